Background: an optimization exercise with open tools, aiming at small area and a short achievable clock period. Do not read the settings as production practice. At most, simulation tests tie the RTL to the original design; equivalence was not proved. The runs stand in the order in which they began. Some may have run side by side, so a run need not build on the results above it, and the first need not be the original design. The series may have gaps, and a smaller design here may also do less where the tests do not look. The RTL of runs 1, 14, 16, 18 to 24, 32, 34 to 42, 47, 48 and 50 was laid out without a check of its function. The clock cells of runs 8 to 38 and 41 to 50 come from the design's own scripts or RTL, not from TritonCTS. No driver is modelled on the clock port, so clock power and skew are understated where the tree is cut down; a real chip needs a root buffer or a tree.

--- run.sh ---
#!/bin/bash
# synth_recipe.tcl (not shown) runs the flow's synth.tcl, then flattens the netlist and writes it again
# the make line also repeats each setting of config.mk as NAME=value (left out here)
make -C /OpenROAD-flow-scripts/flow DESIGN_CONFIG=/design/flow/config.mk WORK_HOME=/design/flow/orfs CLKGATE_MAP_FILE= SYNTH_SCRIPT=/design/flow/synth_recipe.tcl finish
--- config.mk ---
export PLATFORM = sky130hd
export DESIGN_NAME = hb_task_queue_top
export DESIGN_NICKNAME = hb_task_queue_top
export VERILOG_FILES = /design/flow/design.v
export SDC_FILE = /design/flow/constraint.sdc
export NUM_CORES = 4
export LEC_CHECK = 0
export CAP_MARGIN = 20
export CORE_MARGIN = 2
export CORE_UTILIZATION = 40
export SLEW_MARGIN = 20
--- constraint.sdc ---
create_clock -name core_clock -period 3.6 [get_ports {clk}]
set_input_delay 0.7200 -clock core_clock [delete_from_list [all_inputs] [get_ports {clk}]]
set_output_delay 0.7200 -clock core_clock [all_outputs]
set_load 0.01 [all_outputs]
--- design.v ---
module hb_task_queue_core #(
    parameter DEPTH = 16,
    parameter WIDTH = 32
)(
    input  logic clk,
    input  logic reset,                  
    input  logic push_req,
    input  logic [WIDTH-1:0] data_in,
    output logic full,
    output logic valid_out,
    output logic [WIDTH-1:0] data_out,
    input  logic pop_req
);
    localparam PTR_W = $clog2(DEPTH);
    logic [WIDTH-1:0] mem [0:DEPTH-1];
    logic [PTR_W-1:0] head, tail;
    logic [$clog2(DEPTH+1)-1:0] count;
    assign full = (count == DEPTH);
    assign valid_out = (count != 0);
    assign data_out = mem[head];
    always_ff @(posedge clk) begin
        if (reset) begin
            head <= '0;
            tail <= '0;
            count <= '0;
        end else begin
            if (push_req && !full) begin
                mem[tail] <= data_in;
                tail <= tail + 1;
            end
            if (pop_req && (count != 0)) begin
                head <= head + 1;
            end
            if ((push_req && !full) && !(pop_req && (count != 0)))
                count <= count + 1;
            else if (!(push_req && !full) && (pop_req && (count != 0)))
                count <= count - 1;
        end
    end
endmodule
module hb_task_distributor (
    input  logic clk,
    input  logic reset,                  
    input  logic in_valid,
    input  logic [31:0] in_data,
    output logic out_valid,
    output logic [31:0] out_data,
    input  logic consumer_ready
);
    logic buffered_valid;
    logic [31:0] buffered_data;
    assign out_valid = buffered_valid;
    assign out_data  = buffered_data;
    always_ff @(posedge clk) begin
        if (reset) begin
            buffered_valid <= 0;
            buffered_data <= 32'h0;
        end else begin
            if (buffered_valid && consumer_ready) begin
                buffered_valid <= 0;
            end
            if (in_valid && !buffered_valid) begin
                buffered_data <= in_data;
                buffered_valid <= 1;
            end
        end
    end
endmodule
module hb_arbiter_banked (
    input  logic clk,
    input  logic reset,                  
    input  logic in_valid,
    input  logic [31:0] in_data,
    output logic [1:0] grant_out,
    output logic [1:0] served_bank
);
    logic rr;
    always_ff @(posedge clk) begin
        if (reset) begin
            grant_out   <= 2'b00;
            served_bank <= 2'b00;
            rr          <= 0;
        end else begin
            grant_out   <= 2'b00;
            served_bank <= 2'b00;
            if (in_valid) begin
                if (rr == 0) begin
                    grant_out   <= 2'b01;
                    served_bank <= 2'b01;
                    rr          <= 1;
                end else begin
                    grant_out   <= 2'b10;
                    served_bank <= 2'b10;
                    rr          <= 0;
                end
            end
        end
    end
endmodule
module hb_task_queue_top (
    input  logic        clk,
    input  logic        reset,             
    input  logic        push_req,
    input  logic [31:0] data_in,
    input  logic        pop_req,
    output logic        full,
    output logic        valid_out,
    output logic [31:0] data_out,
    input  logic        consumer_ready,
    output logic        dist_out_valid,
    output logic [31:0] dist_out_data,
    output logic [1:0]  grant_out,
    output logic [1:0]  served_bank
);
    hb_task_queue_core #(.DEPTH(16), .WIDTH(32)) dut_queue (
        .clk(clk),
        .reset(reset),
        .push_req(push_req),
        .data_in(data_in),
        .full(full),
        .valid_out(valid_out),
        .data_out(data_out),
        .pop_req(pop_req)
    );
    hb_task_distributor distributor (
        .clk(clk),
        .reset(reset),
        .in_valid(valid_out),
        .in_data(data_out),
        .out_valid(dist_out_valid),
        .out_data(dist_out_data),
        .consumer_ready(consumer_ready)
    );
    hb_arbiter_banked arbiter (
        .clk(clk),
        .reset(reset),
        .in_valid(valid_out),
        .in_data(data_out),
        .grant_out(grant_out),
        .served_bank(served_bank)
    );
endmodule
==> results.py, run 1 <==
metrics = {
    "worst_setup_path": {
        "worstPathMaxFanout": 6,
        "reg2reg_setup_slack_ns": 0.56,
        "timing.rr.end": "dut_queue.count[4]",
        "crit_required_ns": 2.88,
        "cp-start-kind": "flip-flop",
        "critPathKind": "reg2out",
        "cp-end-kind": "output pin",
        "arrival_ns": 2.79,
        "worst_r2r_path_depth": 9,
        "regToRegStartpoint": "dut_queue.count[0]",
    },
    "sta": {
        "total_count_of_max_transition_violations_in_the_final_report": 0,
        "timing.setup.tns_ns": 0,
        "final.setup.worst_slack_ns": 0.08874,
        "max_slew.worst_pin.slew_ns": 0.7217,
        "worst_clock_skew_ns": 0.01531,
        "layout_worst_path_cycle_share_pct": 97.53,
        "final.min_clock_period_ns": 3.511,
        "setup_viol": 0,
        "finalHoldViolCount": 0,
        "clock.fmax_mhz": 284.8,
        "relSlewSlack_pct": 51.59,
    },
    "flow_run": {
        "cap_viol_max_count": 0,
    },
    "synth": {
        "synthCells": 1114,
        "yosys_warnings": 3,
        "synth-seq-area-share_pct": 75.15,
        "synth-seq-cells": 565,
        "synth.top_cells.by_area": "sky130_fd_sc_hd__edfxtp_1 70%, sky130_fd_sc_hd__mux4_2 13%, sky130_fd_sc_hd__dfxtp_1 4.9%",
        "ys_async_sr_fraction_pct": 0,
        "synth.cell_area_um2": 21870,
        "yosys.area.top_type": "sky130_fd_sc_hd__edfxtp_1",
        "synth_enable_flop_cells": 512,
        "synth.top_cell.area_share_pct": 70.30,
        "synth.avg_cell_area_um2": 19.63,
        "ys_dominant_reg_cell": "sky130_fd_sc_hd__edfxtp_1",
        "synthMostInstantiatedCell": "sky130_fd_sc_hd__edfxtp_1",
        "synth.lib_cells_used.distinct": 36,
        "yosys-top-cells-count": "512 x sky130_fd_sc_hd__edfxtp_1, 128 x sky130_fd_sc_hd__mux4_2, 96 x sky130_fd_sc_hd__nor2_1, 70 x sky130_fd_sc_hd__nand2_1, 53 x sky130_fd_sc_hd__dfxtp_1",
    },
    "cts": {
        "htree_num_levels": 2,
        "tritoncts_num_sinks": 565,
        "tritoncts": "yes",
        "clock_path_buffers": 3,
        "clk_pin_slew_ns": 0.06,
        "worstSkewPairLatency_ns": 0.61,
        "clock-root-buffer": "sky130_fd_sc_hd__clkbuf_16",
        "tritoncts.num_buffers": 57,
        "post_cts_hold_buffer_count": 0,
    },
    "routing": {
        "detail_route.wl_per_cell_um": 24.59,
        "detail_route.first_pass.iterations": 5,
        "drt_wl_total_um": 50020,
        "routed-via-count": 10910,
        "post_route_drc": 0,
        "antenna_violating_nets_post_route": 0,
        "drtIter0Drc": 737,
        "via_per_inst": 5.366,
    },
    "min_path": {
        "worst_hold_startpoint": "arbiter.rr",
        "min-delay-path-class": "reg2reg",
        "timing.hold.worst_path_depth": 1,
        "hold-path-endpoint": "arbiter.grant_out[0]",
    },
    "floorplan": {
        "die_h_um": 237.8,
        "die-area_um2": 56560,
        "floorplan.initialDensity_pct": 40.56,
        "ioPinCount": 108,
        "die_x_um": 237.8,
        "placeableCoreArea_um2": 53920,
        "std_cell_rows": 85,
    },
    "status": {
        "outcome": "finished clean",
    },
    "global_routing": {
        "grt_start_max_net_pins": 65,
        "antenna_found_initial": 3,
        "grt_first_pass_wirelength_um": 74080,
        "first_global_vias": 11180,
        "globalRouteTotalUtil_pct": 17.90,
        "grt-ovfl-total": 0,
    },
    "layout": {
        "final_layout_size_suffix_gt1_share_pct": 25.07,
        "postLayoutCoreUtil_pct": 49.71,
        "nFillCells": 4280,
        "syn2layout_area_growth_pct": 22.55,
        "nNetsFinal": 1334,
        "fin_cells": 2034,
    },
    "placed_design": {
        "hpwlAfterDp_um": 28600,
        "gp_congestion": 0.7323,
        "pre_cts_slack_ns": 0.04101,
        "dp_cell_count": 1906,
        "number_of_i_o_port_buffers": 107,
    },
}
layout by cell type, fill, tap and decap left out, types with 4 or more instances in the layout:
master and count:
sky130_fd_sc_hd__buf_4 34, sky130_fd_sc_hd__buf_12 24, sky130_fd_sc_hd__dlymetal6s2s_1 17, sky130_fd_sc_hd__mux2i_1 9, sky130_fd_sc_hd__nand2_1 69, sky130_fd_sc_hd__nor3_4 4, sky130_fd_sc_hd__mux2i_2 13, sky130_fd_sc_hd__edfxtp_1 512
sky130_fd_sc_hd__clkbuf_1 20, sky130_fd_sc_hd__clkinv_2 10, sky130_fd_sc_hd__mux4_2 128, sky130_fd_sc_hd__dfxtp_1 49, sky130_fd_sc_hd__buf_16 6, sky130_fd_sc_hd__mux2i_4 13, sky130_fd_sc_hd__xnor2_1 4, sky130_fd_sc_hd__a21o_1 34
sky130_fd_sc_hd__nor2_1 83, sky130_fd_sc_hd__xor2_1 6, sky130_fd_sc_hd__a221o_1 32, sky130_fd_sc_hd__inv_1 4, sky130_fd_sc_hd__a21oi_1 6, sky130_fd_sc_hd__clkbuf_16 60, sky130_fd_sc_hd__nand2b_1 34, sky130_fd_sc_hd__bufinv_16 6
sky130_fd_sc_hd__clkinv_1 6, sky130_fd_sc_hd__nor2_4 13, sky130_fd_sc_hd__ha_1 9, sky130_fd_sc_hd__clkdlybuf4s50_1 84
cells by family (layout without fill, tap and decap cells):
family,count (synthesis),count (layout),share of synthesized area (%)
buffers and inverters,70,292,1.596
DFF,565,565,75.15
adders and majority gates,10,10,0.6064
muxes,164,164,14.83
and+or+nand+nor,214,214,4.331
AOI/OAI and AO/OA,81,81,3.083
xor gates and xnor gates,10,10,0.4004
other,0,2,0
cell type report:
cell class	instances	area, um2	share of cell area [%]
antenna	2	5.005	0.01867
clock buffer	81	1579	5.891
clock inverter	27	294.0	1.097
inverter	6	22.52	0.08403
multi-input combinational	479	5451	20.34
sequential	565	16450	61.37
tap	696	870.8	3.249
timing repair buffer	178	2132	7.954
what timing repair did:
item,CTS,global route
hold endpoints to repair,0,0
setup buffers,5,9
resized for setup,38,44
cloned,3,1
endpoints found under the setup margin,32,26
metrics by stage:
stage / hold slack (ns) / area [um2]
4_1_cts: 0.4750 / 26510
3_3_place_gp: 0.4541 / 24350
2_1_floorplan: 0.4365 / 21890
6_report: 0.4726 / 26800
3_5_place_dp: 0.4636 / 24350
5_1_grt: 0.5003 / 26800
critical path: stages, from the launching register on:
cell,delay (ns)
sky130_fd_sc_hd__dfxtp_4,0.38
sky130_fd_sc_hd__buf_12,0.15
sky130_fd_sc_hd__clkbuf_16,0.18
sky130_fd_sc_hd__mux4_2,0.54
sky130_fd_sc_hd__mux2i_4,0.24
sky130_fd_sc_hd__nor2_1,0.07
sky130_fd_sc_hd__a21o_1,0.16
sky130_fd_sc_hd__clkdlybuf4s50_1,0.47
worst max-delay path by stage:
stage	from	end	slack, ns
global placement	push_req	dut_queue.mem[6][9]	0.08
finish	flip-flop	data_out[22]	0.09
CTS	flip-flop	data_out[26]	-0.09
detailed placement	push_req	dut_queue.mem[6][10]	0.04
floorplan	push_req	dut_queue.mem[12][0]	0.49
global route	flip-flop	data_out[9]	-0.003
layer usage:
metal,vias to the layer above,GRT usage [%],wire length (um)
li1,4827,-,-
met1,5755,25.10,22240
met2,273,29.36,24360
met3,59,2.892,2609
met4,0,4.669,804
met5,-,0,0
state kept, by name (all words and copies together) (netlist names), named ones only:
register / count
dut_queue.head: 4
distributor.buffered_data: 32
dut_queue.count: 5
arbiter.grant_out: 2
arbiter.rr: 1
dut_queue.mem: 512
distributor.buffered_valid: 1
dut_queue.tail: 4
Power of run 1 is not shown: the default activity estimate is doubtful for this run.
==> inputs of run 2 (changes only) <==
--- a/design.v
+++ b/design.v
@@ -13,26 +13,58 @@
 );
-    localparam PTR_W = $clog2(DEPTH);
-    logic [WIDTH-1:0] mem [0:DEPTH-1];
-    logic [PTR_W-1:0] head, tail;
-    logic [$clog2(DEPTH+1)-1:0] count;
-    assign full = (count == DEPTH);
-    assign valid_out = (count != 0);
-    assign data_out = mem[head];
+    localparam RDEPTH = DEPTH - 1;               
+    localparam PTR_W  = $clog2(RDEPTH);
+    localparam CNT_W  = $clog2(DEPTH + 1);
+    logic [WIDTH-1:0] head_q;
+    logic [WIDTH-1:0] ring [0:RDEPTH-1];
+    logic [PTR_W-1:0] rd, wr;
+    logic [CNT_W-1:0] count;
+    logic             valid_q, full_q, one_q;   
+    logic             le1_q;                    
+    assign data_out  = head_q;
+    assign valid_out = valid_q;
+    assign full      = full_q;
+    wire push_ok = push_req && !full_q;
+    wire pop_ok  = pop_req && valid_q;
+    wire inc     = push_ok && !pop_ok;
+    wire dec     = pop_ok && !push_ok;
+    wire head_en = valid_q ? pop_req : push_req;
+    always_ff @(posedge clk) begin
+        if (head_en)
+            head_q <= le1_q ? data_in : ring[rd];
+    end
+    wire ring_wr  = valid_q && !full_q;
+    wire ring_adv = push_ok && valid_q && !(pop_ok && one_q);
+    wire ring_rd  = pop_ok && !le1_q;
+    always_ff @(posedge clk) begin
+        if (push_req && ring_wr)
+            ring[wr] <= data_in;
+    end
+    function automatic [PTR_W-1:0] ptr_inc(input [PTR_W-1:0] p);
+        ptr_inc = (p == RDEPTH - 1) ? '0 : p + 1'b1;
+    endfunction
     always_ff @(posedge clk) begin
         if (reset) begin
-            head <= '0;
-            tail <= '0;
-            count <= '0;
+            rd      <= '0;
+            wr      <= '0;
+            count   <= '0;
+            valid_q <= 1'b0;
+            full_q  <= 1'b0;
+            one_q   <= 1'b0;
+            le1_q   <= 1'b1;
         end else begin
-            if (push_req && !full) begin
-                mem[tail] <= data_in;
-                tail <= tail + 1;
+            if (ring_adv) wr <= ptr_inc(wr);
+            if (ring_rd)  rd <= ptr_inc(rd);
+            if (inc) begin
+                count   <= count + 1'b1;
+                valid_q <= 1'b1;
+                full_q  <= (count == DEPTH - 1);
+                one_q   <= (count == 0);
+                le1_q   <= (count == 0);
+            end else if (dec) begin
+                count   <= count - 1'b1;
+                valid_q <= (count != 1);
+                full_q  <= 1'b0;
+                one_q   <= (count == 2);
+                le1_q   <= (count <= 2);
             end
-            if (pop_req && (count != 0)) begin
-                head <= head + 1;
-            end
-            if ((push_req && !full) && !(pop_req && (count != 0)))
-                count <= count + 1;
-            else if (!(push_req && !full) && (pop_req && (count != 0)))
-                count <= count - 1;
         end
@@ -54,14 +86,12 @@
     always_ff @(posedge clk) begin
-        if (reset) begin
-            buffered_valid <= 0;
-            buffered_data <= 32'h0;
-        end else begin
-            if (buffered_valid && consumer_ready) begin
-                buffered_valid <= 0;
-            end
-            if (in_valid && !buffered_valid) begin
-                buffered_data <= in_data;
-                buffered_valid <= 1;
-            end
-        end
+        if (in_valid && !buffered_valid)
+            buffered_data <= in_data;
+    end
+    always_ff @(posedge clk) begin
+        if (reset)
+            buffered_valid <= 1'b0;
+        else if (!buffered_valid)
+            buffered_valid <= in_valid;
+        else if (consumer_ready)
+            buffered_valid <= 1'b0;
     end
@@ -77,21 +107,12 @@
     logic rr;
+    logic [1:0] grant;
+    assign grant_out   = grant;
+    assign served_bank = grant;
     always_ff @(posedge clk) begin
         if (reset) begin
-            grant_out   <= 2'b00;
-            served_bank <= 2'b00;
-            rr          <= 0;
+            grant <= 2'b00;
+            rr    <= 1'b0;
         end else begin
-            grant_out   <= 2'b00;
-            served_bank <= 2'b00;
-            if (in_valid) begin
-                if (rr == 0) begin
-                    grant_out   <= 2'b01;
-                    served_bank <= 2'b01;
-                    rr          <= 1;
-                end else begin
-                    grant_out   <= 2'b10;
-                    served_bank <= 2'b10;
-                    rr          <= 0;
-                end
-            end
+            grant <= in_valid ? (rr ? 2'b10 : 2'b01) : 2'b00;
+            if (in_valid) rr <= ~rr;
         end
==> run 2 against run 1 <==
Worst setup slack better by 0.88 ns; register-to-register slack improved by 0.60 ns; core utilization is 2.1 points lower; largest cell class unchanged.
==> results.py, run 2 <==
metrics = {
    "cts": {
        "clock_path_buffers": 3,
        "ctsResizeCount": 0,
        "tritoncts.num_buffers": 58,
        "worstSkewPairLatency_ns": 0.63,
        "htree_num_levels": 2,
        "tritoncts": "yes",
        "clock-root-buffer": "sky130_fd_sc_hd__clkbuf_16",
        "post_cts_hold_buffer_count": 0,
        "clk_pin_slew_ns": 0.06,
        "tritoncts_num_sinks": 569,
        "cts_setup_buffers": 0,
    },
    "synth": {
        "yosys-top-cells-count": "544 x sky130_fd_sc_hd__edfxtp_1, 110 x sky130_fd_sc_hd__mux2i_1, 52 x sky130_fd_sc_hd__mux4_2, 32 x sky130_fd_sc_hd__o221ai_1, 31 x sky130_fd_sc_hd__nand2_1",
        "synth_enable_flop_cells": 544,
        "synth.cell_area_um2": 22190,
        "synth.top_cell.area_share_pct": 73.63,
        "synth.top_cells.by_area": "sky130_fd_sc_hd__edfxtp_1 74%, sky130_fd_sc_hd__mux4_2 5.3%, sky130_fd_sc_hd__mux2i_1 5.0%",
        "yosys.area.top_type": "sky130_fd_sc_hd__edfxtp_1",
        "synth-seq-area-share_pct": 75.89,
        "ys_dominant_reg_cell": "sky130_fd_sc_hd__edfxtp_1",
        "synth-seq-cells": 569,
        "synth.avg_cell_area_um2": 18.80,
        "synthCells": 1180,
        "synth.lib_cells_used.distinct": 52,
        "ys_async_sr_fraction_pct": 0,
        "synthMostInstantiatedCell": "sky130_fd_sc_hd__edfxtp_1",
        "yosys_warnings": 3,
    },
    "routing": {
        "drt_wl_total_um": 47000,
        "drtIter0Drc": 950,
        "via_per_inst": 5.256,
        "antenna_violating_nets_post_route": 0,
        "routed-via-count": 11140,
        "detail_route.first_pass.iterations": 5,
        "detail_route.wl_per_cell_um": 22.17,
        "post_route_drc": 0,
    },
    "floorplan": {
        "ioPinCount": 108,
        "std_cell_rows": 86,
        "die_x_um": 239.5,
        "floorplan.initialDensity_pct": 40.35,
        "placeableCoreArea_um2": 54990,
        "die-area_um2": 57370,
        "die_h_um": 239.5,
    },
    "sta": {
        "layout_worst_path_cycle_share_pct": 73.06,
        "max_slew.worst_pin.slew_ns": 0.8008,
        "worst_clock_skew_ns": 0.02788,
        "total_count_of_max_transition_violations_in_the_final_report": 0,
        "final.setup.worst_slack_ns": 0.9697,
        "finalHoldWorstSlack_ns": 0.4488,
        "clock.fmax_mhz": 380.2,
        "final.min_clock_period_ns": 2.630,
        "relSlewSlack_pct": 46.45,
        "setup_viol": 0,
        "finalHoldViolCount": 0,
        "rsz0062_at_grt": "false",
    },
    "flow_run": {
        "cap_viol_max_count": 0,
    },
    "global_routing": {
        "grt_first_pass_wirelength_um": 71260,
        "grt-ovfl-total": 0,
        "grt_start_max_net_pins": 53,
        "globalRouteTotalUtil_pct": 16.67,
        "antenna_found_initial": 1,
        "first_global_vias": 11500,
    },
    "layout": {
        "fin_cells": 2120,
        "nFillCells": 4562,
        "largest-register": "dut_queue.ring",
        "leading_cell_types_in_the_layout_fill_and_taps_excluded": "544 x sky130_fd_sc_hd__edfxtp_1, 110 x sky130_fd_sc_hd__mux2i_1, 107 x sky130_fd_sc_hd__clkdlybuf4s50_1",
        "n_antenna_cell": 0,
        "syn2layout_area_growth_pct": 17.91,
        "final_layout_size_suffix_gt1_share_pct": 18.66,
        "layout_top_registers": "dut_queue.ring x480, distributor.buffered_data x32, dut_queue.head_q x32",
        "most_common_cell_after_layout_fill_and_taps_aside": "sky130_fd_sc_hd__edfxtp_1",
        "nNetsFinal": 1366,
        "largest_register_ff_count": 480,
    },
    "worst_setup_path": {
        "arrival_ns": 1.91,
        "cp-end-kind": "output pin",
        "crit_path_top_delay_cell": "sky130_fd_sc_hd__dfxtp_1",
        "critical_path.top_delay_family": "flip-flops",
        "crit_required_ns": 2.88,
        "worstPathMaxFanout": 12,
        "cp_slowest_stage_delay_ns": 0.66,
        "cp-start-kind": "flip-flop",
        "critical_path.cell_chain": "clkdlybuf4s50_1",
        "critPathKind": "reg2out",
        "buf_inv_stages_crit_path": 1,
    },
    "placed_design": {
        "pre_cts_slack_ns": 0.6456,
        "number_of_i_o_port_buffers": 107,
        "hpwlAfterDp_um": 27970,
        "dp_cell_count": 2011,
        "gp_congestion": 0.7463,
    },
    "min_path": {
        "min-delay-path-class": "reg2reg",
    },
    "status": {
        "outcome": "finished clean",
    },
}
run 2: cell types whose count changed in the layout (fill, tap and decap cells not counted), sizes merged, moves of 39 or more:
cell   change
mux2i     +75
mux4      -76
nand2     -39
nor2      -71
run 2: worst reg2reg max path: stages (launching register included):
cell and delay, ns:
sky130_fd_sc_hd__dfxtp_4 0.68, sky130_fd_sc_hd__nor2_2 0.28, sky130_fd_sc_hd__nand2_1 0.46, sky130_fd_sc_hd__o221ai_1 0.24
sky130_fd_sc_hd__a211oi_1 0.44, sky130_fd_sc_hd__a21oi_1 0.07
run 2: cell families (layout without fill, tap and decap cells):
logic type               after synthesis  count (layout)  synth area share [%]
buffers and inverters                 91             283                 2.380
multiplexers                         175             175                 11.09
AND/OR/NAND/NOR                      162             162                 4.292
AO/OA/AOI/OAI                        173             173                 5.859
XOR/XNOR                               4               4                0.1579
adder cells (fa/ha/maj)                6               6                0.3384
flip-flops                           569             569                 75.89
run 2: layer usage:
layer / routed length [um] / GRT usage (%) / part of all wire [%]
met2: 22490 / 26.85 / 48
met5: 11 / 0 / 0.023
met3: 2340 / 3.054 / 5.0
met4: 1209 / 5.341 / 2.6
met1: 20950 / 23.00 / 45
run 2: worst paths after layout:
check / startpoint / end / slack (ns) / cells past startpoint
setup / recovery: dut_queue.valid_q / valid_out / 0.97 / 1
hold / removal: dut_queue.head_q[24] / distributor.buffered_data[24] / 0.45 / 0
setup reg to reg: flip-flop / dut_queue.head_q[30] / 1.16 / 5
hold reg to reg: dut_queue.head_q[24] / distributor.buffered_data[24] / 0.45 / 0
run 2: cell type report:
type                            instances  area, um2  share of cell area (%)
Sequential cell                       569      16850                   64.41
Timing Repair Buffer                  154       1511                   5.778
Inverter                               20      75.07                  0.2870
Clock buffer                           72       1504                   5.749
Multi-Input combinational cell        520       4956                   18.95
Tap cell                              748      935.9                   3.578
Clock inverter                         37      327.8                   1.253
run 2: through the flow:
stage | utilization (%) | setup TNS, ns | instance area (um2)
floorplan | - | -23.96 | 22200
global placement | 44.24 | 0 | 24330
detailed placement | 44.24 | 0 | 24330
CTS | 47.57 | 0 | 26160
global route | 47.57 | 0 | 26160
finish | 47.57 | 0 | 26160
Power of run 2 is not shown: the default activity estimate is doubtful for this run.
==> inputs of run 3 (changes only) <==
--- a/config.mk
+++ b/config.mk
@@ -10,2 +10,3 @@
 export CORE_UTILIZATION = 40
+export SETUP_SLACK_MARGIN = 1.8
 export SLEW_MARGIN = 20
==> run 3 against run 2 <==
Sequential share of layout area down 6.6 points; core utilization up 5.5 points; maximum frequency up 33%; via count up 11%; area after synthesis unchanged; clock skew down 0.00095 ns; clock-buffer cell count unchanged; still clean on timing, DRC and antenna; die area unchanged; hold slack worse by 0.0063 ns.
==> results.py, run 3 <==
metrics = {
    "floorplan": {
        "die-area_um2": 57370,
        "placeableCoreArea_um2": 54990,
        "die_h_um": 239.5,
        "floorplan.initialDensity_pct": 40.35,
        "die_x_um": 239.5,
        "ioPinCount": 108,
        "std_cell_rows": 86,
    },
    "sta": {
        "total_count_of_max_transition_violations_in_the_final_report": 0,
        "max_slew.worst_pin.slew_ns": 0.8085,
        "worst_clock_skew_ns": 0.02693,
        "layout_worst_path_cycle_share_pct": 54.80,
        "timing.setup.tns_ns": 0,
        "finalHoldViolCount": 0,
        "rsz0062_at_grt": "true",
        "final.min_clock_period_ns": 1.973,
        "final.setup.worst_slack_ns": 1.627,
        "relSlewSlack_pct": 45.93,
        "clock.fmax_mhz": 506.9,
        "setup_viol": 0,
    },
    "global_routing": {
        "grt_first_pass_wirelength_um": 79270,
        "globalRouteTotalUtil_pct": 18.95,
        "antenna_found_initial": 0,
        "grt-ovfl-total": 0,
        "grt_start_max_net_pins": 66,
        "first_global_vias": 12190,
    },
    "synth": {
        "synth.avg_cell_area_um2": 18.80,
        "ys_dominant_reg_cell": "sky130_fd_sc_hd__edfxtp_1",
        "yosys-top-cells-count": "544 x sky130_fd_sc_hd__edfxtp_1, 110 x sky130_fd_sc_hd__mux2i_1, 52 x sky130_fd_sc_hd__mux4_2, 32 x sky130_fd_sc_hd__o221ai_1, 31 x sky130_fd_sc_hd__nand2_1",
        "synth-seq-cells": 569,
        "synth.lib_cells_used.distinct": 52,
        "synth.cell_area_um2": 22190,
        "synth-seq-area-share_pct": 75.89,
        "synth_enable_flop_cells": 544,
        "synthCells": 1180,
        "synth.top_cells.by_area": "sky130_fd_sc_hd__edfxtp_1 74%, sky130_fd_sc_hd__mux4_2 5.3%, sky130_fd_sc_hd__mux2i_1 5.0%",
        "yosys_warnings": 3,
        "synth.top_cell.area_share_pct": 73.63,
        "synthMostInstantiatedCell": "sky130_fd_sc_hd__edfxtp_1",
        "ys_async_sr_fraction_pct": 0,
        "yosys.area.top_type": "sky130_fd_sc_hd__edfxtp_1",
    },
    "routing": {
        "routed-via-count": 12390,
        "via_per_inst": 5.506,
        "detail_route.first_pass.iterations": 5,
        "drt_wl_total_um": 59090,
        "antenna_violating_nets_post_route": 0,
        "drtIter0Drc": 1407,
        "detail_route.wl_per_cell_um": 26.25,
        "post_route_drc": 0,
    },
    "placed_design": {
        "pre_cts_slack_ns": 0.7383,
        "number_of_i_o_port_buffers": 107,
        "hpwlAfterDp_um": 25860,
        "gp_congestion": 0.7248,
        "dp_cell_count": 2001,
    },
    "layout": {
        "most_common_cell_after_layout_fill_and_taps_aside": "sky130_fd_sc_hd__edfxtp_1",
        "largest_register_ff_count": 480,
        "nNetsFinal": 1504,
        "seqCellArea_um2": 16870,
        "nFillCells": 4217,
        "fin_cells": 2251,
        "final_layout_size_suffix_gt1_share_pct": 37.59,
        "largest-register": "dut_queue.ring",
        "layout_top_registers": "dut_queue.ring x480, distributor.buffered_data x32, dut_queue.head_q x32",
        "syn2layout_area_growth_pct": 31.60,
        "leading_cell_types_in_the_layout_fill_and_taps_excluded": "544 x sky130_fd_sc_hd__edfxtp_1, 106 x sky130_fd_sc_hd__mux2i_1, 78 x sky130_fd_sc_hd__clkbuf_16",
        "multi_input_gate_area_in_the_final_layout_um2": 5605,
        "n_antenna_cell": 0,
    },
    "cts": {
        "clock_path_buffers": 3,
        "htree_num_levels": 2,
        "tritoncts.num_buffers": 59,
        "post_cts_hold_buffer_count": 0,
        "clock-root-buffer": "sky130_fd_sc_hd__clkbuf_16",
        "worstSkewPairLatency_ns": 0.62,
        "tritoncts_num_sinks": 569,
        "tritoncts": "yes",
        "clk_pin_slew_ns": 0.06,
    },
    "min_path": {
        "timing.hold.worst_path_depth": 0,
        "min-delay-path-class": "reg2reg",
    },
    "worst_setup_path": {
        "critPathKind": "reg2reg",
        "cp-start-kind": "flip-flop",
        "arrival_ns": 2.31,
        "worst_r2r_path_depth": 6,
        "crit_required_ns": 3.94,
        "worstPathMaxFanout": 6,
        "cp-end-kind": "flip-flop",
    },
    "status": {
        "outcome": "finished clean",
    },
    "flow_run": {
        "cap_viol_max_count": 0,
    },
}
-- run 3: critical path, stage by stage, from the launching register on --
cell and delay [ns]:
sky130_fd_sc_hd__dfxtp_4 0.44, sky130_fd_sc_hd__buf_8 0.17, sky130_fd_sc_hd__buf_6 0.11, sky130_fd_sc_hd__mux4_2 0.50
sky130_fd_sc_hd__nand2b_4 0.16, sky130_fd_sc_hd__a211oi_2 0.25, sky130_fd_sc_hd__a21oi_1 0.06
-- run 3: final cells by class --
class	instances	share of cell area [%]
Sequential cell	569	57.77
Multi-Input combinational cell	521	19.20
Clock inverter	31	1.106
Tap cell	748	3.205
Timing Repair Buffer	290	13.06
Clock buffer	72	5.370
Inverter	20	0.2957
-- run 3: worst paths after layout --
check / start / to / slack [ns]
worst max-delay path: flip-flop / dut_queue.head_q[2] / 1.63
worst min-delay path: dut_queue.head_q[13] / distributor.buffered_data[13] / 0.44
worst max register to register: flip-flop / dut_queue.head_q[2] / 1.63
worst min register to register: dut_queue.head_q[13] / distributor.buffered_data[13] / 0.44
-- run 3: cells by family after synthesis --
kind of cell / after synthesis / share of synthesized area, %
buf+inv: 91 / 2.380
mux: 175 / 11.09
simple gates: 162 / 4.292
fa+ha+maj: 6 / 0.3384
xor+xnor: 4 / 0.1579
compound gates: 173 / 5.859
flops: 569 / 75.89
-- run 3: timing repair --
action | CTS | global route
setup buffers | 68 | 33
pin swaps | 23 | 42
gates resized for setup | 446 | 115
cloned | 24 | 22
setup endpoints to repair | 664 | 552
-- run 3: per-layer routing --
| metal | share of wire [%] | GRT usage (%) | vias to the layer above |
|---|---|---|---|
| met1 | 41 | 25.93 | 6427 |
| met2 | 49 | 30.97 | 485 |
| met5 | 0 | 0 | - |
| met3 | 6.9 | 3.296 | 129 |
| li1 | - | - | 5352 |
| met4 | 3.4 | 5.947 | 0 |
-- run 3: per-stage QoR --
step	hold slack, ns	area (um2)	utilization (%)
2_1_floorplan	0.4345	22350	-
3_3_place_gp	0.4310	24310	44.21
5_1_grt	0.4566	29200	53.10
6_report	0.4425	29200	53.10
3_5_place_dp	0.4337	24310	44.21
4_1_cts	0.4433	27870	50.68
Power of run 3 is not shown: the default activity estimate is doubtful for this run.
==> inputs of run 4 (changes only) <==
--- a/config.mk
+++ b/config.mk
@@ -10,3 +10,3 @@
 export CORE_UTILIZATION = 40
-export SETUP_SLACK_MARGIN = 1.8
+export SETUP_SLACK_MARGIN = 2.2
 export SLEW_MARGIN = 20
==> run 4 against run 3 <==
Non-clock buffer count is 85 higher; maximum frequency is 3.8% lower; die area did not move; critical path type unchanged.
==> results.py, run 4 <==
metrics = {
    "placed_design": {
        "detailed_place.area_um2": 24330,
        "gp_congestion": 0.7366,
        "hpwlAfterDp_um": 27210,
        "number_of_i_o_port_buffers": 107,
    },
    "worst_setup_path": {
        "reg2reg_setup_slack_ns": 1.55,
        "critPathKind": "reg2reg",
        "worstPathMaxFanout": 8,
        "cp-startpoint": "dut_queue.valid_q",
        "regToRegStartpoint": "dut_queue.valid_q",
        "worst_setup_path_endpoint": "dut_queue.ring[10][21]",
        "cp-end-kind": "flip-flop",
        "cp-start-kind": "flip-flop",
        "arrival_ns": 2.37,
        "timing.rr.end": "dut_queue.ring[10][21]",
        "worst_r2r_path_depth": 10,
        "crit_required_ns": 3.92,
    },
    "floorplan": {
        "die-area_um2": 57370,
        "placeableCoreArea_um2": 54990,
        "std_cell_rows": 86,
        "ioPinCount": 108,
        "floorplan.initialDensity_pct": 40.35,
        "die_x_um": 239.5,
        "die_h_um": 239.5,
    },
    "sta": {
        "relSlewSlack_pct": 31.23,
        "setup_viol": 0,
        "total_count_of_max_transition_violations_in_the_final_report": 0,
        "max_slew.worst_pin.slew_ns": 1.032,
        "worst_clock_skew_ns": 0.01753,
        "timing.setup.tns_ns": 0,
        "rsz0062_at_grt": "true",
        "layout_worst_path_cycle_share_pct": 56.95,
        "clock.fmax_mhz": 487.8,
        "finalHoldViolCount": 0,
        "final.min_clock_period_ns": 2.050,
    },
    "routing": {
        "detail_route.wl_per_cell_um": 27.15,
        "drtIter0Drc": 1203,
        "detail_route.first_pass.iterations": 4,
        "antenna_violating_nets_post_route": 0,
        "drt_wl_total_um": 63380,
        "routed-via-count": 12870,
        "post_route_drc": 0,
        "via_per_inst": 5.513,
    },
    "global_routing": {
        "grt_first_pass_wirelength_um": 85380,
        "globalRouteTotalUtil_pct": 20.64,
        "first_global_vias": 12580,
        "grt_start_max_net_pins": 39,
        "grt-ovfl-total": 0,
        "antenna_found_initial": 0,
    },
    "cts": {
        "clk_pin_slew_ns": 0.06,
        "tritoncts": "yes",
        "tritoncts_num_sinks": 569,
        "worstSkewPairLatency_ns": 0.62,
        "clock_path_buffers": 3,
        "clock-root-buffer": "sky130_fd_sc_hd__clkbuf_16",
        "htree_num_levels": 2,
        "post_cts_hold_buffer_count": 0,
        "tritoncts.num_buffers": 56,
    },
    "min_path": {
        "min-delay-path-class": "reg2reg",
    },
    "layout": {
        "n_antenna_cell": 0,
        "largest-register": "dut_queue.ring",
        "syn2layout_area_growth_pct": 37.72,
        "largest_register_ff_count": 480,
        "finish.instance_area_um2": 30550,
        "final_layout_size_suffix_gt1_share_pct": 42.37,
        "nNetsFinal": 1585,
        "most_common_cell_after_layout_fill_and_taps_aside": "sky130_fd_sc_hd__edfxtp_1",
        "layout_top_registers": "dut_queue.ring x480, distributor.buffered_data x32, dut_queue.head_q x32",
        "leading_cell_types_in_the_layout_fill_and_taps_excluded": "544 x sky130_fd_sc_hd__edfxtp_1, 98 x sky130_fd_sc_hd__mux2i_1, 76 x sky130_fd_sc_hd__clkbuf_16, 76 x sky130_fd_sc_hd__buf_6, 64 x sky130_fd_sc_hd__buf_2",
    },
    "flow_run": {
        "cap_viol_max_count": 0,
    },
    "synth": {
        "yosys_warnings": 3,
        "ys_async_sr_fraction_pct": 0,
        "synth.top_cells.by_area": "sky130_fd_sc_hd__edfxtp_1 74%, sky130_fd_sc_hd__mux4_2 5.3%, sky130_fd_sc_hd__mux2i_1 5.0%",
        "synth-seq-area-share_pct": 75.89,
        "synthMostInstantiatedCell": "sky130_fd_sc_hd__edfxtp_1",
        "ys_dominant_reg_cell": "sky130_fd_sc_hd__edfxtp_1",
        "yosys.area.top_type": "sky130_fd_sc_hd__edfxtp_1",
        "synth.lib_cells_used.distinct": 52,
        "synthCells": 1180,
        "synth.top_cell.area_share_pct": 73.63,
        "yosys-top-cells-count": "544 x sky130_fd_sc_hd__edfxtp_1, 110 x sky130_fd_sc_hd__mux2i_1, 52 x sky130_fd_sc_hd__mux4_2, 32 x sky130_fd_sc_hd__o221ai_1, 31 x sky130_fd_sc_hd__nand2_1",
        "synth.avg_cell_area_um2": 18.80,
        "synth-seq-cells": 569,
        "synth.cell_area_um2": 22190,
        "synth_enable_flop_cells": 544,
    },
    "status": {
        "outcome": "finished clean",
    },
}
[run 4: cell counts after synthesis]
Identical to the previous run, type by type.
[run 4: kinds of logic (layout without fill, tap and decap cells)]
kind of cell | after synthesis | after routing | share of synthesized area (%)
fa+ha+maj | 6 | 6 | 0.3384
buf+inv | 91 | 497 | 2.380
mux | 175 | 175 | 11.09
xor+xnor | 4 | 4 | 0.1579
compound gates | 173 | 173 | 5.859
simple gates | 162 | 162 | 4.292
flops | 569 | 569 | 75.89
[run 4: timing repair]
action	in CTS	in global routing
gates resized for setup	558	126
pin swaps	39	46
setup endpoints to repair	669	670
cloned	46	21
setup buffers	118	42
hold endpoints to repair	0	0
[run 4: worst min-delay path by stage]
stage                                    end            startpoint  slack (ns)  cells past startpoint
6_report       distributor.buffered_data[16]  dut_queue.head_q[16]        0.44                      0
5_1_grt        distributor.buffered_data[31]  dut_queue.head_q[31]        0.46                      0
4_1_cts        distributor.buffered_data[16]  dut_queue.head_q[16]        0.44                      0
3_5_place_dp   distributor.buffered_data[16]  dut_queue.head_q[16]        0.44                      0
3_3_place_gp   distributor.buffered_data[24]  dut_queue.head_q[24]        0.44                      0
2_1_floorplan               arbiter.grant[0]            arbiter.rr        0.43                      1
[run 4: worst max-delay path: stages, from the launching register on]
cell and delay, ns:
sky130_fd_sc_hd__dfxtp_4 0.36, sky130_fd_sc_hd__buf_6 0.12, sky130_fd_sc_hd__buf_12 0.12, sky130_fd_sc_hd__buf_8 0.10, sky130_fd_sc_hd__buf_6 0.10, sky130_fd_sc_hd__nand4_1 0.14, sky130_fd_sc_hd__buf_6 0.18, sky130_fd_sc_hd__buf_6 0.12
sky130_fd_sc_hd__nor2_4 0.21, sky130_fd_sc_hd__buf_6 0.15, sky130_fd_sc_hd__buf_12 0.13
[run 4: layer usage]
metal | share of wire (%) | GRT usage [%]
met1 | 40 | 27.62
met2 | 49 | 33.86
met3 | 5.9 | 3.043
met4 | 4.6 | 8.580
met5 | 0 | 0
[run 4: cell type report]
cell class	count	area, um2
clock buffers	69	1471
clock inverters	33	158.9
fillers	4040	24430
inverters	20	93.84
multi-input cells	520	5762
flip-flops and latches	569	16870
well taps	748	935.9
repair buffers	375	5264
[run 4: per-stage QoR]
step / cells / setup WS [ns] / utilization, % / hold WS (ns)
floorplan: 1180 / 1.048 / - / 0.4345
global placement: 2005 / 0.6401 / 44.26 / 0.4383
detailed placement: 2005 / 0.5728 / 44.26 / 0.4353
CTS: 2271 / 1.615 / 52.97 / 0.4450
global route: 2334 / 1.540 / 55.57 / 0.4575
finish: 2334 / 1.550 / 55.57 / 0.4429
Power of run 4 is not shown: the default activity estimate is doubtful for this run.
==> inputs of run 5 (changes only) <==
==> design.v (replaced) <==
module hb_task_queue_core #(
    parameter DEPTH = 16,
    parameter WIDTH = 32
)(
    input  logic clk,
    input  logic reset,                  
    input  logic push_req,
    input  logic [WIDTH-1:0] data_in,
    output logic full,
    output logic valid_out,
    output logic [WIDTH-1:0] data_out,
    input  logic pop_req,
    output logic empty                   
);
    localparam RDEPTH = DEPTH - 1;       
    logic [WIDTH-1:0] head_q;
    logic [WIDTH-1:0] slot [0:RDEPTH-1];
    logic [DEPTH:0]   occ;               
    logic             valid_q, full_q;   
    logic             le1_q;             
    assign data_out  = head_q;
    assign valid_out = valid_q;
    assign full      = full_q;
    assign empty     = occ[0];
    wire push_ok = push_req && !occ[DEPTH];
    wire pop_ok  = pop_req && !occ[0];
    wire inc     = push_ok && !pop_ok;
    wire dec     = pop_ok && !push_ok;
    wire head_en = occ[0] ? push_req : pop_req;
    logic [WIDTH-1:0] head_d;
    always_comb begin
        head_d = le1_q ? data_in : '0;
        for (int j = 0; j < RDEPTH; j++)
            head_d = head_d | (occ[j+2] ? slot[j] : '0);
    end
    always_ff @(posedge clk) begin
        if (head_en)
            head_q <= head_d;
    end
    wire shift = push_req && !occ[0] && !occ[DEPTH];
    always_ff @(posedge clk) begin
        if (shift) begin
            slot[0] <= data_in;
            for (int j = 1; j < RDEPTH; j++)
                slot[j] <= slot[j-1];
        end
    end
    logic [DEPTH:0] occ_n;
    always_comb begin
        occ_n = occ;
        if (inc)      occ_n = {occ[DEPTH-1:0], 1'b0};
        else if (dec) occ_n = {1'b0, occ[DEPTH:1]};
    end
    always_ff @(posedge clk) begin
        if (reset) begin
            occ     <= {{DEPTH{1'b0}}, 1'b1};
            valid_q <= 1'b0;
            full_q  <= 1'b0;
            le1_q   <= 1'b1;
        end else begin
            occ     <= occ_n;
            valid_q <= !occ_n[0];
            full_q  <= occ_n[DEPTH];
            le1_q   <= occ_n[0] | occ_n[1];
        end
    end
endmodule
module hb_task_distributor (
    input  logic clk,
    input  logic reset,                  
    input  logic in_valid,
    input  logic [31:0] in_data,
    output logic out_valid,
    output logic [31:0] out_data,
    input  logic consumer_ready
);
    logic buffered_valid;                
    logic buffered_empty;                
    logic [31:0] buffered_data;
    assign out_valid = buffered_valid;
    assign out_data  = buffered_data;
    always_ff @(posedge clk) begin
        if (in_valid && buffered_empty)
            buffered_data <= in_data;
    end
    logic valid_n;
    always_comb begin
        if (buffered_empty)
            valid_n = in_valid;
        else
            valid_n = !consumer_ready;
    end
    always_ff @(posedge clk) begin
        if (reset) begin
            buffered_valid <= 1'b0;
            buffered_empty <= 1'b1;
        end else begin
            buffered_valid <= valid_n;
            buffered_empty <= !valid_n;
        end
    end
endmodule
module hb_arbiter_banked (
    input  logic clk,
    input  logic reset,                  
    input  logic in_valid,
    input  logic [31:0] in_data,
    output logic [1:0] grant_out,
    output logic [1:0] served_bank
);
    logic rr;
    logic [1:0] grant;
    assign grant_out   = grant;
    assign served_bank = grant;
    always_ff @(posedge clk) begin
        if (reset) begin
            grant <= 2'b00;
            rr    <= 1'b0;
        end else begin
            grant <= in_valid ? (rr ? 2'b10 : 2'b01) : 2'b00;
            if (in_valid) rr <= ~rr;
        end
    end
endmodule
module hb_task_queue_top (
    input  logic        clk,
    input  logic        reset,             
    input  logic        push_req,
    input  logic [31:0] data_in,
    input  logic        pop_req,
    output logic        full,
    output logic        valid_out,
    output logic [31:0] data_out,
    input  logic        consumer_ready,
    output logic        dist_out_valid,
    output logic [31:0] dist_out_data,
    output logic [1:0]  grant_out,
    output logic [1:0]  served_bank
);
    logic q_empty;
    hb_task_queue_core #(.DEPTH(16), .WIDTH(32)) dut_queue (
        .clk(clk),
        .reset(reset),
        .push_req(push_req),
        .data_in(data_in),
        .full(full),
        .valid_out(valid_out),
        .data_out(data_out),
        .pop_req(pop_req),
        .empty(q_empty)
    );
    hb_task_distributor distributor (
        .clk(clk),
        .reset(reset),
        .in_valid(!q_empty),
        .in_data(data_out),
        .out_valid(dist_out_valid),
        .out_data(dist_out_data),
        .consumer_ready(consumer_ready)
    );
    hb_arbiter_banked arbiter (
        .clk(clk),
        .reset(reset),
        .in_valid(!q_empty),
        .in_data(data_out),
        .grant_out(grant_out),
        .served_bank(served_bank)
    );
endmodule
--- a/config.mk
+++ b/config.mk
@@ -10,3 +10,3 @@
 export CORE_UTILIZATION = 40
-export SETUP_SLACK_MARGIN = 2.2
+export SETUP_SLACK_MARGIN = 1.8
 export SLEW_MARGIN = 20
==> run 5 against run 4 <==
Still clean on timing, DRC and antenna; global-route usage shrank 2.3 points; first-iteration DRC count decreased by 1.5%; worst setup slack gained 0.083 ns; register-to-register slack gained 0.27 ns; clock skew decreased by 0.0016 ns; cell count fell by 20%; critical path type is now reg2out.
==> results.py, run 5 <==
metrics = {
    "cts": {
        "tritoncts_num_sinks": 568,
        "clk_pin_slew_ns": 0.06,
        "tritoncts": "yes",
        "post_cts_hold_buffer_count": 0,
        "worstSkewPairLatency_ns": 0.62,
        "tritoncts.num_buffers": 57,
        "clock-root-buffer": "sky130_fd_sc_hd__clkbuf_16",
        "htree_num_levels": 2,
        "clock_path_buffers": 3,
    },
    "layout": {
        "postLayoutCoreUtil_pct": 48.18,
        "largest-register": "dut_queue.slot",
        "syn2layout_area_growth_pct": 19.11,
        "nNetsFinal": 1186,
        "largest_register_ff_count": 480,
        "n_antenna_cell": 0,
        "nFillCells": 4113,
        "most_common_cell_after_layout_fill_and_taps_aside": "sky130_fd_sc_hd__edfxtp_1",
        "final_layout_size_suffix_gt1_share_pct": 21.14,
        "leading_cell_types_in_the_layout_fill_and_taps_excluded": "544 x sky130_fd_sc_hd__edfxtp_1, 128 x sky130_fd_sc_hd__a22o_1, 127 x sky130_fd_sc_hd__a221oi_1",
        "layout_top_registers": "dut_queue.slot x480, distributor.buffered_data x32, dut_queue.head_q x32",
    },
    "floorplan": {
        "placeableCoreArea_um2": 50170,
        "die_h_um": 229.2,
        "floorplan.initialDensity_pct": 40.45,
        "die-area_um2": 52550,
        "std_cell_rows": 82,
        "ioPinCount": 108,
        "die_x_um": 229.2,
    },
    "worst_setup_path": {
        "buf_inv_stages_crit_path": 1,
        "crit_required_ns": 2.88,
        "crit_path_top_delay_cell": "sky130_fd_sc_hd__edfxtp_1",
        "arrival_ns": 1.25,
        "critical_path.cell_chain": "buf_2",
        "critical_path.top_delay_family": "flip-flops",
        "cp-end-kind": "output pin",
        "worstPathMaxFanout": 2,
        "cp-start-kind": "flip-flop",
        "cp_slowest_stage_delay_ns": 0.45,
        "critPathKind": "reg2out",
    },
    "synth": {
        "post_synth_and_or_nand_nor_area_fraction_pct": 2.343,
        "synth.mux.area_fraction_pct": 0.1541,
        "synth.lib_cells_used.distinct": 27,
        "synth-compound-area-share_pct": 11.84,
        "synth.top_cell.area_share_pct": 80.50,
        "synth-seq-area-share_pct": 82.87,
        "synth.avg_cell_area_um2": 20.17,
        "synth_enable_flop_cells": 544,
        "yosys-top-cells-count": "544 x sky130_fd_sc_hd__edfxtp_1, 139 x sky130_fd_sc_hd__a221oi_1, 128 x sky130_fd_sc_hd__a22o_1, 32 x sky130_fd_sc_hd__nand4_1, 28 x sky130_fd_sc_hd__buf_6",
        "ys_async_sr_fraction_pct": 0,
        "combinational_family_with_the_most_area_after_synthesis": "compound AO/OA/AOI/OAI gates",
        "synthMostInstantiatedCell": "sky130_fd_sc_hd__edfxtp_1",
        "synth.top_cells.by_area": "sky130_fd_sc_hd__edfxtp_1 80%, sky130_fd_sc_hd__a221oi_1 6.0%, sky130_fd_sc_hd__a22o_1 5.5%",
        "ys_dominant_reg_cell": "sky130_fd_sc_hd__edfxtp_1",
        "synthCells": 1006,
        "synth_xor_xnor_area_share_pct": 0.04316,
        "synth.cell_area_um2": 20290,
        "synth-seq-cells": 568,
        "yosys_warnings": 4,
        "synthAdderAreaFrac_pct": 0.1233,
        "yosys.area.top_type": "sky130_fd_sc_hd__edfxtp_1",
    },
    "routing": {
        "drt_wl_total_um": 49910,
        "detail_route.wl_per_cell_um": 26.77,
        "antenna_violating_nets_post_route": 0,
        "post_route_drc": 0,
        "via_per_inst": 5.891,
        "routed-via-count": 10980,
        "drtIter0Drc": 1185,
        "detail_route.first_pass.iterations": 5,
    },
    "global_routing": {
        "first_global_vias": 10880,
        "globalRouteTotalUtil_pct": 18.35,
        "grt-ovfl-total": 0,
        "grt_start_max_net_pins": 84,
        "grt_first_pass_wirelength_um": 71530,
        "antenna_found_initial": 0,
    },
    "placed_design": {
        "gp_congestion": 0.7541,
        "number_of_i_o_port_buffers": 107,
        "hpwlAfterDp_um": 25760,
    },
    "sta": {
        "setup_viol": 0,
        "clock.fmax_mhz": 508.3,
        "worst_clock_skew_ns": 0.01592,
        "layout_worst_path_cycle_share_pct": 54.64,
        "final.min_clock_period_ns": 1.967,
        "rsz0062_at_grt": "true",
        "relSlewSlack_pct": 37.54,
        "max_slew.worst_pin.slew_ns": 0.9340,
        "total_count_of_max_transition_violations_in_the_final_report": 0,
        "finalHoldViolCount": 0,
    },
    "min_path": {
        "min-delay-path-class": "reg2reg",
    },
    "flow_run": {
        "cap_viol_max_count": 0,
    },
    "status": {
        "outcome": "finished clean",
    },
}
## run 5: final timing paths
path                             start                             to  slack, ns  depth (start not counted)
setup / recovery  dut_queue.head_q[22]                   data_out[22]       1.63                          1
hold / removal    dut_queue.head_q[13]  distributor.buffered_data[13]       0.44                          0
hold reg to reg   dut_queue.head_q[13]  distributor.buffered_data[13]       0.44                          0
setup reg to reg      dut_queue.full_q               dut_queue.occ[3]       1.82                          8
## run 5: cells by family (layout without fill, tap and decap cells)
family,after synthesis,count (layout)
muxes,3,3
DFF,568,568
and+or+nand+nor,83,83
buffers and inverters,76,262
AOI/OAI and AO/OA,273,273
xor gates and xnor gates,1,1
adders and majority gates,2,2
## run 5: per-stage QoR
step                setup TNS (ns)  setup WS [ns]  instance area, um2  hold WS, ns  std cells
floorplan                 -2245.62         -4.678               20320       0.4267       1006
detailed placement               0         0.9411               22010       0.4329       1741
CTS                              0          1.577               23960       0.4428       1858
finish                           0          1.633               24170       0.4423       1864
global route                     0          1.565               24170       0.4570       1864
global placement                 0         0.9683               22010       0.4285       1741
## run 5: per-layer routing
| layer | track usage (%) | vias to the layer above | routed length, um |
|---|---|---|---|
| met5 | 0 | - | 0 |
| met4 | 5.682 | 0 | 1180 |
| met3 | 3.909 | 79 | 3963 |
| met2 | 29.15 | 549 | 23820 |
| met1 | 25.45 | 5716 | 20950 |
| li1 | - | 4637 | - |
## run 5: layout make-up
| type | count | area (um2) | area share [%] |
|---|---|---|---|
| Clock inverter | 43 | 480.5 | 1.988 |
| Tap cell | 672 | 840.8 | 3.478 |
| Clock buffer | 61 | 1441 | 5.963 |
| Multi-Input combinational cell | 362 | 3082 | 12.75 |
| Inverter | 2 | 7.507 | 0.03106 |
| Sequential cell | 568 | 16880 | 69.84 |
| Timing Repair Buffer | 156 | 1439 | 5.953 |
## run 5: what timing repair did
action                                  in CTS  in global routing
pin swaps                                    2                  2
endpoints found under the setup margin     585                321
resized for setup                          322                 29
setup buffers                                8                  3
gates cloned                                 5                  3
Power of run 5 is not shown: the default activity estimate is doubtful for this run.
==> inputs of run 6 (changes only) <==
--- a/config.mk
+++ b/config.mk
@@ -10,2 +10,4 @@
 export CORE_UTILIZATION = 40
+export CTS_CLUSTER_DIAMETER = 40
+export CTS_CLUSTER_SIZE = 30
 export SETUP_SLACK_MARGIN = 1.8
==> run 6 against run 5 <==
Worst setup slack better by 0.0051 ns; hold slack worse by 0.0039 ns; register-to-register slack hardly changed; core utilization is 1.4 points higher; critical path depth stayed put; clock skew is 0.0041 ns higher; non-clock buffer count is 4 higher; routed wire length is 0.82% higher; synthesized cell count stayed put; cell count is 2.0% higher.
==> results.py, run 6 <==
metrics = {
    "layout": {
        "nFillCells": 4035,
        "final_layout_size_suffix_gt1_share_pct": 23.52,
        "n_antenna_cell": 0,
        "syn2layout_area_growth_pct": 22.49,
        "nNetsFinal": 1209,
        "finish.instance_area_um2": 24860,
        "layout_top_registers": "dut_queue.slot x480, distributor.buffered_data x32, dut_queue.head_q x32",
        "leading_cell_types_in_the_layout_fill_and_taps_excluded": "544 x sky130_fd_sc_hd__edfxtp_1, 134 x sky130_fd_sc_hd__a221oi_1, 128 x sky130_fd_sc_hd__a22o_1",
        "most_common_cell_after_layout_fill_and_taps_aside": "sky130_fd_sc_hd__edfxtp_1",
        "largest_register_ff_count": 480,
        "largest-register": "dut_queue.slot",
    },
    "sta": {
        "finalHoldViolCount": 0,
        "relSlewSlack_pct": 35.84,
        "rsz0062_at_grt": "true",
        "finalHoldWorstSlack_ns": 0.4384,
        "max_slew.worst_pin.slew_ns": 0.9593,
        "final.min_clock_period_ns": 1.962,
        "worst_clock_skew_ns": 0.02003,
        "final.setup.worst_slack_ns": 1.638,
        "layout_worst_path_cycle_share_pct": 54.50,
        "total_count_of_max_transition_violations_in_the_final_report": 0,
        "setup_viol": 0,
        "clock.fmax_mhz": 509.6,
    },
    "worst_setup_path": {
        "critPathKind": "reg2out",
        "buf_inv_stages_crit_path": 1,
        "critical_path.cell_chain": "buf_6",
        "cp_slowest_stage_delay_ns": 0.47,
        "cp-start-kind": "flip-flop",
        "cp-end-kind": "output pin",
        "crit_path_top_delay_cell": "sky130_fd_sc_hd__edfxtp_1",
        "cp-startpoint": "dut_queue.head_q[1]",
        "regToRegStartpoint": "dut_queue.full_q",
        "critical_path.top_delay_family": "flip-flops",
        "worstPathMaxFanout": 2,
        "arrival_ns": 1.24,
        "crit_required_ns": 2.88,
    },
    "synth": {
        "yosys_warnings": 4,
        "synth-seq-cells": 568,
        "yosys.area.top_type": "sky130_fd_sc_hd__edfxtp_1",
        "synthMostInstantiatedCell": "sky130_fd_sc_hd__edfxtp_1",
        "synth.cell_area_um2": 20290,
        "yosys-top-cells-count": "544 x sky130_fd_sc_hd__edfxtp_1, 139 x sky130_fd_sc_hd__a221oi_1, 128 x sky130_fd_sc_hd__a22o_1, 32 x sky130_fd_sc_hd__nand4_1, 28 x sky130_fd_sc_hd__buf_6",
        "synth.avg_cell_area_um2": 20.17,
        "synth-seq-area-share_pct": 82.87,
        "synth.lib_cells_used.distinct": 27,
        "synth.top_cell.area_share_pct": 80.50,
        "synth.top_cells.by_area": "sky130_fd_sc_hd__edfxtp_1 80%, sky130_fd_sc_hd__a221oi_1 6.0%, sky130_fd_sc_hd__a22o_1 5.5%",
        "synth_enable_flop_cells": 544,
        "ys_dominant_reg_cell": "sky130_fd_sc_hd__edfxtp_1",
        "synthCells": 1006,
        "ys_async_sr_fraction_pct": 0,
    },
    "routing": {
        "drt_wl_total_um": 50320,
        "antenna_violating_nets_post_route": 0,
        "via_per_inst": 5.823,
        "detail_route.wl_per_cell_um": 26.47,
        "drtIter0Drc": 1137,
        "detail_route.first_pass.iterations": 5,
        "post_route_drc": 0,
        "routed-via-count": 11070,
    },
    "cts": {
        "tritoncts_num_sinks": 568,
        "clock_path_buffers": 3,
        "post_cts_hold_buffer_count": 0,
        "htree_num_levels": 3,
        "tritoncts": "yes",
        "worstSkewPairLatency_ns": 0.60,
        "clock-root-buffer": "sky130_fd_sc_hd__clkbuf_16",
        "tritoncts.num_buffers": 75,
        "clk_pin_slew_ns": 0.06,
    },
    "min_path": {
        "min-delay-path-class": "reg2reg",
        "worst_hold_startpoint": "dut_queue.slot[10][4]",
    },
    "global_routing": {
        "grt_first_pass_wirelength_um": 72060,
        "grt_start_max_net_pins": 84,
        "first_global_vias": 11020,
        "grt-ovfl-total": 0,
        "globalRouteTotalUtil_pct": 18.56,
        "antenna_found_initial": 0,
    },
    "floorplan": {
        "floorplan.initialDensity_pct": 40.45,
        "die_h_um": 229.2,
        "placeableCoreArea_um2": 50170,
        "std_cell_rows": 82,
        "die_x_um": 229.2,
        "ioPinCount": 108,
        "die-area_um2": 52550,
    },
    "placed_design": {
        "number_of_i_o_port_buffers": 107,
        "pre_cts_slack_ns": 0.9411,
        "detailed_place.area_um2": 22010,
        "gp_congestion": 0.7541,
        "hpwlAfterDp_um": 25760,
    },
    "status": {
        "outcome": "finished clean",
    },
    "flow_run": {
        "cap_viol_max_count": 0,
    },
}
[run 6: stage by stage]
stage                     setup TNS [ns]  instances  utilization (%)
after floorplan                 -2245.62       1006                -
after global placement                 0       1741            43.88
after detailed placement               0       1741            43.88
after CTS                              0       1892            49.08
after global routing                   0       1901            49.54
final                                  0       1901            49.54
[run 6: kinds of logic after synthesis]
logic type	synth area share, %
xor+xnor	0.04317
buf+inv	2.627
compound gates	11.84
fa+ha+maj	0.1233
simple gates	2.343
mux	0.1541
flops	82.87
[run 6: what timing repair did]
item                                    CTS  global route
setup buffers                             9             6
gates resized for setup                 314            22
pin swaps                                 3             5
gates cloned                              6             3
endpoints found under the setup margin  583           272
[run 6: worst paths after layout]
check	slack, ns	end	cells after the start
max	1.64	data_out[1]	1
min	0.44	dut_queue.slot[11][4]	0
max reg2reg	1.82	dut_queue.slot[0][11]	5
min reg2reg	0.44	dut_queue.slot[11][4]	0
[run 6: layout make-up]
cell class / instances / area (um2) / share of cell area, %
Sequential cell: 568 / 16880 / 67.90
Multi-Input combinational cell: 363 / 3052 / 12.28
Clock buffer: 84 / 1996 / 8.029
Timing Repair Buffer: 160 / 1459 / 5.869
Tap cell: 672 / 840.8 / 3.383
Clock inverter: 52 / 625.6 / 2.517
Inverter: 2 / 7.507 / 0.03020
[run 6: metal layers]
metal	vias to the layer above	global-route usage, %	part of all wire (%)
met5	-	0	0
met4	0	6.838	2.2
met3	62	3.810	7.5
met2	553	29.02	48
met1	5763	25.78	42
li1	4691	-	-
Power of run 6 is not shown: the default activity estimate is doubtful for this run.
==> inputs of run 7 (changes only) <==
--- a/config.mk
+++ b/config.mk
@@ -10,4 +10,4 @@
 export CORE_UTILIZATION = 40
-export CTS_CLUSTER_DIAMETER = 40
-export CTS_CLUSTER_SIZE = 30
+export CTS_CLUSTER_DIAMETER = 60
+export CTS_CLUSTER_SIZE = 25
 export SETUP_SLACK_MARGIN = 1.8
==> run 7 against run 6 <==
Still clean on timing, DRC and antenna; critical path depth is the same; flip-flop and latch count is the same; global-route usage shrank 0.41 points; first-iteration DRC count grew 6.7%; critical path type unchanged; critical endpoint is now data_out[22].
==> results.py, run 7 <==
metrics = {
    "synth": {
        "synth.top_cells.by_area": "sky130_fd_sc_hd__edfxtp_1 80%, sky130_fd_sc_hd__a221oi_1 6.0%, sky130_fd_sc_hd__a22o_1 5.5%",
        "yosys_warnings": 4,
        "synth.avg_cell_area_um2": 20.17,
        "yosys.area.top_type": "sky130_fd_sc_hd__edfxtp_1",
        "synth.lib_cells_used.distinct": 27,
        "synthCells": 1006,
        "synth_enable_flop_cells": 544,
        "yosys-top-cells-count": "544 x sky130_fd_sc_hd__edfxtp_1, 139 x sky130_fd_sc_hd__a221oi_1, 128 x sky130_fd_sc_hd__a22o_1, 32 x sky130_fd_sc_hd__nand4_1, 28 x sky130_fd_sc_hd__buf_6",
        "synth-seq-area-share_pct": 82.87,
        "synth.top_cell.area_share_pct": 80.50,
        "synth.cell_area_um2": 20290,
        "synthMostInstantiatedCell": "sky130_fd_sc_hd__edfxtp_1",
        "ys_async_sr_fraction_pct": 0,
        "ys_dominant_reg_cell": "sky130_fd_sc_hd__edfxtp_1",
        "synth-seq-cells": 568,
    },
    "floorplan": {
        "die_h_um": 229.2,
        "floorplan.initialDensity_pct": 40.45,
        "std_cell_rows": 82,
        "die-area_um2": 52550,
        "die_x_um": 229.2,
        "ioPinCount": 108,
        "placeableCoreArea_um2": 50170,
    },
    "sta": {
        "rsz0062_at_grt": "true",
        "layout_worst_path_cycle_share_pct": 55.04,
        "clock.fmax_mhz": 504.7,
        "setup_viol": 0,
        "finalHoldViolCount": 0,
        "max_slew.worst_pin.slew_ns": 0.9220,
        "final.min_clock_period_ns": 1.981,
        "relSlewSlack_pct": 38.34,
        "total_count_of_max_transition_violations_in_the_final_report": 0,
        "worst_clock_skew_ns": 0.02643,
    },
    "placed_design": {
        "gp_congestion": 0.7541,
        "detailed_place.area_um2": 22010,
        "hpwlAfterDp_um": 25760,
        "number_of_i_o_port_buffers": 107,
    },
    "cts": {
        "clock-root-buffer": "sky130_fd_sc_hd__clkbuf_16",
        "tritoncts_num_sinks": 568,
        "htree_num_levels": 2,
        "worstSkewPairLatency_ns": 0.59,
        "clk_pin_slew_ns": 0.09,
        "tritoncts": "yes",
        "clock_path_buffers": 3,
        "tritoncts.num_buffers": 40,
    },
    "global_routing": {
        "antenna_found_initial": 0,
        "grt_start_max_net_pins": 84,
        "first_global_vias": 10650,
        "globalRouteTotalUtil_pct": 18.15,
        "grt-ovfl-total": 0,
        "grt_first_pass_wirelength_um": 70340,
    },
    "worst_setup_path": {
        "buf_inv_stages_crit_path": 1,
        "cp-end-kind": "output pin",
        "crit_required_ns": 2.88,
        "critical_path.cell_chain": "buf_2",
        "crit_path_top_delay_cell": "sky130_fd_sc_hd__edfxtp_1",
        "worstPathMaxFanout": 2,
        "critPathKind": "reg2out",
        "arrival_ns": 1.26,
        "cp_slowest_stage_delay_ns": 0.49,
        "cp-start-kind": "flip-flop",
        "critical_path.top_delay_family": "flip-flops",
    },
    "routing": {
        "m1WireLength_um": 20880,
        "routed-via-count": 10780,
        "detail_route.wl_per_cell_um": 26.89,
        "via_per_inst": 5.883,
        "wl_met3_um": 3553,
        "route.top_layer_used": "met4",
        "drt_wl_total_um": 49300,
        "post_route_drc": 0,
        "detail_route.first_pass.iterations": 5,
        "antenna_violating_nets_post_route": 0,
        "drtIter0Drc": 1213,
        "route.met2.wl_um": 23640,
    },
    "layout": {
        "layout_top_registers": "dut_queue.slot x480, distributor.buffered_data x32, dut_queue.head_q x32",
        "final_layout_size_suffix_gt1_share_pct": 20.16,
        "finish.instance_area_um2": 23610,
        "n_antenna_cell": 0,
        "largest-register": "dut_queue.slot",
        "largest_register_ff_count": 480,
        "multi_input_gate_area_in_the_final_layout_um2": 3070,
        "leading_cell_types_in_the_layout_fill_and_taps_excluded": "544 x sky130_fd_sc_hd__edfxtp_1, 128 x sky130_fd_sc_hd__a22o_1, 128 x sky130_fd_sc_hd__a221oi_1",
        "most_common_cell_after_layout_fill_and_taps_aside": "sky130_fd_sc_hd__edfxtp_1",
        "nNetsFinal": 1170,
        "syn2layout_area_growth_pct": 16.34,
        "nFillCells": 4143,
        "seqCellArea_um2": 16880,
    },
    "min_path": {
        "min-delay-path-class": "reg2reg",
    },
    "flow_run": {
        "cap_viol_max_count": 0,
    },
    "status": {
        "outcome": "finished clean",
    },
}
run 7: logic make-up after synthesis:
kind of cell	count (synthesis)	synth area share [%]
DFF	568	82.87
buffers and inverters	76	2.627
AOI/OAI and AO/OA	273	11.84
and+or+nand+nor	83	2.343
xor gates and xnor gates	1	0.04317
adders and majority gates	2	0.1233
muxes	3	0.1541
run 7: worst paths after layout:
path	startpoint	endpoint	slack, ns	depth (start not counted)
setup / recovery	dut_queue.head_q[22]	data_out[22]	1.62	1
hold / removal	dut_queue.slot[11][17]	dut_queue.slot[12][17]	0.44	0
setup reg to reg	dut_queue.full_q	dut_queue.slot[10][19]	1.83	5
hold reg to reg	dut_queue.slot[11][17]	dut_queue.slot[12][17]	0.44	0
run 7: layer usage:
layer | up-vias | track usage (%)
met5 | - | 0
li1 | 4586 | -
met1 | 5653 | 25.45
met3 | 65 | 3.088
met2 | 479 | 28.57
met4 | 0 | 6.757
run 7: area by class of cell:
type                    instances  share of cell area (%)
clock inverters                31                   1.558
clock buffers                  41                   4.346
well taps                     672                   3.561
multi-input cells             362                   13.01
inverters                       2                 0.03180
repair buffers                157                   6.015
flip-flops and latches        568                   71.48
run 7: worst register-to-register path: cells and delay by family, from the launching register on:
| family | cells | cell delay, ns |
|---|---|---|
| buffers and inverters | 3 | 0.60 |
| flip-flops | 1 | 0.37 |
| AND/OR/NAND/NOR | 2 | 0.35 |
run 7: what timing repair did:
action	4_1_cts	5_1_grt
pin swaps	2	2
endpoints found under the setup margin	569	257
cloned	6	1
hold buffers	0	0
resized for setup	319	22
setup buffers	8	5
run 7: per-stage QoR:
stage | setup TNS, ns | std cells | setup WS (ns) | util, % | hold slack [ns]
global route | 0 | 1833 | 1.594 | 47.06 | 0.4535
detailed placement | 0 | 1741 | 0.9411 | 43.88 | 0.4329
floorplan | -2245.62 | 1006 | -4.678 | - | 0.4267
finish | 0 | 1833 | 1.619 | 47.06 | 0.4395
CTS | 0 | 1827 | 1.599 | 46.70 | 0.4337
global placement | 0 | 1741 | 0.9683 | 43.88 | 0.4285
Power of run 7 is not shown: the default activity estimate is doubtful for this run.
==> inputs of run 8 (changes only) <==
==> flow/run.sh (new file) <==
#!/bin/bash
# Own layout flow: the standard ORFS flow, with two changes:
#  - the clock tree is built by flow/pre_cts.tcl (a two-level tree) in
#    place of TritonCTS;
#  - every port gets a buf_2 as its port buffer.
# Each ORFS step writes its full log under orfs/logs/; make's own output goes
# to flow_make.log in the work folder.
set -euo pipefail
W=$(pwd)
bash standard.sh \
  PRE_CTS_TCL="$W/flow/pre_cts.tcl" \
  BUFFER_PORTS_ARGS="-buffer_cell sky130_fd_sc_hd__buf_2" \
  finish > "$W/flow_make.log" 2>&1
==> flow/mtree.tcl (new file) <==
# Manual two-level clock tree: NROOT root buffers fed by the clock port, each
# driving a group of leaf buffers; each leaf buffer drives a cluster of sinks.
proc manual_cts {nroot nleaf rootcell leafcell} {
  set block [ord::get_db_block]
  set db [ord::get_db]
  set clknet [$block findNet clk]
  set sinks {}
  foreach it [$clknet getITerms] {
    lassign [$it getAvgXY] ok x y
    lappend sinks [list $it $x $y]
  }
  set n [llength $sinks]
  puts "manual_cts: $n sinks"
  # balanced recursive bisection into nleaf clusters
  proc bisect {pts k} {
    if {$k <= 1} { return [list $pts] }
    set xs [lmap p $pts {lindex $p 1}]; set ys [lmap p $pts {lindex $p 2}]
    set dx [expr {[tcl::mathfunc::max {*}$xs] - [tcl::mathfunc::min {*}$xs]}]
    set dy [expr {[tcl::mathfunc::max {*}$ys] - [tcl::mathfunc::min {*}$ys]}]
    set idx [expr {$dx >= $dy ? 1 : 2}]
    set s [lsort -real -index $idx $pts]
    set k1 [expr {$k / 2}]; set k2 [expr {$k - $k1}]
    set cut [expr {round([llength $s] * double($k1) / $k)}]
    return [concat [bisect [lrange $s 0 [expr {$cut-1}]] $k1] [bisect [lrange $s $cut end] $k2]]
  }
  set clusters [bisect $sinks $nleaf]
  set lmaster [$db findMaster $leafcell]
  set rmaster [$db findMaster $rootcell]
  set leaves {}
  set i 0
  foreach c $clusters {
    set sx 0; set sy 0
    foreach p $c { set sx [expr {$sx + [lindex $p 1]}]; set sy [expr {$sy + [lindex $p 2]}] }
    set cx [expr {round($sx / [llength $c])}]; set cy [expr {round($sy / [llength $c])}]
    set inst [odb::dbInst_create $block $lmaster "clkbuf_leaf_m$i"]
    set net [odb::dbNet_create $block "clknet_leaf_m$i"]
    $net setSigType CLOCK
    foreach p $c { set it [lindex $p 0]; $it disconnect; $it connect $net }
    [$inst findITerm X] connect $net
    $inst setLocation $cx $cy
    $inst setPlacementStatus PLACED
    lappend leaves [list $inst $cx $cy]
    incr i
  }
  set groups [bisect $leaves $nroot]
  set i 0
  foreach g $groups {
    set sx 0; set sy 0
    foreach p $g { set sx [expr {$sx + [lindex $p 1]}]; set sy [expr {$sy + [lindex $p 2]}] }
    set cx [expr {round($sx / [llength $g])}]; set cy [expr {round($sy / [llength $g])}]
    set inst [odb::dbInst_create $block $rmaster "clkbuf_root_m$i"]
    set net [odb::dbNet_create $block "clknet_root_m$i"]
    $net setSigType CLOCK
    foreach p $g { [[lindex $p 0] findITerm A] connect $net }
    [$inst findITerm X] connect $net
    [$inst findITerm A] connect $clknet
    $inst setLocation $cx $cy
    $inst setPlacementStatus PLACED
    incr i
  }
  $clknet setSigType CLOCK
  puts "manual_cts: [llength $clusters] leaves, [llength $groups] roots"
}
==> flow/pre_cts.tcl (new file) <==
# Sourced by ORFS's cts.tcl before clock tree synthesis (PRE_CTS_TCL).
# Replaces TritonCTS with a two-level tree built by manual_cts: four root
# buffers on the clock port, each driving a group of leaf buffers, each leaf
# buffer driving a compact cluster of about 24 flip-flops. It has one buffer
# level less than TritonCTS builds for this design, so the clock arrives at
# every register earlier, with the same small skew.
source [file join [file dirname [info script]] mtree.tcl]

rename clock_tree_synthesis tritoncts_clock_tree_synthesis
proc clock_tree_synthesis {args} {
  set n [llength [[[ord::get_db_block] findNet clk] getITerms]]
  set nleaf [expr {max(4, ($n + 23) / 24)}]
  manual_cts 4 $nleaf sky130_fd_sc_hd__clkbuf_16 sky130_fd_sc_hd__clkbuf_16
  set_propagated_clock [all_clocks]
}
==> standard.sh (new file) <==
#!/bin/bash
# synth_recipe.tcl (not shown) runs the flow's synth.tcl, then flattens the netlist and writes it again
# the make line also repeats each setting of config.mk as NAME=value (left out here)
make -C /OpenROAD-flow-scripts/flow DESIGN_CONFIG=/design/flow/config.mk WORK_HOME=/design/flow/orfs CLKGATE_MAP_FILE= SYNTH_SCRIPT=/design/flow/synth_recipe.tcl "${@:-finish}"
--- a/config.mk
+++ b/config.mk
@@ -10,5 +10,3 @@
 export CORE_UTILIZATION = 40
-export CTS_CLUSTER_DIAMETER = 60
-export CTS_CLUSTER_SIZE = 25
-export SETUP_SLACK_MARGIN = 1.8
+export SETUP_SLACK_MARGIN = 1.9
 export SLEW_MARGIN = 20
removed: run.sh
==> run 8 against run 7 <==
Critical path depth up 5; critical endpoint is now dut_queue.slot[3][20]; sequential share of layout area up 1.8 points; die area unchanged; area after synthesis unchanged; maximum frequency up 13%; clock skew down 0.0080 ns; highest routed layer unchanged; final area down 2.6%; synthesized cell count unchanged; routed wire length down 2.9%; first-iteration DRC count up 7.6%; cell count down 1.0%; global-route usage down 1.0 points.
==> results.py, run 8 <==
metrics = {
    "layout": {
        "final_layout_size_suffix_gt1_share_pct": 20.93,
        "syn2layout_area_growth_pct": 13.32,
        "fin_cells": 1814,
        "largest_register_ff_count": 480,
        "layout_top_registers": "dut_queue.slot x480, distributor.buffered_data x32, dut_queue.head_q x32",
        "most_common_cell_after_layout_fill_and_taps_aside": "sky130_fd_sc_hd__edfxtp_1",
        "leading_cell_types_in_the_layout_fill_and_taps_excluded": "544 x sky130_fd_sc_hd__edfxtp_1, 134 x sky130_fd_sc_hd__a221oi_1, 128 x sky130_fd_sc_hd__a22o_1",
        "largest-register": "dut_queue.slot",
        "n_antenna_cell": 0,
        "nNetsFinal": 1183,
    },
    "global_routing": {
        "grt_start_max_net_pins": 201,
        "globalRouteTotalUtil_pct": 17.12,
        "grt_first_pass_wirelength_um": 68270,
        "grt-ovfl-total": 0,
        "antenna_found_initial": 1,
        "first_global_vias": 10300,
    },
    "worst_setup_path": {
        "critical_path.cell_chain": "buf_2 > nand2b_4 > nor2_4 > buf_6 > buf_4 > bufbuf_16",
        "crit_path_top_delay_cell": "sky130_fd_sc_hd__bufbuf_16",
        "worstPathMaxFanout": 17,
        "cp-start-kind": "input pin",
        "reg2reg_setup_slack_ns": 1.91,
        "cp-end-kind": "flip-flop",
        "critPathKind": "in2reg",
        "cp_slowest_stage_delay_ns": 0.31,
        "crit_required_ns": 3.66,
        "arrival_ns": 1.82,
        "worst_r2r_path_depth": 5,
    },
    "synth": {
        "synthMostInstantiatedCell": "sky130_fd_sc_hd__edfxtp_1",
        "synth-seq-area-share_pct": 82.87,
        "ys_async_sr_fraction_pct": 0,
        "synthCells": 1006,
        "synth.avg_cell_area_um2": 20.17,
        "synth.top_cell.area_share_pct": 80.50,
        "yosys_warnings": 4,
        "synth.cell_area_um2": 20290,
        "synth.top_cells.by_area": "sky130_fd_sc_hd__edfxtp_1 80%, sky130_fd_sc_hd__a221oi_1 6.0%, sky130_fd_sc_hd__a22o_1 5.5%",
        "synth.lib_cells_used.distinct": 27,
        "synth_enable_flop_cells": 544,
        "ys_dominant_reg_cell": "sky130_fd_sc_hd__edfxtp_1",
        "yosys.area.top_type": "sky130_fd_sc_hd__edfxtp_1",
        "synth-seq-cells": 568,
        "yosys-top-cells-count": "544 x sky130_fd_sc_hd__edfxtp_1, 139 x sky130_fd_sc_hd__a221oi_1, 128 x sky130_fd_sc_hd__a22o_1, 32 x sky130_fd_sc_hd__nand4_1, 28 x sky130_fd_sc_hd__buf_6",
    },
    "routing": {
        "drtIter0Drc": 1305,
        "post_route_drc": 0,
        "detail_route.wl_per_cell_um": 26.39,
        "detail_route.first_pass.iterations": 6,
        "routed-via-count": 10720,
        "antenna_violating_nets_post_route": 0,
        "drt_wl_total_um": 47880,
        "via_per_inst": 5.907,
    },
    "floorplan": {
        "die-area_um2": 52550,
        "die_h_um": 229.2,
        "std_cell_rows": 82,
        "die_x_um": 229.2,
        "ioPinCount": 108,
        "floorplan.initialDensity_pct": 40.45,
        "placeableCoreArea_um2": 50170,
    },
    "min_path": {
        "timing.hold.worst_path_depth": 0,
        "min-delay-path-class": "reg2reg",
    },
    "sta": {
        "max_slew.worst_pin.slew_ns": 0.6537,
        "total_count_of_max_transition_violations_in_the_final_report": 0,
        "relSlewSlack_pct": 56.42,
        "rsz0062_at_grt": "true",
        "final.min_clock_period_ns": 1.754,
        "layout_worst_path_cycle_share_pct": 48.72,
        "setup_viol": 0,
        "finalHoldViolCount": 0,
        "clock.fmax_mhz": 570.2,
        "worst_clock_skew_ns": 0.01839,
    },
    "placed_design": {
        "gp_congestion": 0.7624,
        "number_of_i_o_port_buffers": 107,
        "hpwlAfterDp_um": 25160,
        "dp_cell_count": 1744,
    },
    "cts": {
        "clk_pin_slew_ns": 0.09,
        "worstSkewPairLatency_ns": 0.36,
    },
    "status": {
        "outcome": "finished clean",
    },
    "flow_run": {
        "cap_viol_max_count": 0,
    },
}
## run 8: path summary, 6_finish.rpt
path	startpoint	to
min	dut_queue.slot[6][16]	dut_queue.slot[7][16]
min reg2reg	dut_queue.slot[6][16]	dut_queue.slot[7][16]
max	push_req	dut_queue.slot[3][20]
max reg2reg	dut_queue.full_q	dut_queue.head_q[16]
## run 8: kinds of logic after synthesis
| kind of cell | share of synthesized area [%] |
|---|---|
| compound gates | 11.84 |
| simple gates | 2.343 |
| buf+inv | 2.627 |
| xor+xnor | 0.04317 |
| mux | 0.1541 |
| fa+ha+maj | 0.1233 |
| flops | 82.87 |
## run 8: stage by stage
stage	instance area, um2	utilization (%)	worst slack, ns	TNS (ns)	hold WS (ns)
2_1_floorplan	20330	-	-4.678	-2245.62	0.4267
3_3_place_gp	21500	42.85	1.255	0	0.4278
3_5_place_dp	21500	42.85	1.220	0	0.4338
4_1_cts	22540	44.92	1.664	0	0.4493
5_1_grt	23000	45.84	1.850	0	0.4597
6_report	23000	45.84	1.846	0	0.4506
## run 8: final cells by class
cell class,count,area (um2)
flip-flops and latches,568,16850
repair buffers,182,1563
fillers,4195,27170
plain buffers,28,700.7
multi-input cells,362,3033
well taps,672,840.8
inverters,2,7.507
## run 8: critical path, delay by kind of cell
| kind | cells | cell delay (ns) |
|---|---|---|
| buf+inv | 4 | 0.83 |
| simple gates | 2 | 0.24 |
## run 8: metal layers
metal	vias to the layer above	global-route usage, %	part of all wire [%]	wire [um]
met5	-	0	0	0
met2	515	27.41	47	22510
met4	0	2.739	1.8	858
met3	55	2.577	7.7	3703
met1	5581	25.33	43	20810
li1	4564	-	-	-
## run 8: repair_timing
item,4_1_cts,5_1_grt
hold buffers,0,0
gates cloned,6,9
resized for setup,33,18
pin swaps,1,5
setup endpoints to repair,524,491
endpoints found under the hold margin,0,0
buffers inserted,5,22
Power of run 8 is not shown: the default activity estimate is doubtful for this run.
==> inputs of run 9 (changes only) <==
--- a/config.mk
+++ b/config.mk
@@ -10,3 +10,3 @@
 export CORE_UTILIZATION = 40
-export SETUP_SLACK_MARGIN = 1.9
+export SETUP_SLACK_MARGIN = 2.1
 export SLEW_MARGIN = 20
==> run 9 against run 8 <==
Sequential share of layout area shrank 8.6 points; worst setup slack worse by 0.020 ns; global-route usage is 1.6 points higher; routed wire length grew 19%; first-iteration DRC count up 6.1%; critical path depth shrank 5; cell count up 6.6%; synthesized cell count stayed put; clock skew fell by 0.0031 ns; die area unchanged; flip-flop and latch count unchanged; critical endpoint is now dist_out_data[1]; highest routed layer unchanged.
==> results.py, run 9 <==
metrics = {
    "status": {
        "outcome": "finished clean",
    },
    "synth": {
        "synth.avg_cell_area_um2": 20.17,
        "synth.cell_area_um2": 20290,
        "yosys_warnings": 4,
        "synth.top_cell.area_share_pct": 80.50,
        "ys_async_sr_fraction_pct": 0,
        "synth_enable_flop_cells": 544,
        "yosys-top-cells-count": "544 x sky130_fd_sc_hd__edfxtp_1, 139 x sky130_fd_sc_hd__a221oi_1, 128 x sky130_fd_sc_hd__a22o_1, 32 x sky130_fd_sc_hd__nand4_1, 28 x sky130_fd_sc_hd__buf_6",
        "yosys.area.top_type": "sky130_fd_sc_hd__edfxtp_1",
        "synthMostInstantiatedCell": "sky130_fd_sc_hd__edfxtp_1",
        "synth.lib_cells_used.distinct": 27,
        "synth-seq-cells": 568,
        "synth.top_cells.by_area": "sky130_fd_sc_hd__edfxtp_1 80%, sky130_fd_sc_hd__a221oi_1 6.0%, sky130_fd_sc_hd__a22o_1 5.5%",
        "synthCells": 1006,
        "synth-seq-area-share_pct": 82.87,
        "ys_dominant_reg_cell": "sky130_fd_sc_hd__edfxtp_1",
    },
    "global_routing": {
        "grt_first_pass_wirelength_um": 73590,
        "antenna_found_initial": 0,
        "first_global_vias": 10850,
        "grt-ovfl-total": 0,
        "grt_start_max_net_pins": 83,
        "globalRouteTotalUtil_pct": 18.76,
    },
    "worst_setup_path": {
        "cp_slowest_stage_delay_ns": 0.52,
        "critical_path_cell_count": 1,
        "worst_r2r_path_depth": 7,
        "buf_inv_stages_crit_path": 1,
        "crit_path_top_delay_cell": "sky130_fd_sc_hd__edfxtp_1",
        "crit_required_ns": 2.88,
        "arrival_ns": 1.05,
        "cp-start-kind": "flip-flop",
        "critPathKind": "reg2out",
        "cp-end-kind": "output pin",
        "worstPathMaxFanout": 1,
        "critical_path.cell_chain": "buf_6",
        "critical_path.top_delay_family": "flip-flops",
    },
    "sta": {
        "clock.fmax_mhz": 563.7,
        "layout_worst_path_cycle_share_pct": 49.28,
        "setup_viol": 0,
        "worst_clock_skew_ns": 0.01527,
        "timing.setup.tns_ns": 0,
        "total_count_of_max_transition_violations_in_the_final_report": 0,
        "relSlewSlack_pct": 66.10,
        "final.min_clock_period_ns": 1.774,
        "max_slew.worst_pin.slew_ns": 0.5084,
        "finalHoldViolCount": 0,
        "rsz0062_at_grt": "true",
    },
    "routing": {
        "route.top_layer_used": "met4",
        "via_per_inst": 6.104,
        "drtIter0Drc": 1384,
        "drt_wl_total_um": 56770,
        "detail_route.first_pass.iterations": 7,
        "detail_route.wl_per_cell_um": 29.35,
        "antenna_violating_nets_post_route": 0,
        "routed-via-count": 11810,
        "route.met2.wl_um": 26870,
        "wl_met3_um": 4356,
        "m1WireLength_um": 23790,
        "post_route_drc": 0,
    },
    "placed_design": {
        "number_of_i_o_port_buffers": 107,
        "gp_congestion": 0.7602,
        "dp_cell_count": 1736,
        "hpwlAfterDp_um": 25310,
    },
    "floorplan": {
        "die-area_um2": 52550,
        "ioPinCount": 108,
        "placeableCoreArea_um2": 50170,
        "die_x_um": 229.2,
        "die_h_um": 229.2,
        "floorplan.initialDensity_pct": 40.45,
        "std_cell_rows": 82,
    },
    "cts": {
        "post_cts_hold_buffer_count": 0,
        "clk_pin_slew_ns": 0.10,
        "worstSkewPairLatency_ns": 0.36,
    },
    "layout": {
        "syn2layout_area_growth_pct": 28.59,
        "final_layout_size_suffix_gt1_share_pct": 37.32,
        "fin_cells": 1934,
        "largest_register_ff_count": 480,
        "nNetsFinal": 1303,
        "leading_cell_types_in_the_layout_fill_and_taps_excluded": "544 x sky130_fd_sc_hd__edfxtp_1, 128 x sky130_fd_sc_hd__a22o_1, 98 x sky130_fd_sc_hd__buf_2",
        "layout_top_registers": "dut_queue.slot x480, distributor.buffered_data x32, dut_queue.head_q x32",
        "n_antenna_cell": 0,
        "most_common_cell_after_layout_fill_and_taps_aside": "sky130_fd_sc_hd__edfxtp_1",
        "largest-register": "dut_queue.slot",
        "nFillCells": 3846,
    },
    "min_path": {
        "min-delay-path-class": "reg2reg",
        "timing.hold.worst_path_depth": 0,
    },
    "flow_run": {
        "cap_viol_max_count": 0,
    },
}
-- run 9: cell types whose count changed in the layout (fill, tap and decap cells not counted), sizes merged --
cell    change
buf        +89
clkbuf     +31
bufbuf      -1
nor2b       +1
-- run 9: layout make-up --
cell class / count / area, um2 / area share, %
tap: 672 / 840.8 / 3.222
sequential: 568 / 16880 / 64.70
multi-input combinational: 363 / 3736 / 14.32
timing repair buffer: 301 / 3921 / 15.03
inverter: 2 / 12.51 / 0.04795
buffer: 28 / 700.7 / 2.685
-- run 9: cells by family after synthesis --
group	count (synthesis)	synth area share, %
flip-flops	568	82.87
AO/OA/AOI/OAI	273	11.84
AND/OR/NAND/NOR	83	2.343
buffers and inverters	76	2.627
multiplexers	3	0.1541
adder cells (fa/ha/maj)	2	0.1233
XOR/XNOR	1	0.04317
-- run 9: stage by stage --
| step | instance area, um2 | util (%) | setup WS (ns) | hold slack [ns] |
|---|---|---|---|---|
| CTS | 23900 | 47.63 | 1.659 | 0.4493 |
| global placement | 21490 | 42.83 | 1.220 | 0.4285 |
| finish | 26100 | 52.01 | 1.826 | 0.4481 |
| global route | 26100 | 52.01 | 1.810 | 0.4645 |
| detailed placement | 21490 | 42.83 | 1.190 | 0.4346 |
| floorplan | 20410 | - | -4.677 | 0.4267 |
-- run 9: path summary, 6_finish.rpt --
path                                 from               endpoint  slack, ns
max          distributor.buffered_data[1]       dist_out_data[1]       1.83
min                 dut_queue.slot[3][17]  dut_queue.slot[4][17]       0.45
max reg2reg              dut_queue.full_q  dut_queue.slot[10][6]       1.88
min reg2reg         dut_queue.slot[3][17]  dut_queue.slot[4][17]       0.45
-- run 9: what timing repair did --
item	4_1_cts	5_1_grt
setup endpoints to repair	514	556
cloned	14	59
gates resized for setup	117	149
pin swaps	26	34
buffers inserted	74	23
-- run 9: layer usage --
layer  global-route usage, %  vias to the layer above
li1                        -                     4838
met1                   26.88                     6249
met2                   29.75                      628
met3                   2.926                       91
met4                   5.601                        0
met5                       0                        -
Power of run 9 is not shown: the default activity estimate is doubtful for this run.
==> inputs of run 10 (changes only) <==
--- a/design.v
+++ b/design.v
@@ -20,2 +20,3 @@
     logic             le1_q;             
+    logic             mid_q;             
     assign data_out  = head_q;
@@ -38,4 +39,6 @@
             head_q <= head_d;
+        else
+            head_q <= head_q & {WIDTH{!occ[0]}};
     end
-    wire shift = push_req && !occ[0] && !occ[DEPTH];
+    wire shift = push_req && mid_q;
     always_ff @(posedge clk) begin
@@ -59,2 +62,3 @@
             le1_q   <= 1'b1;
+            mid_q   <= 1'b0;
         end else begin
@@ -64,2 +68,3 @@
             le1_q   <= occ_n[0] | occ_n[1];
+            mid_q   <= !occ_n[0] && !occ_n[DEPTH];
         end
@@ -84,2 +89,4 @@
             buffered_data <= in_data;
+        else
+            buffered_data <= buffered_data & {32{!buffered_empty}};
     end
--- a/config.mk
+++ b/config.mk
@@ -10,3 +10,3 @@
 export CORE_UTILIZATION = 40
-export SETUP_SLACK_MARGIN = 2.1
+export SETUP_SLACK_MARGIN = 1.9
 export SLEW_MARGIN = 20
==> run 10 against run 9 <==
Maximum frequency increased by 4.7%; sequential share of layout area grew 4.4 points; worst setup slack better by 0.080 ns; critical endpoint is now full; clock skew rose by 0.0069 ns; highest routed layer is now met5; die area rose by 0.92%; register-to-register slack gained 0.07 ns.
==> results.py, run 10 <==
metrics = {
    "routing": {
        "antenna_violating_nets_post_route": 0,
        "post_route_drc": 0,
        "routed-via-count": 11780,
        "drt_wl_total_um": 51730,
        "detail_route.first_pass.iterations": 5,
        "detail_route.wl_per_cell_um": 25.73,
        "drtIter0Drc": 1276,
        "via_per_inst": 5.862,
    },
    "layout": {
        "syn2layout_area_growth_pct": 14.78,
        "most_common_cell_after_layout_fill_and_taps_aside": "sky130_fd_sc_hd__edfxtp_1",
        "leading_cell_types_in_the_layout_fill_and_taps_excluded": "480 x sky130_fd_sc_hd__edfxtp_1, 152 x sky130_fd_sc_hd__a22o_1, 106 x sky130_fd_sc_hd__buf_2",
        "nFillCells": 4221,
        "final_layout_size_suffix_gt1_share_pct": 22.42,
        "n_antenna_cell": 0,
        "finish.instance_area_um2": 23510,
        "largest-register": "dut_queue.slot",
        "nNetsFinal": 1379,
        "fin_cells": 2010,
        "layout_top_registers": "dut_queue.slot x480, distributor.buffered_data x32, dut_queue.head_q x32",
        "postLayoutCoreUtil_pct": 46.67,
        "largest_register_ff_count": 480,
    },
    "placed_design": {
        "gp_congestion": 0.7665,
        "pre_cts_slack_ns": 1.224,
        "hpwlAfterDp_um": 29420,
        "dp_cell_count": 1934,
        "detailed_place.area_um2": 21840,
        "number_of_i_o_port_buffers": 107,
    },
    "synth": {
        "ys_dominant_reg_cell": "sky130_fd_sc_hd__edfxtp_1",
        "synth.cell_area_um2": 20480,
        "synth.avg_cell_area_um2": 17.11,
        "synth_enable_flop_cells": 480,
        "ys_async_sr_fraction_pct": 0,
        "yosys.area.top_type": "sky130_fd_sc_hd__edfxtp_1",
        "synthCells": 1197,
        "synth.top_cell.area_share_pct": 70.37,
        "synth.lib_cells_used.distinct": 30,
        "synth-seq-area-share_pct": 79.07,
        "synth-seq-cells": 569,
        "synth.top_cells.by_area": "sky130_fd_sc_hd__edfxtp_1 70%, sky130_fd_sc_hd__dfxtp_1 8.7%, sky130_fd_sc_hd__a22o_1 6.5%",
        "yosys_warnings": 4,
        "synthMostInstantiatedCell": "sky130_fd_sc_hd__edfxtp_1",
        "yosys-top-cells-count": "480 x sky130_fd_sc_hd__edfxtp_1, 152 x sky130_fd_sc_hd__a22o_1, 127 x sky130_fd_sc_hd__a221oi_1, 89 x sky130_fd_sc_hd__dfxtp_1, 47 x sky130_fd_sc_hd__nand2_1",
    },
    "sta": {
        "final.min_clock_period_ns": 1.694,
        "relSlewSlack_pct": 66.72,
        "layout_worst_path_cycle_share_pct": 47.07,
        "setup_viol": 0,
        "max_slew.worst_pin.slew_ns": 0.4992,
        "worst_clock_skew_ns": 0.02215,
        "clock.fmax_mhz": 590.2,
        "total_count_of_max_transition_violations_in_the_final_report": 0,
        "finalHoldViolCount": 0,
        "timing.setup.tns_ns": 0,
        "final.setup.worst_slack_ns": 1.906,
        "rsz0062_at_grt": "true",
        "finalHoldWorstSlack_ns": 0.4426,
    },
    "floorplan": {
        "die_x_um": 230.3,
        "placeableCoreArea_um2": 50380,
        "die_h_um": 230.3,
        "std_cell_rows": 82,
        "die-area_um2": 53030,
        "ioPinCount": 108,
        "floorplan.initialDensity_pct": 40.66,
    },
    "cts": {
        "worstSkewPairLatency_ns": 0.37,
        "clk_pin_slew_ns": 0.10,
        "post_cts_hold_buffer_count": 0,
    },
    "global_routing": {
        "grt-ovfl-total": 0,
        "first_global_vias": 11490,
        "globalRouteTotalUtil_pct": 18.49,
        "antenna_found_initial": 1,
        "grt_start_max_net_pins": 78,
        "grt_first_pass_wirelength_um": 74780,
    },
    "worst_setup_path": {
        "crit_required_ns": 2.88,
        "arrival_ns": 0.97,
        "cp-start-kind": "flip-flop",
        "crit_path_top_delay_cell": "sky130_fd_sc_hd__dfxtp_4",
        "critical_path_cell_count": 1,
        "cp-end-kind": "output pin",
        "worstPathMaxFanout": 5,
        "critPathKind": "reg2out",
        "cp_slowest_stage_delay_ns": 0.45,
        "critical_path.cell_chain": "buf_2",
        "buf_inv_stages_crit_path": 1,
        "critical_path.top_delay_family": "flip-flops",
        "worst_r2r_path_depth": 6,
    },
    "min_path": {
        "min-delay-path-class": "reg2reg",
        "timing.hold.worst_path_depth": 0,
    },
    "status": {
        "outcome": "finished clean",
    },
    "flow_run": {
        "cap_viol_max_count": 0,
    },
}
==> run 10: changes by cell type in the layout (fill, tap and decap cells not counted), moves of 29 or more <==
| cell | delta |
|---|---|
| sky130_fd_sc_hd__nand2_1 | +44 |
| sky130_fd_sc_hd__dfxtp_1 | +67 |
| sky130_fd_sc_hd__buf_6 | -31 |
| sky130_fd_sc_hd__a21oi_1 | +29 |
| sky130_fd_sc_hd__a221oi_2 | -59 |
| sky130_fd_sc_hd__inv_1 | +34 |
| sky130_fd_sc_hd__edfxtp_1 | -64 |
| sky130_fd_sc_hd__clkbuf_16 | -37 |
| sky130_fd_sc_hd__a221oi_1 | +49 |
| sky130_fd_sc_hd__o21ai_0 | +34 |
==> run 10: layout make-up <==
cell class | count | area [um2] | share of cell area (%)
Tap cell | 672 | 840.8 | 3.576
Timing Repair Buffer | 202 | 1615 | 6.870
Sequential cell | 569 | 16250 | 69.13
Inverter | 36 | 135.1 | 0.5747
Buffer | 28 | 700.7 | 2.980
Multi-Input combinational cell | 503 | 3966 | 16.87
==> run 10: path summary, 6_finish.rpt <==
check	start	endpoint	slack, ns
max reg2reg	dut_queue.occ[6]	dut_queue.head_q[18]	1.95
max	dut_queue.full_q	full	1.91
min	dut_queue.slot[5][21]	dut_queue.slot[6][21]	0.44
min reg2reg	dut_queue.slot[5][21]	dut_queue.slot[6][21]	0.44
==> run 10: worst reg2reg max path, cell delays in order, from the launching register on <==
cell	delay [ns]
sky130_fd_sc_hd__dfxtp_4	0.37
sky130_fd_sc_hd__buf_12	0.16
sky130_fd_sc_hd__buf_4	0.17
sky130_fd_sc_hd__a22o_1	0.20
sky130_fd_sc_hd__a221oi_1	0.24
sky130_fd_sc_hd__nand4_1	0.19
sky130_fd_sc_hd__a22o_1	0.23
==> run 10: layer usage <==
layer | up-vias | track usage, % | wire [um]
li1 | 5132 | - | -
met1 | 6065 | 26.80 | 22090
met2 | 505 | 29.87 | 24360
met3 | 79 | 2.170 | 3935
met4 | 2 | 4.496 | 1329
met5 | - | 0 | 7
==> run 10: cells by family (layout without fill, tap and decap cells) <==
group | after synthesis | count (layout) | synth area share (%)
xor+xnor | 1 | 1 | 0.04277
compound gates | 352 | 352 | 13.79
buf+inv | 127 | 266 | 3.158
simple gates | 136 | 138 | 3.335
mux | 10 | 10 | 0.4887
fa+ha+maj | 2 | 2 | 0.1221
flops | 569 | 569 | 79.07
==> run 10: what timing repair did <==
| action | CTS | global route |
|---|---|---|
| pin swaps | 8 | 16 |
| gates resized for setup | 58 | 45 |
| endpoints found under the setup margin | 548 | 45 |
| buffers inserted | 25 | 18 |
| gates cloned | 3 | 2 |
Power of run 10 is not shown: the default activity estimate is doubtful for this run.
==> inputs of run 11 (changes only) <==
--- a/config.mk
+++ b/config.mk
@@ -10,3 +10,3 @@
 export CORE_UTILIZATION = 40
-export SETUP_SLACK_MARGIN = 1.9
+export SETUP_SLACK_MARGIN = 2.0
 export SLEW_MARGIN = 20
==> run 11 against run 10 <==
Still clean on timing, DRC and antenna; die area is the same; clock skew shrank 0.0038 ns; register-to-register slack is essentially flat; core utilization grew 1.7 points; critical endpoint unchanged; highest routed layer is now met4.
==> results.py, run 11 <==
metrics = {
    "worst_setup_path": {
        "buf_inv_stages_crit_path": 1,
        "arrival_ns": 1.00,
        "critical_path_cell_count": 1,
        "regToRegStartpoint": "dut_queue.full_q",
        "cp-startpoint": "dut_queue.full_q",
        "critPathKind": "reg2out",
        "critical_path.top_delay_family": "flip-flops",
        "worstPathMaxFanout": 7,
        "cp-start-kind": "flip-flop",
        "cp_slowest_stage_delay_ns": 0.50,
        "worst_r2r_path_depth": 5,
        "critical_path.cell_chain": "buf_6",
        "cp-end-kind": "output pin",
        "reg2reg_setup_slack_ns": 1.95,
        "timing.rr.end": "dut_queue.head_q[9]",
        "worst_setup_path_endpoint": "full",
        "crit_path_top_delay_cell": "sky130_fd_sc_hd__dfxtp_4",
        "crit_required_ns": 2.88,
    },
    "sta": {
        "rsz0062_at_grt": "true",
        "layout_worst_path_cycle_share_pct": 47.78,
        "max_slew.worst_pin.slew_ns": 0.5390,
        "worst_clock_skew_ns": 0.01833,
        "finalHoldViolCount": 0,
        "timing.setup.tns_ns": 0,
        "clock.fmax_mhz": 581.3,
        "final.min_clock_period_ns": 1.720,
        "relSlewSlack_pct": 64.07,
        "setup_viol": 0,
        "total_count_of_max_transition_violations_in_the_final_report": 0,
    },
    "min_path": {
        "min-delay-path-class": "reg2reg",
    },
    "flow_run": {
        "cap_viol_max_count": 0,
    },
    "floorplan": {
        "die-area_um2": 53030,
        "std_cell_rows": 82,
        "placeableCoreArea_um2": 50380,
        "die_x_um": 230.3,
        "ioPinCount": 108,
        "floorplan.initialDensity_pct": 40.66,
        "die_h_um": 230.3,
    },
    "layout": {
        "n_antenna_cell": 0,
        "finish.instance_area_um2": 24370,
        "final_layout_size_suffix_gt1_share_pct": 28.55,
        "syn2layout_area_growth_pct": 18.99,
        "most_common_cell_after_layout_fill_and_taps_aside": "sky130_fd_sc_hd__edfxtp_1",
        "largest_register_ff_count": 480,
        "largest-register": "dut_queue.slot",
        "leading_cell_types_in_the_layout_fill_and_taps_excluded": "480 x sky130_fd_sc_hd__edfxtp_1, 152 x sky130_fd_sc_hd__a22o_1, 92 x sky130_fd_sc_hd__buf_2",
        "layout_top_registers": "dut_queue.slot x480, distributor.buffered_data x32, dut_queue.head_q x32",
        "nNetsFinal": 1400,
        "nFillCells": 4197,
    },
    "cts": {
        "clk_pin_slew_ns": 0.10,
        "worstSkewPairLatency_ns": 0.36,
    },
    "placed_design": {
        "hpwlAfterDp_um": 28800,
        "gp_congestion": 0.7450,
        "detailed_place.area_um2": 21810,
        "number_of_i_o_port_buffers": 107,
    },
    "routing": {
        "detail_route.first_pass.iterations": 5,
        "via_per_inst": 5.886,
        "drtIter0Drc": 1418,
        "routed-via-count": 11950,
        "detail_route.wl_per_cell_um": 26.02,
        "antenna_violating_nets_post_route": 0,
        "post_route_drc": 0,
        "drt_wl_total_um": 52850,
    },
    "global_routing": {
        "grt-ovfl-total": 0,
        "globalRouteTotalUtil_pct": 18.96,
        "antenna_found_initial": 0,
        "grt_first_pass_wirelength_um": 76120,
        "grt_start_max_net_pins": 52,
        "first_global_vias": 11540,
    },
    "synth": {
        "synth-seq-cells": 569,
        "yosys.area.top_type": "sky130_fd_sc_hd__edfxtp_1",
        "synth_enable_flop_cells": 480,
        "synth.top_cells.by_area": "sky130_fd_sc_hd__edfxtp_1 70%, sky130_fd_sc_hd__dfxtp_1 8.7%, sky130_fd_sc_hd__a22o_1 6.5%",
        "synthMostInstantiatedCell": "sky130_fd_sc_hd__edfxtp_1",
        "synthCells": 1197,
        "synth.lib_cells_used.distinct": 30,
        "yosys_warnings": 4,
        "ys_async_sr_fraction_pct": 0,
        "synth.avg_cell_area_um2": 17.11,
        "synth-seq-area-share_pct": 79.07,
        "yosys-top-cells-count": "480 x sky130_fd_sc_hd__edfxtp_1, 152 x sky130_fd_sc_hd__a22o_1, 127 x sky130_fd_sc_hd__a221oi_1, 89 x sky130_fd_sc_hd__dfxtp_1, 47 x sky130_fd_sc_hd__nand2_1",
        "synth.cell_area_um2": 20480,
        "synth.top_cell.area_share_pct": 70.37,
        "ys_dominant_reg_cell": "sky130_fd_sc_hd__edfxtp_1",
    },
    "status": {
        "outcome": "finished clean",
    },
}
## run 11: worst register-to-register path: stages (launching register included)
cell	delay, ns
sky130_fd_sc_hd__dfxtp_4	0.44
sky130_fd_sc_hd__bufbuf_16	0.33
sky130_fd_sc_hd__a22o_1	0.21
sky130_fd_sc_hd__a221oi_1	0.22
sky130_fd_sc_hd__nand4_1	0.14
sky130_fd_sc_hd__a22o_1	0.21
## run 11: layout make-up
type	count	area, um2	share of cell area [%]
Buffer	28	700.7	2.875
Timing Repair Buffer	224	2217	9.097
Sequential cell	569	16310	66.91
Inverter	36	135.1	0.5544
Multi-Input combinational cell	502	4170	17.11
Tap cell	672	840.8	3.450
## run 11: how the worst min path moves through the flow
| stage | to | cells past startpoint | startpoint |
|---|---|---|---|
| CTS | dut_queue.slot[2][15] | 0 | dut_queue.slot[1][15] |
| global route | dut_queue.slot[1][28] | 0 | dut_queue.slot[0][28] |
| global placement | dut_queue.slot[3][29] | 0 | dut_queue.slot[2][29] |
| finish | dut_queue.slot[2][15] | 0 | dut_queue.slot[1][15] |
| detailed placement | dut_queue.slot[14][0] | 0 | dut_queue.slot[13][0] |
| floorplan | dut_queue.slot[2][0] | 0 | dut_queue.slot[1][0] |
## run 11: routing by layer
layer,wire [um],global-route usage [%],vias to the layer above
met4,1200,4.234,0
met5,0,0,-
met1,22850,27.18,6220
li1,-,-,5201
met3,3469,2.133,63
met2,25330,31.19,470
## run 11: metrics by stage
stage	hold slack [ns]	setup slack, ns	util (%)	instances
3_5_place_dp	0.4343	1.070	43.30	1927
2_1_floorplan	0.4267	-1.020	-	1197
5_1_grt	0.4644	1.846	48.38	2031
6_report	0.4394	1.880	48.38	2031
4_1_cts	0.4519	1.877	46.62	1996
3_3_place_gp	0.4280	1.110	43.30	1927
## run 11: timing repair
action / 4_1_cts / 5_1_grt
cloned: 9 / 4
setup buffers: 32 / 31
endpoints found under the setup margin: 566 / 370
hold buffers: 0 / 0
pin swaps: 16 / 39
resized for setup: 121 / 100
## run 11: cells by family after synthesis
family	count (synthesis)	share of synthesized area [%]
buffers and inverters	127	3.158
and+or+nand+nor	136	3.335
adders and majority gates	2	0.1221
AOI/OAI and AO/OA	352	13.79
xor gates and xnor gates	1	0.04277
DFF	569	79.07
muxes	10	0.4887
Power of run 11 is not shown: the default activity estimate is doubtful for this run.
==> inputs of run 12 (changes only) <==
--- a/config.mk
+++ b/config.mk
@@ -12 +12,2 @@
 export SLEW_MARGIN = 20
+export TNS_END_PERCENT = 10
==> run 12 against run 11 <==
Still clean; clock skew decreased by 0.0067 ns; register-to-register slack got worse by 0.06 ns; synthesized cell count unchanged; die area unchanged.
==> results.py, run 12 <==
metrics = {
    "synth": {
        "synth-seq-area-share_pct": 79.07,
        "synthAdderAreaFrac_pct": 0.1222,
        "combinational_family_with_the_most_area_after_synthesis": "compound AO/OA/AOI/OAI gates",
        "synth-compound-area-share_pct": 13.79,
        "yosys-top-cells-count": "480 x sky130_fd_sc_hd__edfxtp_1, 152 x sky130_fd_sc_hd__a22o_1, 127 x sky130_fd_sc_hd__a221oi_1, 89 x sky130_fd_sc_hd__dfxtp_1, 47 x sky130_fd_sc_hd__nand2_1",
        "synth-seq-cells": 569,
        "synth.top_cells.by_area": "sky130_fd_sc_hd__edfxtp_1 70%, sky130_fd_sc_hd__dfxtp_1 8.7%, sky130_fd_sc_hd__a22o_1 6.5%",
        "synth.mux.area_fraction_pct": 0.4887,
        "synth_xor_xnor_area_share_pct": 0.04276,
        "synth.cell_area_um2": 20480,
        "synth.lib_cells_used.distinct": 30,
        "ys_dominant_reg_cell": "sky130_fd_sc_hd__edfxtp_1",
        "ys_async_sr_fraction_pct": 0,
        "synthMostInstantiatedCell": "sky130_fd_sc_hd__edfxtp_1",
        "synthCells": 1197,
        "synth.top_cell.area_share_pct": 70.37,
        "synth_enable_flop_cells": 480,
        "yosys_warnings": 4,
        "synth.avg_cell_area_um2": 17.11,
        "post_synth_and_or_nand_nor_area_fraction_pct": 3.335,
        "yosys.area.top_type": "sky130_fd_sc_hd__edfxtp_1",
    },
    "sta": {
        "max_slew.worst_pin.slew_ns": 0.5376,
        "final.min_clock_period_ns": 1.711,
        "finalHoldViolCount": 0,
        "total_count_of_max_transition_violations_in_the_final_report": 0,
        "rsz0062_at_grt": "true",
        "setup_viol": 0,
        "layout_worst_path_cycle_share_pct": 47.54,
        "worst_clock_skew_ns": 0.01158,
        "relSlewSlack_pct": 64.16,
        "clock.fmax_mhz": 584.3,
    },
    "layout": {
        "multi_input_gate_area_in_the_final_layout_um2": 4064,
        "syn2layout_area_growth_pct": 16.20,
        "largest-register": "dut_queue.slot",
        "n_antenna_cell": 0,
        "layout_top_registers": "dut_queue.slot x480, distributor.buffered_data x32, dut_queue.head_q x32",
        "leading_cell_types_in_the_layout_fill_and_taps_excluded": "480 x sky130_fd_sc_hd__edfxtp_1, 152 x sky130_fd_sc_hd__a22o_1, 103 x sky130_fd_sc_hd__buf_2",
        "nNetsFinal": 1385,
        "nFillCells": 4203,
        "seqCellArea_um2": 16250,
        "postLayoutCoreUtil_pct": 47.25,
        "largest_register_ff_count": 480,
        "most_common_cell_after_layout_fill_and_taps_aside": "sky130_fd_sc_hd__edfxtp_1",
        "final_layout_size_suffix_gt1_share_pct": 24.18,
    },
    "worst_setup_path": {
        "critical_path.cell_chain": "buf_12 > a22o_1 > a221oi_2 > nand4_1 > mux2i_1 > o21ai_1",
        "crit_required_ns": 3.84,
        "timing.rr.end": "dut_queue.head_q[21]",
        "cp_slowest_stage_delay_ns": 0.39,
        "reg2reg_setup_slack_ns": 1.89,
        "crit_path_top_delay_cell": "sky130_fd_sc_hd__dfxtp_4",
        "regToRegStartpoint": "dut_queue.occ[6]",
        "critical_path.top_delay_family": "compound AO/OA/AOI/OAI gates",
        "arrival_ns": 1.95,
        "worst_r2r_path_depth": 6,
        "worstPathMaxFanout": 7,
        "critPathKind": "reg2reg",
        "buf_inv_stages_crit_path": 1,
        "cp-end-kind": "flip-flop",
        "cp-start-kind": "flip-flop",
    },
    "routing": {
        "post_route_drc": 0,
        "routed-via-count": 11830,
        "via_per_inst": 5.869,
        "drtIter0Drc": 1444,
        "antenna_violating_nets_post_route": 0,
        "drt_wl_total_um": 51960,
        "detail_route.wl_per_cell_um": 25.77,
        "detail_route.first_pass.iterations": 5,
    },
    "global_routing": {
        "globalRouteTotalUtil_pct": 18.62,
        "first_global_vias": 11470,
        "antenna_found_initial": 0,
        "grt_start_max_net_pins": 92,
        "grt-ovfl-total": 0,
        "grt_first_pass_wirelength_um": 75390,
    },
    "cts": {
        "worstSkewPairLatency_ns": 0.36,
        "clk_pin_slew_ns": 0.10,
    },
    "placed_design": {
        "hpwlAfterDp_um": 28500,
        "gp_congestion": 0.7606,
        "number_of_i_o_port_buffers": 107,
    },
    "min_path": {
        "worst_hold_startpoint": "dut_queue.slot[13][21]",
        "timing.hold.worst_path_depth": 0,
        "min-delay-path-class": "reg2reg",
        "hold-path-endpoint": "dut_queue.slot[14][21]",
    },
    "flow_run": {
        "cap_viol_max_count": 0,
    },
    "floorplan": {
        "ioPinCount": 108,
        "placeableCoreArea_um2": 50380,
        "std_cell_rows": 82,
        "die-area_um2": 53030,
        "die_x_um": 230.3,
        "floorplan.initialDensity_pct": 40.66,
        "die_h_um": 230.3,
    },
    "status": {
        "outcome": "finished clean",
    },
}
-- run 12: cell type report --
cell class | count | share of cell area (%)
inverter | 36 | 0.5677
timing repair buffer | 209 | 7.596
buffer | 28 | 2.944
sequential | 569 | 68.29
multi-input combinational | 502 | 17.07
tap | 672 | 3.533
-- run 12: logic make-up after synthesis --
family | after synthesis
AO/OA/AOI/OAI | 352
XOR/XNOR | 1
adder cells (fa/ha/maj) | 2
buffers and inverters | 127
flip-flops | 569
multiplexers | 10
AND/OR/NAND/NOR | 136
-- run 12: worst max path at each step --
stage | from | to | slack (ns) | cells past startpoint
finish | dut_queue.occ[6] | dut_queue.head_q[21] | 1.89 | 6
detailed placement | dut_queue.occ[0] | dut_queue.occ[6] | 1.03 | 6
global route | dut_queue.occ[3] | dut_queue.head_q[21] | 1.87 | 5
global placement | dut_queue.occ[0] | dut_queue.occ[12] | 1.12 | 6
CTS | dut_queue.full_q | full | 1.88 | 1
floorplan | push_req | dut_queue.slot[0][0] | -1.02 | 2
-- run 12: stage by stage --
stage	area (um2)	instances	hold WS, ns	TNS (ns)	setup WS, ns
finish	23800	2016	0.4527	0	1.889
CTS	23320	1999	0.4476	0	1.878
global placement	21760	1928	0.4283	0	1.124
global route	23800	2016	0.4645	0	1.865
detailed placement	21760	1928	0.4346	0	1.026
floorplan	20510	1197	0.4267	-489.75	-1.020
-- run 12: worst reg2reg max path, delay by kind of cell, from the launching register on --
family / cells / cell delay, ns
compound gates: 3 / 0.53
flops: 1 / 0.39
simple gates: 1 / 0.28
mux: 1 / 0.23
buf+inv: 1 / 0.15
-- run 12: what timing repair did --
item	in CTS	in global routing
setup buffers	39	15
setup endpoints to repair	564	281
gates cloned	4	2
pin swaps	19	30
hold buffers	0	0
resized for setup	88	51
-- run 12: per-layer routing --
metal | track usage (%) | vias up | routed length (um)
li1 | - | 5149 | -
met2 | 30.65 | 481 | 25010
met4 | 3.609 | 0 | 1083
met1 | 26.86 | 6141 | 22440
met5 | 0 | - | 0
met3 | 2.170 | 61 | 3425
Power of run 12 is not shown: the default activity estimate is doubtful for this run.
==> inputs of run 13 (changes only) <==
--- a/config.mk
+++ b/config.mk
@@ -9,5 +9,4 @@
 export CORE_MARGIN = 2
-export CORE_UTILIZATION = 40
-export SETUP_SLACK_MARGIN = 2.0
+export CORE_UTILIZATION = 50
+export SETUP_SLACK_MARGIN = 1.9
 export SLEW_MARGIN = 20
-export TNS_END_PERCENT = 10
==> run 13 against run 12 <==
Cell count is 8.8% lower; worst setup slack better by 0.036 ns; critical path depth is 1 lower; routed wire length is 4.4% lower; maximum frequency is 2.2% higher; sequential share of layout area is 2.7 points higher; hold slack worse by 0.0057 ns; critical endpoint is now dut_queue.head_q[14]; global-route usage is 4.0 points higher; still clean on timing, DRC and antenna; die area is 20% lower.
==> results.py, run 13 <==
metrics = {
    "routing": {
        "drt_wl_total_um": 49690,
        "post_route_drc": 0,
        "drtIter0Drc": 1192,
        "via_per_inst": 6.373,
        "routed-via-count": 11710,
        "antenna_violating_nets_post_route": 0,
        "detail_route.wl_per_cell_um": 27.03,
        "detail_route.first_pass.iterations": 5,
    },
    "worst_setup_path": {
        "cp-start-kind": "flip-flop",
        "cp-end-kind": "flip-flop",
        "worstPathMaxFanout": 16,
        "crit_required_ns": 3.84,
        "arrival_ns": 1.92,
        "critPathKind": "reg2reg",
    },
    "flow_run": {
        "cap_viol_max_count": 0,
    },
    "layout": {
        "syn2layout_area_growth_pct": 11.72,
        "final_layout_size_suffix_gt1_share_pct": 18.38,
        "largest-register": "dut_queue.slot",
        "nNetsFinal": 1347,
        "most_common_cell_after_layout_fill_and_taps_aside": "sky130_fd_sc_hd__edfxtp_1",
        "layout_top_registers": "dut_queue.slot x480, distributor.buffered_data x32, dut_queue.head_q x32",
        "finish.instance_area_um2": 22880,
        "leading_cell_types_in_the_layout_fill_and_taps_excluded": "480 x sky130_fd_sc_hd__edfxtp_1, 152 x sky130_fd_sc_hd__a22o_1, 115 x sky130_fd_sc_hd__a221oi_1",
        "n_antenna_cell": 0,
        "largest_register_ff_count": 480,
    },
    "global_routing": {
        "grt-ovfl-total": 0,
        "first_global_vias": 10980,
        "antenna_found_initial": 1,
        "globalRouteTotalUtil_pct": 22.65,
        "grt_start_max_net_pins": 91,
        "grt_first_pass_wirelength_um": 71640,
    },
    "floorplan": {
        "ioPinCount": 108,
        "std_cell_rows": 74,
        "die_h_um": 206.4,
        "placeableCoreArea_um2": 40650,
        "floorplan.initialDensity_pct": 50.39,
        "die-area_um2": 42600,
        "die_x_um": 206.4,
    },
    "synth": {
        "ys_dominant_reg_cell": "sky130_fd_sc_hd__edfxtp_1",
        "synth.avg_cell_area_um2": 17.11,
        "synth-seq-cells": 569,
        "synth.top_cell.area_share_pct": 70.37,
        "yosys_warnings": 4,
        "synth.lib_cells_used.distinct": 30,
        "synth.top_cells.by_area": "sky130_fd_sc_hd__edfxtp_1 70%, sky130_fd_sc_hd__dfxtp_1 8.7%, sky130_fd_sc_hd__a22o_1 6.5%",
        "synthCells": 1197,
        "synth_enable_flop_cells": 480,
        "synthMostInstantiatedCell": "sky130_fd_sc_hd__edfxtp_1",
        "synth-seq-area-share_pct": 79.07,
        "yosys.area.top_type": "sky130_fd_sc_hd__edfxtp_1",
        "yosys-top-cells-count": "480 x sky130_fd_sc_hd__edfxtp_1, 152 x sky130_fd_sc_hd__a22o_1, 127 x sky130_fd_sc_hd__a221oi_1, 89 x sky130_fd_sc_hd__dfxtp_1, 47 x sky130_fd_sc_hd__nand2_1",
        "ys_async_sr_fraction_pct": 0,
        "synth.cell_area_um2": 20480,
    },
    "sta": {
        "final.setup.worst_slack_ns": 1.925,
        "rsz0062_at_grt": "true",
        "worst_clock_skew_ns": 0.02025,
        "finalHoldViolCount": 0,
        "total_count_of_max_transition_violations_in_the_final_report": 0,
        "setup_viol": 0,
        "final.min_clock_period_ns": 1.675,
        "relSlewSlack_pct": 65.64,
        "layout_worst_path_cycle_share_pct": 46.53,
        "clock.fmax_mhz": 597.0,
        "max_slew.worst_pin.slew_ns": 0.5143,
    },
    "cts": {
        "clk_pin_slew_ns": 0.09,
        "worstSkewPairLatency_ns": 0.36,
        "post_cts_hold_buffer_count": 0,
    },
    "placed_design": {
        "number_of_i_o_port_buffers": 107,
        "detailed_place.area_um2": 21590,
        "hpwlAfterDp_um": 27770,
        "gp_congestion": 0.7867,
        "pre_cts_slack_ns": 1.233,
    },
    "status": {
        "outcome": "finished clean",
    },
    "min_path": {
        "min-delay-path-class": "reg2reg",
    },
}
-- run 13: kinds of logic (layout without fill, tap and decap cells) --
family	Yosys count	in the layout	share of synthesized area, %
multiplexers	10	10	0.4887
AO/OA/AOI/OAI	352	352	13.79
XOR/XNOR	1	1	0.04277
adder cells (fa/ha/maj)	2	2	0.1221
buffers and inverters	127	234	3.158
flip-flops	569	569	79.07
AND/OR/NAND/NOR	136	138	3.335
-- run 13: routing by layer --
| layer | routed length [um] | GRT usage [%] | share of wire [%] |
|---|---|---|---|
| met1 | 21670 | 34.58 | 44 |
| met2 | 23250 | 35.62 | 47 |
| met3 | 3752 | 2.491 | 7.6 |
| met4 | 1014 | 4.337 | 2.0 |
| met5 | 0 | 0 | 0 |
-- run 13: final cells by class --
type / instances / area [um2]
inverters: 36 / 135.1
well taps: 532 / 665.6
multi-input cells: 503 / 3801
repair buffers: 170 / 1338
fillers: 3155 / 17760
flip-flops and latches: 569 / 16240
plain buffers: 28 / 700.7
-- run 13: path summary, 6_finish.rpt --
kind / startpoint / to / slack (ns) / cells past startpoint
max: dut_queue.occ[13] / dut_queue.head_q[14] / 1.93 / 5
min: dut_queue.slot[4][12] / dut_queue.slot[5][12] / 0.45 / 0
max reg2reg: dut_queue.occ[13] / dut_queue.head_q[14] / 1.93 / 5
min reg2reg: dut_queue.slot[4][12] / dut_queue.slot[5][12] / 0.45 / 0
-- run 13: critical path, cell delays in order, from the launching register on --
cell and delay (ns):
sky130_fd_sc_hd__dfxtp_4 0.46, sky130_fd_sc_hd__buf_6 0.23, sky130_fd_sc_hd__buf_4 0.20, sky130_fd_sc_hd__a221oi_1 0.32, sky130_fd_sc_hd__nand4_1 0.14, sky130_fd_sc_hd__a22o_1 0.22
-- run 13: per-stage QoR --
step           std cells  util [%]  hold slack [ns]  TNS, ns
2_1_floorplan       1197         -           0.4267  -489.75
3_3_place_gp        1782     53.12           0.4299        0
3_5_place_dp        1782     53.12           0.4346        0
4_1_cts             1833     55.89           0.4507        0
5_1_grt             1838     56.30           0.4638        0
6_report            1838     56.30           0.4471        0
-- run 13: repair_timing --
action                     in CTS  in global routing
pin swaps                       4                  5
buffers inserted               21                  5
cloned                          2                  0
gates resized for setup        40                 21
setup endpoints to repair     546                 52
Power of run 13 is not shown: the default activity estimate is doubtful for this run.
==> inputs of run 14 (changes only) <==
--- a/design.v
+++ b/design.v
@@ -17,2 +17,4 @@
     logic [WIDTH-1:0] slot [0:RDEPTH-1];
+    logic [DEPTH-1:0] occ_lo;            
+    logic             nfull_q;           
     logic [DEPTH:0]   occ;               
@@ -25,2 +27,3 @@
     assign empty     = occ[0];
+    assign occ       = {!nfull_q, occ_lo};
     wire push_ok = push_req && !occ[DEPTH];
@@ -58,3 +61,4 @@
         if (reset) begin
-            occ     <= {{DEPTH{1'b0}}, 1'b1};
+            occ_lo  <= {{(DEPTH-1){1'b0}}, 1'b1};
+            nfull_q <= 1'b1;
             valid_q <= 1'b0;
@@ -64,3 +68,4 @@
         end else begin
-            occ     <= occ_n;
+            occ_lo  <= occ_n[DEPTH-1:0];
+            nfull_q <= !occ_n[DEPTH];
             valid_q <= !occ_n[0];
--- a/config.mk
+++ b/config.mk
@@ -9,3 +9,4 @@
 export CORE_MARGIN = 2
-export CORE_UTILIZATION = 50
+export CORE_UTILIZATION = 60
+export PLACE_DENSITY = 0.72
 export SETUP_SLACK_MARGIN = 1.9
==> run 14 against run 13 <==
Still clean; sequential share of layout area shrank 0.17 points; register-to-register slack lost 0.07 ns; flip-flop and latch count grew 1; critical path depth grew 1.
==> results.py, run 14 <==
metrics = {
    "worst_setup_path": {
        "worstPathMaxFanout": 6,
        "critical_path.cell_chain": "clkinvlp_4 > buf_12 > a221oi_2 > nand4_1 > mux2i_1 > o21ai_0",
        "cp-end-kind": "flip-flop",
        "crit_required_ns": 3.85,
        "buf_inv_stages_crit_path": 2,
        "arrival_ns": 1.99,
        "crit_path_top_delay_cell": "sky130_fd_sc_hd__dfxtp_4",
        "critical_path.top_delay_family": "buffers and inverters",
        "cp-start-kind": "flip-flop",
        "critPathKind": "reg2reg",
        "cp_slowest_stage_delay_ns": 0.37,
    },
    "synth": {
        "synth.top_cells.by_area": "sky130_fd_sc_hd__edfxtp_1 70%, sky130_fd_sc_hd__dfxtp_1 8.7%, sky130_fd_sc_hd__a22o_1 6.1%",
        "ys_async_sr_fraction_pct": 0,
        "yosys-top-cells-count": "480 x sky130_fd_sc_hd__edfxtp_1, 144 x sky130_fd_sc_hd__a22o_1, 126 x sky130_fd_sc_hd__a221oi_1, 90 x sky130_fd_sc_hd__dfxtp_1, 47 x sky130_fd_sc_hd__nand2_1",
        "synth-seq-area-share_pct": 78.45,
        "synthMostInstantiatedCell": "sky130_fd_sc_hd__edfxtp_1",
        "ys_dominant_reg_cell": "sky130_fd_sc_hd__edfxtp_1",
        "yosys_warnings": 4,
        "synth_enable_flop_cells": 480,
        "synth.lib_cells_used.distinct": 34,
        "synth.avg_cell_area_um2": 17.23,
        "synthCells": 1200,
        "synth-seq-cells": 570,
        "synth.top_cell.area_share_pct": 69.73,
        "synth.cell_area_um2": 20670,
        "yosys.area.top_type": "sky130_fd_sc_hd__edfxtp_1",
    },
    "layout": {
        "multi_input_gate_area_in_the_final_layout_um2": 3839,
        "largest-register": "dut_queue.slot",
        "most_common_cell_after_layout_fill_and_taps_aside": "sky130_fd_sc_hd__edfxtp_1",
        "seqCellArea_um2": 16270,
        "syn2layout_area_growth_pct": 11.11,
        "fin_cells": 1774,
        "largest_register_ff_count": 480,
        "layout_top_registers": "dut_queue.slot x480, distributor.buffered_data x32, dut_queue.head_q x32",
        "nNetsFinal": 1366,
        "leading_cell_types_in_the_layout_fill_and_taps_excluded": "480 x sky130_fd_sc_hd__edfxtp_1, 144 x sky130_fd_sc_hd__a22o_1, 110 x sky130_fd_sc_hd__a221oi_1",
        "finish.instance_area_um2": 22970,
        "nFillCells": 2257,
        "final_layout_size_suffix_gt1_share_pct": 20.53,
    },
    "global_routing": {
        "grt-ovfl-total": 0,
        "globalRouteTotalUtil_pct": 26.04,
        "grt_first_pass_wirelength_um": 70310,
        "first_global_vias": 11430,
        "grt_start_max_net_pins": 63,
        "antenna_found_initial": 2,
    },
    "flow_run": {
        "cap_viol_max_count": 0,
    },
    "placed_design": {
        "pre_cts_slack_ns": 1.186,
        "dp_cell_count": 1710,
        "hpwlAfterDp_um": 27810,
        "detailed_place.area_um2": 21560,
        "number_of_i_o_port_buffers": 107,
        "gp_congestion": 0.7981,
    },
    "cts": {
        "post_cts_hold_buffer_count": 0,
        "worstSkewPairLatency_ns": 0.36,
        "clk_pin_slew_ns": 0.10,
    },
    "floorplan": {
        "die_x_um": 189.6,
        "placeableCoreArea_um2": 33700,
        "std_cell_rows": 67,
        "die-area_um2": 35950,
        "ioPinCount": 108,
        "die_h_um": 189.6,
        "floorplan.initialDensity_pct": 61.34,
    },
    "sta": {
        "layout_worst_path_cycle_share_pct": 48.50,
        "max_slew.worst_pin.slew_ns": 0.6484,
        "total_count_of_max_transition_violations_in_the_final_report": 0,
        "rsz0062_at_grt": "true",
        "clock.fmax_mhz": 572.7,
        "final.setup.worst_slack_ns": 1.854,
        "timing.setup.tns_ns": 0,
        "finalHoldViolCount": 0,
        "setup_viol": 0,
        "final.min_clock_period_ns": 1.746,
        "worst_clock_skew_ns": 0.01963,
        "relSlewSlack_pct": 56.77,
    },
    "min_path": {
        "min-delay-path-class": "reg2reg",
    },
    "routing": {
        "detail_route.wl_per_cell_um": 26.90,
        "post_route_drc": 0,
        "antenna_violating_nets_post_route": 0,
        "via_per_inst": 6.652,
        "drtIter0Drc": 1302,
        "routed-via-count": 11800,
        "detail_route.first_pass.iterations": 5,
        "drt_wl_total_um": 47710,
    },
    "status": {
        "outcome": "finished clean",
    },
}
[run 14: timing repair]
action	4_1_cts	5_1_grt
endpoints found under the setup margin	484	68
buffers inserted	22	7
pin swaps	4	8
cloned	4	2
gates resized for setup	47	23
hold endpoints to repair	0	0
[run 14: logic make-up after synthesis]
kind of cell	count (synthesis)	synth area share [%]
DFF	570	78.45
AOI/OAI and AO/OA	352	13.74
and+or+nand+nor	136	3.293
buffers and inverters	129	3.874
muxes	10	0.4843
adders and majority gates	2	0.1210
xor gates and xnor gates	1	0.04238
[run 14: metal layers]
| metal | track usage, % | vias to the layer above | wire length (um) |
|---|---|---|---|
| met5 | 0 | - | 11 |
| met4 | 6.649 | 2 | 1181 |
| met3 | 3.357 | 71 | 4532 |
| met2 | 41.81 | 642 | 22870 |
| met1 | 38.54 | 5968 | 19120 |
| li1 | - | 5118 | - |
[run 14: final timing paths]
path	start	to	slack (ns)	cells past startpoint
max reg2reg	dut_queue.nfull_q	dut_queue.head_q[20]	1.85	6
min reg2reg	dut_queue.slot[3][30]	dut_queue.slot[4][30]	0.45	0
max	dut_queue.nfull_q	dut_queue.head_q[20]	1.85	6
min	dut_queue.slot[3][30]	dut_queue.slot[4][30]	0.45	0
[run 14: worst reg2reg max path, delay by kind of cell (launching register included)]
kind,cells,cell delay [ns]
muxes,1,0.21
DFF,1,0.37
AOI/OAI and AO/OA,2,0.31
buffers and inverters,2,0.50
and+or+nand+nor,1,0.25
[run 14: metrics by stage]
stage,hold slack (ns),utilization (%)
6_report,0.4453,68.16
4_1_cts,0.4469,67.42
5_1_grt,0.4614,68.16
2_1_floorplan,0.4267,-
3_5_place_dp,0.4341,63.97
3_3_place_gp,0.4286,63.97
[run 14: layout make-up]
class,count,area share (%)
flip-flops and latches,570,70.82
diodes,1,0.01090
inverters,38,0.6374
multi-input cells,502,16.71
repair buffers,187,6.330
plain buffers,28,3.051
well taps,448,2.440
Power of run 14 is not shown: the default activity estimate is doubtful for this run.
==> inputs of run 15 (changes only) <==
--- a/design.v
+++ b/design.v
@@ -17,4 +17,2 @@
     logic [WIDTH-1:0] slot [0:RDEPTH-1];
-    logic [DEPTH-1:0] occ_lo;            
-    logic             nfull_q;           
     logic [DEPTH:0]   occ;               
@@ -27,3 +25,2 @@
     assign empty     = occ[0];
-    assign occ       = {!nfull_q, occ_lo};
     wire push_ok = push_req && !occ[DEPTH];
@@ -61,4 +58,3 @@
         if (reset) begin
-            occ_lo  <= {{(DEPTH-1){1'b0}}, 1'b1};
-            nfull_q <= 1'b1;
+            occ     <= {{DEPTH{1'b0}}, 1'b1};
             valid_q <= 1'b0;
@@ -68,4 +64,3 @@
         end else begin
-            occ_lo  <= occ_n[DEPTH-1:0];
-            nfull_q <= !occ_n[DEPTH];
+            occ     <= occ_n;
             valid_q <= !occ_n[0];
--- a/config.mk
+++ b/config.mk
@@ -9,4 +9,4 @@
 export CORE_MARGIN = 2
-export CORE_UTILIZATION = 60
-export PLACE_DENSITY = 0.72
+export CORE_UTILIZATION = 70
+export PLACE_DENSITY = 0.82
 export SETUP_SLACK_MARGIN = 1.9
==> run 15 against run 14 <==
Largest cell class unchanged; worst setup slack lost 0.020 ns; core utilization grew 11 points; routed wire length grew 1.1%; sequential share of layout area grew 0.35 points; critical endpoint is now dut_queue.occ[6]; die area shrank 15%; maximum frequency shrank 1.2%; cell count shrank 3.8%.
==> results.py, run 15 <==
metrics = {
    "routing": {
        "detail_route.first_pass.iterations": 5,
        "antenna_violating_nets_post_route": 0,
        "drt_wl_total_um": 48240,
        "routed-via-count": 12190,
        "post_route_drc": 0,
        "via_per_inst": 7.142,
        "detail_route.wl_per_cell_um": 28.26,
        "drtIter0Drc": 1865,
    },
    "layout": {
        "n_antenna_cell": 0,
        "layout_top_registers": "dut_queue.slot x480, distributor.buffered_data x32, dut_queue.head_q x32",
        "largest-register": "dut_queue.slot",
        "largest_register_ff_count": 480,
        "nNetsFinal": 1364,
        "syn2layout_area_growth_pct": 11.40,
        "postLayoutCoreUtil_pct": 79.28,
        "most_common_cell_after_layout_fill_and_taps_aside": "sky130_fd_sc_hd__edfxtp_1",
        "final_layout_size_suffix_gt1_share_pct": 19.50,
        "nFillCells": 1415,
        "leading_cell_types_in_the_layout_fill_and_taps_excluded": "480 x sky130_fd_sc_hd__edfxtp_1, 151 x sky130_fd_sc_hd__a22o_1, 112 x sky130_fd_sc_hd__a221oi_1",
    },
    "synth": {
        "synthAdderAreaFrac_pct": 0.1222,
        "synth.top_cell.area_share_pct": 70.37,
        "synth-compound-area-share_pct": 13.79,
        "synthMostInstantiatedCell": "sky130_fd_sc_hd__edfxtp_1",
        "post_synth_and_or_nand_nor_area_fraction_pct": 3.335,
        "yosys_warnings": 4,
        "synth_enable_flop_cells": 480,
        "synth.cell_area_um2": 20480,
        "synth.lib_cells_used.distinct": 30,
        "yosys.area.top_type": "sky130_fd_sc_hd__edfxtp_1",
        "synth.mux.area_fraction_pct": 0.4887,
        "synth_xor_xnor_area_share_pct": 0.04276,
        "synth.avg_cell_area_um2": 17.11,
        "synth.top_cells.by_area": "sky130_fd_sc_hd__edfxtp_1 70%, sky130_fd_sc_hd__dfxtp_1 8.7%, sky130_fd_sc_hd__a22o_1 6.5%",
        "synth-seq-cells": 569,
        "combinational_family_with_the_most_area_after_synthesis": "compound AO/OA/AOI/OAI gates",
        "yosys-top-cells-count": "480 x sky130_fd_sc_hd__edfxtp_1, 152 x sky130_fd_sc_hd__a22o_1, 127 x sky130_fd_sc_hd__a221oi_1, 89 x sky130_fd_sc_hd__dfxtp_1, 47 x sky130_fd_sc_hd__nand2_1",
        "ys_async_sr_fraction_pct": 0,
        "synth-seq-area-share_pct": 79.07,
        "ys_dominant_reg_cell": "sky130_fd_sc_hd__edfxtp_1",
        "synthCells": 1197,
    },
    "flow_run": {
        "cap_viol_max_count": 0,
    },
    "sta": {
        "timing.setup.tns_ns": 0,
        "finalHoldViolCount": 0,
        "total_count_of_max_transition_violations_in_the_final_report": 0,
        "setup_viol": 0,
        "clock.fmax_mhz": 566.1,
        "relSlewSlack_pct": 49.81,
        "rsz0062_at_grt": "true",
        "layout_worst_path_cycle_share_pct": 49.07,
        "worst_clock_skew_ns": 0.01015,
        "max_slew.worst_pin.slew_ns": 0.7529,
        "final.min_clock_period_ns": 1.767,
    },
    "cts": {
        "worstSkewPairLatency_ns": 0.35,
        "post_cts_hold_buffer_count": 0,
        "clk_pin_slew_ns": 0.09,
    },
    "floorplan": {
        "floorplan.initialDensity_pct": 71.17,
        "die_h_um": 175.1,
        "die_x_um": 175.1,
        "ioPinCount": 108,
        "placeableCoreArea_um2": 28780,
        "std_cell_rows": 62,
        "die-area_um2": 30650,
    },
    "worst_setup_path": {
        "crit_path_top_delay_cell": "sky130_fd_sc_hd__ha_4",
        "buf_inv_stages_crit_path": 3,
        "arrival_ns": 2.04,
        "cp_slowest_stage_delay_ns": 0.25,
        "cp-end-kind": "flip-flop",
        "critical_path.top_delay_family": "buffers and inverters",
        "worstPathMaxFanout": 17,
        "cp-start-kind": "input pin",
        "crit_required_ns": 3.87,
        "critical_path.cell_chain": "buf_4 > nand2b_1 > inv_2 > ha_4 > buf_8 > nand2_1 > a21oi_1 > a21oi_1 > nor2_1",
        "critPathMostFrequentCell": "sky130_fd_sc_hd__a21oi_1",
        "critPathKind": "in2reg",
    },
    "placed_design": {
        "hpwlAfterDp_um": 27280,
        "gp_congestion": 0.8116,
        "number_of_i_o_port_buffers": 107,
    },
    "status": {
        "outcome": "finished clean",
    },
    "global_routing": {
        "globalRouteTotalUtil_pct": 30.49,
        "antenna_found_initial": 0,
        "grt-ovfl-total": 0,
        "grt_first_pass_wirelength_um": 70410,
        "first_global_vias": 11710,
        "grt_start_max_net_pins": 56,
    },
    "min_path": {
        "min-delay-path-class": "reg2reg",
    },
}
==> run 15: per-stage QoR <==
| stage | worst slack (ns) | hold WS (ns) | std cells | cell area, um2 |
|---|---|---|---|---|
| floorplan | -1.020 | 0.4267 | 1197 | 20620 |
| global placement | 1.168 | 0.4277 | 1642 | 21450 |
| detailed placement | 1.136 | 0.4351 | 1642 | 21450 |
| CTS | 1.818 | 0.4507 | 1697 | 22590 |
| global route | 1.789 | 0.4564 | 1707 | 22820 |
| finish | 1.833 | 0.4535 | 1707 | 22820 |
==> run 15: timing repair <==
action	CTS	global route
gates cloned	4	1
gates resized for setup	38	30
pin swaps	6	10
setup buffers	23	9
endpoints found under the setup margin	494	111
==> run 15: layout make-up <==
type	count	area (um2)	area share (%)
Timing Repair Buffer	187	1426	6.251
Buffer	28	700.7	3.071
Tap cell	384	480.5	2.106
Multi-Input combinational cell	503	3837	16.82
Sequential cell	569	16240	71.16
Inverter	36	135.1	0.5922
==> run 15: cell families (layout without fill, tap and decap cells) <==
kind of cell             after synthesis  count (layout)
buffers and inverters                127             251
adder cells (fa/ha/maj)                2               2
AO/OA/AOI/OAI                        352             352
XOR/XNOR                               1               1
AND/OR/NAND/NOR                      136             138
flip-flops                           569             569
multiplexers                          10              10
==> run 15: worst paths after layout <==
path              slack, ns                          start                            end  cells after the start
setup / recovery       1.83                       push_req               dut_queue.occ[6]                      9
hold / removal         0.45  distributor.buffered_data[13]  distributor.buffered_data[13]                      2
setup reg to reg       1.88               dut_queue.full_q              dut_queue.occ[14]                      8
hold reg to reg        0.45  distributor.buffered_data[13]  distributor.buffered_data[13]                      2
==> run 15: per-layer routing <==
layer	global-route usage [%]	share of wire, %	vias to the layer above	routed length, um
met5	0	0	-	0
met4	9.757	3.4	0	1659
met3	4.156	10	113	4971
met2	49.54	48	858	23300
met1	43.87	38	6118	18310
li1	-	-	5102	-
==> run 15: worst min-delay path, delay by kind of cell (launching register included) <==
family          cells  cell delay [ns]
flops               1             0.31
compound gates      1             0.06
buf+inv             1             0.04
Power of run 15 is not shown: the default activity estimate is doubtful for this run.
==> inputs of run 16 (changes only) <==
--- a/design.v
+++ b/design.v
@@ -17,2 +17,4 @@
     logic [WIDTH-1:0] slot [0:RDEPTH-1];
+    logic [DEPTH-1:0] occ_lo;            
+    logic             nfull_q;           
     logic [DEPTH:0]   occ;               
@@ -25,2 +27,3 @@
     assign empty     = occ[0];
+    assign occ       = {!nfull_q, occ_lo};
     wire push_ok = push_req && !occ[DEPTH];
@@ -58,3 +61,4 @@
         if (reset) begin
-            occ     <= {{DEPTH{1'b0}}, 1'b1};
+            occ_lo  <= {{(DEPTH-1){1'b0}}, 1'b1};
+            nfull_q <= 1'b1;
             valid_q <= 1'b0;
@@ -64,3 +68,4 @@
         end else begin
-            occ     <= occ_n;
+            occ_lo  <= occ_n[DEPTH-1:0];
+            nfull_q <= !occ_n[DEPTH];
             valid_q <= !occ_n[0];
--- a/flow/run.sh
+++ b/flow/run.sh
@@ -2,3 +2,3 @@
 # Own layout flow: the standard ORFS flow, with two changes:
-#  - the clock tree is built by flow/pre_cts.tcl (a two-level tree) in
+#  - the clock tree is built by flow/pre_cts.tcl (two inverter levels) in
 #    place of TritonCTS;
--- a/flow/mtree.tcl
+++ b/flow/mtree.tcl
@@ -1,3 +1,5 @@
-# Manual two-level clock tree: NROOT root buffers fed by the clock port, each
-# driving a group of leaf buffers; each leaf buffer drives a cluster of sinks.
+# Manual two-level clock tree: NROOT root cells fed by the clock port, each
+# driving a group of leaf cells; each leaf cell drives a cluster of sinks.
+# The cells may be buffers or inverters (two inverter levels keep the
+# clock's polarity).
 proc manual_cts {nroot nleaf rootcell leafcell} {
@@ -38,3 +40,3 @@
     foreach p $c { set it [lindex $p 0]; $it disconnect; $it connect $net }
-    [$inst findITerm X] connect $net
+    [outpin $inst] connect $net
     $inst setLocation $cx $cy
@@ -54,3 +56,3 @@
     foreach p $g { [[lindex $p 0] findITerm A] connect $net }
-    [$inst findITerm X] connect $net
+    [outpin $inst] connect $net
     [$inst findITerm A] connect $clknet
@@ -63 +65,4 @@
 }
+proc outpin {inst} {
+  foreach it [$inst getITerms] { if {[$it isOutputSignal]} { return $it } }
+}
==> flow/pre_cts.tcl (replaced) <==
# Sourced by ORFS's cts.tcl before clock tree synthesis (PRE_CTS_TCL).
# Replaces TritonCTS with a two-level tree built by manual_cts: four root
# inverters on the clock port, each driving a group of leaf inverters, each
# leaf inverter driving a compact cluster of about 24 flip-flops. Two
# single-stage inverter levels instead of TritonCTS's three buffer levels:
# the clock arrives at every register earlier, with the same small skew.
source [file join [file dirname [info script]] mtree.tcl]

rename clock_tree_synthesis tritoncts_clock_tree_synthesis
proc clock_tree_synthesis {args} {
  set n [llength [[[ord::get_db_block] findNet clk] getITerms]]
  set nleaf [expr {max(4, ($n + 23) / 24)}]
  manual_cts 4 $nleaf sky130_fd_sc_hd__inv_16 sky130_fd_sc_hd__inv_16
  set_propagated_clock [all_clocks]
}
--- a/config.mk
+++ b/config.mk
@@ -9,4 +9,4 @@
 export CORE_MARGIN = 2
-export CORE_UTILIZATION = 70
-export PLACE_DENSITY = 0.82
+export CORE_UTILIZATION = 60
+export PLACE_DENSITY = 0.72
 export SETUP_SLACK_MARGIN = 1.9
==> run 16 against run 15 <==
First-iteration DRC count down 32%; critical path type unchanged; flip-flop and latch count up 1; still clean; global-route usage down 4.2 points.
==> results.py, run 16 <==
metrics = {
    "layout": {
        "syn2layout_area_growth_pct": 11.45,
        "seqCellArea_um2": 16260,
        "layout_top_registers": "dut_queue.slot x480, distributor.buffered_data x32, dut_queue.head_q x32",
        "most_common_cell_after_layout_fill_and_taps_aside": "sky130_fd_sc_hd__edfxtp_1",
        "nFillCells": 2235,
        "leading_cell_types_in_the_layout_fill_and_taps_excluded": "480 x sky130_fd_sc_hd__edfxtp_1, 144 x sky130_fd_sc_hd__a22o_1, 111 x sky130_fd_sc_hd__a221oi_1",
        "largest_register_ff_count": 480,
        "n_antenna_cell": 0,
        "multi_input_gate_area_in_the_final_layout_um2": 3865,
        "final_layout_size_suffix_gt1_share_pct": 21.75,
        "largest-register": "dut_queue.slot",
        "nNetsFinal": 1379,
    },
    "sta": {
        "final.min_clock_period_ns": 1.747,
        "final.setup.worst_slack_ns": 1.853,
        "setup_viol": 0,
        "relSlewSlack_pct": 56.76,
        "clock.fmax_mhz": 572.3,
        "finalHoldViolCount": 0,
        "total_count_of_max_transition_violations_in_the_final_report": 0,
        "worst_clock_skew_ns": 0.01177,
        "max_slew.worst_pin.slew_ns": 0.6486,
        "rsz0062_at_grt": "true",
        "layout_worst_path_cycle_share_pct": 48.54,
    },
    "status": {
        "outcome": "finished clean",
    },
    "synth": {
        "yosys_warnings": 4,
        "synth.top_cell.area_share_pct": 69.73,
        "ys_async_sr_fraction_pct": 0,
        "synth.top_cells.by_area": "sky130_fd_sc_hd__edfxtp_1 70%, sky130_fd_sc_hd__dfxtp_1 8.7%, sky130_fd_sc_hd__a22o_1 6.1%",
        "synth.cell_area_um2": 20670,
        "synthCells": 1200,
        "synth.avg_cell_area_um2": 17.23,
        "synth-seq-area-share_pct": 78.45,
        "synth-seq-cells": 570,
        "yosys.area.top_type": "sky130_fd_sc_hd__edfxtp_1",
        "synth.lib_cells_used.distinct": 34,
        "yosys-top-cells-count": "480 x sky130_fd_sc_hd__edfxtp_1, 144 x sky130_fd_sc_hd__a22o_1, 126 x sky130_fd_sc_hd__a221oi_1, 90 x sky130_fd_sc_hd__dfxtp_1, 47 x sky130_fd_sc_hd__nand2_1",
        "ys_dominant_reg_cell": "sky130_fd_sc_hd__edfxtp_1",
        "synth_enable_flop_cells": 480,
        "synthMostInstantiatedCell": "sky130_fd_sc_hd__edfxtp_1",
    },
    "flow_run": {
        "cap_viol_max_count": 0,
    },
    "routing": {
        "drt_wl_total_um": 48430,
        "route.met2.wl_um": 23070,
        "routed-via-count": 12050,
        "antenna_violating_nets_post_route": 0,
        "route.top_layer_used": "met5",
        "m1WireLength_um": 19820,
        "detail_route.wl_per_cell_um": 27.11,
        "detail_route.first_pass.iterations": 5,
        "post_route_drc": 0,
        "wl_met3_um": 4308,
        "drtIter0Drc": 1262,
        "via_per_inst": 6.744,
    },
    "global_routing": {
        "globalRouteTotalUtil_pct": 26.28,
        "grt-ovfl-total": 0,
        "antenna_found_initial": 1,
        "grt_start_max_net_pins": 63,
        "grt_first_pass_wirelength_um": 71120,
        "first_global_vias": 11600,
    },
    "floorplan": {
        "die_h_um": 189.6,
        "ioPinCount": 108,
        "die-area_um2": 35950,
        "placeableCoreArea_um2": 33700,
        "floorplan.initialDensity_pct": 61.34,
        "die_x_um": 189.6,
        "std_cell_rows": 67,
    },
    "placed_design": {
        "number_of_i_o_port_buffers": 107,
        "gp_congestion": 0.7981,
        "pre_cts_slack_ns": 1.186,
        "hpwlAfterDp_um": 27810,
    },
    "worst_setup_path": {
        "cp-start-kind": "input pin",
        "crit_required_ns": 3.72,
        "arrival_ns": 1.87,
        "critPathMostFrequentCell": "sky130_fd_sc_hd__a21oi_1",
        "crit_path_top_delay_cell": "sky130_fd_sc_hd__a21oi_1",
        "cp-end-kind": "flip-flop",
        "worstPathMaxFanout": 8,
        "critPathKind": "in2reg",
        "cp_slowest_stage_delay_ns": 0.21,
        "critical_path.cell_chain": "buf_12 > nand2_4 > inv_2 > ha_4 > clkbuf_16 > nand3b_1 > a21oi_1 > a21oi_1 > nor2_1",
    },
    "min_path": {
        "min-delay-path-class": "reg2reg",
    },
    "cts": {
        "post_cts_hold_buffer_count": 0,
        "clk_pin_slew_ns": 0.08,
        "worstSkewPairLatency_ns": 0.19,
    },
}
## run 16: kinds of logic (layout without fill, tap and decap cells)
logic type                 Yosys count  count (layout)  share of synthesized area [%]
AOI/OAI and AO/OA                  352             352                          13.74
and+or+nand+nor                    136             137                          3.293
adders and majority gates            2               2                         0.1210
xor gates and xnor gates             1               1                        0.04238
DFF                                570             570                          78.45
muxes                               10              10                         0.4843
buffers and inverters              129             266                          3.874
## run 16: routing by layer
metal  vias up  track usage [%]
li1       5159                -
met1      6132            38.66
met2       662            42.67
met3        90            3.505
met4         2            5.993
met5         -                0
## run 16: area by class of cell
cell class | instances | share of cell area, %
multi-input cells | 502 | 16.78
flip-flops and latches | 570 | 70.59
well taps | 448 | 2.433
repair buffers | 200 | 7.131
inverters | 66 | 3.068
## run 16: timing repair
item,in CTS,in global routing
setup endpoints to repair,524,187
gates cloned,7,2
gates resized for setup,64,28
pin swaps,5,9
buffers inserted,19,20
## run 16: through the flow
stage / hold slack (ns) / instance area, um2 / instances / TNS, ns / util (%)
3_3_place_gp: 0.4286 / 21560 / 1710 / 0 / 63.97
2_1_floorplan: 0.4267 / 20800 / 1200 / -479.28 / -
4_1_cts: 0.4486 / 22680 / 1764 / 0 / 67.31
6_report: 0.4480 / 23040 / 1786 / 0 / 68.36
5_1_grt: 0.4591 / 23040 / 1786 / 0 / 68.36
3_5_place_dp: 0.4341 / 21560 / 1710 / 0 / 63.97
## run 16: critical path, delay by kind of cell
kind | cells | cell delay, ns
AOI/OAI and AO/OA | 2 | 0.28
buffers and inverters | 3 | 0.32
and+or+nand+nor | 3 | 0.35
adders and majority gates | 1 | 0.20
## run 16: path summary, 6_finish.rpt
check / from / endpoint / slack, ns / cells after the start
worst max register to register: dut_queue.nfull_q / dut_queue.head_q[20] / 1.88 / 6
worst min-delay path: dut_queue.slot[3][30] / dut_queue.slot[4][30] / 0.45 / 0
worst max-delay path: push_req / dut_queue.occ_lo[12] / 1.85 / 9
worst min register to register: dut_queue.slot[3][30] / dut_queue.slot[4][30] / 0.45 / 0
Power of run 16 is not shown: the default activity estimate is doubtful for this run.
==> inputs of run 17 (changes only) <==
--- a/design.v
+++ b/design.v
@@ -17,4 +17,2 @@
     logic [WIDTH-1:0] slot [0:RDEPTH-1];
-    logic [DEPTH-1:0] occ_lo;            
-    logic             nfull_q;           
     logic [DEPTH:0]   occ;               
@@ -27,3 +25,2 @@
     assign empty     = occ[0];
-    assign occ       = {!nfull_q, occ_lo};
     wire push_ok = push_req && !occ[DEPTH];
@@ -61,4 +58,3 @@
         if (reset) begin
-            occ_lo  <= {{(DEPTH-1){1'b0}}, 1'b1};
-            nfull_q <= 1'b1;
+            occ     <= {{DEPTH{1'b0}}, 1'b1};
             valid_q <= 1'b0;
@@ -68,4 +64,3 @@
         end else begin
-            occ_lo  <= occ_n[DEPTH-1:0];
-            nfull_q <= !occ_n[DEPTH];
+            occ     <= occ_n;
             valid_q <= !occ_n[0];
==> run 17 against run 16 <==
Area after synthesis shrank 0.91%; hold slack gained 0.0015 ns; first-iteration DRC count grew 5.6%; still clean on timing, DRC and antenna; critical path depth shrank 3; via count shrank 1.2%; worst setup slack gained 0.020 ns.
==> results.py, run 17 <==
metrics = {
    "sta": {
        "rsz0062_at_grt": "true",
        "clock.fmax_mhz": 579.1,
        "final.min_clock_period_ns": 1.727,
        "relSlewSlack_pct": 33.52,
        "layout_worst_path_cycle_share_pct": 47.97,
        "total_count_of_max_transition_violations_in_the_final_report": 0,
        "max_slew.worst_pin.slew_ns": 0.9951,
        "setup_viol": 0,
        "worst_clock_skew_ns": 0.01121,
        "finalHoldViolCount": 0,
    },
    "synth": {
        "synth_enable_flop_cells": 480,
        "synth.top_cells.by_area": "sky130_fd_sc_hd__edfxtp_1 70%, sky130_fd_sc_hd__dfxtp_1 8.7%, sky130_fd_sc_hd__a22o_1 6.5%",
        "synth.avg_cell_area_um2": 17.11,
        "yosys_warnings": 4,
        "yosys-top-cells-count": "480 x sky130_fd_sc_hd__edfxtp_1, 152 x sky130_fd_sc_hd__a22o_1, 127 x sky130_fd_sc_hd__a221oi_1, 89 x sky130_fd_sc_hd__dfxtp_1, 47 x sky130_fd_sc_hd__nand2_1",
        "ys_async_sr_fraction_pct": 0,
        "synthCells": 1197,
        "synth.cell_area_um2": 20480,
        "synthMostInstantiatedCell": "sky130_fd_sc_hd__edfxtp_1",
        "synth-seq-area-share_pct": 79.07,
        "ys_dominant_reg_cell": "sky130_fd_sc_hd__edfxtp_1",
        "synth.lib_cells_used.distinct": 30,
        "yosys.area.top_type": "sky130_fd_sc_hd__edfxtp_1",
        "synth-seq-cells": 569,
        "synth.top_cell.area_share_pct": 70.37,
    },
    "global_routing": {
        "first_global_vias": 11700,
        "globalRouteTotalUtil_pct": 26.34,
        "grt-ovfl-total": 0,
        "grt_first_pass_wirelength_um": 71130,
        "grt_start_max_net_pins": 45,
        "antenna_found_initial": 2,
    },
    "routing": {
        "drt_wl_total_um": 47920,
        "drtIter0Drc": 1333,
        "antenna_violating_nets_post_route": 0,
        "post_route_drc": 0,
        "routed-via-count": 11910,
        "via_per_inst": 6.696,
        "detail_route.wl_per_cell_um": 26.95,
        "detail_route.first_pass.iterations": 5,
    },
    "worst_setup_path": {
        "crit_path_top_delay_cell": "sky130_fd_sc_hd__a22o_1",
        "arrival_ns": 1.79,
        "regToRegStartpoint": "dut_queue.occ[5]",
        "critical_path.top_delay_family": "compound AO/OA/AOI/OAI gates",
        "cp_slowest_stage_delay_ns": 0.22,
        "worst_r2r_path_depth": 6,
        "critical_path.cell_chain": "buf_2 > a22o_1 > a221oi_1 > nand4_1 > mux2i_1 > o21ai_0",
        "cp-start-kind": "input pin",
        "reg2reg_setup_slack_ns": 1.92,
        "critPathKind": "in2reg",
        "timing.rr.end": "dut_queue.head_q[26]",
        "worstPathMaxFanout": 2,
        "buf_inv_stages_crit_path": 1,
        "cp-end-kind": "flip-flop",
        "crit_required_ns": 3.67,
    },
    "layout": {
        "postLayoutCoreUtil_pct": 68.29,
        "most_common_cell_after_layout_fill_and_taps_aside": "sky130_fd_sc_hd__edfxtp_1",
        "largest_register_ff_count": 480,
        "largest-register": "dut_queue.slot",
        "final_layout_size_suffix_gt1_share_pct": 21.07,
        "nNetsFinal": 1370,
        "leading_cell_types_in_the_layout_fill_and_taps_excluded": "480 x sky130_fd_sc_hd__edfxtp_1, 152 x sky130_fd_sc_hd__a22o_1, 105 x sky130_fd_sc_hd__a221oi_1",
        "layout_top_registers": "dut_queue.slot x480, distributor.buffered_data x32, dut_queue.head_q x32",
        "syn2layout_area_growth_pct": 12.08,
    },
    "status": {
        "outcome": "finished clean",
    },
    "floorplan": {
        "ioPinCount": 108,
        "die_x_um": 188.8,
        "die_h_um": 188.8,
        "floorplan.initialDensity_pct": 60.93,
        "std_cell_rows": 67,
        "placeableCoreArea_um2": 33620,
        "die-area_um2": 35630,
    },
    "cts": {
        "worstSkewPairLatency_ns": 0.19,
        "post_cts_hold_buffer_count": 0,
        "clk_pin_slew_ns": 0.08,
    },
    "min_path": {
        "hold-path-endpoint": "dut_queue.slot[12][15]",
        "min-delay-path-class": "reg2reg",
        "timing.hold.worst_path_depth": 0,
        "worst_hold_startpoint": "dut_queue.slot[11][15]",
    },
    "flow_run": {
        "cap_viol_max_count": 0,
    },
    "placed_design": {
        "gp_congestion": 0.7961,
        "hpwlAfterDp_um": 26870,
        "number_of_i_o_port_buffers": 107,
    },
}
[run 17: changes by cell type in the layout (fill, tap and decap cells not counted), sizes merged]
cell	delta
and2	+1
diode	+1
nor3	-1
inv	-1
clkbuf	-2
clkinvlp	-1
dfxtp	-1
or2	-1
nand3b	+1
buf	-5
nand2b	+1
[run 17: per-stage QoR]
stage               setup slack, ns  TNS [ns]  instances  cell area (um2)  hold slack (ns)
floorplan                    -1.020   -489.75       1197            20620           0.4267
global placement              1.158         0       1698            21430           0.4288
detailed placement            1.129         0       1698            21430           0.4322
CTS                           1.903         0       1762            22630           0.4526
global route                  1.812         0       1777            22950           0.4593
finish                        1.873         0       1778            22960           0.4496
[run 17: final cells by class]
cell class / instances / area, um2
sequential: 569 / 16240
multi-input combinational: 503 / 3895
timing repair buffer: 193 / 1558
tap: 448 / 560.5
fill: 2156 / 10660
inverter: 64 / 698.2
antenna: 1 / 2.502
[run 17: kinds of logic (layout without fill, tap and decap cells)]
kind of cell | count (synthesis) | count (layout) | synth area share [%]
AO/OA/AOI/OAI | 352 | 352 | 13.79
adder cells (fa/ha/maj) | 2 | 2 | 0.1221
multiplexers | 10 | 10 | 0.4887
other | 0 | 1 | 0
XOR/XNOR | 1 | 1 | 0.04277
buffers and inverters | 127 | 257 | 3.158
AND/OR/NAND/NOR | 136 | 138 | 3.335
flip-flops | 569 | 569 | 79.07
[run 17: worst reg2reg max path, delay by kind of cell (launching register included)]
| kind | cells | cell delay [ns] |
|---|---|---|
| muxes | 1 | 0.21 |
| buffers and inverters | 1 | 0.20 |
| and+or+nand+nor | 1 | 0.25 |
| AOI/OAI and AO/OA | 3 | 0.52 |
| DFF | 1 | 0.37 |
[run 17: timing repair]
action | 4_1_cts | 5_1_grt
buffers inserted | 28 | 15
gates cloned | 8 | 0
gates resized for setup | 56 | 39
setup endpoints to repair | 505 | 205
hold endpoints to repair | 0 | 0
pin swaps | 8 | 22
[run 17: worst max path at each step]
stage | from | cells after the start | slack (ns) | to
after global placement | push_req | 3 | 1.16 | dut_queue.slot[3][1]
after global routing | dut_queue.occ[0] | 4 | 1.81 | distributor.buffered_empty
final | data_in[20] | 6 | 1.87 | dut_queue.head_q[20]
after floorplan | push_req | 2 | -1.02 | dut_queue.slot[0][0]
after CTS | dut_queue.occ[14] | 5 | 1.90 | dut_queue.head_q[11]
after detailed placement | push_req | 3 | 1.13 | dut_queue.slot[3][1]
[run 17: routing by layer]
metal / global-route usage [%] / vias up / share of wire (%)
met3: 3.092 / 87 / 8.3
li1: - / 5130 / -
met1: 37.80 / 6064 / 40
met5: 0 / - / 0
met4: 7.993 / 0 / 3.3
met2: 43.07 / 625 / 48
Power of run 17 is not shown: the default activity estimate is doubtful for this run.
==> inputs of run 18 (changes only) <==
--- a/design.v
+++ b/design.v
@@ -17,2 +17,4 @@
     logic [WIDTH-1:0] slot [0:RDEPTH-1];
+    logic [DEPTH-1:0] occ_lo;            
+    logic             nfull_q;           
     logic [DEPTH:0]   occ;               
@@ -25,6 +27,3 @@
     assign empty     = occ[0];
-    wire push_ok = push_req && !occ[DEPTH];
-    wire pop_ok  = pop_req && !occ[0];
-    wire inc     = push_ok && !pop_ok;
-    wire dec     = pop_ok && !push_ok;
+    assign occ       = {!nfull_q, occ_lo};
     wire head_en = occ[0] ? push_req : pop_req;
@@ -50,7 +49,29 @@
     end
-    logic [DEPTH:0] occ_n;
+    logic [DEPTH:0] occ_up, occ_dn, occ_both, occ_n;
     always_comb begin
-        occ_n = occ;
-        if (inc)      occ_n = {occ[DEPTH-1:0], 1'b0};
-        else if (dec) occ_n = {1'b0, occ[DEPTH:1]};
+        occ_up          = {occ[DEPTH-1:0], 1'b0};
+        occ_up[DEPTH]   = occ[DEPTH-1] | occ[DEPTH];
+        occ_dn          = {1'b0, occ[DEPTH:1]};
+        occ_dn[0]       = occ[0] | occ[1];
+        occ_both        = occ;
+        occ_both[0]     = 1'b0;
+        occ_both[1]     = occ[0] | occ[1];
+        occ_both[DEPTH-1] = occ[DEPTH-1] | occ[DEPTH];
+        occ_both[DEPTH] = 1'b0;
+    end
+    function automatic [3:0] flags(input [DEPTH:0] o);
+        flags = {!o[0], o[DEPTH], o[0] | o[1], !o[0] && !o[DEPTH]};
+    endfunction
+    wire [3:0] fl_hold = flags(occ);
+    wire [3:0] fl_up   = flags(occ_up);
+    wire [3:0] fl_dn   = flags(occ_dn);
+    wire [3:0] fl_both = flags(occ_both);
+    logic [3:0] fl_n;
+    always_comb begin
+        case ({push_req, pop_req})
+            2'b10:   begin occ_n = occ_up;   fl_n = fl_up;   end
+            2'b01:   begin occ_n = occ_dn;   fl_n = fl_dn;   end
+            2'b11:   begin occ_n = occ_both; fl_n = fl_both; end
+            default: begin occ_n = occ;      fl_n = fl_hold; end
+        endcase
     end
@@ -58,3 +79,4 @@
         if (reset) begin
-            occ     <= {{DEPTH{1'b0}}, 1'b1};
+            occ_lo  <= {{(DEPTH-1){1'b0}}, 1'b1};
+            nfull_q <= 1'b1;
             valid_q <= 1'b0;
@@ -64,7 +86,5 @@
         end else begin
-            occ     <= occ_n;
-            valid_q <= !occ_n[0];
-            full_q  <= occ_n[DEPTH];
-            le1_q   <= occ_n[0] | occ_n[1];
-            mid_q   <= !occ_n[0] && !occ_n[DEPTH];
+            occ_lo  <= occ_n[DEPTH-1:0];
+            nfull_q <= !occ_n[DEPTH];
+            {valid_q, full_q, le1_q, mid_q} <= fl_n;
         end
==> run 18 against run 17 <==
Still clean on timing, DRC and antenna; area after synthesis is 0.31% higher; flip-flop and latch count rose by 1; clock skew up 0.013 ns; sequential share of layout area decreased by 0.078 points; core utilization up 0.060 points; first-iteration DRC count increased by 8.3%; maximum frequency rose by 2.2%; die area is 0.31% higher; final area hardly changed; register-to-register slack gained 0.02 ns; worst setup slack better by 0.037 ns; critical path type unchanged; critical endpoint is now dut_queue.le1_q.
==> results.py, run 18 <==
metrics = {
    "layout": {
        "final_layout_size_suffix_gt1_share_pct": 19.23,
        "nFillCells": 2168,
        "syn2layout_area_growth_pct": 11.83,
        "most_common_cell_after_layout_fill_and_taps_aside": "sky130_fd_sc_hd__edfxtp_1",
        "layout_top_registers": "dut_queue.slot x480, distributor.buffered_data x32, dut_queue.head_q x32",
        "nNetsFinal": 1344,
        "leading_cell_types_in_the_layout_fill_and_taps_excluded": "480 x sky130_fd_sc_hd__edfxtp_1, 173 x sky130_fd_sc_hd__a22o_1, 115 x sky130_fd_sc_hd__a221oi_1",
        "finish.instance_area_um2": 22980,
        "fin_cells": 1748,
        "largest_register_ff_count": 480,
        "n_antenna_cell": 0,
        "largest-register": "dut_queue.slot",
    },
    "routing": {
        "detail_route.wl_per_cell_um": 27.97,
        "drtIter0Drc": 1443,
        "detail_route.first_pass.iterations": 5,
        "via_per_inst": 6.806,
        "post_route_drc": 0,
        "antenna_violating_nets_post_route": 0,
        "routed-via-count": 11900,
        "drt_wl_total_um": 48880,
    },
    "placed_design": {
        "detailed_place.area_um2": 21460,
        "hpwlAfterDp_um": 26240,
        "dp_cell_count": 1679,
        "number_of_i_o_port_buffers": 107,
        "gp_congestion": 0.7911,
    },
    "synth": {
        "synth.avg_cell_area_um2": 17.43,
        "yosys.area.top_type": "sky130_fd_sc_hd__edfxtp_1",
        "synth-seq-area-share_pct": 78.92,
        "yosys_warnings": 4,
        "yosys-top-cells-count": "480 x sky130_fd_sc_hd__edfxtp_1, 173 x sky130_fd_sc_hd__a22o_1, 129 x sky130_fd_sc_hd__a221oi_1, 90 x sky130_fd_sc_hd__dfxtp_1, 42 x sky130_fd_sc_hd__clkbuf_1",
        "ys_dominant_reg_cell": "sky130_fd_sc_hd__edfxtp_1",
        "synth.top_cells.by_area": "sky130_fd_sc_hd__edfxtp_1 70%, sky130_fd_sc_hd__dfxtp_1 8.8%, sky130_fd_sc_hd__a22o_1 7.4%",
        "synthMostInstantiatedCell": "sky130_fd_sc_hd__edfxtp_1",
        "ys_async_sr_fraction_pct": 0,
        "synth_enable_flop_cells": 480,
        "synthCells": 1179,
        "synth.lib_cells_used.distinct": 30,
        "synth-seq-cells": 570,
        "synth.top_cell.area_share_pct": 70.15,
        "synth.cell_area_um2": 20550,
    },
    "sta": {
        "worst_clock_skew_ns": 0.02386,
        "finalHoldWorstSlack_ns": 0.4458,
        "timing.setup.tns_ns": 0,
        "clock.fmax_mhz": 591.7,
        "rsz0062_at_grt": "true",
        "total_count_of_max_transition_violations_in_the_final_report": 0,
        "relSlewSlack_pct": 55.40,
        "layout_worst_path_cycle_share_pct": 46.94,
        "max_slew.worst_pin.slew_ns": 0.6691,
        "setup_viol": 0,
        "finalHoldViolCount": 0,
        "final.min_clock_period_ns": 1.690,
    },
    "worst_setup_path": {
        "arrival_ns": 1.79,
        "timing.rr.end": "dut_queue.head_q[14]",
        "crit_required_ns": 3.70,
        "reg2reg_setup_slack_ns": 1.94,
        "worst_r2r_path_depth": 4,
        "cp-end-kind": "flip-flop",
        "crit_path_top_delay_cell": "sky130_fd_sc_hd__a211o_1",
        "cp_slowest_stage_delay_ns": 0.30,
        "buf_inv_stages_crit_path": 2,
        "critical_path_cell_count": 6,
        "critical_path.top_delay_family": "compound AO/OA/AOI/OAI gates",
        "worstPathMaxFanout": 4,
        "cp-start-kind": "input pin",
        "critPathKind": "in2reg",
        "regToRegStartpoint": "dut_queue.occ_lo[9]",
        "critical_path.cell_chain": "buf_12 > buf_4 > ha_1 > a21oi_1 > o21ai_1 > a211o_1",
    },
    "floorplan": {
        "floorplan.initialDensity_pct": 61.12,
        "die-area_um2": 35740,
        "placeableCoreArea_um2": 33620,
        "die_h_um": 189.1,
        "ioPinCount": 108,
        "std_cell_rows": 67,
        "die_x_um": 189.1,
    },
    "global_routing": {
        "first_global_vias": 11410,
        "globalRouteTotalUtil_pct": 26.66,
        "grt_start_max_net_pins": 41,
        "grt_first_pass_wirelength_um": 71680,
        "grt-ovfl-total": 0,
        "antenna_found_initial": 1,
    },
    "min_path": {
        "min-delay-path-class": "reg2reg",
        "worst_hold_startpoint": "dut_queue.slot[4][4]",
        "timing.hold.worst_path_depth": 0,
        "hold-path-endpoint": "dut_queue.slot[5][4]",
    },
    "flow_run": {
        "cap_viol_max_count": 0,
    },
    "cts": {
        "worstSkewPairLatency_ns": 0.20,
        "clk_pin_slew_ns": 0.09,
    },
    "status": {
        "outcome": "finished clean",
    },
}
run 18: cell types whose count changed in the layout (fill, tap and decap cells not counted), sizes merged, moves of 10 or more:
cell,before,now
mux2i,10,0
buf,192,174
nand3b,15,1
nor2b,2,17
nand2,47,37
a21oi,30,19
a22o,152,173
run 18: metrics by stage:
stage,setup slack (ns),utilization [%]
after floorplan,-0.8783,-
after global placement,1.283,63.78
after detailed placement,1.255,63.84
after CTS,1.856,67.42
after global routing,1.860,68.35
final,1.910,68.35
run 18: worst register-to-register path: stages, from the launching register on:
cell and delay, ns:
sky130_fd_sc_hd__dfxtp_1 0.48, sky130_fd_sc_hd__buf_4 0.33, sky130_fd_sc_hd__a221oi_1 0.32, sky130_fd_sc_hd__nand4_1 0.18, sky130_fd_sc_hd__a22o_1 0.23
run 18: layout make-up:
class,instances,area (um2),area share (%)
Inverter,67,719.4,3.131
Sequential cell,570,16240,70.68
Multi-Input combinational cell,485,3825,16.65
Timing Repair Buffer,178,1633,7.106
Tap cell,448,560.5,2.440
run 18: cell families (layout without fill, tap and decap cells):
family | count (synthesis) | after routing | synth area share [%]
compound gates | 362 | 362 | 14.43
simple gates | 115 | 117 | 2.752
flops | 570 | 570 | 78.92
buf+inv | 126 | 245 | 3.550
fa+ha+maj | 5 | 5 | 0.3045
xor+xnor | 1 | 1 | 0.04263
run 18: worst max-delay path by stage:
stage | end | slack [ns] | startpoint
after floorplan | dut_queue.slot[0][0] | -0.88 | push_req
after CTS | dut_queue.slot[13][6] | 1.86 | push_req
final | dut_queue.le1_q | 1.91 | pop_req
after global placement | dut_queue.slot[0][18] | 1.28 | push_req
after global routing | dut_queue.mid_q | 1.86 | pop_req
after detailed placement | dut_queue.slot[10][18] | 1.25 | push_req
run 18: timing repair:
item / in CTS / in global routing
buffers inserted: 15 / 14
pin swaps: 4 / 6
gates cloned: 10 / 2
endpoints found under the setup margin: 541 / 208
hold buffers: 0 / 0
endpoints found under the hold margin: 0 / 0
gates resized for setup: 50 / 32
run 18: routing by layer:
metal / share of wire, % / GRT usage [%]
met2: 48 / 42.60
met1: 41 / 40.24
met5: 0 / 0
met3: 9.6 / 3.707
met4: 1.6 / 4.718
Power of run 18 is not shown: the default activity estimate is doubtful for this run.
==> inputs of run 19 (changes only) <==
--- a/config.mk
+++ b/config.mk
@@ -11,3 +11,3 @@
 export PLACE_DENSITY = 0.72
-export SETUP_SLACK_MARGIN = 1.9
+export SETUP_SLACK_MARGIN = 2.1
 export SLEW_MARGIN = 20
==> run 19 against run 18 <==
Global-route usage rose by 1.7 points; core utilization up 6.4 points; area after synthesis stayed put; maximum frequency down 3.8%; flip-flop and latch count stayed put; routed wire length grew 17%; first-iteration DRC count grew 18%; clock skew down 0.0012 ns.
==> results.py, run 19 <==
metrics = {
    "status": {
        "outcome": "finished clean",
    },
    "sta": {
        "max_slew.worst_pin.slew_ns": 0.5043,
        "finalHoldViolCount": 0,
        "layout_worst_path_cycle_share_pct": 48.82,
        "clock.fmax_mhz": 569.0,
        "total_count_of_max_transition_violations_in_the_final_report": 0,
        "rsz0062_at_grt": "true",
        "final.min_clock_period_ns": 1.757,
        "worst_clock_skew_ns": 0.02267,
        "finalHoldWorstSlack_ns": 0.4495,
        "relSlewSlack_pct": 66.38,
        "setup_viol": 0,
        "final.setup.worst_slack_ns": 1.843,
    },
    "routing": {
        "route.met2.wl_um": 26410,
        "wl_met3_um": 6626,
        "routed-via-count": 12930,
        "post_route_drc": 0,
        "drt_wl_total_um": 57330,
        "m1WireLength_um": 21810,
        "antenna_violating_nets_post_route": 0,
        "detail_route.first_pass.iterations": 6,
        "detail_route.wl_per_cell_um": 31.02,
        "route.top_layer_used": "met4",
        "drtIter0Drc": 1696,
        "via_per_inst": 6.996,
    },
    "worst_setup_path": {
        "arrival_ns": 1.72,
        "cp-startpoint": "push_req",
        "regToRegStartpoint": "dut_queue.occ_lo[2]",
        "worstPathMaxFanout": 5,
        "cp-start-kind": "input pin",
        "worst_setup_path_endpoint": "dut_queue.slot[3][10]",
        "timing.rr.end": "dut_queue.head_q[3]",
        "worst_r2r_path_depth": 5,
        "reg2reg_setup_slack_ns": 1.87,
        "crit_required_ns": 3.56,
        "cp-end-kind": "flip-flop",
        "critPathKind": "in2reg",
    },
    "layout": {
        "most_common_cell_after_layout_fill_and_taps_aside": "sky130_fd_sc_hd__edfxtp_1",
        "n_antenna_cell": 0,
        "seqCellArea_um2": 16260,
        "syn2layout_area_growth_pct": 22.22,
        "layout_top_registers": "dut_queue.slot x480, distributor.buffered_data x32, dut_queue.head_q x32",
        "multi_input_gate_area_in_the_final_layout_um2": 3936,
        "final_layout_size_suffix_gt1_share_pct": 27.43,
        "largest_register_ff_count": 480,
        "nFillCells": 1873,
        "nNetsFinal": 1444,
        "leading_cell_types_in_the_layout_fill_and_taps_excluded": "480 x sky130_fd_sc_hd__edfxtp_1, 173 x sky130_fd_sc_hd__a22o_1, 109 x sky130_fd_sc_hd__a221oi_1",
        "largest-register": "dut_queue.slot",
    },
    "global_routing": {
        "first_global_vias": 11510,
        "grt-ovfl-total": 0,
        "grt_start_max_net_pins": 85,
        "grt_first_pass_wirelength_um": 75220,
        "globalRouteTotalUtil_pct": 28.32,
        "antenna_found_initial": 0,
    },
    "synth": {
        "synth.top_cell.area_share_pct": 70.15,
        "synth.cell_area_um2": 20550,
        "yosys.area.top_type": "sky130_fd_sc_hd__edfxtp_1",
        "synth-seq-cells": 570,
        "synth_enable_flop_cells": 480,
        "synth.top_cells.by_area": "sky130_fd_sc_hd__edfxtp_1 70%, sky130_fd_sc_hd__dfxtp_1 8.8%, sky130_fd_sc_hd__a22o_1 7.4%",
        "synth.avg_cell_area_um2": 17.43,
        "synth-seq-area-share_pct": 78.92,
        "ys_dominant_reg_cell": "sky130_fd_sc_hd__edfxtp_1",
        "synthMostInstantiatedCell": "sky130_fd_sc_hd__edfxtp_1",
        "yosys_warnings": 4,
        "synthCells": 1179,
        "yosys-top-cells-count": "480 x sky130_fd_sc_hd__edfxtp_1, 173 x sky130_fd_sc_hd__a22o_1, 129 x sky130_fd_sc_hd__a221oi_1, 90 x sky130_fd_sc_hd__dfxtp_1, 42 x sky130_fd_sc_hd__clkbuf_1",
        "ys_async_sr_fraction_pct": 0,
        "synth.lib_cells_used.distinct": 30,
    },
    "cts": {
        "worstSkewPairLatency_ns": 0.20,
        "clk_pin_slew_ns": 0.08,
        "post_cts_hold_buffer_count": 0,
    },
    "placed_design": {
        "pre_cts_slack_ns": 1.290,
        "number_of_i_o_port_buffers": 107,
        "gp_congestion": 0.7779,
        "hpwlAfterDp_um": 25250,
    },
    "floorplan": {
        "ioPinCount": 108,
        "die_h_um": 189.1,
        "die-area_um2": 35740,
        "std_cell_rows": 67,
        "floorplan.initialDensity_pct": 61.12,
        "placeableCoreArea_um2": 33620,
        "die_x_um": 189.1,
    },
    "flow_run": {
        "cap_viol_max_count": 0,
    },
    "min_path": {
        "min-delay-path-class": "reg2reg",
    },
}
## run 19: repair_timing
item / 4_1_cts / 5_1_grt
gates cloned: 20 / 54
pin swaps: 15 / 16
gates resized for setup: 139 / 83
setup endpoints to repair: 569 / 531
setup buffers: 49 / 23
## run 19: worst max-delay path, cell delays in order
cell and delay [ns]:
sky130_fd_sc_hd__buf_12 0.11, sky130_fd_sc_hd__and2_4 0.18, sky130_fd_sc_hd__buf_12 0.13, sky130_fd_sc_hd__clkbuf_16 0.15
sky130_fd_sc_hd__buf_6 0.11, sky130_fd_sc_hd__clkbuf_16 0.16, sky130_fd_sc_hd__clkbuf_16 0.16
## run 19: cells by family (layout without fill, tap and decap cells)
group	Yosys count	in the layout	synth area share (%)
buffers and inverters	126	345	3.550
adder cells (fa/ha/maj)	5	5	0.3045
AND/OR/NAND/NOR	115	117	2.752
XOR/XNOR	1	1	0.04263
flip-flops	570	570	78.92
AO/OA/AOI/OAI	362	362	14.43
## run 19: worst min path at each step
stage | endpoint | cells past startpoint | slack (ns) | start
final | distributor.buffered_data[1] | 2 | 0.45 | distributor.buffered_data[1]
after global routing | dut_queue.slot[13][4] | 0 | 0.46 | dut_queue.slot[12][4]
after CTS | dut_queue.slot[14][9] | 0 | 0.45 | dut_queue.slot[13][9]
after detailed placement | dut_queue.slot[13][7] | 0 | 0.44 | dut_queue.slot[12][7]
after global placement | dut_queue.slot[14][9] | 0 | 0.43 | dut_queue.slot[13][9]
after floorplan | dut_queue.slot[3][0] | 0 | 0.43 | dut_queue.slot[2][0]
## run 19: stage by stage
step / cell area [um2] / setup TNS [ns] / util (%) / std cells
2_1_floorplan: 20690 / -421.58 / - / 1179
3_3_place_gp: 21430 / 0 / 63.76 / 1674
3_5_place_dp: 21430 / 0 / 63.76 / 1674
4_1_cts: 23470 / 0 / 69.81 / 1771
5_1_grt: 25110 / 0 / 74.71 / 1848
6_report: 25110 / 0 / 74.71 / 1848
## run 19: cell type report
cell class / count / area share, %
tap: 448 / 2.232
sequential: 570 / 64.76
multi-input combinational: 485 / 15.67
inverter: 67 / 2.885
timing repair buffer: 278 / 14.44
## run 19: metal layers
| metal | track usage [%] | up-vias |
|---|---|---|
| met5 | 0 | - |
| met4 | 6.701 | 0 |
| met3 | 3.485 | 165 |
| met1 | 43.86 | 6493 |
| li1 | - | 5280 |
| met2 | 43.62 | 991 |
Power of run 19 is not shown: the default activity estimate is doubtful for this run.
==> inputs of run 20 (changes only) <==
--- a/config.mk
+++ b/config.mk
@@ -7,2 +7,3 @@
 export LEC_CHECK = 0
+export ABC_CLOCK_PERIOD_IN_PS = 1600
 export CAP_MARGIN = 20
==> run 20 against run 19 <==
Register-to-register slack is essentially flat; critical path depth did not move; final area unchanged.
==> results.py, run 20 <==
metrics = {
    "synth": {
        "synth_enable_flop_cells": 480,
        "yosys_warnings": 4,
        "synthCells": 1179,
        "ys_dominant_reg_cell": "sky130_fd_sc_hd__edfxtp_1",
        "synth.lib_cells_used.distinct": 30,
        "synth.top_cells.by_area": "sky130_fd_sc_hd__edfxtp_1 70%, sky130_fd_sc_hd__dfxtp_1 8.8%, sky130_fd_sc_hd__a22o_1 7.4%",
        "synth.top_cell.area_share_pct": 70.15,
        "ys_async_sr_fraction_pct": 0,
        "synth-seq-cells": 570,
        "yosys-top-cells-count": "480 x sky130_fd_sc_hd__edfxtp_1, 173 x sky130_fd_sc_hd__a22o_1, 129 x sky130_fd_sc_hd__a221oi_1, 90 x sky130_fd_sc_hd__dfxtp_1, 42 x sky130_fd_sc_hd__clkbuf_1",
        "synth.avg_cell_area_um2": 17.43,
        "synth-seq-area-share_pct": 78.92,
        "synth.cell_area_um2": 20550,
        "synthMostInstantiatedCell": "sky130_fd_sc_hd__edfxtp_1",
        "yosys.area.top_type": "sky130_fd_sc_hd__edfxtp_1",
    },
    "worst_setup_path": {
        "arrival_ns": 1.72,
        "critical_path_cell_count": 7,
        "worstPathMaxFanout": 5,
        "buf_inv_stages_crit_path": 6,
        "worst_setup_path_endpoint": "dut_queue.slot[3][10]",
        "crit_path_top_delay_cell": "sky130_fd_sc_hd__and2_4",
        "crit_required_ns": 3.56,
        "regToRegStartpoint": "dut_queue.occ_lo[2]",
        "cp-start-kind": "input pin",
        "cp-end-kind": "flip-flop",
        "reg2reg_setup_slack_ns": 1.87,
        "worst_r2r_path_depth": 5,
        "cp-startpoint": "push_req",
        "critical_path.top_delay_family": "buffers and inverters",
        "cp_slowest_stage_delay_ns": 0.18,
        "critPathKind": "in2reg",
        "timing.rr.end": "dut_queue.head_q[3]",
        "critical_path.cell_chain": "buf_12 > and2_4 > buf_12 > clkbuf_16 > buf_6 > clkbuf_16 > clkbuf_16",
        "critPathMostFrequentCell": "sky130_fd_sc_hd__clkbuf_16",
    },
    "routing": {
        "drtIter0Drc": 1696,
        "drt_wl_total_um": 57330,
        "via_per_inst": 6.996,
        "detail_route.first_pass.iterations": 6,
        "routed-via-count": 12930,
        "antenna_violating_nets_post_route": 0,
        "detail_route.wl_per_cell_um": 31.02,
        "post_route_drc": 0,
    },
    "floorplan": {
        "floorplan.initialDensity_pct": 61.12,
        "die_h_um": 189.1,
        "std_cell_rows": 67,
        "placeableCoreArea_um2": 33620,
        "die_x_um": 189.1,
        "ioPinCount": 108,
        "die-area_um2": 35740,
    },
    "sta": {
        "total_count_of_max_transition_violations_in_the_final_report": 0,
        "finalHoldViolCount": 0,
        "relSlewSlack_pct": 66.38,
        "clock.fmax_mhz": 569.0,
        "setup_viol": 0,
        "max_slew.worst_pin.slew_ns": 0.5043,
        "layout_worst_path_cycle_share_pct": 48.82,
        "rsz0062_at_grt": "true",
        "worst_clock_skew_ns": 0.02267,
        "final.min_clock_period_ns": 1.757,
    },
    "global_routing": {
        "antenna_found_initial": 0,
        "grt_start_max_net_pins": 85,
        "globalRouteTotalUtil_pct": 28.32,
        "first_global_vias": 11510,
        "grt_first_pass_wirelength_um": 75220,
        "grt-ovfl-total": 0,
    },
    "flow_run": {
        "cap_viol_max_count": 0,
    },
    "layout": {
        "fin_cells": 1848,
        "layout_top_registers": "dut_queue.slot x480, distributor.buffered_data x32, dut_queue.head_q x32",
        "syn2layout_area_growth_pct": 22.22,
        "n_antenna_cell": 0,
        "nNetsFinal": 1444,
        "largest_register_ff_count": 480,
        "leading_cell_types_in_the_layout_fill_and_taps_excluded": "480 x sky130_fd_sc_hd__edfxtp_1, 173 x sky130_fd_sc_hd__a22o_1, 109 x sky130_fd_sc_hd__a221oi_1",
        "most_common_cell_after_layout_fill_and_taps_aside": "sky130_fd_sc_hd__edfxtp_1",
        "final_layout_size_suffix_gt1_share_pct": 27.43,
        "largest-register": "dut_queue.slot",
        "postLayoutCoreUtil_pct": 74.71,
        "nFillCells": 1873,
    },
    "cts": {
        "clk_pin_slew_ns": 0.08,
        "worstSkewPairLatency_ns": 0.20,
        "post_cts_hold_buffer_count": 0,
    },
    "status": {
        "outcome": "finished clean",
    },
    "min_path": {
        "min-delay-path-class": "reg2reg",
        "worst_hold_startpoint": "distributor.buffered_data[1]",
    },
    "placed_design": {
        "dp_cell_count": 1674,
        "gp_congestion": 0.7779,
        "number_of_i_o_port_buffers": 107,
        "hpwlAfterDp_um": 25250,
    },
}
-- run 20: cell counts after synthesis --
Identical to the previous run, type by type.
-- run 20: repair_timing --
action,CTS,global route
endpoints found under the hold margin,0,0
gates cloned,20,54
buffers inserted,49,23
gates resized for setup,139,83
pin swaps,15,16
setup endpoints to repair,569,531
-- run 20: worst reg2reg max path, cell delays in order, from the launching register on --
cell and delay [ns]:
sky130_fd_sc_hd__dfxtp_2 0.38, sky130_fd_sc_hd__bufbuf_16 0.33, sky130_fd_sc_hd__a22o_1 0.26, sky130_fd_sc_hd__a221oi_2 0.22
sky130_fd_sc_hd__nand4_1 0.16, sky130_fd_sc_hd__a22o_1 0.25
-- run 20: stage by stage --
stage	hold WS (ns)	setup TNS (ns)	area (um2)	worst slack [ns]
3_3_place_gp	0.4291	0	21430	1.334
4_1_cts	0.4515	0	23470	1.897
6_report	0.4495	0	25110	1.843
2_1_floorplan	0.4267	-421.58	20690	-0.8783
5_1_grt	0.4616	0	25110	1.822
3_5_place_dp	0.4354	0	21430	1.290
-- run 20: layout make-up --
type	instances	area [um2]	area share, %
repair buffers	278	3627	14.44
flip-flops and latches	570	16260	64.76
multi-input cells	485	3936	15.67
inverters	67	724.4	2.885
well taps	448	560.5	2.232
-- run 20: worst min-delay path by stage --
stage | depth (start not counted) | slack [ns] | endpoint
finish | 2 | 0.45 | distributor.buffered_data[1]
detailed placement | 0 | 0.44 | dut_queue.slot[13][7]
global route | 0 | 0.46 | dut_queue.slot[13][4]
global placement | 0 | 0.43 | dut_queue.slot[14][9]
floorplan | 0 | 0.43 | dut_queue.slot[3][0]
CTS | 0 | 0.45 | dut_queue.slot[14][9]
-- run 20: logic make-up (layout without fill, tap and decap cells) --
family                     Yosys count  in the layout  synth area share [%]
adders and majority gates            5              5                0.3045
buffers and inverters              126            345                 3.550
and+or+nand+nor                    115            117                 2.752
AOI/OAI and AO/OA                  362            362                 14.43
DFF                                570            570                 78.92
xor gates and xnor gates             1              1               0.04263
-- run 20: metal layers --
| layer | GRT usage, % | share of wire (%) | up-vias |
|---|---|---|---|
| li1 | - | - | 5280 |
| met1 | 43.86 | 38 | 6493 |
| met2 | 43.62 | 46 | 991 |
| met3 | 3.485 | 12 | 165 |
| met5 | 0 | 0 | - |
| met4 | 6.701 | 4.3 | 0 |
Power of run 20 is not shown: the default activity estimate is doubtful for this run.
==> inputs of run 21 (changes only) <==
--- a/config.mk
+++ b/config.mk
@@ -7,3 +7,2 @@
 export LEC_CHECK = 0
-export ABC_CLOCK_PERIOD_IN_PS = 1600
 export CAP_MARGIN = 20
@@ -12,3 +11,3 @@
 export PLACE_DENSITY = 0.72
-export SETUP_SLACK_MARGIN = 2.1
+export SETUP_SLACK_MARGIN = 1.95
 export SLEW_MARGIN = 20
==> run 21 against run 20 <==
Hold slack worse by 0.0077 ns; sequential share of layout area increased by 5.9 points; core utilization decreased by 6.2 points; synthesized cell count unchanged; routed wire length is 13% lower; critical endpoint is now dut_queue.head_q[15]; global-route usage decreased by 0.93 points; final area is 8.3% lower; cell count decreased by 5.2%; critical path depth increased by 1; area after synthesis is the same.
==> results.py, run 21 <==
metrics = {
    "global_routing": {
        "grt_first_pass_wirelength_um": 73490,
        "antenna_found_initial": 0,
        "grt-ovfl-total": 0,
        "first_global_vias": 11840,
        "grt_start_max_net_pins": 60,
        "globalRouteTotalUtil_pct": 27.39,
    },
    "sta": {
        "finalHoldWorstSlack_ns": 0.4418,
        "worst_clock_skew_ns": 0.01422,
        "final.min_clock_period_ns": 1.739,
        "layout_worst_path_cycle_share_pct": 48.32,
        "max_slew.worst_pin.slew_ns": 0.7455,
        "clock.fmax_mhz": 574.9,
        "rsz0062_at_grt": "true",
        "relSlewSlack_pct": 50.18,
        "setup_viol": 0,
        "timing.setup.tns_ns": 0,
        "total_count_of_max_transition_violations_in_the_final_report": 0,
        "finalHoldViolCount": 0,
        "final.setup.worst_slack_ns": 1.861,
    },
    "layout": {
        "layout_top_registers": "dut_queue.slot x480, distributor.buffered_data x32, dut_queue.head_q x32",
        "largest_register_ff_count": 480,
        "nFillCells": 2151,
        "n_antenna_cell": 0,
        "multi_input_gate_area_in_the_final_layout_um2": 3860,
        "nNetsFinal": 1348,
        "most_common_cell_after_layout_fill_and_taps_aside": "sky130_fd_sc_hd__edfxtp_1",
        "largest-register": "dut_queue.slot",
        "leading_cell_types_in_the_layout_fill_and_taps_excluded": "480 x sky130_fd_sc_hd__edfxtp_1, 173 x sky130_fd_sc_hd__a22o_1, 122 x sky130_fd_sc_hd__a221oi_1",
        "syn2layout_area_growth_pct": 12.04,
        "seqCellArea_um2": 16270,
        "final_layout_size_suffix_gt1_share_pct": 20.48,
        "postLayoutCoreUtil_pct": 68.49,
    },
    "placed_design": {
        "pre_cts_slack_ns": 1.264,
        "number_of_i_o_port_buffers": 107,
        "gp_congestion": 0.7923,
        "hpwlAfterDp_um": 26870,
    },
    "worst_setup_path": {
        "critical_path_cell_count": 8,
        "critPathMostFrequentCell": "sky130_fd_sc_hd__buf_12",
        "crit_path_top_delay_cell": "sky130_fd_sc_hd__buf_12",
        "reg2reg_setup_slack_ns": 1.93,
        "cp-startpoint": "pop_req",
        "cp_slowest_stage_delay_ns": 0.17,
        "worst_r2r_path_depth": 5,
        "arrival_ns": 1.87,
        "timing.rr.end": "dut_queue.head_q[7]",
        "critical_path.cell_chain": "buf_12 > clkinvlp_4 > buf_6 > buf_4 > o21ai_4 > buf_12 > clkbuf_16 > a22o_1",
        "cp-end-kind": "flip-flop",
        "cp-start-kind": "input pin",
        "worst_setup_path_endpoint": "dut_queue.head_q[15]",
        "critPathKind": "in2reg",
        "critical_path.top_delay_family": "buffers and inverters",
        "worstPathMaxFanout": 5,
        "buf_inv_stages_crit_path": 6,
        "crit_required_ns": 3.73,
        "regToRegStartpoint": "dut_queue.occ_lo[2]",
    },
    "synth": {
        "synth_enable_flop_cells": 480,
        "synth.avg_cell_area_um2": 17.43,
        "yosys_warnings": 4,
        "synthMostInstantiatedCell": "sky130_fd_sc_hd__edfxtp_1",
        "yosys-top-cells-count": "480 x sky130_fd_sc_hd__edfxtp_1, 173 x sky130_fd_sc_hd__a22o_1, 129 x sky130_fd_sc_hd__a221oi_1, 90 x sky130_fd_sc_hd__dfxtp_1, 42 x sky130_fd_sc_hd__clkbuf_1",
        "synth.top_cells.by_area": "sky130_fd_sc_hd__edfxtp_1 70%, sky130_fd_sc_hd__dfxtp_1 8.8%, sky130_fd_sc_hd__a22o_1 7.4%",
        "synth.top_cell.area_share_pct": 70.15,
        "yosys.area.top_type": "sky130_fd_sc_hd__edfxtp_1",
        "synthCells": 1179,
        "synth-seq-area-share_pct": 78.92,
        "synth-seq-cells": 570,
        "ys_async_sr_fraction_pct": 0,
        "synth.cell_area_um2": 20550,
        "ys_dominant_reg_cell": "sky130_fd_sc_hd__edfxtp_1",
        "synth.lib_cells_used.distinct": 30,
    },
    "routing": {
        "via_per_inst": 6.873,
        "antenna_violating_nets_post_route": 0,
        "drtIter0Drc": 1473,
        "drt_wl_total_um": 50000,
        "post_route_drc": 0,
        "detail_route.first_pass.iterations": 5,
        "routed-via-count": 12040,
        "detail_route.wl_per_cell_um": 28.54,
    },
    "cts": {
        "post_cts_hold_buffer_count": 0,
        "worstSkewPairLatency_ns": 0.19,
        "clk_pin_slew_ns": 0.08,
    },
    "floorplan": {
        "floorplan.initialDensity_pct": 61.12,
        "die_h_um": 189.1,
        "placeableCoreArea_um2": 33620,
        "die-area_um2": 35740,
        "die_x_um": 189.1,
        "std_cell_rows": 67,
        "ioPinCount": 108,
    },
    "flow_run": {
        "cap_viol_max_count": 0,
    },
    "min_path": {
        "worst_hold_startpoint": "dut_queue.slot[5][31]",
        "min-delay-path-class": "reg2reg",
    },
    "status": {
        "outcome": "finished clean",
    },
}
-- run 21: cell counts after synthesis --
Identical to the previous run, type by type.
-- run 21: logic make-up (layout without fill, tap and decap cells) --
logic type,Yosys count,count (layout),synth area share (%)
buffers and inverters,126,248,3.550
adder cells (fa/ha/maj),5,5,0.3045
flip-flops,570,570,78.92
XOR/XNOR,1,1,0.04263
AND/OR/NAND/NOR,115,118,2.752
AO/OA/AOI/OAI,362,362,14.43
-- run 21: metrics by stage --
step | cells | instance area, um2
after floorplan | 1179 | 20670
after global placement | 1679 | 21450
after detailed placement | 1679 | 21450
after CTS | 1743 | 22730
after global routing | 1752 | 23020
final | 1752 | 23020
-- run 21: per-layer routing --
layer  vias up  track usage, %  routed length (um)
li1       5068               -                   -
met1      6191           39.85               19810
met2       692           45.05               24150
met3        90           3.429                4650
met4         0           6.160                1393
met5         -               0                   0
-- run 21: what timing repair did --
item,in CTS,in global routing
gates cloned,6,4
pin swaps,16,12
setup endpoints to repair,547,120
gates resized for setup,88,29
buffers inserted,30,5
-- run 21: worst min-delay path by stage --
| stage | endpoint | cells past startpoint |
|---|---|---|
| 2_1_floorplan | dut_queue.slot[3][0] | 0 |
| 3_3_place_gp | dut_queue.slot[9][12] | 0 |
| 3_5_place_dp | dut_queue.slot[12][3] | 0 |
| 4_1_cts | dut_queue.slot[12][31] | 0 |
| 5_1_grt | dut_queue.slot[4][7] | 0 |
| 6_report | dut_queue.slot[6][31] | 0 |
-- run 21: final cells by class --
cell class                 instances  share of cell area, %
inverter                          67                  3.136
timing repair buffer             181                  7.011
tap                              448                  2.435
multi-input combinational        486                  16.77
sequential                       570                  70.65
Power of run 21 is not shown: the default activity estimate is doubtful for this run.
==> inputs of run 22 (changes only) <==
--- a/config.mk
+++ b/config.mk
@@ -11,3 +11,3 @@
 export PLACE_DENSITY = 0.72
-export SETUP_SLACK_MARGIN = 1.95
+export SETUP_SLACK_MARGIN = 2.0
 export SLEW_MARGIN = 20
==> run 22 against run 21 <==
Still clean; sequential share of layout area fell by 1.5 points; core utilization rose by 1.5 points; hold slack improved by 0.0044 ns; maximum frequency fell by 2.2%; via count fell by 0.30%; global-route usage fell by 0.10 points; final area rose by 2.2%; register-to-register slack improved by 0.04 ns; first-iteration DRC count rose by 8.8%; routed wire length rose by 0.69%; critical endpoint is now dut_queue.occ_lo[2]; largest cell class unchanged.
==> results.py, run 22 <==
metrics = {
    "status": {
        "outcome": "finished clean",
    },
    "worst_setup_path": {
        "worst_r2r_path_depth": 4,
        "worst_setup_path_endpoint": "dut_queue.occ_lo[2]",
        "timing.rr.end": "dut_queue.head_q[2]",
        "crit_required_ns": 3.66,
        "arrival_ns": 1.84,
        "cp-start-kind": "input pin",
        "worstPathMaxFanout": 8,
        "reg2reg_setup_slack_ns": 1.97,
        "cp-startpoint": "pop_req",
        "cp-end-kind": "flip-flop",
        "regToRegStartpoint": "dut_queue.le1_q",
        "critPathKind": "in2reg",
    },
    "layout": {
        "n_antenna_cell": 0,
        "nNetsFinal": 1374,
        "syn2layout_area_growth_pct": 14.49,
        "final_layout_size_suffix_gt1_share_pct": 22.41,
        "nFillCells": 2090,
        "finish.instance_area_um2": 23520,
        "sh_seq_area_pct": 69.12,
        "seqCellArea_um2": 16260,
        "inverters_excl_clock": 67,
        "multi_input_gate_area_in_the_final_layout_um2": 3847,
        "flops_and_latches": 570,
        "largest-register": "dut_queue.slot",
        "multi_input_comb_cells": 485,
        "largest_register_ff_count": 480,
        "most_common_cell_after_layout_fill_and_taps_aside": "sky130_fd_sc_hd__edfxtp_1",
        "multi_input_combinational_area_share_pct": 16.36,
        "dominant-cell-class": "sequential cells",
        "leading_cell_types_in_the_layout_fill_and_taps_excluded": "480 x sky130_fd_sc_hd__edfxtp_1, 173 x sky130_fd_sc_hd__a22o_1, 119 x sky130_fd_sc_hd__a221oi_1",
        "layout_top_registers": "dut_queue.slot x480, distributor.buffered_data x32, dut_queue.head_q x32",
    },
    "synth": {
        "yosys.area.top_type": "sky130_fd_sc_hd__edfxtp_1",
        "ys_dominant_reg_cell": "sky130_fd_sc_hd__edfxtp_1",
        "synthMostInstantiatedCell": "sky130_fd_sc_hd__edfxtp_1",
        "combinational_family_with_the_most_area_after_synthesis": "compound AO/OA/AOI/OAI gates",
        "synth.avg_cell_area_um2": 17.43,
        "synth-seq-cells": 570,
        "synth-seq-area-share_pct": 78.92,
        "synth.top_cell.area_share_pct": 70.15,
        "synth_xor_xnor_area_share_pct": 0.04263,
        "yosys_warnings": 4,
        "synthCells": 1179,
        "ys_async_sr_fraction_pct": 0,
        "synth.top_cells.by_area": "sky130_fd_sc_hd__edfxtp_1 70%, sky130_fd_sc_hd__dfxtp_1 8.8%, sky130_fd_sc_hd__a22o_1 7.4%",
        "yosys-top-cells-count": "480 x sky130_fd_sc_hd__edfxtp_1, 173 x sky130_fd_sc_hd__a22o_1, 129 x sky130_fd_sc_hd__a221oi_1, 90 x sky130_fd_sc_hd__dfxtp_1, 42 x sky130_fd_sc_hd__clkbuf_1",
        "post_synth_and_or_nand_nor_area_fraction_pct": 2.752,
        "synthAdderAreaFrac_pct": 0.3045,
        "synth.lib_cells_used.distinct": 30,
        "synth_enable_flop_cells": 480,
        "synth.mux.area_fraction_pct": 0,
        "synth.cell_area_um2": 20550,
        "synth-compound-area-share_pct": 14.43,
    },
    "floorplan": {
        "placeableCoreArea_um2": 33620,
        "die-area_um2": 35740,
        "die_x_um": 189.1,
        "floorplan.initialDensity_pct": 61.12,
        "ioPinCount": 108,
        "die_h_um": 189.1,
        "tapcell.inserted": 448,
        "std_cell_rows": 67,
    },
    "sta": {
        "final.min_clock_period_ns": 1.778,
        "final.setup.worst_slack_ns": 1.822,
        "finalHoldWorstSlack_ns": 0.4462,
        "finalHoldViolCount": 0,
        "relSlewSlack_pct": 60.95,
        "worst_clock_skew_ns": 0.01575,
        "layout_worst_path_cycle_share_pct": 49.38,
        "rsz0062_at_grt": "true",
        "clock.fmax_mhz": 562.5,
        "setup_viol": 0,
        "max_slew.worst_pin.slew_ns": 0.5858,
        "total_count_of_max_transition_violations_in_the_final_report": 0,
    },
    "placed_design": {
        "number_of_i_o_port_buffers": 107,
        "detailed_place.area_um2": 21480,
        "gp_congestion": 0.7931,
        "pre_cts_slack_ns": 1.286,
        "hpwlAfterDp_um": 26410,
    },
    "global_routing": {
        "grt_start_max_net_pins": 96,
        "globalRouteTotalUtil_pct": 27.29,
        "grt_first_pass_wirelength_um": 73210,
        "grt-ovfl-total": 0,
        "first_global_vias": 11730,
        "antenna_found_initial": 0,
    },
    "routing": {
        "detail_route.first_pass.iterations": 7,
        "drt_wl_total_um": 50350,
        "post_route_drc": 0,
        "drtIter0Drc": 1603,
        "routed-via-count": 12010,
        "via_per_inst": 6.752,
        "antenna_violating_nets_post_route": 0,
        "detail_route.wl_per_cell_um": 28.32,
    },
    "min_path": {
        "min-delay-path-class": "reg2reg",
    },
    "flow_run": {
        "cap_viol_max_count": 0,
    },
    "cts": {
        "worstSkewPairLatency_ns": 0.19,
        "clk_pin_slew_ns": 0.08,
    },
}
run 22: cell types whose count changed in the layout (fill, tap and decap cells not counted), moves of 3 or more:
cell / delta
sky130_fd_sc_hd__buf_4: +7
sky130_fd_sc_hd__a221oi_1: -3
sky130_fd_sc_hd__a221oi_2: +3
sky130_fd_sc_hd__a21oi_2: +4
sky130_fd_sc_hd__buf_6: +5
sky130_fd_sc_hd__buf_16: +12
run 22: cells by family (layout without fill, tap and decap cells):
| family | count (synthesis) | in the layout |
|---|---|---|
| AO/OA/AOI/OAI | 362 | 362 |
| XOR/XNOR | 1 | 1 |
| adder cells (fa/ha/maj) | 5 | 5 |
| buffers and inverters | 126 | 275 |
| flip-flops | 570 | 570 |
| AND/OR/NAND/NOR | 115 | 117 |
run 22: worst max-delay path: stages:
cell                         delay (ns)
sky130_fd_sc_hd__buf_8             0.08
sky130_fd_sc_hd__clkinvlp_4        0.16
sky130_fd_sc_hd__ha_4              0.22
sky130_fd_sc_hd__buf_4             0.16
sky130_fd_sc_hd__a22o_1            0.26
sky130_fd_sc_hd__a21oi_2           0.16
sky130_fd_sc_hd__nor2_1            0.06
run 22: through the flow:
| stage | instances | setup TNS [ns] | utilization, % |
|---|---|---|---|
| 2_1_floorplan | 1179 | -421.58 | - |
| 3_5_place_dp | 1677 | 0 | 63.91 |
| 4_1_cts | 1766 | 0 | 69.06 |
| 3_3_place_gp | 1677 | 0 | 63.91 |
| 6_report | 1778 | 0 | 69.98 |
| 5_1_grt | 1778 | 0 | 69.98 |
run 22: how the worst min path moves through the flow:
| stage | endpoint | slack [ns] | depth (start not counted) | start |
|---|---|---|---|---|
| after CTS | dut_queue.slot[14][22] | 0.45 | 0 | dut_queue.slot[13][22] |
| after floorplan | dut_queue.slot[3][0] | 0.43 | 0 | dut_queue.slot[2][0] |
| after detailed placement | dut_queue.slot[6][12] | 0.43 | 0 | dut_queue.slot[5][12] |
| final | dut_queue.slot[14][22] | 0.45 | 0 | dut_queue.slot[13][22] |
| after global placement | dut_queue.slot[12][13] | 0.43 | 0 | dut_queue.slot[11][13] |
| after global routing | dut_queue.slot[7][21] | 0.45 | 0 | dut_queue.slot[6][21] |
run 22: repair_timing:
action                                  in CTS  in global routing
endpoints found under the setup margin     546                459
gates cloned                                15                  6
setup buffers                               46                  6
resized for setup                          100                 29
hold buffers                                 0                  0
pin swaps                                   11                 19
run 22: routing by layer:
layer	track usage, %	wire, um
met3	3.392	4381
met1	39.50	20390
met5	0	0
met2	44.51	24080
met4	7.452	1498
Power of run 22 is not shown: the default activity estimate is doubtful for this run.
==> inputs of run 23 (changes only) <==
--- a/design.v
+++ b/design.v
@@ -68,24 +68,43 @@
     wire [3:0] fl_both = flags(occ_both);
-    logic [3:0] fl_n;
-    always_comb begin
-        case ({push_req, pop_req})
-            2'b10:   begin occ_n = occ_up;   fl_n = fl_up;   end
-            2'b01:   begin occ_n = occ_dn;   fl_n = fl_dn;   end
-            2'b11:   begin occ_n = occ_both; fl_n = fl_both; end
-            default: begin occ_n = occ;      fl_n = fl_hold; end
+    localparam NS = DEPTH + 1 + 4;
+    logic [NS-1:0] ns;
+    hb_req_select #(.W(NS)) next_sel (
+        .push_req(push_req),
+        .pop_req(pop_req),
+        .reset(reset),
+        .v_hold({fl_hold, occ}),
+        .v_push({fl_up, occ_up}),
+        .v_pop({fl_dn, occ_dn}),
+        .v_both({fl_both, occ_both}),
+        .v_reset({4'b0010, {DEPTH{1'b0}}, 1'b1}),
+        .q(ns)
+    );
+    always_ff @(posedge clk) begin
+        occ_lo  <= ns[DEPTH-1:0];
+        nfull_q <= !ns[DEPTH];
+        {valid_q, full_q, le1_q, mid_q} <= ns[NS-1:DEPTH+1];
+    end
+endmodule
+module hb_req_select #(
+    parameter W = 1
+)(
+    input  logic         push_req,
+    input  logic         pop_req,
+    input  logic         reset,
+    input  logic [W-1:0] v_hold,
+    input  logic [W-1:0] v_push,
+    input  logic [W-1:0] v_pop,
+    input  logic [W-1:0] v_both,
+    input  logic [W-1:0] v_reset,
+    output logic [W-1:0] q
+);
+    always_comb begin
+        if (reset)
+            q = v_reset;
+        else case ({push_req, pop_req})
+            2'b10:   q = v_push;
+            2'b01:   q = v_pop;
+            2'b11:   q = v_both;
+            default: q = v_hold;
         endcase
-    end
-    always_ff @(posedge clk) begin
-        if (reset) begin
-            occ_lo  <= {{(DEPTH-1){1'b0}}, 1'b1};
-            nfull_q <= 1'b1;
-            valid_q <= 1'b0;
-            full_q  <= 1'b0;
-            le1_q   <= 1'b1;
-            mid_q   <= 1'b0;
-        end else begin
-            occ_lo  <= occ_n[DEPTH-1:0];
-            nfull_q <= !occ_n[DEPTH];
-            {valid_q, full_q, le1_q, mid_q} <= fl_n;
-        end
     end
--- a/config.mk
+++ b/config.mk
@@ -11,3 +11,5 @@
 export PLACE_DENSITY = 0.72
-export SETUP_SLACK_MARGIN = 2.0
+export SETUP_SLACK_MARGIN = 1.9
 export SLEW_MARGIN = 20
+export SYNTH_HIERARCHICAL = 1
+export SYNTH_MINIMUM_KEEP_SIZE = 0
==> run 23 against run 22 <==
Still clean; area after synthesis grew 3.0%; flip-flop and latch count is the same; cell count grew 0.34%; maximum frequency grew 5.1%; worst setup slack gained 0.086 ns; final area shrank 1.3%; first-iteration DRC count shrank 12%; critical path depth shrank 3; synthesized cell count grew 1.3%; register-to-register slack lost 0.04 ns; clock skew grew 0.0013 ns; critical path type unchanged.
==> results.py, run 23 <==
metrics = {
    "status": {
        "outcome": "finished clean",
    },
    "sta": {
        "rsz0062_at_grt": "false",
        "timing.setup.tns_ns": 0,
        "finalHoldViolCount": 0,
        "final.min_clock_period_ns": 1.692,
        "worst_clock_skew_ns": 0.01702,
        "layout_worst_path_cycle_share_pct": 47.01,
        "max_slew.worst_pin.slew_ns": 0.8658,
        "clock.fmax_mhz": 590.9,
        "relSlewSlack_pct": 42.28,
        "setup_viol": 0,
        "total_count_of_max_transition_violations_in_the_final_report": 0,
    },
    "floorplan": {
        "die-area_um2": 36790,
        "std_cell_rows": 68,
        "ioPinCount": 108,
        "floorplan.initialDensity_pct": 61.12,
        "die_x_um": 191.8,
        "placeableCoreArea_um2": 34630,
        "die_h_um": 191.8,
    },
    "global_routing": {
        "grt-ovfl-total": 0,
        "grt_first_pass_wirelength_um": 70850,
        "globalRouteTotalUtil_pct": 25.97,
        "grt_start_max_net_pins": 73,
        "first_global_vias": 11380,
        "antenna_found_initial": 0,
    },
    "worst_setup_path": {
        "buf_inv_stages_crit_path": 3,
        "cp-end-kind": "flip-flop",
        "critical_path.cell_chain": "buf_6 > and2_4 > buf_12 > buf_12",
        "arrival_ns": 1.55,
        "critical_path.top_delay_family": "buffers and inverters",
        "worstPathMaxFanout": 72,
        "critPathKind": "in2reg",
        "crit_required_ns": 3.45,
        "critPathMostFrequentCell": "sky130_fd_sc_hd__buf_12",
        "crit_path_top_delay_cell": "sky130_fd_sc_hd__buf_12",
        "cp_slowest_stage_delay_ns": 0.34,
        "cp-start-kind": "input pin",
    },
    "routing": {
        "detail_route.first_pass.iterations": 5,
        "antenna_violating_nets_post_route": 0,
        "via_per_inst": 6.701,
        "detail_route.wl_per_cell_um": 27.28,
        "post_route_drc": 0,
        "drtIter0Drc": 1410,
        "routed-via-count": 11960,
        "drt_wl_total_um": 48670,
    },
    "layout": {
        "leading_cell_types_in_the_layout_fill_and_taps_excluded": "480 x sky130_fd_sc_hd__edfxtp_1, 156 x sky130_fd_sc_hd__a22o_1, 104 x sky130_fd_sc_hd__buf_2",
        "largest_register_ff_count": 480,
        "nFillCells": 2299,
        "postLayoutCoreUtil_pct": 67.07,
        "fin_cells": 1784,
        "n_antenna_cell": 0,
        "final_layout_size_suffix_gt1_share_pct": 20.84,
        "most_common_cell_after_layout_fill_and_taps_aside": "sky130_fd_sc_hd__edfxtp_1",
        "layout_top_registers": "dut_queue.slot x480, distributor.buffered_data x32, dut_queue.head_q x32",
        "largest-register": "dut_queue.slot",
        "syn2layout_area_growth_pct": 9.743,
        "nNetsFinal": 1368,
    },
    "synth": {
        "synth.top_cells.by_area": "sky130_fd_sc_hd__edfxtp_1 68%, sky130_fd_sc_hd__dfxtp_1 8.5%, sky130_fd_sc_hd__a22o_1 6.5%",
        "synth.lib_cells_used.distinct": 38,
        "synthCells": 1194,
        "yosys_warnings": 11,
        "ys_async_sr_fraction_pct": 0,
        "synth-seq-area-share_pct": 76.62,
        "synth.top_cell.area_share_pct": 68.11,
        "yosys-top-cells-count": "480 x sky130_fd_sc_hd__edfxtp_1, 156 x sky130_fd_sc_hd__a22o_1, 106 x sky130_fd_sc_hd__a221oi_1, 90 x sky130_fd_sc_hd__dfxtp_1, 58 x sky130_fd_sc_hd__inv_1",
        "yosys.area.top_type": "sky130_fd_sc_hd__edfxtp_1",
        "synth_enable_flop_cells": 480,
        "synth.cell_area_um2": 21160,
        "ys_dominant_reg_cell": "sky130_fd_sc_hd__edfxtp_1",
        "synthMostInstantiatedCell": "sky130_fd_sc_hd__edfxtp_1",
        "synth-seq-cells": 570,
        "synth.avg_cell_area_um2": 17.73,
    },
    "flow_run": {
        "cap_viol_max_count": 0,
    },
    "min_path": {
        "min-delay-path-class": "reg2reg",
    },
    "placed_design": {
        "gp_congestion": 0.7519,
        "dp_cell_count": 1739,
        "hpwlAfterDp_um": 27100,
        "number_of_i_o_port_buffers": 107,
    },
    "cts": {
        "worstSkewPairLatency_ns": 0.20,
        "clk_pin_slew_ns": 0.08,
    },
}
==> run 23: path summary, 6_finish.rpt <==
kind | start | endpoint | slack, ns | depth (start not counted)
min | distributor.buffered_data[20] | distributor.buffered_data[20] | 0.44 | 2
max reg2reg | dut_queue.occ_lo[5] | dut_queue.head_q[28] | 1.93 | 5
min reg2reg | distributor.buffered_data[20] | distributor.buffered_data[20] | 0.44 | 2
max | push_req | dut_queue.slot[0][11] | 1.91 | 4
==> run 23: repair_timing <==
action / in CTS / in global routing
setup endpoints to repair: 535 / 306
pin swaps: 2 / 7
hold buffers: 0 / 0
resized for setup: 47 / 31
setup buffers: 7 / 5
cloned: 3 / 2
==> run 23: stage by stage <==
stage          hold slack (ns)  setup slack, ns  area, um2
2_1_floorplan           0.4267          -0.8906      21270
3_3_place_gp            0.4263            1.252      22150
3_5_place_dp            0.4302            1.216      22150
4_1_cts                 0.4423            1.832      23000
5_1_grt                 0.4591            1.900      23230
6_report                0.4401            1.908      23230
==> run 23: Yosys stat by module, one instance, submodules excluded, excerpt <==
module	area [um2]	flops+latches	copies in the design
hb_arbiter_banked	105.1	3	1
hb_task_distributor	1252	34	1
hb_task_queue_top	3.754	0	1
==> run 23: worst min-delay path, cell delays in order (launching register included) <==
cell	delay, ns
sky130_fd_sc_hd__dfxtp_1	0.31
sky130_fd_sc_hd__inv_1	0.05
sky130_fd_sc_hd__o21ai_1	0.04
==> run 23: metal layers <==
layer	share of wire [%]	vias up	GRT usage (%)	wire length [um]
met2	47	673	40.91	22870
li1	-	5169	-	-
met5	0	-	0	0
met3	9.6	64	2.960	4684
met4	2.0	0	5.059	963
met1	41	6049	39.89	20150
==> run 23: cell families (layout without fill, tap and decap cells) <==
group	after synthesis	after routing	synth area share, %
flip-flops	570	570	76.62
AO/OA/AOI/OAI	364	364	14.60
buffers and inverters	138	244	3.990
AND/OR/NAND/NOR	76	77	2.051
multiplexers	43	43	2.660
other	2	30	0.03548
XOR/XNOR	1	1	0.04139
==> run 23: cell type report <==
type,instances,area [um2],share of cell area [%]
Inverter,87,788.3,3.394
Timing Repair Buffer,157,1267,5.457
Tap cell,455,569.3,2.451
Sequential cell,570,16260,70.01
Multi-Input combinational cell,515,4340,18.69
Power of run 23 is not shown: the default activity estimate is doubtful for this run.
==> inputs of run 24 (changes only) <==
--- a/design.v
+++ b/design.v
@@ -28,3 +28,3 @@
     assign occ       = {!nfull_q, occ_lo};
-    wire head_en = occ[0] ? push_req : pop_req;
+    wire head_en = occ[0] || pop_req;
     logic [WIDTH-1:0] head_d;
@@ -38,4 +38,2 @@
             head_q <= head_d;
-        else
-            head_q <= head_q & {WIDTH{!occ[0]}};
     end
@@ -68,43 +66,24 @@
     wire [3:0] fl_both = flags(occ_both);
-    localparam NS = DEPTH + 1 + 4;
-    logic [NS-1:0] ns;
-    hb_req_select #(.W(NS)) next_sel (
-        .push_req(push_req),
-        .pop_req(pop_req),
-        .reset(reset),
-        .v_hold({fl_hold, occ}),
-        .v_push({fl_up, occ_up}),
-        .v_pop({fl_dn, occ_dn}),
-        .v_both({fl_both, occ_both}),
-        .v_reset({4'b0010, {DEPTH{1'b0}}, 1'b1}),
-        .q(ns)
-    );
+    logic [3:0] fl_n;
+    always_comb begin
+        case ({push_req, pop_req})
+            2'b10:   begin occ_n = occ_up;   fl_n = fl_up;   end
+            2'b01:   begin occ_n = occ_dn;   fl_n = fl_dn;   end
+            2'b11:   begin occ_n = occ_both; fl_n = fl_both; end
+            default: begin occ_n = occ;      fl_n = fl_hold; end
+        endcase
+    end
     always_ff @(posedge clk) begin
-        occ_lo  <= ns[DEPTH-1:0];
-        nfull_q <= !ns[DEPTH];
-        {valid_q, full_q, le1_q, mid_q} <= ns[NS-1:DEPTH+1];
-    end
-endmodule
-module hb_req_select #(
-    parameter W = 1
-)(
-    input  logic         push_req,
-    input  logic         pop_req,
-    input  logic         reset,
-    input  logic [W-1:0] v_hold,
-    input  logic [W-1:0] v_push,
-    input  logic [W-1:0] v_pop,
-    input  logic [W-1:0] v_both,
-    input  logic [W-1:0] v_reset,
-    output logic [W-1:0] q
-);
-    always_comb begin
-        if (reset)
-            q = v_reset;
-        else case ({push_req, pop_req})
-            2'b10:   q = v_push;
-            2'b01:   q = v_pop;
-            2'b11:   q = v_both;
-            default: q = v_hold;
-        endcase
+        if (reset) begin
+            occ_lo  <= {{(DEPTH-1){1'b0}}, 1'b1};
+            nfull_q <= 1'b1;
+            valid_q <= 1'b0;
+            full_q  <= 1'b0;
+            le1_q   <= 1'b1;
+            mid_q   <= 1'b0;
+        end else begin
+            occ_lo  <= occ_n[DEPTH-1:0];
+            nfull_q <= !occ_n[DEPTH];
+            {valid_q, full_q, le1_q, mid_q} <= fl_n;
+        end
     end
--- a/config.mk
+++ b/config.mk
@@ -13,3 +13 @@
 export SLEW_MARGIN = 20
-export SYNTH_HIERARCHICAL = 1
-export SYNTH_MINIMUM_KEEP_SIZE = 0
==> run 24 against run 23 <==
Flip-flop and latch count unchanged; synthesized cell count fell by 4.8%; register-to-register slack hardly changed; cell count decreased by 3.5%; clock skew down 0.0039 ns; highest routed layer is now met5.
==> results.py, run 24 <==
metrics = {
    "status": {
        "outcome": "finished clean",
    },
    "synth": {
        "ys_async_sr_fraction_pct": 0,
        "synthMostInstantiatedCell": "sky130_fd_sc_hd__edfxtp_1",
        "synth.cell_area_um2": 20650,
        "synth.avg_cell_area_um2": 18.17,
        "synth.top_cells.by_area": "sky130_fd_sc_hd__edfxtp_1 74%, sky130_fd_sc_hd__a22o_1 6.0%, sky130_fd_sc_hd__dfxtp_1 5.6%",
        "synthCells": 1137,
        "synth.lib_cells_used.distinct": 33,
        "synth-seq-area-share_pct": 80.06,
        "synth.top_cell.area_share_pct": 74.44,
        "synth_enable_flop_cells": 512,
        "yosys.area.top_type": "sky130_fd_sc_hd__edfxtp_1",
        "ys_dominant_reg_cell": "sky130_fd_sc_hd__edfxtp_1",
        "yosys_warnings": 4,
        "yosys-top-cells-count": "512 x sky130_fd_sc_hd__edfxtp_1, 141 x sky130_fd_sc_hd__a22o_1, 121 x sky130_fd_sc_hd__a221oi_1, 58 x sky130_fd_sc_hd__dfxtp_1, 40 x sky130_fd_sc_hd__inv_1",
        "synth-seq-cells": 570,
    },
    "cts": {
        "worstSkewPairLatency_ns": 0.19,
        "clk_pin_slew_ns": 0.08,
    },
    "global_routing": {
        "globalRouteTotalUtil_pct": 26.18,
        "antenna_found_initial": 2,
        "first_global_vias": 11340,
        "grt_start_max_net_pins": 84,
        "grt_first_pass_wirelength_um": 70470,
        "grt-ovfl-total": 0,
    },
    "routing": {
        "detail_route.first_pass.iterations": 5,
        "drtIter0Drc": 1394,
        "post_route_drc": 0,
        "drt_wl_total_um": 48360,
        "via_per_inst": 6.758,
        "antenna_violating_nets_post_route": 0,
        "routed-via-count": 11640,
        "detail_route.wl_per_cell_um": 28.08,
    },
    "floorplan": {
        "die-area_um2": 35930,
        "placeableCoreArea_um2": 33700,
        "die_h_um": 189.5,
        "die_x_um": 189.5,
        "ioPinCount": 108,
        "std_cell_rows": 67,
        "floorplan.initialDensity_pct": 61.29,
    },
    "worst_setup_path": {
        "worst_r2r_path_depth": 4,
        "cp-start-kind": "input pin",
        "timing.rr.end": "dut_queue.head_q[7]",
        "arrival_ns": 1.72,
        "critPathKind": "in2reg",
        "cp-startpoint": "push_req",
        "cp-end-kind": "flip-flop",
        "regToRegStartpoint": "dut_queue.occ_lo[15]",
        "reg2reg_setup_slack_ns": 1.93,
        "worstPathMaxFanout": 16,
        "worst_setup_path_endpoint": "dut_queue.slot[10][25]",
        "crit_required_ns": 3.55,
    },
    "sta": {
        "worst_clock_skew_ns": 0.01317,
        "max_slew.worst_pin.slew_ns": 0.7472,
        "rsz0062_at_grt": "true",
        "layout_worst_path_cycle_share_pct": 49.26,
        "finalHoldViolCount": 0,
        "total_count_of_max_transition_violations_in_the_final_report": 0,
        "final.min_clock_period_ns": 1.773,
        "setup_viol": 0,
        "finalHoldWorstSlack_ns": 0.4426,
        "relSlewSlack_pct": 49.96,
        "clock.fmax_mhz": 563.9,
    },
    "flow_run": {
        "cap_viol_max_count": 0,
    },
    "layout": {
        "layout_top_registers": "dut_queue.slot x480, distributor.buffered_data x32, dut_queue.head_q x32",
        "n_antenna_cell": 0,
        "leading_cell_types_in_the_layout_fill_and_taps_excluded": "512 x sky130_fd_sc_hd__edfxtp_1, 141 x sky130_fd_sc_hd__a22o_1, 116 x sky130_fd_sc_hd__a221oi_1",
        "final_layout_size_suffix_gt1_share_pct": 21.74,
        "largest_register_ff_count": 480,
        "syn2layout_area_growth_pct": 12.22,
        "largest-register": "dut_queue.slot",
        "nNetsFinal": 1318,
        "most_common_cell_after_layout_fill_and_taps_aside": "sky130_fd_sc_hd__edfxtp_1",
    },
    "placed_design": {
        "gp_congestion": 0.7733,
        "hpwlAfterDp_um": 25840,
        "number_of_i_o_port_buffers": 107,
    },
    "min_path": {
        "min-delay-path-class": "reg2reg",
    },
}
## run 24: cell count changes after synthesis, sizes merged, moves of 5 or more
cell / previous run / this run
ha: 0 / 5
mux2: 43 / 0
nor2b: 0 / 17
edfxtp: 480 / 512
a22o: 161 / 141
nor2: 4 / 18
nand3: 31 / 1
nand2: 0 / 37
o22ai: 21 / 2
dfxtp: 90 / 58
inv: 59 / 40
## run 24: layout make-up
type	instances	area [um2]
inverters	68	724.4
repair buffers	188	1738
fillers	2178	10520
flip-flops and latches	570	16580
multi-input cells	448	3577
well taps	448	560.5
## run 24: metrics by stage
step                TNS [ns]  util (%)  setup slack, ns  cell area, um2  instances
floorplan            -421.58         -          -0.8783           20760       1137
global placement           0     64.16            1.252           21620       1645
detailed placement         0     64.16            1.210           21620       1645
CTS                        0     68.19            1.848           22980       1710
global route               0     68.78            1.811           23180       1722
finish                     0     68.78            1.827           23180       1722
## run 24: cells by family (layout without fill, tap and decap cells)
kind of cell | Yosys count | after routing | share of synthesized area, %
XOR/XNOR | 1 | 1 | 0.04241
buffers and inverters | 121 | 256 | 3.568
adder cells (fa/ha/maj) | 5 | 5 | 0.3029
flip-flops | 570 | 570 | 80.06
AND/OR/NAND/NOR | 110 | 112 | 2.659
AO/OA/AOI/OAI | 330 | 330 | 13.37
## run 24: worst max-delay path, stage by stage
cell	delay, ns
sky130_fd_sc_hd__buf_12	0.11
sky130_fd_sc_hd__and2_4	0.17
sky130_fd_sc_hd__buf_12	0.15
sky130_fd_sc_hd__buf_16	0.14
sky130_fd_sc_hd__buf_12	0.14
sky130_fd_sc_hd__buf_12	0.13
sky130_fd_sc_hd__buf_16	0.15
## run 24: worst min path at each step
stage / endpoint / cells past startpoint / from
floorplan: dut_queue.slot[1][10] / 0 / dut_queue.slot[0][10]
global placement: dut_queue.slot[5][18] / 0 / dut_queue.slot[4][18]
detailed placement: dut_queue.slot[7][27] / 0 / dut_queue.slot[6][27]
CTS: dut_queue.slot[12][0] / 0 / dut_queue.slot[11][0]
global route: dut_queue.slot[1][15] / 0 / dut_queue.slot[0][15]
finish: dut_queue.slot[12][0] / 0 / dut_queue.slot[11][0]
## run 24: repair_timing
item                                    4_1_cts  5_1_grt
buffers inserted                             28       10
hold buffers                                  0        0
pin swaps                                     5       15
cloned                                        9        2
endpoints found under the setup margin      534      208
gates resized for setup                      61       23
## run 24: per-layer routing
layer	wire (um)	GRT usage [%]	vias to the layer above
li1	-	-	4939
met1	19330	39.58	5883
met2	22360	41.03	711
met3	5208	3.376	101
met4	1443	7.007	4
met5	24	0	-
Power of run 24 is not shown: the default activity estimate is doubtful for this run.
==> inputs of run 25 (changes only) <==
==> design.v: back to that of run 10 <==
--- a/flow/run.sh
+++ b/flow/run.sh
@@ -2,3 +2,3 @@
 # Own layout flow: the standard ORFS flow, with two changes:
-#  - the clock tree is built by flow/pre_cts.tcl (two inverter levels) in
+#  - the clock tree is built by flow/pre_cts.tcl (a two-level tree) in
 #    place of TritonCTS;
--- a/flow/mtree.tcl
+++ b/flow/mtree.tcl
@@ -1,5 +1,3 @@
-# Manual two-level clock tree: NROOT root cells fed by the clock port, each
-# driving a group of leaf cells; each leaf cell drives a cluster of sinks.
-# The cells may be buffers or inverters (two inverter levels keep the
-# clock's polarity).
+# Manual two-level clock tree: NROOT root buffers fed by the clock port, each
+# driving a group of leaf buffers; each leaf buffer drives a cluster of sinks.
 proc manual_cts {nroot nleaf rootcell leafcell} {
@@ -40,3 +38,3 @@
     foreach p $c { set it [lindex $p 0]; $it disconnect; $it connect $net }
-    [outpin $inst] connect $net
+    [$inst findITerm X] connect $net
     $inst setLocation $cx $cy
@@ -56,3 +54,3 @@
     foreach p $g { [[lindex $p 0] findITerm A] connect $net }
-    [outpin $inst] connect $net
+    [$inst findITerm X] connect $net
     [$inst findITerm A] connect $clknet
@@ -65,4 +63 @@
 }
-proc outpin {inst} {
-  foreach it [$inst getITerms] { if {[$it isOutputSignal]} { return $it } }
-}
==> flow/pre_cts.tcl (replaced) <==
# Sourced by ORFS's cts.tcl before clock tree synthesis (PRE_CTS_TCL).
# Replaces TritonCTS with a two-level tree built by manual_cts: four root
# buffers on the clock port, each driving a group of leaf buffers, each leaf
# buffer driving a compact cluster of about 24 flip-flops. It has one buffer
# level less than TritonCTS builds for this design, so the clock arrives at
# every register earlier, with the same small skew.
source [file join [file dirname [info script]] mtree.tcl]

rename clock_tree_synthesis tritoncts_clock_tree_synthesis
proc clock_tree_synthesis {args} {
  set n [llength [[[ord::get_db_block] findNet clk] getITerms]]
  set nleaf [expr {max(4, ($n + 23) / 24)}]
  manual_cts 4 $nleaf sky130_fd_sc_hd__clkbuf_16 sky130_fd_sc_hd__clkbuf_16
  set_propagated_clock [all_clocks]
}
==> run 25 against run 24 <==
Register-to-register slack barely moved; cell count rose by 2.6%; maximum frequency up 5.7%; global-route usage is 0.30 points lower; highest routed layer is now met4.
==> results.py, run 25 <==
metrics = {
    "sta": {
        "layout_worst_path_cycle_share_pct": 46.59,
        "rsz0062_at_grt": "true",
        "final.setup.worst_slack_ns": 1.923,
        "finalHoldViolCount": 0,
        "finalHoldWorstSlack_ns": 0.4517,
        "clock.fmax_mhz": 596.2,
        "max_slew.worst_pin.slew_ns": 1.019,
        "total_count_of_max_transition_violations_in_the_final_report": 0,
        "relSlewSlack_pct": 31.95,
        "setup_viol": 0,
        "worst_clock_skew_ns": 0.01641,
        "final.min_clock_period_ns": 1.677,
    },
    "synth": {
        "synth.cell_area_um2": 20480,
        "synthMostInstantiatedCell": "sky130_fd_sc_hd__edfxtp_1",
        "synth.avg_cell_area_um2": 17.11,
        "synth.lib_cells_used.distinct": 30,
        "yosys-top-cells-count": "480 x sky130_fd_sc_hd__edfxtp_1, 152 x sky130_fd_sc_hd__a22o_1, 127 x sky130_fd_sc_hd__a221oi_1, 89 x sky130_fd_sc_hd__dfxtp_1, 47 x sky130_fd_sc_hd__nand2_1",
        "yosys.area.top_type": "sky130_fd_sc_hd__edfxtp_1",
        "synth_enable_flop_cells": 480,
        "ys_async_sr_fraction_pct": 0,
        "synth.top_cells.by_area": "sky130_fd_sc_hd__edfxtp_1 70%, sky130_fd_sc_hd__dfxtp_1 8.7%, sky130_fd_sc_hd__a22o_1 6.5%",
        "synth-seq-area-share_pct": 79.07,
        "ys_dominant_reg_cell": "sky130_fd_sc_hd__edfxtp_1",
        "synth.top_cell.area_share_pct": 70.37,
        "synth-seq-cells": 569,
        "synthCells": 1197,
        "yosys_warnings": 4,
    },
    "placed_design": {
        "hpwlAfterDp_um": 26870,
        "number_of_i_o_port_buffers": 107,
        "gp_congestion": 0.7961,
        "pre_cts_slack_ns": 1.129,
    },
    "layout": {
        "most_common_cell_after_layout_fill_and_taps_aside": "sky130_fd_sc_hd__edfxtp_1",
        "final_layout_size_suffix_gt1_share_pct": 19.06,
        "nFillCells": 2179,
        "postLayoutCoreUtil_pct": 67.86,
        "syn2layout_area_growth_pct": 11.36,
        "largest-register": "dut_queue.slot",
        "layout_top_registers": "dut_queue.slot x480, distributor.buffered_data x32, dut_queue.head_q x32",
        "nNetsFinal": 1358,
        "leading_cell_types_in_the_layout_fill_and_taps_excluded": "480 x sky130_fd_sc_hd__edfxtp_1, 152 x sky130_fd_sc_hd__a22o_1, 114 x sky130_fd_sc_hd__a221oi_1",
        "largest_register_ff_count": 480,
    },
    "routing": {
        "antenna_violating_nets_post_route": 0,
        "post_route_drc": 0,
        "detail_route.wl_per_cell_um": 26.67,
        "detail_route.first_pass.iterations": 6,
        "drtIter0Drc": 1343,
        "routed-via-count": 11740,
        "via_per_inst": 6.650,
        "drt_wl_total_um": 47100,
    },
    "floorplan": {
        "die-area_um2": 35630,
        "ioPinCount": 108,
        "die_h_um": 188.8,
        "std_cell_rows": 67,
        "floorplan.initialDensity_pct": 60.93,
        "die_x_um": 188.8,
        "placeableCoreArea_um2": 33620,
    },
    "worst_setup_path": {
        "regToRegStartpoint": "dut_queue.occ[2]",
        "cp-start-kind": "input pin",
        "cp_slowest_stage_delay_ns": 0.35,
        "buf_inv_stages_crit_path": 2,
        "timing.rr.end": "dut_queue.head_q[21]",
        "critPathKind": "in2reg",
        "worst_r2r_path_depth": 6,
        "crit_required_ns": 3.60,
        "critical_path.cell_chain": "clkbuf_4 > and2_4 > buf_16",
        "worstPathMaxFanout": 82,
        "crit_path_top_delay_cell": "sky130_fd_sc_hd__buf_16",
        "cp-end-kind": "flip-flop",
        "critical_path.top_delay_family": "buffers and inverters",
        "reg2reg_setup_slack_ns": 1.94,
        "arrival_ns": 1.68,
        "critical_path_cell_count": 3,
    },
    "global_routing": {
        "grt-ovfl-total": 0,
        "antenna_found_initial": 2,
        "first_global_vias": 11560,
        "grt_first_pass_wirelength_um": 70150,
        "grt_start_max_net_pins": 83,
        "globalRouteTotalUtil_pct": 25.88,
    },
    "min_path": {
        "worst_hold_startpoint": "distributor.buffered_data[17]",
        "timing.hold.worst_path_depth": 2,
        "hold-path-endpoint": "distributor.buffered_data[17]",
        "min-delay-path-class": "reg2reg",
    },
    "cts": {
        "post_cts_hold_buffer_count": 0,
        "clk_pin_slew_ns": 0.09,
        "worstSkewPairLatency_ns": 0.35,
    },
    "status": {
        "outcome": "finished clean",
    },
    "flow_run": {
        "cap_viol_max_count": 0,
    },
}
## run 25: cell families after synthesis
family	count (synthesis)	share of synthesized area, %
XOR/XNOR	1	0.04277
multiplexers	10	0.4887
buffers and inverters	127	3.158
AO/OA/AOI/OAI	352	13.79
adder cells (fa/ha/maj)	2	0.1221
AND/OR/NAND/NOR	136	3.335
flip-flops	569	79.07
## run 25: area by class of cell
class	instances	area [um2]	area share [%]
multi-input cells	503	3809	16.70
diodes	1	2.502	0.01097
plain buffers	28	700.7	3.072
flip-flops and latches	569	16240	71.21
inverters	36	135.1	0.5924
repair buffers	181	1360	5.962
well taps	448	560.5	2.457
## run 25: stage by stage
stage               cells  area (um2)  TNS, ns
finish               1766       22810        0
global route         1765       22810        0
CTS                  1749       22470        0
detailed placement   1698       21430        0
global placement     1698       21430        0
floorplan            1197       20620  -489.75
## run 25: timing repair
action | CTS | global route
pin swaps | 3 | 8
endpoints found under the setup margin | 505 | 464
setup buffers | 20 | 14
gates resized for setup | 29 | 34
cloned | 3 | 2
## run 25: worst max-delay path by stage
stage,from,endpoint
floorplan,push_req,dut_queue.slot[0][0]
global placement,push_req,dut_queue.slot[3][1]
detailed placement,push_req,dut_queue.slot[3][1]
CTS,dut_queue.occ[3],dut_queue.head_q[23]
global route,dut_queue.occ[0],distributor.buffered_empty
finish,push_req,dut_queue.slot[8][13]
## run 25: routing by layer
layer | vias up | GRT usage (%) | part of all wire, % | wire (um)
met5 | - | 0 | 0 | 0
met4 | 0 | 7.482 | 3.1 | 1460
met3 | 85 | 2.980 | 8.8 | 4131
met2 | 597 | 42.43 | 49 | 22860
met1 | 5967 | 37.22 | 40 | 18650
li1 | 5095 | - | - | -
## run 25: worst min-delay path, stage by stage, from the launching register on
cell and delay (ns):
sky130_fd_sc_hd__dfxtp_1 0.31, sky130_fd_sc_hd__inv_1 0.04, sky130_fd_sc_hd__o21ai_0 0.06
Power of run 25 is not shown: the default activity estimate is doubtful for this run.
==> inputs of run 26 (changes only) <==
--- a/design.v
+++ b/design.v
@@ -15,8 +15,10 @@
     localparam RDEPTH = DEPTH - 1;       
-    logic [WIDTH-1:0] head_q;
-    logic [WIDTH-1:0] slot [0:RDEPTH-1];
-    logic [DEPTH:0]   occ;               
-    logic             valid_q, full_q;   
-    logic             le1_q;             
-    logic             mid_q;             
+    logic [WIDTH-1:0]  head_q;
+    logic [WIDTH-1:0]  slot [0:RDEPTH-1];
+    logic [DEPTH:0]    nocc;             
+    logic [DEPTH:0]    occ;              
+    logic [RDEPTH-1:0] rsel;             
+    logic              valid_q, full_q;  
+    logic              le1_q;            
+    logic              mid_q;            
     assign data_out  = head_q;
@@ -25,7 +27,4 @@
     assign empty     = occ[0];
-    wire push_ok = push_req && !occ[DEPTH];
-    wire pop_ok  = pop_req && !occ[0];
-    wire inc     = push_ok && !pop_ok;
-    wire dec     = pop_ok && !push_ok;
-    wire head_en = occ[0] ? push_req : pop_req;
+    assign occ       = ~nocc;
+    wire head_en = occ[0] || pop_req;
     logic [WIDTH-1:0] head_d;
@@ -34,3 +33,3 @@
         for (int j = 0; j < RDEPTH; j++)
-            head_d = head_d | (occ[j+2] ? slot[j] : '0);
+            head_d = head_d | (rsel[j] ? slot[j] : '0);
     end
@@ -39,4 +38,2 @@
             head_q <= head_d;
-        else
-            head_q <= head_q & {WIDTH{!occ[0]}};
     end
@@ -50,23 +47,51 @@
     end
-    logic [DEPTH:0] occ_n;
+    logic [DEPTH:0] occ_up, occ_dn, occ_both;
     always_comb begin
-        occ_n = occ;
-        if (inc)      occ_n = {occ[DEPTH-1:0], 1'b0};
-        else if (dec) occ_n = {1'b0, occ[DEPTH:1]};
-    end
-    always_ff @(posedge clk) begin
-        if (reset) begin
-            occ     <= {{DEPTH{1'b0}}, 1'b1};
-            valid_q <= 1'b0;
-            full_q  <= 1'b0;
-            le1_q   <= 1'b1;
-            mid_q   <= 1'b0;
-        end else begin
-            occ     <= occ_n;
-            valid_q <= !occ_n[0];
-            full_q  <= occ_n[DEPTH];
-            le1_q   <= occ_n[0] | occ_n[1];
-            mid_q   <= !occ_n[0] && !occ_n[DEPTH];
-        end
-    end
+        occ_up            = {occ[DEPTH-1:0], 1'b0};
+        occ_up[DEPTH]     = occ[DEPTH-1] | occ[DEPTH];
+        occ_dn            = {1'b0, occ[DEPTH:1]};
+        occ_dn[0]         = occ[0] | occ[1];
+        occ_both          = occ;
+        occ_both[0]       = 1'b0;
+        occ_both[1]       = occ[0] | occ[1];
+        occ_both[DEPTH-1] = occ[DEPTH-1] | occ[DEPTH];
+        occ_both[DEPTH]   = 1'b0;
+    end
+    logic s_hold, s_push, s_pop, s_both;
+    hb_req_decode decode (
+        .push_req(push_req),
+        .pop_req(pop_req),
+        .reset(reset),
+        .s_hold(s_hold),
+        .s_push(s_push),
+        .s_pop(s_pop),
+        .s_both(s_both)
+    );
+    wire [DEPTH:0] occ_n = ({(DEPTH+1){s_hold}} & occ)
+                         | ({(DEPTH+1){s_push}} & occ_up)
+                         | ({(DEPTH+1){s_pop}}  & occ_dn)
+                         | ({(DEPTH+1){s_both}} & occ_both)
+                         | {{DEPTH{1'b0}}, reset};
+    always_ff @(posedge clk) begin
+        nocc    <= ~occ_n;
+        rsel    <= occ_n[DEPTH:2];
+        valid_q <= !occ_n[0];
+        full_q  <= occ_n[DEPTH];
+        le1_q   <= occ_n[0] | occ_n[1];
+        mid_q   <= !occ_n[0] && !occ_n[DEPTH];
+    end
+endmodule
+module hb_req_decode (
+    input  logic push_req,
+    input  logic pop_req,
+    input  logic reset,
+    output logic s_hold,
+    output logic s_push,
+    output logic s_pop,
+    output logic s_both
+);
+    assign s_hold = !reset && !push_req && !pop_req;
+    assign s_push = !reset &&  push_req && !pop_req;
+    assign s_pop  = !reset && !push_req &&  pop_req;
+    assign s_both = !reset &&  push_req &&  pop_req;
 endmodule
--- a/flow/run.sh
+++ b/flow/run.sh
@@ -2,3 +2,3 @@
 # Own layout flow: the standard ORFS flow, with two changes:
-#  - the clock tree is built by flow/pre_cts.tcl (a two-level tree) in
+#  - the clock tree is built by flow/pre_cts.tcl (two inverter levels) in
 #    place of TritonCTS;
--- a/flow/mtree.tcl
+++ b/flow/mtree.tcl
@@ -1,3 +1,5 @@
-# Manual two-level clock tree: NROOT root buffers fed by the clock port, each
-# driving a group of leaf buffers; each leaf buffer drives a cluster of sinks.
+# Manual two-level clock tree: NROOT root cells fed by the clock port, each
+# driving a group of leaf cells; each leaf cell drives a cluster of sinks.
+# The cells may be buffers or inverters (two inverter levels keep the
+# clock's polarity).
 proc manual_cts {nroot nleaf rootcell leafcell} {
@@ -38,3 +40,3 @@
     foreach p $c { set it [lindex $p 0]; $it disconnect; $it connect $net }
-    [$inst findITerm X] connect $net
+    [outpin $inst] connect $net
     $inst setLocation $cx $cy
@@ -54,3 +56,3 @@
     foreach p $g { [[lindex $p 0] findITerm A] connect $net }
-    [$inst findITerm X] connect $net
+    [outpin $inst] connect $net
     [$inst findITerm A] connect $clknet
@@ -63 +65,4 @@
 }
+proc outpin {inst} {
+  foreach it [$inst getITerms] { if {[$it isOutputSignal]} { return $it } }
+}
==> flow/pre_cts.tcl (replaced) <==
# Sourced by ORFS's cts.tcl before clock tree synthesis (PRE_CTS_TCL).
# Replaces TritonCTS with a two-level tree built by manual_cts: four root
# inverters on the clock port, each driving a group of leaf inverters, each
# leaf inverter driving a compact cluster of about 24 flip-flops. Two
# single-stage inverter levels instead of TritonCTS's three buffer levels:
# the clock arrives at every register earlier, with the same small skew.
source [file join [file dirname [info script]] mtree.tcl]

rename clock_tree_synthesis tritoncts_clock_tree_synthesis
proc clock_tree_synthesis {args} {
  set n [llength [[[ord::get_db_block] findNet clk] getITerms]]
  set nleaf [expr {max(4, ($n + 23) / 24)}]
  manual_cts 4 $nleaf sky130_fd_sc_hd__inv_16 sky130_fd_sc_hd__inv_16
  set_propagated_clock [all_clocks]
}
--- a/config.mk
+++ b/config.mk
@@ -13 +13,3 @@
 export SLEW_MARGIN = 20
+export SYNTH_HIERARCHICAL = 1
+export SYNTH_MINIMUM_KEEP_SIZE = 0
==> run 26 against run 25 <==
Critical path depth rose by 1; via count shrank 4.8%; core utilization shrank 0.58 points; area after synthesis did not move; cell count shrank 5.3%; hold slack lost 0.013 ns; sequential share of layout area grew 3.1 points; final area fell by 0.85%; global-route usage shrank 0.87 points; flip-flop and latch count is 14 higher; critical path type unchanged.
==> results.py, run 26 <==
metrics = {
    "layout": {
        "leading_cell_types_in_the_layout_fill_and_taps_excluded": "512 x sky130_fd_sc_hd__edfxtp_1, 129 x sky130_fd_sc_hd__a22o_1, 127 x sky130_fd_sc_hd__a221oi_1",
        "layout_top_registers": "dut_queue.slot x480, distributor.buffered_data x32, dut_queue.head_q x32",
        "most_common_cell_after_layout_fill_and_taps_aside": "sky130_fd_sc_hd__edfxtp_1",
        "n_antenna_cell": 0,
        "syn2layout_area_growth_pct": 10.41,
        "final_layout_size_suffix_gt1_share_pct": 17.16,
        "nNetsFinal": 1263,
        "largest_register_ff_count": 480,
        "largest-register": "dut_queue.slot",
        "postLayoutCoreUtil_pct": 67.28,
        "fin_cells": 1672,
    },
    "floorplan": {
        "die_h_um": 188.8,
        "placeableCoreArea_um2": 33620,
        "die-area_um2": 35630,
        "ioPinCount": 108,
        "std_cell_rows": 67,
        "floorplan.initialDensity_pct": 60.93,
        "die_x_um": 188.8,
    },
    "min_path": {
        "timing.hold.worst_path_depth": 0,
        "hold-path-endpoint": "dut_queue.slot[14][29]",
        "worst_hold_startpoint": "dut_queue.slot[13][29]",
        "min-delay-path-class": "reg2reg",
    },
    "worst_setup_path": {
        "regToRegStartpoint": "dut_queue.rsel[1]",
        "crit_required_ns": 3.69,
        "reg2reg_setup_slack_ns": 1.94,
        "critPathKind": "in2reg",
        "arrival_ns": 1.76,
        "timing.rr.end": "dut_queue.head_q[13]",
        "cp-end-kind": "flip-flop",
        "cp-start-kind": "input pin",
        "worst_r2r_path_depth": 3,
        "worstPathMaxFanout": 5,
    },
    "synth": {
        "synthCells": 1104,
        "synth_enable_flop_cells": 512,
        "synth-seq-cells": 583,
        "synth.lib_cells_used.distinct": 34,
        "ys_async_sr_fraction_pct": 0,
        "synth.cell_area_um2": 20480,
        "synth.top_cells.by_area": "sky130_fd_sc_hd__edfxtp_1 75%, sky130_fd_sc_hd__dfxtp_1 6.9%, sky130_fd_sc_hd__a22o_1 5.5%",
        "synth.top_cell.area_share_pct": 75.06,
        "synth-seq-area-share_pct": 82.00,
        "synth.avg_cell_area_um2": 18.55,
        "synthMostInstantiatedCell": "sky130_fd_sc_hd__edfxtp_1",
        "yosys-top-cells-count": "512 x sky130_fd_sc_hd__edfxtp_1, 129 x sky130_fd_sc_hd__a22o_1, 128 x sky130_fd_sc_hd__a221oi_1, 71 x sky130_fd_sc_hd__dfxtp_1, 50 x sky130_fd_sc_hd__clkbuf_1",
        "yosys_warnings": 10,
        "ys_dominant_reg_cell": "sky130_fd_sc_hd__edfxtp_1",
        "yosys.area.top_type": "sky130_fd_sc_hd__edfxtp_1",
    },
    "placed_design": {
        "hpwlAfterDp_um": 24720,
        "gp_congestion": 0.7675,
        "pre_cts_slack_ns": 1.316,
        "number_of_i_o_port_buffers": 107,
        "dp_cell_count": 1624,
    },
    "global_routing": {
        "globalRouteTotalUtil_pct": 25.00,
        "first_global_vias": 10850,
        "grt-ovfl-total": 0,
        "antenna_found_initial": 0,
        "grt_first_pass_wirelength_um": 66920,
        "grt_start_max_net_pins": 64,
    },
    "routing": {
        "drt_wl_total_um": 45150,
        "antenna_violating_nets_post_route": 0,
        "post_route_drc": 0,
        "detail_route.wl_per_cell_um": 27.00,
        "routed-via-count": 11180,
        "drtIter0Drc": 1387,
        "detail_route.first_pass.iterations": 5,
        "via_per_inst": 6.685,
    },
    "sta": {
        "worst_clock_skew_ns": 0.02718,
        "max_slew.worst_pin.slew_ns": 0.7484,
        "clock.fmax_mhz": 598.1,
        "final.setup.worst_slack_ns": 1.928,
        "final.min_clock_period_ns": 1.672,
        "setup_viol": 0,
        "layout_worst_path_cycle_share_pct": 46.44,
        "relSlewSlack_pct": 50.11,
        "finalHoldViolCount": 0,
        "rsz0062_at_grt": "true",
        "total_count_of_max_transition_violations_in_the_final_report": 0,
    },
    "cts": {
        "clk_pin_slew_ns": 0.08,
        "post_cts_hold_buffer_count": 0,
        "worstSkewPairLatency_ns": 0.21,
    },
    "status": {
        "outcome": "finished clean",
    },
    "flow_run": {
        "cap_viol_max_count": 0,
    },
}
-- run 26: metrics by stage --
stage               TNS [ns]  area [um2]  hold slack (ns)
finish                     0       22620           0.4386
global route               0       22620           0.4573
CTS                        0       22560           0.4401
detailed placement         0       21580           0.4331
global placement           0       21580           0.4274
floorplan            -427.47       20520           0.4267
-- run 26: critical path, cell delays in order --
cell and delay, ns:
sky130_fd_sc_hd__buf_12 0.11, sky130_fd_sc_hd__and3b_2 0.25, sky130_fd_sc_hd__a2111oi_4 0.31, sky130_fd_sc_hd__or3b_1 0.37
-- run 26: cell families after synthesis --
kind of cell              count (synthesis)  synth area share (%)
AOI/OAI and AO/OA                       309                 12.74
xor gates and xnor gates                  1               0.04277
buffers and inverters                   112                 2.413
DFF                                     583                 82.00
and+or+nand+nor                          99                 2.804
-- run 26: cell type report --
type                       instances  area [um2]
sequential                       583       16810
fill                            2195       11000
multi-input combinational        410        3286
timing repair buffer             153        1191
inverter                          78       768.2
tap                              448       560.5
-- run 26: Yosys stat by module, one instance, submodules excluded, excerpt --
module               cells inside  area, um2  copies in the design  flops+latches
hb_arbiter_banked               9      105.1                     1              3
hb_req_decode                   4      30.03                     1              0
hb_task_distributor           143       1252                     1             34
hb_task_queue_top               1      3.754                     1              0
-- run 26: repair_timing --
action / CTS / global route
gates cloned: 7 / 0
resized for setup: 41 / 9
buffers inserted: 10 / 2
pin swaps: 3 / 1
endpoints found under the setup margin: 502 / 63
-- run 26: how the worst max path moves through the flow --
stage | from | endpoint | slack (ns)
6_report | pop_req | dut_queue.le1_q | 1.93
5_1_grt | push_req | dut_queue.le1_q | 1.87
4_1_cts | pop_req | dut_queue.le1_q | 1.90
3_5_place_dp | reset | dut_queue.nocc[16] | 1.32
3_3_place_gp | reset | dut_queue.mid_q | 1.32
2_1_floorplan | push_req | dut_queue.slot[0][0] | -0.89
-- run 26: layer usage --
metal	track usage [%]	share of wire, %
met1	37.44	41
met2	39.85	48
met3	4.414	9.9
met5	0	0
met4	4.177	1.5
Power of run 26 is not shown: the default activity estimate is doubtful for this run.
==> inputs of run 27 (changes only) <==
--- a/flow/run.sh
+++ b/flow/run.sh
@@ -1,3 +1,5 @@
 #!/bin/bash
-# Own layout flow: the standard ORFS flow, with two changes:
+# Own layout flow: the standard ORFS flow, with three changes:
+#  - after global placement, flow/post_gp.tcl builds balanced buffer trees
+#    for the nets with very many loads;
 #  - the clock tree is built by flow/pre_cts.tcl (two inverter levels) in
@@ -10,2 +12,3 @@
 bash standard.sh \
+  POST_GLOBAL_PLACE_TCL="$W/flow/post_gp.tcl" \
   PRE_CTS_TCL="$W/flow/pre_cts.tcl" \
==> flow/ftree.tcl (new file) <==
# Balanced buffer trees for high-fanout signal nets, built right after global
# placement: the sinks of each net with more than MAXFO loads are split by
# recursive bisection of their locations into compact groups of at most
# LEAF loads, one buffer per group at the group's centre; if that makes more
# than TOP buffers, they are grouped the same way under another level.
proc ft_bisect {pts k} {
  if {$k <= 1} { return [list $pts] }
  set xs [lmap p $pts {lindex $p 1}]; set ys [lmap p $pts {lindex $p 2}]
  set dx [expr {[tcl::mathfunc::max {*}$xs] - [tcl::mathfunc::min {*}$xs]}]
  set dy [expr {[tcl::mathfunc::max {*}$ys] - [tcl::mathfunc::min {*}$ys]}]
  set idx [expr {$dx >= $dy ? 1 : 2}]
  set s [lsort -real -index $idx $pts]
  set k1 [expr {$k / 2}]; set k2 [expr {$k - $k1}]
  set cut [expr {round([llength $s] * double($k1) / $k)}]
  return [concat [ft_bisect [lrange $s 0 [expr {$cut-1}]] $k1] [ft_bisect [lrange $s $cut end] $k2]]
}

# pts: list of {iterm x y}; returns list of {buffer-input-iterm x y}
proc ft_level {net pts groupsize cell tag} {
  set block [ord::get_db_block]
  set master [[ord::get_db] findMaster $cell]
  set k [expr {([llength $pts] + $groupsize - 1) / $groupsize}]
  set out {}
  set i 0
  foreach g [ft_bisect $pts $k] {
    set sx 0; set sy 0
    foreach p $g { set sx [expr {$sx + [lindex $p 1]}]; set sy [expr {$sy + [lindex $p 2]}] }
    set cx [expr {round($sx / [llength $g])}]; set cy [expr {round($sy / [llength $g])}]
    set name "ftree_${tag}_$i"
    set inst [odb::dbInst_create $block $master $name]
    set onet [odb::dbNet_create $block "${name}_net"]
    foreach p $g { set it [lindex $p 0]; $it disconnect; $it connect $onet }
    [$inst findITerm X] connect $onet
    [$inst findITerm A] connect $net
    $inst setLocation $cx $cy
    $inst setPlacementStatus PLACED
    lappend out [list [$inst findITerm A] $cx $cy]
    incr i
  }
  return $out
}

# Buffers that global placement or synthesis left on a net (not the port
# buffers) are taken out first, so that each tree is built from the real
# loads.
proc ft_is_buf {inst} {
  set m [[$inst getMaster] getName]
  set n [$inst getName]
  if {[string match input* $n] || [string match output* $n]} { return 0 }
  return [expr {[string match sky130_fd_sc_hd__buf_* $m] || [string match sky130_fd_sc_hd__clkbuf_* $m]}]
}
proc ft_outnet {inst} {
  foreach it [$inst getITerms] { if {[$it isOutputSignal]} { return [$it getNet] } }
  return ""
}
# leaves of net through buffers: list of iterms; bufs collects the buffers
proc ft_leaves {net bufsVar} {
  upvar $bufsVar bufs
  set leaves {}
  foreach it [$net getITerms] {
    if {[$it isOutputSignal]} { continue }
    set inst [$it getInst]
    if {[ft_is_buf $inst]} {
      set on [ft_outnet $inst]
      if {$on ne "" && [llength [$on getBTerms]] == 0} {
        lappend bufs $inst
        set leaves [concat $leaves [ft_leaves $on bufs]]
        continue
      }
    }
    lappend leaves $it
  }
  return $leaves
}

proc fanout_trees2 {maxfo leaf top leafcell topcell} {
  set block [ord::get_db_block]
  set todo {}
  foreach net [$block getNets] {
    if {[$net getSigType] ne "SIGNAL"} { continue }
    if {[llength [$net getBTerms]] > 0} { continue }
    set drv ""
    foreach it [$net getITerms] { if {[$it isOutputSignal]} { set drv [$it getInst] } }
    if {$drv eq "" || [ft_is_buf $drv]} { continue }
    set bufs {}
    set leaves [ft_leaves $net bufs]
    if {[llength $leaves] > $maxfo} { lappend todo [list $net $leaves $bufs] }
  }
  set n 0
  foreach t $todo {
    lassign $t net leaves bufs
    foreach b $bufs {
      set on [ft_outnet $b]
      foreach it [$b getITerms] { if {[$it getNet] ne ""} { $it disconnect } }
      odb::dbInst_destroy $b
      if {$on ne "" && [llength [$on getITerms]] == 0} { odb::dbNet_destroy $on }
    }
    set sinks {}
    foreach it $leaves {
      $it disconnect; $it connect $net
      lassign [$it getAvgXY] ok x y
      lappend sinks [list $it $x $y]
    }
    puts "fanout_trees: net [$net getName]: [llength $sinks] loads, removed [llength $bufs] buffers"
    set lvl [ft_level $net $sinks $leaf $leafcell "${n}_l"]
    if {[llength $lvl] > $top} {
      set lvl [ft_level $net $lvl $top $topcell "${n}_t"]
    }
    puts "fanout_trees:   [llength $lvl] buffers on the driver"
    incr n
  }
}
==> flow/post_gp.tcl (new file) <==
# Sourced by ORFS's global_place.tcl after global placement
# (POST_GLOBAL_PLACE_TCL): replaces the buffering of every signal net with
# more than 40 loads (in this design the shift enable of the 15-slot buffer,
# 480 enable pins) by a balanced two-level tree of compact groups.
source [file join [file dirname [info script]] ftree.tcl]
fanout_trees2 40 24 6 sky130_fd_sc_hd__buf_8 sky130_fd_sc_hd__buf_12
==> run 27 against run 26 <==
Synthesized cell count unchanged; critical path depth grew 1; maximum frequency decreased by 2.9%; cell count up 0.18%; routed wire length rose by 0.76%; clock skew is 0.0049 ns lower; final area is essentially flat; global-route usage rose by 0.27 points; hold slack better by 0.0033 ns; flip-flop and latch count is the same; die area did not move; area after synthesis stayed put; critical path type unchanged; highest routed layer unchanged.
==> results.py, run 27 <==
metrics = {
    "sta": {
        "clock.fmax_mhz": 580.7,
        "total_count_of_max_transition_violations_in_the_final_report": 0,
        "final.min_clock_period_ns": 1.722,
        "finalHoldViolCount": 0,
        "rsz0062_at_grt": "true",
        "layout_worst_path_cycle_share_pct": 47.83,
        "worst_clock_skew_ns": 0.02230,
        "max_slew.worst_pin.slew_ns": 0.7288,
        "relSlewSlack_pct": 51.41,
        "setup_viol": 0,
    },
    "synth": {
        "synth_enable_flop_cells": 512,
        "synth-seq-area-share_pct": 82.00,
        "yosys-top-cells-count": "512 x sky130_fd_sc_hd__edfxtp_1, 129 x sky130_fd_sc_hd__a22o_1, 128 x sky130_fd_sc_hd__a221oi_1, 71 x sky130_fd_sc_hd__dfxtp_1, 50 x sky130_fd_sc_hd__clkbuf_1",
        "synth.top_cell.area_share_pct": 75.06,
        "synth.avg_cell_area_um2": 18.55,
        "synthMostInstantiatedCell": "sky130_fd_sc_hd__edfxtp_1",
        "synth.top_cells.by_area": "sky130_fd_sc_hd__edfxtp_1 75%, sky130_fd_sc_hd__dfxtp_1 6.9%, sky130_fd_sc_hd__a22o_1 5.5%",
        "yosys_warnings": 10,
        "ys_async_sr_fraction_pct": 0,
        "synth.cell_area_um2": 20480,
        "synth-seq-cells": 583,
        "ys_dominant_reg_cell": "sky130_fd_sc_hd__edfxtp_1",
        "yosys.area.top_type": "sky130_fd_sc_hd__edfxtp_1",
        "synth.lib_cells_used.distinct": 34,
        "synthCells": 1104,
    },
    "layout": {
        "leading_cell_types_in_the_layout_fill_and_taps_excluded": "512 x sky130_fd_sc_hd__edfxtp_1, 129 x sky130_fd_sc_hd__a22o_1, 127 x sky130_fd_sc_hd__a221oi_1",
        "n_antenna_cell": 0,
        "most_common_cell_after_layout_fill_and_taps_aside": "sky130_fd_sc_hd__edfxtp_1",
        "largest_register_ff_count": 480,
        "postLayoutCoreUtil_pct": 67.22,
        "finish.instance_area_um2": 22600,
        "final_layout_size_suffix_gt1_share_pct": 17.28,
        "largest-register": "dut_queue.slot",
        "syn2layout_area_growth_pct": 10.31,
        "layout_top_registers": "dut_queue.slot x480, distributor.buffered_data x32, dut_queue.head_q x32",
        "nNetsFinal": 1277,
        "fin_cells": 1675,
    },
    "worst_setup_path": {
        "arrival_ns": 1.81,
        "cp-end-kind": "flip-flop",
        "worstPathMaxFanout": 5,
        "critPathKind": "in2reg",
        "crit_required_ns": 3.69,
        "cp-start-kind": "input pin",
    },
    "floorplan": {
        "die_h_um": 188.8,
        "die-area_um2": 35630,
        "std_cell_rows": 67,
        "floorplan.initialDensity_pct": 60.93,
        "placeableCoreArea_um2": 33620,
        "ioPinCount": 108,
        "die_x_um": 188.8,
    },
    "global_routing": {
        "grt-ovfl-total": 0,
        "globalRouteTotalUtil_pct": 25.27,
        "grt_first_pass_wirelength_um": 67410,
        "antenna_found_initial": 0,
        "grt_start_max_net_pins": 33,
        "first_global_vias": 10770,
    },
    "status": {
        "outcome": "finished clean",
    },
    "routing": {
        "routed-via-count": 11240,
        "detail_route.first_pass.iterations": 5,
        "detail_route.wl_per_cell_um": 27.16,
        "via_per_inst": 6.713,
        "drt_wl_total_um": 45490,
        "post_route_drc": 0,
        "antenna_violating_nets_post_route": 0,
        "drtIter0Drc": 1284,
    },
    "flow_run": {
        "cap_viol_max_count": 0,
    },
    "placed_design": {
        "number_of_i_o_port_buffers": 107,
        "hpwlAfterDp_um": 26010,
        "detailed_place.area_um2": 21860,
        "dp_cell_count": 1640,
    },
    "cts": {
        "worstSkewPairLatency_ns": 0.20,
        "post_cts_hold_buffer_count": 0,
        "clk_pin_slew_ns": 0.07,
    },
    "min_path": {
        "min-delay-path-class": "reg2reg",
    },
}
run 27: cell counts after synthesis:
Identical to the previous run, type by type.
run 27: path summary, 6_finish.rpt:
check,end,cells past startpoint,startpoint,slack (ns)
hold reg to reg,distributor.buffered_data[18],2,distributor.buffered_data[18],0.44
setup / recovery,dut_queue.le1_q,5,pop_req,1.88
setup reg to reg,dut_queue.head_q[13],3,dut_queue.rsel[1],1.90
hold / removal,distributor.buffered_data[18],2,distributor.buffered_data[18],0.44
run 27: routing by layer:
metal / global-route usage (%) / share of wire (%)
met3: 4.004 / 9.8
met5: 0 / 0
met1: 37.62 / 40
met2: 40.67 / 48
met4: 4.477 / 1.9
run 27: kinds of logic after synthesis:
logic type	count (synthesis)	synth area share (%)
DFF	583	82.00
AOI/OAI and AO/OA	309	12.74
xor gates and xnor gates	1	0.04277
and+or+nand+nor	99	2.804
buffers and inverters	112	2.413
run 27: Yosys stat by module (local to each module, per instance), excerpt:
module / flip-flops and latches / cells inside / area, um2 / times used
hb_arbiter_banked: 3 / 9 / 105.1 / 1
hb_req_decode: 0 / 4 / 30.03 / 1
hb_task_distributor: 34 / 143 / 1252 / 1
hb_task_queue_top: 0 / 1 / 3.754 / 1
run 27: critical path, cell delays in order:
cell	delay, ns
sky130_fd_sc_hd__buf_8	0.11
sky130_fd_sc_hd__nor3b_4	0.15
sky130_fd_sc_hd__nor2b_4	0.13
sky130_fd_sc_hd__a2111oi_4	0.33
sky130_fd_sc_hd__or3b_1	0.37
run 27: timing repair:
action / 4_1_cts / 5_1_grt
endpoints found under the setup margin: 470 / 23
pin swaps: 3 / 1
cloned: 0 / 0
setup buffers: 5 / 1
resized for setup: 22 / 10
run 27: final cells by class:
class / count / area, um2
Inverter: 78 / 768.2
Timing Repair Buffer: 130 / 760.7
Sequential cell: 583 / 16810
Tap cell: 448 / 560.5
Multi-Input combinational cell: 409 / 3269
Fill cell: 2179 / 11020
Buffer: 27 / 425.4
run 27: per-stage QoR:
stage / hold slack, ns / setup WS [ns] / setup TNS [ns]
CTS: 0.4426 / 1.817 / 0
detailed placement: 0.4343 / 1.275 / 0
global placement: 0.4274 / 1.317 / 0
global route: 0.4529 / 1.836 / 0
floorplan: 0.4267 / -0.8906 / -427.47
finish: 0.4419 / 1.878 / 0
Power of run 27 is not shown: the default activity estimate is doubtful for this run.
==> inputs of run 28 (changes only) <==
--- a/flow/run.sh
+++ b/flow/run.sh
@@ -1,5 +1,3 @@
 #!/bin/bash
-# Own layout flow: the standard ORFS flow, with three changes:
-#  - after global placement, flow/post_gp.tcl builds balanced buffer trees
-#    for the nets with very many loads;
+# Own layout flow: the standard ORFS flow, with two changes:
 #  - the clock tree is built by flow/pre_cts.tcl (two inverter levels) in
@@ -12,3 +10,2 @@
 bash standard.sh \
-  POST_GLOBAL_PLACE_TCL="$W/flow/post_gp.tcl" \
   PRE_CTS_TCL="$W/flow/pre_cts.tcl" \
--- a/config.mk
+++ b/config.mk
@@ -11,3 +11,3 @@
 export PLACE_DENSITY = 0.72
-export SETUP_SLACK_MARGIN = 1.9
+export SETUP_SLACK_MARGIN = 2.05
 export SLEW_MARGIN = 20
removed: flow/ftree.tcl
removed: flow/post_gp.tcl
==> run 28 against run 27 <==
Still clean on timing, DRC and antenna; maximum frequency increased by 2.4%; hold slack worse by 0.012 ns; flip-flop and latch count did not move; area after synthesis did not move; worst setup slack gained 0.041 ns; cell count up 2.6%; largest cell class unchanged.
==> results.py, run 28 <==
metrics = {
    "sta": {
        "finalHoldWorstSlack_ns": 0.4296,
        "total_count_of_max_transition_violations_in_the_final_report": 0,
        "relSlewSlack_pct": 48.67,
        "final.min_clock_period_ns": 1.681,
        "rsz0062_at_grt": "true",
        "setup_viol": 0,
        "layout_worst_path_cycle_share_pct": 46.70,
        "timing.setup.tns_ns": 0,
        "worst_clock_skew_ns": 0.02594,
        "clock.fmax_mhz": 594.8,
        "finalHoldViolCount": 0,
        "max_slew.worst_pin.slew_ns": 0.7699,
    },
    "synth": {
        "yosys-top-cells-count": "512 x sky130_fd_sc_hd__edfxtp_1, 129 x sky130_fd_sc_hd__a22o_1, 128 x sky130_fd_sc_hd__a221oi_1, 71 x sky130_fd_sc_hd__dfxtp_1, 50 x sky130_fd_sc_hd__clkbuf_1",
        "yosys_warnings": 10,
        "synth.cell_area_um2": 20480,
        "yosys.area.top_type": "sky130_fd_sc_hd__edfxtp_1",
        "ys_async_sr_fraction_pct": 0,
        "synthCells": 1104,
        "ys_dominant_reg_cell": "sky130_fd_sc_hd__edfxtp_1",
        "synth.top_cell.area_share_pct": 75.06,
        "synth.avg_cell_area_um2": 18.55,
        "synthMostInstantiatedCell": "sky130_fd_sc_hd__edfxtp_1",
        "synth.lib_cells_used.distinct": 34,
        "synth-seq-area-share_pct": 82.00,
        "synth-seq-cells": 583,
        "synth_enable_flop_cells": 512,
        "synth.top_cells.by_area": "sky130_fd_sc_hd__edfxtp_1 75%, sky130_fd_sc_hd__dfxtp_1 6.9%, sky130_fd_sc_hd__a22o_1 5.5%",
    },
    "layout": {
        "largest-register": "dut_queue.slot",
        "syn2layout_area_growth_pct": 17.06,
        "final_layout_size_suffix_gt1_share_pct": 25.28,
        "n_antenna_cell": 0,
        "largest_register_ff_count": 480,
        "most_common_cell_after_layout_fill_and_taps_aside": "sky130_fd_sc_hd__edfxtp_1",
        "nNetsFinal": 1309,
        "postLayoutCoreUtil_pct": 71.33,
        "layout_top_registers": "dut_queue.slot x480, distributor.buffered_data x32, dut_queue.head_q x32",
        "finish.instance_area_um2": 23980,
        "leading_cell_types_in_the_layout_fill_and_taps_excluded": "512 x sky130_fd_sc_hd__edfxtp_1, 129 x sky130_fd_sc_hd__a22o_1, 102 x sky130_fd_sc_hd__buf_2",
    },
    "worst_setup_path": {
        "crit_required_ns": 3.70,
        "cp-startpoint": "push_req",
        "critical_path.cell_chain": "buf_12 > buf_4 > nor3b_4 > buf_6 > nor2_4 > o221a_2",
        "cp_slowest_stage_delay_ns": 0.35,
        "critPathKind": "in2reg",
        "arrival_ns": 1.78,
        "worstPathMaxFanout": 5,
        "cp-end-kind": "flip-flop",
        "crit_path_top_delay_cell": "sky130_fd_sc_hd__nor3b_4",
        "cp-start-kind": "input pin",
        "regToRegStartpoint": "dut_queue.rsel[10]",
    },
    "status": {
        "outcome": "finished clean",
    },
    "placed_design": {
        "hpwlAfterDp_um": 24720,
        "gp_congestion": 0.7558,
        "detailed_place.area_um2": 21690,
        "number_of_i_o_port_buffers": 107,
    },
    "global_routing": {
        "grt_start_max_net_pins": 53,
        "grt-ovfl-total": 0,
        "grt_first_pass_wirelength_um": 68650,
        "first_global_vias": 11070,
        "globalRouteTotalUtil_pct": 25.63,
        "antenna_found_initial": 0,
    },
    "floorplan": {
        "floorplan.initialDensity_pct": 60.93,
        "die_h_um": 188.8,
        "die_x_um": 188.8,
        "die-area_um2": 35630,
        "ioPinCount": 108,
        "placeableCoreArea_um2": 33620,
        "std_cell_rows": 67,
    },
    "min_path": {
        "worst_hold_startpoint": "dut_queue.slot[1][28]",
        "min-delay-path-class": "reg2reg",
    },
    "routing": {
        "detail_route.wl_per_cell_um": 27.78,
        "antenna_violating_nets_post_route": 0,
        "wl_met3_um": 4625,
        "route.met2.wl_um": 22710,
        "drtIter0Drc": 1379,
        "post_route_drc": 0,
        "detail_route.first_pass.iterations": 5,
        "m1WireLength_um": 19200,
        "routed-via-count": 11540,
        "via_per_inst": 6.718,
        "route.top_layer_used": "met4",
        "drt_wl_total_um": 47720,
    },
    "flow_run": {
        "cap_viol_max_count": 0,
    },
    "cts": {
        "worstSkewPairLatency_ns": 0.20,
        "clk_pin_slew_ns": 0.08,
    },
}
## run 28: metrics by stage
stage,instances,setup WS [ns]
finish,1718,1.919
global route,1718,1.862
CTS,1695,1.940
detailed placement,1626,1.182
global placement,1626,1.252
floorplan,1104,-0.8906
## run 28: kinds of logic after synthesis
| family | after synthesis | share of synthesized area (%) |
|---|---|---|
| XOR/XNOR | 1 | 0.04277 |
| flip-flops | 583 | 82.00 |
| AO/OA/AOI/OAI | 309 | 12.74 |
| buffers and inverters | 112 | 2.413 |
| AND/OR/NAND/NOR | 99 | 2.804 |
## run 28: final timing paths
path                                               to  slack, ns  cells past startpoint
worst min-delay path            dut_queue.slot[2][28]       0.43                      0
worst max register to register    dut_queue.head_q[5]       2.05                      4
worst min register to register  dut_queue.slot[2][28]       0.43                      0
worst max-delay path               dut_queue.nocc[15]       1.92                      6
## run 28: worst max-delay path, delay by kind of cell
kind            cells  cell delay (ns)
simple gates        2             0.38
compound gates      1             0.25
buf+inv             3             0.43
## run 28: timing repair
| item | CTS | global route |
|---|---|---|
| buffers inserted | 32 | 4 |
| gates cloned | 8 | 19 |
| hold buffers | 0 | 0 |
| resized for setup | 81 | 91 |
| setup endpoints to repair | 608 | 279 |
| pin swaps | 7 | 14 |
## run 28: Yosys stat by module, one instance, submodules excluded, excerpt
| module | cells inside | area [um2] | flops+latches |
|---|---|---|---|
| hb_task_distributor | 143 | 1252 | 34 |
| hb_req_decode | 4 | 30.03 | 0 |
| hb_arbiter_banked | 9 | 105.1 | 3 |
| hb_task_queue_top | 1 | 3.754 | 0 |
## run 28: routing by layer
metal / vias up / global-route usage, %
met5: - / 0
met4: 0 / 4.718
met3: 86 / 3.520
met2: 635 / 40.94
met1: 5871 / 38.81
li1: 4950 / -
## run 28: layout make-up
class / count / area [um2]
Fill cell: 2000 / 9638
Inverter: 78 / 768.2
Multi-Input combinational cell: 410 / 3744
Sequential cell: 583 / 16820
Tap cell: 448 / 560.5
Timing Repair Buffer: 199 / 2090
Power of run 28 is not shown: the default activity estimate is doubtful for this run.
==> inputs of run 29 (changes only) <==
--- a/config.mk
+++ b/config.mk
@@ -11,3 +11,3 @@
 export PLACE_DENSITY = 0.72
-export SETUP_SLACK_MARGIN = 2.05
+export SETUP_SLACK_MARGIN = 1.95
 export SLEW_MARGIN = 20
==> run 29 against run 28 <==
Critical endpoint is now dut_queue.le1_q; critical path depth fell by 2; largest cell class unchanged; maximum frequency down 0.73%; register-to-register slack got worse by 0.09 ns; synthesized cell count did not move; worst setup slack worse by 0.012 ns; routed wire length shrank 1.4%; first-iteration DRC count increased by 1.0%; via count is 0.79% lower.
==> results.py, run 29 <==
metrics = {
    "min_path": {
        "min-delay-path-class": "reg2reg",
        "hold-path-endpoint": "distributor.buffered_data[20]",
        "worst_hold_startpoint": "distributor.buffered_data[20]",
        "timing.hold.worst_path_depth": 2,
    },
    "layout": {
        "largest-register": "dut_queue.slot",
        "syn2layout_area_growth_pct": 13.11,
        "final_layout_size_suffix_gt1_share_pct": 19.95,
        "postLayoutCoreUtil_pct": 68.92,
        "fin_cells": 1701,
        "nNetsFinal": 1292,
        "layout_top_registers": "dut_queue.slot x480, distributor.buffered_data x32, dut_queue.head_q x32",
        "leading_cell_types_in_the_layout_fill_and_taps_excluded": "512 x sky130_fd_sc_hd__edfxtp_1, 129 x sky130_fd_sc_hd__a22o_1, 116 x sky130_fd_sc_hd__a221oi_1",
        "largest_register_ff_count": 480,
        "most_common_cell_after_layout_fill_and_taps_aside": "sky130_fd_sc_hd__edfxtp_1",
        "n_antenna_cell": 0,
    },
    "synth": {
        "synth.cell_area_um2": 20480,
        "synth-seq-area-share_pct": 82.00,
        "synth.top_cell.area_share_pct": 75.06,
        "yosys-top-cells-count": "512 x sky130_fd_sc_hd__edfxtp_1, 129 x sky130_fd_sc_hd__a22o_1, 128 x sky130_fd_sc_hd__a221oi_1, 71 x sky130_fd_sc_hd__dfxtp_1, 50 x sky130_fd_sc_hd__clkbuf_1",
        "synth-seq-cells": 583,
        "yosys.area.top_type": "sky130_fd_sc_hd__edfxtp_1",
        "synthCells": 1104,
        "synth.avg_cell_area_um2": 18.55,
        "synth.lib_cells_used.distinct": 34,
        "ys_dominant_reg_cell": "sky130_fd_sc_hd__edfxtp_1",
        "synth_enable_flop_cells": 512,
        "yosys_warnings": 10,
        "synthMostInstantiatedCell": "sky130_fd_sc_hd__edfxtp_1",
        "ys_async_sr_fraction_pct": 0,
        "synth.top_cells.by_area": "sky130_fd_sc_hd__edfxtp_1 75%, sky130_fd_sc_hd__dfxtp_1 6.9%, sky130_fd_sc_hd__a22o_1 5.5%",
    },
    "cts": {
        "worstSkewPairLatency_ns": 0.20,
        "clk_pin_slew_ns": 0.08,
        "post_cts_hold_buffer_count": 0,
    },
    "floorplan": {
        "ioPinCount": 108,
        "floorplan.initialDensity_pct": 60.93,
        "die_h_um": 188.8,
        "std_cell_rows": 67,
        "die-area_um2": 35630,
        "die_x_um": 188.8,
        "placeableCoreArea_um2": 33620,
    },
    "placed_design": {
        "number_of_i_o_port_buffers": 107,
        "hpwlAfterDp_um": 24450,
        "gp_congestion": 0.7801,
        "dp_cell_count": 1625,
        "pre_cts_slack_ns": 1.322,
    },
    "global_routing": {
        "grt_start_max_net_pins": 56,
        "antenna_found_initial": 1,
        "grt-ovfl-total": 0,
        "grt_first_pass_wirelength_um": 68870,
        "first_global_vias": 11190,
        "globalRouteTotalUtil_pct": 25.94,
    },
    "sta": {
        "setup_viol": 0,
        "relSlewSlack_pct": 50.97,
        "final.min_clock_period_ns": 1.694,
        "total_count_of_max_transition_violations_in_the_final_report": 0,
        "rsz0062_at_grt": "true",
        "layout_worst_path_cycle_share_pct": 47.04,
        "clock.fmax_mhz": 590.5,
        "max_slew.worst_pin.slew_ns": 0.7355,
        "final.setup.worst_slack_ns": 1.906,
        "worst_clock_skew_ns": 0.02291,
        "finalHoldViolCount": 0,
    },
    "worst_setup_path": {
        "crit_required_ns": 3.69,
        "critical_path.top_delay_family": "simple AND/OR/NAND/NOR gates",
        "regToRegStartpoint": "dut_queue.rsel[4]",
        "cp_slowest_stage_delay_ns": 0.37,
        "cp-end-kind": "flip-flop",
        "reg2reg_setup_slack_ns": 1.96,
        "cp-start-kind": "input pin",
        "crit_path_top_delay_cell": "sky130_fd_sc_hd__or3b_1",
        "critPathKind": "in2reg",
        "worst_r2r_path_depth": 4,
        "arrival_ns": 1.78,
        "buf_inv_stages_crit_path": 1,
        "worstPathMaxFanout": 6,
        "cp-startpoint": "push_req",
        "timing.rr.end": "dut_queue.head_q[9]",
        "critical_path.cell_chain": "buf_12 > and3b_2 > a2111oi_4 > or3b_1",
    },
    "routing": {
        "post_route_drc": 0,
        "antenna_violating_nets_post_route": 0,
        "drt_wl_total_um": 47070,
        "detail_route.first_pass.iterations": 5,
        "detail_route.wl_per_cell_um": 27.67,
        "via_per_inst": 6.732,
        "routed-via-count": 11450,
        "drtIter0Drc": 1393,
    },
    "flow_run": {
        "cap_viol_max_count": 0,
    },
    "status": {
        "outcome": "finished clean",
    },
}
-- run 29: cell types whose count changed in the layout (fill, tap and decap cells not counted), sizes merged --
cell,change
buf,-8
and2,+1
bufbuf,+2
clkbuf,-12
-- run 29: per-stage QoR --
stage	hold slack [ns]	instance area, um2	TNS, ns
3_5_place_dp	0.4291	21590	0
6_report	0.4374	23170	0
5_1_grt	0.4459	23170	0
4_1_cts	0.4419	22930	0
3_3_place_gp	0.4261	21590	0
2_1_floorplan	0.4267	20530	-427.47
-- run 29: cell families (layout without fill, tap and decap cells) --
family / count (synthesis) / count (layout) / synth area share, %
flops: 583 / 583 / 82.00
compound gates: 309 / 309 / 12.74
buf+inv: 112 / 259 / 2.413
simple gates: 99 / 101 / 2.804
xor+xnor: 1 / 1 / 0.04277
-- run 29: worst reg2reg max path, cell delays in order, from the launching register on --
cell,delay (ns)
sky130_fd_sc_hd__dfxtp_4,0.38
sky130_fd_sc_hd__buf_8,0.20
sky130_fd_sc_hd__a22o_1,0.24
sky130_fd_sc_hd__a221oi_1,0.25
sky130_fd_sc_hd__nand4_1,0.25
-- run 29: layer usage --
metal,up-vias,track usage (%),part of all wire [%]
met2,615,41.57,47
met5,-,0,0.047
met4,2,6.430,2.6
met1,5838,38.26,41
met3,86,3.781,9.2
li1,4910,-,-
-- run 29: per-module statistics from Yosys, one instance, submodules excluded, a selection --
module	times used	flops+latches	cells inside
hb_arbiter_banked	1	3	9
hb_task_distributor	1	34	143
hb_task_queue_top	1	0	1
hb_req_decode	1	0	4
-- run 29: layout make-up --
type,count,area (um2)
Fill cell,2120,10450
Inverter,78,768.2
Multi-Input combinational cell,411,3339
Sequential cell,583,16820
Tap cell,448,560.5
Timing Repair Buffer,181,1685
-- run 29: worst max path at each step --
stage | endpoint | slack [ns] | depth (start not counted)
floorplan | dut_queue.slot[0][0] | -0.89 | 1
finish | dut_queue.le1_q | 1.91 | 4
global placement | dut_queue.slot[2][12] | 1.36 | 3
CTS | dut_queue.head_q[9] | 1.91 | 4
detailed placement | dut_queue.slot[14][12] | 1.32 | 3
global route | dut_queue.le1_q | 1.87 | 4
-- run 29: repair_timing --
| action | CTS | global route |
|---|---|---|
| pin swaps | 5 | 5 |
| cloned | 13 | 3 |
| resized for setup | 56 | 24 |
| buffers inserted | 26 | 5 |
| setup endpoints to repair | 565 | 214 |
Power of run 29 is not shown: the default activity estimate is doubtful for this run.
==> inputs of run 30 (changes only) <==
--- a/flow/run.sh
+++ b/flow/run.sh
@@ -4,3 +4,3 @@
 #    place of TritonCTS;
-#  - every port gets a buf_2 as its port buffer.
+#  - every port gets a buf_1 as its port buffer.
 # Each ORFS step writes its full log under orfs/logs/; make's own output goes
@@ -11,3 +11,3 @@
   PRE_CTS_TCL="$W/flow/pre_cts.tcl" \
-  BUFFER_PORTS_ARGS="-buffer_cell sky130_fd_sc_hd__buf_2" \
+  BUFFER_PORTS_ARGS="-buffer_cell sky130_fd_sc_hd__buf_1" \
   finish > "$W/flow_make.log" 2>&1
--- a/flow/pre_cts.tcl
+++ b/flow/pre_cts.tcl
@@ -3,3 +3,3 @@
 # inverters on the clock port, each driving a group of leaf inverters, each
-# leaf inverter driving a compact cluster of about 24 flip-flops. Two
+# leaf inverter driving a compact cluster of about 18 flip-flops. Two
 # single-stage inverter levels instead of TritonCTS's three buffer levels:
@@ -11,4 +11,4 @@
   set n [llength [[[ord::get_db_block] findNet clk] getITerms]]
-  set nleaf [expr {max(4, ($n + 23) / 24)}]
-  manual_cts 4 $nleaf sky130_fd_sc_hd__inv_16 sky130_fd_sc_hd__inv_16
+  set nleaf [expr {max(4, ($n + 17) / 18)}]
+  manual_cts 4 $nleaf sky130_fd_sc_hd__inv_16 sky130_fd_sc_hd__inv_8
   set_propagated_clock [all_clocks]
--- a/config.mk
+++ b/config.mk
@@ -11,3 +11,3 @@
 export PLACE_DENSITY = 0.72
-export SETUP_SLACK_MARGIN = 1.95
+export SETUP_SLACK_MARGIN = 1.9
 export SLEW_MARGIN = 20
==> run 30 against run 29 <==
Die area unchanged; cell count decreased by 1.1%; still clean; worst setup slack about the same; clock skew decreased by 0.0084 ns; flip-flop and latch count unchanged; register-to-register slack about the same; hold slack improved by 0.0063 ns; core utilization decreased by 2.5 points; area after synthesis unchanged.
==> results.py, run 30 <==
metrics = {
    "synth": {
        "synth.avg_cell_area_um2": 18.55,
        "synth.lib_cells_used.distinct": 34,
        "synth.cell_area_um2": 20480,
        "synth-seq-area-share_pct": 82.00,
        "synthMostInstantiatedCell": "sky130_fd_sc_hd__edfxtp_1",
        "synthCells": 1104,
        "post_synth_and_or_nand_nor_area_fraction_pct": 2.804,
        "ys_dominant_reg_cell": "sky130_fd_sc_hd__edfxtp_1",
        "yosys_warnings": 10,
        "yosys.area.top_type": "sky130_fd_sc_hd__edfxtp_1",
        "synth.top_cell.area_share_pct": 75.06,
        "synth_enable_flop_cells": 512,
        "synth.mux.area_fraction_pct": 0,
        "combinational_family_with_the_most_area_after_synthesis": "compound AO/OA/AOI/OAI gates",
        "yosys-top-cells-count": "512 x sky130_fd_sc_hd__edfxtp_1, 129 x sky130_fd_sc_hd__a22o_1, 128 x sky130_fd_sc_hd__a221oi_1, 71 x sky130_fd_sc_hd__dfxtp_1, 50 x sky130_fd_sc_hd__clkbuf_1",
        "synth.top_cells.by_area": "sky130_fd_sc_hd__edfxtp_1 75%, sky130_fd_sc_hd__dfxtp_1 6.9%, sky130_fd_sc_hd__a22o_1 5.5%",
        "synth_xor_xnor_area_share_pct": 0.04276,
        "synth-seq-cells": 583,
        "ys_async_sr_fraction_pct": 0,
        "synth-compound-area-share_pct": 12.74,
        "synthAdderAreaFrac_pct": 0,
    },
    "min_path": {
        "hold-path-endpoint": "distributor.buffered_data[19]",
        "min-delay-path-class": "reg2reg",
        "timing.hold.worst_path_depth": 2,
        "worst_hold_startpoint": "distributor.buffered_data[19]",
    },
    "placed_design": {
        "number_of_i_o_port_buffers": 107,
        "gp_congestion": 0.7738,
        "detailed_place.area_um2": 21570,
        "hpwlAfterDp_um": 25060,
        "pre_cts_slack_ns": 1.161,
    },
    "layout": {
        "most_common_cell_after_layout_fill_and_taps_aside": "sky130_fd_sc_hd__edfxtp_1",
        "final_layout_size_suffix_gt1_share_pct": 9.231,
        "leading_cell_types_in_the_layout_fill_and_taps_excluded": "512 x sky130_fd_sc_hd__edfxtp_1, 129 x sky130_fd_sc_hd__a22o_1, 127 x sky130_fd_sc_hd__a221oi_1",
        "finish.instance_area_um2": 22340,
        "nNetsFinal": 1274,
        "layout_top_registers": "dut_queue.slot x480, distributor.buffered_data x32, dut_queue.head_q x32",
        "n_antenna_cell": 0,
        "largest-register": "dut_queue.slot",
        "syn2layout_area_growth_pct": 9.065,
        "postLayoutCoreUtil_pct": 66.46,
        "largest_register_ff_count": 480,
    },
    "global_routing": {
        "grt_first_pass_wirelength_um": 67630,
        "globalRouteTotalUtil_pct": 25.21,
        "first_global_vias": 11100,
        "grt-ovfl-total": 0,
        "antenna_found_initial": 0,
        "use_met1_pct": 38.16,
        "global_route.peak_usage_layer": "met2",
        "use_met3_pct": 2.999,
        "use_met2_pct": 40.09,
        "grt_start_max_net_pins": 62,
    },
    "worst_setup_path": {
        "cp_slowest_stage_delay_ns": 0.36,
        "arrival_ns": 1.76,
        "worstPathMaxFanout": 6,
        "critPathKind": "in2reg",
        "critical_path.cell_chain": "buf_12 > nor3b_4 > nor2b_4 > a2111oi_4 > or3b_1",
        "cp-end-kind": "flip-flop",
        "worst_r2r_path_depth": 3,
        "crit_path_top_delay_cell": "sky130_fd_sc_hd__or3b_1",
        "reg2reg_setup_slack_ns": 1.95,
        "cp-start-kind": "input pin",
        "regToRegStartpoint": "dut_queue.rsel[9]",
        "crit_required_ns": 3.67,
        "timing.rr.end": "dut_queue.head_q[22]",
    },
    "floorplan": {
        "die_x_um": 188.8,
        "std_cell_rows": 67,
        "placeableCoreArea_um2": 33620,
        "die_h_um": 188.8,
        "ioPinCount": 108,
        "floorplan.initialDensity_pct": 60.93,
        "die-area_um2": 35630,
    },
    "routing": {
        "post_route_drc": 0,
        "drtIter0Drc": 1230,
        "via_per_inst": 6.659,
        "routed-via-count": 11210,
        "drt_wl_total_um": 45370,
        "antenna_violating_nets_post_route": 0,
        "detail_route.first_pass.iterations": 5,
        "detail_route.wl_per_cell_um": 26.96,
    },
    "cts": {
        "clk_pin_slew_ns": 0.09,
        "worstSkewPairLatency_ns": 0.18,
    },
    "sta": {
        "clock.fmax_mhz": 590.3,
        "final.setup.worst_slack_ns": 1.906,
        "rsz0062_at_grt": "true",
        "worst_clock_skew_ns": 0.01455,
        "finalHoldViolCount": 0,
        "setup_viol": 0,
        "final.min_clock_period_ns": 1.694,
        "timing.setup.tns_ns": 0,
        "max_slew.worst_pin.slew_ns": 0.6509,
        "total_count_of_max_transition_violations_in_the_final_report": 0,
        "relSlewSlack_pct": 56.60,
        "layout_worst_path_cycle_share_pct": 47.05,
    },
    "status": {
        "outcome": "finished clean",
    },
    "flow_run": {
        "cap_viol_max_count": 0,
    },
}
-- run 30: area by class of cell --
class	instances	area [um2]
flip-flops and latches	583	16810
fillers	2237	11280
multi-input cells	410	3272
repair buffers	156	1061
inverters	86	639.4
well taps	448	560.5
-- run 30: layer usage --
metal | wire [um] | vias to the layer above
met3 | 4006 | 70
met5 | 0 | -
met2 | 21660 | 575
li1 | - | 4857
met1 | 18830 | 5705
met4 | 874 | 0
-- run 30: worst max-delay path: cells and delay by family --
| family | cells | cell delay (ns) |
|---|---|---|
| and+or+nand+nor | 3 | 0.65 |
| buffers and inverters | 1 | 0.11 |
| AOI/OAI and AO/OA | 1 | 0.28 |
-- run 30: logic make-up (layout without fill, tap and decap cells) --
logic type | Yosys count | after routing
flip-flops | 583 | 583
AO/OA/AOI/OAI | 309 | 309
buffers and inverters | 112 | 242
AND/OR/NAND/NOR | 99 | 100
XOR/XNOR | 1 | 1
-- run 30: how the worst max path moves through the flow --
stage                                  start                    to  slack (ns)
after floorplan                     push_req  dut_queue.slot[0][0]       -0.89
after global placement                 reset     dut_queue.rsel[5]        1.22
after detailed placement               reset     dut_queue.rsel[3]        1.16
after CTS                 dut_queue.rsel[10]  dut_queue.head_q[31]        1.90
after global routing                push_req       dut_queue.le1_q        1.89
final                               push_req       dut_queue.le1_q        1.91
-- run 30: per-stage QoR --
step	cells	hold slack (ns)
after floorplan	1104	0.4267
after global placement	1632	0.4288
after detailed placement	1632	0.4318
after CTS	1680	0.4467
after global routing	1683	0.4610
final	1683	0.4437
-- run 30: modules after synthesis, one instance, submodules excluded, excerpt --
module               cell area [um2]  cells inside  flops+latches  times used
hb_arbiter_banked              105.1             9              3           1
hb_req_decode                  30.03             4              0           1
hb_task_distributor             1252           143             34           1
hb_task_queue_top              3.754             1              0           1
-- run 30: timing repair --
action / CTS / global route
resized for setup: 28 / 20
pin swaps: 2 / 2
hold buffers: 0 / 0
buffers inserted: 9 / 3
gates cloned: 2 / 0
setup endpoints to repair: 572 / 270
Power of run 30 is not shown: the default activity estimate is doubtful for this run.
==> inputs of run 31 (changes only) <==
--- a/config.mk
+++ b/config.mk
@@ -11,3 +11,3 @@
 export PLACE_DENSITY = 0.72
-export SETUP_SLACK_MARGIN = 1.9
+export SETUP_SLACK_MARGIN = 2.05
 export SLEW_MARGIN = 20
@@ -15 +15,2 @@
 export SYNTH_MINIMUM_KEEP_SIZE = 0
+export TNS_END_PERCENT = 0
==> run 31 against run 30 <==
Critical endpoint is now dut_queue.head_q[31]; sequential share of layout area shrank 0.90 points; synthesized cell count is the same; highest routed layer unchanged; flip-flop and latch count is the same.
==> results.py, run 31 <==
metrics = {
    "sta": {
        "total_count_of_max_transition_violations_in_the_final_report": 0,
        "setup_viol": 0,
        "worst_clock_skew_ns": 0.02129,
        "clock.fmax_mhz": 567.0,
        "layout_worst_path_cycle_share_pct": 48.99,
        "finalHoldViolCount": 0,
        "finalHoldWorstSlack_ns": 0.4456,
        "relSlewSlack_pct": 54.48,
        "rsz0062_at_grt": "true",
        "final.setup.worst_slack_ns": 1.836,
        "max_slew.worst_pin.slew_ns": 0.6828,
        "final.min_clock_period_ns": 1.764,
    },
    "routing": {
        "antenna_violating_nets_post_route": 0,
        "detail_route.first_pass.iterations": 5,
        "route.met2.wl_um": 21700,
        "wl_met3_um": 4366,
        "post_route_drc": 0,
        "route.top_layer_used": "met4",
        "m1WireLength_um": 18860,
        "via_per_inst": 6.682,
        "routed-via-count": 11300,
        "detail_route.wl_per_cell_um": 27.30,
        "drtIter0Drc": 1246,
        "drt_wl_total_um": 46170,
    },
    "layout": {
        "nFillCells": 2198,
        "largest-register": "dut_queue.slot",
        "nNetsFinal": 1282,
        "layout_top_registers": "dut_queue.slot x480, distributor.buffered_data x32, dut_queue.head_q x32",
        "finish.instance_area_um2": 22600,
        "most_common_cell_after_layout_fill_and_taps_aside": "sky130_fd_sc_hd__edfxtp_1",
        "largest_register_ff_count": 480,
        "n_antenna_cell": 0,
        "syn2layout_area_growth_pct": 10.35,
        "final_layout_size_suffix_gt1_share_pct": 9.413,
        "seqCellArea_um2": 16800,
        "multi_input_gate_area_in_the_final_layout_um2": 3248,
        "leading_cell_types_in_the_layout_fill_and_taps_excluded": "512 x sky130_fd_sc_hd__edfxtp_1, 129 x sky130_fd_sc_hd__a22o_1, 127 x sky130_fd_sc_hd__a221oi_1",
    },
    "worst_setup_path": {
        "cp_slowest_stage_delay_ns": 0.27,
        "worst_r2r_path_depth": 4,
        "arrival_ns": 1.63,
        "crit_required_ns": 3.47,
        "critical_path.top_delay_family": "compound AO/OA/AOI/OAI gates",
        "buf_inv_stages_crit_path": 1,
        "timing.rr.end": "dut_queue.head_q[23]",
        "cp-end-kind": "flip-flop",
        "crit_path_top_delay_cell": "sky130_fd_sc_hd__a22o_1",
        "reg2reg_setup_slack_ns": 1.89,
        "cp-start-kind": "input pin",
        "critPathKind": "in2reg",
        "worstPathMaxFanout": 2,
        "critical_path.cell_chain": "buf_1 > a22o_1 > a221oi_1 > nand4_1",
        "regToRegStartpoint": "dut_queue.rsel[10]",
    },
    "synth": {
        "yosys-top-cells-count": "512 x sky130_fd_sc_hd__edfxtp_1, 129 x sky130_fd_sc_hd__a22o_1, 128 x sky130_fd_sc_hd__a221oi_1, 71 x sky130_fd_sc_hd__dfxtp_1, 50 x sky130_fd_sc_hd__clkbuf_1",
        "yosys.area.top_type": "sky130_fd_sc_hd__edfxtp_1",
        "synthMostInstantiatedCell": "sky130_fd_sc_hd__edfxtp_1",
        "synth.top_cell.area_share_pct": 75.06,
        "synth_enable_flop_cells": 512,
        "synth-seq-cells": 583,
        "synth-seq-area-share_pct": 82.00,
        "ys_dominant_reg_cell": "sky130_fd_sc_hd__edfxtp_1",
        "synthCells": 1104,
        "yosys_warnings": 10,
        "synth.cell_area_um2": 20480,
        "synth.top_cells.by_area": "sky130_fd_sc_hd__edfxtp_1 75%, sky130_fd_sc_hd__dfxtp_1 6.9%, sky130_fd_sc_hd__a22o_1 5.5%",
        "ys_async_sr_fraction_pct": 0,
        "synth.avg_cell_area_um2": 18.55,
        "synth.lib_cells_used.distinct": 34,
    },
    "floorplan": {
        "floorplan.initialDensity_pct": 60.93,
        "die-area_um2": 35630,
        "ioPinCount": 108,
        "std_cell_rows": 67,
        "placeableCoreArea_um2": 33620,
        "die_h_um": 188.8,
        "die_x_um": 188.8,
    },
    "placed_design": {
        "detailed_place.area_um2": 21530,
        "hpwlAfterDp_um": 24880,
        "gp_congestion": 0.7893,
        "number_of_i_o_port_buffers": 107,
        "pre_cts_slack_ns": 1.293,
    },
    "min_path": {
        "worst_hold_startpoint": "distributor.buffered_data[14]",
        "min-delay-path-class": "reg2reg",
        "timing.hold.worst_path_depth": 2,
        "hold-path-endpoint": "distributor.buffered_data[14]",
    },
    "status": {
        "outcome": "finished clean",
    },
    "global_routing": {
        "antenna_found_initial": 0,
        "grt_first_pass_wirelength_um": 68370,
        "grt_start_max_net_pins": 45,
        "first_global_vias": 11090,
        "globalRouteTotalUtil_pct": 25.74,
        "grt-ovfl-total": 0,
    },
    "cts": {
        "worstSkewPairLatency_ns": 0.18,
        "post_cts_hold_buffer_count": 0,
        "clk_pin_slew_ns": 0.09,
    },
    "flow_run": {
        "cap_viol_max_count": 0,
    },
}
run 31: cell types whose count changed in the layout (fill, tap and decap cells not counted), sizes merged:
| cell | before | now |
|---|---|---|
| inv | 85 | 86 |
| clkinvlp | 1 | 0 |
| buf | 155 | 161 |
| bufbuf | 1 | 3 |
run 31: per-stage QoR:
stage                     setup TNS, ns  cells  utilization [%]
after floorplan                 -427.47   1104                -
after global placement                0   1631            64.04
after detailed placement              0   1631            64.04
after CTS                             0   1691            67.19
after global routing                  0   1691            67.24
final                                 0   1691            67.24
run 31: cell families (layout without fill, tap and decap cells):
family                    Yosys count  in the layout  synth area share, %
DFF                               583            583                82.00
AOI/OAI and AO/OA                 309            309                12.74
buffers and inverters             112            250                2.413
xor gates and xnor gates            1              1              0.04277
and+or+nand+nor                    99            100                2.804
run 31: final cells by class:
class	count	share of cell area [%]
Timing Repair Buffer	164	6.000
Tap cell	448	2.480
Sequential cell	583	74.34
Multi-Input combinational cell	410	14.37
Inverter	86	2.812
run 31: worst max path at each step:
stage	from	endpoint	slack [ns]	cells after the start
final	data_in[31]	dut_queue.head_q[31]	1.84	4
after global routing	push_req	dut_queue.le1_q	1.84	5
after CTS	push_req	dut_queue.slot[12][5]	1.91	5
after detailed placement	push_req	dut_queue.slot[4][25]	1.29	3
after global placement	push_req	dut_queue.slot[13][28]	1.35	3
after floorplan	push_req	dut_queue.slot[0][0]	-0.89	1
run 31: Yosys stat by module (local to each module, per instance), a selection:
module / cell area (um2) / flip-flops and latches / cells / times used
hb_req_decode: 30.03 / 0 / 4 / 1
hb_task_queue_top: 3.754 / 0 / 1 / 1
hb_arbiter_banked: 105.1 / 3 / 9 / 1
hb_task_distributor: 1252 / 34 / 143 / 1
run 31: worst register-to-register path: stages, from the launching register on:
cell	delay [ns]
sky130_fd_sc_hd__dfxtp_2	0.40
sky130_fd_sc_hd__buf_8	0.22
sky130_fd_sc_hd__a22o_1	0.24
sky130_fd_sc_hd__a221oi_1	0.28
sky130_fd_sc_hd__nand4_1	0.26
run 31: per-layer routing:
layer | vias to the layer above | track usage (%)
met5 | - | 0
met3 | 87 | 3.204
li1 | 4880 | -
met1 | 5742 | 38.92
met4 | 0 | 5.679
met2 | 591 | 40.92
run 31: timing repair:
action                                  CTS  global route
pin swaps                                 3             1
endpoints found under the setup margin  606           584
gates cloned                              9             0
buffers inserted                         14             0
gates resized for setup                  43             6
hold endpoints to repair                  0             0
Power of run 31 is not shown: the default activity estimate is doubtful for this run.
==> inputs of run 32 (changes only) <==
--- a/design.v
+++ b/design.v
@@ -28,3 +28,5 @@
     assign occ       = ~nocc;
-    wire head_en = occ[0] || pop_req;
+    logic [1:0] head_en;
+    hb_or2 head_en_lo (.a(occ[0]), .b(pop_req), .y(head_en[0]));
+    hb_or2 head_en_hi (.a(occ[0]), .b(pop_req), .y(head_en[1]));
     logic [WIDTH-1:0] head_d;
@@ -36,12 +38,17 @@
     always_ff @(posedge clk) begin
-        if (head_en)
-            head_q <= head_d;
-    end
-    wire shift = push_req && mid_q;
-    always_ff @(posedge clk) begin
-        if (shift) begin
+        if (head_en[0])
+            head_q[WIDTH/2-1:0] <= head_d[WIDTH/2-1:0];
+        if (head_en[1])
+            head_q[WIDTH-1:WIDTH/2] <= head_d[WIDTH-1:WIDTH/2];
+    end
+    logic [RDEPTH-1:0] shift;
+    for (genvar j = 0; j < RDEPTH; j++) begin : g_shift
+        hb_and2 shift_en (.a(push_req), .b(mid_q), .y(shift[j]));
+    end
+    always_ff @(posedge clk) begin
+        if (shift[0])
             slot[0] <= data_in;
-            for (int j = 1; j < RDEPTH; j++)
+        for (int j = 1; j < RDEPTH; j++)
+            if (shift[j])
                 slot[j] <= slot[j-1];
-        end
     end
@@ -59,17 +66,22 @@
     end
-    logic s_hold, s_push, s_pop, s_both;
-    hb_req_decode decode (
-        .push_req(push_req),
-        .pop_req(pop_req),
-        .reset(reset),
-        .s_hold(s_hold),
-        .s_push(s_push),
-        .s_pop(s_pop),
-        .s_both(s_both)
-    );
-    wire [DEPTH:0] occ_n = ({(DEPTH+1){s_hold}} & occ)
-                         | ({(DEPTH+1){s_push}} & occ_up)
-                         | ({(DEPTH+1){s_pop}}  & occ_dn)
-                         | ({(DEPTH+1){s_both}} & occ_both)
-                         | {{DEPTH{1'b0}}, reset};
+    localparam NDEC = 3;
+    logic [NDEC-1:0] s_hold, s_push, s_pop, s_both;
+    for (genvar d = 0; d < NDEC; d++) begin : g_dec
+        hb_req_decode decode (
+            .push_req(push_req),
+            .pop_req(pop_req),
+            .reset(reset),
+            .s_hold(s_hold[d]),
+            .s_push(s_push[d]),
+            .s_pop(s_pop[d]),
+            .s_both(s_both[d])
+        );
+    end
+    logic [DEPTH:0] occ_n;
+    for (genvar k = 0; k <= DEPTH; k++) begin : g_next
+        localparam int D = (k * NDEC) / (DEPTH + 1);
+        assign occ_n[k] = (s_hold[D] & occ[k]) | (s_push[D] & occ_up[k])
+                        | (s_pop[D] & occ_dn[k]) | (s_both[D] & occ_both[k])
+                        | (k == 0 ? reset : 1'b0);
+    end
     always_ff @(posedge clk) begin
@@ -96,2 +108,8 @@
     assign s_both = !reset &&  push_req &&  pop_req;
+endmodule
+module hb_and2 (input logic a, input logic b, output logic y);
+    assign y = a & b;
+endmodule
+module hb_or2 (input logic a, input logic b, output logic y);
+    assign y = a | b;
 endmodule
--- a/config.mk
+++ b/config.mk
@@ -11,3 +11,3 @@
 export PLACE_DENSITY = 0.72
-export SETUP_SLACK_MARGIN = 2.05
+export SETUP_SLACK_MARGIN = 1.9
 export SLEW_MARGIN = 20
@@ -15,2 +15 @@
 export SYNTH_MINIMUM_KEEP_SIZE = 0
-export TNS_END_PERCENT = 0
==> run 32 against run 31 <==
Still clean; via count is 3.4% higher; hold slack worse by 0.0096 ns; clock skew is 0.0054 ns higher; cell count is 1.1% higher; critical path depth is 1 higher; synthesized cell count is 2.4% higher; die area is 0.83% higher; maximum frequency is 2.0% higher; flip-flop and latch count stayed put; highest routed layer unchanged.
==> results.py, run 32 <==
metrics = {
    "synth": {
        "synth_enable_flop_cells": 512,
        "synth.top_cell.area_share_pct": 74.43,
        "synth-seq-cells": 583,
        "yosys.area.top_type": "sky130_fd_sc_hd__edfxtp_1",
        "ys_async_sr_fraction_pct": 0,
        "synth.top_cells.by_area": "sky130_fd_sc_hd__edfxtp_1 74%, sky130_fd_sc_hd__dfxtp_1 6.9%, sky130_fd_sc_hd__a22o_1 5.5%",
        "synth.cell_area_um2": 20660,
        "synthMostInstantiatedCell": "sky130_fd_sc_hd__edfxtp_1",
        "yosys_warnings": 10,
        "synth.lib_cells_used.distinct": 35,
        "yosys-top-cells-count": "512 x sky130_fd_sc_hd__edfxtp_1, 129 x sky130_fd_sc_hd__a22o_1, 128 x sky130_fd_sc_hd__a221oi_1, 71 x sky130_fd_sc_hd__dfxtp_1, 53 x sky130_fd_sc_hd__inv_1",
        "ys_dominant_reg_cell": "sky130_fd_sc_hd__edfxtp_1",
        "synthCells": 1130,
        "synth.avg_cell_area_um2": 18.28,
        "synth-seq-area-share_pct": 81.31,
    },
    "sta": {
        "rsz0062_at_grt": "true",
        "max_slew.worst_pin.slew_ns": 0.5767,
        "timing.setup.tns_ns": 0,
        "clock.fmax_mhz": 578.4,
        "final.min_clock_period_ns": 1.729,
        "finalHoldViolCount": 0,
        "total_count_of_max_transition_violations_in_the_final_report": 0,
        "worst_clock_skew_ns": 0.02665,
        "layout_worst_path_cycle_share_pct": 48.02,
        "setup_viol": 0,
        "relSlewSlack_pct": 61.56,
    },
    "flow_run": {
        "cap_viol_max_count": 0,
    },
    "layout": {
        "n_antenna_cell": 0,
        "nFillCells": 2297,
        "most_common_cell_after_layout_fill_and_taps_aside": "sky130_fd_sc_hd__edfxtp_1",
        "final_layout_size_suffix_gt1_share_pct": 10.71,
        "syn2layout_area_growth_pct": 9.073,
        "layout_top_registers": "dut_queue.slot x480, distributor.buffered_data x32, dut_queue.head_q x32",
        "leading_cell_types_in_the_layout_fill_and_taps_excluded": "512 x sky130_fd_sc_hd__edfxtp_1, 129 x sky130_fd_sc_hd__a22o_1, 117 x sky130_fd_sc_hd__a221oi_1",
        "largest_register_ff_count": 480,
        "largest-register": "dut_queue.slot",
        "nNetsFinal": 1300,
        "seqCellArea_um2": 16800,
        "postLayoutCoreUtil_pct": 66.86,
        "multi_input_gate_area_in_the_final_layout_um2": 3497,
    },
    "routing": {
        "antenna_violating_nets_post_route": 0,
        "drtIter0Drc": 1536,
        "via_per_inst": 6.839,
        "post_route_drc": 0,
        "detail_route.first_pass.iterations": 5,
        "detail_route.wl_per_cell_um": 29.22,
        "routed-via-count": 11690,
        "drt_wl_total_um": 49930,
    },
    "global_routing": {
        "globalRouteTotalUtil_pct": 27.53,
        "grt_start_max_net_pins": 46,
        "antenna_found_initial": 0,
        "grt-ovfl-total": 0,
        "grt_first_pass_wirelength_um": 72850,
        "first_global_vias": 11510,
    },
    "cts": {
        "worstSkewPairLatency_ns": 0.19,
        "post_cts_hold_buffer_count": 0,
        "clk_pin_slew_ns": 0.09,
    },
    "placed_design": {
        "number_of_i_o_port_buffers": 107,
        "gp_congestion": 0.8287,
        "hpwlAfterDp_um": 30680,
    },
    "min_path": {
        "worst_hold_startpoint": "dut_queue.slot[5][15]",
        "hold-path-endpoint": "dut_queue.slot[6][15]",
        "min-delay-path-class": "reg2reg",
        "timing.hold.worst_path_depth": 0,
    },
    "floorplan": {
        "std_cell_rows": 67,
        "die_h_um": 189.6,
        "die-area_um2": 35930,
        "floorplan.initialDensity_pct": 61.30,
        "placeableCoreArea_um2": 33700,
        "die_x_um": 189.6,
        "ioPinCount": 108,
    },
    "worst_setup_path": {
        "timing.rr.end": "dut_queue.head_q[22]",
        "worstPathMaxFanout": 9,
        "arrival_ns": 1.80,
        "reg2reg_setup_slack_ns": 1.92,
        "regToRegStartpoint": "dut_queue.rsel[4]",
        "crit_required_ns": 3.68,
        "cp-end-kind": "flip-flop",
        "worst_r2r_path_depth": 4,
        "critPathKind": "in2reg",
        "cp-start-kind": "input pin",
    },
    "status": {
        "outcome": "finished clean",
    },
}
## run 32: metal layers
layer  vias to the layer above  track usage (%)  wire length, um
met5                         -                0                0
li1                       4936                -                -
met1                      5870            40.12            19880
met2                       779            42.84            22840
met4                         0            8.527             1645
met3                       102            5.386             5567
## run 32: cells by family after synthesis
| logic type | after synthesis | share of synthesized area, % |
|---|---|---|
| AOI/OAI and AO/OA | 309 | 12.65 |
| xor gates and xnor gates | 1 | 0.04241 |
| and+or+nand+nor | 124 | 3.592 |
| buffers and inverters | 113 | 2.405 |
| DFF | 583 | 81.31 |
## run 32: through the flow
step           cells  cell area [um2]  hold slack [ns]  worst slack (ns)
3_3_place_gp    1660            21760           0.4281            0.9095
5_1_grt         1709            22530           0.4605             1.824
3_5_place_dp    1660            21760           0.4335            0.7665
2_1_floorplan   1130            20690           0.4267             1.842
6_report        1709            22530           0.4360             1.871
4_1_cts         1702            22360           0.4455             1.832
## run 32: worst max-delay path by stage
stage / from / to / cells past startpoint
global placement: push_req / dut_queue.le1_q / 5
detailed placement: push_req / dut_queue.le1_q / 5
floorplan: pop_req / dut_queue.le1_q / 4
global route: pop_req / dut_queue.nocc[12] / 6
finish: push_req / dut_queue.le1_q / 5
CTS: pop_req / dut_queue.le1_q / 5
## run 32: timing repair
action,in CTS,in global routing
gates resized for setup,40,16
setup endpoints to repair,603,29
cloned,0,2
pin swaps,2,3
buffers inserted,5,5
## run 32: worst max-delay path, cell delays in order
cell and delay [ns]:
sky130_fd_sc_hd__buf_16 0.11, sky130_fd_sc_hd__nor3_2 0.05, sky130_fd_sc_hd__and2b_2 0.21, sky130_fd_sc_hd__a2111oi_4 0.34, sky130_fd_sc_hd__or3b_1 0.37
## run 32: final cells by class
type	count	area share [%]
Multi-Input combinational cell	434	15.52
Timing Repair Buffer	154	4.515
Tap cell	448	2.488
Sequential cell	583	74.57
Inverter	90	2.904
## run 32: Yosys stat by module (local to each module, per instance), excerpt
module | cell area, um2 | copies in the design | cells inside | flops+latches
hb_arbiter_banked | 105.1 | 1 | 9 | 3
hb_or2 | 6.256 | 2 | 1 | 0
hb_task_queue_top | 3.754 | 1 | 1 | 0
hb_req_decode | 30.03 | 3 | 4 | 0
hb_and2 | 6.256 | 15 | 1 | 0
hb_task_distributor | 1252 | 1 | 143 | 34
Power of run 32 is not shown: the default activity estimate is doubtful for this run.
==> inputs of run 33 (changes only) <==
==> design.v: back to that of run 26 <==
--- a/config.mk
+++ b/config.mk
@@ -9,4 +9,4 @@
 export CORE_MARGIN = 2
-export CORE_UTILIZATION = 60
-export PLACE_DENSITY = 0.72
+export CORE_UTILIZATION = 70
+export PLACE_DENSITY = 0.8
 export SETUP_SLACK_MARGIN = 1.9
==> run 33 against run 32 <==
Synthesized cell count decreased by 2.3%; routed wire length fell by 11%; via count shrank 2.9%; hold slack gained 0.0084 ns; first-iteration DRC count shrank 4.2%; final area shrank 1.3%; die area fell by 15%; flip-flop and latch count did not move; worst setup slack worse by 0.012 ns; clock skew is 0.0053 ns lower; register-to-register slack about the same; global-route usage increased by 0.82 points; still clean on timing, DRC and antenna.
==> results.py, run 33 <==
metrics = {
    "synth": {
        "synth.top_cell.area_share_pct": 75.06,
        "synth-compound-area-share_pct": 12.74,
        "combinational_family_with_the_most_area_after_synthesis": "compound AO/OA/AOI/OAI gates",
        "synthAdderAreaFrac_pct": 0,
        "synth_enable_flop_cells": 512,
        "synth.top_cells.by_area": "sky130_fd_sc_hd__edfxtp_1 75%, sky130_fd_sc_hd__dfxtp_1 6.9%, sky130_fd_sc_hd__a22o_1 5.5%",
        "synth-seq-area-share_pct": 82.00,
        "synth.cell_area_um2": 20480,
        "synth_xor_xnor_area_share_pct": 0.04276,
        "post_synth_and_or_nand_nor_area_fraction_pct": 2.804,
        "synth.lib_cells_used.distinct": 34,
        "yosys_warnings": 10,
        "yosys.area.top_type": "sky130_fd_sc_hd__edfxtp_1",
        "yosys-top-cells-count": "512 x sky130_fd_sc_hd__edfxtp_1, 129 x sky130_fd_sc_hd__a22o_1, 128 x sky130_fd_sc_hd__a221oi_1, 71 x sky130_fd_sc_hd__dfxtp_1, 50 x sky130_fd_sc_hd__clkbuf_1",
        "synth-seq-cells": 583,
        "synth.mux.area_fraction_pct": 0,
        "ys_async_sr_fraction_pct": 0,
        "synth.avg_cell_area_um2": 18.55,
        "ys_dominant_reg_cell": "sky130_fd_sc_hd__edfxtp_1",
        "synthCells": 1104,
        "synthMostInstantiatedCell": "sky130_fd_sc_hd__edfxtp_1",
    },
    "routing": {
        "detail_route.first_pass.iterations": 7,
        "drtIter0Drc": 1472,
        "routed-via-count": 11350,
        "detail_route.wl_per_cell_um": 27.41,
        "drt_wl_total_um": 44270,
        "post_route_drc": 0,
        "via_per_inst": 7.027,
        "antenna_violating_nets_post_route": 0,
    },
    "global_routing": {
        "use_met1_pct": 42.42,
        "first_global_vias": 11180,
        "grt_first_pass_wirelength_um": 65430,
        "use_met3_pct": 5.113,
        "global_route.peak_usage_layer": "met2",
        "use_met2_pct": 45.01,
        "globalRouteTotalUtil_pct": 28.36,
        "grt-ovfl-total": 0,
        "grt_start_max_net_pins": 87,
        "antenna_found_initial": 0,
    },
    "floorplan": {
        "placeableCoreArea_um2": 28780,
        "std_cell_rows": 62,
        "ioPinCount": 108,
        "die_x_um": 175.1,
        "die_h_um": 175.1,
        "floorplan.initialDensity_pct": 71.17,
        "die-area_um2": 30650,
    },
    "layout": {
        "most_common_cell_after_layout_fill_and_taps_aside": "sky130_fd_sc_hd__edfxtp_1",
        "finish.instance_area_um2": 22250,
        "nNetsFinal": 1270,
        "postLayoutCoreUtil_pct": 77.30,
        "n_antenna_cell": 0,
        "leading_cell_types_in_the_layout_fill_and_taps_excluded": "512 x sky130_fd_sc_hd__edfxtp_1, 129 x sky130_fd_sc_hd__a22o_1, 122 x sky130_fd_sc_hd__a221oi_1",
        "layout_top_registers": "dut_queue.slot x480, distributor.buffered_data x32, dut_queue.head_q x32",
        "nFillCells": 1547,
        "largest_register_ff_count": 480,
        "syn2layout_area_growth_pct": 8.613,
        "final_layout_size_suffix_gt1_share_pct": 9.098,
        "largest-register": "dut_queue.slot",
    },
    "worst_setup_path": {
        "critPathKind": "in2reg",
        "crit_required_ns": 3.67,
        "worst_r2r_path_depth": 4,
        "cp-end-kind": "flip-flop",
        "cp-start-kind": "input pin",
        "worstPathMaxFanout": 5,
        "arrival_ns": 1.81,
    },
    "cts": {
        "worstSkewPairLatency_ns": 0.18,
        "post_cts_hold_buffer_count": 0,
        "clk_pin_slew_ns": 0.09,
    },
    "placed_design": {
        "gp_congestion": 0.8023,
        "detailed_place.area_um2": 21420,
        "number_of_i_o_port_buffers": 107,
        "hpwlAfterDp_um": 23780,
    },
    "sta": {
        "rsz0062_at_grt": "true",
        "max_slew.worst_pin.slew_ns": 0.6390,
        "finalHoldViolCount": 0,
        "layout_worst_path_cycle_share_pct": 48.34,
        "worst_clock_skew_ns": 0.02139,
        "total_count_of_max_transition_violations_in_the_final_report": 0,
        "final.min_clock_period_ns": 1.740,
        "setup_viol": 0,
        "finalHoldWorstSlack_ns": 0.4444,
        "relSlewSlack_pct": 57.40,
        "clock.fmax_mhz": 574.6,
    },
    "min_path": {
        "min-delay-path-class": "reg2reg",
        "timing.hold.worst_path_depth": 2,
    },
    "status": {
        "outcome": "finished clean",
    },
    "flow_run": {
        "cap_viol_max_count": 0,
    },
}
run 33: cells by family after synthesis:
family                 Yosys count
XOR/XNOR                         1
flip-flops                     583
AO/OA/AOI/OAI                  309
AND/OR/NAND/NOR                 99
buffers and inverters          112
run 33: repair_timing:
item / CTS / global route
endpoints found under the setup margin: 545 / 284
pin swaps: 4 / 4
buffers inserted: 9 / 0
cloned: 1 / 4
resized for setup: 32 / 9
endpoints found under the hold margin: 0 / 0
run 33: metal layers:
metal	share of wire, %	vias to the layer above
met3	11	85
met2	48	719
met5	0	-
li1	-	4841
met4	2.2	0
met1	39	5704
run 33: path summary, 6_finish.rpt:
kind              slack [ns]                       endpoint                           from
setup / recovery        1.86                dut_queue.le1_q                        pop_req
hold / removal          0.44  distributor.buffered_data[17]  distributor.buffered_data[17]
setup reg to reg        1.91            dut_queue.head_q[5]              dut_queue.rsel[4]
hold reg to reg         0.44  distributor.buffered_data[17]  distributor.buffered_data[17]
run 33: final cells by class:
class | count | area [um2] | share of cell area, %
inverters | 86 | 639.4 | 2.874
flip-flops and latches | 583 | 16800 | 75.52
multi-input cells | 410 | 3307 | 14.86
repair buffers | 152 | 1020 | 4.584
well taps | 384 | 480.5 | 2.160
run 33: critical path, stage by stage:
cell                        delay [ns]
sky130_fd_sc_hd__buf_8            0.11
sky130_fd_sc_hd__nor3b_4          0.15
sky130_fd_sc_hd__buf_4            0.14
sky130_fd_sc_hd__nor2b_4          0.12
sky130_fd_sc_hd__a2111oi_4        0.20
sky130_fd_sc_hd__or3b_1           0.37
run 33: stage by stage:
stage | TNS, ns | setup slack, ns | std cells
after floorplan | -427.47 | -0.8906 | 1104
after global placement | 0 | 1.263 | 1564
after detailed placement | 0 | 1.206 | 1564
after CTS | 0 | 1.878 | 1611
after global routing | 0 | 1.840 | 1615
final | 0 | 1.860 | 1615
run 33: per-module statistics from Yosys, one instance, submodules excluded, a selection:
module | times used | flops+latches
hb_arbiter_banked | 1 | 3
hb_task_distributor | 1 | 34
hb_req_decode | 1 | 0
hb_task_queue_top | 1 | 0
Power of run 33 is not shown: the default activity estimate is doubtful for this run.
==> inputs of run 34 (changes only) <==
--- a/design.v
+++ b/design.v
@@ -28,3 +28,5 @@
     assign occ       = ~nocc;
-    wire head_en = occ[0] || pop_req;
+    logic [1:0] head_en;
+    hb_or2 head_en_lo (.a(occ[0]), .b(pop_req), .y(head_en[0]));
+    hb_or2 head_en_hi (.a(occ[0]), .b(pop_req), .y(head_en[1]));
     logic [WIDTH-1:0] head_d;
@@ -36,12 +38,17 @@
     always_ff @(posedge clk) begin
-        if (head_en)
-            head_q <= head_d;
-    end
-    wire shift = push_req && mid_q;
-    always_ff @(posedge clk) begin
-        if (shift) begin
+        if (head_en[0])
+            head_q[WIDTH/2-1:0] <= head_d[WIDTH/2-1:0];
+        if (head_en[1])
+            head_q[WIDTH-1:WIDTH/2] <= head_d[WIDTH-1:WIDTH/2];
+    end
+    logic [RDEPTH-1:0] shift;
+    for (genvar j = 0; j < RDEPTH; j++) begin : g_shift
+        hb_and2 shift_en (.a(push_req), .b(mid_q), .y(shift[j]));
+    end
+    always_ff @(posedge clk) begin
+        if (shift[0])
             slot[0] <= data_in;
-            for (int j = 1; j < RDEPTH; j++)
+        for (int j = 1; j < RDEPTH; j++)
+            if (shift[j])
                 slot[j] <= slot[j-1];
-        end
     end
@@ -59,24 +66,44 @@
     end
-    logic s_hold, s_push, s_pop, s_both;
-    hb_req_decode decode (
-        .push_req(push_req),
-        .pop_req(pop_req),
-        .reset(reset),
-        .s_hold(s_hold),
-        .s_push(s_push),
-        .s_pop(s_pop),
-        .s_both(s_both)
-    );
-    wire [DEPTH:0] occ_n = ({(DEPTH+1){s_hold}} & occ)
-                         | ({(DEPTH+1){s_push}} & occ_up)
-                         | ({(DEPTH+1){s_pop}}  & occ_dn)
-                         | ({(DEPTH+1){s_both}} & occ_both)
-                         | {{DEPTH{1'b0}}, reset};
-    always_ff @(posedge clk) begin
-        nocc    <= ~occ_n;
-        rsel    <= occ_n[DEPTH:2];
-        valid_q <= !occ_n[0];
-        full_q  <= occ_n[DEPTH];
-        le1_q   <= occ_n[0] | occ_n[1];
-        mid_q   <= !occ_n[0] && !occ_n[DEPTH];
+    localparam NDEC = 3;
+    logic [NDEC-1:0] s_hold, s_push, s_pop, s_both;
+    for (genvar d = 0; d < NDEC; d++) begin : g_dec
+        hb_req_decode decode (
+            .push_req(push_req),
+            .pop_req(pop_req),
+            .reset(reset),
+            .s_hold(s_hold[d]),
+            .s_push(s_push[d]),
+            .s_pop(s_pop[d]),
+            .s_both(s_both[d])
+        );
+    end
+    function automatic [3:0] flags(input [DEPTH:0] o);
+        flags = {!o[0], o[DEPTH], o[0] | o[1], !o[0] && !o[DEPTH]};
+    endfunction
+    localparam NB = DEPTH + 1 + 4;
+    wire [NB-1:0] c_hold = {flags(occ), occ};
+    wire [NB-1:0] c_push = {flags(occ_up), occ_up};
+    wire [NB-1:0] c_pop  = {flags(occ_dn), occ_dn};
+    wire [NB-1:0] c_both = {flags(occ_both), occ_both};
+    logic [NB-1:0] nxt;
+    for (genvar k = 0; k < NB; k++) begin : g_next
+        localparam int D = (k * NDEC) / NB;
+        if (k == 0 || k == DEPTH + 2) begin : g_set
+            hb_pick4_set pick (
+                .s0(s_hold[D]), .s1(s_push[D]), .s2(s_pop[D]), .s3(s_both[D]),
+                .a(c_hold[k]), .b(c_push[k]), .c(c_pop[k]), .d(c_both[k]),
+                .set(reset), .y(nxt[k])
+            );
+        end else begin : g_plain
+            hb_pick4 pick (
+                .s0(s_hold[D]), .s1(s_push[D]), .s2(s_pop[D]), .s3(s_both[D]),
+                .a(c_hold[k]), .b(c_push[k]), .c(c_pop[k]), .d(c_both[k]),
+                .y(nxt[k])
+            );
+        end
+    end
+    always_ff @(posedge clk) begin
+        nocc    <= ~nxt[DEPTH:0];
+        rsel    <= nxt[DEPTH:2];
+        {valid_q, full_q, le1_q, mid_q} <= nxt[NB-1:DEPTH+1];
     end
@@ -96,2 +123,23 @@
     assign s_both = !reset &&  push_req &&  pop_req;
+endmodule
+module hb_and2 (input logic a, input logic b, output logic y);
+    assign y = a & b;
+endmodule
+module hb_or2 (input logic a, input logic b, output logic y);
+    assign y = a | b;
+endmodule
+module hb_pick4 (
+    input  logic s0, s1, s2, s3,
+    input  logic a, b, c, d,
+    output logic y
+);
+    assign y = (s0 & a) | (s1 & b) | (s2 & c) | (s3 & d);
+endmodule
+module hb_pick4_set (
+    input  logic s0, s1, s2, s3,
+    input  logic a, b, c, d,
+    input  logic set,
+    output logic y
+);
+    assign y = (s0 & a) | (s1 & b) | (s2 & c) | (s3 & d) | set;
 endmodule
--- a/config.mk
+++ b/config.mk
@@ -9,4 +9,4 @@
 export CORE_MARGIN = 2
-export CORE_UTILIZATION = 70
-export PLACE_DENSITY = 0.8
+export CORE_UTILIZATION = 60
+export PLACE_DENSITY = 0.72
 export SETUP_SLACK_MARGIN = 1.9
==> run 34 against run 33 <==
Critical path depth down 3; area after synthesis is 2.6% higher; final area rose by 3.2%; critical path type unchanged; synthesized cell count is 6.1% higher.
==> results.py, run 34 <==
metrics = {
    "status": {
        "outcome": "finished clean",
    },
    "synth": {
        "synth.top_cells.by_area": "sky130_fd_sc_hd__edfxtp_1 73%, sky130_fd_sc_hd__dfxtp_1 7.0%, sky130_fd_sc_hd__a221oi_1 5.3%",
        "synth.top_cell.area_share_pct": 73.14,
        "yosys_warnings": 10,
        "synth-compound-area-share_pct": 13.04,
        "synth-seq-cells": 585,
        "ys_async_sr_fraction_pct": 0,
        "synthMostInstantiatedCell": "sky130_fd_sc_hd__edfxtp_1",
        "yosys-top-cells-count": "512 x sky130_fd_sc_hd__edfxtp_1, 128 x sky130_fd_sc_hd__a221oi_1, 127 x sky130_fd_sc_hd__a22o_1, 73 x sky130_fd_sc_hd__dfxtp_1, 69 x sky130_fd_sc_hd__inv_1",
        "synth.avg_cell_area_um2": 17.95,
        "synthAdderAreaFrac_pct": 0,
        "synth-seq-area-share_pct": 80.09,
        "synth_xor_xnor_area_share_pct": 0.04166,
        "synth.cell_area_um2": 21020,
        "synth.mux.area_fraction_pct": 0,
        "synth_enable_flop_cells": 512,
        "ys_dominant_reg_cell": "sky130_fd_sc_hd__edfxtp_1",
        "yosys.area.top_type": "sky130_fd_sc_hd__edfxtp_1",
        "post_synth_and_or_nand_nor_area_fraction_pct": 3.232,
        "combinational_family_with_the_most_area_after_synthesis": "compound AO/OA/AOI/OAI gates",
        "synthCells": 1171,
        "synth.lib_cells_used.distinct": 30,
    },
    "cts": {
        "worstSkewPairLatency_ns": 0.19,
        "post_cts_hold_buffer_count": 0,
        "clk_pin_slew_ns": 0.09,
    },
    "layout": {
        "most_common_cell_after_layout_fill_and_taps_aside": "sky130_fd_sc_hd__edfxtp_1",
        "n_antenna_cell": 0,
        "nNetsFinal": 1369,
        "nFillCells": 2325,
        "final_layout_size_suffix_gt1_share_pct": 12.03,
        "layout_top_registers": "dut_queue.slot x480, distributor.buffered_data x32, dut_queue.head_q x32",
        "fin_cells": 1785,
        "largest-register": "dut_queue.slot",
        "multi_input_gate_area_in_the_final_layout_um2": 3692,
        "largest_register_ff_count": 480,
        "seqCellArea_um2": 16840,
        "syn2layout_area_growth_pct": 9.255,
        "leading_cell_types_in_the_layout_fill_and_taps_excluded": "512 x sky130_fd_sc_hd__edfxtp_1, 127 x sky130_fd_sc_hd__a22o_1, 114 x sky130_fd_sc_hd__a221oi_1",
    },
    "worst_setup_path": {
        "cp-start-kind": "input pin",
        "worst_setup_path_endpoint": "dut_queue.slot[14][8]",
        "regToRegStartpoint": "dut_queue.rsel[0]",
        "cp-end-kind": "flip-flop",
        "timing.rr.end": "dut_queue.head_q[9]",
        "reg2reg_setup_slack_ns": 1.97,
        "arrival_ns": 1.57,
        "crit_required_ns": 3.48,
        "worstPathMaxFanout": 28,
        "critPathKind": "in2reg",
        "worst_r2r_path_depth": 4,
        "cp-startpoint": "push_req",
    },
    "floorplan": {
        "placeableCoreArea_um2": 34540,
        "die-area_um2": 36550,
        "ioPinCount": 108,
        "die_h_um": 191.2,
        "floorplan.initialDensity_pct": 60.86,
        "die_x_um": 191.2,
        "std_cell_rows": 68,
    },
    "routing": {
        "via_per_inst": 6.761,
        "drt_wl_total_um": 50680,
        "drtIter0Drc": 1507,
        "detail_route.first_pass.iterations": 7,
        "routed-via-count": 12070,
        "post_route_drc": 0,
        "antenna_violating_nets_post_route": 0,
        "detail_route.wl_per_cell_um": 28.39,
    },
    "global_routing": {
        "antenna_found_initial": 1,
        "grt_first_pass_wirelength_um": 72810,
        "first_global_vias": 11630,
        "globalRouteTotalUtil_pct": 27.25,
        "grt-ovfl-total": 0,
        "grt_start_max_net_pins": 43,
    },
    "placed_design": {
        "pre_cts_slack_ns": 0.7485,
        "hpwlAfterDp_um": 30780,
        "gp_congestion": 0.8156,
        "dp_cell_count": 1714,
        "number_of_i_o_port_buffers": 107,
    },
    "sta": {
        "layout_worst_path_cycle_share_pct": 47.16,
        "timing.setup.tns_ns": 0,
        "final.min_clock_period_ns": 1.698,
        "finalHoldWorstSlack_ns": 0.4385,
        "clock.fmax_mhz": 589.0,
        "relSlewSlack_pct": 61.05,
        "finalHoldViolCount": 0,
        "rsz0062_at_grt": "true",
        "worst_clock_skew_ns": 0.01945,
        "final.setup.worst_slack_ns": 1.902,
        "total_count_of_max_transition_violations_in_the_final_report": 0,
        "setup_viol": 0,
        "max_slew.worst_pin.slew_ns": 0.5842,
    },
    "flow_run": {
        "cap_viol_max_count": 0,
    },
    "min_path": {
        "min-delay-path-class": "reg2reg",
    },
}
## run 34: area by class of cell
cell class | count | share of cell area, %
inverter | 106 | 3.127
tap | 455 | 2.479
timing repair buffer | 173 | 4.968
sequential | 585 | 73.32
timing repair inverter | 1 | 0.03269
multi-input combinational | 465 | 16.08
## run 34: logic make-up (layout without fill, tap and decap cells)
family | after synthesis | count (layout)
xor gates and xnor gates | 1 | 1
and+or+nand+nor | 122 | 123
DFF | 585 | 585
buffers and inverters | 129 | 280
AOI/OAI and AO/OA | 332 | 332
other | 2 | 9
## run 34: how the worst min path moves through the flow
stage,startpoint,endpoint,slack [ns],cells after the start
after CTS,dut_queue.slot[6][17],dut_queue.slot[7][17],0.44,0
final,dut_queue.slot[6][17],dut_queue.slot[7][17],0.44,0
after global placement,distributor.buffered_data[16],distributor.buffered_data[16],0.43,2
after floorplan,dut_queue.slot[1][0],dut_queue.slot[2][0],0.43,0
after detailed placement,distributor.buffered_data[11],distributor.buffered_data[11],0.43,2
after global routing,dut_queue.slot[3][17],dut_queue.slot[4][17],0.45,0
## run 34: what timing repair did
| action | in CTS | in global routing |
|---|---|---|
| pin swaps | 4 | 4 |
| setup endpoints to repair | 572 | 213 |
| buffers inserted | 16 | 16 |
| resized for setup | 57 | 31 |
| cloned | 1 | 1 |
## run 34: through the flow
step           area (um2)  util (%)
6_report            22970     66.49
5_1_grt             22970     66.49
4_1_cts             22700     65.72
3_5_place_dp        21920     63.45
3_3_place_gp        21920     63.45
2_1_floorplan       21070         -
## run 34: per-module statistics from Yosys, one instance, submodules excluded, excerpt
module               times used  flops+latches  cells inside  cell area, um2
hb_task_distributor           1             34           143            1252
hb_arbiter_banked             1              3             9           105.1
hb_req_decode                 3              0             4           30.03
hb_pick4                     19              0             3           18.77
hb_pick4_set                  2              0             3           18.77
hb_and2                      15              0             1           6.256
hb_or2                        2              0             1           6.256
hb_task_queue_top             1              0             1           3.754
## run 34: critical path, cell delays in order
cell                     delay [ns]
sky130_fd_sc_hd__buf_6         0.27
sky130_fd_sc_hd__and2_4        0.31
sky130_fd_sc_hd__buf_12        0.23
## run 34: layer usage
metal	vias up	GRT usage, %	wire length, um
li1	5127	-	-
met1	6117	39.30	20150
met2	731	43.81	23930
met3	94	4.590	5288
met4	0	7.130	1306
met5	-	0	0
Power of run 34 is not shown: the default activity estimate is doubtful for this run.
==> inputs of run 35 (changes only) <==
--- a/config.mk
+++ b/config.mk
@@ -11,3 +11,3 @@
 export PLACE_DENSITY = 0.72
-export SETUP_SLACK_MARGIN = 1.9
+export SETUP_SLACK_MARGIN = 2.0
 export SLEW_MARGIN = 20
==> run 35 against run 34 <==
Register-to-register slack better by 0.02 ns; die area unchanged; flip-flop and latch count is the same; global-route usage rose by 2.0 points; synthesized cell count unchanged; area after synthesis did not move; routed wire length is 6.0% higher; first-iteration DRC count up 5.1%; critical endpoint is now dut_queue.head_q[2]; hold slack better by 0.0043 ns; sequential share of layout area decreased by 0.95 points; cell count fell by 0.50%.
==> results.py, run 35 <==
metrics = {
    "worst_setup_path": {
        "crit_required_ns": 3.49,
        "arrival_ns": 1.52,
        "regToRegStartpoint": "dut_queue.le1_q",
        "worstPathMaxFanout": 2,
        "cp-startpoint": "data_in[2]",
        "cp-start-kind": "input pin",
        "cp-end-kind": "flip-flop",
        "critPathKind": "in2reg",
    },
    "sta": {
        "relSlewSlack_pct": 55.71,
        "rsz0062_at_grt": "true",
        "clock.fmax_mhz": 614.0,
        "layout_worst_path_cycle_share_pct": 45.24,
        "setup_viol": 0,
        "final.min_clock_period_ns": 1.629,
        "final.setup.worst_slack_ns": 1.971,
        "worst_clock_skew_ns": 0.01798,
        "finalHoldViolCount": 0,
        "timing.setup.tns_ns": 0,
        "total_count_of_max_transition_violations_in_the_final_report": 0,
        "max_slew.worst_pin.slew_ns": 0.6643,
        "finalHoldWorstSlack_ns": 0.4428,
    },
    "routing": {
        "routed-via-count": 12210,
        "detail_route.first_pass.iterations": 5,
        "drt_wl_total_um": 53730,
        "post_route_drc": 0,
        "via_per_inst": 6.875,
        "drtIter0Drc": 1584,
        "detail_route.wl_per_cell_um": 30.25,
        "antenna_violating_nets_post_route": 0,
    },
    "synth": {
        "synth-seq-cells": 585,
        "synth.lib_cells_used.distinct": 30,
        "synth.cell_area_um2": 21020,
        "synth_enable_flop_cells": 512,
        "ys_dominant_reg_cell": "sky130_fd_sc_hd__edfxtp_1",
        "synthMostInstantiatedCell": "sky130_fd_sc_hd__edfxtp_1",
        "synth.top_cell.area_share_pct": 73.14,
        "synth.top_cells.by_area": "sky130_fd_sc_hd__edfxtp_1 73%, sky130_fd_sc_hd__dfxtp_1 7.0%, sky130_fd_sc_hd__a221oi_1 5.3%",
        "yosys-top-cells-count": "512 x sky130_fd_sc_hd__edfxtp_1, 128 x sky130_fd_sc_hd__a221oi_1, 127 x sky130_fd_sc_hd__a22o_1, 73 x sky130_fd_sc_hd__dfxtp_1, 69 x sky130_fd_sc_hd__inv_1",
        "synth.avg_cell_area_um2": 17.95,
        "synth-seq-area-share_pct": 80.09,
        "yosys.area.top_type": "sky130_fd_sc_hd__edfxtp_1",
        "ys_async_sr_fraction_pct": 0,
        "synthCells": 1171,
        "yosys_warnings": 10,
    },
    "layout": {
        "syn2layout_area_growth_pct": 10.71,
        "largest-register": "dut_queue.slot",
        "final_layout_size_suffix_gt1_share_pct": 13.17,
        "largest_register_ff_count": 480,
        "n_antenna_cell": 0,
        "fin_cells": 1776,
        "layout_top_registers": "dut_queue.slot x480, distributor.buffered_data x32, dut_queue.head_q x32",
        "leading_cell_types_in_the_layout_fill_and_taps_excluded": "512 x sky130_fd_sc_hd__edfxtp_1, 127 x sky130_fd_sc_hd__a22o_1, 99 x sky130_fd_sc_hd__buf_1",
        "most_common_cell_after_layout_fill_and_taps_aside": "sky130_fd_sc_hd__edfxtp_1",
        "nNetsFinal": 1360,
    },
    "placed_design": {
        "dp_cell_count": 1717,
        "number_of_i_o_port_buffers": 107,
        "pre_cts_slack_ns": 0.7418,
        "gp_congestion": 0.8104,
        "hpwlAfterDp_um": 31590,
    },
    "floorplan": {
        "floorplan.initialDensity_pct": 60.86,
        "ioPinCount": 108,
        "die-area_um2": 36550,
        "std_cell_rows": 68,
        "die_x_um": 191.2,
        "die_h_um": 191.2,
        "placeableCoreArea_um2": 34540,
    },
    "cts": {
        "worstSkewPairLatency_ns": 0.18,
        "clk_pin_slew_ns": 0.09,
    },
    "min_path": {
        "min-delay-path-class": "reg2reg",
        "worst_hold_startpoint": "distributor.buffered_data[11]",
    },
    "status": {
        "outcome": "finished clean",
    },
    "flow_run": {
        "cap_viol_max_count": 0,
    },
    "global_routing": {
        "antenna_found_initial": 0,
        "grt_start_max_net_pins": 42,
        "globalRouteTotalUtil_pct": 29.25,
        "grt_first_pass_wirelength_um": 77160,
        "grt-ovfl-total": 0,
        "first_global_vias": 11940,
    },
}
-- run 35: cell counts after synthesis --
Identical to the previous run, type by type.
-- run 35: per-stage QoR --
step                cell area, um2  util [%]
detailed placement           22000     63.70
floorplan                    21080         -
global placement             22000     63.70
CTS                          23070     66.77
global route                 23270     67.38
finish                       23270     67.38
-- run 35: area by class of cell --
class	count	area (um2)
tap	455	569.3
inverter	106	714.4
timing repair buffer	166	1333
fill	2279	11270
sequential	585	16840
multi-input combinational	464	3816
-- run 35: routing by layer --
| layer | vias to the layer above | global-route usage [%] | wire [um] |
|---|---|---|---|
| met5 | - | 0 | 0 |
| met4 | 0 | 7.604 | 1706 |
| met3 | 117 | 6.829 | 6325 |
| met2 | 831 | 47.81 | 25540 |
| met1 | 6159 | 40.13 | 20160 |
| li1 | 5103 | - | - |
-- run 35: Yosys stat by module, one instance, submodules excluded, excerpt --
module               flops+latches  area [um2]  copies in the design
hb_pick4                         0       18.77                    19
hb_req_decode                    0       30.03                     3
hb_task_queue_top                0       3.754                     1
hb_task_distributor             34        1252                     1
hb_and2                          0       6.256                    15
hb_pick4_set                     0       18.77                     2
hb_or2                           0       6.256                     2
hb_arbiter_banked                3       105.1                     1
-- run 35: worst paths after layout --
| check | end | slack (ns) | depth (start not counted) |
|---|---|---|---|
| worst max-delay path | dut_queue.head_q[2] | 1.97 | 4 |
| worst min-delay path | distributor.buffered_data[11] | 0.44 | 2 |
| worst max register to register | dut_queue.head_q[3] | 1.99 | 4 |
| worst min register to register | distributor.buffered_data[11] | 0.44 | 2 |
-- run 35: cell families after synthesis --
family	after synthesis	share of synthesized area [%]
AO/OA/AOI/OAI	332	13.04
XOR/XNOR	1	0.04167
flip-flops	585	80.09
other	2	0.03573
AND/OR/NAND/NOR	122	3.232
buffers and inverters	129	3.559
-- run 35: timing repair --
| action | CTS | global route |
|---|---|---|
| hold endpoints to repair | 0 | 0 |
| gates resized for setup | 82 | 37 |
| hold buffers | 0 | 0 |
| endpoints found under the setup margin | 593 | 71 |
| buffers inserted | 15 | 0 |
| cloned | 6 | 1 |
| pin swaps | 12 | 13 |
-- run 35: worst max-delay path, stage by stage --
cell and delay, ns:
sky130_fd_sc_hd__buf_1 0.09, sky130_fd_sc_hd__a22o_1 0.27, sky130_fd_sc_hd__a221oi_1 0.23, sky130_fd_sc_hd__nand4_1 0.20
Power of run 35 is not shown: the default activity estimate is doubtful for this run.
==> inputs of run 36 (changes only) <==
--- a/design.v
+++ b/design.v
@@ -79,31 +79,16 @@
     end
-    function automatic [3:0] flags(input [DEPTH:0] o);
-        flags = {!o[0], o[DEPTH], o[0] | o[1], !o[0] && !o[DEPTH]};
-    endfunction
-    localparam NB = DEPTH + 1 + 4;
-    wire [NB-1:0] c_hold = {flags(occ), occ};
-    wire [NB-1:0] c_push = {flags(occ_up), occ_up};
-    wire [NB-1:0] c_pop  = {flags(occ_dn), occ_dn};
-    wire [NB-1:0] c_both = {flags(occ_both), occ_both};
-    logic [NB-1:0] nxt;
-    for (genvar k = 0; k < NB; k++) begin : g_next
-        localparam int D = (k * NDEC) / NB;
-        if (k == 0 || k == DEPTH + 2) begin : g_set
-            hb_pick4_set pick (
-                .s0(s_hold[D]), .s1(s_push[D]), .s2(s_pop[D]), .s3(s_both[D]),
-                .a(c_hold[k]), .b(c_push[k]), .c(c_pop[k]), .d(c_both[k]),
-                .set(reset), .y(nxt[k])
-            );
-        end else begin : g_plain
-            hb_pick4 pick (
-                .s0(s_hold[D]), .s1(s_push[D]), .s2(s_pop[D]), .s3(s_both[D]),
-                .a(c_hold[k]), .b(c_push[k]), .c(c_pop[k]), .d(c_both[k]),
-                .y(nxt[k])
-            );
-        end
-    end
-    always_ff @(posedge clk) begin
-        nocc    <= ~nxt[DEPTH:0];
-        rsel    <= nxt[DEPTH:2];
-        {valid_q, full_q, le1_q, mid_q} <= nxt[NB-1:DEPTH+1];
+    logic [DEPTH:0] occ_n;
+    for (genvar k = 0; k <= DEPTH; k++) begin : g_next
+        localparam int D = (k * NDEC) / (DEPTH + 1);
+        assign occ_n[k] = (s_hold[D] & occ[k]) | (s_push[D] & occ_up[k])
+                        | (s_pop[D] & occ_dn[k]) | (s_both[D] & occ_both[k])
+                        | (k == 0 ? reset : 1'b0);
+    end
+    always_ff @(posedge clk) begin
+        nocc    <= ~occ_n;
+        rsel    <= occ_n[DEPTH:2];
+        valid_q <= !occ_n[0];
+        full_q  <= occ_n[DEPTH];
+        le1_q   <= occ_n[0] | occ_n[1];
+        mid_q   <= !occ_n[0] && !occ_n[DEPTH];
     end
@@ -129,17 +114,2 @@
     assign y = a | b;
-endmodule
-module hb_pick4 (
-    input  logic s0, s1, s2, s3,
-    input  logic a, b, c, d,
-    output logic y
-);
-    assign y = (s0 & a) | (s1 & b) | (s2 & c) | (s3 & d);
-endmodule
-module hb_pick4_set (
-    input  logic s0, s1, s2, s3,
-    input  logic a, b, c, d,
-    input  logic set,
-    output logic y
-);
-    assign y = (s0 & a) | (s1 & b) | (s2 & c) | (s3 & d) | set;
 endmodule
==> run 36 against run 35 <==
Still clean on timing, DRC and antenna; register-to-register slack gained 0.02 ns; maximum frequency shrank 5.8%; hold slack lost 0.0011 ns; final area shrank 0.63%; sequential share of layout area grew 0.30 points; clock skew grew 0.013 ns; core utilization grew 1.3 points; via count shrank 2.1%; area after synthesis shrank 1.7%; global-route usage shrank 1.5 points; flip-flop and latch count shrank 2; largest cell class unchanged.
==> results.py, run 36 <==
metrics = {
    "routing": {
        "via_per_inst": 6.856,
        "detail_route.first_pass.iterations": 5,
        "drtIter0Drc": 1449,
        "antenna_violating_nets_post_route": 0,
        "detail_route.wl_per_cell_um": 29.19,
        "routed-via-count": 11960,
        "drt_wl_total_um": 50910,
        "post_route_drc": 0,
    },
    "layout": {
        "most_common_cell_after_layout_fill_and_taps_aside": "sky130_fd_sc_hd__edfxtp_1",
        "largest_register_ff_count": 480,
        "nNetsFinal": 1335,
        "largest-register": "dut_queue.slot",
        "finish.instance_area_um2": 23130,
        "layout_top_registers": "dut_queue.slot x480, distributor.buffered_data x32, dut_queue.head_q x32",
        "leading_cell_types_in_the_layout_fill_and_taps_excluded": "512 x sky130_fd_sc_hd__edfxtp_1, 129 x sky130_fd_sc_hd__a22o_1, 103 x sky130_fd_sc_hd__buf_1",
        "final_layout_size_suffix_gt1_share_pct": 16.05,
        "n_antenna_cell": 0,
        "syn2layout_area_growth_pct": 11.96,
    },
    "synth": {
        "synth-seq-area-share_pct": 81.31,
        "synthCells": 1130,
        "yosys_warnings": 10,
        "yosys-top-cells-count": "512 x sky130_fd_sc_hd__edfxtp_1, 129 x sky130_fd_sc_hd__a22o_1, 128 x sky130_fd_sc_hd__a221oi_1, 71 x sky130_fd_sc_hd__dfxtp_1, 53 x sky130_fd_sc_hd__inv_1",
        "synth.cell_area_um2": 20660,
        "synth-seq-cells": 583,
        "synth.top_cells.by_area": "sky130_fd_sc_hd__edfxtp_1 74%, sky130_fd_sc_hd__dfxtp_1 6.9%, sky130_fd_sc_hd__a22o_1 5.5%",
        "synth.avg_cell_area_um2": 18.28,
        "synth.top_cell.area_share_pct": 74.43,
        "yosys.area.top_type": "sky130_fd_sc_hd__edfxtp_1",
        "synth_enable_flop_cells": 512,
        "ys_dominant_reg_cell": "sky130_fd_sc_hd__edfxtp_1",
        "synthMostInstantiatedCell": "sky130_fd_sc_hd__edfxtp_1",
        "synth.lib_cells_used.distinct": 35,
        "ys_async_sr_fraction_pct": 0,
    },
    "global_routing": {
        "grt_start_max_net_pins": 46,
        "first_global_vias": 11520,
        "antenna_found_initial": 1,
        "globalRouteTotalUtil_pct": 27.72,
        "grt_first_pass_wirelength_um": 73540,
        "grt-ovfl-total": 0,
    },
    "floorplan": {
        "ioPinCount": 108,
        "die_h_um": 189.6,
        "die-area_um2": 35930,
        "placeableCoreArea_um2": 33700,
        "floorplan.initialDensity_pct": 61.30,
        "die_x_um": 189.6,
        "std_cell_rows": 67,
    },
    "cts": {
        "worstSkewPairLatency_ns": 0.19,
        "clk_pin_slew_ns": 0.09,
        "post_cts_hold_buffer_count": 0,
    },
    "sta": {
        "final.setup.worst_slack_ns": 1.871,
        "final.min_clock_period_ns": 1.729,
        "worst_clock_skew_ns": 0.03055,
        "clock.fmax_mhz": 578.5,
        "finalHoldViolCount": 0,
        "total_count_of_max_transition_violations_in_the_final_report": 0,
        "setup_viol": 0,
        "relSlewSlack_pct": 57.56,
        "layout_worst_path_cycle_share_pct": 48.02,
        "timing.setup.tns_ns": 0,
        "rsz0062_at_grt": "true",
        "max_slew.worst_pin.slew_ns": 0.6367,
    },
    "min_path": {
        "hold-path-endpoint": "distributor.buffered_data[11]",
        "min-delay-path-class": "reg2reg",
        "worst_hold_startpoint": "distributor.buffered_data[11]",
        "timing.hold.worst_path_depth": 2,
    },
    "placed_design": {
        "hpwlAfterDp_um": 30680,
        "pre_cts_slack_ns": 0.7665,
        "gp_congestion": 0.8287,
        "number_of_i_o_port_buffers": 107,
        "detailed_place.area_um2": 21760,
    },
    "status": {
        "outcome": "finished clean",
    },
    "worst_setup_path": {
        "regToRegStartpoint": "dut_queue.rsel[3]",
        "reg2reg_setup_slack_ns": 2.01,
        "arrival_ns": 1.81,
        "worst_r2r_path_depth": 4,
        "cp-end-kind": "flip-flop",
        "crit_required_ns": 3.68,
        "critPathKind": "in2reg",
        "timing.rr.end": "dut_queue.head_q[0]",
        "worstPathMaxFanout": 8,
        "cp-startpoint": "pop_req",
        "cp-start-kind": "input pin",
    },
    "flow_run": {
        "cap_viol_max_count": 0,
    },
}
[run 36: how the worst max path moves through the flow]
stage                                     to  slack [ns]  cells past startpoint
after floorplan              dut_queue.le1_q        1.84                      4
after global placement       dut_queue.le1_q        0.91                      5
after global routing      dut_queue.nocc[15]        1.85                      5
after detailed placement     dut_queue.le1_q        0.77                      5
final                        dut_queue.le1_q        1.87                      5
after CTS                    dut_queue.le1_q        1.83                      5
[run 36: metrics by stage]
step	std cells	hold slack [ns]	util (%)
5_1_grt	1744	0.4605	68.63
3_3_place_gp	1660	0.4281	64.56
2_1_floorplan	1130	0.4267	-
6_report	1744	0.4417	68.63
3_5_place_dp	1660	0.4335	64.56
4_1_cts	1710	0.4455	66.80
[run 36: worst max-delay path: stages]
cell and delay [ns]:
sky130_fd_sc_hd__buf_12 0.11, sky130_fd_sc_hd__nor3b_4 0.15, sky130_fd_sc_hd__and2b_4 0.16, sky130_fd_sc_hd__a2111oi_4 0.30, sky130_fd_sc_hd__or3b_1 0.37
[run 36: layer usage]
metal	up-vias	track usage, %	wire (um)
met5	-	0	13
met4	2	6.857	1627
met3	113	5.239	5839
met2	808	43.91	23550
met1	6022	40.56	19880
li1	5011	-	-
[run 36: logic make-up (layout without fill, tap and decap cells)]
| group | Yosys count | count (layout) | share of synthesized area, % |
|---|---|---|---|
| AO/OA/AOI/OAI | 309 | 309 | 12.65 |
| XOR/XNOR | 1 | 1 | 0.04241 |
| buffers and inverters | 113 | 278 | 2.405 |
| flip-flops | 583 | 583 | 81.31 |
| AND/OR/NAND/NOR | 124 | 125 | 3.592 |
[run 36: timing repair]
| action | 4_1_cts | 5_1_grt |
|---|---|---|
| cloned | 0 | 3 |
| endpoints found under the hold margin | 0 | 0 |
| pin swaps | 9 | 14 |
| buffers inserted | 13 | 31 |
| resized for setup | 56 | 58 |
| setup endpoints to repair | 606 | 69 |
[run 36: final cells by class]
cell class	count	area, um2
Inverter	90	654.4
Multi-Input combinational cell	435	3725
Fill cell	2227	10570
Tap cell	448	560.5
Timing Repair Buffer	188	1384
Sequential cell	583	16800
[run 36: modules after synthesis, one instance, submodules excluded, a selection]
module / cells / flops+latches
hb_task_distributor: 143 / 34
hb_arbiter_banked: 9 / 3
hb_req_decode: 4 / 0
hb_and2: 1 / 0
hb_or2: 1 / 0
hb_task_queue_top: 1 / 0
Power of run 36 is not shown: the default activity estimate is doubtful for this run.
==> inputs of run 37 (changes only) <==
--- a/design.v
+++ b/design.v
@@ -79,16 +79,31 @@
     end
-    logic [DEPTH:0] occ_n;
-    for (genvar k = 0; k <= DEPTH; k++) begin : g_next
-        localparam int D = (k * NDEC) / (DEPTH + 1);
-        assign occ_n[k] = (s_hold[D] & occ[k]) | (s_push[D] & occ_up[k])
-                        | (s_pop[D] & occ_dn[k]) | (s_both[D] & occ_both[k])
-                        | (k == 0 ? reset : 1'b0);
-    end
-    always_ff @(posedge clk) begin
-        nocc    <= ~occ_n;
-        rsel    <= occ_n[DEPTH:2];
-        valid_q <= !occ_n[0];
-        full_q  <= occ_n[DEPTH];
-        le1_q   <= occ_n[0] | occ_n[1];
-        mid_q   <= !occ_n[0] && !occ_n[DEPTH];
+    function automatic [3:0] flags(input [DEPTH:0] o);
+        flags = {!o[0], o[DEPTH], o[0] | o[1], !o[0] && !o[DEPTH]};
+    endfunction
+    localparam NB = DEPTH + 1 + 4;
+    wire [NB-1:0] c_hold = {flags(occ), occ};
+    wire [NB-1:0] c_push = {flags(occ_up), occ_up};
+    wire [NB-1:0] c_pop  = {flags(occ_dn), occ_dn};
+    wire [NB-1:0] c_both = {flags(occ_both), occ_both};
+    logic [NB-1:0] nxt;
+    for (genvar k = 0; k < NB; k++) begin : g_next
+        localparam int D = (k * NDEC) / NB;
+        if (k == 0 || k == DEPTH + 2) begin : g_set
+            hb_pick4_set pick (
+                .s0(s_hold[D]), .s1(s_push[D]), .s2(s_pop[D]), .s3(s_both[D]),
+                .a(c_hold[k]), .b(c_push[k]), .c(c_pop[k]), .d(c_both[k]),
+                .set(reset), .y(nxt[k])
+            );
+        end else begin : g_plain
+            hb_pick4 pick (
+                .s0(s_hold[D]), .s1(s_push[D]), .s2(s_pop[D]), .s3(s_both[D]),
+                .a(c_hold[k]), .b(c_push[k]), .c(c_pop[k]), .d(c_both[k]),
+                .y(nxt[k])
+            );
+        end
+    end
+    always_ff @(posedge clk) begin
+        nocc    <= ~nxt[DEPTH:0];
+        rsel    <= nxt[DEPTH:2];
+        {valid_q, full_q, le1_q, mid_q} <= nxt[NB-1:DEPTH+1];
     end
@@ -114,2 +129,17 @@
     assign y = a | b;
+endmodule
+module hb_pick4 (
+    input  logic s0, s1, s2, s3,
+    input  logic a, b, c, d,
+    output logic y
+);
+    assign y = (s0 & a) | (s1 & b) | (s2 & c) | (s3 & d);
+endmodule
+module hb_pick4_set (
+    input  logic s0, s1, s2, s3,
+    input  logic a, b, c, d,
+    input  logic set,
+    output logic y
+);
+    assign y = (s0 & a) | (s1 & b) | (s2 & c) | (s3 & d) | set;
 endmodule
--- a/config.mk
+++ b/config.mk
@@ -11,3 +11,3 @@
 export PLACE_DENSITY = 0.72
-export SETUP_SLACK_MARGIN = 2.0
+export SETUP_SLACK_MARGIN = 2.1
 export SLEW_MARGIN = 20
==> run 37 against run 36 <==
First-iteration DRC count grew 20%; routed wire length grew 7.9%; critical path depth shrank 1; final area grew 3.6%; hold slack gained 0.00083 ns; flip-flop and latch count grew 2; critical path type is now reg2reg; highest routed layer is now met4.
==> results.py, run 37 <==
metrics = {
    "status": {
        "outcome": "finished clean",
    },
    "synth": {
        "synthCells": 1171,
        "synth.cell_area_um2": 21020,
        "synth-seq-area-share_pct": 80.09,
        "yosys-top-cells-count": "512 x sky130_fd_sc_hd__edfxtp_1, 128 x sky130_fd_sc_hd__a221oi_1, 127 x sky130_fd_sc_hd__a22o_1, 73 x sky130_fd_sc_hd__dfxtp_1, 69 x sky130_fd_sc_hd__inv_1",
        "synth.top_cells.by_area": "sky130_fd_sc_hd__edfxtp_1 73%, sky130_fd_sc_hd__dfxtp_1 7.0%, sky130_fd_sc_hd__a221oi_1 5.3%",
        "synth-seq-cells": 585,
        "synth_enable_flop_cells": 512,
        "synth.top_cell.area_share_pct": 73.14,
        "synth.avg_cell_area_um2": 17.95,
        "yosys_warnings": 10,
        "ys_async_sr_fraction_pct": 0,
        "yosys.area.top_type": "sky130_fd_sc_hd__edfxtp_1",
        "ys_dominant_reg_cell": "sky130_fd_sc_hd__edfxtp_1",
        "synthMostInstantiatedCell": "sky130_fd_sc_hd__edfxtp_1",
        "synth.lib_cells_used.distinct": 30,
    },
    "sta": {
        "relSlewSlack_pct": 49.88,
        "finalHoldViolCount": 0,
        "rsz0062_at_grt": "true",
        "max_slew.worst_pin.slew_ns": 0.7518,
        "total_count_of_max_transition_violations_in_the_final_report": 0,
        "finalHoldWorstSlack_ns": 0.4425,
        "setup_viol": 0,
        "final.setup.worst_slack_ns": 1.963,
        "final.min_clock_period_ns": 1.637,
        "layout_worst_path_cycle_share_pct": 45.48,
        "clock.fmax_mhz": 610.8,
        "worst_clock_skew_ns": 0.01559,
        "timing.setup.tns_ns": 0,
    },
    "layout": {
        "finish.instance_area_um2": 23970,
        "most_common_cell_after_layout_fill_and_taps_aside": "sky130_fd_sc_hd__edfxtp_1",
        "n_antenna_cell": 0,
        "multi_input_gate_area_in_the_final_layout_um2": 4303,
        "nFillCells": 2216,
        "nNetsFinal": 1387,
        "largest-register": "dut_queue.slot",
        "seqCellArea_um2": 16850,
        "leading_cell_types_in_the_layout_fill_and_taps_excluded": "512 x sky130_fd_sc_hd__edfxtp_1, 125 x sky130_fd_sc_hd__a22o_1, 82 x sky130_fd_sc_hd__buf_1",
        "syn2layout_area_growth_pct": 14.02,
        "fin_cells": 1803,
        "final_layout_size_suffix_gt1_share_pct": 20.18,
        "postLayoutCoreUtil_pct": 69.39,
        "largest_register_ff_count": 480,
        "layout_top_registers": "dut_queue.slot x480, distributor.buffered_data x32, dut_queue.head_q x32",
    },
    "min_path": {
        "timing.hold.worst_path_depth": 2,
        "worst_hold_startpoint": "distributor.buffered_data[6]",
        "hold-path-endpoint": "distributor.buffered_data[6]",
        "min-delay-path-class": "reg2reg",
    },
    "routing": {
        "via_per_inst": 6.864,
        "drt_wl_total_um": 54910,
        "detail_route.wl_per_cell_um": 30.46,
        "detail_route.first_pass.iterations": 6,
        "antenna_violating_nets_post_route": 0,
        "routed-via-count": 12380,
        "post_route_drc": 0,
        "drtIter0Drc": 1741,
    },
    "flow_run": {
        "cap_viol_max_count": 0,
    },
    "worst_setup_path": {
        "cp-end-kind": "flip-flop",
        "worstPathMaxFanout": 32,
        "regToRegStartpoint": "dut_queue.rsel[4]",
        "arrival_ns": 1.52,
        "cp-startpoint": "dut_queue.rsel[4]",
        "cp-start-kind": "flip-flop",
        "crit_required_ns": 3.49,
        "critPathKind": "reg2reg",
        "worst_r2r_path_depth": 4,
        "timing.rr.end": "dut_queue.head_q[29]",
        "reg2reg_setup_slack_ns": 1.96,
    },
    "floorplan": {
        "floorplan.initialDensity_pct": 60.86,
        "placeableCoreArea_um2": 34540,
        "ioPinCount": 108,
        "die_h_um": 191.2,
        "std_cell_rows": 68,
        "die-area_um2": 36550,
        "die_x_um": 191.2,
    },
    "global_routing": {
        "grt_start_max_net_pins": 43,
        "grt_first_pass_wirelength_um": 76520,
        "grt-ovfl-total": 0,
        "antenna_found_initial": 0,
        "first_global_vias": 11850,
        "globalRouteTotalUtil_pct": 28.77,
    },
    "placed_design": {
        "pre_cts_slack_ns": 1.136,
        "detailed_place.area_um2": 21780,
        "dp_cell_count": 1702,
        "hpwlAfterDp_um": 29120,
        "gp_congestion": 0.8131,
        "number_of_i_o_port_buffers": 107,
    },
    "cts": {
        "worstSkewPairLatency_ns": 0.18,
        "clk_pin_slew_ns": 0.10,
    },
}
run 37: cell types whose count changed after synthesis, moves of 3 or more:
cell / previous run / this run
sky130_fd_sc_hd__buf_6: 8 / 32
sky130_fd_sc_hd__o221ai_1: 14 / 0
sky130_fd_sc_hd__nand2b_1: 13 / 0
sky130_fd_sc_hd__inv_1: 53 / 69
sky130_fd_sc_hd__clkbuf_1: 48 / 21
sky130_fd_sc_hd__nor2_1: 8 / 3
sky130_fd_sc_hd__a22oi_1: 0 / 38
sky130_fd_sc_hd__nand2_1: 2 / 24
sky130_fd_sc_hd__clkbuf_4: 0 / 3
run 37: critical path, cell delays in order, from the launching register on:
cell and delay (ns):
sky130_fd_sc_hd__dfxtp_1 0.32, sky130_fd_sc_hd__buf_6 0.21, sky130_fd_sc_hd__a22o_1 0.26, sky130_fd_sc_hd__a221oi_1 0.32
sky130_fd_sc_hd__nand4_1 0.21
run 37: layer usage:
| metal | part of all wire (%) | routed length [um] | vias up | GRT usage, % |
|---|---|---|---|---|
| met5 | 0 | 0 | - | 0 |
| met4 | 2.6 | 1423 | 0 | 6.716 |
| met3 | 11 | 6204 | 108 | 5.783 |
| met2 | 47 | 26070 | 860 | 45.83 |
| met1 | 39 | 21210 | 6223 | 41.58 |
| li1 | - | - | 5185 | - |
run 37: area by class of cell:
| cell class | count | area share (%) |
|---|---|---|
| inverter | 106 | 2.981 |
| multi-input combinational | 480 | 17.95 |
| tap | 455 | 2.375 |
| timing repair buffer | 177 | 6.405 |
| sequential | 585 | 70.29 |
run 37: logic make-up after synthesis:
kind of cell | synth area share (%)
xor gates and xnor gates | 0.04167
AOI/OAI and AO/OA | 13.04
and+or+nand+nor | 3.232
buffers and inverters | 3.559
DFF | 80.09
other | 0.03573
run 37: per-module statistics from Yosys (local to each module, per instance), a selection:
module,cells,flip-flops and latches,times used,area [um2]
hb_and2,1,0,15,6.256
hb_arbiter_banked,9,3,1,105.1
hb_or2,1,0,2,6.256
hb_pick4,3,0,19,18.77
hb_pick4_set,3,0,2,18.77
hb_req_decode,4,0,3,30.03
hb_task_distributor,143,34,1,1252
hb_task_queue_top,1,0,1,3.754
run 37: worst max path at each step:
stage | endpoint | slack, ns
finish | dut_queue.head_q[29] | 1.96
detailed placement | dut_queue.slot[8][3] | 1.14
global route | dut_queue.head_q[29] | 1.93
CTS | dut_queue.head_q[24] | 1.96
global placement | dut_queue.slot[9][10] | 1.17
floorplan | dut_queue.head_q[0] | 2.11
run 37: what timing repair did:
action | in CTS | in global routing
setup endpoints to repair | 611 | 181
hold buffers | 0 | 0
resized for setup | 137 | 94
gates cloned | 17 | 2
setup buffers | 20 | 25
pin swaps | 36 | 59
Power of run 37 is not shown: the default activity estimate is doubtful for this run.
==> inputs of run 38 (changes only) <==
--- a/config.mk
+++ b/config.mk
@@ -11,3 +11,3 @@
 export PLACE_DENSITY = 0.72
-export SETUP_SLACK_MARGIN = 2.1
+export SETUP_SLACK_MARGIN = 2.2
 export SLEW_MARGIN = 20
==> run 38 against run 37 <==
Synthesized cell count is the same; clock skew is essentially flat; final area grew 4.7%; highest routed layer unchanged; critical path type unchanged; still clean on timing, DRC and antenna.
==> results.py, run 38 <==
metrics = {
    "status": {
        "outcome": "finished clean",
    },
    "worst_setup_path": {
        "worst_setup_path_endpoint": "dut_queue.head_q[4]",
        "cp-end-kind": "flip-flop",
        "cp-startpoint": "dut_queue.rsel[2]",
        "crit_required_ns": 3.47,
        "worst_r2r_path_depth": 3,
        "regToRegStartpoint": "dut_queue.rsel[2]",
        "worstPathMaxFanout": 32,
        "timing.rr.end": "dut_queue.head_q[4]",
        "critPathKind": "reg2reg",
        "cp-start-kind": "flip-flop",
        "arrival_ns": 1.49,
        "reg2reg_setup_slack_ns": 1.98,
    },
    "layout": {
        "layout_top_registers": "dut_queue.slot x480, distributor.buffered_data x32, dut_queue.head_q x32",
        "leading_cell_types_in_the_layout_fill_and_taps_excluded": "512 x sky130_fd_sc_hd__edfxtp_1, 126 x sky130_fd_sc_hd__a22o_1, 102 x sky130_fd_sc_hd__a221oi_2",
        "nNetsFinal": 1432,
        "fin_cells": 1848,
        "n_antenna_cell": 0,
        "syn2layout_area_growth_pct": 19.36,
        "finish.instance_area_um2": 25090,
        "largest_register_ff_count": 480,
        "largest-register": "dut_queue.slot",
        "final_layout_size_suffix_gt1_share_pct": 32.30,
        "most_common_cell_after_layout_fill_and_taps_aside": "sky130_fd_sc_hd__edfxtp_1",
        "postLayoutCoreUtil_pct": 72.63,
    },
    "flow_run": {
        "cap_viol_max_count": 0,
    },
    "placed_design": {
        "number_of_i_o_port_buffers": 107,
        "pre_cts_slack_ns": 1.092,
        "hpwlAfterDp_um": 29040,
        "detailed_place.area_um2": 21980,
        "dp_cell_count": 1701,
        "gp_congestion": 0.8181,
    },
    "sta": {
        "final.min_clock_period_ns": 1.623,
        "clock.fmax_mhz": 616.3,
        "layout_worst_path_cycle_share_pct": 45.07,
        "finalHoldWorstSlack_ns": 0.4427,
        "final.setup.worst_slack_ns": 1.977,
        "finalHoldViolCount": 0,
        "max_slew.worst_pin.slew_ns": 0.7096,
        "total_count_of_max_transition_violations_in_the_final_report": 0,
        "worst_clock_skew_ns": 0.01531,
        "setup_viol": 0,
        "relSlewSlack_pct": 52.69,
        "rsz0062_at_grt": "true",
        "timing.setup.tns_ns": 0,
    },
    "synth": {
        "synth.avg_cell_area_um2": 17.95,
        "synthCells": 1171,
        "synth.lib_cells_used.distinct": 30,
        "synth_enable_flop_cells": 512,
        "yosys_warnings": 10,
        "ys_async_sr_fraction_pct": 0,
        "synth.cell_area_um2": 21020,
        "ys_dominant_reg_cell": "sky130_fd_sc_hd__edfxtp_1",
        "yosys.area.top_type": "sky130_fd_sc_hd__edfxtp_1",
        "yosys-top-cells-count": "512 x sky130_fd_sc_hd__edfxtp_1, 128 x sky130_fd_sc_hd__a221oi_1, 127 x sky130_fd_sc_hd__a22o_1, 73 x sky130_fd_sc_hd__dfxtp_1, 69 x sky130_fd_sc_hd__inv_1",
        "synth-seq-area-share_pct": 80.09,
        "synth.top_cells.by_area": "sky130_fd_sc_hd__edfxtp_1 73%, sky130_fd_sc_hd__dfxtp_1 7.0%, sky130_fd_sc_hd__a221oi_1 5.3%",
        "synthMostInstantiatedCell": "sky130_fd_sc_hd__edfxtp_1",
        "synth.top_cell.area_share_pct": 73.14,
        "synth-seq-cells": 585,
    },
    "min_path": {
        "min-delay-path-class": "reg2reg",
    },
    "routing": {
        "antenna_violating_nets_post_route": 0,
        "routed-via-count": 12830,
        "drtIter0Drc": 1682,
        "detail_route.wl_per_cell_um": 31.74,
        "via_per_inst": 6.940,
        "detail_route.first_pass.iterations": 5,
        "post_route_drc": 0,
        "drt_wl_total_um": 58660,
    },
    "global_routing": {
        "first_global_vias": 12110,
        "grt-ovfl-total": 0,
        "grt_start_max_net_pins": 41,
        "globalRouteTotalUtil_pct": 30.33,
        "antenna_found_initial": 0,
        "grt_first_pass_wirelength_um": 79950,
    },
    "floorplan": {
        "die-area_um2": 36550,
        "floorplan.initialDensity_pct": 60.86,
        "std_cell_rows": 68,
        "ioPinCount": 108,
        "die_h_um": 191.2,
        "die_x_um": 191.2,
        "placeableCoreArea_um2": 34540,
    },
    "cts": {
        "worstSkewPairLatency_ns": 0.18,
        "clk_pin_slew_ns": 0.09,
        "post_cts_hold_buffer_count": 0,
    },
}
run 38: changes by cell type in the layout (fill, tap and decap cells not counted), moves of 24 or more:
cell and delta:
sky130_fd_sc_hd__buf_1 -63, sky130_fd_sc_hd__dfxtp_2 +24, sky130_fd_sc_hd__a221oi_1 -34, sky130_fd_sc_hd__clkbuf_2 +54
sky130_fd_sc_hd__a221oi_2 +34, sky130_fd_sc_hd__dfxtp_1 -27
run 38: layout make-up:
type                    instances  area [um2]
repair buffers                223        2377
flip-flops and latches        585       16890
fillers                      2034        9453
well taps                     455       569.3
inverters                     106       714.4
multi-input cells             479        4541
run 38: how the worst min path moves through the flow:
stage | start | to | cells after the start
detailed placement | dut_queue.slot[8][25] | dut_queue.slot[9][25] | 0
global placement | dut_queue.slot[3][30] | dut_queue.slot[4][30] | 0
finish | distributor.buffered_data[6] | distributor.buffered_data[6] | 2
global route | dut_queue.slot[4][6] | dut_queue.slot[5][6] | 0
CTS | distributor.buffered_data[13] | distributor.buffered_data[13] | 2
floorplan | dut_queue.slot[2][0] | dut_queue.slot[3][0] | 0
run 38: cells by family (layout without fill, tap and decap cells):
family                 after synthesis  count (layout)  share of synthesized area, %
buffers and inverters              129             329                         3.559
other                                2               9                       0.03573
AND/OR/NAND/NOR                    122             137                         3.232
XOR/XNOR                             1               1                       0.04167
AO/OA/AOI/OAI                      332             332                         13.04
flip-flops                         585             585                         80.09
run 38: modules after synthesis (local to each module, per instance), a selection:
module | cell area, um2 | cells | flip-flops and latches | copies in the design
hb_arbiter_banked | 105.1 | 9 | 3 | 1
hb_pick4 | 18.77 | 3 | 0 | 19
hb_req_decode | 30.03 | 4 | 0 | 3
hb_pick4_set | 18.77 | 3 | 0 | 2
hb_and2 | 6.256 | 1 | 0 | 15
hb_or2 | 6.256 | 1 | 0 | 2
hb_task_queue_top | 3.754 | 1 | 0 | 1
hb_task_distributor | 1252 | 143 | 34 | 1
run 38: critical path: stages, from the launching register on:
cell	delay (ns)
sky130_fd_sc_hd__dfxtp_1	0.31
sky130_fd_sc_hd__buf_4	0.30
sky130_fd_sc_hd__a221oi_1	0.42
sky130_fd_sc_hd__nand4_1	0.25
run 38: repair_timing:
| action | CTS | global route |
|---|---|---|
| setup buffers | 44 | 37 |
| cloned | 25 | 4 |
| resized for setup | 185 | 169 |
| endpoints found under the setup margin | 652 | 326 |
| endpoints found under the hold margin | 0 | 0 |
| pin swaps | 39 | 68 |
run 38: metal layers:
metal / routed length [um] / track usage [%] / up-vias
met5: 0 / 0 / -
li1: - / - / 5284
met3: 7032 / 6.187 / 151
met4: 2470 / 9.112 / 0
met1: 21870 / 43.29 / 6437
met2: 27290 / 47.92 / 953
Power of run 38 is not shown: the default activity estimate is doubtful for this run.
==> inputs of run 39 (changes only) <==
--- a/flow/run.sh
+++ b/flow/run.sh
@@ -1,3 +1,5 @@
 #!/bin/bash
-# Own layout flow: the standard ORFS flow, with two changes:
+# Own layout flow: the standard ORFS flow, with three changes:
+#  - before global routing, flow/pre_grt.tcl strengthens the drivers of
+#    nets with many loads;
 #  - the clock tree is built by flow/pre_cts.tcl (two inverter levels) in
@@ -11,2 +13,3 @@
   PRE_CTS_TCL="$W/flow/pre_cts.tcl" \
+  PRE_GLOBAL_ROUTE_TCL="$W/flow/pre_grt.tcl" \
   BUFFER_PORTS_ARGS="-buffer_cell sky130_fd_sc_hd__buf_1" \
==> flow/pre_grt.tcl (new file) <==
# Sourced by ORFS's global_route.tcl before global routing
# (PRE_GLOBAL_ROUTE_TCL): the driver of every signal net with 20 or more
# loads is made strong (buffers to buf_12, flip-flops to dfxtp_4), then the
# placement is legalized again. The timing repair that follows global
# routing starts from these.
set block [ord::get_db_block]
set up {
  sky130_fd_sc_hd__buf_1 sky130_fd_sc_hd__buf_12
  sky130_fd_sc_hd__buf_2 sky130_fd_sc_hd__buf_12
  sky130_fd_sc_hd__buf_4 sky130_fd_sc_hd__buf_12
  sky130_fd_sc_hd__buf_6 sky130_fd_sc_hd__buf_12
  sky130_fd_sc_hd__buf_8 sky130_fd_sc_hd__buf_12
  sky130_fd_sc_hd__dfxtp_1 sky130_fd_sc_hd__dfxtp_4
  sky130_fd_sc_hd__dfxtp_2 sky130_fd_sc_hd__dfxtp_4
}
set n 0
foreach net [$block getNets] {
  if {[$net getSigType] ne "SIGNAL"} { continue }
  set loads 0
  set drv ""
  foreach it [$net getITerms] {
    if {[$it isOutputSignal]} { set drv [$it getInst] } else { incr loads }
  }
  if {$drv eq "" || $loads < 20} { continue }
  set m [[$drv getMaster] getName]
  if {[dict exists $up $m]} {
    replace_cell $drv [dict get $up $m]
    incr n
  }
}
puts "pre_grt: upsized $n drivers"
detailed_placement
--- a/config.mk
+++ b/config.mk
@@ -11,3 +11,3 @@
 export PLACE_DENSITY = 0.72
-export SETUP_SLACK_MARGIN = 2.2
+export SETUP_SLACK_MARGIN = 2.0
 export SLEW_MARGIN = 20
==> run 39 against run 38 <==
The flow now stops in 5_1_grt; synthesized cell count is the same; area after synthesis is the same.
==> results.py, run 39 <==
metrics = {
    "synth": {
        "synth-seq-area-share_pct": 80.09,
        "synth.avg_cell_area_um2": 17.95,
        "synth.cell_area_um2": 21020,
        "synthMostInstantiatedCell": "sky130_fd_sc_hd__edfxtp_1",
        "yosys-top-cells-count": "512 x sky130_fd_sc_hd__edfxtp_1, 128 x sky130_fd_sc_hd__a221oi_1, 127 x sky130_fd_sc_hd__a22o_1, 73 x sky130_fd_sc_hd__dfxtp_1, 69 x sky130_fd_sc_hd__inv_1",
        "yosys_warnings": 10,
        "yosys.area.top_type": "sky130_fd_sc_hd__edfxtp_1",
        "ys_async_sr_fraction_pct": 0,
        "synth.top_cell.area_share_pct": 73.14,
        "ys_dominant_reg_cell": "sky130_fd_sc_hd__edfxtp_1",
        "synth-seq-cells": 585,
        "synthCells": 1171,
        "synth.lib_cells_used.distinct": 30,
        "synth_enable_flop_cells": 512,
        "synth.top_cells.by_area": "sky130_fd_sc_hd__edfxtp_1 73%, sky130_fd_sc_hd__dfxtp_1 7.0%, sky130_fd_sc_hd__a221oi_1 5.3%",
    },
    "status": {
        "error_message": "[ERROR STA-0124] instance type 'odb__dbInst' is not an instance.",
        "last-stage-reached": "5_1_grt",
        "outcome": "stopped before the end",
    },
    "placed_design": {
        "pre_cts_slack_ns": 0.7418,
        "gp_congestion": 0.8104,
        "hpwlAfterDp_um": 31590,
        "number_of_i_o_port_buffers": 107,
        "detailed_place.area_um2": 22000,
    },
    "floorplan": {
        "floorplan.initialDensity_pct": 60.86,
        "die_h_um": 191.2,
        "die_x_um": 191.2,
        "ioPinCount": 108,
        "std_cell_rows": 68,
    },
    "cts": {
        "post_cts_hold_buffer_count": 0,
    },
}
[run 39: cell families after synthesis]
logic type             synth area share [%]
AO/OA/AOI/OAI                         13.04
flip-flops                            80.09
buffers and inverters                 3.559
other                               0.03573
AND/OR/NAND/NOR                       3.232
XOR/XNOR                            0.04167
[run 39: how the worst max path moves through the flow]
stage,startpoint,endpoint,depth (start not counted)
2_1_floorplan,push_req,dut_queue.slot[0][0],1
3_3_place_gp,push_req,dut_queue.nocc[4],6
3_5_place_dp,push_req,dut_queue.nocc[5],6
4_1_cts,push_req,dut_queue.slot[0][27],6
[run 39: per-stage QoR]
step	hold slack [ns]	cells	util [%]
after floorplan	0.4267	1178	-
after global placement	0.4283	1717	63.70
after detailed placement	0.4336	1717	63.70
after CTS	0.4433	1775	66.77
[run 39: repair_timing]
action                                  in CTS
buffers inserted                            15
gates cloned                                 6
endpoints found under the setup margin     593
resized for setup                           82
pin swaps                                   12
[run 39: Yosys stat by module (local to each module, per instance), excerpt]
module,copies in the design,flops+latches,cells
hb_arbiter_banked,1,3,9
hb_req_decode,3,0,4
hb_task_queue_top,1,0,1
hb_or2,2,0,1
hb_and2,15,0,1
hb_pick4,19,0,3
hb_pick4_set,2,0,3
hb_task_distributor,1,34,143
==> inputs of run 40 (changes only) <==
--- a/config.mk
+++ b/config.mk
@@ -11,3 +11,3 @@
 export PLACE_DENSITY = 0.72
-export SETUP_SLACK_MARGIN = 2.0
+export SETUP_SLACK_MARGIN = 2.1
 export SLEW_MARGIN = 20
==> run 40 against run 39 <==
The run again fails in 5_1_grt; area after synthesis stayed put; synthesized cell count stayed put.
==> results.py, run 40 <==
metrics = {
    "synth": {
        "yosys.area.top_type": "sky130_fd_sc_hd__edfxtp_1",
        "ys_dominant_reg_cell": "sky130_fd_sc_hd__edfxtp_1",
        "synthMostInstantiatedCell": "sky130_fd_sc_hd__edfxtp_1",
        "synth.avg_cell_area_um2": 17.95,
        "synthCells": 1171,
        "synth.cell_area_um2": 21020,
        "synth.top_cells.by_area": "sky130_fd_sc_hd__edfxtp_1 73%, sky130_fd_sc_hd__dfxtp_1 7.0%, sky130_fd_sc_hd__a221oi_1 5.3%",
        "yosys-top-cells-count": "512 x sky130_fd_sc_hd__edfxtp_1, 128 x sky130_fd_sc_hd__a221oi_1, 127 x sky130_fd_sc_hd__a22o_1, 73 x sky130_fd_sc_hd__dfxtp_1, 69 x sky130_fd_sc_hd__inv_1",
        "synth_enable_flop_cells": 512,
        "synth-seq-area-share_pct": 80.09,
        "ys_async_sr_fraction_pct": 0,
        "synth-seq-cells": 585,
        "synth.top_cell.area_share_pct": 73.14,
        "synth.lib_cells_used.distinct": 30,
        "yosys_warnings": 10,
    },
    "floorplan": {
        "die_h_um": 191.2,
        "ioPinCount": 108,
        "die_x_um": 191.2,
        "std_cell_rows": 68,
        "floorplan.initialDensity_pct": 60.86,
    },
    "status": {
        "outcome": "stopped before the end",
        "error_message": "[ERROR STA-0124] instance type 'odb__dbInst' is not an instance.",
        "last-stage-reached": "5_1_grt",
    },
    "placed_design": {
        "gp_congestion": 0.8131,
        "dp_cell_count": 1702,
        "number_of_i_o_port_buffers": 107,
        "hpwlAfterDp_um": 29120,
        "pre_cts_slack_ns": 1.136,
    },
}
-- run 40: cell counts after synthesis --
Identical to the previous run, type by type.
-- run 40: cell families after synthesis --
logic type	synth area share (%)
DFF	80.09
and+or+nand+nor	3.232
AOI/OAI and AO/OA	13.04
xor gates and xnor gates	0.04167
other	0.03573
buffers and inverters	3.559
-- run 40: worst max-delay path by stage --
| stage | endpoint | slack (ns) | cells after the start |
|---|---|---|---|
| floorplan | dut_queue.head_q[0] | 2.11 | 1 |
| global placement | dut_queue.slot[9][10] | 1.17 | 2 |
| detailed placement | dut_queue.slot[8][3] | 1.14 | 2 |
| CTS | dut_queue.head_q[24] | 1.96 | 4 |
-- run 40: Yosys stat by module (local to each module, per instance), a selection --
module / cell area, um2 / flops+latches
hb_task_queue_top: 3.754 / 0
hb_arbiter_banked: 105.1 / 3
hb_and2: 6.256 / 0
hb_or2: 6.256 / 0
hb_task_distributor: 1252 / 34
hb_pick4: 18.77 / 0
hb_req_decode: 30.03 / 0
hb_pick4_set: 18.77 / 0
-- run 40: stage by stage --
stage               cell area [um2]  utilization [%]
CTS                           23210            67.18
detailed placement            21780            63.05
global placement              21780            63.05
floorplan                     21130                -
-- run 40: timing repair --
action                     4_1_cts
setup endpoints to repair      611
hold buffers                     0
gates cloned                    17
pin swaps                       36
buffers inserted                20
resized for setup              137
==> inputs of run 41 (changes only) <==
--- a/flow/pre_grt.tcl
+++ b/flow/pre_grt.tcl
@@ -26,3 +26,3 @@
   if {[dict exists $up $m]} {
-    replace_cell $drv [dict get $up $m]
+    $drv swapMaster [[ord::get_db] findMaster [dict get $up $m]]
     incr n
==> run 41 against run 40 <==
The run now finishes clean; synthesized cell count is the same; area after synthesis stayed put.
==> results.py, run 41 <==
metrics = {
    "sta": {
        "final.setup.worst_slack_ns": 1.968,
        "finalHoldWorstSlack_ns": 0.4426,
        "final.min_clock_period_ns": 1.632,
        "total_count_of_max_transition_violations_in_the_final_report": 0,
        "clock.fmax_mhz": 612.9,
        "rsz0062_at_grt": "true",
        "setup_viol": 0,
        "finalHoldViolCount": 0,
        "worst_clock_skew_ns": 0.01377,
        "layout_worst_path_cycle_share_pct": 45.32,
        "timing.setup.tns_ns": 0,
    },
    "worst_setup_path": {
        "cp_slowest_stage_delay_ns": 0.35,
        "crit_path_top_delay_cell": "sky130_fd_sc_hd__dfxtp_1",
        "buf_inv_stages_crit_path": 1,
        "crit_required_ns": 3.48,
        "critical_path.cell_chain": "buf_12 > a22o_1 > a221oi_1 > nand4_1",
        "worstPathMaxFanout": 32,
        "cp-end-kind": "flip-flop",
        "critical_path.top_delay_family": "compound AO/OA/AOI/OAI gates",
        "critPathKind": "reg2reg",
        "arrival_ns": 1.51,
        "cp-start-kind": "flip-flop",
    },
    "layout": {
        "n_antenna_cell": 0,
        "largest-register": "dut_queue.slot",
        "nNetsFinal": 1391,
        "final_layout_size_suffix_gt1_share_pct": 20.71,
        "syn2layout_area_growth_pct": 15.08,
        "postLayoutCoreUtil_pct": 70.03,
        "layout_top_registers": "dut_queue.slot x480, distributor.buffered_data x32, dut_queue.head_q x32",
        "leading_cell_types_in_the_layout_fill_and_taps_excluded": "512 x sky130_fd_sc_hd__edfxtp_1, 125 x sky130_fd_sc_hd__a22o_1, 82 x sky130_fd_sc_hd__buf_1",
        "nFillCells": 2182,
        "multi_input_gate_area_in_the_final_layout_um2": 4333,
        "seqCellArea_um2": 16850,
        "most_common_cell_after_layout_fill_and_taps_aside": "sky130_fd_sc_hd__edfxtp_1",
        "largest_register_ff_count": 480,
    },
    "global_routing": {
        "antenna_found_initial": 0,
        "first_global_vias": 11880,
        "grt_start_max_net_pins": 43,
        "globalRouteTotalUtil_pct": 28.87,
        "grt_first_pass_wirelength_um": 76730,
        "grt-ovfl-total": 0,
    },
    "floorplan": {
        "die_h_um": 191.2,
        "floorplan.initialDensity_pct": 60.86,
        "placeableCoreArea_um2": 34540,
        "std_cell_rows": 68,
        "die_x_um": 191.2,
        "die-area_um2": 36550,
        "ioPinCount": 108,
    },
    "synth": {
        "synth.cell_area_um2": 21020,
        "synth_enable_flop_cells": 512,
        "synth.top_cell.area_share_pct": 73.14,
        "yosys_warnings": 10,
        "synth.top_cells.by_area": "sky130_fd_sc_hd__edfxtp_1 73%, sky130_fd_sc_hd__dfxtp_1 7.0%, sky130_fd_sc_hd__a221oi_1 5.3%",
        "synth-seq-cells": 585,
        "yosys.area.top_type": "sky130_fd_sc_hd__edfxtp_1",
        "synth.mux.area_fraction_pct": 0,
        "combinational_family_with_the_most_area_after_synthesis": "compound AO/OA/AOI/OAI gates",
        "synth-seq-area-share_pct": 80.09,
        "ys_dominant_reg_cell": "sky130_fd_sc_hd__edfxtp_1",
        "synth_xor_xnor_area_share_pct": 0.04166,
        "synthAdderAreaFrac_pct": 0,
        "synth-compound-area-share_pct": 13.04,
        "synthCells": 1171,
        "post_synth_and_or_nand_nor_area_fraction_pct": 3.232,
        "yosys-top-cells-count": "512 x sky130_fd_sc_hd__edfxtp_1, 128 x sky130_fd_sc_hd__a221oi_1, 127 x sky130_fd_sc_hd__a22o_1, 73 x sky130_fd_sc_hd__dfxtp_1, 69 x sky130_fd_sc_hd__inv_1",
        "ys_async_sr_fraction_pct": 0,
        "synth.avg_cell_area_um2": 17.95,
        "synth.lib_cells_used.distinct": 30,
        "synthMostInstantiatedCell": "sky130_fd_sc_hd__edfxtp_1",
    },
    "routing": {
        "post_route_drc": 0,
        "drtIter0Drc": 1752,
        "drt_wl_total_um": 55650,
        "detail_route.first_pass.iterations": 5,
        "antenna_violating_nets_post_route": 0,
        "detail_route.wl_per_cell_um": 30.80,
        "via_per_inst": 6.879,
        "routed-via-count": 12430,
    },
    "cts": {
        "clk_pin_slew_ns": 0.10,
        "post_cts_hold_buffer_count": 0,
        "worstSkewPairLatency_ns": 0.18,
    },
    "placed_design": {
        "number_of_i_o_port_buffers": 107,
        "pre_cts_slack_ns": 1.136,
        "gp_congestion": 0.8131,
        "hpwlAfterDp_um": 29120,
    },
    "flow_run": {
        "cap_viol_max_count": 0,
    },
    "status": {
        "outcome": "finished clean",
    },
    "min_path": {
        "min-delay-path-class": "reg2reg",
    },
}
==> run 41: repair_timing <==
item,4_1_cts,5_1_grt
endpoints found under the setup margin,611,164
endpoints found under the hold margin,0,0
pin swaps,36,56
buffers inserted,20,28
resized for setup,137,93
gates cloned,17,3
==> run 41: per-layer routing <==
metal,GRT usage (%),vias up,share of wire (%)
li1,-,5195,-
met1,41.66,6257,38
met2,46.17,871,47
met3,5.673,108,12
met4,6.716,0,2.9
met5,0,-,0
==> run 41: per-module statistics from Yosys, one instance, submodules excluded, excerpt <==
module               cells  times used  flip-flops and latches
hb_arbiter_banked        9           1                       3
hb_and2                  1          15                       0
hb_task_distributor    143           1                      34
hb_pick4                 3          19                       0
hb_pick4_set             3           2                       0
hb_req_decode            4           3                       0
hb_or2                   1           2                       0
hb_task_queue_top        1           1                       0
==> run 41: cell type report <==
type,instances,share of cell area (%)
multi-input cells,480,17.91
flip-flops and latches,585,69.64
inverters,106,2.953
well taps,455,2.353
repair buffers,181,7.138
==> run 41: final timing paths <==
check | from | endpoint | slack (ns) | cells past startpoint
setup reg to reg | dut_queue.rsel[4] | dut_queue.head_q[0] | 1.97 | 4
setup / recovery | dut_queue.rsel[4] | dut_queue.head_q[0] | 1.97 | 4
hold reg to reg | distributor.buffered_data[6] | distributor.buffered_data[6] | 0.44 | 2
hold / removal | distributor.buffered_data[6] | distributor.buffered_data[6] | 0.44 | 2
==> run 41: through the flow <==
stage / instances / cell area, um2
2_1_floorplan: 1178 / 21130
3_3_place_gp: 1702 / 21780
3_5_place_dp: 1702 / 21780
4_1_cts: 1776 / 23210
5_1_grt: 1807 / 24190
6_report: 1807 / 24190
==> run 41: tightest hold or removal path, cell delays in order, from the launching register on <==
cell and delay (ns):
sky130_fd_sc_hd__dfxtp_1 0.31, sky130_fd_sc_hd__inv_1 0.05, sky130_fd_sc_hd__o21ai_1 0.05
==> run 41: kinds of logic (layout without fill, tap and decap cells) <==
kind of cell           count (synthesis)  in the layout
flip-flops                           585            585
AO/OA/AOI/OAI                        332            332
buffers and inverters                129            287
AND/OR/NAND/NOR                      122            138
other                                  2              9
XOR/XNOR                               1              1
Power of run 41 is not shown: the default activity estimate is doubtful for this run.
==> inputs of run 42 (changes only) <==
--- a/config.mk
+++ b/config.mk
@@ -11,3 +11,3 @@
 export PLACE_DENSITY = 0.72
-export SETUP_SLACK_MARGIN = 2.1
+export SETUP_SLACK_MARGIN = 2.0
 export SLEW_MARGIN = 20
==> run 42 against run 41 <==
Synthesized cell count is the same; maximum frequency up 0.22%; via count decreased by 1.4%.
==> results.py, run 42 <==
metrics = {
    "routing": {
        "detail_route.wl_per_cell_um": 30.39,
        "detail_route.first_pass.iterations": 6,
        "post_route_drc": 0,
        "drt_wl_total_um": 53970,
        "antenna_violating_nets_post_route": 0,
        "drtIter0Drc": 1576,
        "routed-via-count": 12250,
        "via_per_inst": 6.899,
    },
    "sta": {
        "timing.setup.tns_ns": 0,
        "worst_clock_skew_ns": 0.01883,
        "clock.fmax_mhz": 614.3,
        "final.min_clock_period_ns": 1.628,
        "finalHoldViolCount": 0,
        "setup_viol": 0,
        "layout_worst_path_cycle_share_pct": 45.22,
        "rsz0062_at_grt": "true",
        "total_count_of_max_transition_violations_in_the_final_report": 0,
    },
    "synth": {
        "synth-seq-cells": 585,
        "ys_async_sr_fraction_pct": 0,
        "synth.cell_area_um2": 21020,
        "synth.top_cell.area_share_pct": 73.14,
        "synthMostInstantiatedCell": "sky130_fd_sc_hd__edfxtp_1",
        "synth_enable_flop_cells": 512,
        "synth-seq-area-share_pct": 80.09,
        "synthCells": 1171,
        "synth.avg_cell_area_um2": 17.95,
        "ys_dominant_reg_cell": "sky130_fd_sc_hd__edfxtp_1",
        "synth.lib_cells_used.distinct": 30,
        "yosys.area.top_type": "sky130_fd_sc_hd__edfxtp_1",
        "synth.top_cells.by_area": "sky130_fd_sc_hd__edfxtp_1 73%, sky130_fd_sc_hd__dfxtp_1 7.0%, sky130_fd_sc_hd__a221oi_1 5.3%",
        "yosys-top-cells-count": "512 x sky130_fd_sc_hd__edfxtp_1, 128 x sky130_fd_sc_hd__a221oi_1, 127 x sky130_fd_sc_hd__a22o_1, 73 x sky130_fd_sc_hd__dfxtp_1, 69 x sky130_fd_sc_hd__inv_1",
        "yosys_warnings": 10,
    },
    "worst_setup_path": {
        "regToRegStartpoint": "dut_queue.rsel[0]",
        "worstPathMaxFanout": 2,
        "cp_slowest_stage_delay_ns": 0.27,
        "cp-start-kind": "input pin",
        "timing.rr.end": "dut_queue.head_q[25]",
        "critPathKind": "in2reg",
        "crit_path_top_delay_cell": "sky130_fd_sc_hd__a22o_1",
        "crit_required_ns": 3.49,
        "reg2reg_setup_slack_ns": 2.02,
        "worst_r2r_path_depth": 4,
        "critical_path.cell_chain": "buf_1 > a22o_1 > a221oi_1 > nand4_1",
        "cp-end-kind": "flip-flop",
        "arrival_ns": 1.52,
    },
    "global_routing": {
        "global_route.peak_usage_layer": "met2",
        "use_met2_pct": 48.15,
        "grt_start_max_net_pins": 42,
        "grt-ovfl-total": 0,
        "use_met1_pct": 40.80,
        "antenna_found_initial": 0,
        "first_global_vias": 11920,
        "use_met3_pct": 6.481,
        "grt_first_pass_wirelength_um": 77560,
        "globalRouteTotalUtil_pct": 29.39,
    },
    "layout": {
        "leading_cell_types_in_the_layout_fill_and_taps_excluded": "512 x sky130_fd_sc_hd__edfxtp_1, 127 x sky130_fd_sc_hd__a22o_1, 99 x sky130_fd_sc_hd__buf_1",
        "final_layout_size_suffix_gt1_share_pct": 13.32,
        "largest_register_ff_count": 480,
        "nNetsFinal": 1360,
        "most_common_cell_after_layout_fill_and_taps_aside": "sky130_fd_sc_hd__edfxtp_1",
        "layout_top_registers": "dut_queue.slot x480, distributor.buffered_data x32, dut_queue.head_q x32",
        "nFillCells": 2246,
        "largest-register": "dut_queue.slot",
        "syn2layout_area_growth_pct": 11.70,
        "n_antenna_cell": 0,
    },
    "floorplan": {
        "die_x_um": 191.2,
        "die_h_um": 191.2,
        "floorplan.initialDensity_pct": 60.86,
        "die-area_um2": 36550,
        "std_cell_rows": 68,
        "placeableCoreArea_um2": 34540,
        "ioPinCount": 108,
    },
    "cts": {
        "post_cts_hold_buffer_count": 0,
        "worstSkewPairLatency_ns": 0.18,
        "clk_pin_slew_ns": 0.09,
    },
    "min_path": {
        "timing.hold.worst_path_depth": 2,
        "min-delay-path-class": "reg2reg",
        "worst_hold_startpoint": "distributor.buffered_data[13]",
        "hold-path-endpoint": "distributor.buffered_data[13]",
    },
    "status": {
        "outcome": "finished clean",
    },
    "placed_design": {
        "number_of_i_o_port_buffers": 107,
        "hpwlAfterDp_um": 31590,
        "gp_congestion": 0.8104,
    },
    "flow_run": {
        "cap_viol_max_count": 0,
    },
}
-- run 42: cell families after synthesis --
| logic type | Yosys count | share of synthesized area, % |
|---|---|---|
| buf+inv | 129 | 3.559 |
| flops | 585 | 80.09 |
| other cells | 2 | 0.03573 |
| xor+xnor | 1 | 0.04167 |
| compound gates | 332 | 13.04 |
| simple gates | 122 | 3.232 |
-- run 42: worst max path at each step --
stage	end	slack (ns)	startpoint	cells past startpoint
floorplan	dut_queue.slot[0][0]	2.02	push_req	1
CTS	dut_queue.slot[0][27]	1.97	push_req	6
global placement	dut_queue.nocc[4]	0.81	push_req	6
finish	dut_queue.head_q[2]	1.97	data_in[2]	4
global route	dut_queue.head_q[26]	1.94	data_in[26]	4
detailed placement	dut_queue.nocc[5]	0.74	push_req	6
-- run 42: cell type report --
type / instances / area [um2] / area share [%]
Sequential cell: 585 / 16840 / 71.73
Inverter: 106 / 714.4 / 3.043
Multi-Input combinational cell: 464 / 3829 / 16.31
Timing Repair Buffer: 166 / 1526 / 6.501
Tap cell: 455 / 569.3 / 2.425
-- run 42: critical path: cells and delay by family --
family,cells,cell delay (ns)
AO/OA/AOI/OAI,2,0.50
AND/OR/NAND/NOR,1,0.20
buffers and inverters,1,0.09
-- run 42: through the flow --
| step | util [%] | hold slack, ns | cell area, um2 | instances | setup slack [ns] |
|---|---|---|---|---|---|
| detailed placement | 63.70 | 0.4336 | 22000 | 1717 | 0.7418 |
| floorplan | - | 0.4267 | 21080 | 1178 | 2.021 |
| global placement | 63.70 | 0.4283 | 22000 | 1717 | 0.8118 |
| CTS | 66.77 | 0.4433 | 23070 | 1775 | 1.967 |
| finish | 67.97 | 0.4440 | 23480 | 1776 | 1.972 |
| global route | 67.97 | 0.4606 | 23480 | 1776 | 1.942 |
-- run 42: metal layers --
metal / up-vias / share of wire (%)
met5: - / 0
met4: 0 / 2.8
met3: 107 / 12
met2: 833 / 48
met1: 6194 / 38
li1: 5118 / -
-- run 42: modules after synthesis (local to each module, per instance), excerpt --
| module | flip-flops and latches | area [um2] | cells | times used |
|---|---|---|---|---|
| hb_pick4 | 0 | 18.77 | 3 | 19 |
| hb_and2 | 0 | 6.256 | 1 | 15 |
| hb_task_distributor | 34 | 1252 | 143 | 1 |
| hb_req_decode | 0 | 30.03 | 4 | 3 |
| hb_task_queue_top | 0 | 3.754 | 1 | 1 |
| hb_arbiter_banked | 3 | 105.1 | 9 | 1 |
| hb_pick4_set | 0 | 18.77 | 3 | 2 |
| hb_or2 | 0 | 6.256 | 1 | 2 |
-- run 42: repair_timing --
action,CTS,global route
buffers inserted,15,0
gates cloned,6,1
gates resized for setup,82,36
pin swaps,12,11
endpoints found under the setup margin,593,68
Power of run 42 is not shown: the default activity estimate is doubtful for this run.
==> inputs of run 43 (changes only) <==
--- a/design.v
+++ b/design.v
@@ -17,3 +17,2 @@
     logic [WIDTH-1:0]  slot [0:RDEPTH-1];
-    logic [DEPTH:0]    nocc;             
     logic [DEPTH:0]    occ;              
@@ -27,6 +26,4 @@
     assign empty     = occ[0];
-    assign occ       = ~nocc;
-    logic [1:0] head_en;
-    hb_or2 head_en_lo (.a(occ[0]), .b(pop_req), .y(head_en[0]));
-    hb_or2 head_en_hi (.a(occ[0]), .b(pop_req), .y(head_en[1]));
+    assign occ       = {rsel, valid_q & le1_q, !valid_q};
+    wire head_en = occ[0] || pop_req;
     logic [WIDTH-1:0] head_d;
@@ -38,17 +35,12 @@
     always_ff @(posedge clk) begin
-        if (head_en[0])
-            head_q[WIDTH/2-1:0] <= head_d[WIDTH/2-1:0];
-        if (head_en[1])
-            head_q[WIDTH-1:WIDTH/2] <= head_d[WIDTH-1:WIDTH/2];
+        if (head_en)
+            head_q <= head_d;
     end
-    logic [RDEPTH-1:0] shift;
-    for (genvar j = 0; j < RDEPTH; j++) begin : g_shift
-        hb_and2 shift_en (.a(push_req), .b(mid_q), .y(shift[j]));
-    end
+    wire shift = push_req && mid_q;
     always_ff @(posedge clk) begin
-        if (shift[0])
+        if (shift) begin
             slot[0] <= data_in;
-        for (int j = 1; j < RDEPTH; j++)
-            if (shift[j])
+            for (int j = 1; j < RDEPTH; j++)
                 slot[j] <= slot[j-1];
+        end
     end
@@ -66,44 +58,23 @@
     end
-    localparam NDEC = 3;
-    logic [NDEC-1:0] s_hold, s_push, s_pop, s_both;
-    for (genvar d = 0; d < NDEC; d++) begin : g_dec
-        hb_req_decode decode (
-            .push_req(push_req),
-            .pop_req(pop_req),
-            .reset(reset),
-            .s_hold(s_hold[d]),
-            .s_push(s_push[d]),
-            .s_pop(s_pop[d]),
-            .s_both(s_both[d])
-        );
-    end
-    function automatic [3:0] flags(input [DEPTH:0] o);
-        flags = {!o[0], o[DEPTH], o[0] | o[1], !o[0] && !o[DEPTH]};
-    endfunction
-    localparam NB = DEPTH + 1 + 4;
-    wire [NB-1:0] c_hold = {flags(occ), occ};
-    wire [NB-1:0] c_push = {flags(occ_up), occ_up};
-    wire [NB-1:0] c_pop  = {flags(occ_dn), occ_dn};
-    wire [NB-1:0] c_both = {flags(occ_both), occ_both};
-    logic [NB-1:0] nxt;
-    for (genvar k = 0; k < NB; k++) begin : g_next
-        localparam int D = (k * NDEC) / NB;
-        if (k == 0 || k == DEPTH + 2) begin : g_set
-            hb_pick4_set pick (
-                .s0(s_hold[D]), .s1(s_push[D]), .s2(s_pop[D]), .s3(s_both[D]),
-                .a(c_hold[k]), .b(c_push[k]), .c(c_pop[k]), .d(c_both[k]),
-                .set(reset), .y(nxt[k])
-            );
-        end else begin : g_plain
-            hb_pick4 pick (
-                .s0(s_hold[D]), .s1(s_push[D]), .s2(s_pop[D]), .s3(s_both[D]),
-                .a(c_hold[k]), .b(c_push[k]), .c(c_pop[k]), .d(c_both[k]),
-                .y(nxt[k])
-            );
-        end
-    end
+    logic s_hold, s_push, s_pop, s_both;
+    hb_req_decode decode (
+        .push_req(push_req),
+        .pop_req(pop_req),
+        .reset(reset),
+        .s_hold(s_hold),
+        .s_push(s_push),
+        .s_pop(s_pop),
+        .s_both(s_both)
+    );
+    wire [DEPTH:0] occ_n = ({(DEPTH+1){s_hold}} & occ)
+                         | ({(DEPTH+1){s_push}} & occ_up)
+                         | ({(DEPTH+1){s_pop}}  & occ_dn)
+                         | ({(DEPTH+1){s_both}} & occ_both)
+                         | {{DEPTH{1'b0}}, reset};
     always_ff @(posedge clk) begin
-        nocc    <= ~nxt[DEPTH:0];
-        rsel    <= nxt[DEPTH:2];
-        {valid_q, full_q, le1_q, mid_q} <= nxt[NB-1:DEPTH+1];
+        rsel    <= occ_n[DEPTH:2];
+        valid_q <= !occ_n[0];
+        full_q  <= occ_n[DEPTH];
+        le1_q   <= occ_n[0] | occ_n[1];
+        mid_q   <= !occ_n[0] && !occ_n[DEPTH];
     end
@@ -123,23 +94,2 @@
     assign s_both = !reset &&  push_req &&  pop_req;
-endmodule
-module hb_and2 (input logic a, input logic b, output logic y);
-    assign y = a & b;
-endmodule
-module hb_or2 (input logic a, input logic b, output logic y);
-    assign y = a | b;
-endmodule
-module hb_pick4 (
-    input  logic s0, s1, s2, s3,
-    input  logic a, b, c, d,
-    output logic y
-);
-    assign y = (s0 & a) | (s1 & b) | (s2 & c) | (s3 & d);
-endmodule
-module hb_pick4_set (
-    input  logic s0, s1, s2, s3,
-    input  logic a, b, c, d,
-    input  logic set,
-    output logic y
-);
-    assign y = (s0 & a) | (s1 & b) | (s2 & c) | (s3 & d) | set;
 endmodule
==> flow/run.sh (replaced) <==
#!/bin/bash
# Own layout flow: the standard ORFS flow, with two changes:
#  - the clock tree is built by flow/pre_cts.tcl (two inverter levels) in
#    place of TritonCTS;
#  - every port gets a buf_1 as its port buffer.
# Each ORFS step writes its full log under orfs/logs/; make's own output goes
# to flow_make.log in the work folder.
set -euo pipefail
W=$(pwd)
bash standard.sh \
  PRE_CTS_TCL="$W/flow/pre_cts.tcl" \
  BUFFER_PORTS_ARGS="-buffer_cell sky130_fd_sc_hd__buf_1" \
  finish > "$W/flow_make.log" 2>&1
--- a/config.mk
+++ b/config.mk
@@ -11,3 +11,3 @@
 export PLACE_DENSITY = 0.72
-export SETUP_SLACK_MARGIN = 2.0
+export SETUP_SLACK_MARGIN = 1.95
 export SLEW_MARGIN = 20
removed: flow/pre_grt.tcl
==> run 43 against run 42 <==
Still clean; critical path depth is 2 higher; die area is 3.0% lower; sequential share of layout area grew 2.0 points; via count decreased by 7.2%; core utilization decreased by 1.1 points; first-iteration DRC count shrank 17%; clock skew fell by 0.0022 ns; routed wire length decreased by 13%; cell count fell by 5.3%; worst setup slack worse by 0.19 ns; final area fell by 4.5%.
==> results.py, run 43 <==
metrics = {
    "min_path": {
        "timing.hold.worst_path_depth": 2,
        "hold-path-endpoint": "distributor.buffered_data[14]",
        "min-delay-path-class": "reg2reg",
        "worst_hold_startpoint": "distributor.buffered_data[14]",
    },
    "worst_setup_path": {
        "timing.rr.end": "dut_queue.head_q[14]",
        "regToRegStartpoint": "dut_queue.rsel[7]",
        "worstPathMaxFanout": 6,
        "worst_r2r_path_depth": 3,
        "critical_path.cell_chain": "buf_8 > and3b_2 > or2_4 > buf_4 > a222oi_1 > inv_1",
        "cp-end-kind": "flip-flop",
        "cp-start-kind": "input pin",
        "crit_path_top_delay_cell": "sky130_fd_sc_hd__a222oi_1",
        "crit_required_ns": 3.66,
        "critPathKind": "in2reg",
        "cp_slowest_stage_delay_ns": 0.32,
        "reg2reg_setup_slack_ns": 1.96,
        "arrival_ns": 1.87,
    },
    "cts": {
        "worstSkewPairLatency_ns": 0.18,
        "post_cts_hold_buffer_count": 0,
        "clk_pin_slew_ns": 0.09,
    },
    "synth": {
        "synth_enable_flop_cells": 512,
        "synth.mux.area_fraction_pct": 0,
        "synth.top_cells.by_area": "sky130_fd_sc_hd__edfxtp_1 75%, sky130_fd_sc_hd__a22o_1 5.5%, sky130_fd_sc_hd__a221oi_1 5.4%",
        "synth-seq-cells": 567,
        "synth.top_cell.area_share_pct": 75.44,
        "ys_async_sr_fraction_pct": 0,
        "synth.lib_cells_used.distinct": 36,
        "synth.avg_cell_area_um2": 18.71,
        "synthAdderAreaFrac_pct": 0,
        "synth_xor_xnor_area_share_pct": 0.04298,
        "post_synth_and_or_nand_nor_area_fraction_pct": 2.345,
        "ys_dominant_reg_cell": "sky130_fd_sc_hd__edfxtp_1",
        "combinational_family_with_the_most_area_after_synthesis": "compound AO/OA/AOI/OAI gates",
        "yosys-top-cells-count": "512 x sky130_fd_sc_hd__edfxtp_1, 129 x sky130_fd_sc_hd__a22o_1, 126 x sky130_fd_sc_hd__a221oi_1, 55 x sky130_fd_sc_hd__dfxtp_1, 46 x sky130_fd_sc_hd__inv_1",
        "synthMostInstantiatedCell": "sky130_fd_sc_hd__edfxtp_1",
        "synth.cell_area_um2": 20380,
        "synth-seq-area-share_pct": 80.84,
        "yosys.area.top_type": "sky130_fd_sc_hd__edfxtp_1",
        "yosys_warnings": 10,
        "synth-compound-area-share_pct": 12.85,
        "synthCells": 1089,
    },
    "placed_design": {
        "gp_congestion": 0.7674,
        "number_of_i_o_port_buffers": 107,
        "detailed_place.area_um2": 21040,
        "pre_cts_slack_ns": 1.159,
        "hpwlAfterDp_um": 25170,
    },
    "sta": {
        "relSlewSlack_pct": 63.63,
        "max_slew.worst_pin.slew_ns": 0.5455,
        "final.min_clock_period_ns": 1.817,
        "clock.fmax_mhz": 550.3,
        "setup_viol": 0,
        "layout_worst_path_cycle_share_pct": 50.48,
        "rsz0062_at_grt": "true",
        "worst_clock_skew_ns": 0.01664,
        "total_count_of_max_transition_violations_in_the_final_report": 0,
        "timing.setup.tns_ns": 0,
        "final.setup.worst_slack_ns": 1.783,
        "finalHoldViolCount": 0,
    },
    "flow_run": {
        "cap_viol_max_count": 0,
    },
    "floorplan": {
        "die-area_um2": 35460,
        "die_h_um": 188.3,
        "placeableCoreArea_um2": 33530,
        "std_cell_rows": 67,
        "die_x_um": 188.3,
        "floorplan.initialDensity_pct": 60.78,
        "ioPinCount": 108,
    },
    "layout": {
        "largest-register": "dut_queue.slot",
        "nNetsFinal": 1273,
        "leading_cell_types_in_the_layout_fill_and_taps_excluded": "512 x sky130_fd_sc_hd__edfxtp_1, 129 x sky130_fd_sc_hd__a22o_1, 113 x sky130_fd_sc_hd__a221oi_1",
        "syn2layout_area_growth_pct": 9.995,
        "most_common_cell_after_layout_fill_and_taps_aside": "sky130_fd_sc_hd__edfxtp_1",
        "multi_input_gate_area_in_the_final_layout_um2": 3242,
        "seqCellArea_um2": 16520,
        "nFillCells": 2215,
        "layout_top_registers": "dut_queue.slot x480, distributor.buffered_data x32, dut_queue.head_q x32",
        "final_layout_size_suffix_gt1_share_pct": 13.29,
        "largest_register_ff_count": 480,
        "finish.instance_area_um2": 22420,
        "n_antenna_cell": 0,
    },
    "global_routing": {
        "grt_first_pass_wirelength_um": 68160,
        "antenna_found_initial": 2,
        "grt_start_max_net_pins": 65,
        "grt-ovfl-total": 0,
        "first_global_vias": 11070,
        "globalRouteTotalUtil_pct": 25.49,
    },
    "routing": {
        "antenna_violating_nets_post_route": 0,
        "drt_wl_total_um": 46770,
        "detail_route.wl_per_cell_um": 27.81,
        "drtIter0Drc": 1314,
        "routed-via-count": 11370,
        "detail_route.first_pass.iterations": 8,
        "via_per_inst": 6.759,
        "post_route_drc": 0,
    },
    "status": {
        "outcome": "finished clean",
    },
}
run 43: what timing repair did:
action / 4_1_cts / 5_1_grt
pin swaps: 10 / 13
gates cloned: 7 / 1
buffers inserted: 27 / 19
resized for setup: 67 / 22
hold endpoints to repair: 0 / 0
endpoints found under the setup margin: 581 / 140
run 43: metal layers:
layer | share of wire [%] | wire (um) | up-vias | GRT usage, %
met5 | 0.045 | 21 | - | 0
met2 | 48 | 22390 | 632 | 40.77
met1 | 40 | 18760 | 5819 | 37.24
met3 | 9.6 | 4494 | 72 | 4.843
met4 | 2.4 | 1101 | 4 | 5.619
li1 | - | - | 4842 | -
run 43: worst max-delay path, delay by kind of cell:
| kind | cells | cell delay, ns |
|---|---|---|
| buffers and inverters | 3 | 0.35 |
| and+or+nand+nor | 2 | 0.48 |
| AOI/OAI and AO/OA | 1 | 0.32 |
run 43: cells by family after synthesis:
logic type	after synthesis
AO/OA/AOI/OAI	310
flip-flops	567
XOR/XNOR	1
buffers and inverters	127
AND/OR/NAND/NOR	84
run 43: worst max-delay path by stage:
stage             start               endpoint  slack, ns
2_1_floorplan  push_req   dut_queue.slot[0][0]      -0.89
3_3_place_gp   push_req  dut_queue.slot[3][30]       1.21
3_5_place_dp   push_req  dut_queue.slot[5][30]       1.16
4_1_cts        push_req     dut_queue.rsel[12]       1.90
5_1_grt         pop_req      dut_queue.rsel[6]       1.74
6_report        pop_req      dut_queue.rsel[6]       1.78
run 43: per-module statistics from Yosys (local to each module, per instance), excerpt:
module	times used	flip-flops and latches	cells inside	area [um2]
hb_task_distributor	1	34	143	1252
hb_arbiter_banked	1	3	9	105.1
hb_req_decode	1	0	4	30.03
hb_task_queue_top	1	0	1	3.754
run 43: cell type report:
cell class | count | share of cell area, %
sequential | 567 | 73.72
multi-input combinational | 397 | 14.46
timing repair buffer | 188 | 6.570
inverter | 82 | 2.752
tap | 448 | 2.501
run 43: through the flow:
stage	utilization, %	hold slack [ns]	instances
2_1_floorplan	-	0.4264	1089
3_3_place_gp	62.73	0.4289	1592
3_5_place_dp	62.73	0.4337	1592
4_1_cts	66.00	0.4458	1662
5_1_grt	66.85	0.4550	1682
6_report	66.85	0.4443	1682
Power of run 43 is not shown: the default activity estimate is doubtful for this run.
==> inputs of run 44 (changes only) <==
--- a/config.mk
+++ b/config.mk
@@ -11,3 +11,3 @@
 export PLACE_DENSITY = 0.72
-export SETUP_SLACK_MARGIN = 1.95
+export SETUP_SLACK_MARGIN = 1.9
 export SLEW_MARGIN = 20
==> run 44 against run 43 <==
Global-route usage shrank 0.79 points; register-to-register slack about the same; flip-flop and latch count did not move; critical path depth is 1 lower; maximum frequency increased by 9.9%; sequential share of layout area rose by 1.8 points.
==> results.py, run 44 <==
metrics = {
    "sta": {
        "worst_clock_skew_ns": 0.01041,
        "setup_viol": 0,
        "clock.fmax_mhz": 604.6,
        "final.setup.worst_slack_ns": 1.946,
        "rsz0062_at_grt": "false",
        "layout_worst_path_cycle_share_pct": 45.94,
        "finalHoldViolCount": 0,
        "final.min_clock_period_ns": 1.654,
        "max_slew.worst_pin.slew_ns": 0.6994,
        "total_count_of_max_transition_violations_in_the_final_report": 0,
        "relSlewSlack_pct": 53.27,
    },
    "floorplan": {
        "std_cell_rows": 67,
        "die-area_um2": 35460,
        "die_x_um": 188.3,
        "die_h_um": 188.3,
        "floorplan.initialDensity_pct": 60.78,
        "ioPinCount": 108,
        "placeableCoreArea_um2": 33530,
    },
    "global_routing": {
        "grt_first_pass_wirelength_um": 66140,
        "antenna_found_initial": 0,
        "grt_start_max_net_pins": 54,
        "first_global_vias": 10710,
        "grt-ovfl-total": 0,
        "globalRouteTotalUtil_pct": 24.71,
    },
    "worst_setup_path": {
        "critPathKind": "in2reg",
        "cp_slowest_stage_delay_ns": 0.29,
        "worstPathMaxFanout": 12,
        "critical_path.top_delay_family": "simple AND/OR/NAND/NOR gates",
        "cp-end-kind": "flip-flop",
        "crit_required_ns": 3.65,
        "arrival_ns": 1.71,
        "crit_path_top_delay_cell": "sky130_fd_sc_hd__or2_4",
        "critical_path.cell_chain": "buf_12 > and3b_2 > or2_4 > a222oi_1 > inv_1",
        "buf_inv_stages_crit_path": 2,
        "cp-start-kind": "input pin",
    },
    "routing": {
        "via_per_inst": 6.840,
        "drtIter0Drc": 1503,
        "detail_route.first_pass.iterations": 6,
        "routed-via-count": 11210,
        "post_route_drc": 0,
        "detail_route.wl_per_cell_um": 27.29,
        "drt_wl_total_um": 44720,
        "antenna_violating_nets_post_route": 0,
    },
    "synth": {
        "synth-seq-cells": 567,
        "synth.top_cell.area_share_pct": 75.44,
        "yosys_warnings": 10,
        "synthCells": 1089,
        "synth.top_cells.by_area": "sky130_fd_sc_hd__edfxtp_1 75%, sky130_fd_sc_hd__a22o_1 5.5%, sky130_fd_sc_hd__a221oi_1 5.4%",
        "synth.cell_area_um2": 20380,
        "yosys-top-cells-count": "512 x sky130_fd_sc_hd__edfxtp_1, 129 x sky130_fd_sc_hd__a22o_1, 126 x sky130_fd_sc_hd__a221oi_1, 55 x sky130_fd_sc_hd__dfxtp_1, 46 x sky130_fd_sc_hd__inv_1",
        "synth-seq-area-share_pct": 80.84,
        "synth.avg_cell_area_um2": 18.71,
        "synth_enable_flop_cells": 512,
        "synth.lib_cells_used.distinct": 36,
        "synthMostInstantiatedCell": "sky130_fd_sc_hd__edfxtp_1",
        "ys_async_sr_fraction_pct": 0,
        "ys_dominant_reg_cell": "sky130_fd_sc_hd__edfxtp_1",
        "yosys.area.top_type": "sky130_fd_sc_hd__edfxtp_1",
    },
    "status": {
        "outcome": "finished clean",
    },
    "placed_design": {
        "pre_cts_slack_ns": 1.232,
        "gp_congestion": 0.7750,
        "number_of_i_o_port_buffers": 107,
        "hpwlAfterDp_um": 25310,
    },
    "layout": {
        "nNetsFinal": 1230,
        "largest_register_ff_count": 480,
        "layout_top_registers": "dut_queue.slot x480, distributor.buffered_data x32, dut_queue.head_q x32",
        "largest-register": "dut_queue.slot",
        "most_common_cell_after_layout_fill_and_taps_aside": "sky130_fd_sc_hd__edfxtp_1",
        "nFillCells": 2292,
        "final_layout_size_suffix_gt1_share_pct": 8.648,
        "leading_cell_types_in_the_layout_fill_and_taps_excluded": "512 x sky130_fd_sc_hd__edfxtp_1, 129 x sky130_fd_sc_hd__a22o_1, 126 x sky130_fd_sc_hd__a221oi_1",
        "n_antenna_cell": 0,
        "syn2layout_area_growth_pct": 7.318,
    },
    "flow_run": {
        "cap_viol_max_count": 0,
    },
    "min_path": {
        "min-delay-path-class": "reg2reg",
    },
    "cts": {
        "worstSkewPairLatency_ns": 0.17,
        "post_cts_hold_buffer_count": 0,
        "clk_pin_slew_ns": 0.09,
    },
}
-- run 44: Yosys stat by module (local to each module, per instance), a selection --
module               flip-flops and latches  copies in the design  area [um2]
hb_arbiter_banked                         3                     1       105.1
hb_task_distributor                      34                     1        1252
hb_task_queue_top                         0                     1       3.754
hb_req_decode                             0                     1       30.03
-- run 44: logic make-up after synthesis --
family | share of synthesized area [%]
flops | 80.84
compound gates | 12.85
xor+xnor | 0.04298
simple gates | 2.345
buf+inv | 3.917
-- run 44: stage by stage --
stage               util (%)  instance area, um2  TNS [ns]  hold slack (ns)  std cells
finish                 65.22               21870         0           0.4438       1639
global route           65.22               21870         0           0.4601       1639
CTS                    65.02               21800         0           0.4465       1638
detailed placement     62.77               21050         0           0.4333       1593
global placement       62.69               21020         0           0.4291       1592
floorplan                  -               20390   -427.47           0.4264       1089
-- run 44: worst min-delay path: cells and delay by family, from the launching register on --
kind | cells | cell delay, ns
AO/OA/AOI/OAI | 1 | 0.05
buffers and inverters | 1 | 0.05
flip-flops | 1 | 0.31
-- run 44: repair_timing --
action / in CTS / in global routing
pin swaps: 2 / 5
resized for setup: 44 / 21
setup endpoints to repair: 528 / 102
setup buffers: 4 / 0
cloned: 5 / 1
-- run 44: worst paths after layout --
kind | slack, ns | to | start | cells past startpoint
hold / removal | 0.44 | distributor.buffered_data[20] | distributor.buffered_data[20] | 2
hold reg to reg | 0.44 | distributor.buffered_data[20] | distributor.buffered_data[20] | 2
setup / recovery | 1.95 | dut_queue.rsel[10] | reset | 5
setup reg to reg | 1.95 | dut_queue.head_q[13] | dut_queue.rsel[4] | 4
-- run 44: layer usage --
metal  wire [um]  global-route usage, %
met1       18260                  38.48
met2       20560                  37.54
met3        4787                  3.334
met4        1119                  6.460
met5           0                      0
-- run 44: layout make-up --
class                      instances  area (um2)  share of cell area (%)
inverter                          82       613.1                   2.803
multi-input combinational        396        3154                   14.42
timing repair buffer             146        1028                   4.703
tap                              448       560.5                   2.563
sequential                       567       16510                   75.51
Power of run 44 is not shown: the default activity estimate is doubtful for this run.
==> inputs of run 45 (changes only) <==
--- a/config.mk
+++ b/config.mk
@@ -11,3 +11,3 @@
 export PLACE_DENSITY = 0.72
-export SETUP_SLACK_MARGIN = 1.9
+export SETUP_SLACK_MARGIN = 2.0
 export SLEW_MARGIN = 20
==> run 45 against run 44 <==
Hold slack about the same; maximum frequency down 3.6%; register-to-register slack better by 0.03 ns; first-iteration DRC count grew 11%; worst setup slack lost 0.061 ns; sequential share of layout area is 2.6 points lower; die area is the same; largest cell class unchanged; clock skew grew 0.00098 ns; highest routed layer unchanged; final area grew 3.6%.
==> results.py, run 45 <==
metrics = {
    "layout": {
        "most_common_cell_after_layout_fill_and_taps_aside": "sky130_fd_sc_hd__edfxtp_1",
        "leading_cell_types_in_the_layout_fill_and_taps_excluded": "512 x sky130_fd_sc_hd__edfxtp_1, 129 x sky130_fd_sc_hd__a22o_1, 103 x sky130_fd_sc_hd__buf_1",
        "finish.instance_area_um2": 22660,
        "final_layout_size_suffix_gt1_share_pct": 14.05,
        "largest_register_ff_count": 480,
        "n_antenna_cell": 0,
        "seqCellArea_um2": 16520,
        "nNetsFinal": 1270,
        "largest-register": "dut_queue.slot",
        "syn2layout_area_growth_pct": 11.19,
        "layout_top_registers": "dut_queue.slot x480, distributor.buffered_data x32, dut_queue.head_q x32",
        "multi_input_gate_area_in_the_final_layout_um2": 3331,
        "nFillCells": 2203,
    },
    "sta": {
        "clock.fmax_mhz": 583.1,
        "total_count_of_max_transition_violations_in_the_final_report": 0,
        "setup_viol": 0,
        "final.setup.worst_slack_ns": 1.885,
        "rsz0062_at_grt": "true",
        "layout_worst_path_cycle_share_pct": 47.64,
        "relSlewSlack_pct": 48.83,
        "timing.setup.tns_ns": 0,
        "final.min_clock_period_ns": 1.715,
        "worst_clock_skew_ns": 0.01140,
        "max_slew.worst_pin.slew_ns": 0.7675,
        "finalHoldViolCount": 0,
        "finalHoldWorstSlack_ns": 0.4434,
    },
    "worst_setup_path": {
        "cp-start-kind": "input pin",
        "crit_required_ns": 3.66,
        "worst_r2r_path_depth": 4,
        "reg2reg_setup_slack_ns": 1.98,
        "arrival_ns": 1.77,
        "critPathKind": "in2reg",
        "cp-startpoint": "push_req",
        "worst_setup_path_endpoint": "dut_queue.rsel[10]",
        "regToRegStartpoint": "dut_queue.rsel[3]",
        "timing.rr.end": "dut_queue.head_q[26]",
        "worstPathMaxFanout": 7,
        "cp-end-kind": "flip-flop",
    },
    "global_routing": {
        "globalRouteTotalUtil_pct": 26.14,
        "use_met2_pct": 40.93,
        "grt_first_pass_wirelength_um": 69660,
        "use_met3_pct": 3.353,
        "grt_start_max_net_pins": 76,
        "grt-ovfl-total": 0,
        "antenna_found_initial": 0,
        "global_route.peak_usage_layer": "met2",
        "first_global_vias": 11110,
        "use_met1_pct": 40.67,
    },
    "floorplan": {
        "placeableCoreArea_um2": 33530,
        "std_cell_rows": 67,
        "floorplan.initialDensity_pct": 60.78,
        "die_x_um": 188.3,
        "die-area_um2": 35460,
        "die_h_um": 188.3,
        "ioPinCount": 108,
    },
    "routing": {
        "detail_route.wl_per_cell_um": 28.70,
        "antenna_violating_nets_post_route": 0,
        "post_route_drc": 0,
        "routed-via-count": 11490,
        "drt_wl_total_um": 48180,
        "detail_route.first_pass.iterations": 8,
        "via_per_inst": 6.845,
        "drtIter0Drc": 1668,
    },
    "synth": {
        "synth.avg_cell_area_um2": 18.71,
        "ys_dominant_reg_cell": "sky130_fd_sc_hd__edfxtp_1",
        "synth.top_cells.by_area": "sky130_fd_sc_hd__edfxtp_1 75%, sky130_fd_sc_hd__a22o_1 5.5%, sky130_fd_sc_hd__a221oi_1 5.4%",
        "ys_async_sr_fraction_pct": 0,
        "yosys.area.top_type": "sky130_fd_sc_hd__edfxtp_1",
        "synth-seq-cells": 567,
        "synth.cell_area_um2": 20380,
        "synthCells": 1089,
        "synth.top_cell.area_share_pct": 75.44,
        "synth_enable_flop_cells": 512,
        "yosys-top-cells-count": "512 x sky130_fd_sc_hd__edfxtp_1, 129 x sky130_fd_sc_hd__a22o_1, 126 x sky130_fd_sc_hd__a221oi_1, 55 x sky130_fd_sc_hd__dfxtp_1, 46 x sky130_fd_sc_hd__inv_1",
        "yosys_warnings": 10,
        "synth-seq-area-share_pct": 80.84,
        "synth.lib_cells_used.distinct": 36,
        "synthMostInstantiatedCell": "sky130_fd_sc_hd__edfxtp_1",
    },
    "min_path": {
        "min-delay-path-class": "reg2reg",
    },
    "flow_run": {
        "cap_viol_max_count": 0,
    },
    "placed_design": {
        "pre_cts_slack_ns": 1.194,
        "detailed_place.area_um2": 21050,
        "gp_congestion": 0.7917,
        "hpwlAfterDp_um": 25710,
        "number_of_i_o_port_buffers": 107,
    },
    "status": {
        "outcome": "finished clean",
    },
    "cts": {
        "worstSkewPairLatency_ns": 0.17,
        "clk_pin_slew_ns": 0.09,
    },
}
-- run 45: per-module statistics from Yosys, one instance, submodules excluded, a selection --
module | times used | cell area [um2] | flip-flops and latches | cells
hb_arbiter_banked | 1 | 105.1 | 3 | 9
hb_task_queue_top | 1 | 3.754 | 0 | 1
hb_req_decode | 1 | 30.03 | 0 | 4
hb_task_distributor | 1 | 1252 | 34 | 143
-- run 45: area by class of cell --
type,instances,area share (%)
well taps,448,2.474
repair buffers,184,7.212
inverters,82,2.706
flip-flops and latches,567,72.91
multi-input cells,398,14.70
-- run 45: per-layer routing --
layer	wire length (um)	share of wire, %	vias up
li1	-	-	4830
met1	19210	40	5837
met2	22840	47	745
met3	5143	11	81
met4	991	2.1	0
met5	0	0	-
-- run 45: cell families (layout without fill, tap and decap cells) --
kind of cell / after synthesis / after routing / synth area share, %
AO/OA/AOI/OAI: 310 / 310 / 12.85
AND/OR/NAND/NOR: 84 / 87 / 2.345
buffers and inverters: 127 / 266 / 3.917
XOR/XNOR: 1 / 1 / 0.04298
flip-flops: 567 / 567 / 80.84
-- run 45: critical path: stages --
cell	delay [ns]
sky130_fd_sc_hd__buf_12	0.12
sky130_fd_sc_hd__and3b_2	0.24
sky130_fd_sc_hd__or2_4	0.30
sky130_fd_sc_hd__a222oi_1	0.33
sky130_fd_sc_hd__inv_1	0.06
-- run 45: what timing repair did --
item / CTS / global route
cloned: 11 / 11
hold buffers: 0 / 0
resized for setup: 84 / 29
buffers inserted: 22 / 6
setup endpoints to repair: 555 / 273
pin swaps: 5 / 11
-- run 45: metrics by stage --
stage,instances,utilization [%]
CTS,1662,66.29
detailed placement,1593,62.79
global route,1679,67.57
global placement,1593,62.78
finish,1679,67.57
floorplan,1089,-
-- run 45: worst min path at each step --
stage | depth (start not counted) | to | from
2_1_floorplan | 0 | dut_queue.slot[3][30] | dut_queue.slot[2][30]
3_3_place_gp | 2 | distributor.buffered_data[13] | distributor.buffered_data[13]
3_5_place_dp | 2 | distributor.buffered_data[15] | distributor.buffered_data[15]
4_1_cts | 2 | distributor.buffered_data[15] | distributor.buffered_data[15]
5_1_grt | 0 | dut_queue.slot[3][27] | dut_queue.slot[2][27]
6_report | 2 | distributor.buffered_data[15] | distributor.buffered_data[15]
Power of run 45 is not shown: the default activity estimate is doubtful for this run.
==> inputs of run 46 (changes only) <==
--- a/config.mk
+++ b/config.mk
@@ -11,3 +11,3 @@
 export PLACE_DENSITY = 0.72
-export SETUP_SLACK_MARGIN = 2.0
+export SETUP_SLACK_MARGIN = 1.85
 export SLEW_MARGIN = 20
==> run 46 against run 45 <==
Still clean; critical path depth down 1; core utilization down 2.6 points; synthesized cell count unchanged; die area unchanged; critical path type unchanged; largest cell class unchanged; highest routed layer unchanged.
==> results.py, run 46 <==
metrics = {
    "status": {
        "outcome": "finished clean",
    },
    "sta": {
        "relSlewSlack_pct": 50.01,
        "final.min_clock_period_ns": 1.759,
        "rsz0062_at_grt": "true",
        "max_slew.worst_pin.slew_ns": 0.7482,
        "finalHoldViolCount": 0,
        "timing.setup.tns_ns": 0,
        "total_count_of_max_transition_violations_in_the_final_report": 0,
        "worst_clock_skew_ns": 0.01237,
        "setup_viol": 0,
        "layout_worst_path_cycle_share_pct": 48.85,
        "clock.fmax_mhz": 568.6,
    },
    "synth": {
        "synth-compound-area-share_pct": 12.85,
        "synth-seq-area-share_pct": 80.84,
        "yosys-top-cells-count": "512 x sky130_fd_sc_hd__edfxtp_1, 129 x sky130_fd_sc_hd__a22o_1, 126 x sky130_fd_sc_hd__a221oi_1, 55 x sky130_fd_sc_hd__dfxtp_1, 46 x sky130_fd_sc_hd__inv_1",
        "synthAdderAreaFrac_pct": 0,
        "synth.avg_cell_area_um2": 18.71,
        "synth-seq-cells": 567,
        "synth.top_cells.by_area": "sky130_fd_sc_hd__edfxtp_1 75%, sky130_fd_sc_hd__a22o_1 5.5%, sky130_fd_sc_hd__a221oi_1 5.4%",
        "ys_async_sr_fraction_pct": 0,
        "ys_dominant_reg_cell": "sky130_fd_sc_hd__edfxtp_1",
        "synthMostInstantiatedCell": "sky130_fd_sc_hd__edfxtp_1",
        "yosys.area.top_type": "sky130_fd_sc_hd__edfxtp_1",
        "synth.cell_area_um2": 20380,
        "yosys_warnings": 10,
        "combinational_family_with_the_most_area_after_synthesis": "compound AO/OA/AOI/OAI gates",
        "synth_enable_flop_cells": 512,
        "synthCells": 1089,
        "synth.mux.area_fraction_pct": 0,
        "synth.lib_cells_used.distinct": 36,
        "synth.top_cell.area_share_pct": 75.44,
        "synth_xor_xnor_area_share_pct": 0.04298,
        "post_synth_and_or_nand_nor_area_fraction_pct": 2.345,
    },
    "placed_design": {
        "number_of_i_o_port_buffers": 107,
        "detailed_place.area_um2": 21000,
        "hpwlAfterDp_um": 25020,
        "gp_congestion": 0.7725,
    },
    "floorplan": {
        "die_h_um": 188.3,
        "die_x_um": 188.3,
        "die-area_um2": 35460,
        "std_cell_rows": 67,
        "floorplan.initialDensity_pct": 60.78,
        "ioPinCount": 108,
        "placeableCoreArea_um2": 33530,
    },
    "global_routing": {
        "grt-ovfl-total": 0,
        "first_global_vias": 10930,
        "grt_first_pass_wirelength_um": 67010,
        "antenna_found_initial": 0,
        "grt_start_max_net_pins": 76,
        "globalRouteTotalUtil_pct": 25.04,
    },
    "worst_setup_path": {
        "buf_inv_stages_crit_path": 3,
        "critPathKind": "in2reg",
        "cp-end-kind": "flip-flop",
        "worst_r2r_path_depth": 3,
        "critical_path.cell_chain": "buf_2 > and2_4 > buf_12 > bufbuf_16",
        "worstPathMaxFanout": 46,
        "crit_required_ns": 3.46,
        "cp_slowest_stage_delay_ns": 0.39,
        "arrival_ns": 1.62,
        "cp-start-kind": "input pin",
        "critical_path.top_delay_family": "buffers and inverters",
        "critical_path_cell_count": 4,
        "crit_path_top_delay_cell": "sky130_fd_sc_hd__bufbuf_16",
    },
    "layout": {
        "nNetsFinal": 1231,
        "syn2layout_area_growth_pct": 6.889,
        "multi_input_gate_area_in_the_final_layout_um2": 3139,
        "nFillCells": 2343,
        "largest_register_ff_count": 480,
        "leading_cell_types_in_the_layout_fill_and_taps_excluded": "512 x sky130_fd_sc_hd__edfxtp_1, 129 x sky130_fd_sc_hd__a22o_1, 123 x sky130_fd_sc_hd__a221oi_1",
        "n_antenna_cell": 0,
        "finish.instance_area_um2": 21780,
        "postLayoutCoreUtil_pct": 64.96,
        "most_common_cell_after_layout_fill_and_taps_aside": "sky130_fd_sc_hd__edfxtp_1",
        "layout_top_registers": "dut_queue.slot x480, distributor.buffered_data x32, dut_queue.head_q x32",
        "seqCellArea_um2": 16510,
        "largest-register": "dut_queue.slot",
        "final_layout_size_suffix_gt1_share_pct": 8.725,
    },
    "routing": {
        "via_per_inst": 6.813,
        "post_route_drc": 0,
        "antenna_violating_nets_post_route": 0,
        "detail_route.first_pass.iterations": 8,
        "routed-via-count": 11170,
        "detail_route.wl_per_cell_um": 27.42,
        "drt_wl_total_um": 44970,
        "drtIter0Drc": 1546,
    },
    "cts": {
        "post_cts_hold_buffer_count": 0,
        "worstSkewPairLatency_ns": 0.18,
        "clk_pin_slew_ns": 0.08,
    },
    "min_path": {
        "min-delay-path-class": "reg2reg",
        "timing.hold.worst_path_depth": 2,
    },
    "flow_run": {
        "cap_viol_max_count": 0,
    },
}
==> run 46: cell count changes in the layout (fill, tap and decap cells not counted), sizes merged <==
cell / before / now
buf: 177 / 143
or2: 2 / 1
and2: 4 / 3
bufbuf: 0 / 2
clkbuf: 7 / 2
==> run 46: area by class of cell <==
cell class              count  share of cell area [%]
multi-input cells         396                   14.41
inverters                  82                   2.814
well taps                 448                   2.573
flip-flops and latches    567                   75.81
repair buffers            147                   4.388
==> run 46: worst paths after layout <==
path | start | endpoint | slack (ns)
max | push_req | dut_queue.slot[10][23] | 1.84
min | distributor.buffered_data[17] | distributor.buffered_data[17] | 0.45
max reg2reg | dut_queue.rsel[2] | dut_queue.head_q[13] | 1.90
min reg2reg | distributor.buffered_data[17] | distributor.buffered_data[17] | 0.45
==> run 46: kinds of logic after synthesis <==
logic type	after synthesis
XOR/XNOR	1
AND/OR/NAND/NOR	84
buffers and inverters	127
AO/OA/AOI/OAI	310
flip-flops	567
==> run 46: timing repair <==
| action | in CTS | in global routing |
|---|---|---|
| resized for setup | 27 | 11 |
| cloned | 4 | 1 |
| setup endpoints to repair | 548 | 208 |
| pin swaps | 3 | 1 |
| buffers inserted | 3 | 3 |
==> run 46: per-stage QoR <==
stage          cells  setup slack (ns)  hold slack (ns)
2_1_floorplan   1089           -0.8906           0.4264
3_3_place_gp    1593             1.474           0.4283
3_5_place_dp    1593             1.369           0.4341
4_1_cts         1636             1.851           0.4492
5_1_grt         1640             1.823           0.4618
6_report        1640             1.841           0.4455
==> run 46: worst reg2reg max path: stages (launching register included) <==
cell                       delay (ns)
sky130_fd_sc_hd__dfxtp_2         0.47
sky130_fd_sc_hd__buf_4           0.35
sky130_fd_sc_hd__a221oi_1        0.39
sky130_fd_sc_hd__nand4_1         0.21
==> run 46: layer usage <==
metal	global-route usage, %	wire, um	vias up
met2	39.20	21090	655
met4	5.258	959	0
met1	38.00	18310	5698
met5	0	0	-
li1	-	-	4744
met3	4.079	4615	77
==> run 46: per-module statistics from Yosys (local to each module, per instance), excerpt <==
module               copies in the design  cells inside  flip-flops and latches  cell area (um2)
hb_task_distributor                     1           143                      34             1252
hb_arbiter_banked                       1             9                       3            105.1
hb_req_decode                           1             4                       0            30.03
hb_task_queue_top                       1             1                       0            3.754
Power of run 46 is not shown: the default activity estimate is doubtful for this run.
==> inputs of run 47 (changes only) <==
--- a/design.v
+++ b/design.v
@@ -29,6 +29,14 @@
     logic [WIDTH-1:0] head_d;
-    always_comb begin
-        head_d = le1_q ? data_in : '0;
-        for (int j = 0; j < RDEPTH; j++)
-            head_d = head_d | (rsel[j] ? slot[j] : '0);
+    for (genvar i = 0; i < WIDTH; i++) begin : g_hd
+        logic [5:0] t_n;
+        for (genvar p = 0; p < 5; p++) begin : g_p
+            hb_aoi222 l1 (.a0(rsel[3*p]),   .b0(slot[3*p][i]),
+                          .a1(rsel[3*p+1]), .b1(slot[3*p+1][i]),
+                          .a2(rsel[3*p+2]), .b2(slot[3*p+2][i]), .y(t_n[p]));
+        end
+        hb_nand2 l1d (.a(le1_q), .b(data_in[i]), .y(t_n[5]));
+        logic [1:0] t_o;
+        hb_nand3 l2a (.a(t_n[0]), .b(t_n[1]), .c(t_n[2]), .y(t_o[0]));
+        hb_nand3 l2b (.a(t_n[3]), .b(t_n[4]), .c(t_n[5]), .y(t_o[1]));
+        hb_or2 l3 (.a(t_o[0]), .b(t_o[1]), .y(head_d[i]));
     end
@@ -94,2 +102,15 @@
     assign s_both = !reset &&  push_req &&  pop_req;
+endmodule
+module hb_aoi222 (input logic a0, input logic b0, input logic a1, input logic b1,
+                  input logic a2, input logic b2, output logic y);
+    assign y = !((a0 & b0) | (a1 & b1) | (a2 & b2));
+endmodule
+module hb_nand2 (input logic a, input logic b, output logic y);
+    assign y = !(a & b);
+endmodule
+module hb_nand3 (input logic a, input logic b, input logic c, output logic y);
+    assign y = !(a & b & c);
+endmodule
+module hb_or2 (input logic a, input logic b, output logic y);
+    assign y = a | b;
 endmodule
--- a/config.mk
+++ b/config.mk
@@ -11,3 +11,3 @@
 export PLACE_DENSITY = 0.72
-export SETUP_SLACK_MARGIN = 1.85
+export SETUP_SLACK_MARGIN = 1.9
 export SLEW_MARGIN = 20
==> run 47 against run 46 <==
Via count is 0.26% lower; global-route usage is 0.22 points lower; flip-flop and latch count stayed put; clock skew is 0.00063 ns lower; routed wire length is 2.3% lower; largest cell class unchanged; critical endpoint is now dut_queue.head_q[17]; final area is 0.75% higher; critical path type is now reg2reg.
==> results.py, run 47 <==
metrics = {
    "floorplan": {
        "ioPinCount": 108,
        "die_h_um": 185.2,
        "placeableCoreArea_um2": 32450,
        "std_cell_rows": 66,
        "die-area_um2": 34300,
        "floorplan.initialDensity_pct": 60.70,
        "die_x_um": 185.2,
    },
    "worst_setup_path": {
        "buf_inv_stages_crit_path": 1,
        "cp-start-kind": "flip-flop",
        "cp_slowest_stage_delay_ns": 0.43,
        "critPathKind": "reg2reg",
        "critical_path.top_delay_family": "simple AND/OR/NAND/NOR gates",
        "crit_required_ns": 3.53,
        "worst_r2r_path_depth": 4,
        "worstPathMaxFanout": 7,
        "cp-end-kind": "flip-flop",
        "crit_path_top_delay_cell": "sky130_fd_sc_hd__dfxtp_4",
        "critical_path_cell_count": 4,
        "arrival_ns": 1.68,
        "critical_path.cell_chain": "buf_12 > a222oi_1 > nand3_1 > or2_1",
    },
    "sta": {
        "final.setup.worst_slack_ns": 1.849,
        "total_count_of_max_transition_violations_in_the_final_report": 0,
        "setup_viol": 0,
        "rsz0062_at_grt": "true",
        "layout_worst_path_cycle_share_pct": 48.63,
        "max_slew.worst_pin.slew_ns": 0.6291,
        "clock.fmax_mhz": 571.2,
        "finalHoldViolCount": 0,
        "timing.setup.tns_ns": 0,
        "worst_clock_skew_ns": 0.01174,
        "relSlewSlack_pct": 58.06,
        "final.min_clock_period_ns": 1.751,
    },
    "synth": {
        "post_synth_and_or_nand_nor_area_fraction_pct": 4.662,
        "synth.cell_area_um2": 19700,
        "synth-seq-area-share_pct": 83.64,
        "synthAdderAreaFrac_pct": 0,
        "yosys.area.top_type": "sky130_fd_sc_hd__edfxtp_1",
        "synth.lib_cells_used.distinct": 34,
        "ys_async_sr_fraction_pct": 0,
        "synthCells": 1025,
        "synth.top_cell.area_share_pct": 78.05,
        "synth-compound-area-share_pct": 9.985,
        "synth-seq-cells": 567,
        "synth.avg_cell_area_um2": 19.22,
        "synthMostInstantiatedCell": "sky130_fd_sc_hd__edfxtp_1",
        "yosys_warnings": 11,
        "yosys-top-cells-count": "512 x sky130_fd_sc_hd__edfxtp_1, 172 x sky130_fd_sc_hd__a222oi_1, 95 x sky130_fd_sc_hd__nand3_1, 55 x sky130_fd_sc_hd__dfxtp_1, 46 x sky130_fd_sc_hd__inv_1",
        "synth_xor_xnor_area_share_pct": 0.04446,
        "ys_dominant_reg_cell": "sky130_fd_sc_hd__edfxtp_1",
        "synth_enable_flop_cells": 512,
        "synth.top_cells.by_area": "sky130_fd_sc_hd__edfxtp_1 78%, sky130_fd_sc_hd__a222oi_1 8.7%, sky130_fd_sc_hd__dfxtp_1 5.6%",
        "combinational_family_with_the_most_area_after_synthesis": "compound AO/OA/AOI/OAI gates",
        "synth.mux.area_fraction_pct": 0,
    },
    "routing": {
        "m1WireLength_um": 16980,
        "routed-via-count": 11150,
        "detail_route.first_pass.iterations": 11,
        "detail_route.wl_per_cell_um": 26.42,
        "drtIter0Drc": 2109,
        "wl_met3_um": 4571,
        "route.top_layer_used": "met4",
        "route.met2.wl_um": 21470,
        "via_per_inst": 6.702,
        "antenna_violating_nets_post_route": 0,
        "post_route_drc": 0,
        "drt_wl_total_um": 43930,
    },
    "cts": {
        "worstSkewPairLatency_ns": 0.17,
        "clk_pin_slew_ns": 0.09,
    },
    "global_routing": {
        "grt_start_max_net_pins": 85,
        "globalRouteTotalUtil_pct": 24.82,
        "first_global_vias": 10660,
        "grt-ovfl-total": 0,
        "grt_first_pass_wirelength_um": 64110,
        "antenna_found_initial": 0,
    },
    "layout": {
        "largest_register_ff_count": 480,
        "leading_cell_types_in_the_layout_fill_and_taps_excluded": "512 x sky130_fd_sc_hd__edfxtp_1, 172 x sky130_fd_sc_hd__a222oi_1, 103 x sky130_fd_sc_hd__buf_1",
        "nNetsFinal": 1260,
        "finish.instance_area_um2": 21950,
        "most_common_cell_after_layout_fill_and_taps_aside": "sky130_fd_sc_hd__edfxtp_1",
        "syn2layout_area_growth_pct": 11.41,
        "final_layout_size_suffix_gt1_share_pct": 11.22,
        "fin_cells": 1663,
        "largest-register": "dut_queue.slot",
        "nFillCells": 2140,
        "layout_top_registers": "dut_queue.slot x480, distributor.buffered_data x32, dut_queue.head_q x32",
        "n_antenna_cell": 0,
    },
    "min_path": {
        "min-delay-path-class": "reg2reg",
        "timing.hold.worst_path_depth": 2,
    },
    "status": {
        "outcome": "finished clean",
    },
    "placed_design": {
        "detailed_place.area_um2": 20790,
        "number_of_i_o_port_buffers": 107,
        "hpwlAfterDp_um": 23910,
        "pre_cts_slack_ns": 1.161,
        "dp_cell_count": 1586,
        "gp_congestion": 0.7531,
    },
    "flow_run": {
        "cap_viol_max_count": 0,
    },
}
[run 47: cell types whose count changed after synthesis, sizes merged]
cell,delta
a22o,-128
or2,+32
clkbuf,-22
a222oi,+160
nand3,+64
buf,-42
nand4,-32
a221oi,-128
nand2,+32
[run 47: layer usage]
metal | GRT usage (%) | vias to the layer above
met3 | 2.733 | 61
met5 | 0 | -
met4 | 5.048 | 0
met1 | 36.74 | 5620
li1 | - | 4804
met2 | 40.88 | 660
[run 47: what timing repair did]
| item | in CTS | in global routing |
|---|---|---|
| hold buffers | 0 | 0 |
| resized for setup | 67 | 23 |
| pin swaps | 12 | 18 |
| buffers inserted | 12 | 20 |
| gates cloned | 5 | 4 |
| setup endpoints to repair | 576 | 175 |
[run 47: final timing paths]
kind / end / from / slack (ns)
min reg2reg: distributor.buffered_data[18] / distributor.buffered_data[18] / 0.45
max reg2reg: dut_queue.head_q[17] / dut_queue.rsel[0] / 1.85
max: dut_queue.head_q[17] / dut_queue.rsel[0] / 1.85
min: distributor.buffered_data[18] / distributor.buffered_data[18] / 0.45
[run 47: worst register-to-register path: cells and delay by family (launching register included)]
family / cells / cell delay, ns
buffers and inverters: 1 / 0.18
AO/OA/AOI/OAI: 1 / 0.39
AND/OR/NAND/NOR: 2 / 0.51
flip-flops: 1 / 0.43
[run 47: kinds of logic after synthesis]
logic type      count (synthesis)
compound gates                214
xor+xnor                        1
buf+inv                        63
flops                         567
simple gates                  180
[run 47: per-module statistics from Yosys (local to each module, per instance), excerpt]
module | flip-flops and latches | cell area (um2)
hb_task_distributor | 34 | 1252
hb_arbiter_banked | 3 | 105.1
hb_req_decode | 0 | 30.03
hb_aoi222 | 0 | 10.01
hb_or2 | 0 | 6.256
hb_nand3 | 0 | 5.005
hb_nand2 | 0 | 3.754
hb_task_queue_top | 0 | 3.754
[run 47: stage by stage]
step / hold WS [ns] / utilization (%)
finish: 0.4475 / 67.62
global route: 0.4623 / 67.62
CTS: 0.4483 / 66.59
detailed placement: 0.4325 / 64.06
global placement: 0.4269 / 64.06
floorplan: 0.4252 / -
[run 47: layout make-up]
cell class,count,area [um2],share of cell area [%]
sequential,567,16520,75.29
multi-input combinational,398,2958,13.48
timing repair buffer,173,1287,5.867
inverter,82,616.8,2.811
tap,442,553.0,2.520
timing repair inverter,1,7.507,0.03421
Power of run 47 is not shown: the default activity estimate is doubtful for this run.
==> inputs of run 48 (changes only) <==
--- a/config.mk
+++ b/config.mk
@@ -11,3 +11,3 @@
 export PLACE_DENSITY = 0.72
-export SETUP_SLACK_MARGIN = 1.9
+export SETUP_SLACK_MARGIN = 1.95
 export SLEW_MARGIN = 20
==> run 48 against run 47 <==
Hold slack lost 0.0035 ns; final area grew 2.8%; global-route usage grew 0.52 points; routed wire length grew 6.7%; via count grew 3.7%; register-to-register slack gained 0.02 ns; flip-flop and latch count is the same; highest routed layer unchanged.
==> results.py, run 48 <==
metrics = {
    "status": {
        "outcome": "finished clean",
    },
    "worst_setup_path": {
        "regToRegStartpoint": "dut_queue.rsel[2]",
        "worstPathMaxFanout": 7,
        "critical_path.top_delay_family": "simple AND/OR/NAND/NOR gates",
        "cp-start-kind": "input pin",
        "critPathKind": "in2reg",
        "cp_slowest_stage_delay_ns": 0.36,
        "timing.rr.end": "dut_queue.head_q[13]",
        "cp-end-kind": "flip-flop",
        "critical_path.cell_chain": "buf_1 > buf_6 > and3b_2 > or2_4 > a222oi_1 > inv_1",
        "crit_required_ns": 3.66,
        "arrival_ns": 1.95,
        "buf_inv_stages_crit_path": 3,
        "crit_path_top_delay_cell": "sky130_fd_sc_hd__a222oi_1",
        "worst_r2r_path_depth": 4,
        "reg2reg_setup_slack_ns": 1.87,
    },
    "sta": {
        "max_slew.worst_pin.slew_ns": 0.7279,
        "final.setup.worst_slack_ns": 1.704,
        "final.min_clock_period_ns": 1.896,
        "finalHoldViolCount": 0,
        "worst_clock_skew_ns": 0.02086,
        "rsz0062_at_grt": "true",
        "clock.fmax_mhz": 527.3,
        "total_count_of_max_transition_violations_in_the_final_report": 0,
        "setup_viol": 0,
        "layout_worst_path_cycle_share_pct": 52.68,
        "relSlewSlack_pct": 51.47,
    },
    "synth": {
        "ys_async_sr_fraction_pct": 0,
        "synth.top_cells.by_area": "sky130_fd_sc_hd__edfxtp_1 78%, sky130_fd_sc_hd__a222oi_1 8.7%, sky130_fd_sc_hd__dfxtp_1 5.6%",
        "yosys.area.top_type": "sky130_fd_sc_hd__edfxtp_1",
        "synthMostInstantiatedCell": "sky130_fd_sc_hd__edfxtp_1",
        "synth.lib_cells_used.distinct": 34,
        "synth-seq-area-share_pct": 83.64,
        "synth.top_cell.area_share_pct": 78.05,
        "synthCells": 1025,
        "yosys-top-cells-count": "512 x sky130_fd_sc_hd__edfxtp_1, 172 x sky130_fd_sc_hd__a222oi_1, 95 x sky130_fd_sc_hd__nand3_1, 55 x sky130_fd_sc_hd__dfxtp_1, 46 x sky130_fd_sc_hd__inv_1",
        "ys_dominant_reg_cell": "sky130_fd_sc_hd__edfxtp_1",
        "synth.avg_cell_area_um2": 19.22,
        "synth-seq-cells": 567,
        "synth.cell_area_um2": 19700,
        "synth_enable_flop_cells": 512,
        "yosys_warnings": 11,
    },
    "routing": {
        "drt_wl_total_um": 46870,
        "via_per_inst": 6.784,
        "antenna_violating_nets_post_route": 0,
        "detail_route.wl_per_cell_um": 27.52,
        "drtIter0Drc": 2341,
        "detail_route.first_pass.iterations": 13,
        "routed-via-count": 11550,
        "post_route_drc": 0,
    },
    "placed_design": {
        "pre_cts_slack_ns": 1.187,
        "hpwlAfterDp_um": 24210,
        "number_of_i_o_port_buffers": 107,
        "gp_congestion": 0.7844,
    },
    "floorplan": {
        "die_h_um": 185.2,
        "placeableCoreArea_um2": 32450,
        "die_x_um": 185.2,
        "floorplan.initialDensity_pct": 60.70,
        "ioPinCount": 108,
        "die-area_um2": 34300,
        "std_cell_rows": 66,
    },
    "cts": {
        "clk_pin_slew_ns": 0.09,
        "post_cts_hold_buffer_count": 0,
        "worstSkewPairLatency_ns": 0.18,
    },
    "min_path": {
        "min-delay-path-class": "reg2reg",
        "worst_hold_startpoint": "dut_queue.slot[8][16]",
        "timing.hold.worst_path_depth": 0,
        "hold-path-endpoint": "dut_queue.slot[9][16]",
    },
    "layout": {
        "n_antenna_cell": 0,
        "final_layout_size_suffix_gt1_share_pct": 14.20,
        "syn2layout_area_growth_pct": 14.48,
        "postLayoutCoreUtil_pct": 69.49,
        "most_common_cell_after_layout_fill_and_taps_aside": "sky130_fd_sc_hd__edfxtp_1",
        "leading_cell_types_in_the_layout_fill_and_taps_excluded": "512 x sky130_fd_sc_hd__edfxtp_1, 172 x sky130_fd_sc_hd__a222oi_1, 105 x sky130_fd_sc_hd__buf_1",
        "nNetsFinal": 1300,
        "largest-register": "dut_queue.slot",
        "largest_register_ff_count": 480,
        "layout_top_registers": "dut_queue.slot x480, distributor.buffered_data x32, dut_queue.head_q x32",
    },
    "global_routing": {
        "grt_first_pass_wirelength_um": 65180,
        "first_global_vias": 10720,
        "grt_start_max_net_pins": 48,
        "globalRouteTotalUtil_pct": 25.34,
        "grt-ovfl-total": 0,
        "antenna_found_initial": 0,
    },
    "flow_run": {
        "cap_viol_max_count": 0,
    },
}
==> run 48: stage by stage <==
stage               TNS, ns  instance area (um2)  hold WS (ns)  cells
floorplan           -427.47                19720        0.4252   1025
global placement          0                20810        0.4274   1588
detailed placement        0                20810        0.4312   1588
CTS                       0                21850        0.4471   1658
global route              0                22550        0.4626   1703
finish                    0                22550        0.4440   1703
==> run 48: per-layer routing <==
layer / GRT usage, % / vias up / wire [um] / part of all wire (%)
li1: - / 4895 / - / -
met1: 39.00 / 5752 / 18230 / 39
met2: 39.78 / 822 / 21880 / 47
met3: 3.284 / 84 / 5611 / 12
met4: 5.206 / 0 / 1138 / 2.4
met5: 0 / - / 0 / 0
==> run 48: worst max path at each step <==
stage	to	slack [ns]	startpoint	cells past startpoint
4_1_cts	dut_queue.rsel[7]	1.82	reset	6
2_1_floorplan	dut_queue.slot[0][0]	-0.89	push_req	1
3_5_place_dp	dut_queue.slot[14][29]	1.19	push_req	3
3_3_place_gp	dut_queue.slot[13][29]	1.25	push_req	3
6_report	dut_queue.rsel[7]	1.70	reset	6
5_1_grt	dut_queue.rsel[10]	1.69	reset	6
==> run 48: area by class of cell <==
cell class	instances	area (um2)
repair inverters	1	7.507
fillers	2023	9902
multi-input cells	398	2975
well taps	442	553.0
inverters	82	616.8
repair buffers	213	1869
flip-flops and latches	567	16530
==> run 48: cells by family after synthesis <==
| family | count (synthesis) | synth area share, % |
|---|---|---|
| buffers and inverters | 63 | 1.670 |
| AO/OA/AOI/OAI | 214 | 9.985 |
| AND/OR/NAND/NOR | 180 | 4.662 |
| XOR/XNOR | 1 | 0.04447 |
| flip-flops | 567 | 83.64 |
==> run 48: timing repair <==
item	4_1_cts	5_1_grt
gates resized for setup	59	39
cloned	9	10
buffers inserted	25	35
setup endpoints to repair	578	468
pin swaps	5	42
==> run 48: Yosys stat by module, one instance, submodules excluded, excerpt <==
module	cells inside	times used	flops+latches	cell area [um2]
hb_req_decode	4	1	0	30.03
hb_nand2	1	32	0	3.754
hb_nand3	1	64	0	5.005
hb_task_distributor	143	1	34	1252
hb_arbiter_banked	9	1	3	105.1
hb_aoi222	1	160	0	10.01
hb_or2	1	32	0	6.256
hb_task_queue_top	1	1	0	3.754
Power of run 48 is not shown: the default activity estimate is doubtful for this run.
==> inputs of run 49 (changes only) <==
--- a/design.v
+++ b/design.v
@@ -29,14 +29,6 @@
     logic [WIDTH-1:0] head_d;
-    for (genvar i = 0; i < WIDTH; i++) begin : g_hd
-        logic [5:0] t_n;
-        for (genvar p = 0; p < 5; p++) begin : g_p
-            hb_aoi222 l1 (.a0(rsel[3*p]),   .b0(slot[3*p][i]),
-                          .a1(rsel[3*p+1]), .b1(slot[3*p+1][i]),
-                          .a2(rsel[3*p+2]), .b2(slot[3*p+2][i]), .y(t_n[p]));
-        end
-        hb_nand2 l1d (.a(le1_q), .b(data_in[i]), .y(t_n[5]));
-        logic [1:0] t_o;
-        hb_nand3 l2a (.a(t_n[0]), .b(t_n[1]), .c(t_n[2]), .y(t_o[0]));
-        hb_nand3 l2b (.a(t_n[3]), .b(t_n[4]), .c(t_n[5]), .y(t_o[1]));
-        hb_or2 l3 (.a(t_o[0]), .b(t_o[1]), .y(head_d[i]));
+    always_comb begin
+        head_d = le1_q ? data_in : '0;
+        for (int j = 0; j < RDEPTH; j++)
+            head_d = head_d | (rsel[j] ? slot[j] : '0);
     end
@@ -102,15 +94,2 @@
     assign s_both = !reset &&  push_req &&  pop_req;
-endmodule
-module hb_aoi222 (input logic a0, input logic b0, input logic a1, input logic b1,
-                  input logic a2, input logic b2, output logic y);
-    assign y = !((a0 & b0) | (a1 & b1) | (a2 & b2));
-endmodule
-module hb_nand2 (input logic a, input logic b, output logic y);
-    assign y = !(a & b);
-endmodule
-module hb_nand3 (input logic a, input logic b, input logic c, output logic y);
-    assign y = !(a & b & c);
-endmodule
-module hb_or2 (input logic a, input logic b, output logic y);
-    assign y = a | b;
 endmodule
--- a/config.mk
+++ b/config.mk
@@ -7,3 +7,3 @@
 export LEC_CHECK = 0
-export CAP_MARGIN = 20
+export CAP_MARGIN = 5
 export CORE_MARGIN = 2
@@ -11,4 +11,4 @@
 export PLACE_DENSITY = 0.72
-export SETUP_SLACK_MARGIN = 1.95
-export SLEW_MARGIN = 20
+export SETUP_SLACK_MARGIN = 1.9
+export SLEW_MARGIN = 5
 export SYNTH_HIERARCHICAL = 1
==> run 49 against run 48 <==
Area after synthesis grew 3.5%; synthesized cell count is 6.2% higher; clock skew decreased by 0.012 ns; critical path depth shrank 3; first-iteration DRC count shrank 32%; routed wire length fell by 4.2%; critical path type unchanged.
==> results.py, run 49 <==
metrics = {
    "sta": {
        "final.setup.worst_slack_ns": 1.921,
        "worst_clock_skew_ns": 0.009281,
        "final.min_clock_period_ns": 1.679,
        "layout_worst_path_cycle_share_pct": 46.65,
        "rsz0062_at_grt": "false",
        "timing.setup.tns_ns": 0,
        "setup_viol": 0,
        "clock.fmax_mhz": 595.5,
        "finalHoldViolCount": 0,
        "max_slew.worst_pin.slew_ns": 1.112,
        "total_count_of_max_transition_violations_in_the_final_report": 0,
        "relSlewSlack_pct": 25.88,
    },
    "synth": {
        "synth-compound-area-share_pct": 12.85,
        "synth_xor_xnor_area_share_pct": 0.04298,
        "synthAdderAreaFrac_pct": 0,
        "synth.cell_area_um2": 20380,
        "yosys.area.top_type": "sky130_fd_sc_hd__edfxtp_1",
        "synth.mux.area_fraction_pct": 0,
        "synth-seq-cells": 567,
        "synth-seq-area-share_pct": 80.84,
        "synth.avg_cell_area_um2": 18.71,
        "synth.lib_cells_used.distinct": 36,
        "synth.top_cell.area_share_pct": 75.44,
        "yosys_warnings": 10,
        "synthCells": 1089,
        "ys_async_sr_fraction_pct": 0,
        "synthMostInstantiatedCell": "sky130_fd_sc_hd__edfxtp_1",
        "yosys-top-cells-count": "512 x sky130_fd_sc_hd__edfxtp_1, 129 x sky130_fd_sc_hd__a22o_1, 126 x sky130_fd_sc_hd__a221oi_1, 55 x sky130_fd_sc_hd__dfxtp_1, 46 x sky130_fd_sc_hd__inv_1",
        "ys_dominant_reg_cell": "sky130_fd_sc_hd__edfxtp_1",
        "synth.top_cells.by_area": "sky130_fd_sc_hd__edfxtp_1 75%, sky130_fd_sc_hd__a22o_1 5.5%, sky130_fd_sc_hd__a221oi_1 5.4%",
        "synth_enable_flop_cells": 512,
        "combinational_family_with_the_most_area_after_synthesis": "compound AO/OA/AOI/OAI gates",
        "post_synth_and_or_nand_nor_area_fraction_pct": 2.345,
    },
    "layout": {
        "layout_top_registers": "dut_queue.slot x480, distributor.buffered_data x32, dut_queue.head_q x32",
        "largest-register": "dut_queue.slot",
        "most_common_cell_after_layout_fill_and_taps_aside": "sky130_fd_sc_hd__edfxtp_1",
        "leading_cell_types_in_the_layout_fill_and_taps_excluded": "512 x sky130_fd_sc_hd__edfxtp_1, 129 x sky130_fd_sc_hd__a22o_1, 124 x sky130_fd_sc_hd__a221oi_1",
        "seqCellArea_um2": 16520,
        "nNetsFinal": 1234,
        "largest_register_ff_count": 480,
        "fin_cells": 1643,
        "n_antenna_cell": 0,
        "multi_input_gate_area_in_the_final_layout_um2": 3174,
        "nFillCells": 2295,
        "final_layout_size_suffix_gt1_share_pct": 9.121,
        "syn2layout_area_growth_pct": 7.282,
        "finish.instance_area_um2": 21860,
    },
    "status": {
        "outcome": "finished clean",
    },
    "global_routing": {
        "antenna_found_initial": 0,
        "grt_first_pass_wirelength_um": 65930,
        "first_global_vias": 10710,
        "grt-ovfl-total": 0,
        "globalRouteTotalUtil_pct": 24.61,
        "grt_start_max_net_pins": 90,
    },
    "floorplan": {
        "placeableCoreArea_um2": 33530,
        "die_h_um": 188.3,
        "die-area_um2": 35460,
        "ioPinCount": 108,
        "floorplan.initialDensity_pct": 60.78,
        "die_x_um": 188.3,
        "std_cell_rows": 67,
    },
    "routing": {
        "drtIter0Drc": 1602,
        "m1WireLength_um": 18790,
        "wl_met3_um": 4243,
        "routed-via-count": 11140,
        "post_route_drc": 0,
        "via_per_inst": 6.781,
        "route.met2.wl_um": 20640,
        "drt_wl_total_um": 44900,
        "detail_route.wl_per_cell_um": 27.33,
        "detail_route.first_pass.iterations": 6,
        "route.top_layer_used": "met4",
        "antenna_violating_nets_post_route": 0,
    },
    "placed_design": {
        "gp_congestion": 0.7750,
        "pre_cts_slack_ns": 1.227,
        "detailed_place.area_um2": 21020,
        "number_of_i_o_port_buffers": 107,
        "dp_cell_count": 1592,
        "hpwlAfterDp_um": 25150,
    },
    "min_path": {
        "min-delay-path-class": "reg2reg",
    },
    "flow_run": {
        "cap_viol_max_count": 0,
    },
    "worst_setup_path": {
        "critical_path.cell_chain": "buf_6 > and2_4 > bufbuf_16",
        "arrival_ns": 1.54,
        "crit_path_top_delay_cell": "sky130_fd_sc_hd__bufbuf_16",
        "crit_required_ns": 3.46,
        "worstPathMaxFanout": 52,
        "cp-start-kind": "input pin",
        "cp-end-kind": "flip-flop",
        "critPathKind": "in2reg",
        "cp_slowest_stage_delay_ns": 0.44,
    },
    "cts": {
        "worstSkewPairLatency_ns": 0.17,
        "clk_pin_slew_ns": 0.09,
    },
}
[run 49: cell families after synthesis]
kind of cell    after synthesis
compound gates              310
xor+xnor                      1
flops                       567
simple gates                 84
buf+inv                     127
[run 49: final timing paths]
path / startpoint / end / slack, ns / cells after the start
min: distributor.buffered_data[18] / distributor.buffered_data[18] / 0.44 / 2
min reg2reg: distributor.buffered_data[18] / distributor.buffered_data[18] / 0.44 / 2
max reg2reg: dut_queue.rsel[9] / dut_queue.head_q[23] / 1.96 / 2
max: push_req / dut_queue.slot[6][3] / 1.92 / 3
[run 49: per-layer routing]
metal,vias up,track usage (%)
li1,4762,-
met3,83,4.247
met4,0,6.250
met5,-,0
met1,5682,38.34
met2,614,36.74
[run 49: layout make-up]
class                   count  area share (%)
well taps                 448           2.564
inverters                  82           2.804
flip-flops and latches    567           75.55
multi-input cells         397           14.52
repair buffers            149           4.567
[run 49: critical path, delay by kind of cell]
family                 cells  cell delay, ns
buffers and inverters      2            0.54
and+or+nand+nor            1            0.26
[run 49: Yosys stat by module, one instance, submodules excluded, excerpt]
module               copies in the design  flip-flops and latches  cells inside
hb_req_decode                           1                       0             4
hb_task_distributor                     1                      34           143
hb_arbiter_banked                       1                       3             9
hb_task_queue_top                       1                       0             1
[run 49: repair_timing]
item                                   in CTS  in global routing
pin swaps                                   1                  5
hold buffers                                0                  0
gates cloned                                3                  3
gates resized for setup                    37                 23
endpoints found under the hold margin       0                  0
setup buffers                               5                  4
setup endpoints to repair                 560                471
[run 49: metrics by stage]
step	hold WS, ns	util [%]
floorplan	0.4264	-
global placement	0.4291	62.69
detailed placement	0.4325	62.69
CTS	0.4461	64.66
global route	0.4549	65.20
finish	0.4438	65.20
Power of run 49 is not shown: the default activity estimate is doubtful for this run.
==> inputs of run 50 (changes only) <==
--- a/design.v
+++ b/design.v
@@ -27,3 +27,3 @@
     assign occ       = {rsel, valid_q & le1_q, !valid_q};
-    wire head_en = occ[0] || pop_req;
+    wire head_en = occ[0] ? push_req : pop_req;
     logic [WIDTH-1:0] head_d;
@@ -37,2 +37,4 @@
             head_q <= head_d;
+        else
+            head_q <= head_q & {WIDTH{!occ[0]}};
     end
--- a/config.mk
+++ b/config.mk
@@ -7,3 +7,3 @@
 export LEC_CHECK = 0
-export CAP_MARGIN = 5
+export CAP_MARGIN = 20
 export CORE_MARGIN = 2
@@ -12,3 +12,3 @@
 export SETUP_SLACK_MARGIN = 1.9
-export SLEW_MARGIN = 5
+export SLEW_MARGIN = 20
 export SYNTH_HIERARCHICAL = 1
==> run 50 against run 49 <==
Largest cell class unchanged; clock skew increased by 0.0059 ns; critical endpoint is now dut_queue.rsel[2]; via count increased by 3.9%; register-to-register slack lost 0.02 ns.
==> results.py, run 50 <==
metrics = {
    "status": {
        "outcome": "finished clean",
    },
    "sta": {
        "layout_worst_path_cycle_share_pct": 47.30,
        "final.min_clock_period_ns": 1.703,
        "finalHoldWorstSlack_ns": 0.4427,
        "setup_viol": 0,
        "finalHoldViolCount": 0,
        "final.setup.worst_slack_ns": 1.897,
        "clock.fmax_mhz": 587.3,
        "rsz0062_at_grt": "true",
        "max_slew.worst_pin.slew_ns": 0.7107,
        "total_count_of_max_transition_violations_in_the_final_report": 0,
        "relSlewSlack_pct": 52.62,
        "timing.setup.tns_ns": 0,
        "worst_clock_skew_ns": 0.01521,
    },
    "min_path": {
        "min-delay-path-class": "reg2reg",
    },
    "synth": {
        "synth-seq-cells": 567,
        "yosys-top-cells-count": "480 x sky130_fd_sc_hd__edfxtp_1, 161 x sky130_fd_sc_hd__a22o_1, 128 x sky130_fd_sc_hd__a221oi_1, 87 x sky130_fd_sc_hd__dfxtp_1, 46 x sky130_fd_sc_hd__inv_1",
        "synth.top_cell.area_share_pct": 70.85,
        "ys_dominant_reg_cell": "sky130_fd_sc_hd__edfxtp_1",
        "synth.cell_area_um2": 20340,
        "synth.lib_cells_used.distinct": 29,
        "synth_enable_flop_cells": 480,
        "synthMostInstantiatedCell": "sky130_fd_sc_hd__edfxtp_1",
        "synthCells": 1131,
        "ys_async_sr_fraction_pct": 0,
        "yosys_warnings": 10,
        "synth-seq-area-share_pct": 79.41,
        "synth.avg_cell_area_um2": 17.99,
        "yosys.area.top_type": "sky130_fd_sc_hd__edfxtp_1",
        "synth.top_cells.by_area": "sky130_fd_sc_hd__edfxtp_1 71%, sky130_fd_sc_hd__dfxtp_1 8.6%, sky130_fd_sc_hd__a22o_1 6.9%",
    },
    "worst_setup_path": {
        "worstPathMaxFanout": 7,
        "cp-end-kind": "flip-flop",
        "critical_path.cell_chain": "buf_8 > and3b_2 > or2_4 > a222oi_1 > inv_1",
        "critPathKind": "in2reg",
        "cp_slowest_stage_delay_ns": 0.32,
        "cp-start-kind": "input pin",
        "arrival_ns": 1.76,
        "crit_required_ns": 3.66,
        "crit_path_top_delay_cell": "sky130_fd_sc_hd__a222oi_1",
    },
    "routing": {
        "via_per_inst": 6.844,
        "routed-via-count": 11580,
        "post_route_drc": 0,
        "detail_route.wl_per_cell_um": 27.98,
        "drt_wl_total_um": 47340,
        "antenna_violating_nets_post_route": 0,
        "drtIter0Drc": 1694,
        "detail_route.first_pass.iterations": 9,
    },
    "layout": {
        "fin_cells": 1692,
        "nFillCells": 2234,
        "most_common_cell_after_layout_fill_and_taps_aside": "sky130_fd_sc_hd__edfxtp_1",
        "largest_register_ff_count": 480,
        "syn2layout_area_growth_pct": 8.598,
        "n_antenna_cell": 0,
        "final_layout_size_suffix_gt1_share_pct": 10.85,
        "nNetsFinal": 1283,
        "largest-register": "dut_queue.slot",
        "seqCellArea_um2": 16210,
        "layout_top_registers": "dut_queue.slot x480, distributor.buffered_data x32, dut_queue.head_q x32",
        "multi_input_gate_area_in_the_final_layout_um2": 3496,
        "leading_cell_types_in_the_layout_fill_and_taps_excluded": "480 x sky130_fd_sc_hd__edfxtp_1, 161 x sky130_fd_sc_hd__a22o_1, 115 x sky130_fd_sc_hd__a221oi_1",
    },
    "flow_run": {
        "cap_viol_max_count": 0,
    },
    "global_routing": {
        "antenna_found_initial": 0,
        "grt_first_pass_wirelength_um": 70100,
        "first_global_vias": 11280,
        "grt_start_max_net_pins": 66,
        "globalRouteTotalUtil_pct": 26.24,
        "grt-ovfl-total": 0,
    },
    "cts": {
        "post_cts_hold_buffer_count": 0,
        "clk_pin_slew_ns": 0.10,
        "worstSkewPairLatency_ns": 0.18,
    },
    "floorplan": {
        "floorplan.initialDensity_pct": 60.82,
        "ioPinCount": 108,
        "std_cell_rows": 67,
        "die_h_um": 188.1,
        "placeableCoreArea_um2": 33450,
        "die-area_um2": 35390,
        "die_x_um": 188.1,
    },
    "placed_design": {
        "number_of_i_o_port_buffers": 107,
        "pre_cts_slack_ns": 1.282,
        "dp_cell_count": 1632,
        "gp_congestion": 0.7979,
        "hpwlAfterDp_um": 26770,
    },
}
==> run 50: cell count changes in the layout (fill, tap and decap cells not counted), sizes merged, moves of 2 or more <==
| cell | change |
|---|---|
| dfxtp | +32 |
| nand2b | -2 |
| nand2 | +3 |
| buf | +17 |
| nor2 | +2 |
| edfxtp | -32 |
| clkbuf | -2 |
| a22o | +32 |
==> run 50: worst max-delay path: cells and delay by family <==
family | cells | cell delay (ns)
AOI/OAI and AO/OA | 1 | 0.32
buffers and inverters | 2 | 0.18
and+or+nand+nor | 2 | 0.54
==> run 50: path summary, 6_finish.rpt <==
check,endpoint,slack [ns],startpoint,cells after the start
worst max-delay path,dut_queue.rsel[2],1.90,push_req,5
worst min-delay path,dut_queue.slot[9][11],0.44,dut_queue.slot[8][11],0
worst max register to register,dut_queue.head_q[23],1.94,dut_queue.rsel[3],5
worst min register to register,dut_queue.slot[9][11],0.44,dut_queue.slot[8][11],0
==> run 50: area by class of cell <==
| cell class | count | area share, % |
|---|---|---|
| Multi-Input combinational cell | 432 | 15.82 |
| Inverter | 82 | 2.775 |
| Sequential cell | 567 | 73.38 |
| Tap cell | 448 | 2.537 |
| Timing Repair Buffer | 163 | 5.488 |
==> run 50: Yosys stat by module (local to each module, per instance), excerpt <==
module / cells / area [um2]
hb_arbiter_banked: 9 / 105.1
hb_task_queue_top: 1 / 3.754
hb_task_distributor: 143 / 1252
hb_req_decode: 4 / 30.03
==> run 50: repair_timing <==
item,CTS,global route
buffers inserted,6,12
resized for setup,56,29
gates cloned,6,0
endpoints found under the setup margin,512,79
hold endpoints to repair,0,0
pin swaps,7,11
==> run 50: cell families (layout without fill, tap and decap cells) <==
family	Yosys count	after routing	synth area share [%]
multiplexers	1	1	0.05535
buffers and inverters	134	245	4.010
flip-flops	567	567	79.41
AO/OA/AOI/OAI	341	341	14.10
XOR/XNOR	1	1	0.04306
AND/OR/NAND/NOR	87	89	2.374
==> run 50: stage by stage <==
stage / area (um2) / util [%]
2_1_floorplan: 20370 / -
3_3_place_gp: 21030 / 62.88
3_5_place_dp: 21040 / 62.89
4_1_cts: 21840 / 65.30
5_1_grt: 22090 / 66.05
6_report: 22090 / 66.05
==> run 50: metal layers <==
| metal | vias up | global-route usage, % | part of all wire [%] |
|---|---|---|---|
| li1 | 4940 | - | - |
| met1 | 5841 | 38.09 | 40 |
| met2 | 699 | 41.71 | 47 |
| met3 | 100 | 4.791 | 9.7 |
| met4 | 0 | 6.723 | 2.8 |
| met5 | - | 0 | 0 |
Power of run 50 is not shown: the default activity estimate is doubtful for this run.

## separate check: timing with driven ports
Ports are ideal in the flow. The routed layouts listed here were re-timed in OpenROAD.
Step 1 assumes that a clkbuf_16 drives the clock port and a buf_2 every other input.
Step 2 moves the port delays by t, midway between the first and last clock arrival at a register: inputs arrive t later, outputs are due t later. That takes back most of the time a late clock gives input paths.
Three values: no drivers, after step 1, after step 2; two values: the first two.
run | shift t [ns] | setup WS [ns] | slew at the worst register clock pin (ns) | worst data-port slew with drivers (ns)
run 1 | 0.653 | 0.089 / 0.033 / 0.075 | 0.06 / 0.06 | 0.09
run 2 | 0.669 | 0.970 / 0.915 / 0.588 | 0.06 / 0.06 | 0.06
run 3 | 0.667 | 1.627 / 1.582 / 1.007 | 0.07 / 0.07 | 0.07
run 4 | 0.673 | 1.550 / 1.550 / 0.975 | 0.07 / 0.07 | 0.05
run 5 | 0.657 | 1.633 / 1.583 / 1.218 | 0.06 / 0.06 | 0.04
run 6 | 0.648 | 1.638 / 1.583 / 1.224 | 0.07 / 0.07 | 0.04
run 7 | 0.627 | 1.619 / 1.565 / 1.245 | 0.10 / 0.10 | 0.05
run 8 | 0.472 | 1.846 / 1.760 / 1.462 | 0.10 / 0.10 | 0.10
run 9 | 0.474 | 1.826 / 1.705 / 1.492 | 0.10 / 0.10 | 0.04
run 10 | 0.473 | 1.906 / 1.787 / 1.539 | 0.10 / 0.10 | 0.05
run 11 | 0.472 | 1.880 / 1.757 / 1.601 | 0.10 / 0.10 | 0.06
run 12 | 0.459 | 1.889 / 1.809 / 1.535 | 0.10 / 0.10 | 0.05
run 13 | 0.466 | 1.925 / 1.807 / 1.559 | 0.09 / 0.09 | 0.06
run 14 | 0.463 | 1.854 / 1.840 / 1.542 | 0.10 / 0.10 | 0.09
run 15 | 0.454 | 1.833 / 1.753 / 1.442 | 0.09 / 0.09 | 0.05
run 16 | 0.407 | 1.853 / 1.879 / 1.605 | 0.08 / 0.08 | 0.08
run 17 | 0.405 | 1.873 / 1.829 / 1.658 | 0.08 / 0.08 | 0.09
run 18 | 0.400 | 1.910 / 1.819 / 1.663 | 0.09 / 0.09 | 0.07
run 19 | 0.408 | 1.843 / 1.873 / 1.590 | 0.09 / 0.09 | 0.07
run 20 | 0.408 | 1.843 / 1.873 / 1.590 | 0.09 / 0.09 | 0.07
run 21 | 0.406 | 1.861 / 1.825 / 1.615 | 0.08 / 0.09 | 0.07
run 22 | 0.399 | 1.822 / 1.811 / 1.591 | 0.09 / 0.09 | 0.07
run 23 | 0.398 | 1.908 / 1.865 / 1.679 | 0.08 / 0.09 | 0.05
run 24 | 0.400 | 1.827 / 1.823 / 1.588 | 0.08 / 0.08 | 0.07
run 25 | 0.461 | 1.923 / 1.812 / 1.526 | 0.09 / 0.09 | 0.06
run 26 | 0.412 | 1.928 / 1.765 / 1.669 | 0.08 / 0.09 | 0.06
run 27 | 0.409 | 1.878 / 1.739 / 1.647 | 0.08 / 0.08 | 0.06
run 28 | 0.413 | 1.919 / 1.812 / 1.679 | 0.08 / 0.08 | 0.06
run 29 | 0.410 | 1.906 / 1.776 / 1.663 | 0.08 / 0.08 | 0.07
run 30 | 0.385 | 1.906 / 1.730 / 1.684 | 0.09 / 0.09 | 0.07
run 31 | 0.376 | 1.836 / 1.743 / 1.645 | 0.09 / 0.09 | 0.05
run 32 | 0.385 | 1.871 / 1.804 / 1.525 | 0.09 / 0.10 | 0.17
run 33 | 0.384 | 1.860 / 1.828 / 1.635 | 0.10 / 0.10 | 0.06
run 34 | 0.392 | 1.902 / 1.774 / 1.685 | 0.09 / 0.09 | 0.04
run 35 | 0.387 | 1.971 / 1.815 / 1.567 | 0.10 / 0.10 | 0.28
run 36 | 0.387 | 1.871 / 1.811 / 1.543 | 0.09 / 0.09 | 0.16
run 37 | 0.395 | 1.963 / 1.801 / 1.700 | 0.10 / 0.10 | 0.19
run 38 | 0.399 | 1.977 / 1.822 / 1.513 | 0.10 / 0.10 | 0.38
run 41 | 0.393 | 1.968 / 1.807 / 1.690 | 0.10 / 0.10 | 0.21
run 42 | 0.389 | 1.972 / 1.810 / 1.584 | 0.10 / 0.10 | 0.26
run 43 | 0.384 | 1.783 / 1.820 / 1.539 | 0.10 / 0.10 | 0.10
run 44 | 0.373 | 1.946 / 1.744 / 1.698 | 0.09 / 0.09 | 0.08
run 45 | 0.376 | 1.885 / 1.837 / 1.669 | 0.10 / 0.10 | 0.07
run 46 | 0.384 | 1.841 / 1.819 / 1.647 | 0.09 / 0.10 | 0.04
run 47 | 0.384 | 1.849 / 1.821 / 1.686 | 0.09 / 0.09 | 0.07
run 48 | 0.391 | 1.704 / 1.775 / 1.506 | 0.10 / 0.10 | 0.11
run 49 | 0.380 | 1.921 / 1.740 / 1.678 | 0.09 / 0.09 | 0.09
run 50 | 0.385 | 1.897 / 1.774 / 1.644 | 0.10 / 0.10 | 0.08
After both steps every run listed still meets setup and hold. The setup slack of run 3, which loses most, moves by -0.045 ns with the drivers and by -0.620 ns with both steps.
